Source: an optimization exercise on an open RTL-to-GDS flow (aim: small area). Production flows keep margins and buffers that such runs may drop. RTL that was checked went through simulation tests only; none was proved equivalent to the original. The runs stand in the order in which they began. Some may have run side by side, so a run need not build on the results above it, and the first need not be the original design. Not every run is shown, and edits may drop behaviour that the tests do not exercise. No functional check of the RTL was part of run 2.

==> flow/design.v <==
`default_nettype none
module muladd (
    input  wire [14:0] a,
    input  wire [15:0] b,
    input  wire [33:0] x,
    input  wire [26:10] y,
    input  wire        k,
    output wire [33:0] o
);
    wire m1 = (a[0] & b[10]) ^ (a[1] & b[9]);
    wire m2 = (a[0] & b[10]) & (a[1] & b[9]);
    wire m3 = (a[0] & b[11]) ^ (a[1] & b[10]) ^ (a[2] & b[9]);
    wire m4 = ((a[0] & b[11]) & (a[1] & b[10])) | ((a[2] & b[9]) & ((a[0] & b[11]) ^ (a[1] & b[10])));
    wire m5 = (a[0] & b[12]) ^ (a[1] & b[11]) ^ (a[2] & b[10]);
    wire m6 = ((a[0] & b[12]) & (a[1] & b[11])) | ((a[2] & b[10]) & ((a[0] & b[12]) ^ (a[1] & b[11])));
    wire m7 = (a[3] & b[9]) ^ (a[4] & b[8]);
    wire m8 = (a[3] & b[9]) & (a[4] & b[8]);
    wire m9 = (a[0] & b[13]) ^ (a[1] & b[12]) ^ (a[2] & b[11]);
    wire m10 = ((a[0] & b[13]) & (a[1] & b[12])) | ((a[2] & b[11]) & ((a[0] & b[13]) ^ (a[1] & b[12])));
    wire m11 = (a[3] & b[10]) ^ (a[4] & b[9]) ^ (a[5] & b[8]);
    wire m12 = ((a[3] & b[10]) & (a[4] & b[9])) | ((a[5] & b[8]) & ((a[3] & b[10]) ^ (a[4] & b[9])));
    wire m13 = (a[6] & b[7]) ^ (a[7] & b[6]);
    wire m14 = (a[6] & b[7]) & (a[7] & b[6]);
    wire m15 = (a[0] & b[14]) ^ (a[1] & b[13]) ^ (a[2] & b[12]);
    wire m16 = ((a[0] & b[14]) & (a[1] & b[13])) | ((a[2] & b[12]) & ((a[0] & b[14]) ^ (a[1] & b[13])));
    wire m17 = (a[3] & b[11]) ^ (a[4] & b[10]) ^ (a[5] & b[9]);
    wire m18 = ((a[3] & b[11]) & (a[4] & b[10])) | ((a[5] & b[9]) & ((a[3] & b[11]) ^ (a[4] & b[10])));
    wire m19 = (a[6] & b[8]) ^ (a[7] & b[7]) ^ (a[8] & b[6]);
    wire m20 = ((a[6] & b[8]) & (a[7] & b[7])) | ((a[8] & b[6]) & ((a[6] & b[8]) ^ (a[7] & b[7])));
    wire m21 = (a[9] & b[5]) ^ (a[10] & b[4]);
    wire m22 = (a[9] & b[5]) & (a[10] & b[4]);
    wire m23 = ~(a[0] & b[15]) ^ (a[1] & b[14]) ^ (a[2] & b[13]);
    wire m24 = (~(a[0] & b[15]) & (a[1] & b[14])) | ((a[2] & b[13]) & (~(a[0] & b[15]) ^ (a[1] & b[14])));
    wire m25 = (a[3] & b[12]) ^ (a[4] & b[11]) ^ (a[5] & b[10]);
    wire m26 = ((a[3] & b[12]) & (a[4] & b[11])) | ((a[5] & b[10]) & ((a[3] & b[12]) ^ (a[4] & b[11])));
    wire m27 = (a[6] & b[9]) ^ (a[7] & b[8]) ^ (a[8] & b[7]);
    wire m28 = ((a[6] & b[9]) & (a[7] & b[8])) | ((a[8] & b[7]) & ((a[6] & b[9]) ^ (a[7] & b[8])));
    wire m29 = (a[9] & b[6]) ^ (a[10] & b[5]) ^ (a[11] & b[4]);
    wire m30 = ((a[9] & b[6]) & (a[10] & b[5])) | ((a[11] & b[4]) & ((a[9] & b[6]) ^ (a[10] & b[5])));
    wire m31 = (a[12] & b[3]) ^ (a[13] & b[2]);
    wire m32 = (a[12] & b[3]) & (a[13] & b[2]);
    wire m33 = ~(a[1] & b[15]) ^ (a[2] & b[14]) ^ (a[3] & b[13]);
    wire m34 = (~(a[1] & b[15]) & (a[2] & b[14])) | ((a[3] & b[13]) & (~(a[1] & b[15]) ^ (a[2] & b[14])));
    wire m35 = (a[4] & b[12]) ^ (a[5] & b[11]) ^ (a[6] & b[10]);
    wire m36 = ((a[4] & b[12]) & (a[5] & b[11])) | ((a[6] & b[10]) & ((a[4] & b[12]) ^ (a[5] & b[11])));
    wire m37 = (a[7] & b[9]) ^ (a[8] & b[8]) ^ (a[9] & b[7]);
    wire m38 = ((a[7] & b[9]) & (a[8] & b[8])) | ((a[9] & b[7]) & ((a[7] & b[9]) ^ (a[8] & b[8])));
    wire m39 = (a[10] & b[6]) ^ (a[11] & b[5]) ^ (a[12] & b[4]);
    wire m40 = ((a[10] & b[6]) & (a[11] & b[5])) | ((a[12] & b[4]) & ((a[10] & b[6]) ^ (a[11] & b[5])));
    wire m41 = ~(a[2] & b[15]) ^ (a[3] & b[14]) ^ (a[4] & b[13]);
    wire m42 = (~(a[2] & b[15]) & (a[3] & b[14])) | ((a[4] & b[13]) & (~(a[2] & b[15]) ^ (a[3] & b[14])));
    wire m43 = (a[5] & b[12]) ^ (a[6] & b[11]) ^ (a[7] & b[10]);
    wire m44 = ((a[5] & b[12]) & (a[6] & b[11])) | ((a[7] & b[10]) & ((a[5] & b[12]) ^ (a[6] & b[11])));
    wire m45 = (a[8] & b[9]) ^ (a[9] & b[8]) ^ (a[10] & b[7]);
    wire m46 = ((a[8] & b[9]) & (a[9] & b[8])) | ((a[10] & b[7]) & ((a[8] & b[9]) ^ (a[9] & b[8])));
    wire m47 = ~(a[3] & b[15]) ^ (a[4] & b[14]) ^ (a[5] & b[13]);
    wire m48 = (~(a[3] & b[15]) & (a[4] & b[14])) | ((a[5] & b[13]) & (~(a[3] & b[15]) ^ (a[4] & b[14])));
    wire m49 = (a[6] & b[12]) ^ (a[7] & b[11]) ^ (a[8] & b[10]);
    wire m50 = ((a[6] & b[12]) & (a[7] & b[11])) | ((a[8] & b[10]) & ((a[6] & b[12]) ^ (a[7] & b[11])));
    wire m51 = ~(a[4] & b[15]) ^ (a[5] & b[14]) ^ (a[6] & b[13]);
    wire m52 = (~(a[4] & b[15]) & (a[5] & b[14])) | ((a[6] & b[13]) & (~(a[4] & b[15]) ^ (a[5] & b[14])));
    wire m53 = (a[0] & b[8]) ^ (a[1] & b[7]);
    wire m54 = (a[0] & b[8]) & (a[1] & b[7]);
    wire m55 = (a[0] & b[9]) ^ (a[1] & b[8]) ^ (a[2] & b[7]);
    wire m56 = ((a[0] & b[9]) & (a[1] & b[8])) | ((a[2] & b[7]) & ((a[0] & b[9]) ^ (a[1] & b[8])));
    wire m57 = (a[3] & b[6]) ^ (a[4] & b[5]);
    wire m58 = (a[3] & b[6]) & (a[4] & b[5]);
    wire m59 = (a[2] & b[8]) ^ (a[3] & b[7]) ^ (a[4] & b[6]);
    wire m60 = ((a[2] & b[8]) & (a[3] & b[7])) | ((a[4] & b[6]) & ((a[2] & b[8]) ^ (a[3] & b[7])));
    wire m61 = (a[5] & b[5]) ^ (a[6] & b[4]) ^ (a[7] & b[3]);
    wire m62 = ((a[5] & b[5]) & (a[6] & b[4])) | ((a[7] & b[3]) & ((a[5] & b[5]) ^ (a[6] & b[4])));
    wire m63 = (a[8] & b[2]) ^ (a[9] & b[1]) ^ (a[10] & b[0]);
    wire m64 = ((a[8] & b[2]) & (a[9] & b[1])) | ((a[10] & b[0]) & ((a[8] & b[2]) ^ (a[9] & b[1])));
    wire m65 = (a[3] & b[8]) ^ (a[4] & b[7]) ^ (a[5] & b[6]);
    wire m66 = ((a[3] & b[8]) & (a[4] & b[7])) | ((a[5] & b[6]) & ((a[3] & b[8]) ^ (a[4] & b[7])));
    wire m67 = (a[6] & b[5]) ^ (a[7] & b[4]) ^ (a[8] & b[3]);
    wire m68 = ((a[6] & b[5]) & (a[7] & b[4])) | ((a[8] & b[3]) & ((a[6] & b[5]) ^ (a[7] & b[4])));
    wire m69 = (a[9] & b[2]) ^ (a[10] & b[1]) ^ (a[11] & b[0]);
    wire m70 = ((a[9] & b[2]) & (a[10] & b[1])) | ((a[11] & b[0]) & ((a[9] & b[2]) ^ (a[10] & b[1])));
    wire m71 = x[11] ^ y[11];
    wire m72 = x[11] & y[11];
    wire m73 = (a[5] & b[7]) ^ (a[6] & b[6]) ^ (a[7] & b[5]);
    wire m74 = ((a[5] & b[7]) & (a[6] & b[6])) | ((a[7] & b[5]) & ((a[5] & b[7]) ^ (a[6] & b[6])));
    wire m75 = (a[8] & b[4]) ^ (a[9] & b[3]) ^ (a[10] & b[2]);
    wire m76 = ((a[8] & b[4]) & (a[9] & b[3])) | ((a[10] & b[2]) & ((a[8] & b[4]) ^ (a[9] & b[3])));
    wire m77 = (a[11] & b[1]) ^ (a[12] & b[0]) ^ x[12];
    wire m78 = ((a[11] & b[1]) & (a[12] & b[0])) | (x[12] & ((a[11] & b[1]) ^ (a[12] & b[0])));
    wire m79 = y[12] ^ m5 ^ m7;
    wire m80 = (y[12] & m5) | (m7 & (y[12] ^ m5));
    wire m81 = (a[8] & b[5]) ^ (a[9] & b[4]) ^ (a[10] & b[3]);
    wire m82 = ((a[8] & b[5]) & (a[9] & b[4])) | ((a[10] & b[3]) & ((a[8] & b[5]) ^ (a[9] & b[4])));
    wire m83 = (a[11] & b[2]) ^ (a[12] & b[1]) ^ (a[13] & b[0]);
    wire m84 = ((a[11] & b[2]) & (a[12] & b[1])) | ((a[13] & b[0]) & ((a[11] & b[2]) ^ (a[12] & b[1])));
    wire m85 = x[13] ^ y[13] ^ m9;
    wire m86 = (x[13] & y[13]) | (m9 & (x[13] ^ y[13]));
    wire m87 = m11 ^ m13 ^ m6;
    wire m88 = (m11 & m13) | (m6 & (m11 ^ m13));
    wire m89 = (a[11] & b[3]) ^ (a[12] & b[2]) ^ (a[13] & b[1]);
    wire m90 = ((a[11] & b[3]) & (a[12] & b[2])) | ((a[13] & b[1]) & ((a[11] & b[3]) ^ (a[12] & b[2])));
    wire m91 = (a[14] & b[0]) ^ x[14] ^ y[14];
    wire m92 = ((a[14] & b[0]) & x[14]) | (y[14] & ((a[14] & b[0]) ^ x[14]));
    wire m93 = m15 ^ m17 ^ m19;
    wire m94 = (m15 & m17) | (m19 & (m15 ^ m17));
    wire m95 = m21 ^ m10 ^ m12;
    wire m96 = (m21 & m10) | (m12 & (m21 ^ m10));
    wire m97 = (a[14] & b[1]) ^ x[15] ^ y[15];
    wire m98 = ((a[14] & b[1]) & x[15]) | (y[15] & ((a[14] & b[1]) ^ x[15]));
    wire m99 = 1'b1 ^ m23 ^ m25;
    wire m100 = (1'b1 & m23) | (m25 & (1'b1 ^ m23));
    wire m101 = m27 ^ m29 ^ m31;
    wire m102 = (m27 & m29) | (m31 & (m27 ^ m29));
    wire m103 = m16 ^ m18 ^ m20;
    wire m104 = (m16 & m18) | (m20 & (m16 ^ m18));
    wire m105 = (a[13] & b[3]) ^ (a[14] & b[2]) ^ x[16];
    wire m106 = ((a[13] & b[3]) & (a[14] & b[2])) | (x[16] & ((a[13] & b[3]) ^ (a[14] & b[2])));
    wire m107 = y[16] ^ m33 ^ m35;
    wire m108 = (y[16] & m33) | (m35 & (y[16] ^ m33));
    wire m109 = m37 ^ m39 ^ m24;
    wire m110 = (m37 & m39) | (m24 & (m37 ^ m39));
    wire m111 = m26 ^ m28 ^ m30;
    wire m112 = (m26 & m28) | (m30 & (m26 ^ m28));
    wire m113 = (a[11] & b[6]) ^ (a[12] & b[5]) ^ (a[13] & b[4]);
    wire m114 = ((a[11] & b[6]) & (a[12] & b[5])) | ((a[13] & b[4]) & ((a[11] & b[6]) ^ (a[12] & b[5])));
    wire m115 = (a[14] & b[3]) ^ x[17] ^ y[17];
    wire m116 = ((a[14] & b[3]) & x[17]) | (y[17] & ((a[14] & b[3]) ^ x[17]));
    wire m117 = m41 ^ m43 ^ m45;
    wire m118 = (m41 & m43) | (m45 & (m41 ^ m43));
    wire m119 = m34 ^ m36 ^ m38;
    wire m120 = (m34 & m36) | (m38 & (m34 ^ m36));
    wire m121 = (a[9] & b[9]) ^ (a[10] & b[8]) ^ (a[11] & b[7]);
    wire m122 = ((a[9] & b[9]) & (a[10] & b[8])) | ((a[11] & b[7]) & ((a[9] & b[9]) ^ (a[10] & b[8])));
    wire m123 = (a[12] & b[6]) ^ (a[13] & b[5]) ^ (a[14] & b[4]);
    wire m124 = ((a[12] & b[6]) & (a[13] & b[5])) | ((a[14] & b[4]) & ((a[12] & b[6]) ^ (a[13] & b[5])));
    wire m125 = x[18] ^ y[18] ^ m47;
    wire m126 = (x[18] & y[18]) | (m47 & (x[18] ^ y[18]));
    wire m127 = m49 ^ m42 ^ m44;
    wire m128 = (m49 & m42) | (m44 & (m49 ^ m42));
    wire m129 = (a[7] & b[12]) ^ (a[8] & b[11]) ^ (a[9] & b[10]);
    wire m130 = ((a[7] & b[12]) & (a[8] & b[11])) | ((a[9] & b[10]) & ((a[7] & b[12]) ^ (a[8] & b[11])));
    wire m131 = (a[10] & b[9]) ^ (a[11] & b[8]) ^ (a[12] & b[7]);
    wire m132 = ((a[10] & b[9]) & (a[11] & b[8])) | ((a[12] & b[7]) & ((a[10] & b[9]) ^ (a[11] & b[8])));
    wire m133 = (a[13] & b[6]) ^ (a[14] & b[5]) ^ x[19];
    wire m134 = ((a[13] & b[6]) & (a[14] & b[5])) | (x[19] & ((a[13] & b[6]) ^ (a[14] & b[5])));
    wire m135 = y[19] ^ m51 ^ m48;
    wire m136 = (y[19] & m51) | (m48 & (y[19] ^ m51));
    wire m137 = ~(a[5] & b[15]) ^ (a[6] & b[14]) ^ (a[7] & b[13]);
    wire m138 = (~(a[5] & b[15]) & (a[6] & b[14])) | ((a[7] & b[13]) & (~(a[5] & b[15]) ^ (a[6] & b[14])));
    wire m139 = (a[8] & b[12]) ^ (a[9] & b[11]) ^ (a[10] & b[10]);
    wire m140 = ((a[8] & b[12]) & (a[9] & b[11])) | ((a[10] & b[10]) & ((a[8] & b[12]) ^ (a[9] & b[11])));
    wire m141 = (a[11] & b[9]) ^ (a[12] & b[8]) ^ (a[13] & b[7]);
    wire m142 = ((a[11] & b[9]) & (a[12] & b[8])) | ((a[13] & b[7]) & ((a[11] & b[9]) ^ (a[12] & b[8])));
    wire m143 = (a[14] & b[6]) ^ x[20] ^ y[20];
    wire m144 = ((a[14] & b[6]) & x[20]) | (y[20] & ((a[14] & b[6]) ^ x[20]));
    wire m145 = ~(a[6] & b[15]) ^ (a[7] & b[14]) ^ (a[8] & b[13]);
    wire m146 = (~(a[6] & b[15]) & (a[7] & b[14])) | ((a[8] & b[13]) & (~(a[6] & b[15]) ^ (a[7] & b[14])));
    wire m147 = (a[9] & b[12]) ^ (a[10] & b[11]) ^ (a[11] & b[10]);
    wire m148 = ((a[9] & b[12]) & (a[10] & b[11])) | ((a[11] & b[10]) & ((a[9] & b[12]) ^ (a[10] & b[11])));
    wire m149 = (a[12] & b[9]) ^ (a[13] & b[8]) ^ (a[14] & b[7]);
    wire m150 = ((a[12] & b[9]) & (a[13] & b[8])) | ((a[14] & b[7]) & ((a[12] & b[9]) ^ (a[13] & b[8])));
    wire m151 = ~(a[7] & b[15]) ^ (a[8] & b[14]) ^ (a[9] & b[13]);
    wire m152 = (~(a[7] & b[15]) & (a[8] & b[14])) | ((a[9] & b[13]) & (~(a[7] & b[15]) ^ (a[8] & b[14])));
    wire m153 = (a[10] & b[12]) ^ (a[11] & b[11]) ^ (a[12] & b[10]);
    wire m154 = ((a[10] & b[12]) & (a[11] & b[11])) | ((a[12] & b[10]) & ((a[10] & b[12]) ^ (a[11] & b[11])));
    wire m155 = ~(a[8] & b[15]) ^ (a[9] & b[14]) ^ (a[10] & b[13]);
    wire m156 = (~(a[8] & b[15]) & (a[9] & b[14])) | ((a[10] & b[13]) & (~(a[8] & b[15]) ^ (a[9] & b[14])));
    wire m157 = (a[0] & b[5]) ^ (a[1] & b[4]);
    wire m158 = (a[0] & b[5]) & (a[1] & b[4]);
    wire m159 = (a[0] & b[6]) ^ (a[1] & b[5]) ^ (a[2] & b[4]);
    wire m160 = ((a[0] & b[6]) & (a[1] & b[5])) | ((a[2] & b[4]) & ((a[0] & b[6]) ^ (a[1] & b[5])));
    wire m161 = (a[3] & b[3]) ^ (a[4] & b[2]);
    wire m162 = (a[3] & b[3]) & (a[4] & b[2]);
    wire m163 = (a[0] & b[7]) ^ (a[1] & b[6]) ^ (a[2] & b[5]);
    wire m164 = ((a[0] & b[7]) & (a[1] & b[6])) | ((a[2] & b[5]) & ((a[0] & b[7]) ^ (a[1] & b[6])));
    wire m165 = (a[3] & b[4]) ^ (a[4] & b[3]) ^ (a[5] & b[2]);
    wire m166 = ((a[3] & b[4]) & (a[4] & b[3])) | ((a[5] & b[2]) & ((a[3] & b[4]) ^ (a[4] & b[3])));
    wire m167 = (a[6] & b[1]) ^ (a[7] & b[0]);
    wire m168 = (a[6] & b[1]) & (a[7] & b[0]);
    wire m169 = (a[2] & b[6]) ^ (a[3] & b[5]) ^ (a[4] & b[4]);
    wire m170 = ((a[2] & b[6]) & (a[3] & b[5])) | ((a[4] & b[4]) & ((a[2] & b[6]) ^ (a[3] & b[5])));
    wire m171 = (a[5] & b[3]) ^ (a[6] & b[2]) ^ (a[7] & b[1]);
    wire m172 = ((a[5] & b[3]) & (a[6] & b[2])) | ((a[7] & b[1]) & ((a[5] & b[3]) ^ (a[6] & b[2])));
    wire m173 = (a[8] & b[0]) ^ x[8] ^ m53;
    wire m174 = ((a[8] & b[0]) & x[8]) | (m53 & ((a[8] & b[0]) ^ x[8]));
    wire m175 = (a[5] & b[4]) ^ (a[6] & b[3]) ^ (a[7] & b[2]);
    wire m176 = ((a[5] & b[4]) & (a[6] & b[3])) | ((a[7] & b[2]) & ((a[5] & b[4]) ^ (a[6] & b[3])));
    wire m177 = (a[8] & b[1]) ^ (a[9] & b[0]) ^ x[9];
    wire m178 = ((a[8] & b[1]) & (a[9] & b[0])) | (x[9] & ((a[8] & b[1]) ^ (a[9] & b[0])));
    wire m179 = m55 ^ m57 ^ m54;
    wire m180 = (m55 & m57) | (m54 & (m55 ^ m57));
    wire m181 = x[10] ^ y[10] ^ k;
    wire m182 = (x[10] & y[10]) | (k & (x[10] ^ y[10]));
    wire m183 = m1 ^ m59 ^ m61;
    wire m184 = (m1 & m59) | (m61 & (m1 ^ m59));
    wire m185 = m63 ^ m56 ^ m58;
    wire m186 = (m63 & m56) | (m58 & (m63 ^ m56));
    wire m187 = m3 ^ m2 ^ m65;
    wire m188 = (m3 & m2) | (m65 & (m3 ^ m2));
    wire m189 = m67 ^ m69 ^ m71;
    wire m190 = (m67 & m69) | (m71 & (m67 ^ m69));
    wire m191 = m60 ^ m62 ^ m64;
    wire m192 = (m60 & m62) | (m64 & (m60 ^ m62));
    wire m193 = m4 ^ m73 ^ m75;
    wire m194 = (m4 & m73) | (m75 & (m4 ^ m73));
    wire m195 = m77 ^ m79 ^ m66;
    wire m196 = (m77 & m79) | (m66 & (m77 ^ m79));
    wire m197 = m68 ^ m70 ^ m72;
    wire m198 = (m68 & m70) | (m72 & (m68 ^ m70));
    wire m199 = m8 ^ m81 ^ m83;
    wire m200 = (m8 & m81) | (m83 & (m8 ^ m81));
    wire m201 = m85 ^ m87 ^ m74;
    wire m202 = (m85 & m87) | (m74 & (m85 ^ m87));
    wire m203 = m76 ^ m78 ^ m80;
    wire m204 = (m76 & m78) | (m80 & (m76 ^ m78));
    wire m205 = m14 ^ m89 ^ m91;
    wire m206 = (m14 & m89) | (m91 & (m14 ^ m89));
    wire m207 = m93 ^ m95 ^ m82;
    wire m208 = (m93 & m95) | (m82 & (m93 ^ m95));
    wire m209 = m84 ^ m86 ^ m88;
    wire m210 = (m84 & m86) | (m88 & (m84 ^ m86));
    wire m211 = m22 ^ m97 ^ m99;
    wire m212 = (m22 & m97) | (m99 & (m22 ^ m97));
    wire m213 = m101 ^ m103 ^ m90;
    wire m214 = (m101 & m103) | (m90 & (m101 ^ m103));
    wire m215 = m92 ^ m94 ^ m96;
    wire m216 = (m92 & m94) | (m96 & (m92 ^ m94));
    wire m217 = m32 ^ m105 ^ m107;
    wire m218 = (m32 & m105) | (m107 & (m32 ^ m105));
    wire m219 = m109 ^ m111 ^ m98;
    wire m220 = (m109 & m111) | (m98 & (m109 ^ m111));
    wire m221 = m100 ^ m102 ^ m104;
    wire m222 = (m100 & m102) | (m104 & (m100 ^ m102));
    wire m223 = m40 ^ m113 ^ m115;
    wire m224 = (m40 & m113) | (m115 & (m40 ^ m113));
    wire m225 = m117 ^ m119 ^ m106;
    wire m226 = (m117 & m119) | (m106 & (m117 ^ m119));
    wire m227 = m108 ^ m110 ^ m112;
    wire m228 = (m108 & m110) | (m112 & (m108 ^ m110));
    wire m229 = m46 ^ m121 ^ m123;
    wire m230 = (m46 & m121) | (m123 & (m46 ^ m121));
    wire m231 = m125 ^ m127 ^ m114;
    wire m232 = (m125 & m127) | (m114 & (m125 ^ m127));
    wire m233 = m116 ^ m118 ^ m120;
    wire m234 = (m116 & m118) | (m120 & (m116 ^ m118));
    wire m235 = m50 ^ m129 ^ m131;
    wire m236 = (m50 & m129) | (m131 & (m50 ^ m129));
    wire m237 = m133 ^ m135 ^ m122;
    wire m238 = (m133 & m135) | (m122 & (m133 ^ m135));
    wire m239 = m124 ^ m126 ^ m128;
    wire m240 = (m124 & m126) | (m128 & (m124 ^ m126));
    wire m241 = m52 ^ m137 ^ m139;
    wire m242 = (m52 & m137) | (m139 & (m52 ^ m137));
    wire m243 = m141 ^ m143 ^ m130;
    wire m244 = (m141 & m143) | (m130 & (m141 ^ m143));
    wire m245 = m132 ^ m134 ^ m136;
    wire m246 = (m132 & m134) | (m136 & (m132 ^ m134));
    wire m247 = x[21] ^ y[21] ^ m145;
    wire m248 = (x[21] & y[21]) | (m145 & (x[21] ^ y[21]));
    wire m249 = m147 ^ m149 ^ m138;
    wire m250 = (m147 & m149) | (m138 & (m147 ^ m149));
    wire m251 = m140 ^ m142 ^ m144;
    wire m252 = (m140 & m142) | (m144 & (m140 ^ m142));
    wire m253 = (a[13] & b[9]) ^ (a[14] & b[8]) ^ x[22];
    wire m254 = ((a[13] & b[9]) & (a[14] & b[8])) | (x[22] & ((a[13] & b[9]) ^ (a[14] & b[8])));
    wire m255 = y[22] ^ m151 ^ m153;
    wire m256 = (y[22] & m151) | (m153 & (y[22] ^ m151));
    wire m257 = m146 ^ m148 ^ m150;
    wire m258 = (m146 & m148) | (m150 & (m146 ^ m148));
    wire m259 = (a[11] & b[12]) ^ (a[12] & b[11]) ^ (a[13] & b[10]);
    wire m260 = ((a[11] & b[12]) & (a[12] & b[11])) | ((a[13] & b[10]) & ((a[11] & b[12]) ^ (a[12] & b[11])));
    wire m261 = (a[14] & b[9]) ^ x[23] ^ y[23];
    wire m262 = ((a[14] & b[9]) & x[23]) | (y[23] & ((a[14] & b[9]) ^ x[23]));
    wire m263 = m155 ^ m152 ^ m154;
    wire m264 = (m155 & m152) | (m154 & (m155 ^ m152));
    wire m265 = ~(a[9] & b[15]) ^ (a[10] & b[14]) ^ (a[11] & b[13]);
    wire m266 = (~(a[9] & b[15]) & (a[10] & b[14])) | ((a[11] & b[13]) & (~(a[9] & b[15]) ^ (a[10] & b[14])));
    wire m267 = (a[12] & b[12]) ^ (a[13] & b[11]) ^ (a[14] & b[10]);
    wire m268 = ((a[12] & b[12]) & (a[13] & b[11])) | ((a[14] & b[10]) & ((a[12] & b[12]) ^ (a[13] & b[11])));
    wire m269 = x[24] ^ y[24] ^ m156;
    wire m270 = (x[24] & y[24]) | (m156 & (x[24] ^ y[24]));
    wire m271 = ~(a[10] & b[15]) ^ (a[11] & b[14]) ^ (a[12] & b[13]);
    wire m272 = (~(a[10] & b[15]) & (a[11] & b[14])) | ((a[12] & b[13]) & (~(a[10] & b[15]) ^ (a[11] & b[14])));
    wire m273 = (a[13] & b[12]) ^ (a[14] & b[11]) ^ x[25];
    wire m274 = ((a[13] & b[12]) & (a[14] & b[11])) | (x[25] & ((a[13] & b[12]) ^ (a[14] & b[11])));
    wire m275 = ~(a[11] & b[15]) ^ (a[12] & b[14]) ^ (a[13] & b[13]);
    wire m276 = (~(a[11] & b[15]) & (a[12] & b[14])) | ((a[13] & b[13]) & (~(a[11] & b[15]) ^ (a[12] & b[14])));
    wire m277 = (a[0] & b[3]) ^ (a[1] & b[2]) ^ (a[2] & b[1]);
    wire m278 = ((a[0] & b[3]) & (a[1] & b[2])) | ((a[2] & b[1]) & ((a[0] & b[3]) ^ (a[1] & b[2])));
    wire m279 = (a[0] & b[4]) ^ (a[1] & b[3]) ^ (a[2] & b[2]);
    wire m280 = ((a[0] & b[4]) & (a[1] & b[3])) | ((a[2] & b[2]) & ((a[0] & b[4]) ^ (a[1] & b[3])));
    wire m281 = (a[3] & b[1]) ^ (a[4] & b[0]);
    wire m282 = (a[3] & b[1]) & (a[4] & b[0]);
    wire m283 = (a[2] & b[3]) ^ (a[3] & b[2]) ^ (a[4] & b[1]);
    wire m284 = ((a[2] & b[3]) & (a[3] & b[2])) | ((a[4] & b[1]) & ((a[2] & b[3]) ^ (a[3] & b[2])));
    wire m285 = (a[5] & b[0]) ^ x[5] ^ m157;
    wire m286 = ((a[5] & b[0]) & x[5]) | (m157 & ((a[5] & b[0]) ^ x[5]));
    wire m287 = (a[5] & b[1]) ^ (a[6] & b[0]) ^ x[6];
    wire m288 = ((a[5] & b[1]) & (a[6] & b[0])) | (x[6] & ((a[5] & b[1]) ^ (a[6] & b[0])));
    wire m289 = m159 ^ m161 ^ m158;
    wire m290 = (m159 & m161) | (m158 & (m159 ^ m161));
    wire m291 = x[7] ^ m163 ^ m165;
    wire m292 = (x[7] & m163) | (m165 & (x[7] ^ m163));
    wire m293 = m167 ^ m160 ^ m162;
    wire m294 = (m167 & m160) | (m162 & (m167 ^ m160));
    wire m295 = m169 ^ m171 ^ m173;
    wire m296 = (m169 & m171) | (m173 & (m169 ^ m171));
    wire m297 = m164 ^ m166 ^ m168;
    wire m298 = (m164 & m166) | (m168 & (m164 ^ m166));
    wire m299 = m175 ^ m177 ^ m179;
    wire m300 = (m175 & m177) | (m179 & (m175 ^ m177));
    wire m301 = m170 ^ m172 ^ m174;
    wire m302 = (m170 & m172) | (m174 & (m170 ^ m172));
    wire m303 = m181 ^ m183 ^ m185;
    wire m304 = (m181 & m183) | (m185 & (m181 ^ m183));
    wire m305 = m176 ^ m178 ^ m180;
    wire m306 = (m176 & m178) | (m180 & (m176 ^ m178));
    wire m307 = m187 ^ m189 ^ m191;
    wire m308 = (m187 & m189) | (m191 & (m187 ^ m189));
    wire m309 = m182 ^ m184 ^ m186;
    wire m310 = (m182 & m184) | (m186 & (m182 ^ m184));
    wire m311 = m193 ^ m195 ^ m197;
    wire m312 = (m193 & m195) | (m197 & (m193 ^ m195));
    wire m313 = m188 ^ m190 ^ m192;
    wire m314 = (m188 & m190) | (m192 & (m188 ^ m190));
    wire m315 = m199 ^ m201 ^ m203;
    wire m316 = (m199 & m201) | (m203 & (m199 ^ m201));
    wire m317 = m194 ^ m196 ^ m198;
    wire m318 = (m194 & m196) | (m198 & (m194 ^ m196));
    wire m319 = m205 ^ m207 ^ m209;
    wire m320 = (m205 & m207) | (m209 & (m205 ^ m207));
    wire m321 = m200 ^ m202 ^ m204;
    wire m322 = (m200 & m202) | (m204 & (m200 ^ m202));
    wire m323 = m211 ^ m213 ^ m215;
    wire m324 = (m211 & m213) | (m215 & (m211 ^ m213));
    wire m325 = m206 ^ m208 ^ m210;
    wire m326 = (m206 & m208) | (m210 & (m206 ^ m208));
    wire m327 = m217 ^ m219 ^ m221;
    wire m328 = (m217 & m219) | (m221 & (m217 ^ m219));
    wire m329 = m212 ^ m214 ^ m216;
    wire m330 = (m212 & m214) | (m216 & (m212 ^ m214));
    wire m331 = m223 ^ m225 ^ m227;
    wire m332 = (m223 & m225) | (m227 & (m223 ^ m225));
    wire m333 = m218 ^ m220 ^ m222;
    wire m334 = (m218 & m220) | (m222 & (m218 ^ m220));
    wire m335 = m229 ^ m231 ^ m233;
    wire m336 = (m229 & m231) | (m233 & (m229 ^ m231));
    wire m337 = m224 ^ m226 ^ m228;
    wire m338 = (m224 & m226) | (m228 & (m224 ^ m226));
    wire m339 = m235 ^ m237 ^ m239;
    wire m340 = (m235 & m237) | (m239 & (m235 ^ m237));
    wire m341 = m230 ^ m232 ^ m234;
    wire m342 = (m230 & m232) | (m234 & (m230 ^ m232));
    wire m343 = m241 ^ m243 ^ m245;
    wire m344 = (m241 & m243) | (m245 & (m241 ^ m243));
    wire m345 = m236 ^ m238 ^ m240;
    wire m346 = (m236 & m238) | (m240 & (m236 ^ m238));
    wire m347 = m247 ^ m249 ^ m251;
    wire m348 = (m247 & m249) | (m251 & (m247 ^ m249));
    wire m349 = m242 ^ m244 ^ m246;
    wire m350 = (m242 & m244) | (m246 & (m242 ^ m244));
    wire m351 = m253 ^ m255 ^ m257;
    wire m352 = (m253 & m255) | (m257 & (m253 ^ m255));
    wire m353 = m248 ^ m250 ^ m252;
    wire m354 = (m248 & m250) | (m252 & (m248 ^ m250));
    wire m355 = m259 ^ m261 ^ m263;
    wire m356 = (m259 & m261) | (m263 & (m259 ^ m261));
    wire m357 = m254 ^ m256 ^ m258;
    wire m358 = (m254 & m256) | (m258 & (m254 ^ m256));
    wire m359 = m265 ^ m267 ^ m269;
    wire m360 = (m265 & m267) | (m269 & (m265 ^ m267));
    wire m361 = m260 ^ m262 ^ m264;
    wire m362 = (m260 & m262) | (m264 & (m260 ^ m262));
    wire m363 = y[25] ^ m271 ^ m273;
    wire m364 = (y[25] & m271) | (m273 & (y[25] ^ m271));
    wire m365 = m266 ^ m268 ^ m270;
    wire m366 = (m266 & m268) | (m270 & (m266 ^ m268));
    wire m367 = (a[14] & b[12]) ^ x[26] ^ y[26];
    wire m368 = ((a[14] & b[12]) & x[26]) | (y[26] & ((a[14] & b[12]) ^ x[26]));
    wire m369 = m275 ^ m272 ^ m274;
    wire m370 = (m275 & m272) | (m274 & (m275 ^ m272));
    wire m371 = ~(a[12] & b[15]) ^ (a[13] & b[14]) ^ (a[14] & b[13]);
    wire m372 = (~(a[12] & b[15]) & (a[13] & b[14])) | ((a[14] & b[13]) & (~(a[12] & b[15]) ^ (a[13] & b[14])));
    wire m373 = x[27] ^ m276;
    wire m374 = x[27] & m276;
    wire m375 = ~(a[13] & b[15]) ^ (a[14] & b[14]);
    wire m376 = ~(a[13] & b[15]) & (a[14] & b[14]);
    wire m377 = (a[0] & b[2]) ^ (a[1] & b[1]);
    wire m378 = (a[0] & b[2]) & (a[1] & b[1]);
    wire m379 = (a[3] & b[0]) ^ x[3] ^ k;
    wire m380 = ((a[3] & b[0]) & x[3]) | (k & ((a[3] & b[0]) ^ x[3]));
    wire m381 = x[4] ^ m279 ^ m281;
    wire m382 = (x[4] & m279) | (m281 & (x[4] ^ m279));
    wire m383 = m283 ^ m285 ^ m280;
    wire m384 = (m283 & m285) | (m280 & (m283 ^ m285));
    wire m385 = m287 ^ m289 ^ m284;
    wire m386 = (m287 & m289) | (m284 & (m287 ^ m289));
    wire m387 = m291 ^ m293 ^ m288;
    wire m388 = (m291 & m293) | (m288 & (m291 ^ m293));
    wire m389 = m295 ^ m297 ^ m292;
    wire m390 = (m295 & m297) | (m292 & (m295 ^ m297));
    wire m391 = m299 ^ m301 ^ m296;
    wire m392 = (m299 & m301) | (m296 & (m299 ^ m301));
    wire m393 = m303 ^ m305 ^ m300;
    wire m394 = (m303 & m305) | (m300 & (m303 ^ m305));
    wire m395 = m307 ^ m309 ^ m304;
    wire m396 = (m307 & m309) | (m304 & (m307 ^ m309));
    wire m397 = m311 ^ m313 ^ m308;
    wire m398 = (m311 & m313) | (m308 & (m311 ^ m313));
    wire m399 = m315 ^ m317 ^ m312;
    wire m400 = (m315 & m317) | (m312 & (m315 ^ m317));
    wire m401 = m319 ^ m321 ^ m316;
    wire m402 = (m319 & m321) | (m316 & (m319 ^ m321));
    wire m403 = m323 ^ m325 ^ m320;
    wire m404 = (m323 & m325) | (m320 & (m323 ^ m325));
    wire m405 = m327 ^ m329 ^ m324;
    wire m406 = (m327 & m329) | (m324 & (m327 ^ m329));
    wire m407 = m331 ^ m333 ^ m328;
    wire m408 = (m331 & m333) | (m328 & (m331 ^ m333));
    wire m409 = m335 ^ m337 ^ m332;
    wire m410 = (m335 & m337) | (m332 & (m335 ^ m337));
    wire m411 = m339 ^ m341 ^ m336;
    wire m412 = (m339 & m341) | (m336 & (m339 ^ m341));
    wire m413 = m343 ^ m345 ^ m340;
    wire m414 = (m343 & m345) | (m340 & (m343 ^ m345));
    wire m415 = m347 ^ m349 ^ m344;
    wire m416 = (m347 & m349) | (m344 & (m347 ^ m349));
    wire m417 = m351 ^ m353 ^ m348;
    wire m418 = (m351 & m353) | (m348 & (m351 ^ m353));
    wire m419 = m355 ^ m357 ^ m352;
    wire m420 = (m355 & m357) | (m352 & (m355 ^ m357));
    wire m421 = m359 ^ m361 ^ m356;
    wire m422 = (m359 & m361) | (m356 & (m359 ^ m361));
    wire m423 = m363 ^ m365 ^ m360;
    wire m424 = (m363 & m365) | (m360 & (m363 ^ m365));
    wire m425 = m367 ^ m369 ^ m364;
    wire m426 = (m367 & m369) | (m364 & (m367 ^ m369));
    wire m427 = m371 ^ m373 ^ m368;
    wire m428 = (m371 & m373) | (m368 & (m371 ^ m373));
    wire m429 = x[28] ^ m375 ^ m372;
    wire m430 = (x[28] & m375) | (m372 & (x[28] ^ m375));
    wire m431 = ~(a[14] & b[15]) ^ x[29];
    wire m432 = ~(a[14] & b[15]) & x[29];
    wire m433 = (a[0] & b[1]) ^ (a[1] & b[0]);
    wire m434 = (a[0] & b[1]) & (a[1] & b[0]);
    wire m435 = (a[2] & b[0]) ^ x[2] ^ m377;
    wire m436 = ((a[2] & b[0]) & x[2]) | (m377 & ((a[2] & b[0]) ^ x[2]));
    wire m437 = m277 ^ m379 ^ m378;
    wire m438 = (m277 & m379) | (m378 & (m277 ^ m379));
    wire m439 = m278 ^ m381 ^ m380;
    wire m440 = (m278 & m381) | (m380 & (m278 ^ m381));
    wire m441 = m282 ^ m383 ^ m382;
    wire m442 = (m282 & m383) | (m382 & (m282 ^ m383));
    wire m443 = m286 ^ m385 ^ m384;
    wire m444 = (m286 & m385) | (m384 & (m286 ^ m385));
    wire m445 = m290 ^ m387 ^ m386;
    wire m446 = (m290 & m387) | (m386 & (m290 ^ m387));
    wire m447 = m294 ^ m389 ^ m388;
    wire m448 = (m294 & m389) | (m388 & (m294 ^ m389));
    wire m449 = m298 ^ m391 ^ m390;
    wire m450 = (m298 & m391) | (m390 & (m298 ^ m391));
    wire m451 = m302 ^ m393 ^ m392;
    wire m452 = (m302 & m393) | (m392 & (m302 ^ m393));
    wire m453 = m306 ^ m395 ^ m394;
    wire m454 = (m306 & m395) | (m394 & (m306 ^ m395));
    wire m455 = m310 ^ m397 ^ m396;
    wire m456 = (m310 & m397) | (m396 & (m310 ^ m397));
    wire m457 = m314 ^ m399 ^ m398;
    wire m458 = (m314 & m399) | (m398 & (m314 ^ m399));
    wire m459 = m318 ^ m401 ^ m400;
    wire m460 = (m318 & m401) | (m400 & (m318 ^ m401));
    wire m461 = m322 ^ m403 ^ m402;
    wire m462 = (m322 & m403) | (m402 & (m322 ^ m403));
    wire m463 = m326 ^ m405 ^ m404;
    wire m464 = (m326 & m405) | (m404 & (m326 ^ m405));
    wire m465 = m330 ^ m407 ^ m406;
    wire m466 = (m330 & m407) | (m406 & (m330 ^ m407));
    wire m467 = m334 ^ m409 ^ m408;
    wire m468 = (m334 & m409) | (m408 & (m334 ^ m409));
    wire m469 = m338 ^ m411 ^ m410;
    wire m470 = (m338 & m411) | (m410 & (m338 ^ m411));
    wire m471 = m342 ^ m413 ^ m412;
    wire m472 = (m342 & m413) | (m412 & (m342 ^ m413));
    wire m473 = m346 ^ m415 ^ m414;
    wire m474 = (m346 & m415) | (m414 & (m346 ^ m415));
    wire m475 = m350 ^ m417 ^ m416;
    wire m476 = (m350 & m417) | (m416 & (m350 ^ m417));
    wire m477 = m354 ^ m419 ^ m418;
    wire m478 = (m354 & m419) | (m418 & (m354 ^ m419));
    wire m479 = m358 ^ m421 ^ m420;
    wire m480 = (m358 & m421) | (m420 & (m358 ^ m421));
    wire m481 = m362 ^ m423 ^ m422;
    wire m482 = (m362 & m423) | (m422 & (m362 ^ m423));
    wire m483 = m366 ^ m425 ^ m424;
    wire m484 = (m366 & m425) | (m424 & (m366 ^ m425));
    wire m485 = m370 ^ m427 ^ m426;
    wire m486 = (m370 & m427) | (m426 & (m370 ^ m427));
    wire m487 = m374 ^ m429 ^ m428;
    wire m488 = (m374 & m429) | (m428 & (m374 ^ m429));
    wire m489 = m376 ^ m431 ^ m430;
    wire m490 = (m376 & m431) | (m430 & (m376 ^ m431));
    wire m491 = x[30] ^ 1'b1 ^ m432;
    wire m492 = (x[30] & 1'b1) | (m432 & (x[30] ^ 1'b1));
    wire m493 = x[31] ^ 1'b1;
    wire m494 = x[31] & 1'b1;
    wire m495 = x[32] ^ 1'b1;
    wire m496 = x[32] & 1'b1;
    wire m497 = x[33] ^ 1'b1;
    wire m498 = x[33] & 1'b1;
    wire m499 = (a[0] & b[0]) ^ x[0];
    wire m500 = (a[0] & b[0]) & x[0];
    assign o[0] = m499;
    wire m501 = x[1] ^ m433 ^ m500;
    wire m502 = (x[1] & m433) | (m500 & (x[1] ^ m433));
    assign o[1] = m501;
    wire m503 = m435 ^ m434 ^ m502;
    wire m504 = (m435 & m434) | (m502 & (m435 ^ m434));
    assign o[2] = m503;
    wire m505 = m437 ^ m436 ^ m504;
    wire m506 = (m437 & m436) | (m504 & (m437 ^ m436));
    assign o[3] = m505;
    wire m507 = m439 ^ m438 ^ m506;
    wire m508 = (m439 & m438) | (m506 & (m439 ^ m438));
    assign o[4] = m507;
    wire m509 = m441 ^ m440 ^ m508;
    wire m510 = (m441 & m440) | (m508 & (m441 ^ m440));
    assign o[5] = m509;
    wire m511 = m443 ^ m442 ^ m510;
    wire m512 = (m443 & m442) | (m510 & (m443 ^ m442));
    assign o[6] = m511;
    wire m513 = m445 ^ m444 ^ m512;
    wire m514 = (m445 & m444) | (m512 & (m445 ^ m444));
    assign o[7] = m513;
    wire m515 = m447 ^ m446 ^ m514;
    wire m516 = (m447 & m446) | (m514 & (m447 ^ m446));
    assign o[8] = m515;
    wire m517 = m449 ^ m448 ^ m516;
    wire m518 = (m449 & m448) | (m516 & (m449 ^ m448));
    assign o[9] = m517;
    wire m519 = m451 ^ m450 ^ m518;
    wire m520 = (m451 & m450) | (m518 & (m451 ^ m450));
    assign o[10] = m519;
    wire m521 = m453 ^ m452 ^ m520;
    wire m522 = (m453 & m452) | (m520 & (m453 ^ m452));
    assign o[11] = m521;
    wire m523 = m455 ^ m454 ^ m522;
    wire m524 = (m455 & m454) | (m522 & (m455 ^ m454));
    assign o[12] = m523;
    wire m525 = m457 ^ m456 ^ m524;
    wire m526 = (m457 & m456) | (m524 & (m457 ^ m456));
    assign o[13] = m525;
    wire m527 = m459 ^ m458 ^ m526;
    wire m528 = (m459 & m458) | (m526 & (m459 ^ m458));
    assign o[14] = m527;
    wire m529 = m461 ^ m460 ^ m528;
    wire m530 = (m461 & m460) | (m528 & (m461 ^ m460));
    assign o[15] = m529;
    wire m531 = m463 ^ m462 ^ m530;
    wire m532 = (m463 & m462) | (m530 & (m463 ^ m462));
    assign o[16] = m531;
    wire m533 = m465 ^ m464 ^ m532;
    wire m534 = (m465 & m464) | (m532 & (m465 ^ m464));
    assign o[17] = m533;
    wire m535 = m467 ^ m466 ^ m534;
    wire m536 = (m467 & m466) | (m534 & (m467 ^ m466));
    assign o[18] = m535;
    wire m537 = m469 ^ m468 ^ m536;
    wire m538 = (m469 & m468) | (m536 & (m469 ^ m468));
    assign o[19] = m537;
    wire m539 = m471 ^ m470 ^ m538;
    wire m540 = (m471 & m470) | (m538 & (m471 ^ m470));
    assign o[20] = m539;
    wire m541 = m473 ^ m472 ^ m540;
    wire m542 = (m473 & m472) | (m540 & (m473 ^ m472));
    assign o[21] = m541;
    wire m543 = m475 ^ m474 ^ m542;
    wire m544 = (m475 & m474) | (m542 & (m475 ^ m474));
    assign o[22] = m543;
    wire m545 = m477 ^ m476 ^ m544;
    wire m546 = (m477 & m476) | (m544 & (m477 ^ m476));
    assign o[23] = m545;
    wire m547 = m479 ^ m478 ^ m546;
    wire m548 = (m479 & m478) | (m546 & (m479 ^ m478));
    assign o[24] = m547;
    wire m549 = m481 ^ m480 ^ m548;
    wire m550 = (m481 & m480) | (m548 & (m481 ^ m480));
    assign o[25] = m549;
    wire m551 = m483 ^ m482 ^ m550;
    wire m552 = (m483 & m482) | (m550 & (m483 ^ m482));
    assign o[26] = m551;
    wire m553 = m485 ^ m484 ^ m552;
    wire m554 = (m485 & m484) | (m552 & (m485 ^ m484));
    assign o[27] = m553;
    wire m555 = m487 ^ m486 ^ m554;
    wire m556 = (m487 & m486) | (m554 & (m487 ^ m486));
    assign o[28] = m555;
    wire m557 = m489 ^ m488 ^ m556;
    wire m558 = (m489 & m488) | (m556 & (m489 ^ m488));
    assign o[29] = m557;
    wire m559 = m491 ^ m490 ^ m558;
    wire m560 = (m491 & m490) | (m558 & (m491 ^ m490));
    assign o[30] = m559;
    wire m561 = m493 ^ m492 ^ m560;
    wire m562 = (m493 & m492) | (m560 & (m493 ^ m492));
    assign o[31] = m561;
    wire m563 = m495 ^ m494 ^ m562;
    wire m564 = (m495 & m494) | (m562 & (m495 ^ m494));
    assign o[32] = m563;
    assign o[33] = m497 ^ m496 ^ m564;
endmodule
`default_nettype none
module sid_dac (
    input  wire [10:0] vin,
    input  wire [12:0] noff,
    output wire [12:0] x
);
    wire [16:0] s;
    wire d1 = vin[1] ^ vin[2];
    wire d2 = vin[1] & vin[2];
    wire d3 = vin[2] ^ vin[3];
    wire d4 = vin[2] & vin[3];
    wire d5 = vin[0] ^ vin[1] ^ vin[4];
    wire d6 = (vin[0] & vin[1]) | (vin[4] & (vin[0] ^ vin[1]));
    wire d7 = vin[6] ^ vin[8];
    wire d8 = vin[6] & vin[8];
    wire d9 = vin[2] ^ vin[5] ^ vin[6];
    wire d10 = (vin[2] & vin[5]) | (vin[6] & (vin[2] ^ vin[5]));
    wire d11 = vin[8] ^ vin[9];
    wire d12 = vin[8] & vin[9];
    wire d13 = vin[3] ^ vin[7];
    wire d14 = vin[3] & vin[7];
    wire d15 = vin[1] ^ vin[4] ^ vin[5];
    wire d16 = (vin[1] & vin[4]) | (vin[5] & (vin[1] ^ vin[4]));
    wire d17 = vin[4] ^ vin[5] ^ vin[6];
    wire d18 = (vin[4] & vin[5]) | (vin[6] & (vin[4] ^ vin[5]));
    wire d19 = vin[8] ^ vin[10];
    wire d20 = vin[8] & vin[10];
    wire d21 = vin[1] ^ vin[3] ^ vin[9];
    wire d22 = (vin[1] & vin[3]) | (vin[9] & (vin[1] ^ vin[3]));
    wire d23 = vin[1] ^ vin[3] ^ vin[4];
    wire d24 = (vin[1] & vin[3]) | (vin[4] & (vin[1] ^ vin[3]));
    wire d25 = vin[8] ^ vin[9] ^ vin[10];
    wire d26 = (vin[8] & vin[9]) | (vin[10] & (vin[8] ^ vin[9]));
    wire d27 = noff[0] ^ 1'b1;
    wire d28 = noff[0] & 1'b1;
    wire d29 = vin[9] ^ vin[10] ^ noff[1];
    wire d30 = (vin[9] & vin[10]) | (noff[1] & (vin[9] ^ vin[10]));
    wire d31 = d5 ^ d7 ^ d4;
    wire d32 = (d5 & d7) | (d4 & (d5 ^ d7));
    wire d33 = vin[10] ^ noff[2] ^ d9;
    wire d34 = (vin[10] & noff[2]) | (d9 & (vin[10] ^ noff[2]));
    wire d35 = d11 ^ d6 ^ d8;
    wire d36 = (d11 & d6) | (d8 & (d11 ^ d6));
    wire d37 = vin[9] ^ vin[10] ^ noff[3];
    wire d38 = (vin[9] & vin[10]) | (noff[3] & (vin[9] ^ vin[10]));
    wire d39 = d13 ^ d10 ^ d12;
    wire d40 = (d13 & d10) | (d12 & (d13 ^ d10));
    wire d41 = vin[4] ^ vin[9] ^ vin[10];
    wire d42 = (vin[4] & vin[9]) | (vin[10] & (vin[4] ^ vin[9]));
    wire d43 = noff[4] ^ d14;
    wire d44 = noff[4] & d14;
    wire d45 = vin[5] ^ vin[9];
    wire d46 = vin[5] & vin[9];
    wire d47 = vin[6] ^ vin[9];
    wire d48 = vin[6] & vin[9];
    wire d49 = vin[7] ^ vin[9];
    wire d50 = vin[7] & vin[9];
    wire d51 = vin[8] ^ vin[9];
    wire d52 = vin[8] & vin[9];
    wire d53 = vin[6] ^ vin[8];
    wire d54 = vin[6] & vin[8];
    wire d55 = d1 ^ d17 ^ d19;
    wire d56 = (d1 & d17) | (d19 & (d1 ^ d17));
    wire d57 = d2 ^ d21 ^ d18;
    wire d58 = (d2 & d21) | (d18 & (d2 ^ d21));
    wire d59 = vin[8] ^ 1'b1 ^ d23;
    wire d60 = (vin[8] & 1'b1) | (d23 & (vin[8] ^ 1'b1));
    wire d61 = d3 ^ d25 ^ d27;
    wire d62 = (d3 & d25) | (d27 & (d3 ^ d25));
    wire d63 = d29 ^ d31 ^ d26;
    wire d64 = (d29 & d31) | (d26 & (d29 ^ d31));
    wire d65 = d33 ^ d35 ^ d30;
    wire d66 = (d33 & d35) | (d30 & (d33 ^ d35));
    wire d67 = d37 ^ d39 ^ d34;
    wire d68 = (d37 & d39) | (d34 & (d37 ^ d39));
    wire d69 = d41 ^ d43 ^ d38;
    wire d70 = (d41 & d43) | (d38 & (d41 ^ d43));
    wire d71 = noff[5] ^ d45 ^ d42;
    wire d72 = (noff[5] & d45) | (d42 & (noff[5] ^ d45));
    wire d73 = vin[10] ^ noff[6] ^ d47;
    wire d74 = (vin[10] & noff[6]) | (d47 & (vin[10] ^ noff[6]));
    wire d75 = vin[10] ^ noff[7] ^ d49;
    wire d76 = (vin[10] & noff[7]) | (d49 & (vin[10] ^ noff[7]));
    wire d77 = vin[10] ^ noff[8] ^ d51;
    wire d78 = (vin[10] & noff[8]) | (d51 & (vin[10] ^ noff[8]));
    wire d79 = vin[10] ^ noff[9];
    wire d80 = vin[10] & noff[9];
    wire d81 = vin[10] ^ d15;
    wire d82 = vin[10] & d15;
    wire d83 = d16 ^ d55 ^ d54;
    wire d84 = (d16 & d55) | (d54 & (d16 ^ d55));
    wire d85 = d20 ^ d57 ^ d56;
    wire d86 = (d20 & d57) | (d56 & (d20 ^ d57));
    wire d87 = d22 ^ d59 ^ d58;
    wire d88 = (d22 & d59) | (d58 & (d22 ^ d59));
    wire d89 = d24 ^ d61 ^ d60;
    wire d90 = (d24 & d61) | (d60 & (d24 ^ d61));
    wire d91 = d28 ^ d63 ^ d62;
    wire d92 = (d28 & d63) | (d62 & (d28 ^ d63));
    wire d93 = d32 ^ d65 ^ d64;
    wire d94 = (d32 & d65) | (d64 & (d32 ^ d65));
    wire d95 = d36 ^ d67 ^ d66;
    wire d96 = (d36 & d67) | (d66 & (d36 ^ d67));
    wire d97 = d40 ^ d69 ^ d68;
    wire d98 = (d40 & d69) | (d68 & (d40 ^ d69));
    wire d99 = d44 ^ d71 ^ d70;
    wire d100 = (d44 & d71) | (d70 & (d44 ^ d71));
    wire d101 = d46 ^ d73 ^ d72;
    wire d102 = (d46 & d73) | (d72 & (d46 ^ d73));
    wire d103 = d48 ^ d75 ^ d74;
    wire d104 = (d48 & d75) | (d74 & (d48 ^ d75));
    wire d105 = d50 ^ d77 ^ d76;
    wire d106 = (d50 & d77) | (d76 & (d50 ^ d77));
    wire d107 = d52 ^ d79 ^ d78;
    wire d108 = (d52 & d79) | (d78 & (d52 ^ d79));
    wire d109 = noff[10] ^ d80;
    wire d110 = noff[10] & d80;
    wire d111 = d53 ^ d81;
    wire d112 = d53 & d81;
    assign s[0] = d111;
    wire d113 = d83 ^ d82 ^ d112;
    wire d114 = (d83 & d82) | (d112 & (d83 ^ d82));
    assign s[1] = d113;
    wire d115 = d85 ^ d84 ^ d114;
    wire d116 = (d85 & d84) | (d114 & (d85 ^ d84));
    assign s[2] = d115;
    wire d117 = d87 ^ d86 ^ d116;
    wire d118 = (d87 & d86) | (d116 & (d87 ^ d86));
    assign s[3] = d117;
    wire d119 = d89 ^ d88 ^ d118;
    wire d120 = (d89 & d88) | (d118 & (d89 ^ d88));
    assign s[4] = d119;
    wire d121 = d91 ^ d90 ^ d120;
    wire d122 = (d91 & d90) | (d120 & (d91 ^ d90));
    assign s[5] = d121;
    wire d123 = d93 ^ d92 ^ d122;
    wire d124 = (d93 & d92) | (d122 & (d93 ^ d92));
    assign s[6] = d123;
    wire d125 = d95 ^ d94 ^ d124;
    wire d126 = (d95 & d94) | (d124 & (d95 ^ d94));
    assign s[7] = d125;
    wire d127 = d97 ^ d96 ^ d126;
    wire d128 = (d97 & d96) | (d126 & (d97 ^ d96));
    assign s[8] = d127;
    wire d129 = d99 ^ d98 ^ d128;
    wire d130 = (d99 & d98) | (d128 & (d99 ^ d98));
    assign s[9] = d129;
    wire d131 = d101 ^ d100 ^ d130;
    wire d132 = (d101 & d100) | (d130 & (d101 ^ d100));
    assign s[10] = d131;
    wire d133 = d103 ^ d102 ^ d132;
    wire d134 = (d103 & d102) | (d132 & (d103 ^ d102));
    assign s[11] = d133;
    wire d135 = d105 ^ d104 ^ d134;
    wire d136 = (d105 & d104) | (d134 & (d105 ^ d104));
    assign s[12] = d135;
    wire d137 = d107 ^ d106 ^ d136;
    wire d138 = (d107 & d106) | (d136 & (d107 ^ d106));
    assign s[13] = d137;
    wire d139 = d109 ^ d108 ^ d138;
    wire d140 = (d109 & d108) | (d138 & (d109 ^ d108));
    assign s[14] = d139;
    wire d141 = noff[11] ^ d110 ^ d140;
    wire d142 = (noff[11] & d110) | (d140 & (noff[11] ^ d110));
    assign s[15] = d141;
    assign s[16] = noff[12] ^ d142;
    assign x = s[16:4];
endmodule
`default_nettype none
module sid_filter (
    input  logic               clk,
    input  logic               rst,
    input  logic [4:0]         cycle,
    input  logic [31:0]        freg,
    input  logic               cfg_model,
    input  logic [8:0]         cfg_fc_base,
    input  logic signed [10:0] cfg_fc_offset,
    input  logic signed [21:0] voice_i,
    output logic signed [19:0] audio_o
);
    localparam MOS6581 = 1'b0;
    localparam logic [23:0] MIXER_DC_6581 = 24'(-(1 << 20)/18);
    logic [7:0] freg_fc_lo, freg_fc_hi;
    logic [3:0] freg_res, freg_filt, freg_mode, freg_vol;
    always_comb begin
        { freg_fc_lo, freg_fc_hi, freg_res, freg_filt, freg_mode, freg_vol } = freg;
    end
    function automatic logic [23:0] add24(logic [23:0] x, logic [23:0] y, logic ci);
        logic c;
        c = ci;
        for (int i = 0; i < 24; i++) begin
            add24[i] = x[i] ^ y[i] ^ c;
            c = (x[i] & y[i]) | (c & (x[i] ^ y[i]));
        end
    endfunction
    function automatic logic signed [15:0] clamp(logic signed [16:0] x);
        unique case (x[16:15])
          2'b10: clamp = -32768;
          2'b01: clamp =  32767;
          default:
                 clamp =  x[15:0];
        endcase
    endfunction
    logic c_1, c_2, c_3, c_4, c_5, c_6, c_7, c_8;
    logic first;                 
    always_comb begin
        first = cycle <= 5'd5;
        c_1 = cycle == 1 || cycle == 6;
        c_2 = cycle == 2 || cycle == 7;
        c_3 = cycle == 3 || cycle == 8;
        c_4 = cycle == 4 || cycle == 9;
        c_5 = cycle == 5 || cycle == 10;
        c_6 = cycle == 6 || cycle == 11;
        c_7 = cycle == 7 || cycle == 12;
        c_8 = cycle == 8 || cycle == 13;
    end
    logic ph_lpbp, ph_hp;
    always_ff @(posedge clk) begin
        ph_lpbp <= c_2 || c_4;
        ph_hp   <= c_5;
    end
    logic signed [15:0] v5, v4, v3, v2, v1, v0;
    logic signed [15:0] v_next;
    logic [14:0]        a;
    logic signed [15:0] b;
    logic [33:0]        mx;
    logic [26:10]       my;
    logic [33:0]        o;
    muladd opamp (
        .a (a),
        .b (b),
        .x (mx),
        .y (my),
        .k (ph_hp),
        .o (o)
    );
    always_comb begin
        mx = '0;
        my = '0;
        if (ph_lpbp) begin
            mx = { ~{ v5[15], v5 }, 17'h1ffff };
        end
        if (ph_hp) begin
            mx[26:3] = ~vi;
            my       = ~{ v1[15], v1 };
        end
        v_next = clamp(ph_hp ? o[26:10] : ~o[33:17]);
        audio_o = o[19:0];
    end
    always_ff @(posedge clk) begin
        if (rst) begin
            { v5, v4, v3, v2, v1, v0 } <= '0;
        end else if (c_3 || c_5 || c_6) begin
            { v5, v4, v3, v2, v1, v0 } <= { v4, v3, v2, v1, v0, v_next };
        end
    end
    logic [10:0]        fc;
    logic [11:0]        fc_offset;
    logic [12:0]        dac_x;
    logic signed [10:0] fc_x;
    always_comb begin
        fc = { freg_fc_hi, freg_fc_lo[2:0] };
        fc_offset = { 12'(signed'(cfg_fc_offset)) } + 12'h600;
    end
    sid_dac fc_dac (
        .vin  (fc),
        .noff (~{ fc_offset[11], fc_offset }),
        .x    (dac_x)
    );
    always_ff @(posedge clk) begin
        if (c_1) begin
            fc_x <= (signed'(dac_x) < -1023) ? -11'sd1023 :
                    (signed'(dac_x) >  1023) ?  11'sd1023 :
                    dac_x[10:0];
        end
    end
    logic [15:0] tanh_tbl[1024];
    initial begin
        $readmemh("sid_filter_tanh.hex", tanh_tbl);
    end
    logic [9:0]  tanh_i;
    logic [13:0] tanh_y;
    logic [14:0] w0_p, w0_q, w0;
    logic        w0_c;
    always_comb begin
        tanh_i = 10'(fc_x[10] ? -fc_x : fc_x);
        tanh_y = 14'(tanh_tbl[tanh_i]);
        if (cfg_model == MOS6581) begin
            w0_p = 15'(add24(24'(cfg_fc_base[8:3]), 24'd9883, 1'b0));
            w0_q = { 15{fc_x[10]} } ^ { 1'b0, tanh_y };
            w0_c = fc_x[10];
        end else begin
            w0_p = { 2'b0, fc, 2'b0 };
            w0_q = { 4'b0, fc };
            w0_c = 1'b0;
        end
        w0 = 15'(add24(24'(w0_p), 24'(w0_q), w0_c));
    end
    logic [10:0] _1_Q_lsl10;
    always_comb begin
        if (cfg_model == MOS6581) begin
            unique case (freg_res)
              4'd0: _1_Q_lsl10 = 11'd1448;
              4'd1: _1_Q_lsl10 = 11'd1324;
              4'd2: _1_Q_lsl10 = 11'd1219;
              4'd3: _1_Q_lsl10 = 11'd1129;
              4'd4: _1_Q_lsl10 = 11'd1052;
              4'd5: _1_Q_lsl10 = 11'd984;
              4'd6: _1_Q_lsl10 = 11'd925;
              4'd7: _1_Q_lsl10 = 11'd872;
              4'd8: _1_Q_lsl10 = 11'd826;
              4'd9: _1_Q_lsl10 = 11'd783;
              4'd10: _1_Q_lsl10 = 11'd745;
              4'd11: _1_Q_lsl10 = 11'd711;
              4'd12: _1_Q_lsl10 = 11'd679;
              4'd13: _1_Q_lsl10 = 11'd651;
              4'd14: _1_Q_lsl10 = 11'd624;
              4'd15: _1_Q_lsl10 = 11'd600;
            endcase
        end else begin
            unique case (freg_res)
              4'd0: _1_Q_lsl10 = 11'd1448;
              4'd1: _1_Q_lsl10 = 11'd1328;
              4'd2: _1_Q_lsl10 = 11'd1218;
              4'd3: _1_Q_lsl10 = 11'd1117;
              4'd4: _1_Q_lsl10 = 11'd1024;
              4'd5: _1_Q_lsl10 = 11'd939;
              4'd6: _1_Q_lsl10 = 11'd861;
              4'd7: _1_Q_lsl10 = 11'd790;
              4'd8: _1_Q_lsl10 = 11'd724;
              4'd9: _1_Q_lsl10 = 11'd664;
              4'd10: _1_Q_lsl10 = 11'd609;
              4'd11: _1_Q_lsl10 = 11'd558;
              4'd12: _1_Q_lsl10 = 11'd512;
              4'd13: _1_Q_lsl10 = 11'd470;
              4'd14: _1_Q_lsl10 = 11'd431;
              4'd15: _1_Q_lsl10 = 11'd395;
            endcase
        end
    end
    logic signed [23:0] vd, vi;
    logic signed [16:0] vf;
    logic [3:0]         vol;
    logic [1:0]         mode;    
    logic        v_filt, v_direct;
    logic [23:0] v_base, v_sum;
    logic [23:0] dc;
    always_comb begin
        unique case (1'b1)
          c_2:     v_filt = freg_filt[0];
          c_3:     v_filt = freg_filt[1];
          c_4:     v_filt = freg_filt[2];
          default: v_filt = freg_filt[3];
        endcase
        v_direct = ~v_filt && ~(c_4 && freg_mode[3]);
        dc = (cfg_model == MOS6581) ? MIXER_DC_6581 : 24'd0;
        v_base = v_filt ? (c_2 ? 24'd0 : vi) : (c_2 ? dc : vd);
        v_sum = add24(v_base, 24'(voice_i), 1'b0);
    end
    always_ff @(posedge clk) begin
        if (c_2 || c_3 || c_4 || c_5) begin
            if (v_filt) begin
                vi <= v_sum;
            end else if (c_2) begin
                vi <= '0;
            end
            if (v_direct) begin
                vd <= v_sum;
            end else if (c_2) begin
                vd <= dc;
            end
        end
    end
    logic [16:0] f_base, f_add, f_sum;
    always_comb begin
        f_base = c_4 ? 17'd0 : vf;
        unique case (1'b1)
          c_4:     f_add = freg_mode[0] ? 17'(v0) : 17'd0;
          c_6:     f_add = mode[0]      ? 17'(v0) : 17'd0;
          c_7:     f_add = vd[23:7];
          default: f_add = mode[1]      ? 17'(v0) : 17'd0;
        endcase
        f_sum = 17'(add24(24'(f_base), 24'(f_add), 1'b0));
    end
    always_ff @(posedge clk) begin
        if (c_4 || c_6 || c_7) begin
            vf <= f_sum;
        end
        if (c_5) begin
            mode <= freg_mode[2:1];
            vol  <= freg_vol;
        end
    end
    always_ff @(posedge clk) begin
        unique0 case (1'b1)
          c_2, c_4: begin
              a <= w0;
              b <= v4;
          end
          c_5: begin
              a <= 15'(_1_Q_lsl10);
              b <= v_next;
          end
          c_8: begin
              a <= 15'(vol);
              b <= clamp(f_sum);
          end
          default: ;
        endcase
    end
endmodule
==> flow/sid_filter_tanh.hex <==
0000
001c
0038
0055
0071
008d
00a9
00c6
00e2
00fe
011a
0136
0153
016f
018b
01a7
01c3
01e0
01fc
0218
0234
0250
026c
0288
02a5
02c1
02dd
02f9
0315
0331
034d
0369
0385
03a1
03bd
03d9
03f5
0411
042d
0449
0465
0480
049c
04b8
04d4
04f0
050b
0527
0543
055f
057a
0596
05b2
05cd
05e9
0604
0620
063b
0657
0672
068e
06a9
06c5
06e0
06fb
0717
0732
074d
0768
0783
079f
07ba
07d5
07f0
080b
0826
0841
085c
0877
0892
08ac
08c7
08e2
08fd
0917
0932
094d
0967
0982
099c
09b7
09d1
09eb
0a06
0a20
0a3a
0a55
0a6f
0a89
0aa3
0abd
0ad7
0af1
0b0b
0b25
0b3f
0b59
0b73
0b8c
0ba6
0bc0
0bd9
0bf3
0c0c
0c26
0c3f
0c58
0c72
0c8b
0ca4
0cbe
0cd7
0cf0
0d09
0d22
0d3b
0d54
0d6c
0d85
0d9e
0db7
0dcf
0de8
0e00
0e19
0e31
0e4a
0e62
0e7a
0e93
0eab
0ec3
0edb
0ef3
0f0b
0f23
0f3b
0f53
0f6a
0f82
0f9a
0fb1
0fc9
0fe0
0ff8
100f
1027
103e
1055
106c
1083
109a
10b1
10c8
10df
10f6
110d
1123
113a
1151
1167
117e
1194
11aa
11c1
11d7
11ed
1203
1219
122f
1245
125b
1271
1287
129c
12b2
12c8
12dd
12f3
1308
131d
1333
1348
135d
1372
1387
139c
13b1
13c6
13db
13ef
1404
1419
142d
1442
1456
146b
147f
1493
14a7
14bb
14d0
14e4
14f7
150b
151f
1533
1547
155a
156e
1581
1595
15a8
15bb
15cf
15e2
15f5
1608
161b
162e
1641
1654
1666
1679
168c
169e
16b1
16c3
16d6
16e8
16fa
170d
171f
1731
1743
1755
1767
1778
178a
179c
17ae
17bf
17d1
17e2
17f4
1805
1816
1827
1838
184a
185b
186c
187c
188d
189e
18af
18c0
18d0
18e1
18f1
1902
1912
1922
1932
1943
1953
1963
1973
1983
1993
19a2
19b2
19c2
19d1
19e1
19f1
1a00
1a0f
1a1f
1a2e
1a3d
1a4c
1a5c
1a6b
1a7a
1a89
1a97
1aa6
1ab5
1ac4
1ad2
1ae1
1aef
1afe
1b0c
1b1b
1b29
1b37
1b45
1b53
1b61
1b6f
1b7d
1b8b
1b99
1ba7
1bb5
1bc2
1bd0
1bdd
1beb
1bf8
1c06
1c13
1c20
1c2e
1c3b
1c48
1c55
1c62
1c6f
1c7c
1c89
1c95
1ca2
1caf
1cbb
1cc8
1cd4
1ce1
1ced
1cfa
1d06
1d12
1d1e
1d2b
1d37
1d43
1d4f
1d5b
1d67
1d72
1d7e
1d8a
1d96
1da1
1dad
1db8
1dc4
1dcf
1ddb
1de6
1df1
1dfc
1e08
1e13
1e1e
1e29
1e34
1e3f
1e4a
1e54
1e5f
1e6a
1e75
1e7f
1e8a
1e94
1e9f
1ea9
1eb4
1ebe
1ec8
1ed3
1edd
1ee7
1ef1
1efb
1f05
1f0f
1f19
1f23
1f2d
1f37
1f40
1f4a
1f54
1f5d
1f67
1f71
1f7a
1f83
1f8d
1f96
1fa0
1fa9
1fb2
1fbb
1fc4
1fcd
1fd6
1fdf
1fe8
1ff1
1ffa
2003
200c
2015
201d
2026
202f
2037
2040
2048
2051
2059
2062
206a
2072
207b
2083
208b
2093
209b
20a3
20ab
20b3
20bb
20c3
20cb
20d3
20db
20e2
20ea
20f2
20fa
2101
2109
2110
2118
211f
2127
212e
2135
213d
2144
214b
2153
215a
2161
2168
216f
2176
217d
2184
218b
2192
2199
21a0
21a6
21ad
21b4
21bb
21c1
21c8
21ce
21d5
21dc
21e2
21e9
21ef
21f5
21fc
2202
2208
220f
2215
221b
2221
2227
222e
2234
223a
2240
2246
224c
2252
2258
225d
2263
2269
226f
2275
227a
2280
2286
228b
2291
2297
229c
22a2
22a7
22ad
22b2
22b7
22bd
22c2
22c8
22cd
22d2
22d7
22dd
22e2
22e7
22ec
22f1
22f6
22fb
2300
2305
230a
230f
2314
2319
231e
2323
2328
232d
2331
2336
233b
2340
2344
2349
234e
2352
2357
235b
2360
2364
2369
236d
2372
2376
237b
237f
2383
2388
238c
2390
2394
2399
239d
23a1
23a5
23a9
23ae
23b2
23b6
23ba
23be
23c2
23c6
23ca
23ce
23d2
23d6
23da
23dd
23e1
23e5
23e9
23ed
23f1
23f4
23f8
23fc
23ff
2403
2407
240a
240e
2412
2415
2419
241c
2420
2423
2427
242a
242e
2431
2435
2438
243b
243f
2442
2445
2449
244c
244f
2452
2456
2459
245c
245f
2462
2466
2469
246c
246f
2472
2475
2478
247b
247e
2481
2484
2487
248a
248d
2490
2493
2496
2498
249b
249e
24a1
24a4
24a7
24a9
24ac
24af
24b2
24b4
24b7
24ba
24bc
24bf
24c2
24c4
24c7
24ca
24cc
24cf
24d1
24d4
24d6
24d9
24db
24de
24e0
24e3
24e5
24e8
24ea
24ed
24ef
24f1
24f4
24f6
24f8
24fb
24fd
24ff
2502
2504
2506
2508
250b
250d
250f
2511
2514
2516
2518
251a
251c
251e
2520
2523
2525
2527
2529
252b
252d
252f
2531
2533
2535
2537
2539
253b
253d
253f
2541
2543
2545
2547
2549
254b
254c
254e
2550
2552
2554
2556
2557
2559
255b
255d
255f
2560
2562
2564
2566
2567
2569
256b
256d
256e
2570
2572
2573
2575
2577
2578
257a
257b
257d
257f
2580
2582
2583
2585
2587
2588
258a
258b
258d
258e
2590
2591
2593
2594
2596
2597
2599
259a
259c
259d
259e
25a0
25a1
25a3
25a4
25a5
25a7
25a8
25aa
25ab
25ac
25ae
25af
25b0
25b2
25b3
25b4
25b5
25b7
25b8
25b9
25bb
25bc
25bd
25be
25c0
25c1
25c2
25c3
25c4
25c6
25c7
25c8
25c9
25ca
25cc
25cd
25ce
25cf
25d0
25d1
25d3
25d4
25d5
25d6
25d7
25d8
25d9
25da
25db
25dc
25de
25df
25e0
25e1
25e2
25e3
25e4
25e5
25e6
25e7
25e8
25e9
25ea
25eb
25ec
25ed
25ee
25ef
25f0
25f1
25f2
25f3
25f4
25f5
25f6
25f6
25f7
25f8
25f9
25fa
25fb
25fc
25fd
25fe
25ff
2600
2600
2601
2602
2603
2604
2605
2606
2606
2607
2608
2609
260a
260b
260b
260c
260d
260e
260f
260f
2610
2611
2612
2613
2613
2614
2615
2616
2616
2617
2618
2619
2619
261a
261b
261b
261c
261d
261e
261e
261f
2620
2620
2621
2622
2622
2623
2624
2625
2625
2626
2627
2627
2628
2628
2629
262a
262a
262b
262c
262c
262d
262e
262e
262f
262f
2630
2631
2631
2632
2632
2633
2634
2634
2635
2635
2636
2636
2637
2638
2638
2639
2639
263a
263a
263b
263b
263c
263d
263d
263e
263e
263f
263f
2640
2640
2641
2641
2642
2642
2643
2643
2644
2644
2645
2645
2646
2646
2647
2647
2648
2648
2649
2649
2649
264a
264a
264b
264b
264c
264c
264d
264d
264e
264e
264e
264f
264f
2650
2650
2651
2651
2651
2652
2652
2653
2653
2653
2654
2654
2655
2655
2655
2656
2656
2657
2657
2657
2658
2658
2658
2659
2659
265a
265a
265a
265b
265b
265b
265c
265c
265d
265d
265d
265e
265e
265e
265f
265f
265f
2660
2660
2660
2661
2661
2661
2662
==> flow/run.sh <==
#!/bin/bash
# synth_recipe.tcl (not shown) runs the flow's synth.tcl, then flattens the netlist and writes it again
# the make line also repeats each setting of config.mk as NAME=value (left out here)
make -C /OpenROAD-flow-scripts/flow DESIGN_CONFIG=/design/flow/config.mk WORK_HOME=/design/flow/orfs CLKGATE_MAP_FILE= SYNTH_SCRIPT=/design/flow/synth_recipe.tcl finish
==> flow/config.mk <==
export PLATFORM = sky130hd
export DESIGN_NAME = sid_filter
export DESIGN_NICKNAME = sid_filter
export VERILOG_FILES = /design/flow/design.v
export SDC_FILE = /design/flow/constraint.sdc
export NUM_CORES = 4
export LEC_CHECK = 0
export CAP_MARGIN = 20
export CORE_MARGIN = 2
export CORE_UTILIZATION = 40
export SLEW_MARGIN = 20
export SYNTH_MEMORY_MAX_BITS = 32768
==> flow/constraint.sdc <==
create_clock -name core_clock -period 18.0 [get_ports {clk}]
set_input_delay 3.6000 -clock core_clock [delete_from_list [all_inputs] [get_ports {clk}]]
set_output_delay 3.6000 -clock core_clock [all_outputs]
set_load 0.01 [all_outputs]
==> results of run 1 <==
==> worst min-delay path by stage <==
stage	end	depth (start not counted)	startpoint	slack, ns
after global placement	v5[14]	2	v5[14]	0.43
after floorplan	v5[13]	2	v5[13]	0.43
final	v5[13]	2	v5[13]	0.45
after global routing	v5[13]	2	v5[13]	0.47
after CTS	v2[15]	2	v2[15]	0.45
after detailed placement	v5[1]	2	v5[1]	0.44
==> kinds of logic after synthesis <==
family	Yosys count
xor gates and xnor gates	40
buffers and inverters	731
DFF	211
adders and majority gates	434
AOI/OAI and AO/OA	1066
and+or+nand+nor	1179
muxes	86
==> critical path, delay by kind of cell <==
kind,cells,cell delay [ns]
buffers and inverters,2,0.59
adders and majority gates,22,8.43
and+or+nand+nor,4,0.93
xor gates and xnor gates,3,0.75
AOI/OAI and AO/OA,3,1.05
==> flip-flops by register name, summed over array words and instances, names as in the netlist, 2 cells and up <==
name and count:
a 15, b 16, fc_x 11, mode 2, v0 16, v1 16, v2 16, v3 16
v4 16, v5 16, vd 24, vf 17, vi 24, vol 4
==> cells in the final DEF (no fill, tap or decap), drive strengths merged, types with 13 or more instances in the layout <==
| master | Yosys | routed |
|---|---|---|
| a311oi | 23 | 23 |
| nor4 | 15 | 15 |
| clkbuf | 191 | 34 |
| o221ai | 25 | 25 |
| a2111oi | 17 | 17 |
| o211ai | 58 | 58 |
| a21oi | 307 | 307 |
| nor2b | 29 | 29 |
| o22ai | 36 | 36 |
| nand2 | 516 | 516 |
| clkdlybuf4s50 | 0 | 91 |
| a221oi | 25 | 25 |
| or3 | 17 | 17 |
| a21o | 25 | 25 |
| a31oi | 52 | 52 |
| buf | 158 | 120 |
| mux2i | 51 | 51 |
| dfxtp | 98 | 98 |
| xnor2 | 29 | 29 |
| edfxtp | 113 | 113 |
| nand3 | 107 | 107 |
| and2 | 119 | 119 |
| and3 | 17 | 17 |
| o311ai | 20 | 20 |
| ha | 76 | 76 |
| mux2 | 34 | 34 |
| a22o | 15 | 15 |
| a2bb2oi | 13 | 13 |
| o31ai | 31 | 31 |
| fa | 357 | 357 |
| a211oi | 64 | 64 |
| o21ai | 235 | 235 |
| nor3 | 79 | 79 |
| inv | 380 | 383 |
| nor2 | 192 | 192 |
| nand2b | 35 | 35 |
==> layer usage <==
layer	share of wire, %	vias up	global-route usage (%)
li1	-	12700	-
met2	41	2003	45.9
met1	42	14400	45.3
met5	0.0072	-	0
met3	12	418	8.26
met4	4.9	2	12.3
==> metrics by stage <==
stage	instances	cell area (µm²)	util (%)
3_5_place_dp	4578	31900	42.7
6_report	4629	32800	43.9
2_1_floorplan	3747	30300	-
3_3_place_gp	4578	31900	42.7
4_1_cts	4626	32700	43.8
5_1_grt	4626	32800	43.8
==> area by class of cell <==
cell class	count	area share (%)
antenna	3	0.0229
clock buffer	34	2.22
sequential	211	16.4
clock inverter	14	0.355
timing repair buffer	211	5.60
inverter	382	4.38
multi-input combinational	2805	67.4
tap	969	3.70
==> results.txt, run 1 <==
* **wire length of the first global-routing pass** 188000 µm
* **dominant combinational cell family by area after synthesis** adder cells
* **Yosys warning total** 1
* **number of levels the H-tree was split into** 1
* **Die ar.** 77900 µm²
* **number of pins exceeding their max-slew limit in the final report** 0
* **count of flip-flops with a built-in enable after synthesis** 113
* **DRC marker count from the first detailed-route iteration** 4505
* **FMAX** 66.1 MHz
* **Worst Path Required** 18.28 ns
* **endpoint of the worst setup timing path** vd[23]
* **Detail Placement HPWL** 90300 µm
* **crit share post-route** 84.1%
* **All-Layer GR Usage** 31.8%
* **outcome** finished clean
* **number of storage elements in the synthesis netlist** 211
* **footprint of the multi-input gates** 22100 µm²
* **hold buffer count at CTS** 0
* **most frequent cell after synthesis** sky130_fd_sc_hd__nand2_1
* **syn nets** 4262
* **routed wirelength normalized by instance count** 27.0 µm
* **Final setup viols** 0
* **proportion of synthesized area in mux cells** 3.02%
* **Register Area** 5360 µm²
* **Critical Path Start** cycle[0]
* **initial antenna violation count** 3
* **Post-Syn Area** 30300 µm²
* **Hold Crit Class** register to register
* **normalized max-slew margin** 20.6%
* **launching point of the worst reg2reg path** b[6]
* **maximum fanout along the worst path** 13
* **clock-pin slew of the registers on the worst-case setup and hold paths** 0.06 ns
* **worst slew pin tran** 1.19 ns
* **Hold Slack** 0.451 ns
* **Top cell by count, worst path** sky130_fd_sc_hd__fa_1
* **area of the placeable core** 74700 µm²
* **Gate Count Post-Synth** 3747
* **Root Buffer Master** sky130_fd_sc_hd__clkbuf_16
* **# rows** 100
* **pin count of the biggest net entering global routing** 143
* **CP max stage delay** 0.74 ns
* **worst slack at placement** 2.39 ns
* **number of CTS-inserted buffers** 26
* **TritonCTS Sinks** 211
* **WS Path Type** primary input to register
* **post-route setup TNS** 0 ns
* **count of cell types in the netlist** 108
* **DRC violation count after routing** 0
* **proportion of layout cells with a drive suffix above 1** 7.33%
* **min cycle time layout** 15.13 ns
* **endpoint of the worst-slack reg-to-reg timing path** b[11]
* **worst reg-to-reg setup slack** 3.40 ns
* **area delta synth->final** 8.17%
* **Final Wtd Congestion** 1.04
* **height of the chip** 279 µm
* **setup fix buffers added after clock tree synthesis** 0
* **total overflow reported by the global router** 0
* **synth top area cells** sky130_fd_sc_hd__fa_1 (24%), sky130_fd_sc_hd__edfxtp_1 (11%), sky130_fd_sc_hd__dfxtp_1 (6.5%), sky130_fd_sc_hd__nand2_1 (6.4%), sky130_fd_sc_hd__a21oi_1 (5.1%)
* **count of endpoints failing hold in the final timing report** 0
* **type of element capturing the critical path** register
* **# port buffers** 93
* **Initial Utilization** 40.5%
* **crit start category** primary input
* **average cell area after synthesis** 8.08 µm²
* **number of I/O pins** 102
* **share of flip-flops with an asynchronous set or reset** 0%
* **horizontal extent of the die** 279 µm
* **first-pass iteration count of the detailed router** 7
* **setup repair after global routing missed its margin** no
* **TritonCTS clock tree** yes
* **xor and xnor fraction of the mapped netlist area** 1.24%
* **synthesized-area fraction occupied by and/or/nand/nor cells** 18.2%
* **Vias** 29.6k
* **setup clock skew after layout** 0.0166 ns
* **area share of the largest cell type after synthesis** 23.6%
* **critical-path cell with the highest stage delay** sky130_fd_sc_hd__a211oi_4
* **vias in the first global route** 28.7k
* **number of vias per cell** 6.39
* **fraction of the mapped netlist area in adder cells** 26.8%
* **post-cts repair resize count** 0
* **clock insertion delay at the later pin of the skew report** 0.56 ns
* **# nets final** 4152
* **post-layout worst setup margin** 2.87 ns
* **max-capacitance violation count** 0
* **fillcell total** 7483
* **data arrival time of the critical path** 15.41 ns
* **Top FF cell, synth** sky130_fd_sc_hd__edfxtp_1
* **cell taking the most area after synthesis** sky130_fd_sc_hd__fa_1
* **Longest Clk Path Bufs** 3
* **number of antenna-violating nets in the routed design** 0
* **total detailed-routing wirelength** 125000 µm
* **compound-gate portion of the synthesized area** 23.1%
* **sequential cell area fraction in the yosys report** 17.7%
* **list of most frequent post-synthesis cells** sky130_fd_sc_hd__nand2_1 (514), sky130_fd_sc_hd__inv_1 (377), sky130_fd_sc_hd__fa_1 (357)
* **number of cells traversed by the worst register-to-register path** 47
Power of run 1 is not shown: the default activity estimate is doubtful for this run.
==> run 2: changes to the inputs <==
--- a/flow/design.v
+++ b/flow/design.v
@@ -811,7 +811,5 @@
     endfunction
     logic c_1, c_2, c_3, c_4, c_5, c_6, c_7, c_8;
-    logic first;                 
     always_comb begin
-        first = cycle <= 5'd5;
         c_1 = cycle == 1 || cycle == 6;
         c_2 = cycle == 2 || cycle == 7;
@@ -853,4 +851,5 @@
             my       = ~{ v1[15], v1 };
         end
+        b = ph_lpbp ? v4 : ph_hp ? v0 : clamp(vf);
         v_next = clamp(ph_hp ? o[26:10] : ~o[33:17]);
         audio_o = o[19:0];
@@ -992,5 +991,5 @@
     end
     always_ff @(posedge clk) begin
-        if (c_4 || c_6 || c_7) begin
+        if (c_4 || c_6 || c_7 || c_8) begin
             vf <= f_sum;
         end
@@ -1002,16 +1001,7 @@
     always_ff @(posedge clk) begin
         unique0 case (1'b1)
-          c_2, c_4: begin
-              a <= w0;
-              b <= v4;
-          end
-          c_5: begin
-              a <= 15'(_1_Q_lsl10);
-              b <= v_next;
-          end
-          c_8: begin
-              a <= 15'(vol);
-              b <= clamp(f_sum);
-          end
+          c_2, c_4: a <= w0;
+          c_5:      a <= 15'(_1_Q_lsl10);
+          c_8:      a <= 15'(vol);
           default: ;
         endcase
--- a/flow/config.mk
+++ b/flow/config.mk
@@ -6,7 +6,9 @@
 export NUM_CORES = 4
 export LEC_CHECK = 0
+export ABC_AREA = 1
 export CAP_MARGIN = 20
 export CORE_MARGIN = 2
-export CORE_UTILIZATION = 40
+export CORE_UTILIZATION = 65
+export PLACE_DENSITY = 0.75
 export SLEW_MARGIN = 20
 export SYNTH_MEMORY_MAX_BITS = 32768
==> run 2 against run 1 <==
Effect of this change: first-iteration DRC count grew 23%; clock skew grew 0.0051 ns; critical endpoint is now v0[7]; critical path depth grew 18; cell count shrank 4.8%; hold slack gained 0.036 ns; worst setup slack lost 2.1 ns; sequential share of layout area grew 0.45 points; flip-flop and latch count shrank 16.
==> results.txt, run 2 <==
* **number of cells traversed by the worst register-to-register path** 52, +11%
* **largest registers** vd x24, vi x24, vf x17
* **data arrival time of the critical path** 17.60 ns, +2.19 ns
* **height of the chip** 210 µm, -25%
* **area of the placeable core** 41900 µm², -44%
* **Top cell by count, worst path** sky130_fd_sc_hd__fa_1
* **area delta synth->final** 5.40%
* **count of cell types in the netlist** 60, -44%
* **Yosys warning total** 1, unchanged
* **post-cts repair resize count** 0, unchanged
* **number of antenna-violating nets in the routed design** 0, unchanged
* **total overflow reported by the global router** 0, unchanged
* **Detail Placement HPWL** 78100 µm, -14%
* **average cell area after synthesis** 7.03 µm², -13%
* **initial antenna violation count** 1, -2
* **type of element capturing the critical path** register
* **pin count of the biggest net entering global routing** 124, -13%
* **All-Layer GR Usage** 48.6%, +17 points
* **total detailed-routing wirelength** 107000 µm, -15%
* **Vias** 29.2k, -1.4%
* **most frequent cells in the layout** sky130_fd_sc_hd__nand2_1 (1031), sky130_fd_sc_hd__inv_1 (509), sky130_fd_sc_hd__nor2_1 (448), sky130_fd_sc_hd__fa_1 (358), sky130_fd_sc_hd__nand3_1 (329)
* **share of flip-flops with an asynchronous set or reset** 0%, unchanged
* **outcome** finished clean
* **footprint of the multi-input gates** 19500 µm², -12%
* **Gate Count Post-Synth** 3914, +4.5%
* **hold buffer count at CTS** 0, unchanged
* **cell taking the most area after synthesis** sky130_fd_sc_hd__fa_1
* **endpoint of the worst setup timing path** v0[7]
* **maximum fanout along the worst path** 12, -1
* **number of storage elements in the synthesis netlist** 195, -7.6%
* **number of placed instances, taps included** 4374, -4.5%
* **horizontal extent of the die** 210 µm, -25%
* **Top FF cell, synth** sky130_fd_sc_hd__dfxtp_1
* **clock-pin slew of the registers on the worst-case setup and hold paths** 0.08 ns, +0.02 ns
* **Worst Path Required** 18.37 ns, +0.09 ns
* **count of endpoints failing hold in the final timing report** 0, unchanged
* **FMAX** 58.0 MHz, -12%
* **setup clock skew after layout** 0.0217 ns, +0.00512 ns
* **routed wirelength normalized by instance count** 24.2 µm, -10%
* **fillcell total** 3304, -56%
* **worst reg-to-reg setup slack** 0.77 ns, -2.63 ns
* **number of vias per cell** 6.61, +3.6%
* **TritonCTS Sinks** 195, -7.6%
* **number of levels the H-tree was split into** 4, +3
* **most frequent cell after synthesis** sky130_fd_sc_hd__nand2_1
* **crit share post-route** 95.7%, +12 points
* **critical-path cell with the highest stage delay** sky130_fd_sc_hd__fa_1
* **list of most frequent post-synthesis cells** sky130_fd_sc_hd__nand2_1 (1032), sky130_fd_sc_hd__inv_1 (512), sky130_fd_sc_hd__nor2_1 (450)
* **Longest Clk Path Bufs** 2, -1
* **syn nets** 4422, +3.8%
* **DRC marker count from the first detailed-route iteration** 5530, +23%
* **final cell count without fillers** 4407, -4.8%
* **number of I/O pins** 102, unchanged
* **proportion of layout cells with a drive suffix above 1** 5.07%, -2.3 points
* **number of pins exceeding their max-slew limit in the final report** 0, unchanged
* **post-route setup TNS** 0 ns, unchanged
* **normalized max-slew margin** 29.5%, +8.9 points
* **count of flip-flops with a built-in enable after synthesis** 97, -14%
* **Post-Syn Area** 27500 µm², -9.1%
* **max-capacitance violation count** 0, unchanged
* **vias in the first global route** 28.9k, +0.63%
* **area share of the largest cell type after synthesis** 26.0%, +2.4 points
* **number of CTS-inserted buffers** 17, -35%
* **endpoint of the worst-slack reg-to-reg timing path** v0[7]
* **setup fix buffers added after clock tree synthesis** 0, unchanged
* **first-pass iteration count of the detailed router** 12, +5
* **DRC violation count after routing** 0, unchanged
* **Final setup viols** 0, unchanged
* **CP max stage delay** 0.55 ns, -0.19 ns
* **# nets final** 4362, +5.1%
* **Final Wtd Congestion** 1.11, +6.6%
* **min cycle time layout** 17.23 ns, +2.10 ns
* **WS Path Type** register to register
* **Die ar.** 44000 µm², -44%
* **leading cell type in the layout, fill and taps excluded** sky130_fd_sc_hd__nand2_1
* **worst slew pin tran** 1.06 ns, -0.133 ns
* **synth top area cells** sky130_fd_sc_hd__fa_1 (26%), sky130_fd_sc_hd__nand2_1 (14%), sky130_fd_sc_hd__edfxtp_1 (11%), sky130_fd_sc_hd__dfxtp_1 (7.1%), sky130_fd_sc_hd__inv_1 (7.0%)
* **crit start category** register
* **Critical Path Start** vf[15]
* **Register Area** 4870 µm², -9.0%
* **launching point of the worst reg2reg path** vf[15]
* **TritonCTS clock tree** yes
* **# port buffers** 93, unchanged
* **utilization after layout** 69.3%, +25 points
* **sequential cell area fraction in the yosys report** 17.7%, +0.024 points
* **# rows** 75, -25%
* **Root Buffer Master** sky130_fd_sc_hd__clkbuf_16
* **cell area after placement** 28400 µm², -11%
* **Post-Layout Inst Area** 29000 µm², -11%
* **Initial Utilization** 65.8%, +25 points
* **Hold Crit Class** register to register
* **setup repair after global routing missed its margin** no
* **wire length of the first global-routing pass** 163000 µm, -14%
* **clock insertion delay at the later pin of the skew report** 0.46 ns, -0.10 ns
## run 2: cell types whose count changed after synthesis, moves of 44 or more
cell and change:
sky130_fd_sc_hd__nor3_1 -64, sky130_fd_sc_hd__nor2_1 +261, sky130_fd_sc_hd__a211oi_1 -59, sky130_fd_sc_hd__clkbuf_1 -96
sky130_fd_sc_hd__o21ai_0 +44, sky130_fd_sc_hd__mux2i_1 -51, sky130_fd_sc_hd__and2_1 -119, sky130_fd_sc_hd__nand2_1 +518
sky130_fd_sc_hd__a21oi_1 -161, sky130_fd_sc_hd__nand3_1 +223, sky130_fd_sc_hd__inv_1 +135
## run 2: critical path, delay by kind of cell, from the launching register on
family,cells,cell delay (ns)
flip-flops,1,0.39
AO/OA/AOI/OAI,6,1.64
buffers and inverters,10,1.75
AND/OR/NAND/NOR,4,0.69
adder cells (fa/ha/maj),32,12.66
## run 2: per-stage QoR
stage,hold slack (ns),worst slack (ns)
floorplan,0.447,2.93
global placement,0.456,1.44
detailed placement,0.469,1.10
CTS,0.484,1.04
global route,0.506,0.135
finish,0.486,0.766
## run 2: worst min-delay path by stage
stage,from,end,slack [ns],cells past startpoint
2_1_floorplan,v5[11],v5[11],0.45,2
3_3_place_gp,v2[2],v2[2],0.46,2
3_5_place_dp,v3[1],v3[1],0.47,2
4_1_cts,v3[9],v3[9],0.48,2
5_1_grt,v3[4],v3[4],0.51,2
6_report,v3[14],v3[14],0.49,2
## run 2: kinds of logic after synthesis
family / synth area share (%)
AO/OA/AOI/OAI: 11.6
XOR/XNOR: 0.314
adder cells (fa/ha/maj): 29.1
buffers and inverters: 11.5
flip-flops: 17.7
AND/OR/NAND/NOR: 29.8
## run 2: layer usage
| metal | up-vias | wire length [µm] | track usage (%) |
|---|---|---|---|
| li1 | 12200 | - | - |
| met1 | 13400 | 34100 | 56.8 |
| met2 | 2670 | 46600 | 74.5 |
| met3 | 788 | 14700 | 14.2 |
| met4 | 0 | 11200 | 40.0 |
| met5 | - | 0 | 0 |
## run 2: layout make-up
type / count / share of cell area (%)
antenna: 1 / 0.00862
clock buffer: 18 / 1.51
clock inverter: 14 / 0.461
inverter: 544 / 7.09
multi-input combinational: 2953 / 67.3
sequential: 195 / 16.8
tap: 539 / 2.32
timing repair buffer: 143 / 4.51
Power of run 2 is left out: the tool's default activity adds up to more than one toggle a clock period on the data nets, which glitch-free logic cannot reach.
==> run 3: changes to the inputs <==
--- a/flow/design.v
+++ b/flow/design.v
@@ -775,4 +775,1784 @@
     assign x = s[16:4];
 endmodule
+module sid_tanh (
+    input  wire [9:0]  i,
+    output wire [13:0] y
+);
+  wire new_n25, new_n26, new_n27, new_n28, new_n29, new_n30, new_n31,
+    new_n32, new_n33, new_n34, new_n35, new_n36, new_n37, new_n38, new_n39,
+    new_n40, new_n41, new_n42, new_n43, new_n44, new_n45, new_n46, new_n47,
+    new_n48, new_n49, new_n50, new_n51, new_n52, new_n53, new_n54, new_n55,
+    new_n56, new_n57, new_n58, new_n59, new_n60, new_n61, new_n62, new_n63,
+    new_n64, new_n65, new_n66, new_n67, new_n68, new_n69, new_n70, new_n71,
+    new_n72, new_n73, new_n74, new_n75, new_n76, new_n77, new_n78, new_n79,
+    new_n80, new_n81, new_n82, new_n83, new_n84, new_n85, new_n86, new_n87,
+    new_n88, new_n89, new_n90, new_n91, new_n92, new_n93, new_n94, new_n95,
+    new_n96, new_n97, new_n98, new_n99, new_n100, new_n101, new_n102,
+    new_n103, new_n104, new_n105, new_n106, new_n107, new_n108, new_n109,
+    new_n110, new_n111, new_n112, new_n113, new_n114, new_n115, new_n116,
+    new_n117, new_n118, new_n119, new_n120, new_n121, new_n122, new_n123,
+    new_n124, new_n125, new_n126, new_n127, new_n128, new_n129, new_n130,
+    new_n131, new_n132, new_n133, new_n134, new_n135, new_n136, new_n137,
+    new_n138, new_n139, new_n140, new_n141, new_n142, new_n143, new_n144,
+    new_n145, new_n146, new_n147, new_n148, new_n149, new_n150, new_n151,
+    new_n152, new_n153, new_n154, new_n155, new_n156, new_n157, new_n158,
+    new_n159, new_n160, new_n161, new_n162, new_n163, new_n164, new_n165,
+    new_n166, new_n167, new_n168, new_n169, new_n170, new_n171, new_n172,
+    new_n173, new_n174, new_n175, new_n176, new_n177, new_n178, new_n179,
+    new_n180, new_n181, new_n182, new_n183, new_n184, new_n185, new_n186,
+    new_n187, new_n188, new_n189, new_n190, new_n191, new_n192, new_n193,
+    new_n194, new_n195, new_n196, new_n197, new_n198, new_n199, new_n200,
+    new_n201, new_n202, new_n203, new_n204, new_n205, new_n206, new_n207,
+    new_n208, new_n209, new_n210, new_n211, new_n212, new_n213, new_n214,
+    new_n215, new_n216, new_n217, new_n218, new_n219, new_n220, new_n221,
+    new_n222, new_n223, new_n224, new_n225, new_n226, new_n227, new_n228,
+    new_n229, new_n230, new_n231, new_n232, new_n233, new_n234, new_n235,
+    new_n236, new_n237, new_n238, new_n239, new_n240, new_n241, new_n242,
+    new_n243, new_n244, new_n245, new_n246, new_n247, new_n248, new_n249,
+    new_n250, new_n251, new_n252, new_n253, new_n254, new_n255, new_n256,
+    new_n257, new_n258, new_n259, new_n260, new_n261, new_n262, new_n263,
+    new_n264, new_n265, new_n266, new_n267, new_n268, new_n269, new_n270,
+    new_n271, new_n272, new_n273, new_n274, new_n275, new_n276, new_n277,
+    new_n278, new_n279, new_n280, new_n281, new_n282, new_n283, new_n284,
+    new_n285, new_n286, new_n287, new_n288, new_n289, new_n290, new_n291,
+    new_n292, new_n293, new_n294, new_n295, new_n296, new_n297, new_n298,
+    new_n299, new_n300, new_n301, new_n302, new_n303, new_n304, new_n305,
+    new_n306, new_n307, new_n308, new_n309, new_n310, new_n311, new_n312,
+    new_n313, new_n314, new_n315, new_n316, new_n317, new_n318, new_n319,
+    new_n320, new_n321, new_n322, new_n323, new_n324, new_n325, new_n326,
+    new_n327, new_n328, new_n329, new_n330, new_n331, new_n332, new_n333,
+    new_n334, new_n335, new_n336, new_n337, new_n338, new_n339, new_n340,
+    new_n341, new_n342, new_n343, new_n344, new_n345, new_n346, new_n347,
+    new_n348, new_n349, new_n350, new_n351, new_n352, new_n353, new_n354,
+    new_n355, new_n356, new_n357, new_n358, new_n359, new_n360, new_n361,
+    new_n362, new_n363, new_n364, new_n365, new_n366, new_n367, new_n368,
+    new_n369, new_n370, new_n371, new_n372, new_n373, new_n374, new_n375,
+    new_n376, new_n377, new_n378, new_n379, new_n380, new_n381, new_n382,
+    new_n383, new_n384, new_n385, new_n386, new_n387, new_n388, new_n389,
+    new_n391, new_n392, new_n393, new_n394, new_n395, new_n396, new_n397,
+    new_n398, new_n399, new_n400, new_n401, new_n402, new_n403, new_n404,
+    new_n405, new_n406, new_n407, new_n408, new_n409, new_n410, new_n411,
+    new_n412, new_n413, new_n414, new_n415, new_n416, new_n417, new_n418,
+    new_n419, new_n420, new_n421, new_n422, new_n423, new_n424, new_n425,
+    new_n426, new_n427, new_n428, new_n429, new_n430, new_n431, new_n432,
+    new_n433, new_n434, new_n435, new_n436, new_n437, new_n438, new_n439,
+    new_n440, new_n441, new_n442, new_n443, new_n444, new_n445, new_n446,
+    new_n447, new_n448, new_n449, new_n450, new_n451, new_n452, new_n453,
+    new_n454, new_n455, new_n456, new_n457, new_n458, new_n459, new_n460,
+    new_n461, new_n462, new_n463, new_n464, new_n465, new_n466, new_n467,
+    new_n468, new_n469, new_n470, new_n471, new_n472, new_n473, new_n474,
+    new_n475, new_n476, new_n477, new_n478, new_n479, new_n480, new_n481,
+    new_n482, new_n483, new_n484, new_n485, new_n486, new_n487, new_n488,
+    new_n489, new_n490, new_n491, new_n492, new_n493, new_n494, new_n495,
+    new_n496, new_n497, new_n498, new_n499, new_n500, new_n501, new_n502,
+    new_n503, new_n504, new_n505, new_n506, new_n507, new_n508, new_n509,
+    new_n510, new_n511, new_n512, new_n513, new_n514, new_n515, new_n516,
+    new_n517, new_n518, new_n519, new_n520, new_n521, new_n522, new_n523,
+    new_n524, new_n525, new_n526, new_n527, new_n528, new_n529, new_n530,
+    new_n531, new_n532, new_n533, new_n534, new_n535, new_n536, new_n537,
+    new_n538, new_n539, new_n540, new_n541, new_n542, new_n543, new_n544,
+    new_n545, new_n546, new_n547, new_n548, new_n549, new_n550, new_n551,
+    new_n552, new_n553, new_n554, new_n555, new_n556, new_n557, new_n558,
+    new_n559, new_n560, new_n561, new_n562, new_n563, new_n564, new_n565,
+    new_n566, new_n567, new_n568, new_n569, new_n570, new_n571, new_n572,
+    new_n573, new_n574, new_n575, new_n576, new_n577, new_n578, new_n579,
+    new_n580, new_n581, new_n582, new_n583, new_n584, new_n585, new_n586,
+    new_n587, new_n588, new_n589, new_n590, new_n591, new_n592, new_n593,
+    new_n594, new_n595, new_n596, new_n597, new_n598, new_n599, new_n600,
+    new_n601, new_n602, new_n603, new_n604, new_n605, new_n606, new_n607,
+    new_n608, new_n609, new_n610, new_n611, new_n612, new_n613, new_n614,
+    new_n615, new_n616, new_n617, new_n618, new_n619, new_n620, new_n621,
+    new_n622, new_n623, new_n624, new_n625, new_n626, new_n627, new_n628,
+    new_n629, new_n630, new_n631, new_n632, new_n634, new_n635, new_n636,
+    new_n637, new_n638, new_n639, new_n640, new_n641, new_n642, new_n643,
+    new_n644, new_n645, new_n646, new_n647, new_n648, new_n649, new_n650,
+    new_n651, new_n652, new_n653, new_n654, new_n655, new_n656, new_n657,
+    new_n658, new_n659, new_n660, new_n661, new_n662, new_n663, new_n664,
+    new_n665, new_n666, new_n667, new_n668, new_n669, new_n670, new_n671,
+    new_n672, new_n673, new_n674, new_n675, new_n676, new_n677, new_n678,
+    new_n679, new_n680, new_n681, new_n682, new_n683, new_n684, new_n685,
+    new_n686, new_n687, new_n688, new_n689, new_n690, new_n691, new_n692,
+    new_n693, new_n694, new_n695, new_n696, new_n697, new_n698, new_n699,
+    new_n700, new_n701, new_n702, new_n703, new_n704, new_n705, new_n706,
+    new_n707, new_n708, new_n709, new_n710, new_n711, new_n712, new_n713,
+    new_n714, new_n715, new_n716, new_n717, new_n718, new_n719, new_n720,
+    new_n721, new_n722, new_n723, new_n724, new_n725, new_n726, new_n727,
+    new_n728, new_n729, new_n730, new_n731, new_n732, new_n733, new_n734,
+    new_n735, new_n736, new_n737, new_n738, new_n739, new_n740, new_n741,
+    new_n742, new_n743, new_n744, new_n745, new_n746, new_n747, new_n748,
+    new_n749, new_n750, new_n751, new_n752, new_n753, new_n754, new_n755,
+    new_n756, new_n757, new_n758, new_n759, new_n760, new_n761, new_n762,
+    new_n763, new_n764, new_n765, new_n766, new_n767, new_n768, new_n769,
+    new_n770, new_n771, new_n772, new_n773, new_n774, new_n775, new_n776,
+    new_n777, new_n778, new_n779, new_n780, new_n781, new_n782, new_n783,
+    new_n784, new_n785, new_n786, new_n787, new_n788, new_n789, new_n790,
+    new_n791, new_n792, new_n793, new_n794, new_n795, new_n796, new_n797,
+    new_n798, new_n799, new_n800, new_n801, new_n802, new_n803, new_n804,
+    new_n805, new_n806, new_n807, new_n808, new_n809, new_n810, new_n811,
+    new_n812, new_n813, new_n814, new_n815, new_n816, new_n817, new_n818,
+    new_n819, new_n820, new_n821, new_n822, new_n823, new_n824, new_n825,
+    new_n826, new_n827, new_n828, new_n830, new_n831, new_n832, new_n833,
+    new_n834, new_n835, new_n836, new_n837, new_n838, new_n839, new_n840,
+    new_n841, new_n842, new_n843, new_n844, new_n845, new_n846, new_n847,
+    new_n848, new_n849, new_n850, new_n851, new_n852, new_n853, new_n854,
+    new_n855, new_n856, new_n857, new_n858, new_n859, new_n860, new_n861,
+    new_n862, new_n863, new_n864, new_n865, new_n866, new_n867, new_n868,
+    new_n869, new_n870, new_n871, new_n872, new_n873, new_n874, new_n875,
+    new_n876, new_n877, new_n878, new_n879, new_n880, new_n881, new_n882,
+    new_n883, new_n884, new_n885, new_n886, new_n887, new_n888, new_n889,
+    new_n890, new_n891, new_n892, new_n893, new_n894, new_n895, new_n896,
+    new_n897, new_n898, new_n899, new_n900, new_n901, new_n902, new_n903,
+    new_n904, new_n905, new_n906, new_n907, new_n908, new_n909, new_n910,
+    new_n911, new_n912, new_n913, new_n914, new_n915, new_n916, new_n917,
+    new_n918, new_n919, new_n920, new_n921, new_n922, new_n923, new_n924,
+    new_n925, new_n926, new_n927, new_n928, new_n929, new_n930, new_n931,
+    new_n932, new_n933, new_n934, new_n935, new_n936, new_n937, new_n938,
+    new_n939, new_n940, new_n941, new_n942, new_n943, new_n944, new_n945,
+    new_n946, new_n947, new_n948, new_n949, new_n950, new_n951, new_n952,
+    new_n953, new_n954, new_n955, new_n956, new_n957, new_n958, new_n959,
+    new_n960, new_n961, new_n962, new_n963, new_n964, new_n965, new_n966,
+    new_n967, new_n968, new_n969, new_n970, new_n971, new_n972, new_n973,
+    new_n974, new_n975, new_n976, new_n977, new_n978, new_n979, new_n980,
+    new_n981, new_n982, new_n983, new_n984, new_n985, new_n986, new_n987,
+    new_n988, new_n989, new_n990, new_n991, new_n992, new_n993, new_n994,
+    new_n995, new_n996, new_n997, new_n998, new_n999, new_n1000, new_n1001,
+    new_n1002, new_n1003, new_n1005, new_n1006, new_n1007, new_n1008,
+    new_n1009, new_n1010, new_n1011, new_n1012, new_n1013, new_n1014,
+    new_n1015, new_n1016, new_n1017, new_n1018, new_n1019, new_n1020,
+    new_n1021, new_n1022, new_n1023, new_n1024, new_n1025, new_n1026,
+    new_n1027, new_n1028, new_n1029, new_n1030, new_n1031, new_n1032,
+    new_n1033, new_n1034, new_n1035, new_n1036, new_n1037, new_n1038,
+    new_n1039, new_n1040, new_n1041, new_n1042, new_n1043, new_n1044,
+    new_n1045, new_n1046, new_n1047, new_n1048, new_n1049, new_n1050,
+    new_n1051, new_n1052, new_n1053, new_n1054, new_n1055, new_n1056,
+    new_n1057, new_n1058, new_n1059, new_n1060, new_n1061, new_n1062,
+    new_n1063, new_n1064, new_n1065, new_n1066, new_n1067, new_n1068,
+    new_n1069, new_n1070, new_n1071, new_n1072, new_n1073, new_n1074,
+    new_n1075, new_n1076, new_n1077, new_n1078, new_n1079, new_n1080,
+    new_n1081, new_n1082, new_n1083, new_n1084, new_n1085, new_n1086,
+    new_n1087, new_n1088, new_n1089, new_n1090, new_n1091, new_n1092,
+    new_n1093, new_n1094, new_n1095, new_n1096, new_n1097, new_n1098,
+    new_n1099, new_n1100, new_n1101, new_n1102, new_n1103, new_n1104,
+    new_n1105, new_n1106, new_n1107, new_n1108, new_n1109, new_n1110,
+    new_n1111, new_n1112, new_n1113, new_n1114, new_n1115, new_n1116,
+    new_n1117, new_n1118, new_n1119, new_n1120, new_n1121, new_n1122,
+    new_n1123, new_n1124, new_n1125, new_n1126, new_n1127, new_n1128,
+    new_n1129, new_n1130, new_n1131, new_n1132, new_n1133, new_n1134,
+    new_n1135, new_n1136, new_n1137, new_n1138, new_n1139, new_n1140,
+    new_n1141, new_n1142, new_n1143, new_n1144, new_n1145, new_n1146,
+    new_n1147, new_n1148, new_n1149, new_n1150, new_n1151, new_n1152,
+    new_n1153, new_n1154, new_n1155, new_n1157, new_n1158, new_n1159,
+    new_n1160, new_n1161, new_n1162, new_n1163, new_n1164, new_n1165,
+    new_n1166, new_n1167, new_n1168, new_n1169, new_n1170, new_n1171,
+    new_n1172, new_n1173, new_n1174, new_n1175, new_n1176, new_n1177,
+    new_n1178, new_n1179, new_n1180, new_n1181, new_n1182, new_n1183,
+    new_n1184, new_n1185, new_n1186, new_n1187, new_n1188, new_n1189,
+    new_n1190, new_n1191, new_n1192, new_n1193, new_n1194, new_n1195,
+    new_n1196, new_n1197, new_n1198, new_n1199, new_n1200, new_n1201,
+    new_n1202, new_n1203, new_n1204, new_n1205, new_n1206, new_n1207,
+    new_n1208, new_n1209, new_n1210, new_n1211, new_n1212, new_n1213,
+    new_n1214, new_n1215, new_n1216, new_n1217, new_n1218, new_n1219,
+    new_n1220, new_n1221, new_n1222, new_n1223, new_n1224, new_n1225,
+    new_n1226, new_n1227, new_n1228, new_n1229, new_n1230, new_n1231,
+    new_n1232, new_n1233, new_n1234, new_n1235, new_n1236, new_n1237,
+    new_n1238, new_n1239, new_n1240, new_n1241, new_n1242, new_n1243,
+    new_n1244, new_n1245, new_n1246, new_n1247, new_n1248, new_n1249,
+    new_n1250, new_n1251, new_n1252, new_n1253, new_n1254, new_n1255,
+    new_n1256, new_n1257, new_n1258, new_n1259, new_n1260, new_n1261,
+    new_n1262, new_n1263, new_n1264, new_n1265, new_n1266, new_n1267,
+    new_n1268, new_n1269, new_n1270, new_n1271, new_n1272, new_n1273,
+    new_n1274, new_n1275, new_n1276, new_n1277, new_n1278, new_n1279,
+    new_n1280, new_n1281, new_n1282, new_n1284, new_n1285, new_n1286,
+    new_n1287, new_n1288, new_n1289, new_n1290, new_n1291, new_n1292,
+    new_n1293, new_n1294, new_n1295, new_n1296, new_n1297, new_n1298,
+    new_n1299, new_n1300, new_n1301, new_n1302, new_n1303, new_n1304,
+    new_n1305, new_n1306, new_n1307, new_n1308, new_n1309, new_n1310,
+    new_n1311, new_n1312, new_n1313, new_n1314, new_n1315, new_n1316,
+    new_n1317, new_n1318, new_n1319, new_n1320, new_n1321, new_n1322,
+    new_n1323, new_n1324, new_n1325, new_n1326, new_n1327, new_n1328,
+    new_n1329, new_n1330, new_n1331, new_n1332, new_n1333, new_n1334,
+    new_n1335, new_n1336, new_n1337, new_n1338, new_n1339, new_n1340,
+    new_n1341, new_n1342, new_n1343, new_n1344, new_n1345, new_n1346,
+    new_n1347, new_n1348, new_n1349, new_n1350, new_n1351, new_n1352,
+    new_n1353, new_n1354, new_n1355, new_n1356, new_n1357, new_n1358,
+    new_n1359, new_n1360, new_n1361, new_n1362, new_n1363, new_n1364,
+    new_n1365, new_n1366, new_n1367, new_n1368, new_n1369, new_n1370,
+    new_n1371, new_n1372, new_n1373, new_n1374, new_n1375, new_n1376,
+    new_n1378, new_n1379, new_n1380, new_n1381, new_n1382, new_n1383,
+    new_n1384, new_n1385, new_n1386, new_n1387, new_n1388, new_n1389,
+    new_n1390, new_n1391, new_n1392, new_n1393, new_n1394, new_n1395,
+    new_n1396, new_n1397, new_n1398, new_n1399, new_n1400, new_n1401,
+    new_n1402, new_n1403, new_n1404, new_n1405, new_n1406, new_n1407,
+    new_n1408, new_n1409, new_n1410, new_n1411, new_n1412, new_n1413,
+    new_n1414, new_n1415, new_n1416, new_n1417, new_n1418, new_n1419,
+    new_n1420, new_n1421, new_n1422, new_n1423, new_n1424, new_n1425,
+    new_n1426, new_n1427, new_n1428, new_n1429, new_n1430, new_n1431,
+    new_n1432, new_n1433, new_n1434, new_n1435, new_n1436, new_n1437,
+    new_n1438, new_n1439, new_n1440, new_n1441, new_n1442, new_n1443,
+    new_n1444, new_n1445, new_n1446, new_n1447, new_n1449, new_n1450,
+    new_n1451, new_n1452, new_n1453, new_n1454, new_n1455, new_n1456,
+    new_n1457, new_n1458, new_n1459, new_n1460, new_n1461, new_n1462,
+    new_n1463, new_n1464, new_n1465, new_n1466, new_n1467, new_n1468,
+    new_n1469, new_n1470, new_n1471, new_n1472, new_n1473, new_n1474,
+    new_n1475, new_n1476, new_n1477, new_n1478, new_n1479, new_n1480,
+    new_n1481, new_n1482, new_n1483, new_n1484, new_n1485, new_n1486,
+    new_n1487, new_n1488, new_n1489, new_n1490, new_n1491, new_n1492,
+    new_n1493, new_n1494, new_n1495, new_n1496, new_n1497, new_n1498,
+    new_n1499, new_n1500, new_n1501, new_n1502, new_n1503, new_n1504,
+    new_n1505, new_n1506, new_n1508, new_n1509, new_n1510, new_n1511,
+    new_n1512, new_n1513, new_n1514, new_n1515, new_n1516, new_n1517,
+    new_n1518, new_n1519, new_n1520, new_n1521, new_n1522, new_n1523,
+    new_n1524, new_n1525, new_n1526, new_n1527, new_n1528, new_n1529,
+    new_n1530, new_n1531, new_n1532, new_n1533, new_n1534, new_n1535,
+    new_n1536, new_n1537, new_n1538, new_n1539, new_n1540, new_n1542,
+    new_n1543, new_n1544, new_n1545, new_n1546, new_n1547, new_n1548,
+    new_n1549, new_n1550, new_n1551, new_n1552, new_n1553, new_n1554,
+    new_n1555, new_n1556, new_n1557, new_n1559, new_n1561, new_n1562,
+    new_n1563, new_n1564, new_n1565, new_n1567;
+  assign new_n25 = ~i[7] & ~i[8];
+  assign new_n26 = ~i[4] & ~i[5];
+  assign new_n27 = ~i[0] & ~i[2];
+  assign new_n28 = i[0] & i[2];
+  assign new_n29 = i[1] & ~new_n28;
+  assign new_n30 = ~i[3] & ~new_n29;
+  assign new_n31 = ~new_n27 & new_n30;
+  assign new_n32 = ~i[3] & ~new_n31;
+  assign new_n33 = ~i[1] & ~i[2];
+  assign new_n34 = ~i[0] & ~new_n33;
+  assign new_n35 = i[3] & ~new_n34;
+  assign new_n36 = ~new_n32 & ~new_n35;
+  assign new_n37 = new_n26 & ~new_n36;
+  assign new_n38 = i[0] & i[1];
+  assign new_n39 = ~i[0] & ~i[1];
+  assign new_n40 = ~new_n38 & ~new_n39;
+  assign new_n41 = i[2] & ~new_n40;
+  assign new_n42 = ~i[2] & ~new_n38;
+  assign new_n43 = ~new_n39 & new_n42;
+  assign new_n44 = ~new_n41 & ~new_n43;
+  assign new_n45 = i[3] & new_n44;
+  assign new_n46 = i[4] & ~i[5];
+  assign new_n47 = ~i[0] & ~i[3];
+  assign new_n48 = new_n46 & ~new_n47;
+  assign new_n49 = ~new_n45 & new_n48;
+  assign new_n50 = i[1] & i[2];
+  assign new_n51 = ~new_n33 & ~new_n50;
+  assign new_n52 = ~new_n28 & new_n51;
+  assign new_n53 = i[3] & ~new_n52;
+  assign new_n54 = ~i[4] & i[5];
+  assign new_n55 = ~i[1] & ~i[3];
+  assign new_n56 = new_n54 & ~new_n55;
+  assign new_n57 = ~new_n53 & new_n56;
+  assign new_n58 = i[4] & i[5];
+  assign new_n59 = ~i[3] & ~new_n50;
+  assign new_n60 = ~i[2] & new_n39;
+  assign new_n61 = new_n59 & ~new_n60;
+  assign new_n62 = new_n58 & new_n61;
+  assign new_n63 = ~i[6] & ~new_n62;
+  assign new_n64 = ~new_n57 & new_n63;
+  assign new_n65 = ~new_n49 & new_n64;
+  assign new_n66 = ~new_n37 & new_n65;
+  assign new_n67 = ~new_n27 & ~new_n28;
+  assign new_n68 = ~i[3] & new_n67;
+  assign new_n69 = ~i[4] & ~new_n68;
+  assign new_n70 = ~new_n35 & new_n69;
+  assign new_n71 = i[0] & ~i[3];
+  assign new_n72 = i[0] & new_n33;
+  assign new_n73 = ~new_n34 & ~new_n72;
+  assign new_n74 = i[3] & ~new_n73;
+  assign new_n75 = ~new_n71 & ~new_n74;
+  assign new_n76 = i[4] & new_n75;
+  assign new_n77 = ~new_n70 & ~new_n76;
+  assign new_n78 = i[5] & ~new_n77;
+  assign new_n79 = ~i[3] & ~new_n40;
+  assign new_n80 = i[3] & new_n28;
+  assign new_n81 = new_n45 & ~new_n80;
+  assign new_n82 = ~new_n79 & ~new_n81;
+  assign new_n83 = new_n46 & new_n82;
+  assign new_n84 = ~i[3] & ~new_n33;
+  assign new_n85 = i[3] & ~new_n50;
+  assign new_n86 = ~new_n42 & new_n85;
+  assign new_n87 = ~new_n84 & ~new_n86;
+  assign new_n88 = new_n26 & ~new_n87;
+  assign new_n89 = i[6] & ~new_n88;
+  assign new_n90 = ~new_n83 & new_n89;
+  assign new_n91 = ~new_n78 & new_n90;
+  assign new_n92 = ~new_n66 & ~new_n91;
+  assign new_n93 = new_n25 & ~new_n92;
+  assign new_n94 = ~i[7] & i[8];
+  assign new_n95 = ~new_n41 & ~new_n72;
+  assign new_n96 = i[3] & new_n95;
+  assign new_n97 = new_n40 & new_n59;
+  assign new_n98 = ~new_n33 & new_n97;
+  assign new_n99 = ~new_n96 & ~new_n98;
+  assign new_n100 = new_n26 & ~new_n99;
+  assign new_n101 = i[3] & new_n67;
+  assign new_n102 = new_n54 & ~new_n101;
+  assign new_n103 = ~i[3] & new_n73;
+  assign new_n104 = new_n102 & ~new_n103;
+  assign new_n105 = ~i[0] & i[2];
+  assign new_n106 = i[1] & ~i[3];
+  assign new_n107 = ~new_n105 & new_n106;
+  assign new_n108 = new_n67 & ~new_n107;
+  assign new_n109 = new_n46 & ~new_n108;
+  assign new_n110 = ~new_n67 & new_n106;
+  assign new_n111 = new_n109 & ~new_n110;
+  assign new_n112 = i[0] & new_n58;
+  assign new_n113 = ~i[6] & ~new_n112;
+  assign new_n114 = ~new_n111 & new_n113;
+  assign new_n115 = ~new_n104 & new_n114;
+  assign new_n116 = ~new_n100 & new_n115;
+  assign new_n117 = new_n85 & new_n95;
+  assign new_n118 = new_n44 & ~new_n50;
+  assign new_n119 = new_n54 & ~new_n118;
+  assign new_n120 = ~new_n117 & new_n119;
+  assign new_n121 = ~i[2] & i[3];
+  assign new_n122 = ~i[3] & new_n51;
+  assign new_n123 = ~new_n121 & ~new_n122;
+  assign new_n124 = i[0] & new_n123;
+  assign new_n125 = new_n34 & ~new_n123;
+  assign new_n126 = ~new_n124 & ~new_n125;
+  assign new_n127 = new_n58 & ~new_n126;
+  assign new_n128 = i[0] & ~new_n50;
+  assign new_n129 = ~i[3] & ~new_n128;
+  assign new_n130 = i[3] & ~new_n39;
+  assign new_n131 = new_n67 & new_n130;
+  assign new_n132 = ~new_n129 & ~new_n131;
+  assign new_n133 = new_n46 & new_n132;
+  assign new_n134 = i[0] & i[3];
+  assign new_n135 = new_n26 & ~new_n134;
+  assign new_n136 = ~new_n39 & new_n67;
+  assign new_n137 = ~i[3] & ~new_n136;
+  assign new_n138 = new_n135 & ~new_n137;
+  assign new_n139 = i[6] & ~new_n138;
+  assign new_n140 = ~new_n133 & new_n139;
+  assign new_n141 = ~new_n127 & new_n140;
+  assign new_n142 = ~new_n120 & new_n141;
+  assign new_n143 = ~new_n116 & ~new_n142;
+  assign new_n144 = new_n94 & ~new_n143;
+  assign new_n145 = i[9] & ~new_n144;
+  assign new_n146 = i[7] & ~i[8];
+  assign new_n147 = ~i[3] & ~new_n67;
+  assign new_n148 = ~new_n38 & new_n147;
+  assign new_n149 = i[1] & i[3];
+  assign new_n150 = ~new_n121 & ~new_n149;
+  assign new_n151 = ~new_n43 & ~new_n150;
+  assign new_n152 = ~new_n148 & ~new_n151;
+  assign new_n153 = new_n26 & ~new_n152;
+  assign new_n154 = new_n46 & ~new_n53;
+  assign new_n155 = ~new_n55 & new_n154;
+  assign new_n156 = i[2] & ~new_n38;
+  assign new_n157 = i[0] & new_n29;
+  assign new_n158 = ~new_n156 & ~new_n157;
+  assign new_n159 = i[2] & i[3];
+  assign new_n160 = ~i[4] & ~new_n159;
+  assign new_n161 = i[5] & new_n160;
+  assign new_n162 = new_n158 & new_n161;
+  assign new_n163 = ~i[2] & ~i[3];
+  assign new_n164 = ~i[1] & new_n163;
+  assign new_n165 = new_n58 & ~new_n164;
+  assign new_n166 = ~i[6] & ~new_n165;
+  assign new_n167 = ~new_n162 & new_n166;
+  assign new_n168 = ~new_n155 & new_n167;
+  assign new_n169 = ~new_n153 & new_n168;
+  assign new_n170 = ~i[1] & i[3];
+  assign new_n171 = i[1] & ~new_n105;
+  assign new_n172 = i[2] & new_n39;
+  assign new_n173 = ~new_n171 & ~new_n172;
+  assign new_n174 = ~i[3] & ~new_n173;
+  assign new_n175 = new_n54 & ~new_n174;
+  assign new_n176 = ~new_n170 & new_n175;
+  assign new_n177 = new_n54 & ~new_n176;
+  assign new_n178 = i[6] & ~new_n177;
+  assign new_n179 = i[3] & ~new_n105;
+  assign new_n180 = ~new_n38 & new_n179;
+  assign new_n181 = ~new_n39 & new_n180;
+  assign new_n182 = ~new_n106 & ~new_n181;
+  assign new_n183 = new_n58 & new_n182;
+  assign new_n184 = new_n51 & ~new_n80;
+  assign new_n185 = new_n46 & ~new_n184;
+  assign new_n186 = i[2] & new_n38;
+  assign new_n187 = ~i[3] & ~new_n186;
+  assign new_n188 = i[2] & new_n130;
+  assign new_n189 = ~new_n187 & ~new_n188;
+  assign new_n190 = new_n26 & ~new_n189;
+  assign new_n191 = ~new_n185 & ~new_n190;
+  assign new_n192 = ~new_n183 & new_n191;
+  assign new_n193 = new_n178 & new_n192;
+  assign new_n194 = ~new_n169 & ~new_n193;
+  assign new_n195 = new_n146 & ~new_n194;
+  assign new_n196 = i[7] & i[8];
+  assign new_n197 = i[4] & ~new_n40;
+  assign new_n198 = i[5] & ~new_n197;
+  assign new_n199 = i[3] & ~new_n40;
+  assign new_n200 = ~new_n30 & ~new_n199;
+  assign new_n201 = ~i[4] & ~new_n200;
+  assign new_n202 = new_n198 & ~new_n201;
+  assign new_n203 = ~i[5] & ~new_n32;
+  assign new_n204 = i[3] & ~i[4];
+  assign new_n205 = ~new_n95 & new_n204;
+  assign new_n206 = i[4] & new_n181;
+  assign new_n207 = ~new_n205 & ~new_n206;
+  assign new_n208 = new_n203 & new_n207;
+  assign new_n209 = ~new_n202 & ~new_n208;
+  assign new_n210 = ~i[6] & ~new_n209;
+  assign new_n211 = i[3] & ~new_n173;
+  assign new_n212 = new_n26 & ~new_n106;
+  assign new_n213 = ~new_n211 & new_n212;
+  assign new_n214 = ~i[3] & new_n50;
+  assign new_n215 = ~new_n38 & new_n163;
+  assign new_n216 = ~new_n214 & ~new_n215;
+  assign new_n217 = ~new_n86 & new_n216;
+  assign new_n218 = new_n54 & ~new_n217;
+  assign new_n219 = i[0] & i[4];
+  assign new_n220 = ~i[5] & new_n219;
+  assign new_n221 = new_n163 & new_n220;
+  assign new_n222 = i[6] & ~new_n221;
+  assign new_n223 = ~new_n218 & new_n222;
+  assign new_n224 = ~new_n213 & new_n223;
+  assign new_n225 = ~new_n43 & new_n85;
+  assign new_n226 = ~new_n106 & ~new_n225;
+  assign new_n227 = new_n46 & ~new_n226;
+  assign new_n228 = new_n130 & ~new_n156;
+  assign new_n229 = ~i[3] & ~new_n42;
+  assign new_n230 = ~new_n50 & new_n229;
+  assign new_n231 = ~new_n228 & ~new_n230;
+  assign new_n232 = new_n58 & new_n231;
+  assign new_n233 = ~new_n227 & ~new_n232;
+  assign new_n234 = new_n224 & new_n233;
+  assign new_n235 = ~new_n210 & ~new_n234;
+  assign new_n236 = new_n196 & ~new_n235;
+  assign new_n237 = ~new_n195 & ~new_n236;
+  assign new_n238 = new_n145 & new_n237;
+  assign new_n239 = ~new_n93 & new_n238;
+  assign new_n240 = i[0] & ~i[2];
+  assign new_n241 = new_n96 & ~new_n240;
+  assign new_n242 = ~i[2] & new_n170;
+  assign new_n243 = ~new_n241 & ~new_n242;
+  assign new_n244 = ~new_n51 & new_n147;
+  assign new_n245 = i[4] & ~new_n244;
+  assign new_n246 = new_n243 & new_n245;
+  assign new_n247 = new_n39 & new_n121;
+  assign new_n248 = ~new_n149 & ~new_n247;
+  assign new_n249 = ~i[4] & ~new_n71;
+  assign new_n250 = new_n248 & new_n249;
+  assign new_n251 = i[5] & ~new_n250;
+  assign new_n252 = ~new_n246 & new_n251;
+  assign new_n253 = ~new_n147 & new_n216;
+  assign new_n254 = i[3] & ~new_n29;
+  assign new_n255 = new_n46 & ~new_n254;
+  assign new_n256 = new_n253 & new_n255;
+  assign new_n257 = ~i[5] & new_n250;
+  assign new_n258 = i[6] & ~new_n257;
+  assign new_n259 = ~new_n256 & new_n258;
+  assign new_n260 = ~new_n252 & new_n259;
+  assign new_n261 = ~new_n38 & ~new_n159;
+  assign new_n262 = ~new_n32 & new_n261;
+  assign new_n263 = new_n26 & ~new_n262;
+  assign new_n264 = ~i[2] & ~new_n40;
+  assign new_n265 = ~new_n150 & ~new_n264;
+  assign new_n266 = ~new_n129 & ~new_n265;
+  assign new_n267 = new_n54 & ~new_n266;
+  assign new_n268 = new_n58 & ~new_n180;
+  assign new_n269 = new_n179 & ~new_n264;
+  assign new_n270 = ~i[3] & new_n156;
+  assign new_n271 = new_n46 & ~new_n270;
+  assign new_n272 = ~new_n269 & new_n271;
+  assign new_n273 = ~new_n268 & ~new_n272;
+  assign new_n274 = ~new_n267 & new_n273;
+  assign new_n275 = ~new_n263 & new_n274;
+  assign new_n276 = ~i[6] & ~new_n275;
+  assign new_n277 = ~i[8] & ~new_n276;
+  assign new_n278 = ~new_n260 & new_n277;
+  assign new_n279 = i[7] & ~new_n278;
+  assign new_n280 = new_n59 & ~new_n264;
+  assign new_n281 = ~i[3] & ~new_n44;
+  assign new_n282 = ~new_n280 & ~new_n281;
+  assign new_n283 = new_n26 & ~new_n131;
+  assign new_n284 = new_n282 & new_n283;
+  assign new_n285 = ~i[3] & new_n95;
+  assign new_n286 = ~new_n50 & new_n285;
+  assign new_n287 = i[3] & ~new_n171;
+  assign new_n288 = new_n58 & ~new_n287;
+  assign new_n289 = ~new_n286 & new_n288;
+  assign new_n290 = i[3] & ~new_n60;
+  assign new_n291 = ~new_n186 & new_n290;
+  assign new_n292 = ~new_n50 & new_n79;
+  assign new_n293 = ~new_n291 & ~new_n292;
+  assign new_n294 = new_n46 & ~new_n293;
+  assign new_n295 = new_n40 & new_n84;
+  assign new_n296 = ~new_n164 & ~new_n295;
+  assign new_n297 = new_n102 & new_n296;
+  assign new_n298 = i[6] & ~new_n297;
+  assign new_n299 = ~new_n294 & new_n298;
+  assign new_n300 = ~new_n289 & new_n299;
+  assign new_n301 = ~new_n284 & new_n300;
+  assign new_n302 = ~i[4] & ~new_n147;
+  assign new_n303 = ~new_n241 & new_n302;
+  assign new_n304 = i[4] & ~new_n199;
+  assign new_n305 = ~i[2] & ~new_n39;
+  assign new_n306 = i[3] & ~new_n33;
+  assign new_n307 = ~new_n163 & ~new_n306;
+  assign new_n308 = ~new_n305 & ~new_n307;
+  assign new_n309 = new_n304 & new_n308;
+  assign new_n310 = i[5] & ~new_n309;
+  assign new_n311 = ~new_n303 & new_n310;
+  assign new_n312 = new_n26 & new_n248;
+  assign new_n313 = ~new_n285 & new_n312;
+  assign new_n314 = ~i[0] & new_n149;
+  assign new_n315 = ~new_n33 & new_n46;
+  assign new_n316 = ~new_n314 & new_n315;
+  assign new_n317 = ~i[6] & ~new_n316;
+  assign new_n318 = ~new_n313 & new_n317;
+  assign new_n319 = ~new_n311 & new_n318;
+  assign new_n320 = i[8] & ~new_n319;
+  assign new_n321 = ~new_n301 & new_n320;
+  assign new_n322 = ~i[3] & new_n44;
+  assign new_n323 = ~new_n28 & new_n322;
+  assign new_n324 = i[3] & new_n128;
+  assign new_n325 = i[4] & ~new_n324;
+  assign new_n326 = ~new_n323 & new_n325;
+  assign new_n327 = new_n156 & new_n204;
+  assign new_n328 = i[5] & ~new_n327;
+  assign new_n329 = ~new_n326 & new_n328;
+  assign new_n330 = ~new_n33 & new_n281;
+  assign new_n331 = new_n135 & ~new_n330;
+  assign new_n332 = ~new_n148 & new_n154;
+  assign new_n333 = i[6] & ~new_n332;
+  assign new_n334 = ~new_n331 & new_n333;
+  assign new_n335 = ~new_n329 & new_n334;
+  assign new_n336 = i[5] & ~new_n174;
+  assign new_n337 = new_n304 & new_n336;
+  assign new_n338 = ~new_n186 & new_n229;
+  assign new_n339 = ~new_n159 & ~new_n338;
+  assign new_n340 = new_n26 & ~new_n339;
+  assign new_n341 = ~i[3] & ~new_n60;
+  assign new_n342 = new_n46 & ~new_n341;
+  assign new_n343 = ~new_n60 & new_n85;
+  assign new_n344 = new_n54 & ~new_n343;
+  assign new_n345 = ~i[6] & ~new_n344;
+  assign new_n346 = ~new_n342 & new_n345;
+  assign new_n347 = ~new_n340 & new_n346;
+  assign new_n348 = ~new_n337 & new_n347;
+  assign new_n349 = new_n25 & ~new_n348;
+  assign new_n350 = ~new_n335 & new_n349;
+  assign new_n351 = ~new_n321 & ~new_n350;
+  assign new_n352 = ~new_n279 & new_n351;
+  assign new_n353 = ~new_n28 & new_n85;
+  assign new_n354 = ~new_n33 & new_n353;
+  assign new_n355 = ~i[4] & ~new_n354;
+  assign new_n356 = i[0] & ~new_n84;
+  assign new_n357 = ~new_n67 & new_n84;
+  assign new_n358 = ~new_n356 & ~new_n357;
+  assign new_n359 = i[4] & ~new_n358;
+  assign new_n360 = ~new_n355 & ~new_n359;
+  assign new_n361 = ~i[5] & ~new_n360;
+  assign new_n362 = i[3] & new_n51;
+  assign new_n363 = new_n58 & ~new_n362;
+  assign new_n364 = ~i[6] & ~new_n363;
+  assign new_n365 = ~new_n53 & ~new_n280;
+  assign new_n366 = new_n54 & ~new_n365;
+  assign new_n367 = new_n364 & ~new_n366;
+  assign new_n368 = ~new_n361 & new_n367;
+  assign new_n369 = new_n51 & new_n179;
+  assign new_n370 = new_n254 & ~new_n369;
+  assign new_n371 = ~i[3] & new_n136;
+  assign new_n372 = ~new_n370 & ~new_n371;
+  assign new_n373 = new_n46 & ~new_n372;
+  assign new_n374 = ~new_n52 & new_n160;
+  assign new_n375 = i[5] & new_n374;
+  assign new_n376 = i[6] & ~new_n375;
+  assign new_n377 = ~new_n373 & new_n376;
+  assign new_n378 = new_n84 & ~new_n186;
+  assign new_n379 = ~new_n211 & ~new_n378;
+  assign new_n380 = new_n58 & ~new_n379;
+  assign new_n381 = ~new_n41 & new_n84;
+  assign new_n382 = ~new_n35 & ~new_n381;
+  assign new_n383 = new_n26 & ~new_n382;
+  assign new_n384 = ~new_n380 & ~new_n383;
+  assign new_n385 = new_n377 & new_n384;
+  assign new_n386 = ~new_n368 & ~new_n385;
+  assign new_n387 = new_n196 & ~new_n386;
+  assign new_n388 = ~i[9] & ~new_n387;
+  assign new_n389 = ~new_n352 & new_n388;
+  assign y[0] = new_n239 | new_n389;
+  assign new_n391 = ~new_n81 & new_n282;
+  assign new_n392 = new_n26 & ~new_n391;
+  assign new_n393 = ~new_n31 & ~new_n151;
+  assign new_n394 = new_n46 & ~new_n393;
+  assign new_n395 = i[1] & i[4];
+  assign new_n396 = i[5] & ~new_n395;
+  assign new_n397 = new_n85 & ~new_n264;
+  assign new_n398 = ~i[4] & ~new_n295;
+  assign new_n399 = ~new_n397 & new_n398;
+  assign new_n400 = new_n396 & ~new_n399;
+  assign new_n401 = ~i[6] & ~new_n400;
+  assign new_n402 = ~new_n394 & new_n401;
+  assign new_n403 = ~new_n392 & new_n402;
+  assign new_n404 = i[4] & ~new_n86;
+  assign new_n405 = ~new_n355 & ~new_n404;
+  assign new_n406 = new_n253 & ~new_n405;
+  assign new_n407 = i[5] & ~new_n406;
+  assign new_n408 = new_n26 & ~new_n107;
+  assign new_n409 = ~new_n199 & new_n408;
+  assign new_n410 = i[6] & ~new_n409;
+  assign new_n411 = ~new_n227 & new_n410;
+  assign new_n412 = ~new_n407 & new_n411;
+  assign new_n413 = ~new_n403 & ~new_n412;
+  assign new_n414 = new_n94 & ~new_n413;
+  assign new_n415 = ~new_n71 & new_n283;
+  assign new_n416 = ~new_n132 & ~new_n371;
+  assign new_n417 = new_n46 & ~new_n416;
+  assign new_n418 = ~new_n415 & ~new_n417;
+  assign new_n419 = ~new_n108 & ~new_n110;
+  assign new_n420 = new_n54 & ~new_n419;
+  assign new_n421 = i[6] & ~new_n420;
+  assign new_n422 = new_n58 & ~new_n147;
+  assign new_n423 = ~new_n96 & new_n422;
+  assign new_n424 = new_n421 & ~new_n423;
+  assign new_n425 = new_n418 & new_n424;
+  assign new_n426 = i[5] & ~new_n219;
+  assign new_n427 = new_n101 & ~new_n171;
+  assign new_n428 = ~new_n107 & new_n302;
+  assign new_n429 = ~new_n427 & new_n428;
+  assign new_n430 = new_n426 & ~new_n429;
+  assign new_n431 = new_n26 & ~new_n164;
+  assign new_n432 = new_n170 & ~new_n240;
+  assign new_n433 = ~new_n107 & ~new_n432;
+  assign new_n434 = ~i[0] & ~new_n50;
+  assign new_n435 = new_n433 & new_n434;
+  assign new_n436 = new_n431 & ~new_n435;
+  assign new_n437 = ~new_n124 & new_n436;
+  assign new_n438 = ~new_n68 & ~new_n136;
+  assign new_n439 = new_n46 & ~new_n438;
+  assign new_n440 = ~i[6] & ~new_n439;
+  assign new_n441 = ~new_n437 & new_n440;
+  assign new_n442 = ~new_n430 & new_n441;
+  assign new_n443 = ~new_n425 & ~new_n442;
+  assign new_n444 = new_n146 & ~new_n443;
+  assign new_n445 = i[9] & ~new_n444;
+  assign new_n446 = ~new_n414 & new_n445;
+  assign new_n447 = ~i[3] & ~new_n305;
+  assign new_n448 = ~new_n186 & new_n447;
+  assign new_n449 = new_n404 & ~new_n448;
+  assign new_n450 = ~new_n354 & ~new_n448;
+  assign new_n451 = new_n26 & new_n450;
+  assign new_n452 = ~new_n46 & ~new_n451;
+  assign new_n453 = ~new_n449 & ~new_n452;
+  assign new_n454 = ~new_n39 & new_n121;
+  assign new_n455 = i[4] & ~new_n454;
+  assign new_n456 = i[5] & new_n454;
+  assign new_n457 = ~new_n455 & ~new_n456;
+  assign new_n458 = ~new_n184 & new_n457;
+  assign new_n459 = ~new_n172 & ~new_n305;
+  assign new_n460 = new_n58 & new_n459;
+  assign new_n461 = i[5] & ~new_n460;
+  assign new_n462 = ~new_n458 & new_n461;
+  assign new_n463 = ~i[6] & ~new_n462;
+  assign new_n464 = ~new_n453 & new_n463;
+  assign new_n465 = i[4] & ~new_n163;
+  assign new_n466 = ~new_n343 & new_n465;
+  assign new_n467 = ~new_n51 & ~new_n314;
+  assign new_n468 = ~i[4] & ~new_n467;
+  assign new_n469 = ~new_n466 & ~new_n468;
+  assign new_n470 = ~i[5] & ~new_n469;
+  assign new_n471 = ~new_n215 & ~new_n291;
+  assign new_n472 = new_n58 & new_n471;
+  assign new_n473 = i[2] & new_n149;
+  assign new_n474 = new_n54 & ~new_n473;
+  assign new_n475 = ~new_n229 & new_n474;
+  assign new_n476 = i[6] & ~new_n475;
+  assign new_n477 = ~new_n472 & new_n476;
+  assign new_n478 = ~new_n470 & new_n477;
+  assign new_n479 = ~new_n464 & ~new_n478;
+  assign new_n480 = new_n196 & ~new_n479;
+  assign new_n481 = i[4] & ~new_n59;
+  assign new_n482 = ~new_n163 & ~new_n353;
+  assign new_n483 = ~i[4] & ~new_n482;
+  assign new_n484 = ~new_n481 & ~new_n483;
+  assign new_n485 = i[5] & ~new_n484;
+  assign new_n486 = ~new_n28 & ~new_n50;
+  assign new_n487 = i[3] & ~new_n42;
+  assign new_n488 = new_n486 & new_n487;
+  assign new_n489 = ~new_n106 & ~new_n488;
+  assign new_n490 = new_n46 & ~new_n489;
+  assign new_n491 = ~new_n27 & new_n170;
+  assign new_n492 = ~i[4] & ~new_n491;
+  assign new_n493 = ~i[5] & new_n492;
+  assign new_n494 = ~new_n322 & new_n493;
+  assign new_n495 = ~i[6] & ~new_n494;
+  assign new_n496 = ~new_n490 & new_n495;
+  assign new_n497 = ~new_n485 & new_n496;
+  assign new_n498 = i[3] & ~new_n156;
+  assign new_n499 = i[2] & new_n55;
+  assign new_n500 = i[0] & ~new_n499;
+  assign new_n501 = ~new_n498 & new_n500;
+  assign new_n502 = ~new_n33 & new_n501;
+  assign new_n503 = ~i[0] & i[1];
+  assign new_n504 = ~new_n502 & ~new_n503;
+  assign new_n505 = new_n58 & new_n504;
+  assign new_n506 = ~new_n164 & ~new_n487;
+  assign new_n507 = new_n26 & ~new_n506;
+  assign new_n508 = ~i[3] & ~new_n459;
+  assign new_n509 = new_n46 & ~new_n508;
+  assign new_n510 = ~new_n228 & new_n509;
+  assign new_n511 = ~new_n507 & ~new_n510;
+  assign new_n512 = ~new_n505 & new_n511;
+  assign new_n513 = new_n178 & new_n512;
+  assign new_n514 = ~new_n497 & ~new_n513;
+  assign new_n515 = new_n25 & ~new_n514;
+  assign new_n516 = ~new_n480 & ~new_n515;
+  assign new_n517 = new_n446 & new_n516;
+  assign new_n518 = ~new_n122 & ~new_n170;
+  assign new_n519 = i[4] & ~new_n38;
+  assign new_n520 = ~new_n518 & new_n519;
+  assign new_n521 = ~new_n131 & new_n249;
+  assign new_n522 = ~i[5] & ~new_n521;
+  assign new_n523 = ~new_n520 & new_n522;
+  assign new_n524 = i[3] & i[4];
+  assign new_n525 = new_n50 & new_n524;
+  assign new_n526 = i[5] & ~new_n525;
+  assign new_n527 = ~i[4] & ~new_n306;
+  assign new_n528 = ~new_n230 & new_n527;
+  assign new_n529 = new_n526 & ~new_n528;
+  assign new_n530 = ~i[6] & ~new_n529;
+  assign new_n531 = ~new_n523 & new_n530;
+  assign new_n532 = ~new_n28 & new_n122;
+  assign new_n533 = new_n243 & ~new_n532;
+  assign new_n534 = new_n26 & ~new_n533;
+  assign new_n535 = ~new_n81 & ~new_n97;
+  assign new_n536 = new_n46 & ~new_n535;
+  assign new_n537 = i[3] & new_n73;
+  assign new_n538 = ~new_n525 & new_n537;
+  assign new_n539 = ~i[3] & ~new_n73;
+  assign new_n540 = i[5] & ~new_n539;
+  assign new_n541 = ~new_n538 & new_n540;
+  assign new_n542 = i[6] & ~new_n541;
+  assign new_n543 = ~new_n536 & new_n542;
+  assign new_n544 = ~new_n534 & new_n543;
+  assign new_n545 = ~new_n531 & ~new_n544;
+  assign new_n546 = new_n196 & ~new_n545;
+  assign new_n547 = ~i[4] & ~new_n55;
+  assign new_n548 = ~new_n45 & new_n547;
+  assign new_n549 = i[4] & ~new_n47;
+  assign new_n550 = ~new_n117 & new_n549;
+  assign new_n551 = i[5] & ~new_n550;
+  assign new_n552 = ~new_n548 & new_n551;
+  assign new_n553 = new_n253 & ~new_n498;
+  assign new_n554 = new_n46 & ~new_n553;
+  assign new_n555 = new_n26 & ~new_n55;
+  assign new_n556 = ~new_n454 & new_n555;
+  assign new_n557 = i[6] & ~new_n556;
+  assign new_n558 = ~new_n554 & new_n557;
+  assign new_n559 = ~new_n552 & new_n558;
+  assign new_n560 = ~new_n72 & new_n179;
+  assign new_n561 = ~new_n30 & ~new_n560;
+  assign new_n562 = ~i[4] & ~new_n561;
+  assign new_n563 = ~new_n96 & new_n549;
+  assign new_n564 = ~new_n562 & ~new_n563;
+  assign new_n565 = i[5] & ~new_n564;
+  assign new_n566 = ~new_n187 & new_n404;
+  assign new_n567 = ~i[4] & new_n447;
+  assign new_n568 = ~i[5] & ~new_n567;
+  assign new_n569 = ~new_n566 & new_n568;
+  assign new_n570 = ~i[6] & ~new_n569;
+  assign new_n571 = ~new_n565 & new_n570;
+  assign new_n572 = ~new_n559 & ~new_n571;
+  assign new_n573 = new_n146 & ~new_n572;
+  assign new_n574 = ~i[9] & ~new_n573;
+  assign new_n575 = ~i[4] & ~new_n473;
+  assign new_n576 = i[5] & ~new_n575;
+  assign new_n577 = ~i[3] & new_n486;
+  assign new_n578 = i[4] & ~new_n577;
+  assign new_n579 = new_n459 & new_n578;
+  assign new_n580 = new_n576 & ~new_n579;
+  assign new_n581 = new_n27 & new_n55;
+  assign new_n582 = i[4] & ~new_n581;
+  assign new_n583 = ~i[4] & new_n163;
+  assign new_n584 = ~new_n582 & ~new_n583;
+  assign new_n585 = ~new_n270 & new_n584;
+  assign new_n586 = ~i[5] & new_n585;
+  assign new_n587 = ~i[6] & ~new_n586;
+  assign new_n588 = ~new_n580 & new_n587;
+  assign new_n589 = i[3] & ~new_n136;
+  assign new_n590 = new_n282 & ~new_n589;
+  assign new_n591 = new_n46 & ~new_n590;
+  assign new_n592 = ~new_n170 & ~new_n285;
+  assign new_n593 = new_n58 & ~new_n592;
+  assign new_n594 = ~new_n149 & new_n253;
+  assign new_n595 = new_n26 & ~new_n594;
+  assign new_n596 = i[0] & new_n474;
+  assign new_n597 = i[6] & ~new_n596;
+  assign new_n598 = ~new_n595 & new_n597;
+  assign new_n599 = ~new_n593 & new_n598;
+  assign new_n600 = ~new_n591 & new_n599;
+  assign new_n601 = ~new_n588 & ~new_n600;
+  assign new_n602 = new_n25 & ~new_n601;
+  assign new_n603 = new_n175 & ~new_n369;
+  assign new_n604 = ~new_n186 & new_n487;
+  assign new_n605 = new_n46 & ~new_n604;
+  assign new_n606 = new_n58 & ~new_n473;
+  assign new_n607 = i[0] & new_n606;
+  assign new_n608 = ~i[6] & ~new_n607;
+  assign new_n609 = ~new_n605 & new_n608;
+  assign new_n610 = ~new_n603 & new_n609;
+  assign new_n611 = new_n58 & ~new_n101;
+  assign new_n612 = ~new_n323 & new_n611;
+  assign new_n613 = i[6] & ~new_n509;
+  assign new_n614 = ~new_n612 & new_n613;
+  assign new_n615 = ~i[4] & ~new_n211;
+  assign new_n616 = i[5] & new_n615;
+  assign new_n617 = ~new_n338 & new_n616;
+  assign new_n618 = ~new_n265 & ~new_n285;
+  assign new_n619 = new_n26 & ~new_n618;
+  assign new_n620 = ~new_n617 & ~new_n619;
+  assign new_n621 = new_n614 & new_n620;
+  assign new_n622 = ~new_n610 & ~new_n621;
+  assign new_n623 = new_n40 & new_n51;
+  assign new_n624 = ~i[6] & new_n26;
+  assign new_n625 = ~new_n214 & new_n624;
+  assign new_n626 = ~new_n623 & new_n625;
+  assign new_n627 = ~new_n488 & new_n626;
+  assign new_n628 = new_n94 & ~new_n627;
+  assign new_n629 = ~new_n622 & new_n628;
+  assign new_n630 = ~new_n602 & ~new_n629;
+  assign new_n631 = new_n574 & new_n630;
+  assign new_n632 = ~new_n546 & new_n631;
+  assign y[1] = new_n517 | new_n632;
+  assign new_n634 = new_n150 & ~new_n577;
+  assign new_n635 = ~i[4] & ~new_n634;
+  assign new_n636 = new_n198 & ~new_n635;
+  assign new_n637 = new_n80 & new_n395;
+  assign new_n638 = ~i[5] & ~new_n637;
+  assign new_n639 = ~new_n374 & new_n638;
+  assign new_n640 = ~i[7] & ~new_n639;
+  assign new_n641 = ~new_n636 & new_n640;
+  assign new_n642 = ~i[2] & ~new_n55;
+  assign new_n643 = i[4] & ~new_n642;
+  assign new_n644 = i[5] & ~new_n160;
+  assign new_n645 = i[7] & ~new_n644;
+  assign new_n646 = ~new_n643 & new_n645;
+  assign new_n647 = ~new_n85 & ~new_n214;
+  assign new_n648 = i[5] & ~new_n647;
+  assign new_n649 = ~new_n287 & new_n555;
+  assign new_n650 = ~new_n648 & ~new_n649;
+  assign new_n651 = new_n646 & new_n650;
+  assign new_n652 = ~new_n641 & ~new_n651;
+  assign new_n653 = i[8] & ~new_n652;
+  assign new_n654 = new_n58 & new_n82;
+  assign new_n655 = i[4] & new_n487;
+  assign new_n656 = ~i[5] & ~new_n655;
+  assign new_n657 = ~new_n583 & new_n656;
+  assign new_n658 = ~new_n270 & new_n616;
+  assign new_n659 = ~new_n657 & ~new_n658;
+  assign new_n660 = ~new_n654 & new_n659;
+  assign new_n661 = i[7] & ~new_n660;
+  assign new_n662 = ~new_n128 & new_n521;
+  assign new_n663 = ~new_n35 & new_n549;
+  assign new_n664 = ~new_n662 & ~new_n663;
+  assign new_n665 = i[5] & ~new_n664;
+  assign new_n666 = i[4] & new_n164;
+  assign new_n667 = ~i[5] & ~new_n666;
+  assign new_n668 = ~i[0] & ~i[4];
+  assign new_n669 = ~new_n219 & ~new_n668;
+  assign new_n670 = new_n667 & new_n669;
+  assign new_n671 = ~i[7] & ~new_n670;
+  assign new_n672 = ~new_n665 & new_n671;
+  assign new_n673 = ~i[8] & ~new_n672;
+  assign new_n674 = ~new_n661 & new_n673;
+  assign new_n675 = ~new_n653 & ~new_n674;
+  assign new_n676 = ~i[6] & ~new_n675;
+  assign new_n677 = ~new_n98 & ~new_n560;
+  assign new_n678 = new_n26 & ~new_n677;
+  assign new_n679 = ~i[3] & ~new_n623;
+  assign new_n680 = ~new_n397 & ~new_n679;
+  assign new_n681 = new_n58 & ~new_n680;
+  assign new_n682 = new_n54 & ~new_n132;
+  assign new_n683 = new_n46 & ~new_n164;
+  assign new_n684 = ~i[0] & new_n683;
+  assign new_n685 = ~i[7] & ~new_n684;
+  assign new_n686 = ~new_n682 & new_n685;
+  assign new_n687 = ~new_n681 & new_n686;
+  assign new_n688 = ~new_n678 & new_n687;
+  assign new_n689 = ~new_n172 & new_n447;
+  assign new_n690 = new_n404 & ~new_n689;
+  assign new_n691 = ~i[4] & ~new_n188;
+  assign new_n692 = ~new_n84 & new_n691;
+  assign new_n693 = ~i[5] & ~new_n692;
+  assign new_n694 = ~new_n690 & new_n693;
+  assign new_n695 = ~new_n149 & new_n296;
+  assign new_n696 = ~new_n454 & new_n695;
+  assign new_n697 = new_n54 & ~new_n696;
+  assign new_n698 = ~new_n27 & new_n254;
+  assign new_n699 = ~new_n295 & ~new_n698;
+  assign new_n700 = new_n58 & ~new_n699;
+  assign new_n701 = i[7] & ~new_n700;
+  assign new_n702 = ~new_n697 & new_n701;
+  assign new_n703 = ~new_n694 & new_n702;
+  assign new_n704 = ~new_n688 & ~new_n703;
+  assign new_n705 = i[8] & ~new_n704;
+  assign new_n706 = ~new_n31 & new_n325;
+  assign new_n707 = ~i[5] & ~new_n70;
+  assign new_n708 = ~new_n706 & new_n707;
+  assign new_n709 = ~new_n39 & ~new_n502;
+  assign new_n710 = new_n58 & new_n709;
+  assign new_n711 = i[5] & new_n69;
+  assign new_n712 = ~new_n698 & new_n711;
+  assign new_n713 = i[7] & ~new_n712;
+  assign new_n714 = ~new_n710 & new_n713;
+  assign new_n715 = ~new_n708 & new_n714;
+  assign new_n716 = i[4] & ~new_n181;
+  assign new_n717 = ~new_n679 & new_n716;
+  assign new_n718 = ~i[4] & ~new_n371;
+  assign new_n719 = ~new_n45 & new_n718;
+  assign new_n720 = ~i[5] & ~new_n719;
+  assign new_n721 = ~new_n717 & new_n720;
+  assign new_n722 = new_n363 & ~new_n448;
+  assign new_n723 = ~i[1] & new_n54;
+  assign new_n724 = ~i[7] & ~new_n723;
+  assign new_n725 = ~new_n722 & new_n724;
+  assign new_n726 = ~new_n721 & new_n725;
+  assign new_n727 = ~new_n715 & ~new_n726;
+  assign new_n728 = ~i[8] & ~new_n727;
+  assign new_n729 = i[6] & ~new_n728;
+  assign new_n730 = ~new_n705 & new_n729;
+  assign new_n731 = ~new_n676 & ~new_n730;
+  assign new_n732 = ~i[9] & ~new_n731;
+  assign new_n733 = ~i[3] & new_n34;
+  assign new_n734 = new_n158 & ~new_n733;
+  assign new_n735 = new_n26 & ~new_n734;
+  assign new_n736 = ~new_n229 & new_n606;
+  assign new_n737 = ~i[5] & ~new_n466;
+  assign new_n738 = ~new_n42 & new_n54;
+  assign new_n739 = ~new_n353 & new_n738;
+  assign new_n740 = ~new_n737 & ~new_n739;
+  assign new_n741 = ~new_n736 & new_n740;
+  assign new_n742 = i[6] & ~new_n741;
+  assign new_n743 = ~new_n735 & new_n742;
+  assign new_n744 = i[4] & new_n51;
+  assign new_n745 = ~new_n158 & new_n575;
+  assign new_n746 = ~new_n744 & ~new_n745;
+  assign new_n747 = i[5] & ~new_n746;
+  assign new_n748 = ~i[5] & ~new_n122;
+  assign new_n749 = new_n455 & new_n748;
+  assign new_n750 = ~i[6] & ~new_n749;
+  assign new_n751 = ~new_n747 & new_n750;
+  assign new_n752 = ~new_n743 & ~new_n751;
+  assign new_n753 = ~new_n231 & new_n624;
+  assign new_n754 = ~i[7] & ~new_n753;
+  assign new_n755 = ~new_n752 & new_n754;
+  assign new_n756 = new_n54 & new_n215;
+  assign new_n757 = i[5] & ~new_n756;
+  assign new_n758 = i[4] & new_n290;
+  assign new_n759 = ~new_n575 & ~new_n758;
+  assign new_n760 = new_n757 & ~new_n759;
+  assign new_n761 = new_n28 & new_n149;
+  assign new_n762 = ~new_n59 & ~new_n761;
+  assign new_n763 = new_n26 & ~new_n762;
+  assign new_n764 = new_n46 & ~new_n290;
+  assign new_n765 = ~new_n763 & ~new_n764;
+  assign new_n766 = ~new_n760 & new_n765;
+  assign new_n767 = i[6] & ~new_n766;
+  assign new_n768 = ~new_n85 & ~new_n244;
+  assign new_n769 = new_n46 & ~new_n768;
+  assign new_n770 = i[5] & ~new_n188;
+  assign new_n771 = ~i[4] & ~new_n59;
+  assign new_n772 = ~new_n578 & ~new_n771;
+  assign new_n773 = new_n770 & ~new_n772;
+  assign new_n774 = new_n26 & ~new_n307;
+  assign new_n775 = ~i[6] & ~new_n774;
+  assign new_n776 = ~new_n773 & new_n775;
+  assign new_n777 = ~new_n769 & new_n776;
+  assign new_n778 = ~new_n767 & ~new_n777;
+  assign new_n779 = i[7] & ~new_n778;
+  assign new_n780 = i[8] & ~new_n779;
+  assign new_n781 = ~new_n755 & new_n780;
+  assign new_n782 = i[4] & ~new_n370;
+  assign new_n783 = ~new_n381 & new_n782;
+  assign new_n784 = ~i[5] & ~new_n783;
+  assign new_n785 = ~new_n198 & ~new_n784;
+  assign new_n786 = ~i[0] & new_n518;
+  assign new_n787 = new_n54 & ~new_n502;
+  assign new_n788 = ~new_n786 & new_n787;
+  assign new_n789 = ~i[6] & ~new_n788;
+  assign new_n790 = ~new_n785 & new_n789;
+  assign new_n791 = ~new_n53 & ~new_n174;
+  assign new_n792 = i[4] & ~new_n791;
+  assign new_n793 = ~new_n211 & new_n253;
+  assign new_n794 = ~new_n792 & ~new_n793;
+  assign new_n795 = i[5] & ~new_n794;
+  assign new_n796 = ~new_n79 & ~new_n225;
+  assign new_n797 = new_n26 & ~new_n796;
+  assign new_n798 = new_n46 & ~new_n157;
+  assign new_n799 = new_n433 & new_n798;
+  assign new_n800 = i[6] & ~new_n799;
+  assign new_n801 = ~new_n797 & new_n800;
+  assign new_n802 = ~new_n795 & new_n801;
+  assign new_n803 = ~new_n790 & ~new_n802;
+  assign new_n804 = ~new_n96 & new_n282;
+  assign new_n805 = new_n624 & ~new_n804;
+  assign new_n806 = ~new_n803 & ~new_n805;
+  assign new_n807 = new_n146 & ~new_n806;
+  assign new_n808 = ~new_n117 & new_n422;
+  assign new_n809 = new_n46 & ~new_n101;
+  assign new_n810 = ~new_n137 & new_n809;
+  assign new_n811 = ~new_n47 & ~new_n560;
+  assign new_n812 = new_n26 & ~new_n811;
+  assign new_n813 = ~new_n810 & ~new_n812;
+  assign new_n814 = new_n421 & new_n813;
+  assign new_n815 = ~new_n808 & new_n814;
+  assign new_n816 = ~new_n131 & new_n302;
+  assign new_n817 = new_n426 & ~new_n816;
+  assign new_n818 = ~new_n39 & ~new_n47;
+  assign new_n819 = ~new_n67 & new_n818;
+  assign new_n820 = new_n26 & ~new_n819;
+  assign new_n821 = ~new_n31 & new_n820;
+  assign new_n822 = new_n440 & ~new_n821;
+  assign new_n823 = ~new_n817 & new_n822;
+  assign new_n824 = new_n25 & ~new_n823;
+  assign new_n825 = ~new_n815 & new_n824;
+  assign new_n826 = ~new_n807 & ~new_n825;
+  assign new_n827 = ~new_n781 & new_n826;
+  assign new_n828 = i[9] & ~new_n827;
+  assign y[2] = new_n732 | new_n828;
+  assign new_n830 = new_n26 & new_n709;
+  assign new_n831 = ~i[5] & ~new_n107;
+  assign new_n832 = ~new_n225 & new_n831;
+  assign new_n833 = ~new_n26 & ~new_n832;
+  assign new_n834 = ~new_n795 & new_n833;
+  assign new_n835 = ~new_n830 & ~new_n834;
+  assign new_n836 = i[6] & ~new_n835;
+  assign new_n837 = ~new_n280 & ~new_n370;
+  assign new_n838 = ~i[4] & ~new_n837;
+  assign new_n839 = new_n198 & ~new_n838;
+  assign new_n840 = ~new_n96 & ~new_n281;
+  assign new_n841 = ~i[4] & ~new_n840;
+  assign new_n842 = new_n784 & ~new_n841;
+  assign new_n843 = ~new_n839 & ~new_n842;
+  assign new_n844 = ~i[6] & ~new_n843;
+  assign new_n845 = new_n25 & ~new_n844;
+  assign new_n846 = ~new_n836 & new_n845;
+  assign new_n847 = ~new_n54 & ~new_n773;
+  assign new_n848 = ~i[4] & ~new_n577;
+  assign new_n849 = ~new_n186 & new_n306;
+  assign new_n850 = new_n848 & ~new_n849;
+  assign new_n851 = ~new_n848 & new_n849;
+  assign new_n852 = ~new_n850 & ~new_n851;
+  assign new_n853 = ~new_n847 & new_n852;
+  assign new_n854 = new_n26 & ~new_n343;
+  assign new_n855 = new_n459 & new_n854;
+  assign new_n856 = new_n46 & ~new_n378;
+  assign new_n857 = ~new_n487 & new_n856;
+  assign new_n858 = i[6] & ~new_n857;
+  assign new_n859 = ~new_n855 & new_n858;
+  assign new_n860 = ~new_n853 & new_n859;
+  assign new_n861 = ~new_n498 & ~new_n532;
+  assign new_n862 = new_n46 & ~new_n861;
+  assign new_n863 = ~i[6] & ~new_n460;
+  assign new_n864 = ~new_n862 & new_n863;
+  assign new_n865 = new_n26 & ~new_n761;
+  assign new_n866 = ~new_n230 & ~new_n454;
+  assign new_n867 = new_n865 & new_n866;
+  assign new_n868 = ~new_n53 & new_n216;
+  assign new_n869 = new_n54 & ~new_n868;
+  assign new_n870 = ~new_n867 & ~new_n869;
+  assign new_n871 = new_n864 & new_n870;
+  assign new_n872 = ~new_n860 & ~new_n871;
+  assign new_n873 = new_n146 & ~new_n872;
+  assign new_n874 = i[5] & ~new_n691;
+  assign new_n875 = ~new_n756 & ~new_n874;
+  assign new_n876 = ~new_n524 & ~new_n875;
+  assign new_n877 = ~new_n187 & new_n865;
+  assign new_n878 = ~new_n876 & ~new_n877;
+  assign new_n879 = i[6] & ~new_n878;
+  assign new_n880 = ~i[4] & new_n47;
+  assign new_n881 = ~new_n647 & ~new_n880;
+  assign new_n882 = i[5] & ~new_n881;
+  assign new_n883 = ~new_n59 & new_n160;
+  assign new_n884 = ~i[5] & new_n883;
+  assign new_n885 = ~i[6] & ~new_n683;
+  assign new_n886 = ~new_n884 & new_n885;
+  assign new_n887 = ~new_n882 & new_n886;
+  assign new_n888 = ~i[5] & new_n758;
+  assign new_n889 = new_n94 & ~new_n888;
+  assign new_n890 = ~new_n887 & new_n889;
+  assign new_n891 = ~new_n879 & new_n890;
+  assign new_n892 = i[6] & ~new_n865;
+  assign new_n893 = new_n757 & ~new_n758;
+  assign new_n894 = new_n892 & ~new_n893;
+  assign new_n895 = i[4] & new_n188;
+  assign new_n896 = new_n874 & ~new_n895;
+  assign new_n897 = ~i[5] & ~new_n525;
+  assign new_n898 = ~new_n584 & new_n897;
+  assign new_n899 = ~new_n896 & ~new_n898;
+  assign new_n900 = ~i[6] & ~new_n899;
+  assign new_n901 = ~new_n894 & ~new_n900;
+  assign new_n902 = new_n196 & ~new_n901;
+  assign new_n903 = i[9] & ~new_n902;
+  assign new_n904 = ~new_n891 & new_n903;
+  assign new_n905 = ~new_n873 & new_n904;
+  assign new_n906 = ~new_n846 & new_n905;
+  assign new_n907 = ~i[4] & ~new_n128;
+  assign new_n908 = new_n137 & new_n907;
+  assign new_n909 = ~new_n134 & ~new_n219;
+  assign new_n910 = ~new_n908 & new_n909;
+  assign new_n911 = i[5] & ~new_n910;
+  assign new_n912 = ~new_n101 & ~new_n147;
+  assign new_n913 = new_n46 & ~new_n912;
+  assign new_n914 = new_n26 & ~new_n473;
+  assign new_n915 = new_n44 & new_n914;
+  assign new_n916 = ~i[6] & ~new_n915;
+  assign new_n917 = ~new_n913 & new_n916;
+  assign new_n918 = ~new_n911 & new_n917;
+  assign new_n919 = i[4] & ~new_n560;
+  assign new_n920 = ~new_n371 & new_n919;
+  assign new_n921 = ~i[4] & ~new_n589;
+  assign new_n922 = ~new_n539 & new_n921;
+  assign new_n923 = ~new_n920 & ~new_n922;
+  assign new_n924 = ~i[5] & ~new_n923;
+  assign new_n925 = new_n126 & ~new_n280;
+  assign new_n926 = new_n304 & ~new_n925;
+  assign new_n927 = ~new_n242 & new_n719;
+  assign new_n928 = i[5] & ~new_n927;
+  assign new_n929 = ~new_n926 & new_n928;
+  assign new_n930 = ~new_n924 & ~new_n929;
+  assign new_n931 = i[6] & ~new_n930;
+  assign new_n932 = ~new_n918 & ~new_n931;
+  assign new_n933 = i[7] & ~new_n932;
+  assign new_n934 = i[8] & ~new_n933;
+  assign new_n935 = ~new_n43 & new_n59;
+  assign new_n936 = ~new_n228 & ~new_n935;
+  assign new_n937 = new_n54 & ~new_n936;
+  assign new_n938 = i[4] & new_n339;
+  assign new_n939 = i[5] & ~new_n938;
+  assign new_n940 = ~new_n937 & new_n939;
+  assign new_n941 = ~i[5] & ~new_n395;
+  assign new_n942 = ~new_n221 & ~new_n941;
+  assign new_n943 = ~new_n381 & new_n492;
+  assign new_n944 = ~new_n942 & ~new_n943;
+  assign new_n945 = ~new_n940 & ~new_n944;
+  assign new_n946 = i[6] & ~new_n945;
+  assign new_n947 = new_n44 & new_n85;
+  assign new_n948 = ~i[4] & ~new_n947;
+  assign new_n949 = ~new_n68 & new_n948;
+  assign new_n950 = new_n95 & ~new_n214;
+  assign new_n951 = i[4] & ~new_n950;
+  assign new_n952 = i[5] & ~new_n951;
+  assign new_n953 = ~new_n949 & new_n952;
+  assign new_n954 = new_n46 & ~new_n811;
+  assign new_n955 = new_n135 & ~new_n147;
+  assign new_n956 = ~i[6] & ~new_n955;
+  assign new_n957 = ~new_n954 & new_n956;
+  assign new_n958 = ~new_n953 & new_n957;
+  assign new_n959 = new_n146 & ~new_n958;
+  assign new_n960 = ~new_n946 & new_n959;
+  assign new_n961 = new_n46 & new_n804;
+  assign new_n962 = ~new_n74 & new_n422;
+  assign new_n963 = i[6] & ~new_n962;
+  assign new_n964 = ~new_n44 & new_n54;
+  assign new_n965 = i[3] & ~new_n623;
+  assign new_n966 = new_n26 & ~new_n97;
+  assign new_n967 = ~new_n965 & new_n966;
+  assign new_n968 = ~new_n964 & ~new_n967;
+  assign new_n969 = new_n963 & new_n968;
+  assign new_n970 = ~new_n961 & new_n969;
+  assign new_n971 = ~new_n254 & new_n547;
+  assign new_n972 = i[5] & ~new_n971;
+  assign new_n973 = ~i[4] & new_n40;
+  assign new_n974 = new_n941 & ~new_n973;
+  assign new_n975 = ~new_n972 & ~new_n974;
+  assign new_n976 = ~new_n79 & new_n248;
+  assign new_n977 = new_n58 & new_n976;
+  assign new_n978 = ~i[6] & ~new_n977;
+  assign new_n979 = ~new_n975 & new_n978;
+  assign new_n980 = ~i[7] & ~new_n979;
+  assign new_n981 = ~new_n970 & new_n980;
+  assign new_n982 = ~new_n960 & ~new_n981;
+  assign new_n983 = ~new_n934 & new_n982;
+  assign new_n984 = new_n58 & ~new_n804;
+  assign new_n985 = ~i[3] & ~new_n52;
+  assign new_n986 = new_n615 & ~new_n985;
+  assign new_n987 = new_n941 & ~new_n986;
+  assign new_n988 = ~new_n30 & ~new_n182;
+  assign new_n989 = new_n54 & ~new_n988;
+  assign new_n990 = ~new_n987 & ~new_n989;
+  assign new_n991 = ~new_n984 & new_n990;
+  assign new_n992 = i[6] & ~new_n991;
+  assign new_n993 = new_n58 & ~new_n158;
+  assign new_n994 = ~new_n164 & new_n527;
+  assign new_n995 = new_n638 & ~new_n994;
+  assign new_n996 = new_n54 & new_n85;
+  assign new_n997 = ~i[6] & ~new_n996;
+  assign new_n998 = ~new_n995 & new_n997;
+  assign new_n999 = ~new_n993 & new_n998;
+  assign new_n1000 = new_n94 & ~new_n999;
+  assign new_n1001 = ~new_n992 & new_n1000;
+  assign new_n1002 = ~i[9] & ~new_n1001;
+  assign new_n1003 = ~new_n983 & new_n1002;
+  assign y[3] = new_n906 | new_n1003;
+  assign new_n1005 = ~new_n340 & ~new_n740;
+  assign new_n1006 = i[4] & ~new_n378;
+  assign new_n1007 = new_n770 & new_n1006;
+  assign new_n1008 = ~i[7] & ~new_n1007;
+  assign new_n1009 = ~new_n1005 & new_n1008;
+  assign new_n1010 = ~i[4] & ~new_n761;
+  assign new_n1011 = ~new_n577 & new_n1010;
+  assign new_n1012 = ~new_n33 & new_n524;
+  assign new_n1013 = i[5] & ~new_n1012;
+  assign new_n1014 = ~new_n1011 & new_n1013;
+  assign new_n1015 = i[7] & ~new_n1014;
+  assign new_n1016 = ~new_n290 & ~new_n581;
+  assign new_n1017 = new_n26 & ~new_n1016;
+  assign new_n1018 = new_n46 & ~new_n506;
+  assign new_n1019 = ~new_n1017 & ~new_n1018;
+  assign new_n1020 = new_n1015 & new_n1019;
+  assign new_n1021 = ~new_n1009 & ~new_n1020;
+  assign new_n1022 = i[6] & ~new_n1021;
+  assign new_n1023 = ~new_n156 & ~new_n447;
+  assign new_n1024 = new_n54 & new_n1023;
+  assign new_n1025 = new_n58 & new_n158;
+  assign new_n1026 = ~i[7] & ~new_n1025;
+  assign new_n1027 = ~new_n1024 & new_n1026;
+  assign new_n1028 = ~new_n270 & ~new_n354;
+  assign new_n1029 = new_n46 & ~new_n1028;
+  assign new_n1030 = ~new_n451 & ~new_n1029;
+  assign new_n1031 = new_n1027 & new_n1030;
+  assign new_n1032 = ~i[4] & ~new_n471;
+  assign new_n1033 = ~new_n159 & new_n578;
+  assign new_n1034 = ~i[5] & ~new_n1033;
+  assign new_n1035 = ~new_n1032 & new_n1034;
+  assign new_n1036 = new_n58 & ~new_n1016;
+  assign new_n1037 = ~new_n215 & ~new_n306;
+  assign new_n1038 = new_n54 & ~new_n1037;
+  assign new_n1039 = i[7] & ~new_n1038;
+  assign new_n1040 = ~new_n1036 & new_n1039;
+  assign new_n1041 = ~new_n1035 & new_n1040;
+  assign new_n1042 = ~new_n1031 & ~new_n1041;
+  assign new_n1043 = ~i[6] & ~new_n1042;
+  assign new_n1044 = i[9] & ~new_n1043;
+  assign new_n1045 = ~new_n1022 & new_n1044;
+  assign new_n1046 = new_n46 & ~new_n504;
+  assign new_n1047 = ~new_n39 & ~new_n216;
+  assign new_n1048 = ~new_n149 & ~new_n1047;
+  assign new_n1049 = new_n26 & ~new_n1048;
+  assign new_n1050 = new_n58 & ~new_n501;
+  assign new_n1051 = ~new_n435 & new_n1050;
+  assign new_n1052 = ~new_n1049 & ~new_n1051;
+  assign new_n1053 = ~new_n1046 & new_n1052;
+  assign new_n1054 = new_n789 & new_n1053;
+  assign new_n1055 = new_n26 & ~new_n925;
+  assign new_n1056 = new_n54 & new_n330;
+  assign new_n1057 = ~new_n107 & ~new_n147;
+  assign new_n1058 = i[4] & ~new_n1057;
+  assign new_n1059 = ~new_n101 & ~new_n1058;
+  assign new_n1060 = i[5] & ~new_n1059;
+  assign new_n1061 = i[6] & ~new_n109;
+  assign new_n1062 = ~new_n1060 & new_n1061;
+  assign new_n1063 = ~new_n1056 & new_n1062;
+  assign new_n1064 = ~new_n1055 & new_n1063;
+  assign new_n1065 = ~new_n1054 & ~new_n1064;
+  assign new_n1066 = i[7] & ~new_n1065;
+  assign new_n1067 = new_n58 & ~new_n935;
+  assign new_n1068 = new_n243 & new_n1067;
+  assign new_n1069 = new_n54 & ~new_n448;
+  assign new_n1070 = new_n46 & ~new_n230;
+  assign new_n1071 = ~new_n1069 & ~new_n1070;
+  assign new_n1072 = ~new_n228 & ~new_n1071;
+  assign new_n1073 = new_n26 & new_n868;
+  assign new_n1074 = i[6] & ~new_n1073;
+  assign new_n1075 = ~new_n1072 & new_n1074;
+  assign new_n1076 = ~new_n1068 & new_n1075;
+  assign new_n1077 = ~new_n46 & ~new_n54;
+  assign new_n1078 = new_n459 & new_n1077;
+  assign new_n1079 = ~new_n51 & ~new_n1077;
+  assign new_n1080 = new_n58 & new_n159;
+  assign new_n1081 = ~i[6] & ~new_n1080;
+  assign new_n1082 = ~new_n1079 & new_n1081;
+  assign new_n1083 = ~new_n1078 & new_n1082;
+  assign new_n1084 = ~i[7] & ~new_n1083;
+  assign new_n1085 = ~new_n1076 & new_n1084;
+  assign new_n1086 = ~i[9] & ~new_n1085;
+  assign new_n1087 = ~new_n1066 & new_n1086;
+  assign new_n1088 = ~new_n1045 & ~new_n1087;
+  assign new_n1089 = ~i[8] & ~new_n1088;
+  assign new_n1090 = ~new_n32 & ~new_n698;
+  assign new_n1091 = new_n26 & ~new_n1090;
+  assign new_n1092 = new_n46 & new_n837;
+  assign new_n1093 = ~i[4] & ~new_n170;
+  assign new_n1094 = ~new_n97 & new_n1093;
+  assign new_n1095 = new_n396 & ~new_n1094;
+  assign new_n1096 = ~i[6] & ~new_n1095;
+  assign new_n1097 = ~new_n1092 & new_n1096;
+  assign new_n1098 = ~new_n1091 & new_n1097;
+  assign new_n1099 = ~i[4] & ~new_n488;
+  assign new_n1100 = ~new_n1047 & new_n1099;
+  assign new_n1101 = i[5] & ~new_n217;
+  assign new_n1102 = ~new_n1100 & new_n1101;
+  assign new_n1103 = ~new_n265 & new_n296;
+  assign new_n1104 = new_n26 & ~new_n1103;
+  assign new_n1105 = new_n46 & ~new_n433;
+  assign new_n1106 = i[6] & ~new_n1105;
+  assign new_n1107 = ~new_n1104 & new_n1106;
+  assign new_n1108 = ~new_n1102 & new_n1107;
+  assign new_n1109 = ~new_n1098 & ~new_n1108;
+  assign new_n1110 = i[7] & ~new_n1109;
+  assign new_n1111 = ~new_n129 & new_n325;
+  assign new_n1112 = ~new_n662 & ~new_n1111;
+  assign new_n1113 = i[5] & ~new_n1112;
+  assign new_n1114 = new_n220 & ~new_n473;
+  assign new_n1115 = ~i[6] & ~new_n1114;
+  assign new_n1116 = ~new_n1113 & new_n1115;
+  assign new_n1117 = ~new_n371 & new_n948;
+  assign new_n1118 = i[4] & new_n67;
+  assign new_n1119 = ~i[5] & ~new_n1118;
+  assign new_n1120 = ~new_n1117 & new_n1119;
+  assign new_n1121 = new_n58 & ~new_n98;
+  assign new_n1122 = ~new_n81 & new_n1121;
+  assign new_n1123 = ~new_n96 & ~new_n148;
+  assign new_n1124 = new_n54 & ~new_n1123;
+  assign new_n1125 = i[6] & ~new_n1124;
+  assign new_n1126 = ~new_n1122 & new_n1125;
+  assign new_n1127 = ~new_n1120 & new_n1126;
+  assign new_n1128 = ~new_n1116 & ~new_n1127;
+  assign new_n1129 = new_n75 & new_n624;
+  assign new_n1130 = ~i[7] & ~new_n1129;
+  assign new_n1131 = ~new_n1128 & new_n1130;
+  assign new_n1132 = ~new_n1110 & ~new_n1131;
+  assign new_n1133 = ~i[9] & ~new_n1132;
+  assign new_n1134 = i[5] & new_n524;
+  assign new_n1135 = i[6] & ~new_n1134;
+  assign new_n1136 = ~new_n756 & new_n1135;
+  assign new_n1137 = ~i[5] & ~new_n1010;
+  assign new_n1138 = new_n1136 & ~new_n1137;
+  assign new_n1139 = new_n667 & ~new_n771;
+  assign new_n1140 = new_n526 & ~new_n575;
+  assign new_n1141 = ~i[6] & ~new_n1140;
+  assign new_n1142 = ~new_n1139 & new_n1141;
+  assign new_n1143 = ~new_n1138 & ~new_n1142;
+  assign new_n1144 = ~i[7] & ~new_n1143;
+  assign new_n1145 = new_n582 & ~new_n761;
+  assign new_n1146 = new_n941 & ~new_n1145;
+  assign new_n1147 = ~new_n874 & ~new_n1146;
+  assign new_n1148 = new_n58 & new_n290;
+  assign new_n1149 = new_n892 & ~new_n1148;
+  assign new_n1150 = ~new_n1147 & ~new_n1149;
+  assign new_n1151 = i[7] & ~new_n1150;
+  assign new_n1152 = i[9] & ~new_n1151;
+  assign new_n1153 = ~new_n1144 & new_n1152;
+  assign new_n1154 = i[8] & ~new_n1153;
+  assign new_n1155 = ~new_n1133 & new_n1154;
+  assign y[4] = new_n1089 | new_n1155;
+  assign new_n1157 = new_n280 & ~new_n398;
+  assign new_n1158 = ~new_n151 & ~new_n1157;
+  assign new_n1159 = ~i[5] & ~new_n1158;
+  assign new_n1160 = ~new_n97 & ~new_n370;
+  assign new_n1161 = new_n54 & ~new_n1160;
+  assign new_n1162 = new_n58 & new_n837;
+  assign new_n1163 = i[6] & ~new_n1162;
+  assign new_n1164 = ~new_n1161 & new_n1163;
+  assign new_n1165 = ~new_n1159 & new_n1164;
+  assign new_n1166 = new_n58 & new_n804;
+  assign new_n1167 = ~new_n117 & ~new_n357;
+  assign new_n1168 = new_n54 & ~new_n1167;
+  assign new_n1169 = ~new_n46 & ~new_n431;
+  assign new_n1170 = ~new_n44 & ~new_n1169;
+  assign new_n1171 = new_n46 & new_n80;
+  assign new_n1172 = ~i[6] & ~new_n1171;
+  assign new_n1173 = ~new_n1170 & new_n1172;
+  assign new_n1174 = ~new_n1168 & new_n1173;
+  assign new_n1175 = ~new_n1166 & new_n1174;
+  assign new_n1176 = ~new_n1165 & ~new_n1175;
+  assign new_n1177 = new_n146 & ~new_n1176;
+  assign new_n1178 = i[4] & new_n589;
+  assign new_n1179 = ~new_n1010 & ~new_n1178;
+  assign new_n1180 = i[5] & ~new_n70;
+  assign new_n1181 = ~new_n1179 & new_n1180;
+  assign new_n1182 = new_n26 & new_n416;
+  assign new_n1183 = ~i[5] & ~new_n128;
+  assign new_n1184 = new_n1012 & new_n1183;
+  assign new_n1185 = ~new_n1058 & ~new_n1184;
+  assign new_n1186 = ~new_n1182 & new_n1185;
+  assign new_n1187 = ~new_n1181 & new_n1186;
+  assign new_n1188 = i[6] & ~new_n1187;
+  assign new_n1189 = ~new_n537 & ~new_n1077;
+  assign new_n1190 = ~new_n539 & new_n1189;
+  assign new_n1191 = ~new_n35 & new_n1077;
+  assign new_n1192 = ~new_n733 & new_n1191;
+  assign new_n1193 = ~i[6] & ~new_n1192;
+  assign new_n1194 = ~new_n1190 & new_n1193;
+  assign new_n1195 = ~i[7] & ~new_n1194;
+  assign new_n1196 = ~new_n1188 & new_n1195;
+  assign new_n1197 = ~i[8] & ~new_n1196;
+  assign new_n1198 = new_n408 & ~new_n432;
+  assign new_n1199 = i[6] & ~new_n1198;
+  assign new_n1200 = ~new_n937 & new_n1199;
+  assign new_n1201 = ~new_n86 & ~new_n985;
+  assign new_n1202 = new_n58 & ~new_n1201;
+  assign new_n1203 = ~new_n265 & ~new_n935;
+  assign new_n1204 = new_n46 & ~new_n1203;
+  assign new_n1205 = ~new_n1202 & ~new_n1204;
+  assign new_n1206 = new_n1200 & new_n1205;
+  assign new_n1207 = ~i[4] & ~new_n976;
+  assign new_n1208 = new_n941 & ~new_n1207;
+  assign new_n1209 = new_n130 & ~new_n157;
+  assign new_n1210 = ~new_n55 & new_n58;
+  assign new_n1211 = ~new_n1209 & new_n1210;
+  assign new_n1212 = ~new_n40 & ~new_n473;
+  assign new_n1213 = new_n54 & ~new_n1212;
+  assign new_n1214 = ~i[6] & ~new_n1213;
+  assign new_n1215 = ~new_n1211 & new_n1214;
+  assign new_n1216 = ~new_n1208 & new_n1215;
+  assign new_n1217 = new_n94 & ~new_n1216;
+  assign new_n1218 = ~new_n1206 & new_n1217;
+  assign new_n1219 = new_n158 & ~new_n487;
+  assign new_n1220 = new_n26 & ~new_n1219;
+  assign new_n1221 = new_n742 & ~new_n1220;
+  assign new_n1222 = new_n46 & ~new_n1023;
+  assign new_n1223 = ~i[6] & ~new_n1222;
+  assign new_n1224 = ~i[0] & new_n583;
+  assign new_n1225 = new_n51 & ~new_n1224;
+  assign new_n1226 = i[5] & new_n1225;
+  assign new_n1227 = new_n26 & ~new_n362;
+  assign new_n1228 = ~new_n448 & new_n1227;
+  assign new_n1229 = ~new_n1226 & ~new_n1228;
+  assign new_n1230 = new_n1223 & new_n1229;
+  assign new_n1231 = i[7] & ~new_n1230;
+  assign new_n1232 = ~new_n1221 & new_n1231;
+  assign new_n1233 = ~new_n1218 & ~new_n1232;
+  assign new_n1234 = ~new_n1197 & new_n1233;
+  assign new_n1235 = ~new_n1177 & ~new_n1234;
+  assign new_n1236 = ~i[9] & ~new_n1235;
+  assign new_n1237 = new_n26 & ~new_n290;
+  assign new_n1238 = new_n58 & ~new_n581;
+  assign new_n1239 = ~new_n756 & ~new_n1238;
+  assign new_n1240 = ~new_n578 & new_n1239;
+  assign new_n1241 = ~new_n1237 & new_n1240;
+  assign new_n1242 = ~i[6] & ~new_n1241;
+  assign new_n1243 = ~i[4] & new_n577;
+  assign new_n1244 = i[5] & ~new_n1243;
+  assign new_n1245 = ~new_n1012 & new_n1244;
+  assign new_n1246 = ~i[3] & new_n1018;
+  assign new_n1247 = new_n26 & ~new_n581;
+  assign new_n1248 = i[6] & ~new_n1247;
+  assign new_n1249 = ~new_n1246 & new_n1248;
+  assign new_n1250 = ~new_n1245 & new_n1249;
+  assign new_n1251 = ~new_n1242 & ~new_n1250;
+  assign new_n1252 = i[7] & ~new_n1251;
+  assign new_n1253 = new_n465 & ~new_n473;
+  assign new_n1254 = ~i[5] & ~new_n1253;
+  assign new_n1255 = ~new_n204 & ~new_n666;
+  assign new_n1256 = new_n770 & new_n1255;
+  assign new_n1257 = ~new_n1254 & ~new_n1256;
+  assign new_n1258 = ~new_n121 & ~new_n229;
+  assign new_n1259 = new_n26 & ~new_n1258;
+  assign new_n1260 = i[6] & ~new_n1259;
+  assign new_n1261 = ~new_n1257 & new_n1260;
+  assign new_n1262 = i[5] & ~new_n583;
+  assign new_n1263 = ~new_n655 & new_n1262;
+  assign new_n1264 = ~new_n1258 & new_n1263;
+  assign new_n1265 = new_n46 & new_n189;
+  assign new_n1266 = new_n775 & ~new_n1265;
+  assign new_n1267 = ~new_n1264 & new_n1266;
+  assign new_n1268 = ~i[7] & ~new_n1267;
+  assign new_n1269 = ~new_n1261 & new_n1268;
+  assign new_n1270 = ~i[8] & ~new_n1269;
+  assign new_n1271 = ~new_n1252 & new_n1270;
+  assign new_n1272 = ~i[6] & ~new_n874;
+  assign new_n1273 = new_n196 & ~new_n1272;
+  assign new_n1274 = i[6] & new_n1148;
+  assign new_n1275 = new_n1273 & ~new_n1274;
+  assign new_n1276 = ~new_n865 & new_n1135;
+  assign new_n1277 = ~new_n474 & ~new_n683;
+  assign new_n1278 = ~new_n1276 & new_n1277;
+  assign new_n1279 = new_n94 & ~new_n1278;
+  assign new_n1280 = ~new_n1275 & ~new_n1279;
+  assign new_n1281 = ~new_n1271 & new_n1280;
+  assign new_n1282 = i[9] & ~new_n1281;
+  assign y[5] = ~new_n1236 & ~new_n1282;
+  assign new_n1284 = ~i[4] & new_n338;
+  assign new_n1285 = ~new_n1225 & ~new_n1284;
+  assign new_n1286 = ~i[5] & ~new_n1285;
+  assign new_n1287 = new_n54 & ~new_n1219;
+  assign new_n1288 = ~new_n247 & ~new_n482;
+  assign new_n1289 = new_n58 & ~new_n1288;
+  assign new_n1290 = ~i[6] & ~new_n1289;
+  assign new_n1291 = ~new_n1287 & new_n1290;
+  assign new_n1292 = ~new_n1286 & new_n1291;
+  assign new_n1293 = ~new_n61 & ~new_n487;
+  assign new_n1294 = i[4] & ~new_n1293;
+  assign new_n1295 = new_n160 & ~new_n378;
+  assign new_n1296 = ~new_n1294 & ~new_n1295;
+  assign new_n1297 = ~i[5] & ~new_n1296;
+  assign new_n1298 = ~new_n85 & new_n165;
+  assign new_n1299 = ~new_n61 & new_n161;
+  assign new_n1300 = i[6] & ~new_n1299;
+  assign new_n1301 = ~new_n1298 & new_n1300;
+  assign new_n1302 = ~new_n1297 & new_n1301;
+  assign new_n1303 = ~i[7] & ~new_n1302;
+  assign new_n1304 = ~new_n1292 & new_n1303;
+  assign new_n1305 = i[4] & ~new_n290;
+  assign new_n1306 = ~new_n187 & ~new_n1305;
+  assign new_n1307 = ~i[5] & new_n1306;
+  assign new_n1308 = i[6] & ~new_n1307;
+  assign new_n1309 = ~new_n876 & new_n1308;
+  assign new_n1310 = ~new_n186 & new_n342;
+  assign new_n1311 = ~new_n648 & new_n775;
+  assign new_n1312 = ~new_n1310 & new_n1311;
+  assign new_n1313 = i[7] & ~new_n1312;
+  assign new_n1314 = ~new_n1309 & new_n1313;
+  assign new_n1315 = ~new_n1304 & ~new_n1314;
+  assign new_n1316 = i[8] & ~new_n1315;
+  assign new_n1317 = ~new_n404 & ~new_n1099;
+  assign new_n1318 = ~i[5] & new_n253;
+  assign new_n1319 = ~new_n1317 & new_n1318;
+  assign new_n1320 = ~new_n149 & new_n866;
+  assign new_n1321 = new_n54 & ~new_n1320;
+  assign new_n1322 = new_n58 & ~new_n450;
+  assign new_n1323 = ~i[6] & ~new_n1322;
+  assign new_n1324 = ~new_n1321 & new_n1323;
+  assign new_n1325 = ~new_n1319 & new_n1324;
+  assign new_n1326 = i[4] & new_n866;
+  assign new_n1327 = ~i[4] & ~new_n866;
+  assign new_n1328 = ~i[5] & ~new_n1327;
+  assign new_n1329 = ~new_n1326 & new_n1328;
+  assign new_n1330 = new_n58 & ~new_n1023;
+  assign new_n1331 = i[6] & ~new_n1330;
+  assign new_n1332 = ~new_n869 & new_n1331;
+  assign new_n1333 = ~new_n1329 & new_n1332;
+  assign new_n1334 = new_n146 & ~new_n1333;
+  assign new_n1335 = ~new_n1325 & new_n1334;
+  assign new_n1336 = ~new_n176 & new_n222;
+  assign new_n1337 = new_n58 & ~new_n106;
+  assign new_n1338 = ~new_n1203 & new_n1337;
+  assign new_n1339 = ~new_n287 & ~new_n292;
+  assign new_n1340 = new_n26 & ~new_n1339;
+  assign new_n1341 = ~new_n490 & ~new_n1340;
+  assign new_n1342 = ~new_n1338 & new_n1341;
+  assign new_n1343 = new_n1336 & new_n1342;
+  assign new_n1344 = i[4] & ~new_n695;
+  assign new_n1345 = new_n457 & new_n695;
+  assign new_n1346 = ~i[6] & ~new_n1345;
+  assign new_n1347 = ~new_n1344 & new_n1346;
+  assign new_n1348 = new_n25 & ~new_n1347;
+  assign new_n1349 = ~new_n1343 & new_n1348;
+  assign new_n1350 = ~i[9] & ~new_n1349;
+  assign new_n1351 = ~new_n1335 & new_n1350;
+  assign new_n1352 = ~new_n1316 & new_n1351;
+  assign new_n1353 = ~new_n160 & new_n897;
+  assign new_n1354 = i[6] & ~new_n165;
+  assign new_n1355 = ~new_n1353 & new_n1354;
+  assign new_n1356 = new_n644 & ~new_n655;
+  assign new_n1357 = new_n46 & ~new_n188;
+  assign new_n1358 = new_n26 & new_n163;
+  assign new_n1359 = ~i[6] & ~new_n1358;
+  assign new_n1360 = ~new_n1357 & new_n1359;
+  assign new_n1361 = ~new_n1356 & new_n1360;
+  assign new_n1362 = ~new_n1355 & ~new_n1361;
+  assign new_n1363 = new_n25 & ~new_n1362;
+  assign new_n1364 = ~new_n757 & ~new_n1237;
+  assign new_n1365 = i[6] & ~new_n581;
+  assign new_n1366 = ~new_n1244 & new_n1365;
+  assign new_n1367 = ~new_n1364 & ~new_n1366;
+  assign new_n1368 = new_n146 & ~new_n1367;
+  assign new_n1369 = ~i[6] & new_n897;
+  assign new_n1370 = ~new_n683 & new_n1369;
+  assign new_n1371 = new_n94 & ~new_n892;
+  assign new_n1372 = ~new_n1370 & new_n1371;
+  assign new_n1373 = i[9] & ~new_n1372;
+  assign new_n1374 = ~new_n1273 & new_n1373;
+  assign new_n1375 = ~new_n1368 & new_n1374;
+  assign new_n1376 = ~new_n1363 & new_n1375;
+  assign y[6] = ~new_n1352 & ~new_n1376;
+  assign new_n1378 = i[9] & ~new_n1371;
+  assign new_n1379 = i[6] & new_n1244;
+  assign new_n1380 = ~i[6] & ~new_n757;
+  assign new_n1381 = ~new_n1379 & ~new_n1380;
+  assign new_n1382 = i[7] & ~new_n1381;
+  assign new_n1383 = ~new_n160 & new_n1354;
+  assign new_n1384 = ~i[7] & ~new_n46;
+  assign new_n1385 = ~new_n161 & new_n1384;
+  assign new_n1386 = ~new_n1383 & new_n1385;
+  assign new_n1387 = ~new_n1382 & ~new_n1386;
+  assign new_n1388 = ~i[8] & ~new_n1387;
+  assign new_n1389 = new_n1378 & ~new_n1388;
+  assign new_n1390 = new_n245 & ~new_n353;
+  assign new_n1391 = i[5] & ~new_n883;
+  assign new_n1392 = ~new_n1390 & new_n1391;
+  assign new_n1393 = ~new_n487 & ~new_n577;
+  assign new_n1394 = ~i[4] & new_n1393;
+  assign new_n1395 = i[4] & ~new_n1393;
+  assign new_n1396 = ~i[5] & ~new_n1395;
+  assign new_n1397 = ~new_n1394 & new_n1396;
+  assign new_n1398 = ~i[6] & ~new_n1397;
+  assign new_n1399 = ~new_n1392 & new_n1398;
+  assign new_n1400 = ~new_n215 & new_n1237;
+  assign new_n1401 = new_n58 & ~new_n186;
+  assign new_n1402 = ~new_n341 & new_n1401;
+  assign new_n1403 = new_n46 & ~new_n121;
+  assign new_n1404 = ~new_n214 & new_n1403;
+  assign new_n1405 = i[6] & ~new_n1404;
+  assign new_n1406 = ~new_n1038 & new_n1405;
+  assign new_n1407 = ~new_n1402 & new_n1406;
+  assign new_n1408 = ~new_n1400 & new_n1407;
+  assign new_n1409 = new_n146 & ~new_n1408;
+  assign new_n1410 = ~new_n1399 & new_n1409;
+  assign new_n1411 = ~new_n343 & new_n848;
+  assign new_n1412 = new_n939 & ~new_n1411;
+  assign new_n1413 = new_n46 & new_n339;
+  assign new_n1414 = ~new_n577 & new_n1227;
+  assign new_n1415 = ~i[6] & ~new_n1414;
+  assign new_n1416 = ~new_n1413 & new_n1415;
+  assign new_n1417 = ~new_n1412 & new_n1416;
+  assign new_n1418 = i[5] & new_n1296;
+  assign new_n1419 = new_n46 & ~new_n482;
+  assign new_n1420 = new_n26 & ~new_n849;
+  assign new_n1421 = ~new_n508 & new_n1420;
+  assign new_n1422 = i[6] & ~new_n1421;
+  assign new_n1423 = ~new_n1419 & new_n1422;
+  assign new_n1424 = ~new_n1418 & new_n1423;
+  assign new_n1425 = new_n25 & ~new_n1424;
+  assign new_n1426 = ~new_n1417 & new_n1425;
+  assign new_n1427 = i[5] & new_n1306;
+  assign new_n1428 = ~i[5] & new_n881;
+  assign new_n1429 = ~i[6] & ~new_n1428;
+  assign new_n1430 = ~new_n1427 & new_n1429;
+  assign new_n1431 = ~i[5] & ~new_n481;
+  assign new_n1432 = new_n160 & ~new_n164;
+  assign new_n1433 = new_n1431 & ~new_n1432;
+  assign new_n1434 = new_n161 & ~new_n581;
+  assign new_n1435 = new_n1135 & ~new_n1434;
+  assign new_n1436 = ~new_n1433 & new_n1435;
+  assign new_n1437 = new_n94 & ~new_n1436;
+  assign new_n1438 = ~new_n1430 & new_n1437;
+  assign new_n1439 = ~new_n584 & new_n638;
+  assign new_n1440 = new_n1141 & ~new_n1439;
+  assign new_n1441 = ~new_n46 & new_n1136;
+  assign new_n1442 = new_n196 & ~new_n1441;
+  assign new_n1443 = ~new_n1440 & new_n1442;
+  assign new_n1444 = ~i[9] & ~new_n1443;
+  assign new_n1445 = ~new_n1438 & new_n1444;
+  assign new_n1446 = ~new_n1426 & new_n1445;
+  assign new_n1447 = ~new_n1410 & new_n1446;
+  assign y[7] = ~new_n1389 & ~new_n1447;
+  assign new_n1449 = ~new_n583 & ~new_n637;
+  assign new_n1450 = ~i[5] & ~new_n1449;
+  assign new_n1451 = ~new_n526 & ~new_n1450;
+  assign new_n1452 = ~i[6] & ~new_n1451;
+  assign new_n1453 = i[6] & new_n757;
+  assign new_n1454 = i[7] & ~new_n1453;
+  assign new_n1455 = ~new_n1452 & new_n1454;
+  assign new_n1456 = ~new_n26 & new_n473;
+  assign new_n1457 = ~new_n575 & ~new_n1456;
+  assign new_n1458 = new_n364 & ~new_n1457;
+  assign new_n1459 = ~new_n644 & ~new_n1431;
+  assign new_n1460 = new_n26 & new_n164;
+  assign new_n1461 = i[6] & ~new_n1460;
+  assign new_n1462 = ~new_n1459 & new_n1461;
+  assign new_n1463 = ~i[7] & ~new_n1462;
+  assign new_n1464 = ~new_n1458 & new_n1463;
+  assign new_n1465 = i[8] & ~new_n1464;
+  assign new_n1466 = ~new_n1455 & new_n1465;
+  assign new_n1467 = ~new_n487 & ~new_n585;
+  assign new_n1468 = i[5] & ~new_n1467;
+  assign new_n1469 = ~new_n163 & new_n1357;
+  assign new_n1470 = ~new_n306 & new_n1247;
+  assign new_n1471 = i[6] & ~new_n1470;
+  assign new_n1472 = ~new_n1469 & new_n1471;
+  assign new_n1473 = ~new_n1468 & new_n1472;
+  assign new_n1474 = i[4] & ~new_n1258;
+  assign new_n1475 = ~i[5] & new_n527;
+  assign new_n1476 = ~new_n1244 & ~new_n1475;
+  assign new_n1477 = ~new_n1474 & new_n1476;
+  assign new_n1478 = i[4] & ~new_n187;
+  assign new_n1479 = new_n576 & ~new_n1478;
+  assign new_n1480 = ~i[6] & ~new_n1479;
+  assign new_n1481 = ~new_n1477 & new_n1480;
+  assign new_n1482 = ~new_n1473 & ~new_n1481;
+  assign new_n1483 = new_n25 & ~new_n1482;
+  assign new_n1484 = i[4] & new_n581;
+  assign new_n1485 = ~new_n771 & ~new_n1484;
+  assign new_n1486 = ~new_n895 & new_n1485;
+  assign new_n1487 = i[5] & ~new_n1486;
+  assign new_n1488 = new_n656 & ~new_n848;
+  assign new_n1489 = ~i[6] & ~new_n1488;
+  assign new_n1490 = ~new_n1487 & new_n1489;
+  assign new_n1491 = ~new_n1145 & new_n1453;
+  assign new_n1492 = ~new_n1237 & new_n1431;
+  assign new_n1493 = ~new_n63 & new_n1492;
+  assign new_n1494 = ~new_n1491 & ~new_n1493;
+  assign new_n1495 = ~new_n1490 & new_n1494;
+  assign new_n1496 = new_n146 & ~new_n1495;
+  assign new_n1497 = ~new_n1483 & ~new_n1496;
+  assign new_n1498 = ~new_n1466 & new_n1497;
+  assign new_n1499 = ~i[9] & ~new_n1498;
+  assign new_n1500 = new_n146 & ~new_n1380;
+  assign new_n1501 = ~i[5] & new_n160;
+  assign new_n1502 = i[6] & ~new_n1501;
+  assign new_n1503 = new_n25 & ~new_n1502;
+  assign new_n1504 = ~new_n624 & new_n1503;
+  assign new_n1505 = new_n1378 & ~new_n1504;
+  assign new_n1506 = ~new_n1500 & new_n1505;
+  assign y[8] = ~new_n1499 & ~new_n1506;
+  assign new_n1508 = i[9] & ~new_n1503;
+  assign new_n1509 = i[8] & ~new_n1371;
+  assign new_n1510 = new_n1508 & ~new_n1509;
+  assign new_n1511 = new_n656 & ~new_n1243;
+  assign new_n1512 = ~new_n1238 & ~new_n1511;
+  assign new_n1513 = ~i[6] & ~new_n1512;
+  assign new_n1514 = new_n112 & new_n473;
+  assign new_n1515 = i[6] & ~new_n1514;
+  assign new_n1516 = ~new_n1364 & new_n1515;
+  assign new_n1517 = ~new_n1513 & ~new_n1516;
+  assign new_n1518 = new_n146 & ~new_n1517;
+  assign new_n1519 = ~new_n644 & new_n1461;
+  assign new_n1520 = ~new_n1369 & ~new_n1519;
+  assign new_n1521 = ~i[7] & ~new_n1520;
+  assign new_n1522 = ~i[6] & new_n638;
+  assign new_n1523 = i[7] & ~new_n1522;
+  assign new_n1524 = ~new_n1453 & new_n1523;
+  assign new_n1525 = i[8] & ~new_n1524;
+  assign new_n1526 = ~new_n1521 & new_n1525;
+  assign new_n1527 = new_n1244 & ~new_n1478;
+  assign new_n1528 = i[4] & ~new_n215;
+  assign new_n1529 = ~i[5] & ~new_n1528;
+  assign new_n1530 = ~i[6] & ~new_n1529;
+  assign new_n1531 = ~new_n1527 & new_n1530;
+  assign new_n1532 = ~i[5] & ~new_n527;
+  assign new_n1533 = ~new_n895 & new_n1532;
+  assign new_n1534 = i[6] & ~new_n1238;
+  assign new_n1535 = ~new_n1533 & new_n1534;
+  assign new_n1536 = ~new_n1531 & ~new_n1535;
+  assign new_n1537 = new_n25 & ~new_n1536;
+  assign new_n1538 = ~i[9] & ~new_n1537;
+  assign new_n1539 = ~new_n1526 & new_n1538;
+  assign new_n1540 = ~new_n1518 & new_n1539;
+  assign y[9] = ~new_n1510 & ~new_n1540;
+  assign new_n1542 = i[6] & ~new_n1475;
+  assign new_n1543 = ~new_n1238 & new_n1542;
+  assign new_n1544 = ~i[6] & ~new_n1244;
+  assign new_n1545 = ~new_n1543 & ~new_n1544;
+  assign new_n1546 = ~i[7] & ~new_n1545;
+  assign new_n1547 = ~new_n1237 & new_n1515;
+  assign new_n1548 = ~i[6] & new_n656;
+  assign new_n1549 = i[7] & ~new_n1548;
+  assign new_n1550 = ~new_n1547 & new_n1549;
+  assign new_n1551 = ~i[8] & ~new_n1550;
+  assign new_n1552 = ~new_n1546 & new_n1551;
+  assign new_n1553 = ~i[7] & ~new_n1461;
+  assign new_n1554 = i[8] & ~new_n1553;
+  assign new_n1555 = ~new_n1523 & new_n1554;
+  assign new_n1556 = ~new_n1552 & ~new_n1555;
+  assign new_n1557 = ~i[9] & ~new_n1556;
+  assign y[10] = new_n1508 | new_n1557;
+  assign new_n1559 = i[8] & new_n1523;
+  assign y[13] = i[9] | new_n1559;
+  assign new_n1561 = i[6] & new_n1514;
+  assign new_n1562 = new_n146 & ~new_n1561;
+  assign new_n1563 = ~new_n1548 & new_n1562;
+  assign new_n1564 = new_n25 & ~new_n1542;
+  assign new_n1565 = ~new_n1563 & ~new_n1564;
+  assign y[11] = ~y[13] & new_n1565;
+  assign new_n1567 = ~i[8] & ~new_n1549;
+  assign y[12] = ~y[13] & ~new_n1567;
+endmodule
 `default_nettype none
 module sid_filter (
@@ -882,15 +2662,14 @@
         end
     end
-    logic [15:0] tanh_tbl[1024];
-    initial begin
-        $readmemh("sid_filter_tanh.hex", tanh_tbl);
-    end
     logic [9:0]  tanh_i;
     logic [13:0] tanh_y;
     logic [14:0] w0_p, w0_q, w0;
     logic        w0_c;
+    sid_tanh tanh_tbl (
+        .i (tanh_i),
+        .y (tanh_y)
+    );
     always_comb begin
         tanh_i = 10'(fc_x[10] ? -fc_x : fc_x);
-        tanh_y = 14'(tanh_tbl[tanh_i]);
         if (cfg_model == MOS6581) begin
             w0_p = 15'(add24(24'(cfg_fc_base[8:3]), 24'd9883, 1'b0));
removed: flow/sid_filter_tanh.hex
==> run 3 against run 2 <==
Effect of this change: synthesized area shrank 3.7%; still clean; first-iteration DRC count fell by 15%; final area fell by 2.7%; hold slack got worse by 0.021 ns; core utilization up 1.2 points; sequential share of layout area increased by 0.47 points.
==> results.txt, run 3 <==
* **number of antenna-violating nets in the routed design** 0, unchanged
* **Longest Clk Path Bufs** 2, unchanged
* **area delta synth->final** 6.44%
* **count of endpoints failing hold in the final timing report** 0, unchanged
* **list of most frequent post-synthesis cells** sky130_fd_sc_hd__nand2_1 (937), sky130_fd_sc_hd__inv_1 (576), sky130_fd_sc_hd__fa_1 (357)
* **Final Wtd Congestion** 1.17, +5.5%
* **crit start category** register
* **routed length on met1** 33600 µm, -1.5%
* **initial antenna violation count** 4, +3
* **leading cell type in the layout, fill and taps excluded** sky130_fd_sc_hd__nand2_1
* **number of levels the H-tree was split into** 4, unchanged
* **min cycle time layout** 17.41 ns, +0.180 ns
* **DRC violation count after routing** 0, unchanged
* **count of flip-flops with a built-in enable after synthesis** 97, unchanged
* **first-pass iteration count of the detailed router** 21, +9
* **share of flip-flops with an asynchronous set or reset** 0%, unchanged
* **number of pins exceeding their max-slew limit in the final report** 0, unchanged
* **routed wirelength normalized by instance count** 25.3 µm, +4.7%
* **Yosys warning total** 1, unchanged
* **setup clock skew after layout** 0.0172 ns, -0.00455 ns
* **number of vias per cell** 6.63, +0.16%
* **Gate Count Post-Synth** 3699, -5.5%
* **Hold Crit Class** register to register
* **DRC marker count from the first detailed-route iteration** 4692, -15%
* **clock insertion delay at the later pin of the skew report** 0.49 ns, +0.03 ns
* **# nets final** 4185, -4.1%
* **largest registers** vd x24, vi x24, vf x17
* **number of I/O pins** 102, unchanged
* **number of storage elements in the synthesis netlist** 195, unchanged
* **hold buffer count at CTS** 0, unchanged
* **crit share post-route** 96.7%, +1.0 points
* **height of the chip** 206 µm, -1.8%
* **clock-pin slew of the registers on the worst-case setup and hold paths** 0.09 ns, about the same
* **average cell area after synthesis** 7.17 µm², +1.9%
* **# port buffers** 93, unchanged
* **All-Layer GR Usage** 51.4%, +2.8 points
* **critical-path cell with the highest stage delay** sky130_fd_sc_hd__fa_1
* **CP max stage delay** 0.55 ns, about the same
* **Top cell by count, worst path** sky130_fd_sc_hd__fa_1
* **Detail Placement HPWL** 77800 µm, -0.33%
* **data arrival time of the critical path** 17.73 ns, +0.13 ns
* **FMAX** 57.4 MHz, -1.0%
* **total detailed-routing wirelength** 106000 µm, -0.17%
* **sequential cell area fraction in the yosys report** 18.4%, +0.68 points
* **area of the placeable core** 40000 µm², -4.4%
* **horizontal extent of the die** 206 µm, -1.8%
* **Initial Utilization** 66.3%, +0.49 points
* **synth top area cells** sky130_fd_sc_hd__fa_1 (27%), sky130_fd_sc_hd__nand2_1 (13%), sky130_fd_sc_hd__edfxtp_1 (11%), sky130_fd_sc_hd__inv_1 (8.2%), sky130_fd_sc_hd__dfxtp_1 (7.4%)
* **Worst Path Required** 18.32 ns, -0.05 ns
* **type of element capturing the critical path** register
* **number of CTS-inserted buffers** 17, unchanged
* **proportion of layout cells with a drive suffix above 1** 4.27%, -0.80 points
* **highest routed metal layer** met5
* **Root Buffer Master** sky130_fd_sc_hd__clkbuf_16
* **maximum fanout along the worst path** 11, -1
* **Vias** 27.8k, -4.5%
* **worst slew pin tran** 1.03 ns, -0.0317 ns
* **Post-Syn Area** 26500 µm², -3.7%
* **wire length of the first global-routing pass** 161000 µm, -0.88%
* **syn nets** 4222, -4.5%
* **cell taking the most area after synthesis** sky130_fd_sc_hd__fa_1
* **total overflow reported by the global router** 0, unchanged
* **pin count of the biggest net entering global routing** 97, -22%
* **Die ar.** 42400 µm², -3.6%
* **most frequent cell after synthesis** sky130_fd_sc_hd__nand2_1
* **most frequent cells in the layout** sky130_fd_sc_hd__nand2_1 (932), sky130_fd_sc_hd__inv_1 (573), sky130_fd_sc_hd__fa_1 (357), sky130_fd_sc_hd__nor2_1 (341), sky130_fd_sc_hd__nand3_1 (274)
* **normalized max-slew margin** 31.6%, +2.1 points
* **area share of the largest cell type after synthesis** 27.0%, +0.92 points
* **WS Path Type** register to register
* **number of placed instances, taps included** 4166, -4.8%
* **max-capacitance violation count** 0, unchanged
* **# rows** 73, -2.7%
* **Detail Route met2 WL** 46200 µm, -0.71%
* **routed wl met3** 14900 µm, +1.2%
* **Top FF cell, synth** sky130_fd_sc_hd__dfxtp_1
* **TritonCTS clock tree** yes
* **final cell count without fillers** 4201, -4.7%
* **outcome** finished clean
* **TritonCTS Sinks** 195, unchanged
* **Final setup viols** 0, unchanged
* **count of cell types in the netlist** 51, -15%
* **vias in the first global route** 27.8k, -4.0%
[run 3: worst paths after layout]
path	start	end	slack, ns	cells after the start
hold reg to reg	v3[10]	v3[10]	0.47	2
setup reg to reg	vf[15]	v0[14]	0.59	52
hold / removal	v3[10]	v3[10]	0.47	2
setup / recovery	vf[15]	v0[14]	0.59	52
[run 3: stage by stage]
stage	worst slack, ns	util, %	TNS (ns)	area, µm²	hold slack, ns
global route	-0.0131	70.5	-0.0275	28200	0.475
finish	0.586	70.5	0	28200	0.466
floorplan	1.36	-	0	26500	0.436
detailed placement	-0.0884	68.9	-0.431	27600	0.452
CTS	0.0225	70.4	0	28200	0.463
global placement	0.310	68.9	0	27600	0.448
[run 3: cells by family (layout without fill, tap and decap cells)]
group,Yosys count,after routing,synth area share (%)
AOI/OAI and AO/OA,606,606,13.0
DFF,195,195,18.4
and+or+nand+nor,1641,1641,25.4
adders and majority gates,441,441,30.9
xor gates and xnor gates,7,7,0.231
muxes,3,3,0.113
other,0,1,0
buffers and inverters,806,782,12.0
[run 3: final cells by class]
cell class	count	area [µm²]
inverter	605	2280
fill	3113	11800
antenna	1	2.50
tap	525	657
multi-input combinational	2698	18500
clock inverter	15	176
sequential	195	4870
timing repair buffer	145	1320
clock buffer	17	425
[run 3: routing by layer]
metal  global-route usage [%]  vias to the layer above
li1                         -                    11600
met4                     43.6                        4
met3                     16.8                      834
met5                        0                        -
met2                     78.2                     2529
met1                     58.5                    12800
[run 3: critical path: cells and delay by family, from the launching register on]
kind | cells | cell delay, ns
fa+ha+maj | 32 | 13.96
buf+inv | 11 | 1.26
compound gates | 7 | 1.23
flops | 1 | 0.42
simple gates | 2 | 0.35
[run 3: what timing repair did]
item | CTS | global route
endpoints found under the setup margin | 7 | 16
gates resized for setup | 1 | 10
setup buffers | 0 | 1
Power of run 3 is left out for the same reason.
==> run 4: changes to the inputs <==
==> flow/design.v (replaced) <==
`default_nettype none
module muladd (
    input  wire [14:0] a,
    input  wire [15:0] b,
    input  wire [33:0] x,
    input  wire [26:10] y,
    input  wire        k,
    output wire [33:0] o
);
    wire bn0 = a[1];
    wire b10 = a[0] ^ 1'b0;
    wire b20 = (a[1] & ~a[0] & ~1'b0) | (~a[1] & a[0] & 1'b0);
    wire bp0_0 = ((b10 & b[0]) | (b20 & 1'b0)) ^ bn0;
    wire bp0_1 = ((b10 & b[1]) | (b20 & b[0])) ^ bn0;
    wire bp0_2 = ((b10 & b[2]) | (b20 & b[1])) ^ bn0;
    wire bp0_3 = ((b10 & b[3]) | (b20 & b[2])) ^ bn0;
    wire bp0_4 = ((b10 & b[4]) | (b20 & b[3])) ^ bn0;
    wire bp0_5 = ((b10 & b[5]) | (b20 & b[4])) ^ bn0;
    wire bp0_6 = ((b10 & b[6]) | (b20 & b[5])) ^ bn0;
    wire bp0_7 = ((b10 & b[7]) | (b20 & b[6])) ^ bn0;
    wire bp0_8 = ((b10 & b[8]) | (b20 & b[7])) ^ bn0;
    wire bp0_9 = ((b10 & b[9]) | (b20 & b[8])) ^ bn0;
    wire bp0_10 = ((b10 & b[10]) | (b20 & b[9])) ^ bn0;
    wire bp0_11 = ((b10 & b[11]) | (b20 & b[10])) ^ bn0;
    wire bp0_12 = ((b10 & b[12]) | (b20 & b[11])) ^ bn0;
    wire bp0_13 = ((b10 & b[13]) | (b20 & b[12])) ^ bn0;
    wire bp0_14 = ((b10 & b[14]) | (b20 & b[13])) ^ bn0;
    wire bp0_15 = ((b10 & b[15]) | (b20 & b[14])) ^ bn0;
    wire bp0_16 = ((b10 & b[15]) | (b20 & b[15])) ^ bn0;
    wire bn1 = a[3];
    wire b11 = a[2] ^ a[1];
    wire b21 = (a[3] & ~a[2] & ~a[1]) | (~a[3] & a[2] & a[1]);
    wire bp1_0 = ((b11 & b[0]) | (b21 & 1'b0)) ^ bn1;
    wire bp1_1 = ((b11 & b[1]) | (b21 & b[0])) ^ bn1;
    wire bp1_2 = ((b11 & b[2]) | (b21 & b[1])) ^ bn1;
    wire bp1_3 = ((b11 & b[3]) | (b21 & b[2])) ^ bn1;
    wire bp1_4 = ((b11 & b[4]) | (b21 & b[3])) ^ bn1;
    wire bp1_5 = ((b11 & b[5]) | (b21 & b[4])) ^ bn1;
    wire bp1_6 = ((b11 & b[6]) | (b21 & b[5])) ^ bn1;
    wire bp1_7 = ((b11 & b[7]) | (b21 & b[6])) ^ bn1;
    wire bp1_8 = ((b11 & b[8]) | (b21 & b[7])) ^ bn1;
    wire bp1_9 = ((b11 & b[9]) | (b21 & b[8])) ^ bn1;
    wire bp1_10 = ((b11 & b[10]) | (b21 & b[9])) ^ bn1;
    wire bp1_11 = ((b11 & b[11]) | (b21 & b[10])) ^ bn1;
    wire bp1_12 = ((b11 & b[12]) | (b21 & b[11])) ^ bn1;
    wire bp1_13 = ((b11 & b[13]) | (b21 & b[12])) ^ bn1;
    wire bp1_14 = ((b11 & b[14]) | (b21 & b[13])) ^ bn1;
    wire bp1_15 = ((b11 & b[15]) | (b21 & b[14])) ^ bn1;
    wire bp1_16 = ((b11 & b[15]) | (b21 & b[15])) ^ bn1;
    wire bn2 = a[5];
    wire b12 = a[4] ^ a[3];
    wire b22 = (a[5] & ~a[4] & ~a[3]) | (~a[5] & a[4] & a[3]);
    wire bp2_0 = ((b12 & b[0]) | (b22 & 1'b0)) ^ bn2;
    wire bp2_1 = ((b12 & b[1]) | (b22 & b[0])) ^ bn2;
    wire bp2_2 = ((b12 & b[2]) | (b22 & b[1])) ^ bn2;
    wire bp2_3 = ((b12 & b[3]) | (b22 & b[2])) ^ bn2;
    wire bp2_4 = ((b12 & b[4]) | (b22 & b[3])) ^ bn2;
    wire bp2_5 = ((b12 & b[5]) | (b22 & b[4])) ^ bn2;
    wire bp2_6 = ((b12 & b[6]) | (b22 & b[5])) ^ bn2;
    wire bp2_7 = ((b12 & b[7]) | (b22 & b[6])) ^ bn2;
    wire bp2_8 = ((b12 & b[8]) | (b22 & b[7])) ^ bn2;
    wire bp2_9 = ((b12 & b[9]) | (b22 & b[8])) ^ bn2;
    wire bp2_10 = ((b12 & b[10]) | (b22 & b[9])) ^ bn2;
    wire bp2_11 = ((b12 & b[11]) | (b22 & b[10])) ^ bn2;
    wire bp2_12 = ((b12 & b[12]) | (b22 & b[11])) ^ bn2;
    wire bp2_13 = ((b12 & b[13]) | (b22 & b[12])) ^ bn2;
    wire bp2_14 = ((b12 & b[14]) | (b22 & b[13])) ^ bn2;
    wire bp2_15 = ((b12 & b[15]) | (b22 & b[14])) ^ bn2;
    wire bp2_16 = ((b12 & b[15]) | (b22 & b[15])) ^ bn2;
    wire bn3 = a[7];
    wire b13 = a[6] ^ a[5];
    wire b23 = (a[7] & ~a[6] & ~a[5]) | (~a[7] & a[6] & a[5]);
    wire bp3_0 = ((b13 & b[0]) | (b23 & 1'b0)) ^ bn3;
    wire bp3_1 = ((b13 & b[1]) | (b23 & b[0])) ^ bn3;
    wire bp3_2 = ((b13 & b[2]) | (b23 & b[1])) ^ bn3;
    wire bp3_3 = ((b13 & b[3]) | (b23 & b[2])) ^ bn3;
    wire bp3_4 = ((b13 & b[4]) | (b23 & b[3])) ^ bn3;
    wire bp3_5 = ((b13 & b[5]) | (b23 & b[4])) ^ bn3;
    wire bp3_6 = ((b13 & b[6]) | (b23 & b[5])) ^ bn3;
    wire bp3_7 = ((b13 & b[7]) | (b23 & b[6])) ^ bn3;
    wire bp3_8 = ((b13 & b[8]) | (b23 & b[7])) ^ bn3;
    wire bp3_9 = ((b13 & b[9]) | (b23 & b[8])) ^ bn3;
    wire bp3_10 = ((b13 & b[10]) | (b23 & b[9])) ^ bn3;
    wire bp3_11 = ((b13 & b[11]) | (b23 & b[10])) ^ bn3;
    wire bp3_12 = ((b13 & b[12]) | (b23 & b[11])) ^ bn3;
    wire bp3_13 = ((b13 & b[13]) | (b23 & b[12])) ^ bn3;
    wire bp3_14 = ((b13 & b[14]) | (b23 & b[13])) ^ bn3;
    wire bp3_15 = ((b13 & b[15]) | (b23 & b[14])) ^ bn3;
    wire bp3_16 = ((b13 & b[15]) | (b23 & b[15])) ^ bn3;
    wire bn4 = a[9];
    wire b14 = a[8] ^ a[7];
    wire b24 = (a[9] & ~a[8] & ~a[7]) | (~a[9] & a[8] & a[7]);
    wire bp4_0 = ((b14 & b[0]) | (b24 & 1'b0)) ^ bn4;
    wire bp4_1 = ((b14 & b[1]) | (b24 & b[0])) ^ bn4;
    wire bp4_2 = ((b14 & b[2]) | (b24 & b[1])) ^ bn4;
    wire bp4_3 = ((b14 & b[3]) | (b24 & b[2])) ^ bn4;
    wire bp4_4 = ((b14 & b[4]) | (b24 & b[3])) ^ bn4;
    wire bp4_5 = ((b14 & b[5]) | (b24 & b[4])) ^ bn4;
    wire bp4_6 = ((b14 & b[6]) | (b24 & b[5])) ^ bn4;
    wire bp4_7 = ((b14 & b[7]) | (b24 & b[6])) ^ bn4;
    wire bp4_8 = ((b14 & b[8]) | (b24 & b[7])) ^ bn4;
    wire bp4_9 = ((b14 & b[9]) | (b24 & b[8])) ^ bn4;
    wire bp4_10 = ((b14 & b[10]) | (b24 & b[9])) ^ bn4;
    wire bp4_11 = ((b14 & b[11]) | (b24 & b[10])) ^ bn4;
    wire bp4_12 = ((b14 & b[12]) | (b24 & b[11])) ^ bn4;
    wire bp4_13 = ((b14 & b[13]) | (b24 & b[12])) ^ bn4;
    wire bp4_14 = ((b14 & b[14]) | (b24 & b[13])) ^ bn4;
    wire bp4_15 = ((b14 & b[15]) | (b24 & b[14])) ^ bn4;
    wire bp4_16 = ((b14 & b[15]) | (b24 & b[15])) ^ bn4;
    wire bn5 = a[11];
    wire b15 = a[10] ^ a[9];
    wire b25 = (a[11] & ~a[10] & ~a[9]) | (~a[11] & a[10] & a[9]);
    wire bp5_0 = ((b15 & b[0]) | (b25 & 1'b0)) ^ bn5;
    wire bp5_1 = ((b15 & b[1]) | (b25 & b[0])) ^ bn5;
    wire bp5_2 = ((b15 & b[2]) | (b25 & b[1])) ^ bn5;
    wire bp5_3 = ((b15 & b[3]) | (b25 & b[2])) ^ bn5;
    wire bp5_4 = ((b15 & b[4]) | (b25 & b[3])) ^ bn5;
    wire bp5_5 = ((b15 & b[5]) | (b25 & b[4])) ^ bn5;
    wire bp5_6 = ((b15 & b[6]) | (b25 & b[5])) ^ bn5;
    wire bp5_7 = ((b15 & b[7]) | (b25 & b[6])) ^ bn5;
    wire bp5_8 = ((b15 & b[8]) | (b25 & b[7])) ^ bn5;
    wire bp5_9 = ((b15 & b[9]) | (b25 & b[8])) ^ bn5;
    wire bp5_10 = ((b15 & b[10]) | (b25 & b[9])) ^ bn5;
    wire bp5_11 = ((b15 & b[11]) | (b25 & b[10])) ^ bn5;
    wire bp5_12 = ((b15 & b[12]) | (b25 & b[11])) ^ bn5;
    wire bp5_13 = ((b15 & b[13]) | (b25 & b[12])) ^ bn5;
    wire bp5_14 = ((b15 & b[14]) | (b25 & b[13])) ^ bn5;
    wire bp5_15 = ((b15 & b[15]) | (b25 & b[14])) ^ bn5;
    wire bp5_16 = ((b15 & b[15]) | (b25 & b[15])) ^ bn5;
    wire bn6 = a[13];
    wire b16 = a[12] ^ a[11];
    wire b26 = (a[13] & ~a[12] & ~a[11]) | (~a[13] & a[12] & a[11]);
    wire bp6_0 = ((b16 & b[0]) | (b26 & 1'b0)) ^ bn6;
    wire bp6_1 = ((b16 & b[1]) | (b26 & b[0])) ^ bn6;
    wire bp6_2 = ((b16 & b[2]) | (b26 & b[1])) ^ bn6;
    wire bp6_3 = ((b16 & b[3]) | (b26 & b[2])) ^ bn6;
    wire bp6_4 = ((b16 & b[4]) | (b26 & b[3])) ^ bn6;
    wire bp6_5 = ((b16 & b[5]) | (b26 & b[4])) ^ bn6;
    wire bp6_6 = ((b16 & b[6]) | (b26 & b[5])) ^ bn6;
    wire bp6_7 = ((b16 & b[7]) | (b26 & b[6])) ^ bn6;
    wire bp6_8 = ((b16 & b[8]) | (b26 & b[7])) ^ bn6;
    wire bp6_9 = ((b16 & b[9]) | (b26 & b[8])) ^ bn6;
    wire bp6_10 = ((b16 & b[10]) | (b26 & b[9])) ^ bn6;
    wire bp6_11 = ((b16 & b[11]) | (b26 & b[10])) ^ bn6;
    wire bp6_12 = ((b16 & b[12]) | (b26 & b[11])) ^ bn6;
    wire bp6_13 = ((b16 & b[13]) | (b26 & b[12])) ^ bn6;
    wire bp6_14 = ((b16 & b[14]) | (b26 & b[13])) ^ bn6;
    wire bp6_15 = ((b16 & b[15]) | (b26 & b[14])) ^ bn6;
    wire bp6_16 = ((b16 & b[15]) | (b26 & b[15])) ^ bn6;
    wire bn7 = 1'b0;
    wire b17 = a[14] ^ a[13];
    wire b27 = (1'b0 & ~a[14] & ~a[13]) | (~1'b0 & a[14] & a[13]);
    wire bp7_0 = ((b17 & b[0]) | (b27 & 1'b0)) ^ bn7;
    wire bp7_1 = ((b17 & b[1]) | (b27 & b[0])) ^ bn7;
    wire bp7_2 = ((b17 & b[2]) | (b27 & b[1])) ^ bn7;
    wire bp7_3 = ((b17 & b[3]) | (b27 & b[2])) ^ bn7;
    wire bp7_4 = ((b17 & b[4]) | (b27 & b[3])) ^ bn7;
    wire bp7_5 = ((b17 & b[5]) | (b27 & b[4])) ^ bn7;
    wire bp7_6 = ((b17 & b[6]) | (b27 & b[5])) ^ bn7;
    wire bp7_7 = ((b17 & b[7]) | (b27 & b[6])) ^ bn7;
    wire bp7_8 = ((b17 & b[8]) | (b27 & b[7])) ^ bn7;
    wire bp7_9 = ((b17 & b[9]) | (b27 & b[8])) ^ bn7;
    wire bp7_10 = ((b17 & b[10]) | (b27 & b[9])) ^ bn7;
    wire bp7_11 = ((b17 & b[11]) | (b27 & b[10])) ^ bn7;
    wire bp7_12 = ((b17 & b[12]) | (b27 & b[11])) ^ bn7;
    wire bp7_13 = ((b17 & b[13]) | (b27 & b[12])) ^ bn7;
    wire bp7_14 = ((b17 & b[14]) | (b27 & b[13])) ^ bn7;
    wire bp7_15 = ((b17 & b[15]) | (b27 & b[14])) ^ bn7;
    wire bp7_16 = ((b17 & b[15]) | (b27 & b[15])) ^ bn7;
    wire m1 = bp0_10 ^ bp1_8;
    wire m2 = bp0_10 & bp1_8;
    wire m3 = bp0_12 ^ bp1_10;
    wire m4 = bp0_12 & bp1_10;
    wire m5 = bp0_13 ^ bp1_11;
    wire m6 = bp0_13 & bp1_11;
    wire m7 = bp0_14 ^ bp1_12 ^ bp2_10;
    wire m8 = (bp0_14 & bp1_12) | (bp2_10 & (bp0_14 ^ bp1_12));
    wire m9 = bp3_8 ^ bp4_6;
    wire m10 = bp3_8 & bp4_6;
    wire m11 = bp0_15 ^ bp1_13 ^ bp2_11;
    wire m12 = (bp0_15 & bp1_13) | (bp2_11 & (bp0_15 ^ bp1_13));
    wire m13 = bp3_9 ^ bp4_7;
    wire m14 = bp3_9 & bp4_7;
    wire m15 = ~bp0_16 ^ bp1_14 ^ bp2_12;
    wire m16 = (~bp0_16 & bp1_14) | (bp2_12 & (~bp0_16 ^ bp1_14));
    wire m17 = bp3_10 ^ bp4_8 ^ bp5_6;
    wire m18 = (bp3_10 & bp4_8) | (bp5_6 & (bp3_10 ^ bp4_8));
    wire m19 = bp1_15 ^ bp2_13 ^ bp3_11;
    wire m20 = (bp1_15 & bp2_13) | (bp3_11 & (bp1_15 ^ bp2_13));
    wire m21 = bp4_9 ^ bp5_7;
    wire m22 = bp4_9 & bp5_7;
    wire m23 = ~bp1_16 ^ bp2_14 ^ bp3_12;
    wire m24 = (~bp1_16 & bp2_14) | (bp3_12 & (~bp1_16 ^ bp2_14));
    wire m25 = bp2_15 ^ bp3_13;
    wire m26 = bp2_15 & bp3_13;
    wire m27 = bp0_8 ^ bp1_6;
    wire m28 = bp0_8 & bp1_6;
    wire m29 = bp0_9 ^ bp1_7;
    wire m30 = bp0_9 & bp1_7;
    wire m31 = bp2_6 ^ bp3_4 ^ bp4_2;
    wire m32 = (bp2_6 & bp3_4) | (bp4_2 & (bp2_6 ^ bp3_4));
    wire m33 = bp5_0 ^ bn5 ^ x[10];
    wire m34 = (bp5_0 & bn5) | (x[10] & (bp5_0 ^ bn5));
    wire m35 = bp0_11 ^ bp1_9 ^ bp2_7;
    wire m36 = (bp0_11 & bp1_9) | (bp2_7 & (bp0_11 ^ bp1_9));
    wire m37 = bp3_5 ^ bp4_3 ^ bp5_1;
    wire m38 = (bp3_5 & bp4_3) | (bp5_1 & (bp3_5 ^ bp4_3));
    wire m39 = x[11] ^ y[11];
    wire m40 = x[11] & y[11];
    wire m41 = bp2_8 ^ bp3_6 ^ bp4_4;
    wire m42 = (bp2_8 & bp3_6) | (bp4_4 & (bp2_8 ^ bp3_6));
    wire m43 = bp5_2 ^ bp6_0 ^ bn6;
    wire m44 = (bp5_2 & bp6_0) | (bn6 & (bp5_2 ^ bp6_0));
    wire m45 = x[12] ^ y[12] ^ m3;
    wire m46 = (x[12] & y[12]) | (m3 & (x[12] ^ y[12]));
    wire m47 = bp2_9 ^ bp3_7 ^ bp4_5;
    wire m48 = (bp2_9 & bp3_7) | (bp4_5 & (bp2_9 ^ bp3_7));
    wire m49 = bp5_3 ^ bp6_1 ^ x[13];
    wire m50 = (bp5_3 & bp6_1) | (x[13] & (bp5_3 ^ bp6_1));
    wire m51 = y[13] ^ m5 ^ m4;
    wire m52 = (y[13] & m5) | (m4 & (y[13] ^ m5));
    wire m53 = bp5_4 ^ bp6_2 ^ bp7_0;
    wire m54 = (bp5_4 & bp6_2) | (bp7_0 & (bp5_4 ^ bp6_2));
    wire m55 = bn7 ^ x[14] ^ y[14];
    wire m56 = (bn7 & x[14]) | (y[14] & (bn7 ^ x[14]));
    wire m57 = m7 ^ m9 ^ m6;
    wire m58 = (m7 & m9) | (m6 & (m7 ^ m9));
    wire m59 = bp5_5 ^ bp6_3 ^ bp7_1;
    wire m60 = (bp5_5 & bp6_3) | (bp7_1 & (bp5_5 ^ bp6_3));
    wire m61 = x[15] ^ y[15] ^ m11;
    wire m62 = (x[15] & y[15]) | (m11 & (x[15] ^ y[15]));
    wire m63 = m13 ^ m8 ^ m10;
    wire m64 = (m13 & m8) | (m10 & (m13 ^ m8));
    wire m65 = bp6_4 ^ bp7_2 ^ x[16];
    wire m66 = (bp6_4 & bp7_2) | (x[16] & (bp6_4 ^ bp7_2));
    wire m67 = y[16] ^ 1'b1 ^ m15;
    wire m68 = (y[16] & 1'b1) | (m15 & (y[16] ^ 1'b1));
    wire m69 = m17 ^ m12 ^ m14;
    wire m70 = (m17 & m12) | (m14 & (m17 ^ m12));
    wire m71 = bp6_5 ^ bp7_3 ^ x[17];
    wire m72 = (bp6_5 & bp7_3) | (x[17] & (bp6_5 ^ bp7_3));
    wire m73 = y[17] ^ 1'b1 ^ m19;
    wire m74 = (y[17] & 1'b1) | (m19 & (y[17] ^ 1'b1));
    wire m75 = m21 ^ m16 ^ m18;
    wire m76 = (m21 & m16) | (m18 & (m21 ^ m16));
    wire m77 = bp4_10 ^ bp5_8 ^ bp6_6;
    wire m78 = (bp4_10 & bp5_8) | (bp6_6 & (bp4_10 ^ bp5_8));
    wire m79 = bp7_4 ^ x[18] ^ y[18];
    wire m80 = (bp7_4 & x[18]) | (y[18] & (bp7_4 ^ x[18]));
    wire m81 = m23 ^ m20 ^ m22;
    wire m82 = (m23 & m20) | (m22 & (m23 ^ m20));
    wire m83 = bp4_11 ^ bp5_9 ^ bp6_7;
    wire m84 = (bp4_11 & bp5_9) | (bp6_7 & (bp4_11 ^ bp5_9));
    wire m85 = bp7_5 ^ x[19] ^ y[19];
    wire m86 = (bp7_5 & x[19]) | (y[19] & (bp7_5 ^ x[19]));
    wire m87 = 1'b1 ^ m25 ^ m24;
    wire m88 = (1'b1 & m25) | (m24 & (1'b1 ^ m25));
    wire m89 = ~bp2_16 ^ bp3_14 ^ bp4_12;
    wire m90 = (~bp2_16 & bp3_14) | (bp4_12 & (~bp2_16 ^ bp3_14));
    wire m91 = bp5_10 ^ bp6_8 ^ bp7_6;
    wire m92 = (bp5_10 & bp6_8) | (bp7_6 & (bp5_10 ^ bp6_8));
    wire m93 = x[20] ^ y[20] ^ m26;
    wire m94 = (x[20] & y[20]) | (m26 & (x[20] ^ y[20]));
    wire m95 = bp3_15 ^ bp4_13 ^ bp5_11;
    wire m96 = (bp3_15 & bp4_13) | (bp5_11 & (bp3_15 ^ bp4_13));
    wire m97 = bp6_9 ^ bp7_7 ^ x[21];
    wire m98 = (bp6_9 & bp7_7) | (x[21] & (bp6_9 ^ bp7_7));
    wire m99 = y[21] ^ 1'b1;
    wire m100 = y[21] & 1'b1;
    wire m101 = ~bp3_16 ^ bp4_14 ^ bp5_12;
    wire m102 = (~bp3_16 & bp4_14) | (bp5_12 & (~bp3_16 ^ bp4_14));
    wire m103 = bp6_10 ^ bp7_8 ^ x[22];
    wire m104 = (bp6_10 & bp7_8) | (x[22] & (bp6_10 ^ bp7_8));
    wire m105 = bp4_15 ^ bp5_13 ^ bp6_11;
    wire m106 = (bp4_15 & bp5_13) | (bp6_11 & (bp4_15 ^ bp5_13));
    wire m107 = bp7_9 ^ x[23];
    wire m108 = bp7_9 & x[23];
    wire m109 = ~bp4_16 ^ bp5_14 ^ bp6_12;
    wire m110 = (~bp4_16 & bp5_14) | (bp6_12 & (~bp4_16 ^ bp5_14));
    wire m111 = bp5_15 ^ bp6_13;
    wire m112 = bp5_15 & bp6_13;
    wire m113 = bp0_4 ^ bp1_2;
    wire m114 = bp0_4 & bp1_2;
    wire m115 = bp0_5 ^ bp1_3;
    wire m116 = bp0_5 & bp1_3;
    wire m117 = bp0_6 ^ bp1_4 ^ bp2_2;
    wire m118 = (bp0_6 & bp1_4) | (bp2_2 & (bp0_6 ^ bp1_4));
    wire m119 = bp3_0 ^ bn3;
    wire m120 = bp3_0 & bn3;
    wire m121 = bp0_7 ^ bp1_5 ^ bp2_3;
    wire m122 = (bp0_7 & bp1_5) | (bp2_3 & (bp0_7 ^ bp1_5));
    wire m123 = bp3_1 ^ x[7];
    wire m124 = bp3_1 & x[7];
    wire m125 = bp2_4 ^ bp3_2 ^ bp4_0;
    wire m126 = (bp2_4 & bp3_2) | (bp4_0 & (bp2_4 ^ bp3_2));
    wire m127 = bn4 ^ x[8] ^ m27;
    wire m128 = (bn4 & x[8]) | (m27 & (bn4 ^ x[8]));
    wire m129 = bp2_5 ^ bp3_3 ^ bp4_1;
    wire m130 = (bp2_5 & bp3_3) | (bp4_1 & (bp2_5 ^ bp3_3));
    wire m131 = x[9] ^ m29 ^ m28;
    wire m132 = (x[9] & m29) | (m28 & (x[9] ^ m29));
    wire m133 = y[10] ^ k ^ m1;
    wire m134 = (y[10] & k) | (m1 & (y[10] ^ k));
    wire m135 = m31 ^ m33 ^ m30;
    wire m136 = (m31 & m33) | (m30 & (m31 ^ m33));
    wire m137 = m2 ^ m35 ^ m37;
    wire m138 = (m2 & m35) | (m37 & (m2 ^ m35));
    wire m139 = m39 ^ m32 ^ m34;
    wire m140 = (m39 & m32) | (m34 & (m39 ^ m32));
    wire m141 = m41 ^ m43 ^ m45;
    wire m142 = (m41 & m43) | (m45 & (m41 ^ m43));
    wire m143 = m36 ^ m38 ^ m40;
    wire m144 = (m36 & m38) | (m40 & (m36 ^ m38));
    wire m145 = m47 ^ m49 ^ m51;
    wire m146 = (m47 & m49) | (m51 & (m47 ^ m49));
    wire m147 = m42 ^ m44 ^ m46;
    wire m148 = (m42 & m44) | (m46 & (m42 ^ m44));
    wire m149 = m53 ^ m55 ^ m57;
    wire m150 = (m53 & m55) | (m57 & (m53 ^ m55));
    wire m151 = m48 ^ m50 ^ m52;
    wire m152 = (m48 & m50) | (m52 & (m48 ^ m50));
    wire m153 = m59 ^ m61 ^ m63;
    wire m154 = (m59 & m61) | (m63 & (m59 ^ m61));
    wire m155 = m54 ^ m56 ^ m58;
    wire m156 = (m54 & m56) | (m58 & (m54 ^ m56));
    wire m157 = m65 ^ m67 ^ m69;
    wire m158 = (m65 & m67) | (m69 & (m65 ^ m67));
    wire m159 = m60 ^ m62 ^ m64;
    wire m160 = (m60 & m62) | (m64 & (m60 ^ m62));
    wire m161 = m71 ^ m73 ^ m75;
    wire m162 = (m71 & m73) | (m75 & (m71 ^ m73));
    wire m163 = m66 ^ m68 ^ m70;
    wire m164 = (m66 & m68) | (m70 & (m66 ^ m68));
    wire m165 = m77 ^ m79 ^ m81;
    wire m166 = (m77 & m79) | (m81 & (m77 ^ m79));
    wire m167 = m72 ^ m74 ^ m76;
    wire m168 = (m72 & m74) | (m76 & (m72 ^ m74));
    wire m169 = m83 ^ m85 ^ m87;
    wire m170 = (m83 & m85) | (m87 & (m83 ^ m85));
    wire m171 = m78 ^ m80 ^ m82;
    wire m172 = (m78 & m80) | (m82 & (m78 ^ m80));
    wire m173 = m89 ^ m91 ^ m93;
    wire m174 = (m89 & m91) | (m93 & (m89 ^ m91));
    wire m175 = m84 ^ m86 ^ m88;
    wire m176 = (m84 & m86) | (m88 & (m84 ^ m86));
    wire m177 = m95 ^ m97 ^ m99;
    wire m178 = (m95 & m97) | (m99 & (m95 ^ m97));
    wire m179 = m90 ^ m92 ^ m94;
    wire m180 = (m90 & m92) | (m94 & (m90 ^ m92));
    wire m181 = y[22] ^ m101 ^ m103;
    wire m182 = (y[22] & m101) | (m103 & (y[22] ^ m101));
    wire m183 = m96 ^ m98 ^ m100;
    wire m184 = (m96 & m98) | (m100 & (m96 ^ m98));
    wire m185 = y[23] ^ 1'b1 ^ m105;
    wire m186 = (y[23] & 1'b1) | (m105 & (y[23] ^ 1'b1));
    wire m187 = m107 ^ m102 ^ m104;
    wire m188 = (m107 & m102) | (m104 & (m107 ^ m102));
    wire m189 = bp7_10 ^ x[24] ^ y[24];
    wire m190 = (bp7_10 & x[24]) | (y[24] & (bp7_10 ^ x[24]));
    wire m191 = m109 ^ m106 ^ m108;
    wire m192 = (m109 & m106) | (m108 & (m109 ^ m106));
    wire m193 = bp7_11 ^ x[25] ^ y[25];
    wire m194 = (bp7_11 & x[25]) | (y[25] & (bp7_11 ^ x[25]));
    wire m195 = 1'b1 ^ m111 ^ m110;
    wire m196 = (1'b1 & m111) | (m110 & (1'b1 ^ m111));
    wire m197 = ~bp5_16 ^ bp6_14 ^ bp7_12;
    wire m198 = (~bp5_16 & bp6_14) | (bp7_12 & (~bp5_16 ^ bp6_14));
    wire m199 = x[26] ^ y[26] ^ m112;
    wire m200 = (x[26] & y[26]) | (m112 & (x[26] ^ y[26]));
    wire m201 = bp6_15 ^ bp7_13 ^ x[27];
    wire m202 = (bp6_15 & bp7_13) | (x[27] & (bp6_15 ^ bp7_13));
    wire m203 = bp0_2 ^ bp1_0;
    wire m204 = bp0_2 & bp1_0;
    wire m205 = bp0_3 ^ bp1_1 ^ x[3];
    wire m206 = (bp0_3 & bp1_1) | (x[3] & (bp0_3 ^ bp1_1));
    wire m207 = bp2_0 ^ bn2 ^ x[4];
    wire m208 = (bp2_0 & bn2) | (x[4] & (bp2_0 ^ bn2));
    wire m209 = bp2_1 ^ x[5] ^ m115;
    wire m210 = (bp2_1 & x[5]) | (m115 & (bp2_1 ^ x[5]));
    wire m211 = x[6] ^ m117 ^ m119;
    wire m212 = (x[6] & m117) | (m119 & (x[6] ^ m117));
    wire m213 = m121 ^ m123 ^ m118;
    wire m214 = (m121 & m123) | (m118 & (m121 ^ m123));
    wire m215 = m125 ^ m127 ^ m122;
    wire m216 = (m125 & m127) | (m122 & (m125 ^ m127));
    wire m217 = m129 ^ m131 ^ m126;
    wire m218 = (m129 & m131) | (m126 & (m129 ^ m131));
    wire m219 = m133 ^ m135 ^ m130;
    wire m220 = (m133 & m135) | (m130 & (m133 ^ m135));
    wire m221 = m137 ^ m139 ^ m134;
    wire m222 = (m137 & m139) | (m134 & (m137 ^ m139));
    wire m223 = m141 ^ m143 ^ m138;
    wire m224 = (m141 & m143) | (m138 & (m141 ^ m143));
    wire m225 = m145 ^ m147 ^ m142;
    wire m226 = (m145 & m147) | (m142 & (m145 ^ m147));
    wire m227 = m149 ^ m151 ^ m146;
    wire m228 = (m149 & m151) | (m146 & (m149 ^ m151));
    wire m229 = m153 ^ m155 ^ m150;
    wire m230 = (m153 & m155) | (m150 & (m153 ^ m155));
    wire m231 = m157 ^ m159 ^ m154;
    wire m232 = (m157 & m159) | (m154 & (m157 ^ m159));
    wire m233 = m161 ^ m163 ^ m158;
    wire m234 = (m161 & m163) | (m158 & (m161 ^ m163));
    wire m235 = m165 ^ m167 ^ m162;
    wire m236 = (m165 & m167) | (m162 & (m165 ^ m167));
    wire m237 = m169 ^ m171 ^ m166;
    wire m238 = (m169 & m171) | (m166 & (m169 ^ m171));
    wire m239 = m173 ^ m175 ^ m170;
    wire m240 = (m173 & m175) | (m170 & (m173 ^ m175));
    wire m241 = m177 ^ m179 ^ m174;
    wire m242 = (m177 & m179) | (m174 & (m177 ^ m179));
    wire m243 = m181 ^ m183 ^ m178;
    wire m244 = (m181 & m183) | (m178 & (m181 ^ m183));
    wire m245 = m185 ^ m187 ^ m182;
    wire m246 = (m185 & m187) | (m182 & (m185 ^ m187));
    wire m247 = m189 ^ m191 ^ m186;
    wire m248 = (m189 & m191) | (m186 & (m189 ^ m191));
    wire m249 = m193 ^ m195 ^ m190;
    wire m250 = (m193 & m195) | (m190 & (m193 ^ m195));
    wire m251 = m197 ^ m199 ^ m194;
    wire m252 = (m197 & m199) | (m194 & (m197 ^ m199));
    wire m253 = 1'b1 ^ m201 ^ m198;
    wire m254 = (1'b1 & m201) | (m198 & (1'b1 ^ m201));
    wire m255 = ~bp6_16 ^ bp7_14 ^ x[28];
    wire m256 = (~bp6_16 & bp7_14) | (x[28] & (~bp6_16 ^ bp7_14));
    wire m257 = bp7_15 ^ x[29];
    wire m258 = bp7_15 & x[29];
    wire m259 = bp0_0 ^ bn0;
    wire m260 = bp0_0 & bn0;
    wire m261 = bp0_1 ^ x[1];
    wire m262 = bp0_1 & x[1];
    wire m263 = bn1 ^ x[2] ^ m203;
    wire m264 = (bn1 & x[2]) | (m203 & (bn1 ^ x[2]));
    wire m265 = k ^ m205 ^ m204;
    wire m266 = (k & m205) | (m204 & (k ^ m205));
    wire m267 = m113 ^ m207 ^ m206;
    wire m268 = (m113 & m207) | (m206 & (m113 ^ m207));
    wire m269 = m114 ^ m209 ^ m208;
    wire m270 = (m114 & m209) | (m208 & (m114 ^ m209));
    wire m271 = m116 ^ m211 ^ m210;
    wire m272 = (m116 & m211) | (m210 & (m116 ^ m211));
    wire m273 = m120 ^ m213 ^ m212;
    wire m274 = (m120 & m213) | (m212 & (m120 ^ m213));
    wire m275 = m124 ^ m215 ^ m214;
    wire m276 = (m124 & m215) | (m214 & (m124 ^ m215));
    wire m277 = m128 ^ m217 ^ m216;
    wire m278 = (m128 & m217) | (m216 & (m128 ^ m217));
    wire m279 = m132 ^ m219 ^ m218;
    wire m280 = (m132 & m219) | (m218 & (m132 ^ m219));
    wire m281 = m136 ^ m221 ^ m220;
    wire m282 = (m136 & m221) | (m220 & (m136 ^ m221));
    wire m283 = m140 ^ m223 ^ m222;
    wire m284 = (m140 & m223) | (m222 & (m140 ^ m223));
    wire m285 = m144 ^ m225 ^ m224;
    wire m286 = (m144 & m225) | (m224 & (m144 ^ m225));
    wire m287 = m148 ^ m227 ^ m226;
    wire m288 = (m148 & m227) | (m226 & (m148 ^ m227));
    wire m289 = m152 ^ m229 ^ m228;
    wire m290 = (m152 & m229) | (m228 & (m152 ^ m229));
    wire m291 = m156 ^ m231 ^ m230;
    wire m292 = (m156 & m231) | (m230 & (m156 ^ m231));
    wire m293 = m160 ^ m233 ^ m232;
    wire m294 = (m160 & m233) | (m232 & (m160 ^ m233));
    wire m295 = m164 ^ m235 ^ m234;
    wire m296 = (m164 & m235) | (m234 & (m164 ^ m235));
    wire m297 = m168 ^ m237 ^ m236;
    wire m298 = (m168 & m237) | (m236 & (m168 ^ m237));
    wire m299 = m172 ^ m239 ^ m238;
    wire m300 = (m172 & m239) | (m238 & (m172 ^ m239));
    wire m301 = m176 ^ m241 ^ m240;
    wire m302 = (m176 & m241) | (m240 & (m176 ^ m241));
    wire m303 = m180 ^ m243 ^ m242;
    wire m304 = (m180 & m243) | (m242 & (m180 ^ m243));
    wire m305 = m184 ^ m245 ^ m244;
    wire m306 = (m184 & m245) | (m244 & (m184 ^ m245));
    wire m307 = m188 ^ m247 ^ m246;
    wire m308 = (m188 & m247) | (m246 & (m188 ^ m247));
    wire m309 = m192 ^ m249 ^ m248;
    wire m310 = (m192 & m249) | (m248 & (m192 ^ m249));
    wire m311 = m196 ^ m251 ^ m250;
    wire m312 = (m196 & m251) | (m250 & (m196 ^ m251));
    wire m313 = m200 ^ m253 ^ m252;
    wire m314 = (m200 & m253) | (m252 & (m200 ^ m253));
    wire m315 = m202 ^ m255 ^ m254;
    wire m316 = (m202 & m255) | (m254 & (m202 ^ m255));
    wire m317 = 1'b1 ^ m257 ^ m256;
    wire m318 = (1'b1 & m257) | (m256 & (1'b1 ^ m257));
    wire m319 = ~bp7_16 ^ x[30] ^ m258;
    wire m320 = (~bp7_16 & x[30]) | (m258 & (~bp7_16 ^ x[30]));
    wire m321 = x[31] ^ 1'b1;
    wire m322 = x[31] & 1'b1;
    wire m323 = x[32] ^ 1'b1;
    wire m324 = x[32] & 1'b1;
    wire m325 = x[33] ^ 1'b1;
    wire m326 = x[33] & 1'b1;
    wire m327 = x[0] ^ m259;
    wire m328 = x[0] & m259;
    assign o[0] = m327;
    wire m329 = m261 ^ m260 ^ m328;
    wire m330 = (m261 & m260) | (m328 & (m261 ^ m260));
    assign o[1] = m329;
    wire m331 = m263 ^ m262 ^ m330;
    wire m332 = (m263 & m262) | (m330 & (m263 ^ m262));
    assign o[2] = m331;
    wire m333 = m265 ^ m264 ^ m332;
    wire m334 = (m265 & m264) | (m332 & (m265 ^ m264));
    assign o[3] = m333;
    wire m335 = m267 ^ m266 ^ m334;
    wire m336 = (m267 & m266) | (m334 & (m267 ^ m266));
    assign o[4] = m335;
    wire m337 = m269 ^ m268 ^ m336;
    wire m338 = (m269 & m268) | (m336 & (m269 ^ m268));
    assign o[5] = m337;
    wire m339 = m271 ^ m270 ^ m338;
    wire m340 = (m271 & m270) | (m338 & (m271 ^ m270));
    assign o[6] = m339;
    wire m341 = m273 ^ m272 ^ m340;
    wire m342 = (m273 & m272) | (m340 & (m273 ^ m272));
    assign o[7] = m341;
    wire m343 = m275 ^ m274 ^ m342;
    wire m344 = (m275 & m274) | (m342 & (m275 ^ m274));
    assign o[8] = m343;
    wire m345 = m277 ^ m276 ^ m344;
    wire m346 = (m277 & m276) | (m344 & (m277 ^ m276));
    assign o[9] = m345;
    wire m347 = m279 ^ m278 ^ m346;
    wire m348 = (m279 & m278) | (m346 & (m279 ^ m278));
    assign o[10] = m347;
    wire m349 = m281 ^ m280 ^ m348;
    wire m350 = (m281 & m280) | (m348 & (m281 ^ m280));
    assign o[11] = m349;
    wire m351 = m283 ^ m282 ^ m350;
    wire m352 = (m283 & m282) | (m350 & (m283 ^ m282));
    assign o[12] = m351;
    wire m353 = m285 ^ m284 ^ m352;
    wire m354 = (m285 & m284) | (m352 & (m285 ^ m284));
    assign o[13] = m353;
    wire m355 = m287 ^ m286 ^ m354;
    wire m356 = (m287 & m286) | (m354 & (m287 ^ m286));
    assign o[14] = m355;
    wire m357 = m289 ^ m288 ^ m356;
    wire m358 = (m289 & m288) | (m356 & (m289 ^ m288));
    assign o[15] = m357;
    wire m359 = m291 ^ m290 ^ m358;
    wire m360 = (m291 & m290) | (m358 & (m291 ^ m290));
    assign o[16] = m359;
    wire m361 = m293 ^ m292 ^ m360;
    wire m362 = (m293 & m292) | (m360 & (m293 ^ m292));
    assign o[17] = m361;
    wire m363 = m295 ^ m294 ^ m362;
    wire m364 = (m295 & m294) | (m362 & (m295 ^ m294));
    assign o[18] = m363;
    wire m365 = m297 ^ m296 ^ m364;
    wire m366 = (m297 & m296) | (m364 & (m297 ^ m296));
    assign o[19] = m365;
    wire m367 = m299 ^ m298 ^ m366;
    wire m368 = (m299 & m298) | (m366 & (m299 ^ m298));
    assign o[20] = m367;
    wire m369 = m301 ^ m300 ^ m368;
    wire m370 = (m301 & m300) | (m368 & (m301 ^ m300));
    assign o[21] = m369;
    wire m371 = m303 ^ m302 ^ m370;
    wire m372 = (m303 & m302) | (m370 & (m303 ^ m302));
    assign o[22] = m371;
    wire m373 = m305 ^ m304 ^ m372;
    wire m374 = (m305 & m304) | (m372 & (m305 ^ m304));
    assign o[23] = m373;
    wire m375 = m307 ^ m306 ^ m374;
    wire m376 = (m307 & m306) | (m374 & (m307 ^ m306));
    assign o[24] = m375;
    wire m377 = m309 ^ m308 ^ m376;
    wire m378 = (m309 & m308) | (m376 & (m309 ^ m308));
    assign o[25] = m377;
    wire m379 = m311 ^ m310 ^ m378;
    wire m380 = (m311 & m310) | (m378 & (m311 ^ m310));
    assign o[26] = m379;
    wire m381 = m313 ^ m312 ^ m380;
    wire m382 = (m313 & m312) | (m380 & (m313 ^ m312));
    assign o[27] = m381;
    wire m383 = m315 ^ m314 ^ m382;
    wire m384 = (m315 & m314) | (m382 & (m315 ^ m314));
    assign o[28] = m383;
    wire m385 = m317 ^ m316 ^ m384;
    wire m386 = (m317 & m316) | (m384 & (m317 ^ m316));
    assign o[29] = m385;
    wire m387 = m319 ^ m318 ^ m386;
    wire m388 = (m319 & m318) | (m386 & (m319 ^ m318));
    assign o[30] = m387;
    wire m389 = m321 ^ m320 ^ m388;
    wire m390 = (m321 & m320) | (m388 & (m321 ^ m320));
    assign o[31] = m389;
    wire m391 = m323 ^ m322 ^ m390;
    wire m392 = (m323 & m322) | (m390 & (m323 ^ m322));
    assign o[32] = m391;
    assign o[33] = m325 ^ m324 ^ m392;
endmodule
`default_nettype none
module sid_dac (
    input  wire [10:0] vin,
    input  wire [12:0] noff,
    output wire [12:0] x
);
    wire [16:0] s;
    wire d1 = ~vin[3] ^ ~vin[4] ^ vin[5];
    wire d2 = (~vin[3] & ~vin[4]) | (vin[5] & (~vin[3] ^ ~vin[4]));
    wire d3 = ~vin[1] ^ ~vin[4] ^ ~vin[5];
    wire d4 = (~vin[1] & ~vin[4]) | (~vin[5] & (~vin[1] ^ ~vin[4]));
    wire d5 = vin[6] ^ ~vin[8] ^ vin[9];
    wire d6 = (vin[6] & ~vin[8]) | (vin[9] & (vin[6] ^ ~vin[8]));
    wire d7 = ~vin[1] ^ vin[2] ^ ~vin[4];
    wire d8 = (~vin[1] & vin[2]) | (~vin[4] & (~vin[1] ^ vin[2]));
    wire d9 = vin[0] ^ vin[3] ^ ~vin[6];
    wire d10 = (vin[0] & vin[3]) | (~vin[6] & (vin[0] ^ vin[3]));
    wire d11 = vin[1] ^ vin[2] ^ vin[4];
    wire d12 = (vin[1] & vin[2]) | (vin[4] & (vin[1] ^ vin[2]));
    wire d13 = vin[3] ^ vin[6] ^ vin[7];
    wire d14 = (vin[3] & vin[6]) | (vin[7] & (vin[3] ^ vin[6]));
    wire d15 = vin[8] ^ noff[3];
    wire d16 = vin[8] & noff[3];
    wire d17 = vin[4] ^ noff[4];
    wire d18 = vin[4] & noff[4];
    wire d19 = ~vin[6] ^ ~vin[8];
    wire d20 = ~vin[6] & ~vin[8];
    wire d21 = vin[2] ^ 1'b1;
    wire d22 = vin[2] & 1'b1;
    wire d23 = vin[10] ^ 1'b1 ^ d1;
    wire d24 = (vin[10] & 1'b1) | (d1 & (vin[10] ^ 1'b1));
    wire d25 = ~vin[9] ^ ~vin[10];
    wire d26 = ~vin[9] & ~vin[10];
    wire d27 = noff[1] ^ 1'b1 ^ d9;
    wire d28 = (noff[1] & 1'b1) | (d9 & (noff[1] ^ 1'b1));
    wire d29 = vin[5] ^ noff[2] ^ d11;
    wire d30 = (vin[5] & noff[2]) | (d11 & (vin[5] ^ noff[2]));
    wire d31 = 1'b1 ^ d13 ^ d15;
    wire d32 = (1'b1 & d13) | (d15 & (1'b1 ^ d13));
    wire d33 = 1'b1 ^ d17 ^ d14;
    wire d34 = (1'b1 & d17) | (d14 & (1'b1 ^ d17));
    wire d35 = vin[5] ^ ~vin[10] ^ noff[5];
    wire d36 = (vin[5] & ~vin[10]) | (noff[5] & (vin[5] ^ ~vin[10]));
    wire d37 = vin[6] ^ noff[6];
    wire d38 = vin[6] & noff[6];
    wire d39 = vin[7] ^ noff[7];
    wire d40 = vin[7] & noff[7];
    wire d41 = vin[8] ^ noff[8];
    wire d42 = vin[8] & noff[8];
    wire d43 = vin[9] ^ noff[9];
    wire d44 = vin[9] & noff[9];
    wire d45 = vin[10] ^ noff[10];
    wire d46 = vin[10] & noff[10];
    wire d47 = ~vin[10] ^ d3;
    wire d48 = ~vin[10] & d3;
    wire d49 = d4 ^ d21 ^ d20;
    wire d50 = (d4 & d21) | (d20 & (d4 ^ d21));
    wire d51 = d5 ^ d23 ^ d22;
    wire d52 = (d5 & d23) | (d22 & (d5 ^ d23));
    wire d53 = d2 ^ d6 ^ d24;
    wire d54 = (d2 & d6) | (d24 & (d2 ^ d6));
    wire d55 = noff[0] ^ d7 ^ d25;
    wire d56 = (noff[0] & d7) | (d25 & (noff[0] ^ d7));
    wire d57 = d8 ^ d27 ^ d26;
    wire d58 = (d8 & d27) | (d26 & (d8 ^ d27));
    wire d59 = d10 ^ d29 ^ d28;
    wire d60 = (d10 & d29) | (d28 & (d10 ^ d29));
    wire d61 = d12 ^ d31 ^ d30;
    wire d62 = (d12 & d31) | (d30 & (d12 ^ d31));
    wire d63 = d16 ^ d33 ^ d32;
    wire d64 = (d16 & d33) | (d32 & (d16 ^ d33));
    wire d65 = d18 ^ d35 ^ d34;
    wire d66 = (d18 & d35) | (d34 & (d18 ^ d35));
    wire d67 = 1'b1 ^ d37 ^ d36;
    wire d68 = (1'b1 & d37) | (d36 & (1'b1 ^ d37));
    wire d69 = 1'b1 ^ d39 ^ d38;
    wire d70 = (1'b1 & d39) | (d38 & (1'b1 ^ d39));
    wire d71 = 1'b1 ^ d41 ^ d40;
    wire d72 = (1'b1 & d41) | (d40 & (1'b1 ^ d41));
    wire d73 = 1'b1 ^ d43 ^ d42;
    wire d74 = (1'b1 & d43) | (d42 & (1'b1 ^ d43));
    wire d75 = 1'b1 ^ d45 ^ d44;
    wire d76 = (1'b1 & d45) | (d44 & (1'b1 ^ d45));
    wire d77 = noff[11] ^ 1'b1 ^ d46;
    wire d78 = (noff[11] & 1'b1) | (d46 & (noff[11] ^ 1'b1));
    wire d79 = noff[12] ^ 1'b1;
    wire d80 = noff[12] & 1'b1;
    wire d81 = d19 ^ d47;
    wire d82 = d19 & d47;
    assign s[0] = d81;
    wire d83 = d49 ^ d48 ^ d82;
    wire d84 = (d49 & d48) | (d82 & (d49 ^ d48));
    assign s[1] = d83;
    wire d85 = d51 ^ d50 ^ d84;
    wire d86 = (d51 & d50) | (d84 & (d51 ^ d50));
    assign s[2] = d85;
    wire d87 = d53 ^ d52 ^ d86;
    wire d88 = (d53 & d52) | (d86 & (d53 ^ d52));
    assign s[3] = d87;
    wire d89 = d55 ^ d54 ^ d88;
    wire d90 = (d55 & d54) | (d88 & (d55 ^ d54));
    assign s[4] = d89;
    wire d91 = d57 ^ d56 ^ d90;
    wire d92 = (d57 & d56) | (d90 & (d57 ^ d56));
    assign s[5] = d91;
    wire d93 = d59 ^ d58 ^ d92;
    wire d94 = (d59 & d58) | (d92 & (d59 ^ d58));
    assign s[6] = d93;
    wire d95 = d61 ^ d60 ^ d94;
    wire d96 = (d61 & d60) | (d94 & (d61 ^ d60));
    assign s[7] = d95;
    wire d97 = d63 ^ d62 ^ d96;
    wire d98 = (d63 & d62) | (d96 & (d63 ^ d62));
    assign s[8] = d97;
    wire d99 = d65 ^ d64 ^ d98;
    wire d100 = (d65 & d64) | (d98 & (d65 ^ d64));
    assign s[9] = d99;
    wire d101 = d67 ^ d66 ^ d100;
    wire d102 = (d67 & d66) | (d100 & (d67 ^ d66));
    assign s[10] = d101;
    wire d103 = d69 ^ d68 ^ d102;
    wire d104 = (d69 & d68) | (d102 & (d69 ^ d68));
    assign s[11] = d103;
    wire d105 = d71 ^ d70 ^ d104;
    wire d106 = (d71 & d70) | (d104 & (d71 ^ d70));
    assign s[12] = d105;
    wire d107 = d73 ^ d72 ^ d106;
    wire d108 = (d73 & d72) | (d106 & (d73 ^ d72));
    assign s[13] = d107;
    wire d109 = d75 ^ d74 ^ d108;
    wire d110 = (d75 & d74) | (d108 & (d75 ^ d74));
    assign s[14] = d109;
    wire d111 = d77 ^ d76 ^ d110;
    wire d112 = (d77 & d76) | (d110 & (d77 ^ d76));
    assign s[15] = d111;
    assign s[16] = d79 ^ d78 ^ d112;
    assign x = s[16:4];
endmodule
module sid_tanh_tbl (
    input  wire [9:0]  i,
    output wire [13:0] b,
    output wire [8:0] d,
    output wire [1:0] r
);
  wire new_n36, new_n37, new_n38, new_n39, new_n40, new_n41, new_n42,
    new_n43, new_n44, new_n45, new_n46, new_n47, new_n48, new_n49, new_n50,
    new_n51, new_n52, new_n53, new_n54, new_n55, new_n56, new_n57, new_n58,
    new_n59, new_n60, new_n61, new_n62, new_n63, new_n64, new_n65, new_n66,
    new_n67, new_n68, new_n69, new_n70, new_n71, new_n72, new_n73, new_n74,
    new_n75, new_n76, new_n77, new_n78, new_n79, new_n80, new_n81, new_n82,
    new_n83, new_n84, new_n86, new_n87, new_n88, new_n89, new_n90, new_n91,
    new_n92, new_n93, new_n94, new_n95, new_n96, new_n97, new_n98, new_n99,
    new_n100, new_n101, new_n102, new_n103, new_n104, new_n105, new_n106,
    new_n107, new_n108, new_n109, new_n110, new_n111, new_n112, new_n113,
    new_n114, new_n116, new_n117, new_n118, new_n119, new_n120, new_n121,
    new_n122, new_n123, new_n124, new_n125, new_n126, new_n127, new_n128,
    new_n129, new_n130, new_n131, new_n132, new_n133, new_n134, new_n135,
    new_n136, new_n137, new_n139, new_n140, new_n141, new_n142, new_n143,
    new_n144, new_n145, new_n146, new_n147, new_n148, new_n149, new_n150,
    new_n151, new_n152, new_n153, new_n154, new_n155, new_n156, new_n158,
    new_n159, new_n160, new_n161, new_n162, new_n163, new_n164, new_n165,
    new_n166, new_n167, new_n168, new_n169, new_n170, new_n171, new_n172,
    new_n173, new_n174, new_n175, new_n176, new_n177, new_n178, new_n179,
    new_n181, new_n182, new_n183, new_n184, new_n185, new_n186, new_n187,
    new_n188, new_n189, new_n190, new_n191, new_n192, new_n193, new_n194,
    new_n196, new_n197, new_n198, new_n199, new_n200, new_n201, new_n202,
    new_n203, new_n204, new_n205, new_n206, new_n207, new_n208, new_n209,
    new_n210, new_n211, new_n212, new_n214, new_n215, new_n216, new_n217,
    new_n218, new_n219, new_n220, new_n221, new_n222, new_n223, new_n224,
    new_n225, new_n226, new_n227, new_n228, new_n229, new_n231, new_n232,
    new_n233, new_n234, new_n235, new_n236, new_n237, new_n238, new_n239,
    new_n240, new_n241, new_n242, new_n244, new_n245, new_n246, new_n247,
    new_n248, new_n249, new_n250, new_n251, new_n253, new_n254, new_n255,
    new_n256, new_n257, new_n258, new_n259, new_n261, new_n265, new_n266,
    new_n267, new_n268, new_n269, new_n270, new_n271, new_n272, new_n273,
    new_n274, new_n276, new_n277, new_n278, new_n279, new_n280, new_n281,
    new_n282, new_n283, new_n284, new_n285, new_n286, new_n287, new_n288,
    new_n289, new_n291, new_n292, new_n293, new_n294, new_n295, new_n296,
    new_n297, new_n298, new_n299, new_n300, new_n301, new_n302, new_n304,
    new_n305, new_n306, new_n307, new_n308, new_n309, new_n310, new_n311,
    new_n312, new_n313, new_n314, new_n315, new_n316, new_n317, new_n319,
    new_n320, new_n321, new_n322, new_n323, new_n324, new_n325, new_n326,
    new_n327, new_n329, new_n330, new_n331, new_n332, new_n333, new_n334,
    new_n335, new_n337, new_n338, new_n339, new_n340, new_n341, new_n342,
    new_n344, new_n345, new_n346, new_n349, new_n350, new_n351, new_n352,
    new_n353, new_n354, new_n355, new_n356, new_n357, new_n358, new_n359,
    new_n360, new_n361, new_n362, new_n363, new_n364, new_n365, new_n366,
    new_n367, new_n368, new_n369, new_n370, new_n371, new_n372, new_n373,
    new_n374, new_n375, new_n376, new_n377, new_n378, new_n379, new_n380,
    new_n381, new_n382, new_n383, new_n384, new_n385, new_n386, new_n387,
    new_n388, new_n389, new_n390, new_n391, new_n392, new_n393, new_n394,
    new_n395, new_n396, new_n397, new_n398, new_n399, new_n400, new_n401,
    new_n402, new_n403, new_n404, new_n405, new_n406, new_n407, new_n408,
    new_n409, new_n410, new_n411, new_n412, new_n413, new_n414, new_n415,
    new_n416, new_n417, new_n418, new_n419, new_n420, new_n421, new_n422,
    new_n423, new_n424, new_n425, new_n426, new_n427, new_n428, new_n429,
    new_n430, new_n431, new_n432, new_n433, new_n434, new_n435, new_n436,
    new_n437, new_n438, new_n439, new_n440, new_n441, new_n442, new_n443,
    new_n444, new_n445, new_n446, new_n447, new_n448, new_n449, new_n450,
    new_n451, new_n452, new_n453, new_n454, new_n455, new_n456, new_n457,
    new_n458, new_n459, new_n460, new_n461, new_n462, new_n463, new_n464,
    new_n465, new_n466, new_n467, new_n468, new_n469, new_n470, new_n471,
    new_n472, new_n473, new_n474, new_n475, new_n476, new_n477, new_n478,
    new_n479, new_n480, new_n481, new_n482, new_n483, new_n484, new_n485,
    new_n486, new_n487, new_n488, new_n489, new_n490, new_n491, new_n492,
    new_n493, new_n494, new_n495, new_n496, new_n497, new_n498, new_n499,
    new_n500, new_n501, new_n502, new_n503, new_n504, new_n505, new_n506,
    new_n507, new_n508, new_n509, new_n510, new_n511, new_n512, new_n513,
    new_n514, new_n515, new_n516, new_n517, new_n518, new_n519, new_n520,
    new_n521, new_n522, new_n523, new_n524, new_n525, new_n526, new_n527,
    new_n528, new_n529, new_n530, new_n531, new_n532, new_n533, new_n534,
    new_n535, new_n536, new_n537, new_n538, new_n539, new_n540, new_n541,
    new_n542, new_n543, new_n544, new_n545, new_n546, new_n547, new_n548,
    new_n549, new_n550, new_n551, new_n552, new_n553, new_n554, new_n555,
    new_n556, new_n557, new_n558, new_n559, new_n560, new_n561, new_n562,
    new_n563, new_n564, new_n565, new_n566, new_n567, new_n568, new_n569,
    new_n570, new_n571, new_n572, new_n573, new_n574, new_n575, new_n576,
    new_n577, new_n578, new_n579, new_n580, new_n581, new_n582, new_n583,
    new_n584, new_n585, new_n586, new_n587, new_n588, new_n589, new_n590,
    new_n591, new_n592, new_n593, new_n594, new_n595, new_n597, new_n598,
    new_n599, new_n600, new_n601, new_n602, new_n603, new_n604, new_n605,
    new_n606, new_n607, new_n608, new_n609, new_n610, new_n611, new_n612,
    new_n613, new_n614, new_n615, new_n616, new_n617, new_n618, new_n619,
    new_n620, new_n621, new_n622, new_n623, new_n624, new_n625, new_n626,
    new_n627, new_n628, new_n629, new_n630, new_n631, new_n632, new_n633,
    new_n634, new_n635, new_n636, new_n637, new_n638, new_n639, new_n640;
  assign new_n36 = i[5] & i[6];
  assign new_n37 = ~i[5] & ~i[6];
  assign new_n38 = ~new_n36 & ~new_n37;
  assign new_n39 = ~i[7] & new_n38;
  assign new_n40 = ~i[4] & ~i[5];
  assign new_n41 = ~i[5] & ~i[7];
  assign new_n42 = i[4] & new_n38;
  assign new_n43 = ~i[7] & ~new_n42;
  assign new_n44 = ~new_n41 & ~new_n43;
  assign new_n45 = ~new_n40 & ~new_n44;
  assign new_n46 = ~new_n39 & ~new_n45;
  assign new_n47 = ~new_n36 & ~new_n46;
  assign new_n48 = ~i[8] & i[9];
  assign new_n49 = i[4] & i[5];
  assign new_n50 = ~new_n40 & ~new_n49;
  assign new_n51 = i[6] & ~new_n50;
  assign new_n52 = i[4] & ~i[6];
  assign new_n53 = ~i[4] & i[6];
  assign new_n54 = ~new_n52 & ~new_n53;
  assign new_n55 = i[7] & ~new_n54;
  assign new_n56 = ~new_n51 & new_n55;
  assign new_n57 = new_n48 & ~new_n56;
  assign new_n58 = ~new_n47 & new_n57;
  assign new_n59 = i[4] & ~i[5];
  assign new_n60 = ~i[4] & ~new_n38;
  assign new_n61 = ~new_n42 & ~new_n60;
  assign new_n62 = i[7] & ~new_n61;
  assign new_n63 = ~new_n59 & new_n62;
  assign new_n64 = ~new_n39 & ~new_n63;
  assign new_n65 = i[8] & ~i[9];
  assign new_n66 = ~i[7] & new_n49;
  assign new_n67 = new_n65 & ~new_n66;
  assign new_n68 = ~new_n64 & new_n67;
  assign new_n69 = ~i[8] & ~i[9];
  assign new_n70 = i[6] & i[7];
  assign new_n71 = ~new_n50 & new_n70;
  assign new_n72 = new_n69 & ~new_n71;
  assign new_n73 = new_n41 & new_n54;
  assign new_n74 = new_n72 & ~new_n73;
  assign new_n75 = i[8] & i[9];
  assign new_n76 = ~new_n39 & new_n75;
  assign new_n77 = ~i[4] & i[7];
  assign new_n78 = i[5] & i[7];
  assign new_n79 = i[6] & ~new_n78;
  assign new_n80 = i[4] & ~new_n79;
  assign new_n81 = ~new_n77 & ~new_n80;
  assign new_n82 = new_n76 & ~new_n81;
  assign new_n83 = ~new_n74 & ~new_n82;
  assign new_n84 = ~new_n68 & new_n83;
  assign b[0] = new_n58 | ~new_n84;
  assign new_n86 = ~i[7] & new_n37;
  assign new_n87 = new_n48 & ~new_n86;
  assign new_n88 = ~new_n44 & ~new_n60;
  assign new_n89 = i[7] & ~new_n37;
  assign new_n90 = i[6] & ~new_n40;
  assign new_n91 = new_n89 & ~new_n90;
  assign new_n92 = ~new_n88 & ~new_n91;
  assign new_n93 = new_n87 & ~new_n92;
  assign new_n94 = ~i[6] & i[7];
  assign new_n95 = ~new_n50 & new_n94;
  assign new_n96 = ~i[7] & ~new_n51;
  assign new_n97 = ~new_n52 & new_n96;
  assign new_n98 = ~new_n95 & ~new_n97;
  assign new_n99 = new_n40 & new_n70;
  assign new_n100 = new_n69 & ~new_n99;
  assign new_n101 = new_n98 & new_n100;
  assign new_n102 = new_n50 & ~new_n54;
  assign new_n103 = i[7] & ~new_n49;
  assign new_n104 = ~new_n102 & new_n103;
  assign new_n105 = new_n67 & ~new_n104;
  assign new_n106 = ~i[4] & i[5];
  assign new_n107 = new_n89 & ~new_n106;
  assign new_n108 = new_n75 & ~new_n107;
  assign new_n109 = ~i[4] & ~i[6];
  assign new_n110 = i[4] & new_n41;
  assign new_n111 = ~new_n109 & ~new_n110;
  assign new_n112 = new_n108 & new_n111;
  assign new_n113 = ~new_n105 & ~new_n112;
  assign new_n114 = ~new_n101 & new_n113;
  assign b[1] = new_n93 | ~new_n114;
  assign new_n116 = ~new_n37 & new_n97;
  assign new_n117 = ~new_n63 & ~new_n116;
  assign new_n118 = new_n69 & ~new_n117;
  assign new_n119 = i[7] & new_n61;
  assign new_n120 = ~new_n109 & new_n119;
  assign new_n121 = ~i[5] & ~new_n70;
  assign new_n122 = ~new_n109 & new_n121;
  assign new_n123 = i[4] & i[7];
  assign new_n124 = i[5] & ~i[6];
  assign new_n125 = new_n123 & new_n124;
  assign new_n126 = ~new_n122 & ~new_n125;
  assign new_n127 = ~new_n120 & new_n126;
  assign new_n128 = new_n65 & new_n127;
  assign new_n129 = ~i[7] & ~new_n50;
  assign new_n130 = ~new_n38 & new_n75;
  assign new_n131 = ~new_n129 & new_n130;
  assign new_n132 = ~i[6] & new_n77;
  assign new_n133 = ~new_n36 & new_n48;
  assign new_n134 = ~new_n110 & new_n133;
  assign new_n135 = ~new_n132 & new_n134;
  assign new_n136 = ~new_n131 & ~new_n135;
  assign new_n137 = ~new_n128 & new_n136;
  assign b[2] = new_n118 | ~new_n137;
  assign new_n139 = new_n54 & new_n103;
  assign new_n140 = ~i[8] & ~new_n139;
  assign new_n141 = i[6] & ~i[7];
  assign new_n142 = i[5] & new_n141;
  assign new_n143 = ~i[6] & ~i[7];
  assign new_n144 = ~new_n142 & ~new_n143;
  assign new_n145 = new_n140 & new_n144;
  assign new_n146 = ~i[7] & ~new_n53;
  assign new_n147 = ~new_n38 & new_n146;
  assign new_n148 = i[8] & ~new_n107;
  assign new_n149 = ~new_n147 & new_n148;
  assign new_n150 = ~new_n145 & ~new_n149;
  assign new_n151 = ~i[9] & ~new_n150;
  assign new_n152 = ~new_n62 & new_n76;
  assign new_n153 = ~new_n56 & new_n80;
  assign new_n154 = new_n48 & ~new_n122;
  assign new_n155 = ~new_n153 & new_n154;
  assign new_n156 = ~new_n152 & ~new_n155;
  assign b[3] = new_n151 | ~new_n156;
  assign new_n158 = new_n69 & ~new_n77;
  assign new_n159 = ~new_n110 & new_n158;
  assign new_n160 = i[6] & new_n159;
  assign new_n161 = ~new_n65 & ~new_n160;
  assign new_n162 = i[8] & ~new_n142;
  assign new_n163 = new_n98 & ~new_n120;
  assign new_n164 = new_n162 & new_n163;
  assign new_n165 = ~new_n161 & ~new_n164;
  assign new_n166 = ~i[7] & new_n61;
  assign new_n167 = ~i[6] & ~new_n41;
  assign new_n168 = ~new_n78 & ~new_n167;
  assign new_n169 = ~i[4] & new_n168;
  assign new_n170 = ~new_n125 & ~new_n169;
  assign new_n171 = new_n89 & new_n170;
  assign new_n172 = ~new_n166 & ~new_n171;
  assign new_n173 = i[8] & new_n172;
  assign new_n174 = ~new_n37 & ~new_n106;
  assign new_n175 = ~i[8] & ~new_n89;
  assign new_n176 = ~new_n123 & new_n175;
  assign new_n177 = ~new_n174 & new_n176;
  assign new_n178 = i[9] & ~new_n177;
  assign new_n179 = ~new_n173 & new_n178;
  assign b[4] = new_n165 | new_n179;
  assign new_n181 = i[4] & new_n36;
  assign new_n182 = ~new_n46 & ~new_n181;
  assign new_n183 = new_n48 & ~new_n123;
  assign new_n184 = ~new_n182 & new_n183;
  assign new_n185 = ~new_n78 & ~new_n141;
  assign new_n186 = ~new_n106 & ~new_n185;
  assign new_n187 = ~i[8] & ~new_n186;
  assign new_n188 = i[8] & ~new_n141;
  assign new_n189 = ~new_n102 & new_n188;
  assign new_n190 = ~i[9] & ~new_n189;
  assign new_n191 = ~new_n187 & new_n190;
  assign new_n192 = ~new_n36 & new_n108;
  assign new_n193 = ~new_n116 & new_n192;
  assign new_n194 = ~new_n191 & ~new_n193;
  assign b[5] = new_n184 | ~new_n194;
  assign new_n196 = new_n96 & ~new_n124;
  assign new_n197 = new_n89 & ~new_n109;
  assign new_n198 = ~new_n47 & ~new_n197;
  assign new_n199 = ~new_n196 & ~new_n198;
  assign new_n200 = new_n75 & new_n199;
  assign new_n201 = ~new_n37 & new_n43;
  assign new_n202 = i[7] & new_n50;
  assign new_n203 = ~new_n201 & ~new_n202;
  assign new_n204 = new_n48 & ~new_n203;
  assign new_n205 = ~new_n54 & ~new_n123;
  assign new_n206 = ~new_n49 & ~new_n205;
  assign new_n207 = new_n69 & ~new_n206;
  assign new_n208 = ~new_n36 & new_n89;
  assign new_n209 = new_n65 & ~new_n146;
  assign new_n210 = ~new_n208 & new_n209;
  assign new_n211 = ~new_n207 & ~new_n210;
  assign new_n212 = ~new_n204 & new_n211;
  assign b[6] = new_n200 | ~new_n212;
  assign new_n214 = i[4] & ~new_n185;
  assign new_n215 = ~new_n109 & ~new_n214;
  assign new_n216 = new_n172 & new_n215;
  assign new_n217 = new_n40 & new_n143;
  assign new_n218 = new_n69 & ~new_n217;
  assign new_n219 = ~new_n216 & new_n218;
  assign new_n220 = new_n89 & ~new_n181;
  assign new_n221 = ~new_n109 & new_n220;
  assign new_n222 = new_n48 & ~new_n221;
  assign new_n223 = ~new_n45 & new_n222;
  assign new_n224 = new_n65 & new_n144;
  assign new_n225 = ~new_n119 & new_n224;
  assign new_n226 = ~i[7] & ~new_n90;
  assign new_n227 = new_n75 & new_n226;
  assign new_n228 = ~new_n225 & ~new_n227;
  assign new_n229 = ~new_n223 & new_n228;
  assign b[7] = new_n219 | ~new_n229;
  assign new_n231 = new_n50 & new_n143;
  assign new_n232 = ~new_n199 & ~new_n231;
  assign new_n233 = new_n48 & ~new_n232;
  assign new_n234 = new_n77 & ~new_n124;
  assign new_n235 = ~i[7] & new_n124;
  assign new_n236 = ~new_n234 & ~new_n235;
  assign new_n237 = ~new_n52 & ~new_n66;
  assign new_n238 = new_n236 & new_n237;
  assign new_n239 = new_n69 & ~new_n238;
  assign new_n240 = new_n65 & new_n215;
  assign new_n241 = ~new_n227 & ~new_n240;
  assign new_n242 = ~new_n239 & new_n241;
  assign b[8] = new_n233 | ~new_n242;
  assign new_n244 = ~new_n120 & ~new_n201;
  assign new_n245 = ~i[8] & ~new_n244;
  assign new_n246 = i[8] & ~new_n220;
  assign new_n247 = ~new_n196 & new_n246;
  assign new_n248 = ~i[9] & ~new_n247;
  assign new_n249 = ~new_n245 & new_n248;
  assign new_n250 = new_n48 & ~new_n226;
  assign new_n251 = ~new_n227 & ~new_n250;
  assign b[9] = ~new_n249 & new_n251;
  assign new_n253 = ~new_n91 & new_n218;
  assign new_n254 = ~new_n45 & new_n253;
  assign new_n255 = ~i[8] & new_n226;
  assign new_n256 = i[9] & ~new_n255;
  assign new_n257 = i[8] & ~new_n89;
  assign new_n258 = ~new_n226 & new_n257;
  assign new_n259 = ~new_n256 & ~new_n258;
  assign b[10] = new_n254 | ~new_n259;
  assign new_n261 = ~i[9] & ~new_n89;
  assign b[11] = ~new_n255 & new_n261;
  assign b[13] = ~new_n69 & ~new_n261;
  assign b[12] = ~new_n175 & ~b[13];
  assign new_n265 = new_n72 & new_n238;
  assign new_n266 = ~new_n116 & new_n265;
  assign new_n267 = new_n48 & new_n170;
  assign new_n268 = ~new_n71 & ~new_n147;
  assign new_n269 = i[9] & ~new_n268;
  assign new_n270 = ~i[9] & ~new_n50;
  assign new_n271 = ~new_n79 & new_n270;
  assign new_n272 = ~new_n269 & ~new_n271;
  assign new_n273 = i[8] & ~new_n272;
  assign new_n274 = ~new_n267 & ~new_n273;
  assign d[0] = new_n266 | ~new_n274;
  assign new_n276 = ~new_n59 & ~new_n234;
  assign new_n277 = ~new_n166 & new_n276;
  assign new_n278 = i[6] & new_n277;
  assign new_n279 = i[8] & ~new_n235;
  assign new_n280 = ~new_n278 & new_n279;
  assign new_n281 = ~new_n43 & new_n140;
  assign new_n282 = ~i[9] & ~new_n281;
  assign new_n283 = ~new_n280 & new_n282;
  assign new_n284 = new_n75 & ~new_n277;
  assign new_n285 = ~new_n54 & new_n78;
  assign new_n286 = ~i[7] & new_n40;
  assign new_n287 = new_n87 & ~new_n286;
  assign new_n288 = ~new_n285 & new_n287;
  assign new_n289 = ~new_n284 & ~new_n288;
  assign d[1] = new_n283 | ~new_n289;
  assign new_n291 = i[5] & ~new_n163;
  assign new_n292 = new_n69 & ~new_n234;
  assign new_n293 = ~new_n291 & new_n292;
  assign new_n294 = new_n87 & ~new_n88;
  assign new_n295 = ~new_n120 & new_n294;
  assign new_n296 = ~new_n167 & new_n237;
  assign new_n297 = new_n75 & ~new_n296;
  assign new_n298 = new_n65 & ~new_n95;
  assign new_n299 = ~new_n96 & new_n298;
  assign new_n300 = ~new_n221 & new_n299;
  assign new_n301 = ~new_n297 & ~new_n300;
  assign new_n302 = ~new_n295 & new_n301;
  assign d[2] = ~new_n293 & new_n302;
  assign new_n304 = ~new_n127 & new_n149;
  assign new_n305 = ~new_n37 & new_n96;
  assign new_n306 = new_n176 & ~new_n305;
  assign new_n307 = i[8] & new_n53;
  assign new_n308 = ~i[9] & ~new_n307;
  assign new_n309 = ~new_n306 & new_n308;
  assign new_n310 = ~new_n304 & new_n309;
  assign new_n311 = ~new_n94 & ~new_n141;
  assign new_n312 = new_n75 & ~new_n311;
  assign new_n313 = ~new_n168 & new_n236;
  assign new_n314 = new_n48 & ~new_n313;
  assign new_n315 = ~new_n97 & new_n314;
  assign new_n316 = ~new_n305 & new_n315;
  assign new_n317 = ~new_n312 & ~new_n316;
  assign d[3] = new_n310 | ~new_n317;
  assign new_n319 = new_n48 & new_n296;
  assign new_n320 = ~i[4] & ~new_n78;
  assign new_n321 = ~new_n143 & new_n320;
  assign new_n322 = ~new_n80 & ~new_n321;
  assign new_n323 = new_n65 & ~new_n322;
  assign new_n324 = new_n75 & new_n143;
  assign new_n325 = ~new_n86 & new_n159;
  assign new_n326 = ~new_n324 & ~new_n325;
  assign new_n327 = ~new_n323 & new_n326;
  assign d[4] = new_n319 | ~new_n327;
  assign new_n329 = new_n48 & ~new_n311;
  assign new_n330 = new_n162 & ~new_n231;
  assign new_n331 = ~new_n221 & new_n330;
  assign new_n332 = ~i[8] & ~new_n39;
  assign new_n333 = ~new_n202 & new_n332;
  assign new_n334 = ~i[9] & ~new_n333;
  assign new_n335 = ~new_n331 & new_n334;
  assign d[5] = new_n329 | new_n335;
  assign new_n337 = new_n65 & ~new_n198;
  assign new_n338 = new_n37 & ~new_n77;
  assign new_n339 = ~new_n91 & ~new_n338;
  assign new_n340 = new_n69 & ~new_n339;
  assign new_n341 = new_n48 & new_n143;
  assign new_n342 = ~new_n340 & ~new_n341;
  assign d[6] = new_n337 | ~new_n342;
  assign new_n344 = i[8] & ~new_n217;
  assign new_n345 = ~new_n197 & new_n344;
  assign new_n346 = ~new_n176 & ~new_n345;
  assign d[7] = ~i[9] & ~new_n346;
  assign d[8] = ~i[9] & ~new_n344;
  assign new_n349 = ~i[0] & ~i[1];
  assign new_n350 = ~i[2] & new_n349;
  assign new_n351 = new_n40 & ~new_n350;
  assign new_n352 = ~i[2] & ~i[3];
  assign new_n353 = i[0] & ~i[2];
  assign new_n354 = ~i[1] & ~i[3];
  assign new_n355 = i[1] & i[3];
  assign new_n356 = ~new_n354 & ~new_n355;
  assign new_n357 = ~new_n353 & ~new_n356;
  assign new_n358 = ~new_n352 & ~new_n357;
  assign new_n359 = ~i[3] & new_n350;
  assign new_n360 = new_n40 & ~new_n359;
  assign new_n361 = i[1] & i[2];
  assign new_n362 = i[3] & ~new_n361;
  assign new_n363 = i[0] & ~new_n362;
  assign new_n364 = i[0] & ~new_n354;
  assign new_n365 = ~i[1] & new_n352;
  assign new_n366 = i[2] & i[3];
  assign new_n367 = ~new_n365 & ~new_n366;
  assign new_n368 = ~new_n364 & ~new_n367;
  assign new_n369 = ~new_n363 & ~new_n368;
  assign new_n370 = i[0] & ~i[1];
  assign new_n371 = ~i[0] & i[3];
  assign new_n372 = ~new_n370 & ~new_n371;
  assign new_n373 = new_n369 & ~new_n372;
  assign new_n374 = ~i[1] & ~i[2];
  assign new_n375 = new_n373 & ~new_n374;
  assign new_n376 = new_n360 & ~new_n375;
  assign new_n377 = ~new_n49 & ~new_n376;
  assign new_n378 = new_n358 & ~new_n377;
  assign new_n379 = new_n351 & ~new_n378;
  assign new_n380 = ~new_n350 & ~new_n358;
  assign new_n381 = new_n49 & new_n380;
  assign new_n382 = ~i[0] & new_n352;
  assign new_n383 = new_n106 & ~new_n382;
  assign new_n384 = new_n366 & ~new_n370;
  assign new_n385 = new_n383 & ~new_n384;
  assign new_n386 = i[1] & new_n59;
  assign new_n387 = new_n352 & new_n386;
  assign new_n388 = ~i[6] & ~new_n387;
  assign new_n389 = ~new_n385 & new_n388;
  assign new_n390 = ~new_n381 & new_n389;
  assign new_n391 = ~new_n379 & new_n390;
  assign new_n392 = ~new_n355 & ~new_n364;
  assign new_n393 = ~i[0] & i[1];
  assign new_n394 = ~new_n370 & ~new_n393;
  assign new_n395 = ~new_n352 & ~new_n366;
  assign new_n396 = ~new_n394 & new_n395;
  assign new_n397 = ~i[3] & ~new_n350;
  assign new_n398 = ~new_n361 & ~new_n396;
  assign new_n399 = new_n397 & ~new_n398;
  assign new_n400 = ~new_n396 & ~new_n399;
  assign new_n401 = ~new_n370 & new_n400;
  assign new_n402 = new_n392 & new_n401;
  assign new_n403 = new_n367 & ~new_n402;
  assign new_n404 = ~new_n354 & new_n403;
  assign new_n405 = new_n360 & ~new_n404;
  assign new_n406 = ~new_n373 & ~new_n397;
  assign new_n407 = new_n59 & ~new_n406;
  assign new_n408 = ~i[1] & ~new_n399;
  assign new_n409 = ~new_n362 & ~new_n397;
  assign new_n410 = i[5] & ~new_n409;
  assign new_n411 = ~i[4] & new_n410;
  assign new_n412 = ~new_n408 & new_n411;
  assign new_n413 = new_n352 & ~new_n370;
  assign new_n414 = new_n49 & ~new_n413;
  assign new_n415 = ~new_n362 & ~new_n371;
  assign new_n416 = ~new_n397 & new_n415;
  assign new_n417 = i[2] & new_n416;
  assign new_n418 = new_n414 & ~new_n417;
  assign new_n419 = i[6] & ~new_n418;
  assign new_n420 = ~new_n412 & new_n419;
  assign new_n421 = ~new_n407 & new_n420;
  assign new_n422 = ~new_n405 & new_n421;
  assign new_n423 = i[7] & ~new_n422;
  assign new_n424 = ~new_n391 & new_n423;
  assign new_n425 = ~i[2] & ~new_n393;
  assign new_n426 = ~new_n373 & new_n425;
  assign new_n427 = new_n411 & ~new_n426;
  assign new_n428 = new_n383 & ~new_n427;
  assign new_n429 = new_n59 & ~new_n350;
  assign new_n430 = ~new_n369 & new_n413;
  assign new_n431 = new_n429 & ~new_n430;
  assign new_n432 = i[2] & ~new_n394;
  assign new_n433 = new_n397 & ~new_n432;
  assign new_n434 = new_n431 & new_n433;
  assign new_n435 = ~new_n361 & new_n434;
  assign new_n436 = i[2] & ~new_n371;
  assign new_n437 = ~i[1] & ~new_n436;
  assign new_n438 = ~i[2] & i[3];
  assign new_n439 = new_n40 & ~new_n438;
  assign new_n440 = ~new_n399 & new_n439;
  assign new_n441 = ~new_n437 & new_n440;
  assign new_n442 = ~i[2] & ~new_n349;
  assign new_n443 = ~new_n415 & ~new_n442;
  assign new_n444 = new_n59 & new_n443;
  assign new_n445 = ~new_n396 & ~new_n417;
  assign new_n446 = new_n381 & new_n445;
  assign new_n447 = ~new_n444 & ~new_n446;
  assign new_n448 = ~new_n441 & new_n447;
  assign new_n449 = ~new_n435 & new_n448;
  assign new_n450 = ~new_n428 & new_n449;
  assign new_n451 = new_n141 & ~new_n450;
  assign new_n452 = new_n401 & ~new_n417;
  assign new_n453 = new_n59 & ~new_n452;
  assign new_n454 = ~new_n394 & new_n440;
  assign new_n455 = ~new_n362 & ~new_n442;
  assign new_n456 = ~new_n349 & new_n438;
  assign new_n457 = ~i[4] & ~new_n456;
  assign new_n458 = ~new_n455 & new_n457;
  assign new_n459 = i[3] & i[4];
  assign new_n460 = new_n432 & new_n459;
  assign new_n461 = ~new_n458 & ~new_n460;
  assign new_n462 = i[5] & ~new_n461;
  assign new_n463 = ~new_n454 & ~new_n462;
  assign new_n464 = ~new_n453 & new_n463;
  assign new_n465 = new_n143 & ~new_n464;
  assign new_n466 = ~new_n451 & ~new_n465;
  assign new_n467 = ~new_n424 & new_n466;
  assign new_n468 = new_n65 & ~new_n467;
  assign new_n469 = new_n40 & new_n403;
  assign new_n470 = ~new_n366 & ~new_n406;
  assign new_n471 = new_n49 & new_n470;
  assign new_n472 = new_n106 & new_n369;
  assign new_n473 = new_n59 & new_n380;
  assign new_n474 = ~new_n472 & ~new_n473;
  assign new_n475 = ~new_n471 & new_n474;
  assign new_n476 = ~new_n469 & new_n475;
  assign new_n477 = new_n143 & ~new_n476;
  assign new_n478 = ~new_n355 & new_n471;
  assign new_n479 = new_n40 & ~new_n401;
  assign new_n480 = new_n59 & new_n369;
  assign new_n481 = new_n106 & ~new_n352;
  assign new_n482 = ~new_n350 & new_n481;
  assign new_n483 = ~new_n480 & ~new_n482;
  assign new_n484 = ~new_n479 & new_n483;
  assign new_n485 = ~new_n478 & new_n484;
  assign new_n486 = new_n141 & ~new_n485;
  assign new_n487 = ~new_n393 & new_n431;
  assign new_n488 = ~i[0] & new_n409;
  assign new_n489 = new_n49 & ~new_n488;
  assign new_n490 = i[2] & ~new_n392;
  assign new_n491 = new_n351 & ~new_n490;
  assign new_n492 = i[3] & new_n59;
  assign new_n493 = ~new_n383 & ~new_n492;
  assign new_n494 = ~new_n491 & new_n493;
  assign new_n495 = ~new_n489 & new_n494;
  assign new_n496 = ~new_n487 & new_n495;
  assign new_n497 = i[6] & ~new_n496;
  assign new_n498 = i[4] & ~new_n369;
  assign new_n499 = new_n37 & ~new_n416;
  assign new_n500 = ~new_n498 & new_n499;
  assign new_n501 = ~i[3] & ~i[4];
  assign new_n502 = new_n393 & new_n501;
  assign new_n503 = new_n124 & ~new_n365;
  assign new_n504 = ~new_n502 & new_n503;
  assign new_n505 = ~new_n500 & ~new_n504;
  assign new_n506 = ~new_n497 & new_n505;
  assign new_n507 = i[7] & ~new_n506;
  assign new_n508 = ~new_n486 & ~new_n507;
  assign new_n509 = ~new_n477 & new_n508;
  assign new_n510 = new_n48 & ~new_n509;
  assign new_n511 = new_n106 & ~new_n438;
  assign new_n512 = ~i[0] & i[2];
  assign new_n513 = ~new_n353 & ~new_n512;
  assign new_n514 = i[1] & new_n395;
  assign new_n515 = ~new_n513 & new_n514;
  assign new_n516 = new_n59 & ~new_n515;
  assign new_n517 = ~new_n511 & ~new_n516;
  assign new_n518 = ~new_n365 & ~new_n517;
  assign new_n519 = ~new_n376 & ~new_n518;
  assign new_n520 = new_n143 & ~new_n519;
  assign new_n521 = ~new_n369 & ~new_n417;
  assign new_n522 = new_n40 & ~new_n521;
  assign new_n523 = ~new_n431 & ~new_n522;
  assign new_n524 = new_n70 & ~new_n523;
  assign new_n525 = new_n356 & ~new_n513;
  assign new_n526 = ~new_n417 & ~new_n525;
  assign new_n527 = new_n181 & ~new_n526;
  assign new_n528 = ~i[1] & ~new_n512;
  assign new_n529 = ~new_n459 & ~new_n528;
  assign new_n530 = ~new_n349 & ~new_n513;
  assign new_n531 = ~new_n529 & ~new_n530;
  assign new_n532 = new_n37 & ~new_n531;
  assign new_n533 = ~new_n361 & new_n501;
  assign new_n534 = i[0] & ~i[6];
  assign new_n535 = ~new_n59 & new_n534;
  assign new_n536 = ~new_n533 & new_n535;
  assign new_n537 = ~new_n532 & ~new_n536;
  assign new_n538 = ~new_n527 & new_n537;
  assign new_n539 = i[7] & ~new_n538;
  assign new_n540 = new_n351 & ~new_n399;
  assign new_n541 = new_n429 & ~new_n490;
  assign new_n542 = new_n383 & ~new_n394;
  assign new_n543 = new_n414 & ~new_n525;
  assign new_n544 = ~new_n542 & ~new_n543;
  assign new_n545 = ~new_n541 & new_n544;
  assign new_n546 = ~new_n540 & new_n545;
  assign new_n547 = new_n141 & ~new_n546;
  assign new_n548 = ~new_n539 & ~new_n547;
  assign new_n549 = ~new_n524 & new_n548;
  assign new_n550 = ~new_n520 & new_n549;
  assign new_n551 = new_n75 & ~new_n550;
  assign new_n552 = new_n106 & ~new_n416;
  assign new_n553 = ~new_n395 & new_n552;
  assign new_n554 = ~new_n359 & new_n398;
  assign new_n555 = new_n49 & new_n554;
  assign new_n556 = ~new_n425 & new_n501;
  assign new_n557 = ~new_n362 & ~new_n556;
  assign new_n558 = new_n59 & new_n384;
  assign new_n559 = ~new_n351 & ~new_n558;
  assign new_n560 = new_n557 & ~new_n559;
  assign new_n561 = new_n94 & ~new_n560;
  assign new_n562 = ~new_n555 & new_n561;
  assign new_n563 = ~new_n553 & new_n562;
  assign new_n564 = new_n360 & new_n470;
  assign new_n565 = ~new_n399 & new_n415;
  assign new_n566 = new_n49 & ~new_n374;
  assign new_n567 = new_n565 & new_n566;
  assign new_n568 = ~new_n456 & new_n552;
  assign new_n569 = new_n141 & ~new_n558;
  assign new_n570 = ~new_n568 & new_n569;
  assign new_n571 = ~new_n567 & new_n570;
  assign new_n572 = ~new_n564 & new_n571;
  assign new_n573 = ~new_n563 & ~new_n572;
  assign new_n574 = ~new_n435 & ~new_n573;
  assign new_n575 = new_n49 & ~new_n445;
  assign new_n576 = ~new_n443 & ~new_n554;
  assign new_n577 = ~i[4] & ~new_n576;
  assign new_n578 = new_n492 & ~new_n512;
  assign new_n579 = new_n70 & ~new_n578;
  assign new_n580 = ~new_n577 & new_n579;
  assign new_n581 = ~new_n575 & new_n580;
  assign new_n582 = ~new_n434 & new_n581;
  assign new_n583 = ~new_n365 & ~new_n515;
  assign new_n584 = ~i[4] & ~new_n583;
  assign new_n585 = ~new_n50 & ~new_n382;
  assign new_n586 = ~new_n584 & new_n585;
  assign new_n587 = new_n59 & ~new_n359;
  assign new_n588 = new_n143 & ~new_n587;
  assign new_n589 = ~new_n411 & new_n588;
  assign new_n590 = ~new_n586 & new_n589;
  assign new_n591 = new_n69 & ~new_n590;
  assign new_n592 = ~new_n582 & new_n591;
  assign new_n593 = ~new_n574 & new_n592;
  assign new_n594 = ~new_n551 & ~new_n593;
  assign new_n595 = ~new_n510 & new_n594;
  assign r[0] = new_n468 | ~new_n595;
  assign new_n597 = new_n59 & new_n403;
  assign new_n598 = new_n557 & ~new_n597;
  assign new_n599 = new_n37 & ~new_n598;
  assign new_n600 = ~i[5] & ~new_n365;
  assign new_n601 = ~new_n417 & new_n600;
  assign new_n602 = new_n90 & ~new_n382;
  assign new_n603 = new_n601 & new_n602;
  assign new_n604 = new_n181 & ~new_n416;
  assign new_n605 = new_n109 & new_n395;
  assign new_n606 = ~new_n604 & ~new_n605;
  assign new_n607 = new_n400 & new_n606;
  assign new_n608 = ~new_n603 & new_n607;
  assign new_n609 = ~new_n599 & new_n608;
  assign new_n610 = i[7] & ~new_n609;
  assign new_n611 = ~new_n373 & ~new_n403;
  assign new_n612 = new_n59 & ~new_n611;
  assign new_n613 = i[5] & ~new_n457;
  assign new_n614 = ~new_n565 & new_n613;
  assign new_n615 = ~new_n612 & ~new_n614;
  assign new_n616 = new_n141 & ~new_n615;
  assign new_n617 = ~i[8] & ~new_n616;
  assign new_n618 = ~new_n610 & new_n617;
  assign new_n619 = ~new_n358 & new_n445;
  assign new_n620 = ~new_n50 & ~new_n441;
  assign new_n621 = ~new_n619 & new_n620;
  assign new_n622 = ~new_n427 & ~new_n621;
  assign new_n623 = ~new_n597 & new_n622;
  assign new_n624 = new_n141 & ~new_n623;
  assign new_n625 = new_n59 & ~new_n352;
  assign new_n626 = ~new_n378 & ~new_n625;
  assign new_n627 = new_n94 & ~new_n626;
  assign new_n628 = new_n99 & new_n404;
  assign new_n629 = ~new_n454 & new_n601;
  assign new_n630 = new_n410 & new_n461;
  assign new_n631 = ~new_n629 & ~new_n630;
  assign new_n632 = new_n143 & ~new_n631;
  assign new_n633 = i[8] & ~new_n632;
  assign new_n634 = ~new_n628 & new_n633;
  assign new_n635 = ~new_n627 & new_n634;
  assign new_n636 = ~new_n624 & new_n635;
  assign new_n637 = ~i[9] & ~new_n636;
  assign new_n638 = ~new_n618 & new_n637;
  assign new_n639 = new_n341 & new_n625;
  assign new_n640 = ~new_n357 & new_n639;
  assign r[1] = new_n638 | new_n640;
endmodule
module sid_tanh (
    input  wire [9:0]  i,
    output wire [13:0] y
);
    wire [13:0] tb;
    wire [8:0] td;
    wire [1:0] tr;
    wire [17:0] ts;
    sid_tanh_tbl tbl (.i(i), .b(tb), .d(td), .r(tr));
    wire t1 = tb[0] ^ tr[0] ^ (td[4] & i[0]);
    wire t2 = (tb[0] & tr[0]) | ((td[4] & i[0]) & (tb[0] ^ tr[0]));
    wire t3 = tb[1] ^ tr[1] ^ (td[5] & i[0]);
    wire t4 = (tb[1] & tr[1]) | ((td[5] & i[0]) & (tb[1] ^ tr[1]));
    wire t5 = (td[4] & i[1]) ^ (td[3] & i[2]);
    wire t6 = (td[4] & i[1]) & (td[3] & i[2]);
    wire t7 = tb[2] ^ (td[6] & i[0]) ^ (td[5] & i[1]);
    wire t8 = (tb[2] & (td[6] & i[0])) | ((td[5] & i[1]) & (tb[2] ^ (td[6] & i[0])));
    wire t9 = (td[4] & i[2]) ^ (td[3] & i[3]);
    wire t10 = (td[4] & i[2]) & (td[3] & i[3]);
    wire t11 = tb[3] ^ (td[7] & i[0]) ^ (td[6] & i[1]);
    wire t12 = (tb[3] & (td[7] & i[0])) | ((td[6] & i[1]) & (tb[3] ^ (td[7] & i[0])));
    wire t13 = (td[5] & i[2]) ^ (td[4] & i[3]);
    wire t14 = (td[5] & i[2]) & (td[4] & i[3]);
    wire t15 = tb[4] ^ (td[8] & i[0]) ^ (td[7] & i[1]);
    wire t16 = (tb[4] & (td[8] & i[0])) | ((td[7] & i[1]) & (tb[4] ^ (td[8] & i[0])));
    wire t17 = (td[6] & i[2]) ^ (td[5] & i[3]);
    wire t18 = (td[6] & i[2]) & (td[5] & i[3]);
    wire t19 = tb[5] ^ (td[8] & i[1]) ^ (td[7] & i[2]);
    wire t20 = (tb[5] & (td[8] & i[1])) | ((td[7] & i[2]) & (tb[5] ^ (td[8] & i[1])));
    wire t21 = (td[3] & i[0]) ^ (td[2] & i[1]);
    wire t22 = (td[3] & i[0]) & (td[2] & i[1]);
    wire t23 = (td[3] & i[1]) ^ (td[2] & i[2]) ^ (td[1] & i[3]);
    wire t24 = ((td[3] & i[1]) & (td[2] & i[2])) | ((td[1] & i[3]) & ((td[3] & i[1]) ^ (td[2] & i[2])));
    wire t25 = (td[2] & i[3]) ^ t3 ^ t5;
    wire t26 = ((td[2] & i[3]) & t3) | (t5 & ((td[2] & i[3]) ^ t3));
    wire t27 = t7 ^ t9 ^ t4;
    wire t28 = (t7 & t9) | (t4 & (t7 ^ t9));
    wire t29 = t11 ^ t13 ^ t8;
    wire t30 = (t11 & t13) | (t8 & (t11 ^ t13));
    wire t31 = t15 ^ t17 ^ t12;
    wire t32 = (t15 & t17) | (t12 & (t15 ^ t17));
    wire t33 = (td[6] & i[3]) ^ t19 ^ t16;
    wire t34 = ((td[6] & i[3]) & t19) | (t16 & ((td[6] & i[3]) ^ t19));
    wire t35 = tb[6] ^ (td[8] & i[2]) ^ (td[7] & i[3]);
    wire t36 = (tb[6] & (td[8] & i[2])) | ((td[7] & i[3]) & (tb[6] ^ (td[8] & i[2])));
    wire t37 = (td[2] & i[0]) ^ (td[1] & i[1]);
    wire t38 = (td[2] & i[0]) & (td[1] & i[1]);
    wire t39 = (td[1] & i[2]) ^ (td[0] & i[3]) ^ t21;
    wire t40 = ((td[1] & i[2]) & (td[0] & i[3])) | (t21 & ((td[1] & i[2]) ^ (td[0] & i[3])));
    wire t41 = t1 ^ t23 ^ t22;
    wire t42 = (t1 & t23) | (t22 & (t1 ^ t23));
    wire t43 = t2 ^ t25 ^ t24;
    wire t44 = (t2 & t25) | (t24 & (t2 ^ t25));
    wire t45 = t6 ^ t27 ^ t26;
    wire t46 = (t6 & t27) | (t26 & (t6 ^ t27));
    wire t47 = t10 ^ t29 ^ t28;
    wire t48 = (t10 & t29) | (t28 & (t10 ^ t29));
    wire t49 = t14 ^ t31 ^ t30;
    wire t50 = (t14 & t31) | (t30 & (t14 ^ t31));
    wire t51 = t18 ^ t33 ^ t32;
    wire t52 = (t18 & t33) | (t32 & (t18 ^ t33));
    wire t53 = t20 ^ t35 ^ t34;
    wire t54 = (t20 & t35) | (t34 & (t20 ^ t35));
    wire t55 = tb[7] ^ (td[8] & i[3]) ^ t36;
    wire t56 = (tb[7] & (td[8] & i[3])) | (t36 & (tb[7] ^ (td[8] & i[3])));
    assign ts[0] = (td[0] & i[0]);
    wire t57 = (td[1] & i[0]) ^ (td[0] & i[1]);
    wire t58 = (td[1] & i[0]) & (td[0] & i[1]);
    assign ts[1] = t57;
    wire t59 = (td[0] & i[2]) ^ t37 ^ t58;
    wire t60 = ((td[0] & i[2]) & t37) | (t58 & ((td[0] & i[2]) ^ t37));
    assign ts[2] = t59;
    wire t61 = t39 ^ t38 ^ t60;
    wire t62 = (t39 & t38) | (t60 & (t39 ^ t38));
    assign ts[3] = t61;
    wire t63 = t41 ^ t40 ^ t62;
    wire t64 = (t41 & t40) | (t62 & (t41 ^ t40));
    assign ts[4] = t63;
    wire t65 = t43 ^ t42 ^ t64;
    wire t66 = (t43 & t42) | (t64 & (t43 ^ t42));
    assign ts[5] = t65;
    wire t67 = t45 ^ t44 ^ t66;
    wire t68 = (t45 & t44) | (t66 & (t45 ^ t44));
    assign ts[6] = t67;
    wire t69 = t47 ^ t46 ^ t68;
    wire t70 = (t47 & t46) | (t68 & (t47 ^ t46));
    assign ts[7] = t69;
    wire t71 = t49 ^ t48 ^ t70;
    wire t72 = (t49 & t48) | (t70 & (t49 ^ t48));
    assign ts[8] = t71;
    wire t73 = t51 ^ t50 ^ t72;
    wire t74 = (t51 & t50) | (t72 & (t51 ^ t50));
    assign ts[9] = t73;
    wire t75 = t53 ^ t52 ^ t74;
    wire t76 = (t53 & t52) | (t74 & (t53 ^ t52));
    assign ts[10] = t75;
    wire t77 = t55 ^ t54 ^ t76;
    wire t78 = (t55 & t54) | (t76 & (t55 ^ t54));
    assign ts[11] = t77;
    wire t79 = tb[8] ^ t56 ^ t78;
    wire t80 = (tb[8] & t56) | (t78 & (tb[8] ^ t56));
    assign ts[12] = t79;
    wire t81 = tb[9] ^ t80;
    wire t82 = tb[9] & t80;
    assign ts[13] = t81;
    wire t83 = tb[10] ^ t82;
    wire t84 = tb[10] & t82;
    assign ts[14] = t83;
    wire t85 = tb[11] ^ t84;
    wire t86 = tb[11] & t84;
    assign ts[15] = t85;
    wire t87 = tb[12] ^ t86;
    wire t88 = tb[12] & t86;
    assign ts[16] = t87;
    assign ts[17] = tb[13] ^ t88;
    assign y = ts[17:4];
endmodule
`default_nettype none
module sid_filter (
    input  logic               clk,
    input  logic               rst,
    input  logic [4:0]         cycle,
    input  logic [31:0]        freg,
    input  logic               cfg_model,
    input  logic [8:0]         cfg_fc_base,
    input  logic signed [10:0] cfg_fc_offset,
    input  logic signed [21:0] voice_i,
    output logic signed [19:0] audio_o
);
    localparam MOS6581 = 1'b0;
    localparam logic [23:0] MIXER_DC_6581 = 24'(-(1 << 20)/18);
    logic [7:0] freg_fc_lo, freg_fc_hi;
    logic [3:0] freg_res, freg_filt, freg_mode, freg_vol;
    always_comb begin
        { freg_fc_lo, freg_fc_hi, freg_res, freg_filt, freg_mode, freg_vol } = freg;
    end
    function automatic logic [23:0] add24(logic [23:0] x, logic [23:0] y, logic ci);
        logic c;
        c = ci;
        for (int i = 0; i < 24; i++) begin
            add24[i] = x[i] ^ y[i] ^ c;
            c = (x[i] & y[i]) | (c & (x[i] ^ y[i]));
        end
    endfunction
    function automatic logic signed [15:0] clamp(logic signed [16:0] x);
        unique case (x[16:15])
          2'b10: clamp = -32768;
          2'b01: clamp =  32767;
          default:
                 clamp =  x[15:0];
        endcase
    endfunction
    logic c_1, c_2, c_3, c_4, c_5, c_6, c_7, c_8;
    always_comb begin
        c_1 = cycle == 1 || cycle == 6;
        c_2 = cycle == 2 || cycle == 7;
        c_3 = cycle == 3 || cycle == 8;
        c_4 = cycle == 4 || cycle == 9;
        c_5 = cycle == 5 || cycle == 10;
        c_6 = cycle == 6 || cycle == 11;
        c_7 = cycle == 7 || cycle == 12;
        c_8 = cycle == 8 || cycle == 13;
    end
    logic ph_lpbp, ph_hp;
    always_ff @(posedge clk) begin
        ph_lpbp <= c_2 || c_4;
        ph_hp   <= c_5;
    end
    logic signed [15:0] v5, v4, v3, v2, v1, v0;
    logic signed [15:0] v_next;
    logic [14:0]        a;
    logic signed [15:0] b;
    logic [33:0]        mx;
    logic [26:10]       my;
    logic [33:0]        o;
    muladd opamp (
        .a (a),
        .b (b),
        .x (mx),
        .y (my),
        .k (ph_hp),
        .o (o)
    );
    always_comb begin
        mx = '0;
        my = '0;
        if (ph_lpbp) begin
            mx = { ~{ v5[15], v5 }, 17'h1ffff };
        end
        if (ph_hp) begin
            mx[26:3] = ~vi;
            my       = ~{ v1[15], v1 };
        end
        b = ph_lpbp ? v4 : ph_hp ? v0 : clamp(vf);
        v_next = clamp(ph_hp ? o[26:10] : ~o[33:17]);
        audio_o = o[19:0];
    end
    always_ff @(posedge clk) begin
        if (rst) begin
            { v5, v4, v3, v2, v1, v0 } <= '0;
        end else if (c_3 || c_5 || c_6) begin
            { v5, v4, v3, v2, v1, v0 } <= { v4, v3, v2, v1, v0, v_next };
        end
    end
    logic [10:0]        fc;
    logic [11:0]        fc_offset;
    logic [12:0]        dac_x;
    logic signed [10:0] fc_x;
    always_comb begin
        fc = { freg_fc_hi, freg_fc_lo[2:0] };
        fc_offset = { 12'(signed'(cfg_fc_offset)) } + 12'h600;
    end
    sid_dac fc_dac (
        .vin  (fc),
        .noff (~{ fc_offset[11], fc_offset }),
        .x    (dac_x)
    );
    always_ff @(posedge clk) begin
        if (c_1) begin
            fc_x <= (signed'(dac_x) < -1023) ? -11'sd1023 :
                    (signed'(dac_x) >  1023) ?  11'sd1023 :
                    dac_x[10:0];
        end
    end
    logic [9:0]  tanh_i;
    logic [13:0] tanh_y;
    logic [14:0] w0_p, w0_q, w0;
    logic        w0_c;
    sid_tanh tanh_tbl (
        .i (tanh_i),
        .y (tanh_y)
    );
    always_comb begin
        tanh_i = 10'(fc_x[10] ? -fc_x : fc_x);
        if (cfg_model == MOS6581) begin
            w0_p = 15'(add24(24'(cfg_fc_base[8:3]), 24'd9883, 1'b0));
            w0_q = { 15{fc_x[10]} } ^ { 1'b0, tanh_y };
            w0_c = fc_x[10];
        end else begin
            w0_p = { 2'b0, fc, 2'b0 };
            w0_q = { 4'b0, fc };
            w0_c = 1'b0;
        end
        w0 = 15'(add24(24'(w0_p), 24'(w0_q), w0_c));
    end
    logic [10:0] _1_Q_lsl10;
    always_comb begin
        if (cfg_model == MOS6581) begin
            unique case (freg_res)
              4'd0: _1_Q_lsl10 = 11'd1448;
              4'd1: _1_Q_lsl10 = 11'd1324;
              4'd2: _1_Q_lsl10 = 11'd1219;
              4'd3: _1_Q_lsl10 = 11'd1129;
              4'd4: _1_Q_lsl10 = 11'd1052;
              4'd5: _1_Q_lsl10 = 11'd984;
              4'd6: _1_Q_lsl10 = 11'd925;
              4'd7: _1_Q_lsl10 = 11'd872;
              4'd8: _1_Q_lsl10 = 11'd826;
              4'd9: _1_Q_lsl10 = 11'd783;
              4'd10: _1_Q_lsl10 = 11'd745;
              4'd11: _1_Q_lsl10 = 11'd711;
              4'd12: _1_Q_lsl10 = 11'd679;
              4'd13: _1_Q_lsl10 = 11'd651;
              4'd14: _1_Q_lsl10 = 11'd624;
              4'd15: _1_Q_lsl10 = 11'd600;
            endcase
        end else begin
            unique case (freg_res)
              4'd0: _1_Q_lsl10 = 11'd1448;
              4'd1: _1_Q_lsl10 = 11'd1328;
              4'd2: _1_Q_lsl10 = 11'd1218;
              4'd3: _1_Q_lsl10 = 11'd1117;
              4'd4: _1_Q_lsl10 = 11'd1024;
              4'd5: _1_Q_lsl10 = 11'd939;
              4'd6: _1_Q_lsl10 = 11'd861;
              4'd7: _1_Q_lsl10 = 11'd790;
              4'd8: _1_Q_lsl10 = 11'd724;
              4'd9: _1_Q_lsl10 = 11'd664;
              4'd10: _1_Q_lsl10 = 11'd609;
              4'd11: _1_Q_lsl10 = 11'd558;
              4'd12: _1_Q_lsl10 = 11'd512;
              4'd13: _1_Q_lsl10 = 11'd470;
              4'd14: _1_Q_lsl10 = 11'd431;
              4'd15: _1_Q_lsl10 = 11'd395;
            endcase
        end
    end
    logic signed [23:0] vd, vi;
    logic signed [16:0] vf;
    logic [3:0]         vol;
    logic [1:0]         mode;    
    logic        v_filt, v_direct;
    logic [23:0] v_base, v_sum;
    logic [23:0] dc;
    always_comb begin
        unique case (1'b1)
          c_2:     v_filt = freg_filt[0];
          c_3:     v_filt = freg_filt[1];
          c_4:     v_filt = freg_filt[2];
          default: v_filt = freg_filt[3];
        endcase
        v_direct = ~v_filt && ~(c_4 && freg_mode[3]);
        dc = (cfg_model == MOS6581) ? MIXER_DC_6581 : 24'd0;
        v_base = v_filt ? (c_2 ? 24'd0 : vi) : (c_2 ? dc : vd);
        v_sum = add24(v_base, 24'(voice_i), 1'b0);
    end
    always_ff @(posedge clk) begin
        if (c_2 || c_3 || c_4 || c_5) begin
            if (v_filt) begin
                vi <= v_sum;
            end else if (c_2) begin
                vi <= '0;
            end
            if (v_direct) begin
                vd <= v_sum;
            end else if (c_2) begin
                vd <= dc;
            end
        end
    end
    logic [16:0] f_base, f_add, f_sum;
    always_comb begin
        f_base = c_4 ? 17'd0 : vf;
        unique case (1'b1)
          c_4:     f_add = freg_mode[0] ? 17'(v0) : 17'd0;
          c_6:     f_add = mode[0]      ? 17'(v0) : 17'd0;
          c_7:     f_add = vd[23:7];
          default: f_add = mode[1]      ? 17'(v0) : 17'd0;
        endcase
        f_sum = 17'(add24(24'(f_base), 24'(f_add), 1'b0));
    end
    always_ff @(posedge clk) begin
        if (c_4 || c_6 || c_7 || c_8) begin
            vf <= f_sum;
        end
        if (c_5) begin
            mode <= freg_mode[2:1];
            vol  <= freg_vol;
        end
    end
    always_ff @(posedge clk) begin
        unique0 case (1'b1)
          c_2, c_4: a <= w0;
          c_5:      a <= 15'(_1_Q_lsl10);
          c_8:      a <= 15'(vol);
          default: ;
        endcase
    end
endmodule
==> run 4 against run 3 <==
Effect of this change: clock skew increased by 0.0081 ns; critical path depth is 1 higher; via count is 24% lower; wire length fell by 31%; critical endpoint is now v0[6]; largest cell class unchanged; register-to-register slack improved by 0.37 ns; still clean on timing, DRC and antenna.
==> results.txt, run 4 <==
* **synth top area cells** sky130_fd_sc_hd__fa_1 (23%), sky130_fd_sc_hd__edfxtp_1 (13%), sky130_fd_sc_hd__dfxtp_1 (8.4%), sky130_fd_sc_hd__nand2_1 (8.2%), sky130_fd_sc_hd__inv_1 (8.0%)
* **total overflow reported by the global router** 0, unchanged
* **first-pass iteration count of the detailed router** 6, -71%
* **syn nets** 3403, -19%
* **Cells on Worst Hold Path** 2, unchanged
* **crit start category** register
* **Initial Utilization** 65.7%, -0.54 points
* **min cycle time layout** 17.04 ns, -0.371 ns
* **area share of the largest cell type after synthesis** 23.1%, -3.9 points
* **CP max stage delay** 0.50 ns, -0.05 ns
* **clock insertion delay at the later pin of the skew report** 0.48 ns, about the same
* **Longest Clk Path Bufs** 2, unchanged
* **Yosys warning total** 1, unchanged
* **worst reg-to-reg setup slack** 0.96 ns, +0.37 ns
* **vias in the first global route** 21.4k, -23%
* **Top cell by count, worst path** sky130_fd_sc_hd__fa_1
* **fillcell total** 2756, -11%
* **data arrival time of the critical path** 17.35 ns, -0.38 ns
* **Hold Crit Class** register to register
* **wire length of the first global-routing pass** 116000 µm, -28%
* **setup repair after global routing missed its margin** no
* **endpoint of the worst-slack reg-to-reg timing path** v0[6]
* **hold wc startpoint** v2[15]
* **pin count of the biggest net entering global routing** 97, unchanged
* **list of most frequent post-synthesis cells** sky130_fd_sc_hd__nand2_1 (506), sky130_fd_sc_hd__inv_1 (495), sky130_fd_sc_hd__fa_1 (268)
* **worst slew pin tran** 1.03 ns, +0.00725 ns
* **leading cell type in the layout, fill and taps excluded** sky130_fd_sc_hd__nand2_1
* **Crit path buffers/inverters** 7, -4
* **count of cell types in the netlist** 58, +14%
* **most frequent cell after synthesis** sky130_fd_sc_hd__nand2_1
* **most frequent cells in the layout** sky130_fd_sc_hd__nand2_1 (504), sky130_fd_sc_hd__inv_1 (494), sky130_fd_sc_hd__fa_1 (268), sky130_fd_sc_hd__nor2_1 (191), sky130_fd_sc_hd__a21oi_1 (178)
* **count of flip-flops with a built-in enable after synthesis** 97, unchanged
* **post-route setup TNS** 0 ns, unchanged
* **highest routed metal layer** met4
* **largest registers** vd x24, vi x24, vf x17
* **proportion of layout cells with a drive suffix above 1** 5.82%, +1.6 points
* **height of the chip** 193 µm, -6.2%
* **Die ar.** 37300 µm², -12%
* **initial antenna violation count** 1, -3
* **crit share post-route** 94.7%, -2.1 points
* **DRC marker count from the first detailed-route iteration** 2977, -37%
* **share of flip-flops with an asynchronous set or reset** 0%, unchanged
* **max-capacitance violation count** 0, unchanged
* **DRC violation count after routing** 0, unchanged
* **hold buffer count at CTS** 0, unchanged
* **Top FF cell, synth** sky130_fd_sc_hd__dfxtp_1
* **Worst Hold Endpoint** v2[15]
* **number of antenna-violating nets in the routed design** 0, unchanged
* **Gate Count Post-Synth** 2939, -21%
* **number of storage elements in the synthesis netlist** 195, unchanged
* **Critical Path Start** vf[15]
* **# nets final** 3388, -19%
* **total detailed-routing wirelength** 73500 µm, -31%
* **Final setup viols** 0, unchanged
* **number of levels the H-tree was split into** 4, unchanged
* **setup clock skew after layout** 0.0253 ns, +0.00809 ns
* **# port buffers** 93, unchanged
* **average cell area after synthesis** 7.92 µm², +10%
* **cell taking the most area after synthesis** sky130_fd_sc_hd__fa_1
* **routed wirelength normalized by instance count** 21.6 µm, -15%
* **Post-Syn Area** 23300 µm², -12%
* **number of vias per cell** 6.23, -6.0%
* **launching point of the worst reg2reg path** vf[15]
* **TritonCTS clock tree** yes
* **footprint of the multi-input gates** 15600 µm², -16%
* **All-Layer GR Usage** 39.8%, -12 points
* **Root Buffer Master** sky130_fd_sc_hd__clkbuf_16
* **FMAX** 58.7 MHz, +2.2%
* **area of the placeable core** 35400 µm², -12%
* **number of cells traversed by the worst register-to-register path** 53, +1.9%
* **Vias** 21.2k, -24%
* **horizontal extent of the die** 193 µm, -6.2%
* **number of CTS-inserted buffers** 17, unchanged
* **number of pins exceeding their max-slew limit in the final report** 0, unchanged
* **# rows** 69, -5.5%
* **number of I/O pins** 102, unchanged
* **clock-pin slew of the registers on the worst-case setup and hold paths** 0.10 ns, about the same
* **outcome** finished clean
* **Register Area** 4870 µm², unchanged
* **Final Wtd Congestion** 0.976, -16%
* **Worst Path Required** 18.30 ns, -0.02 ns
* **Detail Placement HPWL** 56400 µm, -28%
* **Detail Route met2 WL** 35300 µm, -24%
* **TritonCTS Sinks** 195, unchanged
* **largest delay contributor family on the critical path** adder cells
* **type of element capturing the critical path** register
* **critical-path cell with the highest stage delay** sky130_fd_sc_hd__fa_1
* **area delta synth->final** 7.07%
* **count of endpoints failing hold in the final timing report** 0, unchanged
* **maximum fanout along the worst path** 17, +6
* **routed wl met3** 7000 µm, -53%
* **normalized max-slew margin** 31.1%, -0.56 points
* **routed length on met1** 26800 µm, -20%
* **sequential cell area fraction in the yosys report** 20.9%, +2.6 points
* **WS Path Type** register to register
-- run 4: cell count changes in the layout (fill, tap and decap cells not counted), moves of 45 or more --
| cell | change |
|---|---|
| sky130_fd_sc_hd__fa_1 | -89 |
| sky130_fd_sc_hd__inv_1 | -79 |
| sky130_fd_sc_hd__nand2_1 | -428 |
| sky130_fd_sc_hd__nand3_1 | -161 |
| sky130_fd_sc_hd__nor2_1 | -150 |
| sky130_fd_sc_hd__o21ai_0 | -45 |
| sky130_fd_sc_hd__o22ai_1 | +117 |
| sky130_fd_sc_hd__xor2_1 | +113 |
-- run 4: layout make-up --
class                           instances  area share (%)
Antenna cell                            1          0.0100
Clock buffer                           17            1.71
Clock inverter                         15           0.904
Inverter                              520            7.84
Multi-Input combinational cell       2054            62.6
Sequential cell                       195            19.6
Tap cell                              461            2.32
Timing Repair Buffer                  136            5.01
-- run 4: how the worst max path moves through the flow --
| stage | end | slack (ns) | cells past startpoint |
|---|---|---|---|
| after floorplan | v0[10] | 2.68 | 54 |
| after global routing | v0[6] | 0.16 | 53 |
| after detailed placement | v0[6] | 0.89 | 53 |
| after CTS | v0[6] | 0.71 | 53 |
| final | v0[6] | 0.96 | 53 |
| after global placement | v0[6] | 1.16 | 53 |
-- run 4: timing repair --
action,4_1_cts,5_1_grt
endpoints found under the setup margin,0,8
setup buffers,0,0
resized for setup,0,2
-- run 4: cell families (layout without fill, tap and decap cells) --
family                     after synthesis  count (layout)  share of synthesized area [%]
and+or+nand+nor                        909             909                           16.9
other                                    0               1                              0
AOI/OAI and AO/OA                      621             621                           15.5
DFF                                    195             195                           20.9
adders and majority gates              382             382                           29.2
buffers and inverters                  690             688                           12.1
xor gates and xnor gates               130             130                           4.89
muxes                                   12              12                          0.522
-- run 4: worst min-delay path, delay by kind of cell (launching register included) --
family	cells	cell delay (ns)
compound gates	1	0.05
simple gates	1	0.06
flops	1	0.32
-- run 4: routing by layer --
layer / track usage, % / vias to the layer above
met5: 0 / -
met4: 22.0 / 0
met3: 7.48 / 324
met2: 66.4 / 1280
met1: 49.0 / 10100
li1: - / 9441
-- run 4: stage by stage --
stage / instance area (µm²) / hold slack, ns / std cells / util [%] / setup slack (ns)
after floorplan: 23300 / 0.435 / 2939 / - / 2.68
after global placement: 24200 / 0.445 / 3366 / 68.5 / 1.16
after detailed placement: 24200 / 0.454 / 3366 / 68.5 / 0.889
after CTS: 24900 / 0.465 / 3398 / 70.3 / 0.707
after global routing: 24900 / 0.482 / 3398 / 70.4 / 0.156
final: 24900 / 0.466 / 3399 / 70.4 / 0.957
Power of run 4 is left out for the same reason.
==> run 5: changes to the inputs <==
==> flow/flow/run.sh (new file) <==
#!/bin/bash
# Own layout flow: the standard synthesis, then
#  - fixfa.py removes inverters between full adders (choosing each full
#    adder's polarity; the logic and the registers stay the same),
#  - ports are buffered with the smallest buffer (buf_1),
# then the standard layout from the synthesized netlist on.
set -euo pipefail
R=orfs/results/${FLOW_PLATFORM}/sid_filter/base
bash standard.sh synth > synth.log 2>&1
python3 flow/fixfa.py $R/1_2_yosys.v $R/1_2_yosys_fixfa.v > fixfa.log 2>&1
cp $R/1_2_yosys.v $R/1_2_yosys_orig.v
cp $R/1_2_yosys_fixfa.v $R/1_2_yosys.v
touch $R/1_2_yosys.v
export BUFFER_PORTS_ARGS="-buffer_cell sky130_fd_sc_hd__buf_1"
bash standard.sh > layout.log 2>&1
==> flow/flow/fixfa.py (new file) <==
#!/usr/bin/env python3
"""Removes inverters between full adders in a Yosys netlist.

A full adder is self-dual: fa(~a, ~b, ~c) = ~fa(a, b, c).  Synthesis leaves
inverters where adders of different polarity meet; this picks, for each
fa cell, whether it works on true or complemented signals so that as few
inverters as possible are needed, and rewrites the netlist.  The circuit
stays logically the same; registers are untouched.
Usage: fixfa.py in.v out.v"""
import re, sys, collections

src = open(sys.argv[1]).read()
mod_start = src.index('module ')
hdr_end = src.index(';', mod_start) + 1
head, body = src[:hdr_end], src[hdr_end:]
ports = set(re.findall(r'^\s*(?:input|output|inout)\s+(?:\[[^\]]*\]\s*)?(\S+?)\s*;', body, re.M))

inst_re = re.compile(r'^  (sky130_fd_sc_hd__\w+) (\S+)\s+\((.*?)\n  \);\n', re.S | re.M)
insts = []
for m in inst_re.finditer(body):
    pins = re.findall(r'\.(\w+)\(([^()]*)\)', m.group(3))
    insts.append([m.group(1), m.group(2), [(p, n.strip()) for p, n in pins], m.start(), m.end()])

OUTP = {'X', 'Y', 'Q', 'Q_N', 'SUM', 'COUT', 'HI', 'LO'}
def is_inv(t): return re.match(r'sky130_fd_sc_hd__inv_\d+$', t)
def is_fa(t): return re.match(r'sky130_fd_sc_hd__fa_\d+$', t)

def base(n):
    # port bit names like audio_o[3] -> audio_o
    return n.split('[')[0].lstrip('\\')

def is_port_net(n):
    return base(n) in {base(p) for p in ports}

drv = {}
for k, (t, name, pins, _, _) in enumerate(insts):
    for p, n in pins:
        if p in OUTP:
            drv[n] = (k, p)

# Removable inverters: output not a port net.
inv = {}
for k, (t, name, pins, _, _) in enumerate(insts):
    if is_inv(t):
        d = dict(pins)
        if not is_port_net(d['Y']) and d['A'] and d['Y']:
            inv[k] = (d['A'], d['Y'])
inv_out = {y: a for k, (a, y) in inv.items()}

def root(n):
    pol = 0
    seen = 0
    while n in inv_out and seen < 64:
        n = inv_out[n]
        pol ^= 1
        seen += 1
    return n, pol

fas = [k for k, i in enumerate(insts) if is_fa(i[0])]
fa_idx = {k: j for j, k in enumerate(fas)}

# Loads: every input pin of a non-removed cell.
loads = []   # (inst k, pin index, root, pol, fa j or -1)
for k, (t, name, pins, _, _) in enumerate(insts):
    if k in inv:
        continue
    for pi, (p, n) in enumerate(pins):
        if p in OUTP or not n or n.startswith("1'"):
            continue
        r, pol = root(n)
        loads.append((k, pi, r, pol, fa_idx.get(k, -1)))

def src_fa(r):
    d = drv.get(r)
    if d and d[0] in fa_idx:
        return fa_idx[d[0]]
    return -1

by_root = collections.defaultdict(list)
for L in loads:
    by_root[L[2]].append(L)
roots = list(by_root)
root_src = {r: src_fa(r) for r in roots}
flip = [0] * len(fas)

def need(L, r):
    s = root_src[r]
    return L[3] ^ (flip[L[4]] if L[4] >= 0 else 0) ^ (flip[s] if s >= 0 else 0)

def root_cost(r):
    return 1 if any(need(L, r) for L in by_root[r]) else 0

# Roots touched by each fa: its input roots and its output roots.
touch = collections.defaultdict(set)
for L in loads:
    if L[4] >= 0:
        touch[L[4]].add(L[2])
for r in roots:
    if root_src[r] >= 0:
        touch[root_src[r]].add(r)

before = sum(root_cost(r) for r in roots)
changed = True
while changed:
    changed = False
    for j in range(len(fas)):
        rs = touch[j]
        c0 = sum(root_cost(r) for r in rs)
        flip[j] ^= 1
        c1 = sum(root_cost(r) for r in rs)
        if c1 < c0:
            changed = True
        else:
            flip[j] ^= 1
after = sum(root_cost(r) for r in roots)

# Rebuild.
newnets = {}
for r in roots:
    if root_cost(r):
        newnets[r] = None
cnt = 0
for r in list(newnets):
    cnt += 1
    newnets[r] = f'_fxinv{cnt}_'
for k, pi, r, pol, j in loads:
    L = (k, pi, r, pol, j)
    n = newnets[r] if need(L, r) else r
    p, _ = insts[k][2][pi]
    insts[k][2][pi] = (p, n)

out = []
pos = 0
for k, (t, name, pins, s, e) in enumerate(insts):
    out.append(body[pos:s])
    pos = e
    if k in inv:
        continue
    pl = ',\n'.join(f'    .{p}({n}{" " if n.startswith(chr(92)) else ""})' for p, n in pins)
    out.append(f'  {t} {name}{" " if name.startswith(chr(92)) else ""} (\n{pl}\n  );\n')
tail = body[pos:]
extra = ''.join(f'  wire {n};\n' for n in newnets.values())
extra += ''.join(f'  sky130_fd_sc_hd__inv_1 _fxi{i}_ (\n    .A({r}{" " if r.startswith(chr(92)) else ""}),\n    .Y({n})\n  );\n'
                 for i, (r, n) in enumerate(newnets.items()))
tail = tail.replace('endmodule', extra + 'endmodule', 1)
open(sys.argv[2], 'w').write(head + ''.join(out) + tail)
print(f'fixfa: {len(fas)} full adders, {sum(flip)} flipped; inverters {len(inv)} removed, {len(newnets)} added '
      f'(cost {before} -> {after})')
==> flow/standard.sh (new file) <==
#!/bin/bash
# synth_recipe.tcl (not shown) runs the flow's synth.tcl, then flattens the netlist and writes it again
# the make line also repeats each setting of config.mk as NAME=value (left out here)
make -C /OpenROAD-flow-scripts/flow DESIGN_CONFIG=/design/flow/config.mk WORK_HOME=/design/flow/orfs CLKGATE_MAP_FILE= SYNTH_SCRIPT=/design/flow/synth_recipe.tcl "${@:-finish}"
removed: flow/run.sh
==> run 5 against run 4 <==
Effect of this change: fmax fell by 1.1%; critical path type unchanged; cell count decreased by 4.8%; core utilization decreased by 1.6 points; first-iteration DRC count decreased by 21%; flip-flop and latch count did not move; global-route usage is 0.46 points higher; critical endpoint unchanged; synthesized area decreased by 2.5%; sequential share of layout area rose by 1.0 points; still clean on timing, DRC and antenna; die area shrank 2.5%; via count shrank 3.0%.
==> results.txt, run 5 <==
* **Final setup viols** 0, unchanged
* **largest delay contributor family on the critical path** adder cells
* **vias in the first global route** 20.3k, -5.2%
* **most frequent cells in the layout** sky130_fd_sc_hd__nand2_1 (505), sky130_fd_sc_hd__inv_1 (350), sky130_fd_sc_hd__fa_1 (268), sky130_fd_sc_hd__nor2_1 (191), sky130_fd_sc_hd__a21oi_1 (177)
* **setup fix buffers added after clock tree synthesis** 0, unchanged
* **clock insertion delay at the later pin of the skew report** 0.48 ns, about the same
* **hold buffer count at CTS** 0, unchanged
* **DRC marker count from the first detailed-route iteration** 2354, -21%
* **total overflow reported by the global router** 0, unchanged
* **Detail Placement HPWL** 54600 µm, -3.2%
* **initial antenna violation count** 0, -1
* **max-capacitance violation count** 0, unchanged
* **data arrival time of the critical path** 17.54 ns, +0.19 ns
* **proportion of layout cells with a drive suffix above 1** 5.68%, -0.14 points
* **horizontal extent of the die** 191 µm, -1.2%
* **count of endpoints failing hold in the final timing report** 0, unchanged
* **type of element capturing the critical path** register
* **Longest Clk Path Bufs** 2, unchanged
* **leading cell type in the layout, fill and taps excluded** sky130_fd_sc_hd__nand2_1
* **FMAX** 58.0 MHz, -1.1%
* **WS Path Type** register to register
* **Worst Path Required** 18.30 ns, about the same
* **crit share post-route** 95.8%, +1.1 points
* **syn nets** 3246, -4.6%
* **antenna diode count** 0, -1
* **maximum fanout along the worst path** 15, -2
* **All-Layer GR Usage** 40.3%, +0.46 points
* **number of levels the H-tree was split into** 4, unchanged
* **TritonCTS clock tree** yes
* **outcome** finished clean
* **first-pass iteration count of the detailed router** 9, +3
* **TritonCTS Sinks** 195, unchanged
* **crit start category** register
* **min cycle time layout** 17.24 ns, +0.193 ns
* **area of the placeable core** 34500 µm², -2.7%
* **Hold Slack** 0.453 ns, -0.0123 ns
* **Top cell by count, worst path** sky130_fd_sc_hd__fa_1
* **wire length of the first global-routing pass** 112000 µm, -4.2%
* **number of vias per cell** 6.34, +1.9%
* **area delta synth->final** 4.50%
* **DRC violation count after routing** 0, unchanged
* **routed wirelength normalized by instance count** 22.1 µm, +2.2%
* **largest registers** vd x24, vi x24, vf x17
* **post-cts repair resize count** 0, unchanged
* **Final Wtd Congestion** 0.996, +2.1%
* **Post-Syn Area** 22700 µm², -2.5%
* **Initial Utilization** 65.8%, +0.080 points
* **CP max stage delay** 0.45 ns, -0.05 ns
* **average cell area after synthesis** 8.15 µm², +3.0%
* **critical-path cell with the highest stage delay** sky130_fd_sc_hd__fa_1
* **fillcell total** 2733, -0.83%
* **Root Buffer Master** sky130_fd_sc_hd__clkbuf_16
* **number of antenna-violating nets in the routed design** 0, unchanged
* **# nets final** 3232, -4.6%
* **clock-pin slew of the registers on the worst-case setup and hold paths** 0.08 ns, -0.02 ns
* **worst slew pin tran** 1.00 ns, -0.0282 ns
* **number of CTS-inserted buffers** 17, unchanged
* **post-route setup TNS** 0 ns, unchanged
* **Crit path buffers/inverters** 5, -2
* **setup clock skew after layout** 0.0234 ns, -0.00184 ns
* **normalized max-slew margin** 33.0%, +2.0 points
* **setup repair after global routing missed its margin** no
* **Yosys warning total** 1, unchanged
* **Hold Crit Class** register to register
* **pin count of the biggest net entering global routing** 97, unchanged
* **# port buffers** 93, unchanged
* **number of pins exceeding their max-slew limit in the final report** 0, unchanged
* **Vias** 20.5k, -3.0%
* **cell area after placement** 23100 µm², -4.8%
* **total detailed-routing wirelength** 71500 µm, -2.7%
* **# rows** 68, -1.4%
* **number of I/O pins** 102, unchanged
* **Post-Layout Inst Area** 23700 µm², -4.9%
* **Die ar.** 36400 µm², -2.5%
* **height of the chip** 191 µm, -1.2%
* **Gate Count Post-Synth** 2782, -5.3%
## run 5: worst reg2reg max path, delay by kind of cell (launching register included)
kind | cells | cell delay (ns)
and+or+nand+nor | 5 | 0.81
AOI/OAI and AO/OA | 6 | 0.91
xor gates and xnor gates | 1 | 0.13
adders and majority gates | 36 | 14.01
DFF | 1 | 0.41
buffers and inverters | 5 | 0.83
## run 5: final cells by class
cell class	count	area, µm²	share of cell area (%)
well taps	455	569	2.40
clock inverters	14	169	0.713
clock buffers	18	433	1.83
flip-flops and latches	195	4870	20.6
repair buffers	137	681	2.87
multi-input cells	2054	15600	65.9
inverters	363	1360	5.75
## run 5: path summary, 6_finish.rpt
| path | startpoint | end | slack (ns) | cells after the start |
|---|---|---|---|---|
| worst max register to register | vf[15] | v0[6] | 0.76 | 53 |
| worst max-delay path | vf[15] | v0[6] | 0.76 | 53 |
| worst min-delay path | v3[2] | v4[2] | 0.45 | 2 |
| worst min register to register | v3[2] | v4[2] | 0.45 | 2 |
## run 5: metrics by stage
step	utilization, %	worst slack, ns	cells
after global placement	67.0	1.11	3204
after global routing	68.8	0.0971	3236
after CTS	68.8	0.631	3236
after floorplan	-	2.00	2782
final	68.8	0.764	3236
after detailed placement	67.0	0.746	3204
## run 5: routing by layer
| metal | global-route usage (%) | part of all wire (%) |
|---|---|---|
| met4 | 25.5 | 7.4 |
| met2 | 65.7 | 47 |
| met5 | 0 | 0 |
| met3 | 6.44 | 8.5 |
| met1 | 50.0 | 37 |
Power of run 5 is left out for the same reason.
==> run 6: changes to the inputs <==
--- a/flow/design.v
+++ b/flow/design.v
@@ -1603,6 +1603,10 @@
     logic [26:10]       my;
     logic [33:0]        o;
+    logic [14:0] a_op;
+    always_comb begin
+        a_op = (ph_lpbp || ph_hp) ? a : { 11'b0, vol };
+    end
     muladd opamp (
-        .a (a),
+        .a (a_op),
         .b (b),
         .x (mx),
@@ -1635,5 +1639,5 @@
     logic [11:0]        fc_offset;
     logic [12:0]        dac_x;
-    logic signed [10:0] fc_x;
+    logic signed [10:0] fc_x, fc_x_next;
     always_comb begin
         fc = { freg_fc_hi, freg_fc_lo[2:0] };
@@ -1645,10 +1649,9 @@
         .x    (dac_x)
     );
-    always_ff @(posedge clk) begin
-        if (c_1) begin
-            fc_x <= (signed'(dac_x) < -1023) ? -11'sd1023 :
+    always_comb begin
+        fc_x_next = (signed'(dac_x) < -1023) ? -11'sd1023 :
                     (signed'(dac_x) >  1023) ?  11'sd1023 :
                     dac_x[10:0];
-        end
+        fc_x = a[10:0];
     end
     logic [9:0]  tanh_i;
@@ -1770,7 +1773,7 @@
     always_ff @(posedge clk) begin
         unique0 case (1'b1)
-          c_2, c_4: a <= w0;
+          c_1:      a <= 15'(unsigned'(fc_x_next));
+          c_2:      a <= w0;
           c_5:      a <= 15'(_1_Q_lsl10);
-          c_8:      a <= 15'(vol);
           default: ;
         endcase
==> run 6 against run 5 <==
Effect of this change: first-iteration DRC count rose by 29%; flip-flop and latch count down 11; sequential share of layout area down 1.1 points; clock skew shrank 0.0067 ns.
==> results.txt, run 6 <==
* **launching point of the worst reg2reg path** ph_hp
* **number of vias per cell** 6.54, +3.1%
* **average cell area after synthesis** 8.20 µm², +0.58%
* **leading cell type in the layout, fill and taps excluded** sky130_fd_sc_hd__nand2_1
* **number of levels the H-tree was split into** 4, unchanged
* **pin count of the biggest net entering global routing** 109, +12%
* **clock insertion delay at the later pin of the skew report** 0.46 ns, -0.02 ns
* **Post-Syn Area** 22400 µm², -1.3%
* **DRC marker count from the first detailed-route iteration** 3026, +29%
* **setup fix buffers added after clock tree synthesis** 0, unchanged
* **Root Buffer Master** sky130_fd_sc_hd__clkbuf_16
* **Vias** 20.8k, +1.4%
* **normalized max-slew margin** 22.7%, -10 points
* **# rows** 67, -1.5%
* **Top cell by count, worst path** sky130_fd_sc_hd__fa_1
* **largest registers** vd x24, vi x24, vf x17
* **wire length of the first global-routing pass** 115000 µm, +2.7%
* **DRC violation count after routing** 0, unchanged
* **largest delay contributor family on the critical path** adder cells
* **min cycle time layout** 17.16 ns, -0.0721 ns
* **Longest Clk Path Bufs** 2, unchanged
* **Final setup viols** 0, unchanged
* **maximum fanout along the worst path** 17, +2
* **post-layout worst setup margin** 0.836 ns, +0.0721 ns
* **first-pass iteration count of the detailed router** 10, +1
* **number of I/O pins** 102, unchanged
* **Hold Crit Class** register to register
* **Hold Slack** 0.473 ns, +0.0197 ns
* **number of CTS-inserted buffers** 17, unchanged
* **routed wirelength normalized by instance count** 23.0 µm, +4.0%
* **crit start category** register
* **endpoint of the worst setup timing path** v0[4]
* **Yosys warning total** 1, unchanged
* **CP max stage delay** 0.66 ns, +0.21 ns
* **initial antenna violation count** 0, unchanged
* **final cell count without fillers** 3182, -1.7%
* **post-route setup TNS** 0 ns, unchanged
* **Initial Utilization** 66.4%, +0.61 points
* **worst slew pin tran** 1.16 ns, +0.151 ns
* **clock-pin slew of the registers on the worst-case setup and hold paths** 0.08 ns, about the same
* **type of element capturing the critical path** register
* **most frequent cells in the layout** sky130_fd_sc_hd__nand2_1 (339), sky130_fd_sc_hd__inv_1 (337), sky130_fd_sc_hd__nor2_1 (321), sky130_fd_sc_hd__fa_1 (269), sky130_fd_sc_hd__o21ai_0 (242)
* **number of placed instances, taps included** 3150, -1.7%
* **post-cts repair resize count** 0, unchanged
* **horizontal extent of the die** 190 µm, -0.64%
* **max-capacitance violation count** 0, unchanged
* **All-Layer GR Usage** 41.5%, +1.2 points
* **setup repair after global routing missed its margin** no
* **antenna diode count** 0, unchanged
* **FMAX** 58.3 MHz, +0.42%
* **total overflow reported by the global router** 0, unchanged
* **Crit path buffers/inverters** 6, +1
* **crit share post-route** 95.4%, -0.40 points
* **height of the chip** 190 µm, -0.64%
* **count of endpoints failing hold in the final timing report** 0, unchanged
* **proportion of layout cells with a drive suffix above 1** 6.62%, +0.94 points
* **Final Wtd Congestion** 1.01, +1.4%
* **WS Path Type** register to register
* **outcome** finished clean
* **Die ar.** 35900 µm², -1.3%
* **total detailed-routing wirelength** 73100 µm, +2.2%
* **count of cell instances traversed by the critical path** 50, -5.7%
* **TritonCTS Sinks** 184, -5.6%
* **Worst Path Required** 18.29 ns, about the same
* **endpoint of the worst-slack reg-to-reg timing path** v0[4]
* **vias in the first global route** 21.1k, +3.8%
* **hold buffer count at CTS** 0, unchanged
* **setup clock skew after layout** 0.0167 ns, -0.00667 ns
* **number of antenna-violating nets in the routed design** 0, unchanged
* **# port buffers** 93, unchanged
* **TritonCTS clock tree** yes
* **# nets final** 3185, -1.5%
* **number of pins exceeding their max-slew limit in the final report** 0, unchanged
* **critical-path cell with the highest stage delay** sky130_fd_sc_hd__ha_1
* **area of the placeable core** 33700 µm², -2.2%
* **Gate Count Post-Synth** 2730, -1.9%
* **Detail Placement HPWL** 55000 µm, +0.70%
* **worst reg-to-reg setup slack** 0.84 ns, +0.07 ns
* **area delta synth->final** 4.48%, about the same
* **syn nets** 3194, -1.6%
* **Critical Path Start** ph_hp
* **worst slack at placement** 1.02 ns, +0.273 ns
* **number of cells traversed by the worst register-to-register path** 50, -5.7%
* **data arrival time of the critical path** 17.45 ns, -0.09 ns
## run 6: stage by stage
stage	cell area [µm²]	util, %
after floorplan	22400	-
after global placement	22800	67.7
after detailed placement	22800	67.7
after CTS	23400	69.4
after global routing	23400	69.4
final	23400	69.4
## run 6: worst min-delay path by stage
stage,startpoint,endpoint,cells after the start
2_1_floorplan,v3[0],v4[0],2
3_3_place_gp,v3[15],v4[15],2
3_5_place_dp,v2[7],v3[7],2
4_1_cts,v2[12],v3[12],2
5_1_grt,v2[13],v3[13],2
6_report,v2[12],v3[12],2
## run 6: worst min-delay path, cell delays in order (launching register included)
cell	delay (ns)
sky130_fd_sc_hd__dfxtp_1	0.32
sky130_fd_sc_hd__nor2_1	0.05
sky130_fd_sc_hd__nor2_1	0.08
## run 6: cell type report
type | count | area [µm²]
Fill cell | 2646 | 10300
Clock inverter | 13 | 130
Sequential cell | 184 | 4540
Clock buffer | 19 | 443
Inverter | 345 | 1290
Tap cell | 448 | 561
Timing Repair Buffer | 140 | 702
Multi-Input combinational cell | 2033 | 15700
## run 6: layer usage
layer / vias to the layer above / wire [µm] / track usage [%] / part of all wire (%)
li1: 9004 / - / - / -
met1: 9858 / 26200 / 50.8 / 36
met2: 1534 / 33200 / 67.0 / 45
met3: 427 / 8320 / 9.81 / 11
met4: 2 / 5360 / 24.6 / 7.3
met5: - / 56 / 0.275 / 0.077
Power of run 6 is not shown: the default activity estimate is doubtful for this run.
==> run 7: changes to the inputs <==
--- a/flow/flow/run.sh
+++ b/flow/flow/run.sh
@@ -1,4 +1,6 @@
 #!/bin/bash
 # Own layout flow: the standard synthesis, then
+#  - resynth.sh re-maps the combinational cells with an area-oriented ABC
+#    script (registers, full and half adders untouched),
 #  - fixfa.py removes inverters between full adders (choosing each full
 #    adder's polarity; the logic and the registers stay the same),
@@ -7,7 +9,9 @@
 set -euo pipefail
 R=orfs/results/${FLOW_PLATFORM}/sid_filter/base
+LIB=$FLOW_HOME/platforms/${FLOW_PLATFORM}/lib/sky130_fd_sc_hd__tt_025C_1v80.lib
 bash standard.sh synth > synth.log 2>&1
-python3 flow/fixfa.py $R/1_2_yosys.v $R/1_2_yosys_fixfa.v > fixfa.log 2>&1
 cp $R/1_2_yosys.v $R/1_2_yosys_orig.v
+bash flow/resynth.sh $LIB $R/1_2_yosys_orig.v $R/1_2_yosys_rs.v flow/resynth.abc > resynth.log 2>&1
+python3 flow/fixfa.py $R/1_2_yosys_rs.v $R/1_2_yosys_fixfa.v > fixfa.log 2>&1
 cp $R/1_2_yosys_fixfa.v $R/1_2_yosys.v
 touch $R/1_2_yosys.v
==> flow/flow/resynth.abc (new file) <==
&get -n
&st
&dch -f
&nf -R 1000 -p
&put
topo
stime -c
==> flow/flow/resynth.sh (new file) <==
#!/bin/bash
# Re-maps the combinational logic of a synthesized netlist with an
# area-oriented ABC script.  Flip-flops, full and half adders stay as they
# are (black boxes, same instance names); every other cell is read as its
# liberty function and mapped again.
# Usage: resynth.sh LIB in.v out.v abc_script
set -euo pipefail
LIB=$1; IN=$2; OUT=$3; SCR=$4
YOSYS=$(command -v yosys || echo "$FLOW_HOME/../tools/install/yosys/bin/yosys")
DU="-dont_use *lpflow* -dont_use *probe* -dont_use *clkbuf* -dont_use *clkinv* -dont_use *dlygate* -dont_use *dlymetal* -dont_use *clkdly*"
"$YOSYS" -p "read_liberty -ignore_miss_func $LIB; read_verilog $IN; hierarchy -top $FLOW_TOP; \
  blackbox sky130_fd_sc_hd__fa_* sky130_fd_sc_hd__ha_* sky130_fd_sc_hd__df* sky130_fd_sc_hd__edf* sky130_fd_sc_hd__conb_*; \
  flatten; rename -hide w:*.*; opt_clean -purge; abc -liberty $LIB $DU -D ${FLOW_PERIOD_NS}000 -script $SCR; opt_clean; \
  hilomap -singleton -hicell sky130_fd_sc_hd__conb_1 HI -locell sky130_fd_sc_hd__conb_1 LO; \
  splitnets; opt_clean -purge; stat -liberty $LIB; write_verilog -noattr -nohex -nodec $OUT"
==> run 7 against run 6 <==
Effect of this change: still clean on timing, DRC and antenna; clock skew fell by 0.0066 ns; core utilization rose by 2.5 points; via count fell by 4.6%; flip-flop and latch count did not move; synthesized cell count fell by 17%; global-route usage rose by 1.6 points; die area fell by 7.8%; hold slack got worse by 0.022 ns; fmax rose by 1.0%; synthesized area fell by 8.0%; critical path type unchanged; critical endpoint is now v0[3].
==> results.txt, run 7 <==
* **outcome** finished clean
* **WS Path Type** register to register
* **TritonCTS clock tree** yes
* **setup clock skew after layout** 0.0102 ns, -0.00657 ns
* **total overflow reported by the global router** 0, unchanged
* **Final setup viols** 0, unchanged
* **Gate Count Post-Synth** 2274, -17%
* **critical-path cell with the highest stage delay** sky130_fd_sc_hd__o31a_1
* **proportion of layout cells with a drive suffix above 1** 4.23%, -2.4 points
* **DRC marker count from the first detailed-route iteration** 2910, -3.8%
* **Post-Syn Area** 20600 µm², -8.0%
* **Initial Utilization** 65.6%, -0.81 points
* **data arrival time of the critical path** 17.33 ns, -0.12 ns
* **Yosys warning total** 1, unchanged
* **met3 GRT Util** 12.1%, +2.2 points
* **initial antenna violation count** 3, +3
* **Final Wtd Congestion** 1.03, +2.1%
* **area delta synth->final** 9.65%
* **setup repair after global routing missed its margin** no
* **most frequent cells in the layout** sky130_fd_sc_hd__nand2_1 (283), sky130_fd_sc_hd__fa_1 (269), sky130_fd_sc_hd__a21oi_1 (261), sky130_fd_sc_hd__inv_1 (207), sky130_fd_sc_hd__nor2_1 (164)
* **maximum fanout along the worst path** 45, +28
* **# nets final** 2911, -8.6%
* **number of pins exceeding their max-slew limit in the final report** 0, unchanged
* **syn nets** 2738, -14%
* **Worst Path Required** 18.35 ns, +0.06 ns
* **horizontal extent of the die** 182 µm, -4.0%
* **max-capacitance violation count** 0, unchanged
* **crit share post-route** 94.4%, -0.99 points
* **hold buffer count at CTS** 0, unchanged
* **utilization after layout** 71.9%, +2.5 points
* **count of endpoints failing hold in the final timing report** 0, unchanged
* **met2 track utilization from global routing** 70.3%, +3.3 points
* **average cell area after synthesis** 9.06 µm², +10%
* **pin count of the biggest net entering global routing** 98, -10%
* **min cycle time layout** 16.99 ns, -0.178 ns
* **routed wirelength normalized by instance count** 24.5 µm, +6.4%
* **Top cell by count, worst path** sky130_fd_sc_hd__fa_1
* **Post-Layout Inst Area** 22600 µm², -3.4%
* **worst slew pin tran** 1.16 ns, +0.00857 ns
* **clock-pin slew of the registers on the worst-case setup and hold paths** 0.08 ns, about the same
* **number of CTS-inserted buffers** 17, unchanged
* **Root Buffer Master** sky130_fd_sc_hd__clkbuf_16
* **crit start category** register
* **Hold Crit Class** register to register
* **normalized max-slew margin** 21.4%, -1.3 points
* **leading cell type in the layout, fill and taps excluded** sky130_fd_sc_hd__nand2_1
* **type of element capturing the critical path** register
* **footprint of the multi-input gates** 15300 µm², -2.5%
* **height of the chip** 182 µm, -4.0%
* **CP max stage delay** 0.67 ns, about the same
* **FMAX** 58.9 MHz, +1.0%
* **largest registers** vd x24, vi x24, vf x17
* **All-Layer GR Usage** 43.0%, +1.6 points
* **TritonCTS Sinks** 184, unchanged
* **# port buffers** 93, unchanged
* **Register Area** 4550 µm², about the same
* **vias in the first global route** 20.4k, -3.3%
* **total detailed-routing wirelength** 70000 µm, -4.2%
* **Longest Clk Path Bufs** 2, unchanged
* **post-route setup TNS** 0 ns, unchanged
* **number of I/O pins** 102, unchanged
* **clock insertion delay at the later pin of the skew report** 0.46 ns, about the same
* **number of antenna-violating nets in the routed design** 0, unchanged
* **number of vias per cell** 6.93, +5.9%
* **number of levels the H-tree was split into** 4, unchanged
* **first-pass iteration count of the detailed router** 7, -3
* **DRC violation count after routing** 0, unchanged
* **Vias** 19.9k, -4.6%
* **most crowded layer after global routing** met2
* **# rows** 65, -3.0%
* **Die ar.** 33100 µm², -7.8%
* **fraction of met1 tracks used by global routing** 51.3%, +0.54 points
* **fillcell total** 2239, -15%
* **area of the placeable core** 31400 µm², -6.8%
* **cell area after placement** 21900 µm², -3.8%
* **Detail Placement HPWL** 51700 µm, -6.1%
* **wire length of the first global-routing pass** 110000 µm, -3.8%
-- run 7: path summary, 6_finish.rpt --
path | start | endpoint | slack [ns] | depth (start not counted)
worst min register to register | v3[3] | v3[3] | 0.45 | 2
worst min-delay path | v3[3] | v3[3] | 0.45 | 2
worst max-delay path | ph_hp | v0[3] | 1.01 | 48
worst max register to register | ph_hp | v0[3] | 1.01 | 48
-- run 7: critical path: cells and delay by family (launching register included) --
kind	cells	cell delay, ns
AO/OA/AOI/OAI	5	1.52
XOR/XNOR	1	0.22
adder cells (fa/ha/maj)	31	12.54
buffers and inverters	7	1.70
flip-flops	1	0.33
AND/OR/NAND/NOR	4	0.51
-- run 7: area by class of cell --
class	count	share of cell area, %
timing repair buffer	154	3.67
sequential	184	20.1
clock inverter	14	0.665
multi-input combinational	1883	67.9
inverter	207	3.44
tap	402	2.23
clock buffer	18	1.99
antenna	2	0.0222
-- run 7: timing repair --
| item | in CTS | in global routing |
|---|---|---|
| endpoints found under the setup margin | 0 | 15 |
| setup buffers | 0 | 0 |
| resized for setup | 0 | 1 |
-- run 7: through the flow --
| step | hold slack, ns | std cells | setup WS, ns |
|---|---|---|---|
| floorplan | 0.421 | 2274 | 0.0485 |
| global placement | 0.439 | 2829 | 1.27 |
| detailed placement | 0.445 | 2829 | 0.945 |
| CTS | 0.454 | 2861 | 0.885 |
| global route | 0.465 | 2862 | 0.261 |
| finish | 0.451 | 2864 | 1.01 |
-- run 7: metal layers --
metal | routed length [µm] | vias to the layer above
li1 | - | 8405
met1 | 24300 | 9497
met2 | 32700 | 1517
met3 | 8320 | 436
met4 | 4670 | 2
met5 | 11 | -
Power of run 7 is not shown: default switching activity piles up to over one toggle a cycle in this logic, so the estimate is an artifact.
==> run 8: changes to the inputs <==
--- a/flow/flow/run.sh
+++ b/flow/flow/run.sh
@@ -2,5 +2,5 @@
 # Own layout flow: the standard synthesis, then
 #  - resynth.sh re-maps the combinational cells with an area-oriented ABC
-#    script (registers, full and half adders untouched),
+#    script (registers and full adders untouched),
 #  - fixfa.py removes inverters between full adders (choosing each full
 #    adder's polarity; the logic and the registers stay the same),
==> flow/flow/resynth.sh (replaced) <==
#!/bin/bash
# Re-maps the combinational logic of a synthesized netlist with an
# area-oriented ABC script.  Flip-flops and full adders stay as they are
# (black boxes, same instance names); every other cell, half adders
# included, is read as its liberty function and mapped again.
# Usage: resynth.sh LIB in.v out.v abc_script
set -euo pipefail
LIB=$1; IN=$2; OUT=$3; SCR=$4
YOSYS=$(command -v yosys || echo "$FLOW_HOME/../tools/install/yosys/bin/yosys")
DU="-dont_use *lpflow* -dont_use *probe* -dont_use *clkbuf* -dont_use *clkinv* -dont_use *dlygate* -dont_use *dlymetal* -dont_use *clkdly*"
"$YOSYS" -p "read_liberty -ignore_miss_func $LIB; read_verilog $IN; hierarchy -top $FLOW_TOP; \
  blackbox sky130_fd_sc_hd__fa_* sky130_fd_sc_hd__df* sky130_fd_sc_hd__edf* sky130_fd_sc_hd__conb_*; \
  flatten; rename -hide w:*.*; opt_clean -purge; abc -liberty $LIB $DU -D ${FLOW_PERIOD_NS}000 -script $SCR; opt_clean; \
  hilomap -singleton -hicell sky130_fd_sc_hd__conb_1 HI -locell sky130_fd_sc_hd__conb_1 LO; \
  splitnets; opt_clean -purge; stat -liberty $LIB; write_verilog -noattr -nohex -nodec $OUT"
==> run 8 against run 7 <==
Effect of this change: die area down 2.5%; wire length up 2.6%; first-iteration DRC count up 12%; clock skew down 0.0019 ns; largest cell class unchanged.
==> results.txt, run 8 <==
* **outcome** finished clean
* **FMAX** 57.9 MHz, -1.7%
* **fillcell total** 2139, -4.5%
* **Worst Hold Endpoint** v2[5]
* **wire length of the first global-routing pass** 113000 µm, +2.2%
* **clock insertion delay at the later pin of the skew report** 0.46 ns, about the same
* **cell area after placement** 21600 µm², -1.6%
* **Root Buffer Master** sky130_fd_sc_hd__clkbuf_16
* **WS Path Type** register to register
* **launching point of the worst reg2reg path** ph_lpbp
* **met2 track utilization from global routing** 71.1%, +0.79 points
* **Final setup viols** 0, unchanged
* **number of I/O pins** 102, unchanged
* **# rows** 64, -1.5%
* **Worst Path Required** 18.30 ns, -0.05 ns
* **hold wc startpoint** v2[5]
* **# port buffers** 93, unchanged
* **setup repair after global routing missed its margin** no
* **post-route setup TNS** 0 ns, unchanged
* **Cells on Worst Hold Path** 2, unchanged
* **number of CTS-inserted buffers** 17, unchanged
* **number of vias per cell** 7.11, +2.5%
* **Longest Clk Path Bufs** 2, unchanged
* **All-Layer GR Usage** 44.6%, +1.6 points
* **worst reg-to-reg setup slack** 0.72 ns, -0.29 ns
* **footprint of the multi-input gates** 15100 µm², -1.4%
* **vias in the first global route** 20.6k, +1.2%
* **antenna diode count** 0, -2
* **Die ar.** 32300 µm², -2.5%
* **setup clock skew after layout** 0.00826 ns, -0.00192 ns
* **DRC marker count from the first detailed-route iteration** 3248, +12%
* **Top cell by count, worst path** sky130_fd_sc_hd__fa_1
* **TritonCTS Sinks** 184, unchanged
* **area of the placeable core** 30500 µm², -2.8%
* **total overflow reported by the global router** 0, unchanged
* **TritonCTS clock tree** yes
* **horizontal extent of the die** 180 µm, -1.2%
* **number of cells traversed by the worst register-to-register path** 53, +10%
* **Hold Crit Class** register to register
* **Final Wtd Congestion** 1.01, -1.9%
* **routed wirelength normalized by instance count** 24.8 µm, +1.3%
* **maximum fanout along the worst path** 30, -33%
* **initial antenna violation count** 0, -3
* **# nets final** 2842, -2.4%
* **Post-Layout Inst Area** 22200 µm², -1.6%
* **crit start category** register
* **leading cell type in the layout, fill and taps excluded** sky130_fd_sc_hd__nand2_1
* **area delta synth->final** 10.7%
* **Detail Placement HPWL** 51900 µm, +0.44%
* **Register Area** 4550 µm², unchanged
* **worst slew pin tran** 1.25 ns, +0.0874 ns
* **Post-Syn Area** 20100 µm², -2.5%
* **data arrival time of the critical path** 17.57 ns, +0.24 ns
* **total detailed-routing wirelength** 71900 µm, +2.6%
* **syn nets** 2650, -3.2%
* **Yosys warning total** 1, unchanged
* **max-capacitance violation count** 0, unchanged
* **first-pass iteration count of the detailed router** 12, +5
* **endpoint of the worst-slack reg-to-reg timing path** v0[6]
* **number of placed instances, taps included** 2866, +1.3%
* **most crowded layer after global routing** met2
* **most frequent cells in the layout** sky130_fd_sc_hd__nand2_1 (390), sky130_fd_sc_hd__a21oi_1 (288), sky130_fd_sc_hd__fa_1 (269), sky130_fd_sc_hd__nor2_1 (200), sky130_fd_sc_hd__inv_1 (136)
* **proportion of layout cells with a drive suffix above 1** 5.15%, +0.92 points
* **crit share post-route** 96.0%, +1.6 points
* **type of element capturing the critical path** register
* **normalized max-slew margin** 15.6%, -5.7 points
* **largest registers** vd x24, vi x24, vf x17
* **DRC violation count after routing** 0, unchanged
* **hold buffer count at CTS** 0, unchanged
* **Hold Slack** 0.453 ns, +0.00183 ns
* **final cell count without fillers** 2900, +1.3%
* **Vias** 20.6k, +3.8%
* **number of levels the H-tree was split into** 4, unchanged
* **pin count of the biggest net entering global routing** 97, -1.0%
* **average cell area after synthesis** 8.73 µm², -3.6%
* **Gate Count Post-Synth** 2299, +1.1%
* **met3 GRT Util** 12.5%, +0.49 points
* **critical-path cell with the highest stage delay** sky130_fd_sc_hd__fa_1
* **CP max stage delay** 0.50 ns, -0.17 ns
* **count of endpoints failing hold in the final timing report** 0, unchanged
* **height of the chip** 180 µm, -1.2%
* **number of antenna-violating nets in the routed design** 0, unchanged
* **number of pins exceeding their max-slew limit in the final report** 0, unchanged
* **clock-pin slew of the registers on the worst-case setup and hold paths** 0.07 ns, about the same
* **fraction of met1 tracks used by global routing** 53.0%, +1.7 points
* **Initial Utilization** 65.8%, +0.19 points
* **min cycle time layout** 17.28 ns, +0.291 ns
run 8: cell type report:
| class | instances | share of cell area (%) |
|---|---|---|
| Clock buffer | 19 | 2.04 |
| Clock inverter | 13 | 0.585 |
| Inverter | 137 | 2.33 |
| Multi-Input combinational cell | 1978 | 68.0 |
| Sequential cell | 184 | 20.4 |
| Tap cell | 396 | 2.23 |
| Timing Repair Buffer | 172 | 4.35 |
| Timing Repair inverter | 1 | 0.0225 |
run 8: how the worst max path moves through the flow:
stage	start	end	slack, ns	depth (start not counted)
after global placement	ph_lpbp	v0[1]	1.54	54
after detailed placement	ph_lpbp	v0[6]	0.95	53
after floorplan	ph_hp	v0[0]	0.43	49
after global routing	ph_lpbp	v0[13]	0.17	54
after CTS	ph_lpbp	v0[6]	0.82	53
final	ph_lpbp	v0[6]	0.72	53
run 8: what timing repair did:
| action | in CTS | in global routing |
|---|---|---|
| endpoints found under the setup margin | 0 | 2 |
| setup buffers | 0 | 0 |
| resized for setup | 0 | 1 |
run 8: critical path: cells and delay by family, from the launching register on:
family | cells | cell delay (ns)
buffers and inverters | 8 | 1.48
xor gates and xnor gates | 1 | 0.23
DFF | 1 | 0.31
AOI/OAI and AO/OA | 5 | 1.14
adders and majority gates | 32 | 12.78
and+or+nand+nor | 7 | 1.18
run 8: per-layer routing:
layer,share of wire [%],up-vias,routed length [µm]
met1,33,9690,23900
met2,46,1834,32900
met5,0,-,0
met3,13,544,9230
met4,8.1,0,5840
li1,-,8541,-
run 8: per-stage QoR:
| stage | setup slack [ns] | utilization (%) |
|---|---|---|
| final | 0.723 | 72.9 |
| after floorplan | 0.428 | - |
| after global placement | 1.54 | 70.8 |
| after detailed placement | 0.949 | 70.8 |
| after global routing | 0.172 | 72.9 |
| after CTS | 0.818 | 72.7 |
Power of run 8 is not shown: the default activity estimate is doubtful for this run.
==> run 9: changes to the inputs <==
--- a/flow/config.mk
+++ b/flow/config.mk
@@ -10,4 +10,5 @@
 export CORE_MARGIN = 2
 export CORE_UTILIZATION = 65
+export CTS_BUF_LIST = sky130_fd_sc_hd__clkbuf_8
 export PLACE_DENSITY = 0.75
 export SLEW_MARGIN = 20
==> run 9 against run 8 <==
Effect of this change: critical endpoint is now v0[7]; largest cell class unchanged; non-clock buffer count did not move; critical path depth rose by 1; worst setup slack got worse by 0.21 ns; synthesized cell count did not move.
==> results.txt, run 9 <==
* **outcome** finished clean
* **average cell area after synthesis** 8.73 µm², unchanged
* **Vias** 20.4k, -0.89%
* **Post-Syn Area** 20100 µm², unchanged
* **most frequent cells in the layout** sky130_fd_sc_hd__nand2_1 (390), sky130_fd_sc_hd__a21oi_1 (288), sky130_fd_sc_hd__fa_1 (269), sky130_fd_sc_hd__nor2_1 (200), sky130_fd_sc_hd__inv_1 (137)
* **Crit path buffers/inverters** 8, unchanged
* **clock-pin slew of the registers on the worst-case setup and hold paths** 0.11 ns, +0.04 ns
* **Initial Utilization** 65.8%, unchanged
* **min cycle time layout** 17.48 ns, +0.206 ns
* **launching point of the worst reg2reg path** ph_lpbp
* **WS Path Type** register to register
* **count of endpoints failing hold in the final timing report** 0, unchanged
* **vias in the first global route** 20.6k, -0.37%
* **# nets final** 2842, unchanged
* **fillcell total** 2190, +2.4%
* **Final setup viols** 0, unchanged
* **area of the placeable core** 30500 µm², unchanged
* **TritonCTS clock tree** yes
* **height of the chip** 180 µm, unchanged
* **Root Buffer Master** sky130_fd_sc_hd__clkbuf_8
* **Cells on Worst Hold Path** 2, unchanged
* **number of levels the H-tree was split into** 4, unchanged
* **Longest Clk Path Bufs** 2, unchanged
* **CP max stage delay** 0.50 ns, about the same
* **Detail Placement HPWL** 51900 µm, unchanged
* **hold wc startpoint** v2[5]
* **endpoint of the worst-slack reg-to-reg timing path** v0[7]
* **DRC marker count from the first detailed-route iteration** 3248, unchanged
* **TritonCTS Sinks** 184, unchanged
* **Yosys warning total** 1, unchanged
* **critical-path cell with the highest stage delay** sky130_fd_sc_hd__fa_1
* **number of vias per cell** 7.04, -0.89%
* **Top cell by count, worst path** sky130_fd_sc_hd__fa_1
* **Final Wtd Congestion** 1.01, unchanged
* **worst slew pin tran** 1.31 ns, +0.0581 ns
* **data arrival time of the critical path** 17.89 ns, +0.32 ns
* **FMAX** 57.2 MHz, -1.2%
* **final cell count without fillers** 2900, unchanged
* **type of element capturing the critical path** register
* **clock insertion delay at the later pin of the skew report** 0.52 ns, +0.06 ns
* **count of cell instances traversed by the critical path** 54, +1.9%
* **number of CTS-inserted buffers** 17, unchanged
* **Die ar.** 32300 µm², unchanged
* **# rows** 64, unchanged
* **number of pins exceeding their max-slew limit in the final report** 0, unchanged
* **All-Layer GR Usage** 44.3%, -0.28 points
* **largest delay contributor family on the critical path** adder cells
* **setup clock skew after layout** 0.0144 ns, +0.00614 ns
* **horizontal extent of the die** 180 µm, unchanged
* **routed wirelength normalized by instance count** 24.5 µm, -1.0%
* **antenna diode count** 0, unchanged
* **largest registers** vd x24, vi x24, vf x17
* **maximum fanout along the worst path** 30, unchanged
* **setup repair after global routing missed its margin** no
* **pin count of the biggest net entering global routing** 97, unchanged
* **DRC violation count after routing** 0, unchanged
* **total detailed-routing wirelength** 71100 µm, -1.0%
* **max-capacitance violation count** 0, unchanged
* **# port buffers** 93, unchanged
* **hold buffer count at CTS** 0, unchanged
* **Worst Path Required** 18.41 ns, +0.11 ns
* **setup fix buffers added after clock tree synthesis** 0, unchanged
* **number of antenna-violating nets in the routed design** 0, unchanged
* **post-cts repair resize count** 0, unchanged
* **proportion of layout cells with a drive suffix above 1** 5.15%, unchanged
* **wire length of the first global-routing pass** 112000 µm, -0.59%
* **number of cells traversed by the worst register-to-register path** 54, +1.9%
* **post-route setup TNS** 0 ns, unchanged
* **number of placed instances, taps included** 2866, unchanged
* **crit share post-route** 97.1%, +1.1 points
* **total overflow reported by the global router** 0, unchanged
* **Worst Hold Endpoint** v2[5]
* **normalized max-slew margin** 11.7%, -3.9 points
* **Gate Count Post-Synth** 2299, unchanged
* **worst reg-to-reg setup slack** 0.52 ns, -0.21 ns
* **syn nets** 2650, unchanged
* **number of I/O pins** 102, unchanged
* **first-pass iteration count of the detailed router** 9, -3
* **area delta synth->final** 9.80%
* **initial antenna violation count** 0, unchanged
* **Hold Crit Class** register to register
* **leading cell type in the layout, fill and taps excluded** sky130_fd_sc_hd__nand2_1
* **crit start category** register
==> run 9: worst max-delay path by stage <==
| stage | from | to | slack, ns |
|---|---|---|---|
| 6_report | ph_lpbp | v0[7] | 0.52 |
| 5_1_grt | ph_lpbp | v0[13] | 0.04 |
| 3_3_place_gp | ph_lpbp | v0[1] | 1.54 |
| 4_1_cts | ph_lpbp | v0[3] | 0.73 |
| 3_5_place_dp | ph_lpbp | v0[6] | 0.95 |
| 2_1_floorplan | ph_hp | v0[0] | 0.43 |
==> run 9: per-layer routing <==
metal / vias up / global-route usage [%] / routed length, µm
met5: - / 0 / 0
met4: 0 / 28.1 / 5580
met3: 513 / 10.4 / 8860
met2: 1800 / 70.9 / 32800
met1: 9580 / 54.3 / 23900
li1: 8533 / - / -
==> run 9: worst reg2reg max path: cells and delay by family (launching register included) <==
kind            cells  cell delay [ns]
buf+inv             8             1.48
xor+xnor            1             0.24
simple gates        7             1.31
flops               1             0.33
fa+ha+maj          32            12.84
compound gates      6             1.19
==> run 9: metrics by stage <==
stage | hold slack, ns | area, µm² | util (%) | setup slack (ns)
5_1_grt | 0.473 | 22000 | 72.3 | 0.0416
2_1_floorplan | 0.421 | 20100 | - | 0.428
6_report | 0.458 | 22000 | 72.3 | 0.517
4_1_cts | 0.459 | 22000 | 72.1 | 0.730
3_5_place_dp | 0.445 | 21600 | 70.8 | 0.949
3_3_place_gp | 0.439 | 21600 | 70.8 | 1.54
==> run 9: layout make-up <==
cell class / instances / area [µm²] / area share, %
clock inverter: 15 / 164 / 0.744
timing repair buffer: 172 / 966 / 4.38
tap: 396 / 495 / 2.25
multi-input combinational: 1978 / 15100 / 68.6
timing repair inverter: 1 / 5.00 / 0.0227
clock buffer: 17 / 234 / 1.06
sequential: 184 / 4550 / 20.6
inverter: 137 / 518 / 2.35
Power of run 9 is not shown: the default activity estimate is doubtful for this run.
==> run 10: changes to the inputs <==
==> flow/config.mk (replaced) <==
export PLATFORM = sky130hd
export DESIGN_NAME = sid_filter
export DESIGN_NICKNAME = sid_filter
export VERILOG_FILES = /design/flow/design.v
export SDC_FILE = /design/flow/constraint.sdc
export NUM_CORES = 4
export LEC_CHECK = 0
export ABC_AREA = 1
export CAP_MARGIN = 5
export CORE_MARGIN = 2
export CORE_UTILIZATION = 70
export PLACE_DENSITY = 0.8
export SLEW_MARGIN = 5
export SYNTH_MEMORY_MAX_BITS = 32768
==> run 10 against run 9 <==
Effect of this change: clock skew increased by 0.0046 ns; fmax about the same; synthesized area unchanged; hold slack improved by 0.0060 ns; cell count decreased by 0.59%; first-iteration DRC count increased by 46%.
==> results.txt, run 10 <==
* **CP max stage delay** 0.51 ns, about the same
* **largest registers** vd x24, vi x24, vf x17
* **number of pins exceeding their max-slew limit in the final report** 0, unchanged
* **footprint of the multi-input gates** 15100 µm², about the same
* **setup fix buffers added after clock tree synthesis** 0, unchanged
* **TritonCTS clock tree** yes
* **hold wc startpoint** v2[7]
* **pin count of the biggest net entering global routing** 99, +2.1%
* **syn nets** 2650, unchanged
* **number of I/O pins** 102, unchanged
* **vias in the first global route** 21.6k, +5.2%
* **min cycle time layout** 17.49 ns, +0.00924 ns
* **crit share post-route** 97.2%, about the same
* **Yosys warning total** 1, unchanged
* **# nets final** 2840, -0.070%
* **Worst Path Required** 18.32 ns, -0.09 ns
* **Die ar.** 30100 µm², -7.0%
* **crit start category** register
* **normalized max-slew margin** 14.7%, +2.9 points
* **Register Area** 4550 µm², unchanged
* **total overflow reported by the global router** 0, unchanged
* **FMAX** 57.2 MHz, about the same
* **cell area after placement** 21600 µm², -0.17%
* **clock-pin slew of the registers on the worst-case setup and hold paths** 0.08 ns, -0.03 ns
* **count of endpoints failing hold in the final timing report** 0, unchanged
* **TritonCTS Sinks** 184, unchanged
* **# rows** 61, -4.7%
* **area of the placeable core** 28000 µm², -8.2%
* **number of CTS-inserted buffers** 17, unchanged
* **leading cell type in the layout, fill and taps excluded** sky130_fd_sc_hd__nand2_1
* **number of vias per cell** 7.52, +6.7%
* **endpoint of the worst-slack reg-to-reg timing path** v0[8]
* **setup clock skew after layout** 0.0190 ns, +0.00458 ns
* **height of the chip** 173 µm, -3.6%
* **Vias** 21.7k, +6.1%
* **Detail Placement HPWL** 51800 µm, -0.18%
* **DRC violation count after routing** 0, unchanged
* **Gate Count Post-Synth** 2299, unchanged
* **proportion of layout cells with a drive suffix above 1** 5.12%, -0.036 points
* **routed wirelength normalized by instance count** 27.7 µm, +13%
* **number of antenna-violating nets in the routed design** 0, unchanged
* **first-pass iteration count of the detailed router** 13, +4
* **Cells on Worst Hold Path** 2, unchanged
* **Post-Syn Area** 20100 µm², unchanged
* **Top cell by count, worst path** sky130_fd_sc_hd__fa_1
* **worst reg-to-reg setup slack** 0.51 ns, about the same
* **critical-path cell with the highest stage delay** sky130_fd_sc_hd__nand2_2
* **# port buffers** 93, unchanged
* **Post-Layout Inst Area** 22200 µm², +0.70%
* **worst slack at placement** 0.966 ns, +0.0175 ns
* **number of cells traversed by the worst register-to-register path** 53, -1.9%
* **Hold Crit Class** register to register
* **fillcell total** 1621, -26%
* **total detailed-routing wirelength** 79800 µm, +12%
* **post-route setup TNS** 0 ns, unchanged
* **most frequent cells in the layout** sky130_fd_sc_hd__nand2_1 (389), sky130_fd_sc_hd__a21oi_1 (288), sky130_fd_sc_hd__fa_1 (269), sky130_fd_sc_hd__nor2_1 (200), sky130_fd_sc_hd__inv_1 (136)
* **post-layout worst setup margin** 0.508 ns, -0.00924 ns
* **data arrival time of the critical path** 17.82 ns, -0.07 ns
* **horizontal extent of the die** 173 µm, -3.6%
* **setup repair after global routing missed its margin** no
* **All-Layer GR Usage** 53.1%, +8.8 points
* **DRC marker count from the first detailed-route iteration** 4755, +46%
* **Initial Utilization** 71.7%, +5.9 points
* **wire length of the first global-routing pass** 122000 µm, +9.4%
* **Root Buffer Master** sky130_fd_sc_hd__clkbuf_16
* **clock insertion delay at the later pin of the skew report** 0.46 ns, -0.06 ns
* **area delta synth->final** 10.6%
* **outcome** finished clean
* **initial antenna violation count** 4, +4
* **Final Wtd Congestion** 1.07, +5.2%
* **max-capacitance violation count** 0, unchanged
* **Worst Hold Endpoint** v3[7]
* **maximum fanout along the worst path** 23, -23%
* **worst slew pin tran** 1.27 ns, -0.0433 ns
* **WS Path Type** register to register
* **Longest Clk Path Bufs** 2, unchanged
* **average cell area after synthesis** 8.73 µm², unchanged
* **launching point of the worst reg2reg path** ph_lpbp
* **Final setup viols** 0, unchanged
* **number of levels the H-tree was split into** 4, unchanged
* **type of element capturing the critical path** register
==> run 10: changes by cell type in the layout (fill, tap and decap cells not counted), moves of 2 or more <==
cell                         delta
sky130_fd_sc_hd__diode_2        +3
sky130_fd_sc_hd__clkbuf_8      -17
sky130_fd_sc_hd__inv_8          -2
sky130_fd_sc_hd__or3_2          +2
sky130_fd_sc_hd__clkinvlp_4     -2
sky130_fd_sc_hd__clkinv_4       +2
sky130_fd_sc_hd__or3_4          -2
sky130_fd_sc_hd__clkinv_8       +4
sky130_fd_sc_hd__clkbuf_16     +17
==> run 10: cell type report <==
type,count,share of cell area [%]
multi-input cells,1978,68.0
flip-flops and latches,184,20.5
repair buffers,171,4.22
inverters,137,2.33
well taps,378,2.13
clock buffers,17,1.92
clock inverters,15,0.851
diodes,3,0.0338
==> run 10: timing repair <==
item	in CTS	in global routing
hold endpoints to repair	0	0
hold buffers	0	0
setup endpoints to repair	0	15
gates resized for setup	0	2
==> run 10: worst max path at each step <==
stage	cells after the start	from	endpoint
floorplan	49	ph_hp	v0[0]
global route	53	ph_lpbp	v0[4]
detailed placement	53	ph_lpbp	v0[0]
finish	53	ph_lpbp	v0[8]
CTS	53	ph_lpbp	v0[4]
global placement	53	ph_lpbp	v0[1]
==> run 10: worst max-delay path, delay by kind of cell, from the launching register on <==
kind,cells,cell delay (ns)
and+or+nand+nor,8,2.03
AOI/OAI and AO/OA,6,0.94
adders and majority gates,32,12.84
buffers and inverters,6,1.00
xor gates and xnor gates,1,0.17
DFF,1,0.40
==> run 10: layer usage <==
layer	track usage, %	vias to the layer above	part of all wire, %
met1	58.0	9810	29
met4	40.0	18	10
met3	27.1	868	18
met5	8.01	-	0.40
li1	-	8538	-
met2	78.2	2439	42
==> run 10: stage by stage <==
step | utilization (%) | std cells | hold WS, ns
after global routing | 79.2 | 2880 | 0.474
after global placement | 77.0 | 2848 | 0.437
after detailed placement | 77.0 | 2848 | 0.448
after floorplan | - | 2299 | 0.421
after CTS | 79.2 | 2880 | 0.461
final | 79.2 | 2883 | 0.464
Power of run 10 is not shown: the default activity estimate is doubtful for this run.
==> run 11: changes to the inputs <==
--- a/flow/config.mk
+++ b/flow/config.mk
@@ -7,8 +7,9 @@
 export LEC_CHECK = 0
 export ABC_AREA = 1
-export CAP_MARGIN = 5
+export CAP_MARGIN = 20
 export CORE_MARGIN = 2
-export CORE_UTILIZATION = 70
-export PLACE_DENSITY = 0.8
-export SLEW_MARGIN = 5
+export CORE_UTILIZATION = 65
+export GPL_TIMING_DRIVEN = 0
+export PLACE_DENSITY = 0.75
+export SLEW_MARGIN = 20
 export SYNTH_MEMORY_MAX_BITS = 32768
==> run 11 against run 10 <==
Effect of this change: critical path depth shrank 3; non-clock buffer count shrank 29; clock-buffer cell count grew 2; highest routed layer is now met4.
==> results.txt, run 11 <==
* **outcome** finished clean
* **Die ar.** 32300 µm², +7.5%
* **Vias** 20.8k, -4.0%
* **most frequent cells in the layout** sky130_fd_sc_hd__nand2_1 (389), sky130_fd_sc_hd__a21oi_1 (287), sky130_fd_sc_hd__fa_1 (269), sky130_fd_sc_hd__nor2_1 (193), sky130_fd_sc_hd__inv_1 (135)
* **largest delay contributor family on the critical path** adder cells
* **# port buffers** 93, unchanged
* **Final Wtd Congestion** 1.00, -6.0%
* **Critical Path Start** vf[16]
* **Worst Path Required** 18.34 ns, +0.02 ns
* **worst reg-to-reg setup slack** 0.42 ns, -0.08 ns
* **All-Layer GR Usage** 45.8%, -7.4 points
* **number of antenna-violating nets in the routed design** 0, unchanged
* **fillcell total** 2063, +27%
* **type of element capturing the critical path** register
* **fraction of met1 tracks used by global routing** 54.4%, -3.6 points
* **WS Path Type** register to register
* **number of placed instances, taps included** 2831, -0.60%
* **# rows** 64, +4.9%
* **proportion of layout cells with a drive suffix above 1** 5.82%, +0.70 points
* **Yosys warning total** 1, unchanged
* **area delta synth->final** 12.4%
* **Gate Count Post-Synth** 2299, unchanged
* **TritonCTS Sinks** 184, unchanged
* **horizontal extent of the die** 180 µm, +3.7%
* **antenna diode count** 0, -3
* **hold buffer count at CTS** 0, unchanged
* **number of pins exceeding their max-slew limit in the final report** 0, unchanged
* **Crit path buffers/inverters** 4, -2
* **hold wc startpoint** v2[5]
* **post-route setup TNS** 0 ns, unchanged
* **setup clock skew after layout** 0.0153 ns, -0.00365 ns
* **initial antenna violation count** 0, -4
* **crit start category** register
* **number of I/O pins** 102, unchanged
* **Initial Utilization** 65.8%, -5.9 points
* **number of levels the H-tree was split into** 4, unchanged
* **worst slew pin tran** 1.20 ns, -0.0676 ns
* **clock-pin slew of the registers on the worst-case setup and hold paths** 0.08 ns, about the same
* **data arrival time of the critical path** 17.92 ns, +0.10 ns
* **crit share post-route** 97.6%, +0.46 points
* **footprint of the multi-input gates** 15400 µm², +1.7%
* **final cell count without fillers** 2870, -0.45%
* **Post-Syn Area** 20100 µm², unchanged
* **most crowded layer after global routing** met2
* **FMAX** 56.9 MHz, -0.47%
* **critical-path cell with the highest stage delay** sky130_fd_sc_hd__o21ai_1
* **Longest Clk Path Bufs** 2, unchanged
* **count of endpoints failing hold in the final timing report** 0, unchanged
* **Root Buffer Master** sky130_fd_sc_hd__clkbuf_16
* **utilization after layout** 73.9%, -5.3 points
* **first-pass iteration count of the detailed router** 10, -3
* **Hold Crit Class** register to register
* **Register Area** 4550 µm², +0.14%
* **met3 GRT Util** 14.4%, -13 points
* **launching point of the worst reg2reg path** vf[16]
* **# nets final** 2812, -0.99%
* **min cycle time layout** 17.58 ns, +0.0832 ns
* **syn nets** 2650, unchanged
* **wire length of the first global-routing pass** 115000 µm, -5.9%
* **TritonCTS clock tree** yes
* **routed wirelength normalized by instance count** 26.1 µm, -5.8%
* **CP max stage delay** 0.86 ns, +0.35 ns
* **pin count of the biggest net entering global routing** 78, -21%
* **clock insertion delay at the later pin of the skew report** 0.47 ns, about the same
* **maximum fanout along the worst path** 15, -35%
* **DRC marker count from the first detailed-route iteration** 3505, -26%
* **height of the chip** 180 µm, +3.7%
* **DRC violation count after routing** 0, unchanged
* **leading cell type in the layout, fill and taps excluded** sky130_fd_sc_hd__nand2_1
* **average cell area after synthesis** 8.73 µm², unchanged
* **area of the placeable core** 30500 µm², +8.9%
* **setup repair after global routing missed its margin** no
* **normalized max-slew margin** 19.2%, +4.6 points
* **Worst Hold Endpoint** v3[5]
* **Cells on Worst Hold Path** 2, unchanged
* **total overflow reported by the global router** 0, unchanged
* **met2 track utilization from global routing** 71.7%, -6.5 points
* **max-capacitance violation count** 0, unchanged
* **total detailed-routing wirelength** 74900 µm, -6.2%
* **number of cells traversed by the worst register-to-register path** 50, -5.7%
* **number of CTS-inserted buffers** 17, unchanged
* **largest registers** vd x24, vi x24, vf x17
* **number of vias per cell** 7.25, -3.5%
* **Top cell by count, worst path** sky130_fd_sc_hd__fa_1
* **Detail Placement HPWL** 52900 µm, +2.1%
* **vias in the first global route** 20.8k, -3.7%
* **Final setup viols** 0, unchanged
* **endpoint of the worst-slack reg-to-reg timing path** v0[1]
[run 11: worst reg2reg max path, delay by kind of cell, from the launching register on]
family,cells,cell delay [ns]
fa+ha+maj,32,12.76
simple gates,7,1.75
flops,1,0.50
compound gates,6,1.86
xor+xnor,1,0.27
buf+inv,4,0.30
[run 11: worst max-delay path by stage]
stage | end | cells after the start
floorplan | v0[0] | 49
global placement | v0[1] | 49
detailed placement | v0[4] | 51
CTS | v0[4] | 51
global route | v0[1] | 50
finish | v0[1] | 50
[run 11: per-layer routing]
layer / vias to the layer above / part of all wire (%)
li1: 8477 / -
met1: 9747 / 33
met2: 2008 / 45
met3: 582 / 14
met4: 0 / 8.8
met5: - / 0
[run 11: metrics by stage]
stage | hold WS [ns] | cell area, µm² | setup slack [ns]
CTS | 0.456 | 22400 | 0.0851
global route | 0.472 | 22600 | 0.0308
finish | 0.454 | 22600 | 0.425
detailed placement | 0.445 | 21800 | -0.898
global placement | 0.435 | 20900 | -2.94
floorplan | 0.421 | 20100 | 0.428
[run 11: final cells by class]
cell class                 instances  area share (%)
multi-input combinational       1978            68.1
clock buffer                      19            2.11
timing repair buffer             142            4.43
inverter                         137            2.31
clock inverter                    13           0.654
timing repair inverter             1          0.0222
tap                              396            2.20
sequential                       184            20.2
[run 11: timing repair]
action                     in CTS  in global routing
gates resized for setup         4                  7
buffers inserted                0                  3
gates cloned                    1                  0
setup endpoints to repair      16                 15
Power of run 11 is not shown: the default activity estimate is doubtful for this run.
==> run 12: changes to the inputs <==
--- a/flow/config.mk
+++ b/flow/config.mk
@@ -7,9 +7,9 @@
 export LEC_CHECK = 0
 export ABC_AREA = 1
-export CAP_MARGIN = 20
+export CAP_MARGIN = 5
 export CORE_MARGIN = 2
 export CORE_UTILIZATION = 65
-export GPL_TIMING_DRIVEN = 0
+export CTS_BUF_LIST = sky130_fd_sc_hd__clkbuf_8
 export PLACE_DENSITY = 0.75
-export SLEW_MARGIN = 20
+export SLEW_MARGIN = 5
 export SYNTH_MEMORY_MAX_BITS = 32768
==> run 12 against run 11 <==
Effect of this change: critical path type unchanged; still clean; clock skew rose by 0.0011 ns; synthesized cell count unchanged; largest cell class unchanged; first-iteration DRC count is 7.4% lower; sequential share of layout area grew 0.48 points; fmax up 0.54%; final area shrank 2.4%; register-to-register slack better by 0.09 ns; synthesized area did not move.
==> results.txt, run 12 <==
* **crit start category** register
* **TritonCTS Sinks** 184, unchanged
* **type of element capturing the critical path** register
* **pin count of the biggest net entering global routing** 97, +24%
* **total detailed-routing wirelength** 71100 µm, -5.0%
* **# nets final** 2841, +1.0%
* **horizontal extent of the die** 180 µm, unchanged
* **Cells on Worst Hold Path** 2, unchanged
* **wire length of the first global-routing pass** 112000 µm, -2.9%
* **Post-Syn Area** 20100 µm², unchanged
* **CP max stage delay** 0.50 ns, -0.36 ns
* **data arrival time of the critical path** 17.89 ns, -0.03 ns
* **Vias** 20.4k, -1.9%
* **initial antenna violation count** 0, unchanged
* **Top cell by count, worst path** sky130_fd_sc_hd__fa_1
* **count of endpoints failing hold in the final timing report** 0, unchanged
* **Initial Utilization** 65.8%, unchanged
* **syn nets** 2650, unchanged
* **# port buffers** 93, unchanged
* **WS Path Type** register to register
* **largest registers** vd x24, vi x24, vf x17
* **antenna diode count** 0, unchanged
* **area of the placeable core** 30500 µm², unchanged
* **Hold Crit Class** register to register
* **critical-path cell with the highest stage delay** sky130_fd_sc_hd__fa_1
* **first-pass iteration count of the detailed router** 11, +1
* **setup repair after global routing missed its margin** no
* **number of pins exceeding their max-slew limit in the final report** 0, unchanged
* **number of vias per cell** 7.05, -2.9%
* **number of antenna-violating nets in the routed design** 0, unchanged
* **routed wirelength normalized by instance count** 24.5 µm, -5.9%
* **proportion of layout cells with a drive suffix above 1** 5.07%, -0.75 points
* **outcome** finished clean
* **max-capacitance violation count** 0, unchanged
* **count of cell instances traversed by the critical path** 54, +8.0%
* **Final setup viols** 0, unchanged
* **post-route setup TNS** 0 ns, unchanged
* **total overflow reported by the global router** 0, unchanged
* **setup clock skew after layout** 0.0164 ns, +0.00108 ns
* **Crit path buffers/inverters** 8, +4
* **Worst Path Required** 18.41 ns, +0.07 ns
* **Root Buffer Master** sky130_fd_sc_hd__clkbuf_8
* **normalized max-slew margin** 14.2%, -5.0 points
* **area delta synth->final** 9.63%
* **number of I/O pins** 102, unchanged
* **leading cell type in the layout, fill and taps excluded** sky130_fd_sc_hd__nand2_1
* **hold buffer count at CTS** 0, unchanged
* **# rows** 64, unchanged
* **average cell area after synthesis** 8.73 µm², unchanged
* **vias in the first global route** 20.6k, -1.3%
* **Final Wtd Congestion** 1.01, +1.2%
* **most frequent cells in the layout** sky130_fd_sc_hd__nand2_1 (390), sky130_fd_sc_hd__a21oi_1 (288), sky130_fd_sc_hd__fa_1 (269), sky130_fd_sc_hd__nor2_1 (201), sky130_fd_sc_hd__inv_1 (137)
* **DRC marker count from the first detailed-route iteration** 3247, -7.4%
* **clock-pin slew of the registers on the worst-case setup and hold paths** 0.11 ns, +0.03 ns
* **clock insertion delay at the later pin of the skew report** 0.52 ns, +0.05 ns
* **Yosys warning total** 1, unchanged
* **worst slew pin tran** 1.28 ns, +0.0826 ns
* **fillcell total** 2196, +6.4%
* **worst reg-to-reg setup slack** 0.52 ns, +0.09 ns
* **min cycle time layout** 17.48 ns, -0.0938 ns
* **FMAX** 57.2 MHz, +0.54%
* **largest delay contributor family on the critical path** adder cells
* **Longest Clk Path Bufs** 2, unchanged
* **DRC violation count after routing** 0, unchanged
* **crit share post-route** 97.1%, -0.52 points
* **Die ar.** 32300 µm², unchanged
* **height of the chip** 180 µm, unchanged
* **Detail Placement HPWL** 51900 µm, -1.9%
* **TritonCTS clock tree** yes
* **number of levels the H-tree was split into** 4, unchanged
* **number of CTS-inserted buffers** 17, unchanged
* **All-Layer GR Usage** 44.3%, -1.5 points
* **number of cells traversed by the worst register-to-register path** 54, +8.0%
* **maximum fanout along the worst path** 30, +15
* **Gate Count Post-Synth** 2299, unchanged
==> run 12: layer usage <==
metal | routed length, µm | up-vias | track usage (%)
met5 | 0 | - | 0
met4 | 5460 | 0 | 28.1
met3 | 8750 | 474 | 10.4
met2 | 32700 | 1775 | 70.9
met1 | 24200 | 9648 | 54.3
li1 | - | 8527 | -
==> run 12: path summary, 6_finish.rpt <==
check,start,endpoint
setup / recovery,ph_lpbp,v0[7]
hold / removal,v2[5],v2[5]
setup reg to reg,ph_lpbp,v0[7]
hold reg to reg,v2[5],v2[5]
==> run 12: what timing repair did <==
action,in CTS,in global routing
setup buffers,0,0
resized for setup,0,1
endpoints found under the setup margin,0,14
==> run 12: tightest hold or removal path: cells and delay by family, from the launching register on <==
kind / cells / cell delay [ns]
AOI/OAI and AO/OA: 1 / 0.05
DFF: 1 / 0.33
and+or+nand+nor: 1 / 0.05
==> run 12: layout make-up <==
cell class	instances	area [µm²]	area share [%]
Clock buffer	17	234	1.06
Timing Repair inverter	1	5.00	0.0227
Multi-Input combinational cell	1978	15100	68.6
Timing Repair Buffer	171	938	4.26
Clock inverter	15	164	0.745
Sequential cell	184	4550	20.7
Inverter	137	518	2.35
Tap cell	396	495	2.25
==> run 12: through the flow <==
stage          cell area (µm²)  setup slack (ns)  hold WS, ns  std cells  util [%]
2_1_floorplan            20100             0.428        0.421       2299         -
3_3_place_gp             21600              1.54        0.439       2866      70.8
3_5_place_dp             21600             0.949        0.445       2866      70.8
4_1_cts                  22000             0.730        0.459       2898      72.1
5_1_grt                  22000            0.0340        0.473       2899      72.1
6_report                 22000             0.518        0.458       2899      72.1
Power of run 12 is not shown: the default activity estimate is doubtful for this run.

==> re-timing with driven ports <==
The results above use ideal ports. As a check the final layouts listed here were re-extracted and re-timed, cells and wires unchanged. Step 1, drivers: a clkbuf_16 drives clk and a buf_2 each remaining input, both assumed. Step 2 adds t to the input delays and takes it off the output delays; t is the mean of the earliest and latest rising clock arrival at the registers after step 1. Input paths then give back, and output paths get back, about the clock's delay inside the block. Three values: ideal, step 1, step 2; two values: the first two.
run | t, ns | slack for setup (ns) | hold WS [ns] | clock arrival spread, ns
run 1 | 0.607 | 2.867 / 2.901 / 2.294 | 0.451 / 0.451 / 0.451 | 0.019 / 0.019
run 2 | 0.503 | 0.766 / 0.766 / 0.766 | 0.486 / 0.486 / 0.486 | 0.021 / 0.022
run 3 | 0.546 | 0.586 / 0.586 / 0.586 | 0.466 / 0.466 / 0.466 | 0.018 / 0.018
run 4 | 0.525 | 0.957 / 0.957 / 0.957 | 0.466 / 0.466 / 0.466 | 0.027 / 0.026
run 5 | 0.518 | 0.764 / 0.764 / 0.764 | 0.453 / 0.453 / 0.453 | 0.024 / 0.025
run 6 | 0.512 | 0.836 / 0.836 / 0.836 | 0.473 / 0.473 / 0.473 | 0.017 / 0.017
run 7 | 0.511 | 1.014 / 1.014 / 1.014 | 0.451 / 0.451 / 0.451 | 0.010 / 0.010
run 8 | 0.512 | 0.723 / 0.723 / 0.723 | 0.453 / 0.453 / 0.453 | 0.009 / 0.009
run 9 | 0.554 | 0.517 / 0.517 / 0.517 | 0.458 / 0.458 / 0.458 | 0.016 / 0.017
run 10 | 0.500 | 0.508 / 0.508 / 0.508 | 0.464 / 0.464 / 0.464 | 0.019 / 0.019
run 11 | 0.511 | 0.425 / 0.425 / 0.425 | 0.454 / 0.454 / 0.454 | 0.016 / 0.016
run 12 | 0.554 | 0.518 / 0.518 / 0.518 | 0.458 / 0.458 / 0.458 | 0.018 / 0.018
After both steps every run listed still meets setup and hold. The setup slack of run 1, which loses most, moves by +0.034 ns with the drivers and by -0.573 ns with both steps.
